From an optimization exercise on the open Yosys and OpenROAD flow, aimed at small area, a short achievable clock period and few clock cycles; shortcuts taken in it are not production practice. Where RTL was checked, it was by simulation tests only, not by an equivalence proof against the original. Order is by start time. A run may have started before the one above it ended, and the first run may already hold edits. The series may have gaps, and a smaller design here may also do less where the tests do not look. For runs 2 and 4, only the layout was checked, not whether the RTL still works.

[design/flow/design.v]
module CHIP (	mem_read_D,
				mem_write_D,
				mem_addr_D,
				mem_rdata_D,
				mem_wdata_D,
				mem_ready_D,
				mem_read_I,
				mem_write_I,
				mem_addr_I,
				mem_rdata_I,
				mem_wdata_I,
				mem_ready_I,
				clk,
				rst_n,
				DCACHE_addr,
				DCACHE_wdata,
				DCACHE_wen
				);
output			mem_read_I;
output			mem_write_I;
output	[31:4]	mem_addr_I;
input	[127:0]	mem_rdata_I;
output	[127:0]	mem_wdata_I;
input			mem_ready_I;
output			mem_read_D;
output			mem_write_D;
output	[31:4]	mem_addr_D;
input	[127:0]	mem_rdata_D;
output	[127:0]	mem_wdata_D;
input			mem_ready_D;
input			clk, rst_n;
output	[29:0]	DCACHE_addr;
output	[31:0]	DCACHE_wdata;
output			DCACHE_wen;
wire [29:0] ICACHE_addr;
wire [31:0] ICACHE_rdata;
wire ICACHE_ren;
wire ICACHE_wen;
wire [31:0] ICACHE_wdata;
wire ICACHE_stall;
wire [29:0] DCACHE_addr;
wire [31:0] DCACHE_rdata;
wire DCACHE_ren;
wire DCACHE_wen_int;
wire [31:0] DCACHE_wdata;
wire DCACHE_stall;
	MIPS_Pipeline i_MIPS(
		clk, 
		rst_n,
		ICACHE_addr,
		ICACHE_rdata,
		ICACHE_ren,
		ICACHE_wen,
		ICACHE_wdata,
		ICACHE_stall,
		DCACHE_addr,
		DCACHE_rdata,
		DCACHE_ren,
		DCACHE_wen_int,
		DCACHE_wdata,
		DCACHE_stall
	);
	assign DCACHE_wen = DCACHE_wen_int & ~DCACHE_stall & ~ICACHE_stall;
	cache D_cache(
		clk,
		~rst_n,
		DCACHE_ren,
		DCACHE_wen_int,
		DCACHE_addr,
		DCACHE_rdata,
		DCACHE_wdata,
		DCACHE_stall,
		mem_read_D,
		mem_write_D,
		mem_addr_D,
		mem_rdata_D,
		mem_wdata_D,
		mem_ready_D
	);
	cache I_cache(
		clk,
		~rst_n,
		ICACHE_ren,
		ICACHE_wen,
		ICACHE_addr,
		ICACHE_rdata,
		ICACHE_wdata,
		ICACHE_stall,
		mem_read_I,
		mem_write_I,
		mem_addr_I,
		mem_rdata_I,
		mem_wdata_I,
		mem_ready_I
	);
endmodule
module MIPS_Pipeline(
        clk, 
        rst_n,
        ICACHE_addr,
        ICACHE_rdata,
        ICACHE_ren,
        ICACHE_wen,
        ICACHE_wdata,
        ICACHE_stall,
        DCACHE_addr,
        DCACHE_rdata,
        DCACHE_ren,
        DCACHE_wen,
        DCACHE_wdata,
        DCACHE_stall
    );
    input clk;
    input rst_n; 
    output [29:0] ICACHE_addr;
    input [31:0] ICACHE_rdata;
    output ICACHE_ren;
    output ICACHE_wen;
    output [31:0] ICACHE_wdata;
    input ICACHE_stall;
    output reg [29:0] DCACHE_addr;
    input [31:0] DCACHE_rdata;
    output reg DCACHE_ren;
    output reg DCACHE_wen;
    output reg [31:0] DCACHE_wdata;
    input DCACHE_stall;
    parameter R_TYPE = 6'b000000;
	integer i;
	wire j, jal, jr, branch_signal, branch;
	wire memtoreg;
	wire regwrite;
	wire memread;
	wire memwrite;
	wire ALUsrc;
	reg [3:0] ALUop;
	wire RegDst;
	wire memtoreg_b;
	wire regwrite_b;
	wire memread_b;
	wire memwrite_b;
	wire ALUsrc_b;
	wire [3:0] ALUop_b;
	wire RegDst_b;
	wire bubble;
	wire redo;
	wire nope;
	reg [4:0] MEM_WB_reg_rd;
	reg [4:0] EX_MEM_reg_rd;
	reg [1:0] ForwardA;
	reg [1:0] ForwardB;
	reg [31:0] PC_in;
	wire [31:0] PC_next;
	wire [31:0] PC_4;
	wire [31:0] PC_4_ID_w;
	reg [31:0] jump_addr;
	wire [31:0] jump_or_PC_add4;
	wire [31:0] jump_out;
	wire [31:0] branch_out;
	wire [31:0] instruction_next;
	reg [31:0] instruction;
	wire [31:0] instruction_w;
	reg [4:0] rtrd_prev;
	reg [4:0] rtrd;
	reg [3:0] ALUop_EX;
	reg [31:0] RegMemory[0:31];
	reg memtoreg_EX;
	reg regwrite_EX;
	reg jal_EX;
	reg jal_ex;
	reg memwrite_EX;
	reg memread_EX;
	reg memwrite_ex;
	reg memread_ex;
	reg ALUsrc_EX;
	reg ALUsrc_ex;
	reg [31:0] ReadData1_EX;
	reg [31:0] ReadData2_EX;
	reg [31:0] sign_ext_out_EX;
	wire [31:0] sign_ext_out;
	reg [31:0] PC_4_EX;
	reg [4:0] rs_EX;
	reg [4:0] rtrd_EX;
	reg [3:0]ALUop_ex;
	reg memtoreg_ex;
	reg regwrite_ex;
	reg [31:0] ReadData1_ex;
	reg [31:0] ReadData2_ex;
	reg [31:0] sign_ext_out_ex;
	reg [31:0] PC_4_ex;
	reg [4:0] rs_ex;
	reg [4:0] rtrd_ex;
  	reg memtoreg_MEM;
	reg regwrite_MEM;
	reg jal_MEM;
	reg memwrite_MEM;
	reg memread_MEM;
	reg [31:0] ALU_out_MEM;
	reg [31:0] Mem_writedata;
	reg [31:0] PC_4_MEM;
	reg memtoreg_MEM_w;
	reg regwrite_MEM_w;
	reg jal_MEM_w;
	reg memwrite_MEM_w;
	reg memread_MEM_w;
	reg [31:0] ALU_out_MEM_w;
	reg [31:0] Mem_writedata_w;
	reg [4:0] EX_MEM_reg_rd_w;
	reg [31:0] PC_4_MEM_w;
  	reg [4:0] EX_reg_rd;
	reg [31:0] ReadMem_MEM;
	reg [31:0] writedata_MEM;
	reg memtoreg_WB;
	reg regwrite_WB;
	reg jal_WB;
	reg [31:0] ReadMem_WB;	
	reg [31:0] ALU_out_WB;
	reg [4:0] MEM_WB_reg_rd_no_jal;
	reg [31:0] PC_4_WB;
	reg memtoreg_WB_w;
	reg regwrite_WB_w;
	reg jal_WB_w;
	reg [31:0] ReadMem_WB_w;
	reg [31:0] ALU_out_WB_w;
	reg [4:0] MEM_WB_reg_rd_w;
	reg [31:0] PC_4_WB_w;
  	reg [31:0] ALU_input1;
	reg [31:0] ALU_input2;
	reg [31:0] ALU_input2_no_ALUsrc;
	reg [31:0] write_data_1;
	reg [31:0] WriteData;
  	wire [5:0] op;
	wire [4:0] rs;
	wire [4:0] rt;
	wire [4:0] rd;
	wire [15:0] imm;
	wire [25:0] addr;
	wire [5:0] funct;
	reg [31:0] ReadData1;
	reg [31:0] ReadData2;
	reg [4:0] WriteReg;
	reg [31:0] ALU_out_EX;
	reg [31:0] PC_4_ID;
	reg zero;
	wire [27:0] shiftl_out_2;
	wire [31:0] shiftl_out;
	assign op = instruction[31:26];
	assign rs = instruction[25:21];
	assign rt = instruction[20:16];
	assign rd = instruction[15:11];
	assign imm = instruction[15:0];
	assign addr = instruction[25:0];
	assign funct = instruction[5:0];
	assign memtoreg = (op==6'b100011)? 1'b1: 1'b0;
	assign regwrite = (op==6'b000100 || op==6'b000010 || ((op==R_TYPE)&&(funct == 6'b001000))||(op==6'b101011) || instruction==0)? 1'b0:1'b1;
	assign memread = memtoreg;
	assign memwrite = (op==6'b101011)? 1'b1: 1'b0;
	assign ALUsrc = (op==R_TYPE || op==6'b000010 || op==6'b000011)?1'b0:1'b1;
	assign RegDst = (op==R_TYPE)?1'b1:1'b0;
	assign memtoreg_b = (bubble)? 0: memtoreg;
	assign regwrite_b = (bubble)? 0: regwrite;
	assign memread_b =  (bubble)? 0: memread;
  	assign memwrite_b = (bubble)? 0: memwrite;
	assign ALUop_b =    (bubble)? 0: ALUop;
	assign ALUsrc_b =   (bubble)? 0: ALUsrc;
	assign RegDst_b =   (bubble)? 0: RegDst;
	assign jr = (op == R_TYPE && (funct == 6'b001000 || funct == 6'b001001))? 1'b1:1'b0;
	assign jal = ((op == 6'b000011)||(op == R_TYPE && funct == 6'b001001))? 1'b1:1'b0;
	assign j = (op == 6'b000010)? 1'b1: 1'b0;
	assign branch_signal = (op == 6'b000100)? 1'b1: 1'b0;
	assign branch = branch_signal & zero;
	always@(*)begin
		case(op)
			R_TYPE:
				case(funct)
					6'b100000: ALUop = 0;
					6'b100010: ALUop = 1;
					6'b100100: ALUop = 2;
					6'b100101: ALUop = 3;
					6'b100110: ALUop = 4;
					6'b000000: ALUop = 5;
					6'b000011: ALUop = 6;
					6'b000010: ALUop = 7;
					6'b101010: ALUop = 8;
					6'b011011: ALUop = 9;
					default: ALUop = 0;
				endcase
			6'b001000: ALUop = 0;
			6'b001100: ALUop = 2;
			6'b001101: ALUop = 3;
			6'b001110: ALUop = 4;
			6'b001010: ALUop = 8;
			6'b000100: ALUop = 1;  
			default: ALUop = 0;
		endcase
	end
	assign redo = (DCACHE_stall || ICACHE_stall)? 1'b1: 1'b0;
	assign nope = (j || jr || branch || jal)?1'b1: 1'b0;
	assign bubble = (memread_EX && ((EX_reg_rd == rs)||(EX_reg_rd == rt)))? 1'b1: 1'b0;
	assign ICACHE_ren = 1'b1;
	assign ICACHE_wen = 1'b0;
	assign ICACHE_wdata = 0;
	assign PC_4 = PC_in + 3'b100;
	assign jump_or_PC_add4 = (j||jal||jr||branch)? jump_addr: PC_4;
    assign PC_next = (bubble || redo)? PC_in: jump_or_PC_add4;
	assign instruction_next = (bubble)?instruction:
							(nope)?32'b0:
							ICACHE_rdata;
	assign instruction_w = (redo)? instruction: instruction_next;
    assign ICACHE_addr = PC_in [31:2];
	assign  PC_4_ID_w = (redo || bubble)? PC_4_ID: PC_4;
	always @(posedge clk or negedge rst_n)
		begin 
          	if(~rst_n) begin
            	PC_in<=0;
              	instruction <= 0;
				PC_4_ID <= 0;
          	end
			else begin 
				PC_in <= PC_next;
				instruction <= instruction_w;
				PC_4_ID <= PC_4_ID_w;
			end
		end
always@(*) begin
	WriteReg = MEM_WB_reg_rd;
    WriteData = write_data_1;
end    
always@(*)begin
  case(ForwardA)
    2'b00: ReadData1 = RegMemory[rs];
    2'b01:	ReadData1 = ALU_out_EX;
    2'b10:	ReadData1 = writedata_MEM;
    2'b11:	ReadData1 = WriteData;
  endcase
  case(ForwardB)
    2'b00: ReadData2 = RegMemory[rt];
    2'b01:	ReadData2 = ALU_out_EX;
    2'b10:	ReadData2 = writedata_MEM;
    2'b11:	ReadData2 = WriteData;
  endcase
end  
assign  sign_ext_out = {{16{imm[15]}},imm[15:0]};  
assign  shiftl_out = sign_ext_out << 2;  
assign  branch_out = PC_4_ID + shiftl_out;  
assign  shiftl_out_2 = {addr,2'b00};  
assign  jump_out = {PC_4_ID[31:28],shiftl_out_2[27:0]}; 
always@(*)begin
    if(ReadData1==ReadData2)
        zero = 1;
    else 
        zero = 0;
    if(jr)
        jump_addr = ReadData1;
    else if (branch)
        jump_addr = branch_out;
    else
        jump_addr = jump_out;
end
always@(*)begin
	if(redo) begin
    memtoreg_ex = memtoreg_EX;
 	regwrite_ex = regwrite_EX;
	jal_ex = jal_EX;
    memread_ex = memread_EX;
    memwrite_ex = memwrite_EX;
    ALUsrc_ex = ALUsrc_EX;
    ALUop_ex = ALUop_EX;
    ReadData1_ex = ReadData1_EX;
    ReadData2_ex = ReadData2_EX;
    PC_4_ex = PC_4_EX;
    rs_ex = rs_EX;
    rtrd_ex = EX_reg_rd;
    sign_ext_out_ex = sign_ext_out_EX;
	end
	else begin
    memtoreg_ex = memtoreg_b;
 	regwrite_ex = regwrite_b;
	jal_ex = jal;
    memread_ex = memread_b;
    memwrite_ex = memwrite_b;
    ALUsrc_ex = ALUsrc_b;
    ALUop_ex = ALUop_b;
    ReadData1_ex = ReadData1;
    ReadData2_ex = ReadData2;
    PC_4_ex = PC_4_ID;
    rs_ex = rs;
    rtrd_ex = rtrd;
    sign_ext_out_ex = sign_ext_out;
	end
end 
always @(posedge clk or negedge rst_n)begin
    if (~rst_n)begin
        for(i=0;i<32;i=i+1)
            RegMemory[i] <= 0;
		memtoreg_EX <= 0;
		regwrite_EX <= 0;
		jal_EX <= 0;
		memread_EX <= 0;
		memwrite_EX <= 0;
		ALUsrc_EX <= 0;
		ALUop_EX <= 0;
		ReadData1_EX <= 0;
		ReadData2_EX <= 0;
		PC_4_EX <= 0;
		rs_EX <= 0;
		EX_reg_rd <= 0;
		sign_ext_out_EX <= 0;
    end
    else
    begin
        if (regwrite_WB)begin
			RegMemory[WriteReg] <= WriteData;
        end
		memtoreg_EX <= memtoreg_ex;
		regwrite_EX <= regwrite_ex;
		jal_EX <= jal_ex;
		memread_EX <= memread_ex;
		memwrite_EX <= memwrite_ex;
		ALUsrc_EX <= ALUsrc_ex;
		ALUop_EX <= ALUop_ex;
		ReadData1_EX <= ReadData1_ex;
		ReadData2_EX <= ReadData2_ex;
		PC_4_EX <= PC_4_ex;
		rs_EX <= rs_ex;
		EX_reg_rd <= rtrd_ex;
		sign_ext_out_EX <= sign_ext_out_ex;
    end 
end
  	always@(*)
        if (RegDst)
            rtrd_prev = rd;
		else
          	rtrd_prev = rt;
  	always@(*)
        if (jal)
            rtrd = 5'b11111;
		else
          	rtrd = rtrd_prev;    
always@(*)
begin
    if(regwrite_EX & (EX_reg_rd == rs))
        ForwardA = 2'd1;
    else if(regwrite_MEM & (EX_MEM_reg_rd == rs) )
        ForwardA = 2'd2;
    else if(regwrite_WB & (WriteReg == rs))
        ForwardA = 2'd3;
    else
        ForwardA = 2'd0;
end
always@(*)
begin
    if(regwrite_EX & (EX_reg_rd == rt))
        ForwardB = 2'd1;
    else if(regwrite_MEM & (EX_MEM_reg_rd == rt) )
        ForwardB = 2'd2;
    else if(regwrite_WB & (WriteReg == rt))
        ForwardB = 2'd3;
    else
        ForwardB = 2'd0;
end
always@(*)
begin
    ALU_input1 = ReadData1_EX;
	ALU_input2_no_ALUsrc = ReadData2_EX;
end
always@(*)
begin
    if(ALUsrc_EX)
        ALU_input2 = sign_ext_out_EX;
    else
        ALU_input2 = ALU_input2_no_ALUsrc;
end
always@(*)
begin
    case(ALUop_EX)
    4'd0:  ALU_out_EX = ALU_input1 + ALU_input2;
    4'd1:  ALU_out_EX = ALU_input1 - ALU_input2;
    4'd2:  ALU_out_EX = ALU_input1 & ALU_input2;
    4'd3:  ALU_out_EX = ALU_input1 | ALU_input2;
    4'd4:  ALU_out_EX = ALU_input1 ^ ALU_input2;
    4'd5:  ALU_out_EX = ALU_input1 << ALU_input2;
    4'd6:  ALU_out_EX = ALU_input1 >>> ALU_input2;
    4'd7:  ALU_out_EX = ALU_input1 >> ALU_input2;
    4'd8:	begin
      		if(ALU_input1 < ALU_input2)
            	ALU_out_EX = 1;
            else
                ALU_out_EX = 0;
    	end
    default: ALU_out_EX = ~(ALU_input1 | ALU_input2);
    endcase
end
always@(*)
begin
  	if(redo)
    begin
        memtoreg_MEM_w      = memtoreg_MEM;
        regwrite_MEM_w      = regwrite_MEM;
        jal_MEM_w           = jal_MEM;
        memwrite_MEM_w      = memwrite_MEM;
        memread_MEM_w       = memread_MEM;
        ALU_out_MEM_w       = ALU_out_MEM;
        Mem_writedata_w     = Mem_writedata;
        EX_MEM_reg_rd_w     = EX_MEM_reg_rd;
        PC_4_MEM_w          = PC_4_MEM;
    end
    else
    begin
        memtoreg_MEM_w      = memtoreg_EX;
        regwrite_MEM_w      = regwrite_EX;
        jal_MEM_w           = jal_EX;
        memwrite_MEM_w      = memwrite_EX;
        memread_MEM_w       = memread_EX;
        ALU_out_MEM_w       = ALU_out_EX;
        Mem_writedata_w     = ALU_input2_no_ALUsrc;
        EX_MEM_reg_rd_w     = EX_reg_rd;
        PC_4_MEM_w          = PC_4_EX;
    end
end
always@(posedge clk or negedge rst_n)
begin
	if(~rst_n) begin
		memtoreg_MEM    <= 0;
		regwrite_MEM    <= 0;
		jal_MEM         <= 0;
		memwrite_MEM    <= 0;
		memread_MEM     <= 0;
		ALU_out_MEM     <= 0;
		Mem_writedata   <= 0;
		EX_MEM_reg_rd   <= 0;
		PC_4_MEM        <= 0;
	end
	else begin
		memtoreg_MEM    <= memtoreg_MEM_w;
		regwrite_MEM    <= regwrite_MEM_w;
		jal_MEM         <= jal_MEM_w;
		memwrite_MEM    <= memwrite_MEM_w;
		memread_MEM     <= memread_MEM_w;
		ALU_out_MEM     <= ALU_out_MEM_w;
		Mem_writedata   <= Mem_writedata_w;
		EX_MEM_reg_rd   <= EX_MEM_reg_rd_w;
		PC_4_MEM        <= PC_4_MEM_w;
	end
end
always@(*)
begin
  	DCACHE_addr = ALU_out_MEM [31:2];
    ReadMem_MEM = DCACHE_rdata;
    DCACHE_ren = memread_MEM;
    DCACHE_wen = memwrite_MEM;
    DCACHE_wdata = Mem_writedata;
end
always@(*)
begin
	if(jal_MEM)
		writedata_MEM = PC_4_MEM;
	else if (memtoreg_MEM)
		writedata_MEM = ReadMem_MEM;
	else
		writedata_MEM = ALU_out_MEM;
end
always@(*)
begin
  	if(redo)
    begin
        memtoreg_WB_w               = memtoreg_WB;
        regwrite_WB_w               = regwrite_WB;
        jal_WB_w                    = jal_WB;
        ReadMem_WB_w                = write_data_1;
        ALU_out_WB_w                = ALU_out_WB;
        MEM_WB_reg_rd_w             = MEM_WB_reg_rd;
        PC_4_WB_w                   = PC_4_WB;
    end
    else
    begin
        memtoreg_WB_w               = memtoreg_MEM;
        regwrite_WB_w               = regwrite_MEM;
        jal_WB_w                    = jal_MEM;
        ReadMem_WB_w                = writedata_MEM;
        ALU_out_WB_w                = ALU_out_MEM;
        MEM_WB_reg_rd_w      = EX_MEM_reg_rd;
        PC_4_WB_w                   = PC_4_MEM;
    end
end
always@(posedge clk or negedge rst_n)
begin
	if(~rst_n)begin
		memtoreg_WB             <= 0;
		regwrite_WB             <= 0;
		jal_WB                  <= 0;
		ReadMem_WB              <= 0;
		ALU_out_WB              <= 0;
		MEM_WB_reg_rd           <= 0;
		PC_4_WB                 <= 0;
	end
	else begin
		memtoreg_WB             <= memtoreg_WB_w;
		regwrite_WB             <= regwrite_WB_w;
		jal_WB                  <= jal_WB_w;
		write_data_1              <= ReadMem_WB_w;
		ALU_out_WB              <= ALU_out_WB_w;
		MEM_WB_reg_rd           <= MEM_WB_reg_rd_w;
		PC_4_WB                 <= PC_4_WB_w;
	end
end
endmodule
module cache(
    clk,
    proc_reset,
    proc_read,
    proc_write,
    proc_addr,
    proc_rdata,
    proc_wdata,
    proc_stall,
    mem_read,
    mem_write,
    mem_addr,
    mem_rdata,
    mem_wdata,
    mem_ready
);
    input          clk;
    input          proc_reset;
    input          proc_read, proc_write;
    input   [29:0] proc_addr;
    input   [31:0] proc_wdata;
    output         proc_stall;
    output  [31:0] proc_rdata;
    input  [127:0] mem_rdata;
    input          mem_ready;
    output         mem_read, mem_write;
    output  [27:0] mem_addr;
    output [127:0] mem_wdata;
reg [127:0] mem_wdata;
reg [31:0] Cache_w [0:31];
reg [31:0] Cache_r [0:31];
reg [31:0] proc_rdata;
reg [27:0] mem_addr;
reg [24:0] tag_w[0:7], tag_r[0:7];
reg [1:0] current_state, next_state;
reg v_w[0:7], v_r[0:7], d_w[0:7], d_r[0:7], hit, dirty, proc_stall, mem_read, mem_write;
integer i, j, k;
always@(*)
begin
    case(current_state)
    2'b10:
    begin
        if(mem_ready)
            next_state = 2'b00;
        else
            next_state = 2'b10;
    end
    2'b11:
    begin
        if(mem_ready)
            next_state = 2'b10;
        else
            next_state = 2'b11;
    end
    default:
    begin
        if((~proc_read) & (~proc_write))
            next_state = 2'b00;
        else if(~hit)
        begin
            if(dirty)
                next_state = 2'b11;
            else
                next_state = 2'b10;
        end
        else
            next_state = 2'b00;
    end
    endcase
end
always@(*)
begin
    case(current_state)
    2'b00:
    if(proc_write)
    begin
        for(j = 0; j < 8; j = j + 1)
        begin
            v_w[j] = v_r[j];
            d_w[j] = d_r[j];
            tag_w[j] = tag_r[j];
        end
        for(j = 0; j < 32; j = j + 1)
            Cache_w[j] = Cache_r[j];
        if(hit)
        case(proc_addr[4:0])
        5'd0: begin
            Cache_w[0] = proc_wdata;
            d_w[0] = 1'b1;
            end
        5'd1: begin
            Cache_w[1] = proc_wdata;
            d_w[0] = 1'b1;
            end
        5'd2: begin
            Cache_w[2] = proc_wdata;
            d_w[0] = 1'b1;
            end
        5'd3: begin
            Cache_w[3] = proc_wdata;
            d_w[0] = 1'b1;
            end
        5'd4: begin
            Cache_w[4] = proc_wdata;
            d_w[1] = 1'b1;
            end
        5'd5: begin
            Cache_w[5] = proc_wdata;
            d_w[1] = 1'b1;
            end
        5'd6: begin
            Cache_w[6] = proc_wdata;
            d_w[1] = 1'b1;
            end
        5'd7: begin
            Cache_w[7] = proc_wdata;
            d_w[1] = 1'b1;
            end
        5'd8: begin
            Cache_w[8] = proc_wdata;
            d_w[2] = 1'b1;
            end
        5'd9: begin
            Cache_w[9] = proc_wdata;
            d_w[2] = 1'b1;
            end
        5'd10: begin
            Cache_w[10] = proc_wdata;
            d_w[2] = 1'b1;
            end
        5'd11: begin
            Cache_w[11] = proc_wdata;
            d_w[2] = 1'b1;
            end
        5'd12: begin
            Cache_w[12] = proc_wdata;
            d_w[3] = 1'b1;
            end
        5'd13: begin
            Cache_w[13] = proc_wdata;
            d_w[3] = 1'b1;
            end
        5'd14: begin
            Cache_w[14] = proc_wdata;
            d_w[3] = 1'b1;
            end
        5'd15: begin
            Cache_w[15] = proc_wdata;
            d_w[3] = 1'b1;
            end
        5'd16: begin
            Cache_w[16] = proc_wdata;
            d_w[4] = 1'b1;
            end
        5'd17: begin
            Cache_w[17] = proc_wdata;
            d_w[4] = 1'b1;
            end
        5'd18: begin
            Cache_w[18] = proc_wdata;
            d_w[4] = 1'b1;
            end
        5'd19: begin
            Cache_w[19] = proc_wdata;
            d_w[4] = 1'b1;
            end
        5'd20: begin
            Cache_w[20] = proc_wdata;
            d_w[5] = 1'b1;
            end
        5'd21: begin
            Cache_w[21] = proc_wdata;
            d_w[5] = 1'b1;
            end
        5'd22: begin
            Cache_w[22] = proc_wdata;
            d_w[5] = 1'b1;
            end
        5'd23: begin
            Cache_w[23] = proc_wdata;
            d_w[5] = 1'b1;
            end
        5'd24: begin
            Cache_w[24] = proc_wdata;
            d_w[6] = 1'b1;
            end
        5'd25: begin
            Cache_w[25] = proc_wdata;
            d_w[6] = 1'b1;
            end
        5'd26: begin
            Cache_w[26] = proc_wdata;
            d_w[6] = 1'b1;
            end
        5'd27: begin
            Cache_w[27] = proc_wdata;
            d_w[6] = 1'b1;
            end
        5'd28: begin
            Cache_w[28] = proc_wdata;
            d_w[7] = 1'b1;
            end
        5'd29: begin
            Cache_w[29] = proc_wdata;
            d_w[7] = 1'b1;
            end
        5'd30: begin
            Cache_w[30] = proc_wdata;
            d_w[7] = 1'b1;
            end
        default: begin
            Cache_w[31] = proc_wdata;
            d_w[7] = 1'b1;
            end
        endcase
    end
    else
    begin
        for(j = 0; j < 8; j = j + 1)
        begin
            v_w[j] = v_r[j];
            d_w[j] = d_r[j];            
            tag_w[j] = tag_r[j];
        end
        for(j = 0; j < 32; j = j + 1)
            Cache_w[j] = Cache_r[j];
    end
    2'b10:
    begin
        for(j = 0; j < 8; j = j + 1)
        begin
            v_w[j] = v_r[j];
            d_w[j] = d_r[j];            
            tag_w[j] = tag_r[j];
        end
        for(j = 0; j < 32; j = j + 1)
            Cache_w[j] = Cache_r[j];
        case(mem_addr[2:0])
        3'd0:begin
            {Cache_w[3], Cache_w[2], Cache_w[1], Cache_w[0]} = mem_rdata;
            tag_w[0] = mem_addr[27:3];
            v_w[0] = 1;
            d_w[0] = 0;
            end
        3'd1:begin
            {Cache_w[7], Cache_w[6], Cache_w[5], Cache_w[4]} = mem_rdata;
            tag_w[1] = mem_addr[27:3];
            v_w[1] = 1;
            d_w[1] = 0;
            end
        3'd2:begin
            {Cache_w[11], Cache_w[10], Cache_w[9], Cache_w[8]} = mem_rdata;
            tag_w[2] = mem_addr[27:3];
            v_w[2] = 1;
            d_w[2] = 0;
            end
        3'd3:begin
            {Cache_w[15], Cache_w[14], Cache_w[13], Cache_w[12]} = mem_rdata;
            tag_w[3] = mem_addr[27:3];
            v_w[3] = 1;
            d_w[3] = 0;
            end
        3'd4:begin
            {Cache_w[19], Cache_w[18], Cache_w[17], Cache_w[16]} = mem_rdata;
            tag_w[4] = mem_addr[27:3];
            v_w[4] = 1;
            d_w[4] = 0;
            end
        3'd5:begin
            {Cache_w[23], Cache_w[22], Cache_w[21], Cache_w[20]} = mem_rdata;
            tag_w[5] = mem_addr[27:3];
            v_w[5] = 1;
            d_w[5] = 0;
            end
        3'd6:begin
            {Cache_w[27], Cache_w[26], Cache_w[25], Cache_w[24]} = mem_rdata;
            tag_w[6] = mem_addr[27:3];
            v_w[6] = 1;
            d_w[6] = 0;
            end
        default:begin
            {Cache_w[31], Cache_w[30], Cache_w[29], Cache_w[28]} = mem_rdata;
            tag_w[7] = mem_addr[27:3];
            v_w[7] = 1;
            d_w[7] = 0;
            end
        endcase
    end
    default:
    begin
        for(j = 0; j < 8; j = j + 1)
        begin
            v_w[j] = v_r[j];
            d_w[j] = d_r[j];            
            tag_w[j] = tag_r[j];
        end
        for(j = 0; j < 32; j = j + 1)
            Cache_w[j] = Cache_r[j];
    end
    endcase
end
always@(*)
begin
    case(proc_addr[4:2])
    3'd0: begin
        hit = v_r[0] & (proc_addr[29:5] == tag_r[0]);
        dirty = d_r[0];
        end
    3'd1: begin
        hit = v_r[1] & (proc_addr[29:5] == tag_r[1]);
        dirty = d_r[1];
        end
    3'd2: begin
        hit = v_r[2] & (proc_addr[29:5] == tag_r[2]);
        dirty = d_r[2];
        end
    3'd3: begin
        hit = v_r[3] & (proc_addr[29:5] == tag_r[3]);
        dirty = d_r[3];
        end
    3'd4: begin
        hit = v_r[4] & (proc_addr[29:5] == tag_r[4]);
        dirty = d_r[4];
        end
    3'd5: begin
        hit = v_r[5] & (proc_addr[29:5] == tag_r[5]);
        dirty = d_r[5];
        end
    3'd6: begin
        hit = v_r[6] & (proc_addr[29:5] == tag_r[6]);
        dirty = d_r[6];
        end
    default: begin
        hit = v_r[7] & (proc_addr[29:5] == tag_r[7]);
        dirty = d_r[7];
        end
    endcase
end
always@(*)
begin
    if(~current_state[1])
        if((~proc_read) & (~proc_write))
            proc_stall = 1'b0;
        else if(hit)
            proc_stall = 1'b0;
        else
            proc_stall = 1'b1;
    else
        proc_stall = 1'b1;
    case(proc_addr[4:0])
    5'd0: proc_rdata = Cache_r[0];
    5'd1: proc_rdata = Cache_r[1];
    5'd2: proc_rdata = Cache_r[2];
    5'd3: proc_rdata = Cache_r[3];
    5'd4: proc_rdata = Cache_r[4];
    5'd5: proc_rdata = Cache_r[5];
    5'd6: proc_rdata = Cache_r[6];
    5'd7: proc_rdata = Cache_r[7];
    5'd8: proc_rdata = Cache_r[8];
    5'd9: proc_rdata = Cache_r[9];
    5'd10: proc_rdata = Cache_r[10];
    5'd11: proc_rdata = Cache_r[11];
    5'd12: proc_rdata = Cache_r[12];
    5'd13: proc_rdata = Cache_r[13];
    5'd14: proc_rdata = Cache_r[14];
    5'd15: proc_rdata = Cache_r[15];
    5'd16: proc_rdata = Cache_r[16];
    5'd17: proc_rdata = Cache_r[17];
    5'd18: proc_rdata = Cache_r[18];
    5'd19: proc_rdata = Cache_r[19];
    5'd20: proc_rdata = Cache_r[20];
    5'd21: proc_rdata = Cache_r[21];
    5'd22: proc_rdata = Cache_r[22];
    5'd23: proc_rdata = Cache_r[23];
    5'd24: proc_rdata = Cache_r[24];
    5'd25: proc_rdata = Cache_r[25];
    5'd26: proc_rdata = Cache_r[26];
    5'd27: proc_rdata = Cache_r[27];
    5'd28: proc_rdata = Cache_r[28];
    5'd29: proc_rdata = Cache_r[29];
    5'd30: proc_rdata = Cache_r[30];
    default: proc_rdata = Cache_r[31];
    endcase
    if(next_state == 2'b10)
        mem_read = 1'b1;
    else
        mem_read = 1'b0;
    if(next_state == 2'b11)
        mem_write = 1'b1;
    else
        mem_write = 1'b0;
    if(next_state == 2'b11)
        case(proc_addr[4:2])
        3'd0: mem_addr = {tag_r[0], 3'd0};
        3'd1: mem_addr = {tag_r[1], 3'd1};
        3'd2: mem_addr = {tag_r[2], 3'd2};
        3'd3: mem_addr = {tag_r[3], 3'd3};
        3'd4: mem_addr = {tag_r[4], 3'd4};
        3'd5: mem_addr = {tag_r[5], 3'd5};
        3'd6: mem_addr = {tag_r[6], 3'd6};
        default: mem_addr = {tag_r[7], 3'd7};
        endcase 
    else 
        mem_addr = proc_addr[29:2];
    case(proc_addr[4:2])
    3'd0: mem_wdata = {Cache_r[3], Cache_r[2], Cache_r[1], Cache_r[0]};
    3'd1: mem_wdata = {Cache_r[7], Cache_r[6], Cache_r[5], Cache_r[4]};
    3'd2: mem_wdata = {Cache_r[11], Cache_r[10], Cache_r[9], Cache_r[8]};
    3'd3: mem_wdata = {Cache_r[15], Cache_r[14], Cache_r[13], Cache_r[12]};
    3'd4: mem_wdata = {Cache_r[19], Cache_r[18], Cache_r[17], Cache_r[16]};
    3'd5: mem_wdata = {Cache_r[23], Cache_r[22], Cache_r[21], Cache_r[20]};
    3'd6: mem_wdata = {Cache_r[27], Cache_r[26], Cache_r[25], Cache_r[24]};
    default: mem_wdata = {Cache_r[31], Cache_r[30], Cache_r[29], Cache_r[28]};
    endcase
end
always@( posedge clk or posedge proc_reset ) begin
    if( proc_reset ) begin 
        current_state <= 2'b00;
        for(i = 0; i < 8; i = i + 1)
        begin
            v_r[i] <= 0;
            d_r[i] <= 0;
        end
    end
    else begin
        current_state <= next_state;
        for(i = 0; i < 8; i = i + 1)
        begin
            v_r[i] <= v_w[i];
            d_r[i] <= d_w[i];
        end
    end    
end
always@( posedge clk )
begin
    for(k = 0; k < 8; k = k + 1)
    begin
        tag_r[k] <= tag_w[k];
    end
    for(k = 0; k < 32; k = k + 1)
        Cache_r[k] <= Cache_w[k];
end
endmodule
[design/flow/run.sh]
#!/bin/bash
# synth_recipe.tcl (not shown) runs the flow's synth.tcl, then flattens the netlist and writes it again
# the make line also repeats each setting of config.mk as NAME=value (left out here)
make -C /OpenROAD-flow-scripts/flow DESIGN_CONFIG=/design/flow/config.mk WORK_HOME=/design/flow/orfs CLKGATE_MAP_FILE= SYNTH_SCRIPT=/design/flow/synth_recipe.tcl finish
[design/flow/config.mk]
export PLATFORM = sky130hd
export DESIGN_NAME = CHIP
export DESIGN_NICKNAME = CHIP
export VERILOG_FILES = /design/flow/design.v
export SDC_FILE = /design/flow/constraint.sdc
export NUM_CORES = 8
export LEC_CHECK = 0
export CAP_MARGIN = 20
export CORE_MARGIN = 2
export CORE_UTILIZATION = 40
export SLEW_MARGIN = 20
[design/flow/constraint.sdc]
create_clock -name core_clock -period 12.0 [get_ports {clk}]
set_input_delay 2.4000 -clock core_clock [delete_from_list [all_inputs] [get_ports {clk}]]
set_output_delay 2.4000 -clock core_clock [all_outputs]
set_load 0.01 [all_outputs]
==> results of run 1 <==
-- worst paths after layout --
kind | startpoint | slack, ns | to | depth (start not counted)
min in group asynchronous | rst_n | 1.26 | i_MIPS.RegMemory[30][29] | 1
worst max register to register | i_MIPS.ALUsrc_EX | 3.12 | i_MIPS.PC_in[0] | 20
worst min register to register | i_MIPS.PC_4_EX[20] | 0.41 | i_MIPS.PC_4_MEM[20] | 2
worst min-delay path | i_MIPS.PC_4_EX[20] | 0.41 | i_MIPS.PC_4_MEM[20] | 2
max in group asynchronous | rst_n | 7.48 | i_MIPS.ALU_out_MEM[3] | 4
worst max-delay path | i_MIPS.ALU_out_MEM[5] | 1.99 | mem_addr_D[20] | 14
-- per-stage QoR --
step / cells / cell area, um^2 / util, % / setup slack [ns] / hold slack (ns)
after floorplan: 15573 / 187400 / - / 3.087 / 0.4334
after global placement: 21693 / 202400 / 43.35 / 3.407 / 0.4510
after detailed placement: 21698 / 202500 / 43.37 / 3.309 / 0.4527
after CTS: 22459 / 216200 / 46.29 / 2.268 / 0.4048
after global routing: 22470 / 216300 / 46.31 / 1.904 / 0.4536
final: 22538 / 216400 / 46.35 / 1.994 / 0.4054
-- tightest hold or removal path, delay by kind of cell (launching register included) --
kind	cells	cell delay (ns)
flops	1	0.34
simple gates	2	0.11
-- cell usage in the layout, fill, tap and decap left out, types with 147 or more instances in the layout --
master | netlist | routed
a21oi_1 | 591 | 579
a221oi_1 | 274 | 273
a22o_1 | 147 | 147
a22oi_1 | 889 | 889
and3_1 | 200 | 198
buf_4 | 45 | 556
clkbuf_16 | 0 | 419
clkdlybuf4s50_1 | 0 | 637
dfrtp_1 | 1385 | 1361
edfxtp_1 | 2480 | 2480
inv_1 | 182 | 177
mux2_2 | 1200 | 1200
mux2i_1 | 343 | 342
nand2_1 | 1636 | 1621
nand3_1 | 427 | 423
nand4_1 | 272 | 272
nor2_1 | 824 | 691
nor3_1 | 179 | 163
o21ai_0 | 623 | 615
xnor2_1 | 299 | 299
xor2_1 | 212 | 212
-- cells by family (layout without fill, tap and decap cells) --
logic type / Yosys count / count (layout) / share of synthesized area, %
and+or+nand+nor: 4112 / 4112 / 10.24
muxes: 1683 / 1683 / 10.73
buffers and inverters: 1487 / 2180 / 3.210
xor gates and xnor gates: 511 / 511 / 2.389
other: 0 / 74 / 0
AOI/OAI and AO/OA: 3781 / 3781 / 14.28
adders and majority gates: 134 / 134 / 0.9068
DFF: 3865 / 3865 / 58.24
-- registers in the layout, summed over array words and instances, names as in the netlist, 8 cells and up --
signal,cells
i_MIPS.PC_4_ID,32
D_cache.v_r,8
I_cache.tag_r,200
i_MIPS.Mem_writedata,32
i_MIPS.PC_4_MEM,32
i_MIPS.write_data_1,32
i_MIPS.ReadData2_EX,32
i_MIPS.sign_ext_out_EX,16
i_MIPS.PC_4_EX,32
D_cache.d_r,8
i_MIPS.PC_in,32
i_MIPS.instruction,32
i_MIPS.ReadData1_EX,32
i_MIPS.RegMemory,1024
I_cache.Cache_r,1024
D_cache.tag_r,200
i_MIPS.ALU_out_MEM,32
D_cache.Cache_r,1024
I_cache.v_r,8
-- routing by layer --
metal / track usage [%] / share of wire [%]
met1: 48.52 / 36
met4: 24.16 / 8.3
met5: 0.3673 / 0.098
met2: 52.87 / 41
met3: 13.04 / 14
-- final cells by class --
class | instances | area [um^2]
inverter | 199 | 759.5
clock inverter | 207 | 2216
fill | 42182 | 250600
tap | 6198 | 7755
clock buffer | 554 | 11390
multi-input combinational | 10221 | 73880
sequential | 3865 | 109200
timing repair buffer | 1220 | 11070
antenna | 74 | 185.2
-- Yosys cell counts, types with 147 or more instances --
master    instances  area share [%]
xnor2_1         299             1.4
clkbuf_1        908             1.8
mux2i_1         343             1.8
o21ai_0         623             1.7
xor2_1          212            0.99
nand2_1        1636             3.3
a221oi_1        274             1.3
edfxtp_1       2480              40
buf_1           200            0.40
a22oi_1         889             3.6
a22o_1          147            0.69
mux2_2         1200             7.2
inv_1           182            0.36
nor3_1          179            0.48
nor2_1          824             1.7
nand3_1         427             1.1
a21oi_1         591             1.6
nand4_1         272            0.91
nor4_1          149            0.50
and3_1          200            0.67
dfrtp_1        1385              18
==> impl_metrics.json, run 1 <==
{
  "status": "timing/DRC/antenna clean",
  "endpoint_kind": "primary output",
  "clockRootBuffer": "clkbuf_16",
  "port_buffers": 638,
  "grt_max_degree": 146,
  "place.gp.congestion": 1.057,
  "remaining_drc_errors": 0,
  "drt_iter0_drc": 27452,
  "syn2layout_area_growth_pct": 15.51,
  "clock_path_buffers": 4,
  "start_util_pct": 40.12,
  "fin_nets": 16316,
  "grt_overflow": 0,
  "cp_num_buf_inv": 3,
  "synth-main-ff-cell": "edfxtp_1",
  "startpoint_type": "flip-flop",
  "cts_resized": 0,
  "path_delay_family": "compound AO/OA/AOI/OAI gates",
  "ys_async_sr_fraction_pct": 35.83,
  "grtUsageTotal_pct": 37.38,
  "rows": 251,
  "relSlewSlack_pct": 10.63,
  "synth_warnings": 11,
  "cts_tree": "built",
  "finClkSkew_ns": 0.09946,
  "drtPass1Iterations": 13,
  "maxCapViolations": 0,
  "path_cells": "buf_4 > and3b_2 > nand4_1 > nor4_1 > nand4_1 > nand4_1 > nor2_1 > a21boi_1 > o211ai_1 > o22ai_4 > buf_4 > nor2_1 > a21oi_1 > clkdlybuf4s50_1",
  "ys_ff_latch": 3865,
  "grt_pass1_wl_mm": 1236,
  "insertion_delay_ns": 1.09,
  "dp_hpwl_mm": 595.1,
  "syn_avg_cell_area_um2": 12.03,
  "hold_viol": 0,
  "die_area_um2": 473900,
  "setup-tns-final_ns": 0,
  "synthDistinctLibCells": 105,
  "crit_arrival_ns": 7.61,
  "cp.required_ns": 9.60,
  "cts_sinks": 3865,
  "critPathKind": "reg -> out",
  "max_stage_delay_ns": 0.85,
  "slew_viol_final": 0,
  "routedWlPerCell_um": 40.59,
  "ctsHoldBuffers": 0,
  "post-route-period-util_pct": 83.38,
  "rsz0062_at_grt": "no",
  "fmax_mhz": 99.94,
  "crit_slowest_cell": "a21oi_1",
  "core_area_um2": 467000,
  "ioPinCount": 639,
  "finalSetupViolCount": 0,
  "htreeDepth": 5,
  "worst_pin_slew_ns": 1.328,
  "hold_class": "reg -> reg",
  "first_global_vias": 145060,
  "ys_seq_area_share_pct": 58.24,
  "via_per_inst": 6.931,
  "drt-total-wl_mm": 914.8,
  "syn_inst": 15573,
  "drive_above_1_share_pct": 18.10,
  "critPathMaxFanout": 52,
  "dieWidth_um": 688.4,
  "postCtsSetupBuffers": 0,
  "die_h_um": 688.4,
  "cpMostUsedCell": "nand4_1",
  "antenna_found_initial": 123,
  "path_clk_slew_ns": 0.06,
  "drtAntennaViolNets": 0,
  "cts_buffers": 415,
  "synth_edf_count": 2480,
  "min_period_ns": 10.01,
  "syn_area_um2": 187400,
  "vias": 156222
}
Testbench counts, summed over its fixed seeds: cycles 110,076.
Power of run 1 is not shown: the default activity estimate is doubtful for this run.
==> run 2, diff against run 1 <==
==> design/flow/design.v (replaced) <==
module CHIP (	mem_read_D,
				mem_write_D,
				mem_addr_D,
				mem_rdata_D,
				mem_wdata_D,
				mem_ready_D,
				mem_read_I,
				mem_write_I,
				mem_addr_I,
				mem_rdata_I,
				mem_wdata_I,
				mem_ready_I,
				clk,
				rst_n,
				DCACHE_addr,
				DCACHE_wdata,
				DCACHE_wen
				);
output			mem_read_I;
output			mem_write_I;
output	[31:4]	mem_addr_I;
input	[127:0]	mem_rdata_I;
output	[127:0]	mem_wdata_I;
input			mem_ready_I;
output			mem_read_D;
output			mem_write_D;
output	[31:4]	mem_addr_D;
input	[127:0]	mem_rdata_D;
output	[127:0]	mem_wdata_D;
input			mem_ready_D;
input			clk, rst_n;
output	[29:0]	DCACHE_addr;
output	[31:0]	DCACHE_wdata;
output			DCACHE_wen;
localparam IL = 8;             
localparam IB = 3;             
localparam DS = 4;             
localparam DSB = 2;            
localparam ITW = 10 - IB;      
localparam DTW = 10 - DSB;
localparam PREFETCH = 1;       
localparam IFWD = 1;           
localparam DFWD = 0;           
reg  [13:0] pc;
reg         id_v;              
reg  [31:0] id_ins;
reg  [13:0] id_pc4;
reg         ex_wr, ex_ld, ex_st, ex_beq, ex_jr, ex_link, ex_imm;
reg  [3:0]  ex_op;
reg  [4:0]  ex_rd;
reg  [31:0] ex_a, ex_b;
reg  [15:0] ex_im;
reg  [13:0] ex_pc4;
reg  [13:0] ex_bt;
reg         ex_fa_m, ex_fa_w, ex_fb_m, ex_fb_w;
reg         m_wr, m_ld, m_st, m_first;
reg  [4:0]  m_rd;
reg  [31:0] m_res, m_sd;
reg         w_wr;
reg  [4:0]  w_rd;
reg  [31:0] w_d;
reg  [31:0] rf [0:31];
reg  [31:0] rf_ok;             
reg  [127:0] ic_data [0:IL-1];
reg  [ITW-1:0] ic_tag [0:IL-1];
reg  [IL-1:0] ic_val;
reg         ib_busy;
reg  [9:0]  ib_line;
wire [9:0]  pc_line = pc[13:4];
wire [IB-1:0] pc_idx = pc_line[IB-1:0];
wire [9:0]  nx_line = pc_line + 10'd1;
wire [IB-1:0] nx_idx = nx_line[IB-1:0];
wire        ic_hit = ic_val[pc_idx] & (ic_tag[pc_idx] == pc_line[9:IB]);
wire        ic_nhit = ic_val[nx_idx] & (ic_tag[nx_idx] == nx_line[9:IB]);
wire        ib_pc = ib_busy & (ib_line == pc_line);
wire        ib_nx = ib_busy & (ib_line == nx_line);
wire        ib_fill = ib_busy & mem_ready_I;
wire        if_fwd = (IFWD != 0) & ib_fill & ib_pc;
wire        if_hit = ic_hit | if_fwd;
wire        ib_can = ~ib_busy | mem_ready_I;
wire        ib_dem = ~ic_hit & ~ib_pc;
wire        ib_pf = (PREFETCH != 0) & ~ic_nhit & ~ib_nx;
assign mem_read_I = ib_can & (ib_dem | ib_pf);
wire [9:0]  ib_req = ib_dem ? pc_line : nx_line;
assign mem_addr_I = {18'd0, ib_req};
assign mem_write_I = 1'b0;
assign mem_wdata_I = 128'd0;
wire [127:0] if_line = if_fwd ? mem_rdata_I : ic_data[pc_idx];
reg  [31:0] if_ins;
always @(*) begin
	case (pc[3:2])
	2'd0: if_ins = if_line[31:0];
	2'd1: if_ins = if_line[63:32];
	2'd2: if_ins = if_line[95:64];
	default: if_ins = if_line[127:96];
	endcase
end
integer k;
always @(posedge clk or negedge rst_n) begin
	if (~rst_n) begin
		ic_val <= 0;
		ib_busy <= 1'b0;
	end else begin
		if (ib_fill)
			ic_val[ib_line[IB-1:0]] <= 1'b1;
		if (mem_read_I & ib_can)
			ib_busy <= 1'b1;
		else if (ib_fill)
			ib_busy <= 1'b0;
	end
end
always @(posedge clk) begin
	if (mem_read_I & ib_can)
		ib_line <= ib_req;
	if (ib_fill) begin
		ic_data[ib_line[IB-1:0]] <= mem_rdata_I;
		ic_tag[ib_line[IB-1:0]] <= ib_line[9:IB];
	end
end
reg  [31:0] dc_data [0:DS*8-1];    
reg  [DTW-1:0] dc_tag [0:DS*2-1];  
reg  [DS*2-1:0] dc_val, dc_dirty;
reg  [DS-1:0] dc_lru;              
reg  [1:0]  ds;                    
wire [9:0]  m_line = m_res[13:4];
wire [DSB-1:0] m_set = m_line[DSB-1:0];
wire [DTW-1:0] m_tag = m_line[9:DSB];
wire        m_mem = m_ld | m_st;
wire        dh0 = dc_val[{m_set,1'b0}] & (dc_tag[{m_set,1'b0}] == m_tag);
wire        dh1 = dc_val[{m_set,1'b1}] & (dc_tag[{m_set,1'b1}] == m_tag);
wire        dc_hit = dh0 | dh1;
wire        vway = ~dc_val[{m_set,1'b0}] ? 1'b0 : ~dc_val[{m_set,1'b1}] ? 1'b1 : dc_lru[m_set];
wire        dc_vdirty = dc_val[{m_set,vway}] & dc_dirty[{m_set,vway}];
wire        d_fill = (ds == 2'd2) & mem_ready_D;
wire        d_fwd = (DFWD != 0) & d_fill;
wire        d_ok = dc_hit | d_fwd;
wire        dstall = m_mem & ~d_ok;
wire        m_way = dc_hit ? dh1 : vway;
assign mem_write_D = (ds == 2'd0) & m_mem & ~dc_hit & dc_vdirty;
assign mem_read_D  = ((ds == 2'd0) & m_mem & ~dc_hit & ~dc_vdirty) |
                     ((ds == 2'd1) & mem_ready_D);
assign mem_addr_D  = {18'd0, mem_write_D ? {dc_tag[{m_set,vway}], m_set} : m_line};
assign mem_wdata_D = {dc_data[{m_set,vway,2'd3}], dc_data[{m_set,vway,2'd2}],
                      dc_data[{m_set,vway,2'd1}], dc_data[{m_set,vway,2'd0}]};
reg  [31:0] m_fw;
always @(*) begin
	case (m_res[3:2])
	2'd0: m_fw = mem_rdata_D[31:0];
	2'd1: m_fw = mem_rdata_D[63:32];
	2'd2: m_fw = mem_rdata_D[95:64];
	default: m_fw = mem_rdata_D[127:96];
	endcase
end
wire [31:0] m_ldw = d_fwd ? m_fw : dc_data[{m_set,dh1,m_res[3:2]}];
wire        m_stw = m_st & d_ok;
always @(posedge clk or negedge rst_n) begin
	if (~rst_n) begin
		ds <= 2'd0;
		dc_val <= 0;
		dc_dirty <= 0;
		dc_lru <= 0;
	end else begin
		case (ds)
		2'd0: if (mem_write_D) ds <= 2'd1; else if (mem_read_D) ds <= 2'd2;
		2'd1: if (mem_ready_D) ds <= 2'd2;
		default: if (mem_ready_D) ds <= 2'd0;
		endcase
		if (d_fill) begin
			dc_val[{m_set,vway}] <= 1'b1;
			dc_dirty[{m_set,vway}] <= m_stw;
		end else if (m_stw)
			dc_dirty[{m_set,m_way}] <= 1'b1;
		if (m_mem & d_ok)
			dc_lru[m_set] <= ~m_way;
	end
end
integer r, w;
always @(posedge clk) begin
	for (r = 0; r < DS*2; r = r + 1)
		for (w = 0; w < 4; w = w + 1)
			if ({m_set,m_way} == r) begin
				if (m_stw & (m_res[3:2] == w))
					dc_data[r*4+w] <= m_sd;
				else if (d_fill)
					dc_data[r*4+w] <= mem_rdata_D[32*w +: 32];
			end
	if (d_fill)
		dc_tag[{m_set,vway}] <= m_tag;
end
assign DCACHE_wen = m_st & m_first;
assign DCACHE_addr = m_res[31:2];
assign DCACHE_wdata = m_sd;
wire [5:0]  if_op = if_ins[31:26];
wire        if_j = if_hit & ((if_op == 6'h02) | (if_op == 6'h03));
wire [13:0] pc4 = pc + 14'd4;
wire [5:0]  op = id_ins[31:26];
wire [4:0]  rs = id_ins[25:21];
wire [4:0]  rt = id_ins[20:16];
wire [4:0]  rd = id_ins[15:11];
wire [5:0]  fn = id_ins[5:0];
wire        is_r = (op == 6'h00);
wire        is_nop = (id_ins == 32'd0);
wire        is_jr = is_r & ((fn == 6'h08) | (fn == 6'h09));
wire        is_jalr = is_r & (fn == 6'h09);
wire        is_jal = (op == 6'h03);
wire        is_j = (op == 6'h02);
wire        is_beq = (op == 6'h04);
wire        is_lw = (op == 6'h23);
wire        is_sw = (op == 6'h2B);
wire        d_wr = id_v & ~(is_beq | is_j | (is_r & (fn == 6'h08)) | is_sw | is_nop);
wire [4:0]  d_rd = (is_jal | is_jalr) ? 5'd31 : is_r ? rd : rt;
wire        use_rs = ~(is_j | is_jal);
wire        use_rt = is_r | is_beq | is_sw;
reg  [3:0]  d_op;
always @(*) begin
	case (op)
	6'h00:
		case (fn)
		6'h22: d_op = 4'd1;
		6'h24: d_op = 4'd2;
		6'h25: d_op = 4'd3;
		6'h26: d_op = 4'd4;
		6'h00: d_op = 4'd5;
		6'h03: d_op = 4'd7;
		6'h02: d_op = 4'd7;
		6'h2A: d_op = 4'd8;
		6'h1B: d_op = 4'd9;
		default: d_op = 4'd0;
		endcase
	6'h0C: d_op = 4'd2;
	6'h0D: d_op = 4'd3;
	6'h0E: d_op = 4'd4;
	6'h0A: d_op = 4'd8;
	default: d_op = 4'd0;
	endcase
end
wire [31:0] rf_a = (w_wr & (w_rd == rs)) ? w_d : (rf[rs] & {32{rf_ok[rs]}});
wire [31:0] rf_b = (w_wr & (w_rd == rt)) ? w_d : (rf[rt] & {32{rf_ok[rt]}});
wire        lu = id_v & ex_ld & ((use_rs & (ex_rd == rs)) | (use_rt & (ex_rd == rt)));
wire [31:0] fa = ex_fa_m ? m_res : ex_fa_w ? w_d : ex_a;
wire [31:0] fb = ex_fb_m ? m_res : ex_fb_w ? w_d : ex_b;
wire [31:0] sx = {{16{ex_im[15]}}, ex_im};
wire [31:0] o2 = ex_imm ? sx : fb;
reg  [31:0] alu;
always @(*) begin
	case (ex_op)
	4'd0: alu = fa + o2;
	4'd1: alu = fa - o2;
	4'd2: alu = fa & o2;
	4'd3: alu = fa | o2;
	4'd4: alu = fa ^ o2;
	4'd5: alu = fa << o2;
	4'd7: alu = fa >> o2;
	4'd8: alu = {31'd0, fa < o2};
	default: alu = ~(fa | o2);
	endcase
end
wire [31:0] ex_res = ex_link ? {18'd0, ex_pc4} : alu;
wire        ex_taken = (ex_beq & (fa == fb)) | ex_jr;
wire [13:0] ex_tgt = ex_jr ? fa[13:0] : ex_bt;
wire        redir = ex_taken & ~dstall;
wire        id_hold = dstall | lu;
always @(posedge clk or negedge rst_n) begin
	if (~rst_n) begin
		pc <= 14'd0;
		id_v <= 1'b0;
		ex_wr <= 1'b0; ex_ld <= 1'b0; ex_st <= 1'b0; ex_beq <= 1'b0; ex_jr <= 1'b0; ex_link <= 1'b0;
		m_wr <= 1'b0; m_ld <= 1'b0; m_st <= 1'b0; m_first <= 1'b0;
		w_wr <= 1'b0;
		rf_ok <= 32'd0;
	end else begin
		if (redir) begin
			pc <= ex_tgt;
			id_v <= 1'b0;
		end else if (~id_hold) begin
			if (if_hit) begin
				pc <= if_j ? {if_ins[11:0], 2'b00} : pc4;
				id_v <= 1'b1;
			end else
				id_v <= 1'b0;
		end
		if (~dstall) begin
			if (lu | redir) begin
				ex_wr <= 1'b0; ex_ld <= 1'b0; ex_st <= 1'b0; ex_beq <= 1'b0; ex_jr <= 1'b0; ex_link <= 1'b0;
			end else begin
				ex_wr <= d_wr;
				ex_ld <= id_v & is_lw;
				ex_st <= id_v & is_sw;
				ex_beq <= id_v & is_beq;
				ex_jr <= id_v & is_jr;
				ex_link <= is_jal | is_jalr;
			end
		end
		if (~dstall) begin
			m_wr <= ex_wr;
			m_ld <= ex_ld;
			m_st <= ex_st;
			m_first <= 1'b1;
		end else
			m_first <= 1'b0;
		if (~dstall) begin
			w_wr <= m_wr;
		end
		if (w_wr)
			rf_ok[w_rd] <= 1'b1;
	end
end
always @(posedge clk) begin
	if (~id_hold & ~redir & if_hit) begin
		id_ins <= if_ins;
		id_pc4 <= pc4;
	end
	if (~dstall) begin
		ex_op <= d_op;
		ex_imm <= ~is_r;
		ex_rd <= d_rd;
		ex_a <= rf_a;
		ex_b <= rf_b;
		ex_im <= id_ins[15:0];
		ex_pc4 <= id_pc4;
		ex_bt <= id_pc4 + {id_ins[11:0], 2'b00};
		ex_fa_m <= ex_wr & ~ex_ld & (ex_rd == rs);
		ex_fa_w <= m_wr & (m_rd == rs);
		ex_fb_m <= ex_wr & ~ex_ld & (ex_rd == rt);
		ex_fb_w <= m_wr & (m_rd == rt);
		m_rd <= ex_rd;
		m_res <= ex_res;
		m_sd <= fb;
		w_rd <= m_rd;
		w_d <= m_ld ? m_ldw : m_res;
	end
	if (w_wr)
		rf[w_rd] <= w_d;
end
endmodule
==> run 2 against run 1 <==
  * Critical path depth stayed put
  * Fmax is 4.9% lower
  * Area after synthesis down 11%
  * Die area decreased by 11%
  * Synthesized cell count down 33%
  * First-iteration DRC count is 35% lower
  * Largest cell class unchanged
  * Setup slack worse by 0.51 ns
  * Non-clock buffer count decreased by 409
==> impl_metrics.json, run 2 <==
{
  "status": "timing/DRC/antenna clean",
  "ys_top_cells_by_count": "edfxtp_1 (3474), mux4_2 (978), nand2_1 (874)",
  "r2r_slack_ns": 4.91,
  "finalSetupViolCount": 0,
  "ys_ff_latch": 3575,
  "ys_seq_area_share_pct": 64.08,
  "die_h_um": 649.5,
  "synth_warnings": 2,
  "dieWidth_um": 649.5,
  "syn_avg_cell_area_um2": 15.98,
  "fin_nets": 11215,
  "core_area_um2": 415700,
  "ctsHoldBuffers": 0,
  "port_buffers": 473,
  "ioPinCount": 639,
  "synth-main-ff-cell": "edfxtp_1",
  "critPathMaxFanout": 48,
  "cts_buffers": 380,
  "synth_area_leaders": "edfxtp_1 (63%), mux4_2 (13%), mux2i_1 (2.1%)",
  "synthDistinctLibCells": 90,
  "layout_commonest_cell": "edfxtp_1",
  "synth_top_area_cell": "edfxtp_1",
  "crit_arrival_ns": 8.12,
  "post-route-period-util_pct": 87.65,
  "grtUsageTotal_pct": 28.68,
  "die_area_um2": 421800,
  "start_util_pct": 40.09,
  "cts_resized": 0,
  "remaining_drc_errors": 0,
  "place.gp.congestion": 0.9726,
  "drtAntennaViolNets": 0,
  "multi_input_area_um2": 56330,
  "hold_depth": 0,
  "insertion_delay_ns": 1.02,
  "drt-total-wl_mm": 625.2,
  "ys_async_sr_fraction_pct": 2.490,
  "synth_top_area_share_pct": 62.60,
  "syn2layout_area_growth_pct": 14.22,
  "drive_above_1_share_pct": 19.16,
  "dp_hpwl_mm": 377.1,
  "clock_path_buffers": 4,
  "antenna_found_initial": 58,
  "drt_iter0_drc": 17710,
  "critPathKind": "reg -> out",
  "slew_viol_final": 0,
  "cts_sinks": 3575,
  "min_period_ns": 10.52,
  "cp.required_ns": 9.60,
  "synth_edf_count": 3474,
  "startpoint_type": "flip-flop",
  "maxCapViolations": 0,
  "ff_latch_area_um2": 106800,
  "grt_overflow": 0,
  "postCtsSetupBuffers": 0,
  "finClkSkew_ns": 0.1094,
  "routedWlPerCell_um": 37.54,
  "worst_pin_slew_ns": 1.248,
  "hold_viol": 0,
  "r2r.worst_path.cells": 17,
  "syn_area_um2": 166700,
  "clockRootBuffer": "clkbuf_16",
  "vias": 110581,
  "rsz0062_at_grt": "no",
  "first_global_vias": 109255,
  "endpoint_kind": "primary output",
  "syn_inst": 10431,
  "grt_pass1_wl_mm": 863.1,
  "via_per_inst": 6.641,
  "synth_most_common_cell": "edfxtp_1",
  "grt_max_degree": 131,
  "path_clk_slew_ns": 0.06,
  "postLayoutCoreUtil_pct": 45.78,
  "cts_tree": "built",
  "relSlewSlack_pct": 16.58,
  "final_cell_mix": "edfxtp_1 (3474), mux4_2 (978), nand2_1 (870)",
  "hold_class": "reg -> reg",
  "htreeDepth": 5,
  "fmax_mhz": 95.07,
  "nFillCells": 35631,
  "rows": 237,
  "drtPass1Iterations": 14,
  "setup-tns-final_ns": 0
}
-- run 2: cell families (layout without fill, tap and decap cells) --
logic type / count (synthesis) / in the layout / synth area share, %
AOI/OAI and AO/OA: 2081 / 2081 / 9.312
xor gates and xnor gates: 170 / 170 / 0.9114
adders and majority gates: 143 / 143 / 1.086
buffers and inverters: 1155 / 1677 / 3.119
DFF: 3575 / 3575 / 64.08
muxes: 1555 / 1555 / 16.86
other: 1 / 202 / 0.002250
and+or+nand+nor: 1751 / 1751 / 4.634
-- run 2: per-layer routing --
metal | routed length (um) | track usage (%)
met1 | 224900 | 36.45
met2 | 285800 | 44.83
met3 | 73230 | 7.570
met4 | 41010 | 15.86
met5 | 265 | 0
-- run 2: worst max-delay path: stages (launching register included) --
cell	delay (ns)
edfxtp_1	0.59
buf_4	0.74
mux4_2	0.40
o21ai_2	0.29
buf_4	0.33
inv_1	0.25
ha_4	0.67
inv_1	0.28
nor2_4	0.77
buf_4	0.70
a22oi_1	0.15
nand3_1	0.14
mux2i_1	0.08
o21ai_0	0.88
clkdlybuf4s50_1	0.73
-- run 2: worst paths after layout --
kind	from	to
max	m_res[4]	mem_wdata_D[26]
min	id_pc4[1]	ex_bt[1]
max reg2reg	ex_fb_w	m_res[30]
min reg2reg	id_pc4[1]	ex_bt[1]
max in group asynchronous	rst_n	pc[5]
min in group asynchronous	rst_n	rf_ok[7]
-- run 2: final cells by class --
cell class	count	share of cell area, %
flip-flops and latches	3575	56.13
inverters	180	0.3635
repair buffers	811	3.976
multi-input cells	5865	29.60
well taps	5497	3.613
clock buffers	458	5.188
clock inverters	228	1.089
diodes	37	0.04864
-- run 2: metrics by stage --
| step | hold slack, ns | setup WS (ns) | cells | cell area, um^2 |
|---|---|---|---|---|
| global placement | 0.4031 | 3.003 | 15914 | 178000 |
| global route | 0.4423 | 1.683 | 16634 | 190300 |
| finish | 0.4394 | 1.482 | 16651 | 190300 |
| floorplan | 0.4003 | -4.236 | 10595 | 167300 |
| CTS | 0.4424 | 1.905 | 16600 | 190000 |
| detailed placement | 0.4253 | 2.953 | 15914 | 178100 |
Power of run 2 is not shown: the default activity estimate is doubtful for this run.
==> run 3, diff against run 2 <==
==> design/flow/design.v (replaced) <==
module CHIP (	mem_read_D,
				mem_write_D,
				mem_addr_D,
				mem_rdata_D,
				mem_wdata_D,
				mem_ready_D,
				mem_read_I,
				mem_write_I,
				mem_addr_I,
				mem_rdata_I,
				mem_wdata_I,
				mem_ready_I,
				clk,
				rst_n,
				DCACHE_addr,
				DCACHE_wdata,
				DCACHE_wen
				);
output			mem_read_I;
output			mem_write_I;
output	[31:4]	mem_addr_I;
input	[127:0]	mem_rdata_I;
output	[127:0]	mem_wdata_I;
input			mem_ready_I;
output			mem_read_D;
output			mem_write_D;
output	[31:4]	mem_addr_D;
input	[127:0]	mem_rdata_D;
output	[127:0]	mem_wdata_D;
input			mem_ready_D;
input			clk, rst_n;
output	[29:0]	DCACHE_addr;
output	[31:0]	DCACHE_wdata;
output			DCACHE_wen;
localparam IS = 2;             
localparam ISB = 1;            
localparam IW = 3;             
localparam IWB = 2;            
localparam INB = 3;            
localparam DS = 1;             
localparam DSB = 0;            
localparam DW = 2;             
localparam DWB = 1;            
localparam DNB = 1;            
localparam ITW = 10 - ISB;     
localparam DTW = 10 - DSB;
localparam PREFETCH = 1;       
localparam IFWD = 1;           
localparam DFWD = 1;           
reg  [13:0] pc;
reg         id_v;              
reg  [31:0] id_ins;
reg  [13:0] id_pc4;
reg         ex_wr, ex_ld, ex_st, ex_beq, ex_jr, ex_imm;
reg  [3:0]  ex_op;
reg  [4:0]  ex_rd;
reg  [31:0] ex_a, ex_b;
reg  [15:0] ex_im;
reg  [13:0] ex_pc4;
reg  [13:0] ex_bt;
reg  [13:0] ex_addr;           
reg         ex_fa, ex_fb;      
reg         w_wr;
reg  [4:0]  w_rd;
reg  [31:0] w_d;               
reg  [13:2] w_addr;            
reg         st_q;              
reg  [31:0] rf [0:31];
reg  [31:0] rf_ok;             
localparam IN = IS * IW;           
reg  [127:0] ic_data [0:IN-1];     
reg  [ITW-1:0] ic_tag [0:IN-1];
reg  [IN-1:0] ic_val;
reg  [IWB-1:0] ic_age [0:IN-1];    
reg         iq_v;                  
reg  [9:0]  iq_line;
reg         ib_busy;               
reg  [9:0]  ib_line;
wire [9:0]  pc_line = pc[13:4];
wire [9:0]  nx_line = pc_line + 10'd1;
integer r, w;
reg  [IN-1:0] ih, inh;             
reg  [INB-1:0] ih_idx;
reg  [INB-1:0] iv_idx;             
always @(*) begin
	ih_idx = 0;
	iv_idx = 0;
	for (r = 0; r < IN; r = r + 1) begin
		ih[r] = ((r / IW) == (pc_line % IS)) & ic_val[r] & (ic_tag[r] == pc_line[9:ISB]);
		inh[r] = ((r / IW) == (nx_line % IS)) & ic_val[r] & (ic_tag[r] == nx_line[9:ISB]);
		if (ih[r])
			ih_idx = ih_idx | r;
	end
	for (r = IN - 1; r >= 0; r = r - 1)
		if (((r / IW) == (ib_line % IS)) & (ic_age[r] == IW - 1))
			iv_idx = r;
	for (r = IN - 1; r >= 0; r = r - 1)
		if (((r / IW) == (ib_line % IS)) & ~ic_val[r])
			iv_idx = r;
end
wire        ic_hit = |ih;
wire        ic_nhit = |inh;
wire        ib_fill = ib_busy & mem_ready_I;
wire        i_acc = iq_v & (~ib_busy | mem_ready_I);
wire        ib_busy_n = i_acc | (ib_busy & ~mem_ready_I);
wire [9:0]  ib_line_n = i_acc ? iq_line : ib_line;
wire        if_fwd = (IFWD != 0) & ib_fill & (ib_line == pc_line);
wire        if_hit = ic_hit | if_fwd;
wire        i_have_pc = ic_hit | (ib_fill & (ib_line == pc_line)) | (ib_busy_n & (ib_line_n == pc_line));
wire        i_have_nx = ic_nhit | (ib_fill & (ib_line == nx_line)) | (ib_busy_n & (ib_line_n == nx_line));
assign mem_read_I = iq_v;
assign mem_addr_I = {18'd0, iq_line};
assign mem_write_I = 1'b0;
assign mem_wdata_I = 128'd0;
wire [127:0] if_line = if_fwd ? mem_rdata_I : ic_data[ih_idx];
reg  [31:0] if_ins;
always @(*) begin
	case (pc[3:2])
	2'd0: if_ins = if_line[31:0];
	2'd1: if_ins = if_line[63:32];
	2'd2: if_ins = if_line[95:64];
	default: if_ins = if_line[127:96];
	endcase
end
wire        iage_upd = ib_fill | ic_hit;
wire [INB-1:0] iage_idx = ib_fill ? iv_idx : ih_idx;
always @(posedge clk or negedge rst_n) begin
	if (~rst_n) begin
		ic_val <= 0;
		for (r = 0; r < IN; r = r + 1)
			ic_age[r] <= r % IW;
		ib_busy <= 1'b0;
		iq_v <= 1'b0;
	end else begin
		if (ib_fill)
			ic_val[iv_idx] <= 1'b1;
		if (iage_upd & (IW > 1))
			for (r = 0; r < IN; r = r + 1)
				if ((r / IW) == (iage_idx / IW)) begin
					if (r == iage_idx)
						ic_age[r] <= 0;
					else if (ic_age[r] < ic_age[iage_idx])
						ic_age[r] <= ic_age[r] + 1'b1;
				end
		ib_busy <= ib_busy_n;
		iq_v <= ~i_have_pc | ((PREFETCH != 0) & ~i_have_nx);
	end
end
always @(posedge clk) begin
	iq_line <= ~i_have_pc ? pc_line : nx_line;
	if (i_acc)
		ib_line <= iq_line;
	if (ib_fill) begin
		ic_data[iv_idx] <= mem_rdata_I;
		ic_tag[iv_idx] <= ib_line[9:ISB];
	end
end
localparam DN = DS * DW;           
reg  [31:0] dc_data [0:DN*4-1];    
reg  [DTW-1:0] dc_tag [0:DN-1];
reg  [DN-1:0] dc_val, dc_dirty;
reg  [DWB-1:0] dc_age [0:DN-1];    
reg         dq_rd, dq_wr;          
reg  [9:0]  dq_line;
reg  [127:0] dq_wdata;
reg         wb_pend;               
reg  [9:0]  wb_line;
reg         db_busy;               
reg         db_rd;                 
reg         f_pend;                
reg  [9:0]  f_line;
reg  [DNB-1:0] f_idx;              
reg         f_st;                  
reg  [1:0]  f_word;
reg  [31:0] f_data;
wire [9:0]  m_line = ex_addr[13:4];
wire [DTW-1:0] m_tag = m_line[9:DSB];
wire        m_ld = ex_ld;
wire        m_st = ex_st;
wire        m_mem = m_ld | m_st;
wire [31:0] m_sd = fb;
reg  [DN-1:0] dh;                  
reg  [DN-1:0] d_inset;             
reg  [DNB-1:0] h_idx;              
reg  [DNB-1:0] v_idx;              
reg         v_found;
always @(*) begin
	h_idx = 0;
	v_idx = 0;
	v_found = 1'b0;
	for (r = 0; r < DN; r = r + 1) begin
		d_inset[r] = ((r / DW) == (m_line % DS));
		dh[r] = d_inset[r] & dc_val[r] & (dc_tag[r] == m_tag);
		if (dh[r])
			h_idx = h_idx | r;
	end
	for (r = DN - 1; r >= 0; r = r - 1)
		if (d_inset[r] & (dc_age[r] == DW - 1)) begin
			v_idx = r;
			v_found = 1'b1;
		end
	for (r = DN - 1; r >= 0; r = r - 1)
		if (d_inset[r] & ~dc_val[r])
			v_idx = r;
end
wire        dc_hit = |dh;
wire        dc_vdirty = dc_val[v_idx] & dc_dirty[v_idx];
wire        d_acc = (dq_rd | dq_wr) & (~db_busy | mem_ready_D);
wire        d_fill = db_busy & db_rd & mem_ready_D;
wire        d_conf = (f_pend & (h_idx == f_idx)) | (d_fill & m_st);
wire        d_hitok = dc_hit & ~d_conf;
wire        d_fwd = (DFWD != 0) & d_fill & ~f_st & m_ld & (m_line == f_line);
wire        d_free = ~f_pend & ~dq_rd & ~dq_wr;
wire        d_issue = d_free & m_mem & ~dc_hit;
wire        d_ok = d_hitok | d_fwd | (d_issue & m_st);
wire        dstall = m_mem & ~d_ok;
assign mem_read_D  = dq_rd;
assign mem_write_D = dq_wr;
assign mem_addr_D  = {18'd0, dq_line};
assign mem_wdata_D = dq_wdata;
reg  [31:0] m_fw;
always @(*) begin
	case (ex_addr[3:2])
	2'd0: m_fw = mem_rdata_D[31:0];
	2'd1: m_fw = mem_rdata_D[63:32];
	2'd2: m_fw = mem_rdata_D[95:64];
	default: m_fw = mem_rdata_D[127:96];
	endcase
end
wire [31:0] m_ldw = d_fwd ? m_fw : dc_data[{h_idx,ex_addr[3:2]}];
wire        m_stw = m_st & d_hitok;
wire        dw_fst = d_fill & f_st;
wire [31:0] dw_sd = dw_fst ? f_data : m_sd;
reg  [3:0]  dw_st;                 
reg  [DN*4-1:0] dw_en;
always @(*) begin
	for (w = 0; w < 4; w = w + 1)
		dw_st[w] = (m_stw & (ex_addr[3:2] == w)) | (dw_fst & (f_word == w));
	for (r = 0; r < DN; r = r + 1)
		for (w = 0; w < 4; w = w + 1)
			dw_en[r*4+w] = (m_stw & dh[r] & (ex_addr[3:2] == w)) |
			               (d_fill & (f_idx == r));
end
wire        age_upd = d_fill | (m_mem & d_hitok);
wire [DNB-1:0] age_idx = d_fill ? f_idx : h_idx;
always @(posedge clk or negedge rst_n) begin
	if (~rst_n) begin
		dc_val <= 0;
		dc_dirty <= 0;
		for (r = 0; r < DN; r = r + 1)
			dc_age[r] <= r % DW;
		dq_rd <= 1'b0;
		dq_wr <= 1'b0;
		wb_pend <= 1'b0;
		db_busy <= 1'b0;
		f_pend <= 1'b0;
	end else begin
		if (d_issue) begin
			dq_rd <= 1'b1;
			wb_pend <= dc_vdirty;
			f_pend <= 1'b1;
		end else if (d_acc) begin
			dq_rd <= 1'b0;
			dq_wr <= dq_rd & wb_pend;
			wb_pend <= 1'b0;
		end
		if (d_acc)
			db_busy <= 1'b1;
		else if (mem_ready_D)
			db_busy <= 1'b0;
		if (d_fill) begin
			dc_val[f_idx] <= 1'b1;
			dc_dirty[f_idx] <= f_st;
			f_pend <= 1'b0;
		end
		if (m_stw)
			dc_dirty[h_idx] <= 1'b1;
		if (age_upd & (DW > 1))
			for (r = 0; r < DN; r = r + 1)
				if ((r / DW) == (age_idx / DW)) begin
					if (r == age_idx)
						dc_age[r] <= 0;
					else if (dc_age[r] < dc_age[age_idx])
						dc_age[r] <= dc_age[r] + 1'b1;
				end
	end
end
always @(posedge clk) begin
	if (d_acc)
		db_rd <= dq_rd;
	if (d_issue) begin
		dq_line <= m_line;
		dq_wdata <= {dc_data[{v_idx,2'd3}], dc_data[{v_idx,2'd2}],
		             dc_data[{v_idx,2'd1}], dc_data[{v_idx,2'd0}]};
		wb_line <= (dc_tag[v_idx] << DSB) | (m_line % DS);
		f_line <= m_line;
		f_idx <= v_idx;
		f_st <= m_st;
		f_word <= ex_addr[3:2];
		f_data <= m_sd;
	end else if (d_acc)
		dq_line <= wb_line;
	for (r = 0; r < DN; r = r + 1)
		for (w = 0; w < 4; w = w + 1)
			if (dw_en[r*4+w])
				dc_data[r*4+w] <= dw_st[w] ? dw_sd : mem_rdata_D[32*w +: 32];
	if (d_fill)
		dc_tag[f_idx] <= f_line[9:DSB];
end
assign DCACHE_wen = st_q;
assign DCACHE_addr = {18'd0, w_addr};
assign DCACHE_wdata = w_d;
wire [5:0]  if_op = if_ins[31:26];
wire        if_j = (if_op == 6'h02) | (if_op == 6'h03);
wire [13:0] pc4 = pc + 14'd4;
wire [5:0]  op = id_ins[31:26];
wire [4:0]  rs = id_ins[25:21];
wire [4:0]  rt = id_ins[20:16];
wire [4:0]  rd = id_ins[15:11];
wire [5:0]  fn = id_ins[5:0];
wire        is_r = (op == 6'h00);
wire        is_nop = (id_ins == 32'd0);
wire        is_jr = is_r & ((fn == 6'h08) | (fn == 6'h09));
wire        is_jalr = is_r & (fn == 6'h09);
wire        is_jal = (op == 6'h03);
wire        is_j = (op == 6'h02);
wire        is_beq = (op == 6'h04);
wire        is_lw = (op == 6'h23);
wire        is_sw = (op == 6'h2B);
wire        d_wr = id_v & ~(is_beq | is_j | (is_r & (fn == 6'h08)) | is_sw | is_nop);
wire [4:0]  d_rd = (is_jal | is_jalr) ? 5'd31 : is_r ? rd : rt;
wire        use_rs = ~(is_j | is_jal);
wire        use_rt = is_r | is_beq | is_sw;
reg  [3:0]  d_op;
always @(*) begin
	case (op)
	6'h00:
		case (fn)
		6'h22: d_op = 4'd1;
		6'h24: d_op = 4'd2;
		6'h25: d_op = 4'd3;
		6'h26: d_op = 4'd4;
		6'h00: d_op = 4'd5;
		6'h03: d_op = 4'd7;
		6'h02: d_op = 4'd7;
		6'h2A: d_op = 4'd8;
		6'h1B: d_op = 4'd9;
		default: d_op = 4'd0;
		endcase
	6'h0C: d_op = 4'd2;
	6'h0D: d_op = 4'd3;
	6'h0E: d_op = 4'd4;
	6'h0A: d_op = 4'd8;
	6'h2B: d_op = 4'd6;
	6'h03: d_op = 4'd10;
	default: d_op = 4'd0;
	endcase
	if (is_jalr)
		d_op = 4'd10;
end
wire [31:0] rf_a = (w_wr & (w_rd == rs)) ? w_d : (rf[rs] & {32{rf_ok[rs]}});
wire [31:0] rf_b = (w_wr & (w_rd == rt)) ? w_d : (rf[rt] & {32{rf_ok[rt]}});
wire        lu = id_v & (is_lw | is_sw) & ex_wr & (ex_rd == rs);
wire [13:0] id_addr = rf_a[13:0] + id_ins[13:0];
wire [31:0] fa = ex_fa ? w_d : ex_a;
wire [31:0] fb = ex_fb ? w_d : ex_b;
wire [31:0] sx = {{16{ex_im[15]}}, ex_im};
wire [31:0] o2 = ex_imm ? sx : fb;
reg  [31:0] alu;
always @(*) begin
	case (ex_op)
	4'd0: alu = fa + o2;
	4'd1: alu = fa - o2;
	4'd2: alu = fa & o2;
	4'd3: alu = fa | o2;
	4'd4: alu = fa ^ o2;
	4'd5: alu = fa << o2;
	4'd6: alu = o2;
	4'd7: alu = fa >> o2;
	4'd8: alu = {31'd0, fa < o2};
	4'd10: alu = {18'd0, ex_pc4};
	default: alu = ~(fa | o2);
	endcase
end
wire [31:0] ex_res = ex_ld ? m_ldw : alu;
wire        ex_taken = (ex_beq & (fa == fb)) | ex_jr;
wire [13:0] ex_tgt = ex_jr ? fa[13:0] : ex_bt;
wire        redir = ex_taken & ~dstall;
wire        id_hold = dstall | lu;
always @(posedge clk or negedge rst_n) begin
	if (~rst_n) begin
		pc <= 14'd0;
		id_v <= 1'b0;
		ex_wr <= 1'b0; ex_ld <= 1'b0; ex_st <= 1'b0; ex_beq <= 1'b0; ex_jr <= 1'b0;
		w_wr <= 1'b0;
		st_q <= 1'b0;
		rf_ok <= 32'd0;
	end else begin
		if (redir) begin
			pc <= ex_tgt;
			id_v <= 1'b0;
		end else if (~id_hold) begin
			if (if_hit) begin
				pc <= if_j ? {if_ins[11:0], 2'b00} : pc4;
				id_v <= 1'b1;
			end else
				id_v <= 1'b0;
		end
		if (~dstall) begin
			if (lu | redir) begin
				ex_wr <= 1'b0; ex_ld <= 1'b0; ex_st <= 1'b0; ex_beq <= 1'b0; ex_jr <= 1'b0;
			end else begin
				ex_wr <= d_wr;
				ex_ld <= id_v & is_lw;
				ex_st <= id_v & is_sw;
				ex_beq <= id_v & is_beq;
				ex_jr <= id_v & is_jr;
			end
		end
		if (~dstall)
			w_wr <= ex_wr;
		st_q <= ~dstall & ex_st;
		if (w_wr)
			rf_ok[w_rd] <= 1'b1;
	end
end
always @(posedge clk) begin
	if (~id_hold & ~redir & if_hit) begin
		id_ins <= if_ins;
		id_pc4 <= pc4;
	end
	if (~dstall) begin
		ex_op <= d_op;
		ex_imm <= ~is_r & ~is_sw;
		ex_rd <= d_rd;
		ex_a <= rf_a;
		ex_b <= rf_b;
		ex_im <= id_ins[15:0];
		ex_pc4 <= id_pc4;
		ex_bt <= id_pc4 + {id_ins[11:0], 2'b00};
		ex_addr <= id_addr;
		ex_fa <= ex_wr & (ex_rd == rs);
		ex_fb <= ex_wr & (ex_rd == rt);
		w_rd <= ex_rd;
		w_d <= ex_res;
		w_addr <= ex_addr[13:2];
	end
	if (w_wr)
		rf[w_rd] <= w_d;
end
endmodule
==> run 3 against run 2 <==
  * Wire length decreased by 27%
  * Sequential share of layout area decreased by 3.2 points
  * Via count decreased by 22%
  * Utilization increased by 0.35 points
  * First-iteration DRC count decreased by 33%
  * Synthesized cell count decreased by 15%
  * Hold slack improved by 0.0084 ns
  * Largest cell class unchanged
  * Highest routed layer unchanged
==> impl_metrics.json, run 3 <==
{
  "nFillCells": 28178,
  "synthDistinctLibCells": 101,
  "finalSetupViolCount": 0,
  "drive_above_1_share_pct": 19.43,
  "htreeDepth": 5,
  "rsz0062_at_grt": "no",
  "synth_warnings": 4,
  "fin_nets": 9691,
  "hold_viol": 0,
  "drt-total-wl_mm": 453.6,
  "start_util_pct": 40.13,
  "syn_avg_cell_area_um2": 14.66,
  "regMostFlops": "rf",
  "antenna_found_initial": 55,
  "postCtsSetupBuffers": 0,
  "ys_seq_area_share_pct": 60.85,
  "critPathMaxFanout": 52,
  "syn_inst": 8866,
  "fmax_mhz": 151.7,
  "ctsHoldBuffers": 0,
  "drt_iter0_drc": 11804,
  "synth_area_leaders": "edfxtp_1 (59%), mux4_2 (12%), mux2i_1 (3.2%)",
  "largest_reg_flops": 1024,
  "grt_max_degree": 138,
  "cts_resized": 0,
  "core_area_um2": 323700,
  "ioPinCount": 639,
  "min_period_ns": 6.594,
  "dp_hpwl_mm": 285.8,
  "status": "timing/DRC/antenna clean",
  "synth_top_area_cell": "edfxtp_1",
  "vias": 85777,
  "slew_viol_final": 0,
  "multi_input_area_um2": 47590,
  "setup-tns-final_ns": 0,
  "synth_edf_count": 2542,
  "post-route-period-util_pct": 54.95,
  "ys_ff_latch": 2657,
  "drtPass1Iterations": 8,
  "worst_pin_slew_ns": 1.293,
  "grt_overflow": 0,
  "synth_most_common_cell": "edfxtp_1",
  "grt_pass1_wl_mm": 638.7,
  "ys_top_cells_by_count": "edfxtp_1 (2542), nand2_1 (748), mux4_2 (718)",
  "insertion_delay_ns": 0.94,
  "ys_async_sr_fraction_pct": 3.199,
  "cts_sinks": 2657,
  "cts_buffers": 297,
  "place.gp.congestion": 0.9836,
  "clock_path_buffers": 4,
  "drtAntennaViolNets": 0,
  "relSlewSlack_pct": 13.79,
  "r2r.worst_path.cells": 18,
  "layout_commonest_cell": "edfxtp_1",
  "synth_top_area_share_pct": 58.75,
  "hold_depth": 0,
  "via_per_inst": 6.187,
  "die_area_um2": 329400,
  "routedWlPerCell_um": 32.72,
  "first_global_vias": 84725,
  "clockRootBuffer": "clkbuf_16",
  "path_clk_slew_ns": 0.08,
  "crit_arrival_ns": 7.35,
  "cts_tree": "built",
  "dieWidth_um": 573.9,
  "syn2layout_area_growth_pct": 14.94,
  "whs_ns": 0.4479,
  "final_cell_mix": "edfxtp_1 (2542), nand2_1 (746), mux4_2 (718)",
  "remaining_drc_errors": 0,
  "port_buffers": 455,
  "grtUsageTotal_pct": 26.76,
  "critPathKind": "reg -> reg",
  "finClkSkew_ns": 0.08576,
  "synth-main-ff-cell": "edfxtp_1",
  "startpoint_type": "flip-flop",
  "endpoint_kind": "flip-flop",
  "die_h_um": 573.9,
  "cp.required_ns": 12.75,
  "rows": 209,
  "ff_latch_area_um2": 79100,
  "maxCapViolations": 0,
  "hold_class": "reg -> reg",
  "syn_area_um2": 129900
}
## run 3: cell count changes after synthesis, moves of 62 or more
cell	previous run	this run
edfxtp_1	3474	2542
o21ai_0	332	521
mux4_2	978	718
a222oi_1	311	24
mux2i_1	356	418
mux2_2	82	237
a22oi_1	253	35
a221oi_1	147	66
a22o_1	109	16
mux2_1	134	0
a211oi_1	30	120
nand2_1	874	748
clkbuf_1	571	418
## run 3: cell type report
class	instances	area share, %
Timing Repair Buffer	732	4.520
Sequential cell	2657	52.97
Clock buffer	348	5.209
Inverter	200	0.5127
Clock inverter	186	1.272
Multi-Input combinational cell	5398	31.87
Tap cell	4325	3.623
Antenna cell	18	0.03016
## run 3: kinds of logic after synthesis
group           after synthesis  share of synthesized area [%]
buf+inv                     993                          3.564
fa+ha+maj                   146                          1.421
compound gates             1669                          8.379
mux                        1376                          17.75
xor+xnor                    269                          1.839
other cells                   1                       0.002886
flops                      2657                          60.85
simple gates               1755                          6.187
## run 3: path summary, 6_finish.rpt
kind,startpoint,end,slack [ns]
hold / removal,id_pc4[10],ex_pc4[10],0.45
min in group asynchronous,rst_n,st_q,1.40
max in group asynchronous,rst_n,ex_ld,9.31
setup / recovery,ex_fb,w_d[0],5.41
hold reg to reg,id_pc4[10],ex_pc4[10],0.45
setup reg to reg,ex_fb,w_d[0],5.41
## run 3: per-layer routing
layer | vias up | share of wire, % | wire (um) | GRT usage [%]
met2 | 4860 | 46 | 210500 | 42.36
met3 | 974 | 9.2 | 41860 | 5.543
met4 | 66 | 4.8 | 21900 | 11.28
met5 | - | 0.093 | 422 | 0
met1 | 44207 | 39 | 178900 | 35.89
li1 | 35670 | - | - | -
## run 3: worst max-delay path: stages (launching register included)
cell and delay (ns):
edfxtp_1 0.32, buf_4 0.43, mux2_2 0.35, o21ai_4 0.06, buf_4 0.34, inv_2 0.10
buf_4 0.59, fa_1 0.36, o21bai_1 0.09, a21oi_1 0.30, nor2_1 0.15, a211o_1 0.35
and2_1 0.21, a2111oi_1 0.70, a21oi_1 0.36, a221oi_1 0.57, o41ai_1 0.23, or4_1 0.65
a31oi_1 0.24
## run 3: per-stage QoR
stage,setup WS [ns],util (%),std cells,area (um^2)
2_1_floorplan,2.360,-,9048,130600
3_3_place_gp,5.224,43.10,13306,139500
3_5_place_dp,5.158,43.12,13310,139600
4_1_cts,5.452,46.11,13844,149300
5_1_grt,5.120,46.12,13850,149300
6_report,5.406,46.13,13864,149300
Testbench counts for the RTL of run 3, summed over its fixed seeds: cycles 87,857.
Power of run 3 is not shown: the default activity estimate is doubtful for this run.
==> run 4, diff against run 3 <==
==> design/flow/design.v (replaced) <==
module CHIP (	mem_read_D,
				mem_write_D,
				mem_addr_D,
				mem_rdata_D,
				mem_wdata_D,
				mem_ready_D,
				mem_read_I,
				mem_write_I,
				mem_addr_I,
				mem_rdata_I,
				mem_wdata_I,
				mem_ready_I,
				clk,
				rst_n,
				DCACHE_addr,
				DCACHE_wdata,
				DCACHE_wen
				);
output			mem_read_I;
output			mem_write_I;
output	[31:4]	mem_addr_I;
input	[127:0]	mem_rdata_I;
output	[127:0]	mem_wdata_I;
input			mem_ready_I;
output			mem_read_D;
output			mem_write_D;
output	[31:4]	mem_addr_D;
input	[127:0]	mem_rdata_D;
output	[127:0]	mem_wdata_D;
input			mem_ready_D;
input			clk, rst_n;
output	[29:0]	DCACHE_addr;
output	[31:0]	DCACHE_wdata;
output			DCACHE_wen;
integer i, j;
reg  [13:0] pc;
reg         id_v;              
reg  [31:0] id_ins;
reg  [13:0] id_pc4;
reg         ex_wr, ex_ld, ex_st, ex_beq, ex_jr;
reg  [4:0]  ex_rd;
reg  [31:0] ex_a, ex_b;        
reg         ex_fa, ex_fb;      
reg         ex_imm;            
reg  [15:0] ex_im;
reg         ex_sub;            
reg         ex_s_add, ex_s_and, ex_s_or, ex_s_xor, ex_s_nor, ex_s_sll, ex_s_srl,
            ex_s_slt, ex_s_link;
reg  [13:0] ex_pc4;
reg  [13:0] ex_bt;             
reg  [13:0] ex_addr;           
reg         w_wr;
reg  [4:0]  w_rd;
reg  [31:0] w_d;               
reg  [13:2] w_addr;            
reg  [31:0] w_sd;              
reg         st_q;              
reg  [31:0] rf [0:31];
reg  [31:0] rf_ok;             
wire        dstall;            
wire        lu;                
wire        redir;             
reg  [127:0] ic_data [0:5];        
reg  [8:0]  ic_tag [0:5];
reg  [5:0]  ic_val;
reg  [1:0]  ic_age [0:5];          
reg         iq_v;                  
reg  [9:0]  iq_line;
reg         ib_busy;               
reg  [9:0]  ib_line;
wire [9:0]  pc_line = pc[13:4];
reg  [9:0]  nx_line;               
reg  [5:0]  ih, inh;               
reg  [5:0]  iv;                    
reg  [5:0]  iv_old;
reg  [31:0] if_ins;
always @(*) begin
	for (i = 0; i < 6; i = i + 1) begin
		ih[i] = ((i / 3) == pc_line[0]) & ic_val[i] & (ic_tag[i] == pc_line[9:1]);
		inh[i] = ((i / 3) == nx_line[0]) & ic_val[i] & (ic_tag[i] == nx_line[9:1]);
		iv_old[i] = ((i / 3) == ib_line[0]) & (ic_age[i] == 2'd2);
	end
	iv = 6'd0;
	if (ib_line[0]) begin
		if (~ic_val[3]) iv[3] = 1'b1;
		else if (~ic_val[4]) iv[4] = 1'b1;
		else if (~ic_val[5]) iv[5] = 1'b1;
		else iv[5:3] = iv_old[5:3];
	end else begin
		if (~ic_val[0]) iv[0] = 1'b1;
		else if (~ic_val[1]) iv[1] = 1'b1;
		else if (~ic_val[2]) iv[2] = 1'b1;
		else iv[2:0] = iv_old[2:0];
	end
	if_ins = 32'd0;
	for (i = 0; i < 6; i = i + 1)
		if_ins = if_ins | ({32{ih[i]}} & ic_data[i][32*pc[3:2] +: 32]);
end
wire        if_hit = |ih;
wire        ic_nhit = |inh;
wire        ib_fill = ib_busy & mem_ready_I;
wire        i_acc = iq_v & (~ib_busy | mem_ready_I);
wire        iq_pc = iq_v & (iq_line == pc_line);
wire        iq_nx = iq_v & (iq_line == nx_line);
wire        i_have_pc = if_hit | (ib_busy & (ib_line == pc_line)) | (iq_pc & (~ib_busy | mem_ready_I));
wire        i_have_nx = ic_nhit | (ib_busy & (ib_line == nx_line)) | (iq_nx & (~ib_busy | mem_ready_I));
assign mem_read_I = iq_v;
assign mem_addr_I = {18'd0, iq_line};
assign mem_write_I = 1'b0;
assign mem_wdata_I = 128'd0;
reg  [5:0]  iu;
reg  [1:0]  iu_age;
always @(*) begin
	iu = ih;
	iu_age = 2'd0;
	for (i = 0; i < 6; i = i + 1)
		if (iu[i])
			iu_age = iu_age | ic_age[i];
end
wire        iu_set = pc_line[0];
always @(posedge clk or negedge rst_n) begin
	if (~rst_n) begin
		ic_val <= 6'd0;
		for (i = 0; i < 6; i = i + 1)
			ic_age[i] <= i % 3;
		ib_busy <= 1'b0;
		iq_v <= 1'b0;
	end else begin
		if (ib_fill)
			ic_val <= ic_val | iv;
		if (|iu)
			for (i = 0; i < 6; i = i + 1)
				if ((i / 3) == iu_set) begin
					if (iu[i])
						ic_age[i] <= 2'd0;
					else if (ic_age[i] < iu_age)
						ic_age[i] <= ic_age[i] + 2'd1;
				end
		if (i_acc)
			ib_busy <= 1'b1;
		else if (mem_ready_I)
			ib_busy <= 1'b0;
		iq_v <= ~i_have_pc | ~i_have_nx;
	end
end
always @(posedge clk) begin
	iq_line <= ~i_have_pc ? pc_line : nx_line;
	nx_line <= pc_line + 10'd1;
	if (i_acc)
		ib_line <= iq_line;
	for (i = 0; i < 6; i = i + 1)
		if (ib_fill & iv[i]) begin
			ic_data[i] <= mem_rdata_I;
			ic_tag[i] <= ib_line[9:1];
		end
end
reg  [31:0] dc_data [0:7];         
reg  [9:0]  dc_tag [0:1];
reg  [1:0]  dc_val, dc_dirty;
reg         dc_lru;                
reg         dq_rd, dq_wr;          
reg  [9:0]  dq_line;
reg  [127:0] dq_wdata;
reg         wb_pend;               
reg  [9:0]  wb_line;
reg         db_busy;               
reg         db_rd;                 
reg         f_pend;                
reg  [9:0]  f_line;
reg         f_idx;                 
reg         f_st;                  
reg  [1:0]  f_word;
reg  [31:0] f_data;
reg         f_ld;                  
wire [31:0] fb;                    
wire [9:0]  m_line = ex_addr[13:4];
wire [1:0]  m_word = ex_addr[3:2];
wire        m_mem = ex_ld | ex_st;
wire        dh0 = dc_val[0] & (dc_tag[0] == m_line);
wire        dh1 = dc_val[1] & (dc_tag[1] == m_line);
wire        dc_hit = dh0 | dh1;
wire        v_idx = ~dc_val[0] ? 1'b0 : ~dc_val[1] ? 1'b1 : dc_lru;
wire        dc_vdirty = dc_val[v_idx] & dc_dirty[v_idx];
wire        d_acc = (dq_rd | dq_wr) & (~db_busy | mem_ready_D);
wire        d_rdy = db_busy & db_rd;   
wire        d_fill = d_rdy & mem_ready_D;
wire        d_conf = f_pend & (dh1 == f_idx);
wire        d_hitok = dc_hit & ~d_conf;
wire        d_free = ~f_pend & ~dq_rd & ~dq_wr;
wire        d_issue = d_free & m_mem & ~dc_hit;
wire        d_fwd = f_ld & d_rdy & mem_ready_D;
wire        d_go_early = ~m_mem | d_hitok | (d_issue & ex_st);
wire        d_go_fill = f_ld & d_rdy;
assign      dstall = ~(d_go_early | (d_go_fill & mem_ready_D));
assign mem_read_D  = dq_rd;
assign mem_write_D = dq_wr;
assign mem_addr_D  = {18'd0, dq_line};
assign mem_wdata_D = dq_wdata;
wire [31:0] m_fw = mem_rdata_D[32*m_word +: 32];
wire [31:0] m_cw = dc_data[{dh1, m_word}];
wire        m_stw = ex_st & d_hitok;
reg  [31:0] dw_sd [0:1];           
reg  [7:0]  dw_st;                 
reg  [7:0]  dw_en;
always @(*) begin
	for (i = 0; i < 2; i = i + 1) begin
		dw_sd[i] = (f_pend & (f_idx == i)) ? f_data : fb;
		for (j = 0; j < 4; j = j + 1) begin
			dw_st[i*4+j] = (f_pend & (f_idx == i)) ? (f_st & (f_word == j)) : (m_word == j);
			dw_en[i*4+j] = (m_stw & (dh1 == i) & (m_word == j)) | (d_fill & (f_idx == i));
		end
	end
end
always @(posedge clk or negedge rst_n) begin
	if (~rst_n) begin
		dc_val <= 2'd0;
		dc_dirty <= 2'd0;
		dc_lru <= 1'b0;
		dq_rd <= 1'b0;
		dq_wr <= 1'b0;
		wb_pend <= 1'b0;
		db_busy <= 1'b0;
		f_pend <= 1'b0;
		f_ld <= 1'b0;
	end else begin
		if (d_issue) begin
			dq_rd <= 1'b1;
			wb_pend <= dc_vdirty;
			f_pend <= 1'b1;
			f_ld <= ex_ld;
		end else if (d_acc) begin
			dq_rd <= 1'b0;
			dq_wr <= dq_rd & wb_pend;
			wb_pend <= 1'b0;
		end
		if (d_acc)
			db_busy <= 1'b1;
		else if (mem_ready_D)
			db_busy <= 1'b0;
		if (d_fill) begin
			dc_val[f_idx] <= 1'b1;
			dc_dirty[f_idx] <= f_st;
			f_pend <= 1'b0;
			f_ld <= 1'b0;
		end
		if (m_stw)
			dc_dirty[dh1] <= 1'b1;
		if (d_fill)
			dc_lru <= ~f_idx;
		else if (m_mem & d_hitok)
			dc_lru <= ~dh1;
	end
end
always @(posedge clk) begin
	if (d_acc)
		db_rd <= dq_rd;
	if (d_issue) begin
		dq_line <= m_line;
		dq_wdata <= {dc_data[{v_idx,2'd3}], dc_data[{v_idx,2'd2}],
		             dc_data[{v_idx,2'd1}], dc_data[{v_idx,2'd0}]};
		wb_line <= dc_tag[v_idx];
		f_line <= m_line;
		f_idx <= v_idx;
		f_st <= ex_st;
		f_word <= m_word;
		f_data <= fb;
	end else if (d_acc)
		dq_line <= wb_line;
	for (i = 0; i < 8; i = i + 1)
		if (dw_en[i])
			dc_data[i] <= dw_st[i] ? dw_sd[i / 4] : mem_rdata_D[32*(i % 4) +: 32];
	if (d_fill)
		dc_tag[f_idx] <= f_line;
end
assign DCACHE_wen = st_q;
assign DCACHE_addr = {18'd0, w_addr};
assign DCACHE_wdata = w_sd;
wire        if_j = (if_ins[31:26] == 6'h02) | (if_ins[31:26] == 6'h03);
wire [13:0] pc4 = pc + 14'd4;
wire [5:0]  op = id_ins[31:26];
wire [4:0]  rs = id_ins[25:21];
wire [4:0]  rt = id_ins[20:16];
wire [4:0]  rd = id_ins[15:11];
wire [5:0]  fn = id_ins[5:0];
wire        is_r = (op == 6'h00);
wire        is_nop = (id_ins == 32'd0);
wire        is_jr = is_r & ((fn == 6'h08) | (fn == 6'h09));
wire        is_jalr = is_r & (fn == 6'h09);
wire        is_jal = (op == 6'h03);
wire        is_j = (op == 6'h02);
wire        is_beq = (op == 6'h04);
wire        is_lw = (op == 6'h23);
wire        is_sw = (op == 6'h2B);
wire        d_wr = id_v & ~(is_beq | is_j | (is_r & (fn == 6'h08)) | is_sw | is_nop);
wire [4:0]  d_rd = (is_jal | is_jalr) ? 5'd31 : is_r ? rd : rt;
wire        f_sub  = is_r & (fn == 6'h22);
wire        f_and  = (is_r & (fn == 6'h24)) | (op == 6'h0C);
wire        f_or   = (is_r & (fn == 6'h25)) | (op == 6'h0D);
wire        f_xor  = (is_r & (fn == 6'h26)) | (op == 6'h0E);
wire        f_nor  = is_r & (fn == 6'h1B);
wire        f_sll  = is_r & (fn == 6'h00);
wire        f_srl  = is_r & ((fn == 6'h02) | (fn == 6'h03));
wire        f_slt  = (is_r & (fn == 6'h2A)) | (op == 6'h0A);
wire        f_link = is_jal | is_jalr;
wire        f_add  = ~(f_sub | f_and | f_or | f_xor | f_nor | f_sll | f_srl | f_slt | f_link | is_lw);
wire        byp_a = w_wr & (w_rd == rs);
wire        byp_b = w_wr & (w_rd == rt);
wire [31:0] rf_ra = rf[rs] & {32{rf_ok[rs]}};
wire [31:0] rf_a = byp_a ? w_d : rf_ra;
wire [31:0] rf_b = byp_b ? w_d : (rf[rt] & {32{rf_ok[rt]}});
assign      lu = id_v & (is_lw | is_sw) & ex_wr & (ex_rd == rs);
wire [13:0] id_addr = byp_a ? w_d[13:0] + id_ins[13:0] : rf_ra[13:0] + id_ins[13:0];
wire [31:0] fa = ex_fa ? w_d : ex_a;
assign      fb = ex_fb ? w_d : ex_b;
wire [31:0] o2 = ex_imm ? {{16{ex_im[15]}}, ex_im} : fb;
wire [31:0] ad_b = o2 ^ {32{ex_sub}};
reg  [31:0] ad_g, ad_p, ad_s;
integer lv;
always @(*) begin
	ad_g = fa & ad_b;
	ad_p = fa ^ ad_b;
	ad_g[0] = ad_g[0] | (ad_p[0] & ex_sub);
	for (lv = 1; lv < 32; lv = lv * 2)
		for (i = 31; i >= lv; i = i - 1) begin
			ad_g[i] = ad_g[i] | (ad_p[i] & ad_g[i-lv]);
			ad_p[i] = ad_p[i] & ad_p[i-lv];
		end
	ad_s = (fa ^ ad_b) ^ {ad_g[30:0], ex_sub};
end
wire        sh_big = |fb[31:5];
wire [31:0] sh_l = fa << fb[4:0];
wire [31:0] sh_r = fa >> fb[4:0];
wire [31:0] ex_res =
	({32{ex_s_add}}  & ad_s) |
	({32{ex_s_and}}  & (fa & o2)) |
	({32{ex_s_or}}   & (fa | o2)) |
	({32{ex_s_xor}}  & (fa ^ o2)) |
	({32{ex_s_nor}}  & ~(fa | o2)) |
	({32{ex_s_sll & ~sh_big}} & sh_l) |
	({32{ex_s_srl & ~sh_big}} & sh_r) |
	({32{ex_s_slt}}  & {31'd0, ~ad_g[31]}) |
	({32{ex_s_link}} & {18'd0, ex_pc4}) |
	({32{ex_ld}}     & m_cw);
wire        ex_taken = (ex_beq & (fa == fb)) | ex_jr;
wire [13:0] ex_tgt = ex_jr ? fa[13:0] : ex_bt;
assign      redir = ex_taken & ~dstall;
wire        id_hold = dstall | lu;
always @(posedge clk or negedge rst_n) begin
	if (~rst_n) begin
		pc <= 14'd0;
		id_v <= 1'b0;
		ex_wr <= 1'b0; ex_ld <= 1'b0; ex_st <= 1'b0; ex_beq <= 1'b0; ex_jr <= 1'b0;
		w_wr <= 1'b0;
		st_q <= 1'b0;
		rf_ok <= 32'd0;
	end else begin
		if (redir) begin
			pc <= ex_tgt;
			id_v <= 1'b0;
		end else if (~id_hold) begin
			if (if_hit) begin
				pc <= if_j ? {if_ins[11:0], 2'b00} : pc4;
				id_v <= 1'b1;
			end else
				id_v <= 1'b0;
		end
		if (~dstall) begin
			if (lu | redir) begin
				ex_wr <= 1'b0; ex_ld <= 1'b0; ex_st <= 1'b0; ex_beq <= 1'b0; ex_jr <= 1'b0;
			end else begin
				ex_wr <= d_wr;
				ex_ld <= id_v & is_lw;
				ex_st <= id_v & is_sw;
				ex_beq <= id_v & is_beq;
				ex_jr <= id_v & is_jr;
			end
		end
		if (~dstall)
			w_wr <= ex_wr;
		st_q <= ~dstall & ex_st;
		if (w_wr)
			rf_ok[w_rd] <= 1'b1;
	end
end
always @(posedge clk) begin
	if (~id_hold & ~redir & if_hit) begin
		id_ins <= if_ins;
		id_pc4 <= pc4;
	end
	if (~dstall) begin
		ex_rd <= d_rd;
		ex_a <= rf_a;
		ex_b <= rf_b;
		ex_fa <= ex_wr & (ex_rd == rs);
		ex_fb <= ex_wr & (ex_rd == rt);
		ex_imm <= ~is_r & ~is_sw;
		ex_im <= id_ins[15:0];
		ex_sub <= f_sub | f_slt;
		ex_s_add <= f_add | f_sub;
		ex_s_and <= f_and;
		ex_s_or <= f_or;
		ex_s_xor <= f_xor;
		ex_s_nor <= f_nor;
		ex_s_sll <= f_sll;
		ex_s_srl <= f_srl;
		ex_s_slt <= f_slt;
		ex_s_link <= f_link;
		ex_pc4 <= id_pc4;
		ex_bt <= id_pc4 + {id_ins[11:0], 2'b00};
		ex_addr <= id_addr;
		w_rd <= ex_rd;
		w_d <= d_fwd ? m_fw : ex_res;
		w_addr <= ex_addr[13:2];
		w_sd <= fb;
	end
	if (w_wr)
		rf[w_rd] <= w_d;
end
endmodule
==> design/flow/flow/run.sh (new file) <==
#!/bin/bash
# Layout flow: the standard ORFS flow (standard.sh, standard synthesis
# unchanged), with three layout settings changed:
#  - timing repair aims for 7.5 ns of setup slack, so it keeps sizing and
#    buffering the critical paths well below the 12 ns clock period;
#  - cell sizing may swap cells of any footprint (the platform default only
#    allows swaps between cells of the same footprint);
#  - the port buffers are sky130_fd_sc_hd__buf_4 instead of delay buffers.
# make's full output goes to flow_make.log; every ORFS step also keeps its own
# log under orfs/logs/.
set -euo pipefail
cd "$(dirname "$0")/.."
bash standard.sh \
  SETUP_SLACK_MARGIN=7.5 \
  MATCH_CELL_FOOTPRINT=0 \
  "BUFFER_PORTS_ARGS=-buffer_cell sky130_fd_sc_hd__buf_4" \
  finish > flow_make.log 2>&1
==> design/flow/standard.sh (new file) <==
#!/bin/bash
# synth_recipe.tcl (not shown) runs the flow's synth.tcl, then flattens the netlist and writes it again
# the make line also repeats each setting of config.mk as NAME=value (left out here)
make -C /OpenROAD-flow-scripts/flow DESIGN_CONFIG=/design/flow/config.mk WORK_HOME=/design/flow/orfs CLKGATE_MAP_FILE= SYNTH_SCRIPT=/design/flow/synth_recipe.tcl "${@:-finish}"
removed: design/flow/run.sh
==> run 4 against run 3 <==
  * Register-to-register slack improved by 2.1 ns
  * Global-route usage decreased by 1.5 points
  * Setup slack improved by 2.1 ns
  * Highest routed layer unchanged
  * Still clean
  * Count of clock-buffer cells in the layout increased by 14
  * Sequential cell count increased by 48
  * Critical path depth decreased by 4
  * Utilization increased by 0.26 points
==> impl_metrics.json, run 4 <==
{
  "antenna_found_initial": 53,
  "start_util_pct": 40.17,
  "ioPinCount": 639,
  "min_period_ns": 4.522,
  "synth-main-ff-cell": "edfxtp_1",
  "hold_class": "reg -> reg",
  "cts_buffers": 297,
  "synth_top_area_share_pct": 60.97,
  "rows": 207,
  "insertion_delay_ns": 0.94,
  "ys_ff_latch": 2705,
  "relSlewSlack_pct": 18.73,
  "synthDistinctLibCells": 93,
  "fmax_mhz": 221.1,
  "grtUsageTotal_pct": 25.21,
  "drtPass1Iterations": 7,
  "syn2layout_area_growth_pct": 15.48,
  "synth_most_common_cell": "edfxtp_1",
  "layout_commonest_cell": "edfxtp_1",
  "path_clk_slew_ns": 0.07,
  "routedWlPerCell_um": 31.94,
  "synth_warnings": 6,
  "remaining_drc_errors": 0,
  "post-route-period-util_pct": 37.68,
  "worst_pin_slew_ns": 1.204,
  "cp.required_ns": 12.64,
  "finalSetupViolCount": 0,
  "critPathKind": "reg -> reg",
  "startpoint_type": "flip-flop",
  "endpoint_kind": "flip-flop",
  "hold_viol": 0,
  "htreeDepth": 5,
  "fin_nets": 9116,
  "port_buffers": 455,
  "clockRootBuffer": "clkbuf_16",
  "syn_avg_cell_area_um2": 15.52,
  "ys_seq_area_share_pct": 63.11,
  "finClkSkew_ns": 0.08788,
  "drt_iter0_drc": 10363,
  "crit_arrival_ns": 5.16,
  "grt_pass1_wl_mm": 587.5,
  "dp_hpwl_mm": 264.7,
  "dp_slack_ns": 5.770,
  "regMostFlops": "rf",
  "synth_top_area_cell": "edfxtp_1",
  "setup-tns-final_ns": 0,
  "final_cell_mix": "edfxtp_1 (2590), nand2_1 (1075), mux4_2 (883)",
  "place.gp.congestion": 0.9596,
  "grt_max_degree": 139,
  "startpoint": "ex_fb",
  "clock_path_buffers": 4,
  "drive_above_1_share_pct": 25.73,
  "synth_area_leaders": "edfxtp_1 (61%), mux4_2 (16%), nand2_1 (3.2%)",
  "worstHoldStart": "id_pc4[0]",
  "die_area_um2": 323400,
  "ys_async_sr_fraction_pct": 3.142,
  "drtAntennaViolNets": 0,
  "rr_startpoint": "ex_fb",
  "synth_edf_count": 2590,
  "vias": 79696,
  "setup_ws_ns": 7.478,
  "first_global_vias": 78604,
  "cts_tree": "built",
  "rsz0062_at_grt": "yes",
  "largest_reg_flops": 1024,
  "maxCapViolations": 0,
  "core_area_um2": 317500,
  "postLayoutCoreUtil_pct": 46.39,
  "cts_sinks": 2705,
  "syn_area_um2": 127600,
  "dieWidth_um": 568.7,
  "nFillCells": 27222,
  "drt-total-wl_mm": 419.8,
  "critPathMaxFanout": 10,
  "ys_top_cells_by_count": "edfxtp_1 (2590), nand2_1 (1082), mux4_2 (883)",
  "die_h_um": 568.7,
  "slew_viol_final": 0,
  "ctsHoldBuffers": 0,
  "status": "timing/DRC/antenna clean",
  "syn_inst": 8219,
  "grt_overflow": 0,
  "via_per_inst": 6.064
}
[run 4: cell count changes after synthesis, sizes merged, moves of 44 or more]
cell	change
o211ai	-67
a221oi	-44
nand3	-77
a211oi	-103
xnor2	+64
nor2	-88
mux2	-188
a21oi	-110
edfxtp	+48
a22oi	+99
mux4	+165
mux2i	-132
nor3	-57
nand2	+332
[run 4: stage by stage]
stage | hold slack [ns] | std cells | cell area, um^2
6_report | 0.4422 | 13142 | 147300
5_1_grt | 0.4570 | 13134 | 147300
4_1_cts | 0.4488 | 13099 | 146500
3_5_place_dp | 0.4343 | 12519 | 135700
3_3_place_gp | 0.4244 | 12518 | 135700
2_1_floorplan | 0.4003 | 8401 | 128400
[run 4: routing by layer]
layer / up-vias / GRT usage [%] / part of all wire (%)
li1: 32973 / - / -
met1: 41092 / 33.35 / 38
met2: 4592 / 40.07 / 47
met3: 959 / 6.134 / 11
met4: 80 / 9.993 / 4.6
met5: - / 0 / 0.12
[run 4: cells by family (layout without fill, tap and decap cells)]
| group | count (synthesis) | after routing | synth area share [%] |
|---|---|---|---|
| DFF | 2705 | 2705 | 63.11 |
| buffers and inverters | 869 | 1419 | 3.199 |
| and+or+nand+nor | 1736 | 1736 | 5.826 |
| xor gates and xnor gates | 317 | 317 | 2.177 |
| AOI/OAI and AO/OA | 1224 | 1225 | 5.920 |
| other | 1 | 193 | 0.002940 |
| muxes | 1221 | 1221 | 18.32 |
| adders and majority gates | 146 | 146 | 1.444 |
[run 4: critical path, cell delays in order (launching register included)]
cell       delay (ns)
edfxtp_1         0.41
buf_4            0.17
buf_12           0.18
buf_12           0.16
mux2i_2          0.49
inv_1            0.29
o21ai_1          0.42
xnor2_1          0.18
ha_1             0.29
nand2b_1         0.34
o2111ai_1        0.16
a21oi_1          0.29
o21ai_0          0.28
nor3_1           0.41
a21oi_1          0.12
[run 4: final cells by class]
cell class                      count  area, um^2  share of cell area (%)
Sequential cell                  2705       80550                   54.68
Multi-Input combinational cell   4828       44890                   30.47
Clock buffer                      362        7896                   5.360
Timing Repair Buffer              720        6211                   4.216
Tap cell                         4180        5230                   3.550
Clock inverter                    179        1898                   1.289
Inverter                          157       605.6                  0.4111
Antenna cell                       10       25.02                 0.01699
Timing Repair inverter              1       5.005                0.003398
[run 4: worst paths after layout]
check,end,slack [ns],cells after the start
min in group asynchronous,st_q,1.34,1
max in group asynchronous,pc[2],9.50,2
hold / removal,ex_bt[0],0.44,0
setup reg to reg,w_d[0],7.48,14
hold reg to reg,ex_bt[0],0.44,0
setup / recovery,w_d[0],7.48,14
[run 4: timing repair]
action,CTS,global route
resized for setup,132,92
endpoints found under the setup margin,431,211
setup buffers,28,26
pin swaps,3,10
cloned,11,5
Power of run 4 is not shown: the default activity estimate is doubtful for this run.
==> run 5, diff against run 4 <==
--- a/design/flow/design.v
+++ b/design/flow/design.v
@@ -73,4 +73,5 @@
 reg  [5:0]  ih, inh;               
 reg  [5:0]  iv;                    
+reg  [5:0]  iv_q;                  
 reg  [5:0]  iv_old;
 reg  [31:0] if_ins;
@@ -79,8 +80,8 @@
 		ih[i] = ((i / 3) == pc_line[0]) & ic_val[i] & (ic_tag[i] == pc_line[9:1]);
 		inh[i] = ((i / 3) == nx_line[0]) & ic_val[i] & (ic_tag[i] == nx_line[9:1]);
-		iv_old[i] = ((i / 3) == ib_line[0]) & (ic_age[i] == 2'd2);
+		iv_old[i] = ((i / 3) == iq_line[0]) & (ic_age[i] == 2'd2);
 	end
 	iv = 6'd0;
-	if (ib_line[0]) begin
+	if (iq_line[0]) begin
 		if (~ic_val[3]) iv[3] = 1'b1;
 		else if (~ic_val[4]) iv[4] = 1'b1;
@@ -112,5 +113,5 @@
 reg  [1:0]  iu_age;
 always @(*) begin
-	iu = ih;
+	iu = i_acc ? iv : ih;
 	iu_age = 2'd0;
 	for (i = 0; i < 6; i = i + 1)
@@ -118,5 +119,5 @@
 			iu_age = iu_age | ic_age[i];
 end
-wire        iu_set = pc_line[0];
+wire        iu_set = i_acc ? iq_line[0] : pc_line[0];
 always @(posedge clk or negedge rst_n) begin
 	if (~rst_n) begin
@@ -127,6 +128,5 @@
 		iq_v <= 1'b0;
 	end else begin
-		if (ib_fill)
-			ic_val <= ic_val | iv;
+		ic_val <= (ic_val | ({6{ib_fill}} & iv_q)) & ~({6{i_acc}} & iv);
 		if (|iu)
 			for (i = 0; i < 6; i = i + 1)
@@ -147,16 +147,23 @@
 	iq_line <= ~i_have_pc ? pc_line : nx_line;
 	nx_line <= pc_line + 10'd1;
-	if (i_acc)
+	if (i_acc) begin
 		ib_line <= iq_line;
-	for (i = 0; i < 6; i = i + 1)
-		if (ib_fill & iv[i]) begin
+		iv_q <= iv;
+	end
+	for (i = 0; i < 6; i = i + 1) begin
+		if (i_acc & iv[i])
+			ic_tag[i] <= iq_line[9:1];
+		if (ib_busy & iv_q[i])
 			ic_data[i] <= mem_rdata_I;
-			ic_tag[i] <= ib_line[9:1];
-		end
+	end
 end
-reg  [31:0] dc_data [0:7];         
-reg  [9:0]  dc_tag [0:1];
-reg  [1:0]  dc_val, dc_dirty;
-reg         dc_lru;                
+localparam DN = 2;                 
+localparam DNB = 1;                
+localparam PF = 1;                 
+localparam PFW = 3;                
+reg  [31:0] dc_data [0:DN*4-1];    
+reg  [9:0]  dc_tag [0:DN-1];
+reg  [DN-1:0] dc_val, dc_dirty;
+reg  [DNB-1:0] dc_age [0:DN-1];    
 reg         dq_rd, dq_wr;          
 reg  [9:0]  dq_line;
@@ -168,5 +175,5 @@
 reg         f_pend;                
 reg  [9:0]  f_line;
-reg         f_idx;                 
+reg  [DN-1:0] f_oh;                
 reg         f_st;                  
 reg  [1:0]  f_word;
@@ -176,17 +183,48 @@
 wire [9:0]  m_line = ex_addr[13:4];
 wire [1:0]  m_word = ex_addr[3:2];
+wire [9:0]  ex_nline = m_line + 10'd1;  
 wire        m_mem = ex_ld | ex_st;
-wire        dh0 = dc_val[0] & (dc_tag[0] == m_line);
-wire        dh1 = dc_val[1] & (dc_tag[1] == m_line);
-wire        dc_hit = dh0 | dh1;
-wire        v_idx = ~dc_val[0] ? 1'b0 : ~dc_val[1] ? 1'b1 : dc_lru;
-wire        dc_vdirty = dc_val[v_idx] & dc_dirty[v_idx];
+reg  [DN-1:0] dh, dnh, v_oh;
+reg  [DNB-1:0] h_age;
+reg  [31:0] m_cw;
+reg  [127:0] v_line;
+reg  [9:0]  v_tag;
+reg         v_found;
+always @(*) begin
+	h_age = 0;
+	m_cw = 32'd0;
+	for (i = 0; i < DN; i = i + 1) begin
+		dh[i] = dc_val[i] & (dc_tag[i] == m_line);
+		dnh[i] = dc_val[i] & (dc_tag[i] == ex_nline);
+		if (dh[i]) h_age = h_age | dc_age[i];
+		m_cw = m_cw | ({32{dh[i]}} & dc_data[i*4 + m_word]);
+	end
+	v_oh = 0;
+	v_found = 1'b0;
+	for (i = 0; i < DN; i = i + 1)
+		if (~v_found & ~dc_val[i]) begin v_oh[i] = 1'b1; v_found = 1'b1; end
+	for (i = 0; i < DN; i = i + 1)
+		if (~v_found & (dc_age[i] == DN - 1) & ~dh[i]) begin v_oh[i] = 1'b1; v_found = 1'b1; end
+	for (i = 0; i < DN; i = i + 1)
+		if (~v_found & (dc_age[i] == DN - 2)) begin v_oh[i] = 1'b1; v_found = 1'b1; end
+	v_line = 128'd0;
+	v_tag = 10'd0;
+	for (i = 0; i < DN; i = i + 1) begin
+		v_line = v_line | ({128{v_oh[i]}} & {dc_data[i*4+3], dc_data[i*4+2], dc_data[i*4+1], dc_data[i*4]});
+		v_tag = v_tag | ({10{v_oh[i]}} & dc_tag[i]);
+	end
+end
+wire        dc_hit_w = |dh;
+wire        dc_hit = dc_hit_w;
+wire        dc_vdirty = |(v_oh & dc_val & dc_dirty);
 wire        d_acc = (dq_rd | dq_wr) & (~db_busy | mem_ready_D);
 wire        d_rdy = db_busy & db_rd;   
 wire        d_fill = d_rdy & mem_ready_D;
-wire        d_conf = f_pend & (dh1 == f_idx);
+wire        d_conf = f_pend & |(dh & f_oh);
 wire        d_hitok = dc_hit & ~d_conf;
 wire        d_free = ~f_pend & ~dq_rd & ~dq_wr;
 wire        d_issue = d_free & m_mem & ~dc_hit;
+wire        d_pf = (PF != 0) & d_free & ex_ld & d_hitok & (m_word >= PFW) & ~(|dnh);
+wire        d_req = d_issue | d_pf;
 wire        d_fwd = f_ld & d_rdy & mem_ready_D;
 wire        d_go_early = ~m_mem | d_hitok | (d_issue & ex_st);
@@ -198,23 +236,32 @@
 assign mem_wdata_D = dq_wdata;
 wire [31:0] m_fw = mem_rdata_D[32*m_word +: 32];
-wire [31:0] m_cw = dc_data[{dh1, m_word}];
 wire        m_stw = ex_st & d_hitok;
-reg  [31:0] dw_sd [0:1];           
-reg  [7:0]  dw_st;                 
-reg  [7:0]  dw_en;
+reg  [31:0] dw_sd [0:DN-1];        
+reg  [DN*4-1:0] dw_st;             
+reg  [DN*4-1:0] dw_en;
 always @(*) begin
-	for (i = 0; i < 2; i = i + 1) begin
-		dw_sd[i] = (f_pend & (f_idx == i)) ? f_data : fb;
+	for (i = 0; i < DN; i = i + 1) begin
+		dw_sd[i] = (f_pend & f_oh[i]) ? f_data : fb;
 		for (j = 0; j < 4; j = j + 1) begin
-			dw_st[i*4+j] = (f_pend & (f_idx == i)) ? (f_st & (f_word == j)) : (m_word == j);
-			dw_en[i*4+j] = (m_stw & (dh1 == i) & (m_word == j)) | (d_fill & (f_idx == i));
+			dw_st[i*4+j] = (f_pend & f_oh[i]) ? (f_st & (f_word == j)) : (m_word == j);
+			dw_en[i*4+j] = (m_stw & dh[i] & (m_word == j)) | (d_rdy & f_oh[i]);
 		end
 	end
 end
+wire        dage_upd = d_fill | (m_mem & d_hitok);
+reg  [DN-1:0] du;
+reg  [DNB-1:0] du_age;
+always @(*) begin
+	du = d_fill ? f_oh : dh;
+	du_age = 0;
+	for (i = 0; i < DN; i = i + 1)
+		if (du[i]) du_age = du_age | dc_age[i];
+end
 always @(posedge clk or negedge rst_n) begin
 	if (~rst_n) begin
-		dc_val <= 2'd0;
-		dc_dirty <= 2'd0;
-		dc_lru <= 1'b0;
+		dc_val <= 0;
+		dc_dirty <= 0;
+		for (i = 0; i < DN; i = i + 1)
+			dc_age[i] <= i;
 		dq_rd <= 1'b0;
 		dq_wr <= 1'b0;
@@ -224,9 +271,9 @@
 		f_ld <= 1'b0;
 	end else begin
-		if (d_issue) begin
+		if (d_req) begin
 			dq_rd <= 1'b1;
 			wb_pend <= dc_vdirty;
 			f_pend <= 1'b1;
-			f_ld <= ex_ld;
+			f_ld <= d_issue & ex_ld;
 		end else if (d_acc) begin
 			dq_rd <= 1'b0;
@@ -239,15 +286,17 @@
 			db_busy <= 1'b0;
 		if (d_fill) begin
-			dc_val[f_idx] <= 1'b1;
-			dc_dirty[f_idx] <= f_st;
+			dc_val <= dc_val | f_oh;
+			dc_dirty <= (dc_dirty & ~f_oh) | ({DN{f_st}} & f_oh) | ({DN{m_stw}} & dh);
 			f_pend <= 1'b0;
 			f_ld <= 1'b0;
-		end
-		if (m_stw)
-			dc_dirty[dh1] <= 1'b1;
-		if (d_fill)
-			dc_lru <= ~f_idx;
-		else if (m_mem & d_hitok)
-			dc_lru <= ~dh1;
+		end else if (m_stw)
+			dc_dirty <= dc_dirty | dh;
+		if (dage_upd)
+			for (i = 0; i < DN; i = i + 1) begin
+				if (du[i])
+					dc_age[i] <= 0;
+				else if (dc_age[i] < du_age)
+					dc_age[i] <= dc_age[i] + 1'b1;
+			end
 	end
 end
@@ -255,21 +304,21 @@
 	if (d_acc)
 		db_rd <= dq_rd;
-	if (d_issue) begin
-		dq_line <= m_line;
-		dq_wdata <= {dc_data[{v_idx,2'd3}], dc_data[{v_idx,2'd2}],
-		             dc_data[{v_idx,2'd1}], dc_data[{v_idx,2'd0}]};
-		wb_line <= dc_tag[v_idx];
-		f_line <= m_line;
-		f_idx <= v_idx;
-		f_st <= ex_st;
+	if (d_req) begin
+		dq_line <= d_issue ? m_line : ex_nline;
+		dq_wdata <= v_line;
+		wb_line <= v_tag;
+		f_line <= d_issue ? m_line : ex_nline;
+		f_oh <= v_oh;
+		f_st <= d_issue & ex_st;
 		f_word <= m_word;
 		f_data <= fb;
 	end else if (d_acc)
 		dq_line <= wb_line;
-	for (i = 0; i < 8; i = i + 1)
+	for (i = 0; i < DN*4; i = i + 1)
 		if (dw_en[i])
 			dc_data[i] <= dw_st[i] ? dw_sd[i / 4] : mem_rdata_D[32*(i % 4) +: 32];
-	if (d_fill)
-		dc_tag[f_idx] <= f_line;
+	for (i = 0; i < DN; i = i + 1)
+		if (d_fill & f_oh[i])
+			dc_tag[i] <= f_line;
 end
 assign DCACHE_wen = st_q;
==> run 5 against run 4 <==
  * Non-clock buffer count is 27 higher
  * Synthesized cell count is 3.8% lower
  * Sequential share of layout area is 0.16 points lower
  * Area after synthesis is 0.62% higher
  * Wire length is 0.90% lower
  * Setup slack better by 0.056 ns
  * Sequential cell count is 8 higher
  * Register-to-register slack better by 0.06 ns
  * Fmax is 1.2% higher
  * Still clean on timing, DRC and antenna
  * Highest routed layer unchanged
  * Die area is 0.62% higher
  * First-iteration DRC count is 3.0% higher
  * Cell count is 2.2% lower
==> impl_metrics.json, run 5 <==
{
  "synth_most_common_cell": "edfxtp_1",
  "die_h_um": 570.5,
  "clockRootBuffer": "clkbuf_16",
  "synth_top_area_share_pct": 60.76,
  "synthDistinctLibCells": 99,
  "path_cells": "buf_12 > buf_16 > mux4_2 > mux4_2 > mux2i_4 > o21ai_4 > ha_4 > a21o_1 > a21o_1 > a21o_1 > a21o_1 > a21o_1 > a221oi_4 > o21ai_2 > o21a_1 > nor2_2 > xnor2_1",
  "drt-total-wl_mm": 416.1,
  "rsz0062_at_grt": "yes",
  "worstHoldStart": "f_line[9]",
  "cp_num_buf_inv": 2,
  "regMostFlops": "rf",
  "setup-tns-final_ns": 0,
  "start_util_pct": 40.29,
  "place.gp.congestion": 0.9456,
  "relSlewSlack_pct": 17.28,
  "layout_commonest_cell": "edfxtp_1",
  "hold_class": "reg -> reg",
  "whs_endpoint": "dc_tag[0][9]",
  "cts_tree": "built",
  "slew_viol_final": 0,
  "cp.depth": 17,
  "r2r_slack_ns": 7.53,
  "maxCapViolations": 0,
  "ys_top_cells_by_count": "edfxtp_1 (2597), mux4_2 (941), nand2_1 (629)",
  "cpMostUsedCell": "a21o_1",
  "clock_path_buffers": 4,
  "hold_depth": 0,
  "htreeDepth": 5,
  "crit_slowest_cell": "mux4_2",
  "path_clk_slew_ns": 0.07,
  "drive_above_1_share_pct": 27.31,
  "endpoint_kind": "flip-flop",
  "synth_edf_count": 2597,
  "setup_ws_ns": 7.534,
  "ys_async_sr_fraction_pct": 3.170,
  "cts_buffers": 296,
  "drtAntennaViolNets": 0,
  "min_period_ns": 4.466,
  "synth_top_area_cell": "edfxtp_1",
  "dp_hpwl_mm": 260.2,
  "syn_inst": 7908,
  "dieWidth_um": 570.5,
  "finClkSkew_ns": 0.09510,
  "die_area_um2": 325400,
  "crit_arrival_ns": 5.11,
  "synth_warnings": 8,
  "port_buffers": 455,
  "vias": 79205,
  "critPathKind": "reg -> reg",
  "grtUsageTotal_pct": 24.80,
  "synth-main-ff-cell": "edfxtp_1",
  "drtPass1Iterations": 9,
  "post-route-period-util_pct": 37.22,
  "path_delay_family": "compound AO/OA/AOI/OAI gates",
  "insertion_delay_ns": 0.95,
  "fin_nets": 8825,
  "ioPinCount": 639,
  "worst_pin_slew_ns": 1.228,
  "finalSetupViolCount": 0,
  "synth_area_leaders": "edfxtp_1 (61%), mux4_2 (17%), o21ai_0 (2.1%)",
  "grt_overflow": 0,
  "syn_area_um2": 128400,
  "syn_avg_cell_area_um2": 16.23,
  "final_cell_mix": "edfxtp_1 (2597), mux4_2 (941), buf_4 (672)",
  "largest_reg_flops": 1024,
  "remaining_drc_errors": 0,
  "r2r.worst_path.cells": 17,
  "via_per_inst": 6.164,
  "core_area_um2": 318600,
  "cp.required_ns": 12.65,
  "first_global_vias": 77519,
  "ys_seq_area_share_pct": 62.91,
  "max_stage_delay_ns": 0.51,
  "antenna_found_initial": 69,
  "hold_viol": 0,
  "drt_iter0_drc": 10675,
  "placed_cell_area_um2": 136500,
  "status": "timing/DRC/antenna clean",
  "routedWlPerCell_um": 32.38,
  "ys_ff_latch": 2713,
  "critPathMaxFanout": 6,
  "startpoint_type": "flip-flop",
  "fmax_mhz": 223.9,
  "fin_area_um2": 148200,
  "postLayoutCoreUtil_pct": 46.51,
  "rows": 207,
  "grt_max_degree": 157,
  "cts_sinks": 2713,
  "syn2layout_area_growth_pct": 15.44,
  "ctsHoldBuffers": 0,
  "dp_slack_ns": 5.804,
  "grt_pass1_wl_mm": 581.4,
  "timing.rr.end": "ex_addr[13]"
}
-- run 5: cell count changes in the layout (fill, tap and decap cells not counted), moves of 17 or more --
cell | before | now
mux2i_1 | 234 | 198
a22o_1 | 6 | 172
buf_4 | 649 | 672
o21ai_0 | 531 | 498
mux4_2 | 883 | 941
xor2_1 | 80 | 103
nand2_1 | 1075 | 624
clkinv_2 | 56 | 39
nor2_1 | 239 | 217
nor4_1 | 26 | 51
o22ai_1 | 36 | 19
mux2i_2 | 31 | 13
-- run 5: layout make-up --
| class | count | area (um^2) |
|---|---|---|
| Antenna cell | 19 | 47.55 |
| Clock buffer | 365 | 7760 |
| Clock inverter | 160 | 1862 |
| Fill cell | 27050 | 170400 |
| Inverter | 161 | 615.6 |
| Multi-Input combinational cell | 4504 | 45330 |
| Sequential cell | 2713 | 80790 |
| Tap cell | 4180 | 5230 |
| Timing Repair Buffer | 747 | 6533 |
| Timing Repair inverter | 1 | 5.005 |
-- run 5: how the worst max path moves through the flow --
stage | slack [ns] | startpoint | end
floorplan | 5.31 | mem_ready_D | ex_a[0]
global placement | 5.80 | flip-flop | ex_addr[13]
detailed placement | 5.80 | flip-flop | ex_addr[13]
CTS | 7.33 | w_d[21] | w_d[27]
global route | 7.44 | ex_fb | w_d[27]
finish | 7.53 | flip-flop | ex_addr[13]
-- run 5: per-stage QoR --
stage,instances,hold WS [ns]
after CTS,12784,0.4106
after floorplan,8090,0.4003
after global routing,12832,0.4163
after detailed placement,12212,0.4188
final,12850,0.4276
after global placement,12210,0.4201
-- run 5: kinds of logic after synthesis --
logic type | after synthesis | share of synthesized area, %
flops | 2713 | 62.91
buf+inv | 876 | 3.263
simple gates | 1260 | 4.372
fa+ha+maj | 141 | 1.386
xor+xnor | 357 | 2.442
other cells | 1 | 0.002922
mux | 1231 | 18.88
compound gates | 1329 | 6.744
-- run 5: metal layers --
metal / wire length, um / global-route usage (%) / vias to the layer above
met5: 653 / 0 / -
met4: 17030 / 9.062 / 98
met3: 41840 / 5.311 / 865
met2: 192900 / 39.16 / 4409
met1: 163700 / 33.85 / 41368
li1: - / - / 32465
-- run 5: repair_timing --
action | in CTS | in global routing
endpoints found under the setup margin | 339 | 104
gates resized for setup | 120 | 94
buffers inserted | 35 | 37
pin swaps | 6 | 26
gates cloned | 12 | 10
-- run 5: worst reg2reg max path, stage by stage, from the launching register on --
cell,delay [ns]
dfxtp_4,0.36
buf_12,0.16
buf_16,0.17
mux4_2,0.51
mux4_2,0.51
mux2i_4,0.37
o21ai_4,0.13
ha_4,0.26
a21o_1,0.15
a21o_1,0.15
a21o_1,0.16
a21o_1,0.17
a21o_1,0.20
a221oi_4,0.39
o21ai_2,0.12
o21a_1,0.22
nor2_2,0.12
xnor2_1,0.07
Testbench counts for the RTL of run 5, summed over its fixed seeds: cycles 81,464.
Power of run 5 is not shown: the default activity estimate is doubtful for this run.
==> run 6, diff against run 5 <==
--- a/design/flow/design.v
+++ b/design/flow/design.v
@@ -76,4 +76,5 @@
 reg  [5:0]  iv_old;
 reg  [31:0] if_ins;
+reg  [17:0] if_nx;                 
 always @(*) begin
 	for (i = 0; i < 6; i = i + 1) begin
@@ -95,6 +96,13 @@
 	end
 	if_ins = 32'd0;
-	for (i = 0; i < 6; i = i + 1)
+	if_nx = 18'd0;
+	for (i = 0; i < 6; i = i + 1) begin
 		if_ins = if_ins | ({32{ih[i]}} & ic_data[i][32*pc[3:2] +: 32]);
+		case (pc[3:2])
+		2'd0: if_nx = if_nx | ({18{ih[i]}} & {ic_data[i][63:58], ic_data[i][43:32]});
+		2'd1: if_nx = if_nx | ({18{ih[i]}} & {ic_data[i][95:90], ic_data[i][75:64]});
+		default: if_nx = if_nx | ({18{ih[i]}} & {ic_data[i][127:122], ic_data[i][107:96]});
+		endcase
+	end
 end
 wire        if_hit = |ih;
@@ -110,8 +118,9 @@
 assign mem_write_I = 1'b0;
 assign mem_wdata_I = 128'd0;
+reg         i_acc_q;               
 reg  [5:0]  iu;
 reg  [1:0]  iu_age;
 always @(*) begin
-	iu = i_acc ? iv : ih;
+	iu = i_acc_q ? iv_q : ih;
 	iu_age = 2'd0;
 	for (i = 0; i < 6; i = i + 1)
@@ -119,5 +128,5 @@
 			iu_age = iu_age | ic_age[i];
 end
-wire        iu_set = i_acc ? iq_line[0] : pc_line[0];
+wire        iu_set = i_acc_q ? ib_line[0] : pc_line[0];
 always @(posedge clk or negedge rst_n) begin
 	if (~rst_n) begin
@@ -127,5 +136,7 @@
 		ib_busy <= 1'b0;
 		iq_v <= 1'b0;
+		i_acc_q <= 1'b0;
 	end else begin
+		i_acc_q <= i_acc;
 		ic_val <= (ic_val | ({6{ib_fill}} & iv_q)) & ~({6{i_acc}} & iv);
 		if (|iu)
@@ -180,4 +191,5 @@
 reg  [31:0] f_data;
 reg         f_ld;                  
+reg         f_arm;                 
 wire [31:0] fb;                    
 wire [9:0]  m_line = ex_addr[13:4];
@@ -227,8 +239,7 @@
 wire        d_pf = (PF != 0) & d_free & ex_ld & d_hitok & (m_word >= PFW) & ~(|dnh);
 wire        d_req = d_issue | d_pf;
-wire        d_fwd = f_ld & d_rdy & mem_ready_D;
+wire        d_fwd = f_arm & mem_ready_D;
 wire        d_go_early = ~m_mem | d_hitok | (d_issue & ex_st);
-wire        d_go_fill = f_ld & d_rdy;
-assign      dstall = ~(d_go_early | (d_go_fill & mem_ready_D));
+assign      dstall = ~(d_go_early | (f_arm & mem_ready_D));
 assign mem_read_D  = dq_rd;
 assign mem_write_D = dq_wr;
@@ -270,5 +281,10 @@
 		f_pend <= 1'b0;
 		f_ld <= 1'b0;
+		f_arm <= 1'b0;
 	end else begin
+		if (d_acc & dq_rd & f_ld)
+			f_arm <= 1'b1;
+		else if (mem_ready_D)
+			f_arm <= 1'b0;
 		if (d_req) begin
 			dq_rd <= 1'b1;
@@ -326,4 +342,5 @@
 assign DCACHE_wdata = w_sd;
 wire        if_j = (if_ins[31:26] == 6'h02) | (if_ins[31:26] == 6'h03);
+wire        if_fold = (pc[3:2] != 2'd3) & (if_nx[17:12] == 6'h02);
 wire [13:0] pc4 = pc + 14'd4;
 wire [5:0]  op = id_ins[31:26];
@@ -409,5 +426,5 @@
 		end else if (~id_hold) begin
 			if (if_hit) begin
-				pc <= if_j ? {if_ins[11:0], 2'b00} : pc4;
+				pc <= if_j ? {if_ins[11:0], 2'b00} : if_fold ? {if_nx[11:0], 2'b00} : pc4;
 				id_v <= 1'b1;
 			end else
==> design/flow/flow/run.sh (replaced) <==
#!/bin/bash
# Layout flow: the standard ORFS flow (standard.sh, standard synthesis
# unchanged; config.mk's settings come in through config.mk), with three
# layout settings changed:
#  - timing repair aims for 8 ns of setup slack, so it keeps sizing and
#    buffering the critical paths well below the 12 ns clock period;
#  - cell sizing may swap cells of any footprint (the platform default only
#    allows swaps between cells of the same footprint);
#  - the port buffers are sky130_fd_sc_hd__buf_2 instead of delay buffers.
# make's full output goes to flow_make.log; every ORFS step also keeps its own
# log under orfs/logs/.
set -euo pipefail
cd "$(dirname "$0")/.."
bash standard.sh \
  SETUP_SLACK_MARGIN=8.0 \
  MATCH_CELL_FOOTPRINT=0 \
  "BUFFER_PORTS_ARGS=-buffer_cell sky130_fd_sc_hd__buf_2" \
  finish > flow_make.log 2>&1
--- a/design/flow/config.mk
+++ b/design/flow/config.mk
@@ -8,4 +8,8 @@
 export CAP_MARGIN = 20
 export CORE_MARGIN = 2
-export CORE_UTILIZATION = 40
+export CORE_UTILIZATION = 60
+export CTS_BUF_LIST = sky130_fd_sc_hd__clkbuf_16
+export CTS_CLUSTER_DIAMETER = 80
+export CTS_CLUSTER_SIZE = 20
 export SLEW_MARGIN = 20
+export TNS_END_PERCENT = 20
==> run 6 against run 5 <==
  * Setup slack better by 0.17 ns
  * Global-route usage is 11 points higher
  * Cell count fell by 9.5%
  * Via count is 3.1% higher
  * Area after synthesis up 1.7%
  * Register-to-register slack better by 0.17 ns
  * First-iteration DRC count increased by 5.1%
  * Sequential share of layout area increased by 1.8 points
  * Design area shrank 3.1%
  * Sequential cell count up 2
  * Clock skew fell by 0.049 ns
  * Highest routed layer unchanged
==> impl_metrics.json, run 6 <==
{
  "r2r.worst_path.cells": 6,
  "grt_max_degree": 124,
  "insertion_delay_ns": 0.89,
  "syn_area_um2": 130600,
  "critPathKind": "reg -> reg",
  "start_util_pct": 60.25,
  "placedCellCount": 11227,
  "layout_commonest_cell": "edfxtp_1",
  "routedWlPerCell_um": 34.56,
  "hold_viol": 0,
  "hold_class": "reg -> reg",
  "place.gp.congestion": 0.9884,
  "crit_slowest_cell": "dfxtp_4",
  "largest_reg_flops": 1024,
  "ys_async_sr_fraction_pct": 3.241,
  "clock_path_buffers": 3,
  "finalSetupViolCount": 0,
  "setup-tns-final_ns": 0,
  "setup_ws_ns": 7.700,
  "htreeDepth": 4,
  "die_area_um2": 221400,
  "maxCapViolations": 0,
  "first_global_vias": 80012,
  "rows": 171,
  "startpoint_type": "flip-flop",
  "dieWidth_um": 470.5,
  "fmax_mhz": 232.6,
  "vias": 81638,
  "remaining_drc_errors": 0,
  "ys_top_cells_by_count": "edfxtp_1 (2597), mux4_2 (942), nand2_1 (686)",
  "endpoint_kind": "flip-flop",
  "antenna_found_initial": 40,
  "drt-total-wl_mm": 401.8,
  "synth_top_area_cell": "edfxtp_1",
  "grtUsageTotal_pct": 35.84,
  "synth-main-ff-cell": "edfxtp_1",
  "r2r_slack_ns": 7.70,
  "path_cells": "buf_12 > buf_12 > mux4_2 > mux4_2 > mux2i_1 > o21ai_0",
  "ys_ff_latch": 2715,
  "synthDistinctLibCells": 96,
  "finClkSkew_ns": 0.04627,
  "ioPinCount": 639,
  "fin_area_um2": 143500,
  "cts_sinks": 2715,
  "placed_cell_area_um2": 135600,
  "grt_pass1_wl_mm": 569.9,
  "worstHoldStart": "id_pc4[0]",
  "final_cell_mix": "edfxtp_1 (2597), mux4_2 (942), nand2_1 (680)",
  "syn_avg_cell_area_um2": 15.76,
  "critPathMaxFanout": 113,
  "dp_hpwl_mm": 245.4,
  "fin_nets": 9093,
  "ff_latch_area_um2": 80850,
  "path_clk_slew_ns": 0.09,
  "dp_slack_ns": 5.581,
  "drt_iter0_drc": 11215,
  "synth_warnings": 8,
  "synth_most_common_cell": "edfxtp_1",
  "cts_buffers": 159,
  "status": "timing/DRC/antenna clean",
  "via_per_inst": 7.022,
  "syn2layout_area_growth_pct": 9.912,
  "synth_area_leaders": "edfxtp_1 (60%), mux4_2 (16%), o21ai_0 (2.1%)",
  "nFillCells": 15009,
  "synth_edf_count": 2597,
  "min_period_ns": 4.300,
  "multi_input_area_um2": 47680,
  "rsz0062_at_grt": "yes",
  "worst_pin_slew_ns": 1.160,
  "cts_tree": "built",
  "post-route-period-util_pct": 35.83,
  "synth_top_area_share_pct": 59.72,
  "cp.required_ns": 12.60,
  "regMostFlops": "rf",
  "port_buffers": 455,
  "crit_arrival_ns": 4.90,
  "max_stage_delay_ns": 0.75,
  "relSlewSlack_pct": 21.86,
  "die_h_um": 470.5,
  "slew_viol_final": 0,
  "clockRootBuffer": "clkbuf_16",
  "finalNonFillerCells": 11626,
  "drtPass1Iterations": 6,
  "syn_inst": 8286,
  "grt_overflow": 0,
  "ys_seq_area_share_pct": 61.87,
  "hold_depth": 0,
  "drtAntennaViolNets": 0,
  "core_area_um2": 216700,
  "drive_above_1_share_pct": 25.74
}
## run 6: cell families (layout without fill, tap and decap cells)
kind of cell	after synthesis	in the layout	share of synthesized area (%)
flip-flops	2715	2715	61.87
other	1	198	0.002872
multiplexers	1250	1250	18.74
adder cells (fa/ha/maj)	142	142	1.372
XOR/XNOR	353	353	2.368
buffers and inverters	916	1199	3.306
AND/OR/NAND/NOR	1386	1392	4.832
AO/OA/AOI/OAI	1523	1523	7.504
## run 6: per-stage QoR
stage	utilization [%]	hold WS, ns
after floorplan	-	0.4003
after global placement	62.57	0.4031
after detailed placement	62.57	0.4124
after CTS	65.92	0.4328
after global routing	66.22	0.4463
final	66.22	0.4326
## run 6: layer usage
layer  share of wire, %  vias to the layer above  track usage (%)
met1                 37                    42040            50.12
met5              0.076                        -                0
met3                 11                      905            6.534
met2                 48                     5172            56.49
li1                   -                    33471                -
met4                4.6                       50            14.40
## run 6: layout make-up
cell class                 instances  share of cell area, %
tap                             2854                  2.488
timing repair inverter             1               0.005231
inverter                         173                 0.4681
antenna                           15                0.02615
timing repair buffer             798                  4.244
multi-input combinational       4843                  33.22
clock inverter                    68                 0.4446
sequential                      2715                  56.33
clock buffer                     159                  2.772
## run 6: path summary, 6_finish.rpt
kind | to
worst max-delay path | ex_b[21]
worst min-delay path | ex_bt[0]
worst max register to register | ex_b[21]
worst min register to register | ex_bt[0]
max in group asynchronous | pc[2]
min in group asynchronous | ic_age[1][1]
## run 6: worst max-delay path: cells and delay by family, from the launching register on
family,cells,cell delay [ns]
mux,3,1.52
buf+inv,2,1.02
flops,1,0.75
compound gates,1,0.20
## run 6: timing repair
action / 4_1_cts / 5_1_grt
resized for setup: 292 / 76
gates cloned: 31 / 5
hold buffers: 0 / 0
buffers inserted: 99 / 21
setup endpoints to repair: 889 / 649
pin swaps: 37 / 18
Testbench counts for the RTL of run 6, summed over its fixed seeds: cycles 76,405.
Power of run 6 is not shown: the default activity estimate is doubtful for this run.
==> run 7, diff against run 6 <==
--- a/design/flow/design.v
+++ b/design/flow/design.v
@@ -40,8 +40,6 @@
 reg         ex_wr, ex_ld, ex_st, ex_beq, ex_jr;
 reg  [4:0]  ex_rd;
-reg  [31:0] ex_a, ex_b;        
-reg         ex_fa, ex_fb;      
-reg         ex_imm;            
-reg  [15:0] ex_im;
+reg  [31:0] ex_a;              
+reg  [31:0] ex_b;              
 reg         ex_sub;            
 reg         ex_s_add, ex_s_and, ex_s_or, ex_s_xor, ex_s_nor, ex_s_sll, ex_s_srl,
@@ -192,5 +190,4 @@
 reg         f_ld;                  
 reg         f_arm;                 
-wire [31:0] fb;                    
 wire [9:0]  m_line = ex_addr[13:4];
 wire [1:0]  m_word = ex_addr[3:2];
@@ -253,5 +250,5 @@
 always @(*) begin
 	for (i = 0; i < DN; i = i + 1) begin
-		dw_sd[i] = (f_pend & f_oh[i]) ? f_data : fb;
+		dw_sd[i] = (f_pend & f_oh[i]) ? f_data : ex_b;
 		for (j = 0; j < 4; j = j + 1) begin
 			dw_st[i*4+j] = (f_pend & f_oh[i]) ? (f_st & (f_word == j)) : (m_word == j);
@@ -328,5 +325,5 @@
 		f_st <= d_issue & ex_st;
 		f_word <= m_word;
-		f_data <= fb;
+		f_data <= ex_b;
 	end else if (d_acc)
 		dq_line <= wb_line;
@@ -369,15 +366,30 @@
 wire        f_slt  = (is_r & (fn == 6'h2A)) | (op == 6'h0A);
 wire        f_link = is_jal | is_jalr;
+wire        id_sub = f_sub | f_slt;
 wire        f_add  = ~(f_sub | f_and | f_or | f_xor | f_nor | f_sll | f_srl | f_slt | f_link | is_lw);
 wire        byp_a = w_wr & (w_rd == rs);
 wire        byp_b = w_wr & (w_rd == rt);
-wire [31:0] rf_ra = rf[rs] & {32{rf_ok[rs]}};
+wire [31:0] rs_oh = (32'd1 << rs) & rf_ok;
+wire [31:0] rt_oh = (32'd1 << rt) & rf_ok;
+reg  [31:0] rf_ra, rf_rb;
+always @(*) begin
+	rf_ra = 32'd0;
+	rf_rb = 32'd0;
+	for (i = 0; i < 32; i = i + 1) begin
+		rf_ra = rf_ra | ({32{rs_oh[i]}} & rf[i]);
+		rf_rb = rf_rb | ({32{rt_oh[i]}} & rf[i]);
+	end
+end
 wire [31:0] rf_a = byp_a ? w_d : rf_ra;
-wire [31:0] rf_b = byp_b ? w_d : (rf[rt] & {32{rf_ok[rt]}});
+wire [31:0] rf_b = byp_b ? w_d : rf_rb;
+wire        fwd_a = ex_wr & (ex_rd == rs);
+wire        fwd_b = ex_wr & (ex_rd == rt);
+wire        use_imm = ~is_r & ~is_sw & ~is_beq;
+wire [31:0] id_imm = {{16{id_ins[15]}}, id_ins[15:0]};
 assign      lu = id_v & (is_lw | is_sw) & ex_wr & (ex_rd == rs);
 wire [13:0] id_addr = byp_a ? w_d[13:0] + id_ins[13:0] : rf_ra[13:0] + id_ins[13:0];
-wire [31:0] fa = ex_fa ? w_d : ex_a;
-assign      fb = ex_fb ? w_d : ex_b;
-wire [31:0] o2 = ex_imm ? {{16{ex_im[15]}}, ex_im} : fb;
+wire [31:0] fa = ex_a;
+wire [31:0] fb = ex_b;
+wire [31:0] o2 = ex_b;
 wire [31:0] ad_b = o2 ^ {32{ex_sub}};
 reg  [31:0] ad_g, ad_p, ad_s;
@@ -397,5 +409,5 @@
 wire [31:0] sh_l = fa << fb[4:0];
 wire [31:0] sh_r = fa >> fb[4:0];
-wire [31:0] ex_res =
+wire [31:0] ex_res_c =
 	({32{ex_s_add}}  & ad_s) |
 	({32{ex_s_and}}  & (fa & o2)) |
@@ -408,4 +420,5 @@
 	({32{ex_s_link}} & {18'd0, ex_pc4}) |
 	({32{ex_ld}}     & m_cw);
+wire [31:0] ex_res = ex_res_c | ({32{f_arm}} & m_fw);
 wire        ex_taken = (ex_beq & (fa == fb)) | ex_jr;
 wire [13:0] ex_tgt = ex_jr ? fa[13:0] : ex_bt;
@@ -456,11 +469,7 @@
 	if (~dstall) begin
 		ex_rd <= d_rd;
-		ex_a <= rf_a;
-		ex_b <= rf_b;
-		ex_fa <= ex_wr & (ex_rd == rs);
-		ex_fb <= ex_wr & (ex_rd == rt);
-		ex_imm <= ~is_r & ~is_sw;
-		ex_im <= id_ins[15:0];
-		ex_sub <= f_sub | f_slt;
+		ex_a <= ({32{fwd_a}} & ex_res) | ({32{~fwd_a}} & rf_a);
+		ex_b <= ({32{use_imm}} & id_imm) | ({32{~use_imm & fwd_b}} & ex_res) | ({32{~use_imm & ~fwd_b}} & rf_b);
+		ex_sub <= id_sub;
 		ex_s_add <= f_add | f_sub;
 		ex_s_and <= f_and;
@@ -476,7 +485,7 @@
 		ex_addr <= id_addr;
 		w_rd <= ex_rd;
-		w_d <= d_fwd ? m_fw : ex_res;
+		w_d <= ex_res;
 		w_addr <= ex_addr[13:2];
-		w_sd <= fb;
+		w_sd <= ex_b;
 	end
 	if (w_wr)
==> run 7 against run 6 <==
  * Clock skew rose by 0.033 ns
  * Fmax is 0.28% lower
  * Cell count up 3.0%
  * Sequential share of layout area increased by 1.9 points
  * Largest cell class unchanged
==> impl_metrics.json, run 7 <==
{
  "ys_seq_area_share_pct": 64.49,
  "synth_top_area_cell": "edfxtp_1",
  "syn2layout_area_growth_pct": 10.77,
  "rows": 166,
  "critPathMaxFanout": 17,
  "cts_sinks": 2686,
  "synth_edf_count": 2578,
  "vias": 92730,
  "setup-tns-final_ns": 0,
  "path_clk_slew_ns": 0.08,
  "ioPinCount": 639,
  "ys_top_cells_by_count": "edfxtp_1 (2578), a22oi_1 (644), a21oi_1 (561)",
  "worst_pin_slew_ns": 1.240,
  "ys_async_sr_fraction_pct": 3.276,
  "clockRootBuffer": "clkbuf_16",
  "worstHoldStart": "id_pc4[1]",
  "antenna_found_initial": 68,
  "dieWidth_um": 458.8,
  "drt_iter0_drc": 21128,
  "placed_cell_area_um2": 128600,
  "htreeDepth": 4,
  "finClkSkew_ns": 0.07885,
  "insertion_delay_ns": 0.91,
  "die_h_um": 458.8,
  "slew_viol_final": 0,
  "grt_max_degree": 160,
  "synth_most_common_cell": "edfxtp_1",
  "die_area_um2": 210500,
  "ctsHoldBuffers": 0,
  "port_buffers": 455,
  "layout_commonest_cell": "edfxtp_1",
  "routedWlPerCell_um": 39.99,
  "synth_area_leaders": "edfxtp_1 (62%), mux4_2 (5.6%), a22oi_1 (3.9%)",
  "synth_top_area_share_pct": 62.38,
  "syn_avg_cell_area_um2": 14.19,
  "cts_tree": "built",
  "syn_area_um2": 124100,
  "largest_reg_flops": 1024,
  "core_area_um2": 205000,
  "finalSetupViolCount": 0,
  "dp_hpwl_mm": 261.1,
  "start_util_pct": 60.53,
  "grt_overflow": 0,
  "startpoint_type": "flip-flop",
  "grt_pass1_wl_mm": 657.9,
  "drt-total-wl_mm": 478.7,
  "cts_buffers": 159,
  "cp.required_ns": 12.60,
  "clock_path_buffers": 3,
  "hold_viol": 0,
  "crit_arrival_ns": 4.92,
  "min_period_ns": 4.312,
  "startpoint": "id_ins[24]",
  "regMostFlops": "rf",
  "via_per_inst": 7.746,
  "fin_nets": 9549,
  "maxCapViolations": 0,
  "nFillCells": 14434,
  "rr_startpoint": "id_ins[24]",
  "critPathKind": "reg -> reg",
  "post-route-period-util_pct": 35.94,
  "drive_above_1_share_pct": 18.69,
  "status": "timing/DRC/antenna clean",
  "rsz0062_at_grt": "yes",
  "grtUsageTotal_pct": 44.42,
  "relSlewSlack_pct": 17.30,
  "first_global_vias": 86827,
  "place.gp.congestion": 0.9649,
  "syn_inst": 8744,
  "hold_class": "reg -> reg",
  "endpoint_kind": "flip-flop",
  "synth_warnings": 8,
  "drtPass1Iterations": 17,
  "synth-main-ff-cell": "edfxtp_1",
  "drtAntennaViolNets": 0,
  "synthDistinctLibCells": 104,
  "fmax_mhz": 231.9,
  "remaining_drc_errors": 0,
  "final_cell_mix": "edfxtp_1 (2578), a22oi_1 (643), a21oi_1 (542)",
  "fin_area_um2": 137500,
  "ys_ff_latch": 2686
}
## run 7: repair_timing
item / 4_1_cts / 5_1_grt
setup buffers: 137 / 65
pin swaps: 55 / 49
gates cloned: 27 / 4
setup endpoints to repair: 583 / 408
gates resized for setup: 252 / 107
## run 7: layout make-up
| cell class | instances | area, um^2 | share of cell area [%] |
|---|---|---|---|
| antenna | 64 | 160.2 | 0.1165 |
| clock buffer | 160 | 4004 | 2.913 |
| clock inverter | 73 | 699.4 | 0.5088 |
| inverter | 256 | 989.7 | 0.7200 |
| multi-input combinational | 5158 | 41360 | 30.09 |
| sequential | 2686 | 80040 | 58.23 |
| tap | 2688 | 3363 | 2.447 |
| timing repair buffer | 886 | 6835 | 4.973 |
## run 7: kinds of logic (layout without fill, tap and decap cells)
logic type | after synthesis | count (layout) | synth area share, %
compound gates | 2499 | 2501 | 14.36
xor+xnor | 301 | 301 | 2.149
buf+inv | 1089 | 1375 | 4.036
fa+ha+maj | 142 | 142 | 1.444
flops | 2686 | 2686 | 64.49
other cells | 1 | 247 | 0.003022
simple gates | 1482 | 1487 | 5.970
mux | 544 | 544 | 7.553
## run 7: final timing paths
kind / endpoint / cells after the start / slack, ns
max: ex_addr[13] / 17 / 7.69
min: ex_bt[1] / 0 / 0.43
max reg2reg: ex_addr[13] / 17 / 7.69
min reg2reg: ex_bt[1] / 0 / 0.43
max in group asynchronous: pc[3] / 3 / 9.42
min in group asynchronous: db_busy / 1 / 1.44
## run 7: layer usage
metal,track usage [%],share of wire (%),vias to the layer above
met3,19.39,16,2596
met1,57.98,34,45383
li1,-,-,35558
met5,2.090,0.35,-
met2,61.59,41,9098
met4,25.93,8.0,95
## run 7: through the flow
step / setup WS, ns / hold WS (ns) / cells / util [%]
6_report: 7.688 / 0.4250 / 11971 / 67.05
5_1_grt: 7.727 / 0.4392 / 11929 / 67.00
4_1_cts: 7.810 / 0.4226 / 11826 / 66.35
3_5_place_dp: 6.745 / 0.4135 / 11429 / 62.72
3_3_place_gp: 6.845 / 0.4227 / 11428 / 62.71
2_1_floorplan: 7.325 / 0.4003 / 8926 / -
## run 7: critical path, stage by stage (launching register included)
cell      delay (ns)
edfxtp_1        0.37
buf_4           0.14
buf_4           0.13
nor2b_4         0.46
and3_4          0.45
buf_8           0.33
a22oi_1         0.15
nand4_1         0.14
nor4_4          0.08
a21oi_2         0.29
ha_1            0.27
nand2b_1        0.17
a21oi_2         0.08
a211o_1         0.32
a21boi_4        0.21
o21a_1          0.19
a21oi_1         0.09
xnor2_1         0.13
Testbench counts for the RTL of run 7, summed over its fixed seeds: cycles 76,405.
Power of run 7 is not shown: the default activity estimate is doubtful for this run.
==> run 8, diff against run 7 <==
--- a/design/flow/design.v
+++ b/design/flow/design.v
@@ -39,4 +39,6 @@
 reg  [13:0] id_pc4;
 reg         ex_wr, ex_ld, ex_st, ex_beq, ex_jr;
+reg         id_rp, ex_rp;      
+reg  [13:0] ras;               
 reg  [4:0]  ex_rd;
 reg  [31:0] ex_a;              
@@ -95,12 +97,10 @@
 	if_ins = 32'd0;
 	if_nx = 18'd0;
-	for (i = 0; i < 6; i = i + 1) begin
-		if_ins = if_ins | ({32{ih[i]}} & ic_data[i][32*pc[3:2] +: 32]);
-		case (pc[3:2])
-		2'd0: if_nx = if_nx | ({18{ih[i]}} & {ic_data[i][63:58], ic_data[i][43:32]});
-		2'd1: if_nx = if_nx | ({18{ih[i]}} & {ic_data[i][95:90], ic_data[i][75:64]});
-		default: if_nx = if_nx | ({18{ih[i]}} & {ic_data[i][127:122], ic_data[i][107:96]});
-		endcase
-	end
+	for (i = 0; i < 6; i = i + 1)
+		for (j = 0; j < 4; j = j + 1) begin
+			if_ins = if_ins | ({32{ih[i] & (pc[3:2] == j)}} & ic_data[i][32*j +: 32]);
+			if (j < 3)
+				if_nx = if_nx | ({18{ih[i] & (pc[3:2] == j)}} & {ic_data[i][32*j+63 -: 6], ic_data[i][32*j+43 -: 12]});
+		end
 end
 wire        if_hit = |ih;
@@ -340,4 +340,6 @@
 wire        if_j = (if_ins[31:26] == 6'h02) | (if_ins[31:26] == 6'h03);
 wire        if_fold = (pc[3:2] != 2'd3) & (if_nx[17:12] == 6'h02);
+wire        if_link = (if_ins[31:26] == 6'h03) | ((if_ins[31:26] == 6'h00) & (if_ins[5:0] == 6'h09));
+wire        if_ret = (if_ins[31:26] == 6'h00) & (if_ins[5:0] == 6'h08) & (if_ins[25:21] == 5'd31);
 wire [13:0] pc4 = pc + 14'd4;
 wire [5:0]  op = id_ins[31:26];
@@ -387,5 +389,5 @@
 wire        use_imm = ~is_r & ~is_sw & ~is_beq;
 wire [31:0] id_imm = {{16{id_ins[15]}}, id_ins[15:0]};
-assign      lu = id_v & (is_lw | is_sw) & ex_wr & (ex_rd == rs);
+assign      lu = id_v & (((is_lw | is_sw) & ex_wr & (ex_rd == rs)) | (f_arm & (fwd_a | fwd_b)));
 wire [13:0] id_addr = byp_a ? w_d[13:0] + id_ins[13:0] : rf_ra[13:0] + id_ins[13:0];
 wire [31:0] fa = ex_a;
@@ -421,5 +423,5 @@
 	({32{ex_ld}}     & m_cw);
 wire [31:0] ex_res = ex_res_c | ({32{f_arm}} & m_fw);
-wire        ex_taken = (ex_beq & (fa == fb)) | ex_jr;
+wire        ex_taken = (ex_beq & (fa == fb)) | (ex_jr & ~(ex_rp & (fa[13:0] == ex_pc4)));
 wire [13:0] ex_tgt = ex_jr ? fa[13:0] : ex_bt;
 assign      redir = ex_taken & ~dstall;
@@ -430,4 +432,6 @@
 		id_v <= 1'b0;
 		ex_wr <= 1'b0; ex_ld <= 1'b0; ex_st <= 1'b0; ex_beq <= 1'b0; ex_jr <= 1'b0;
+		id_rp <= 1'b0; ex_rp <= 1'b0;
+		ras <= 14'd0;
 		w_wr <= 1'b0;
 		st_q <= 1'b0;
@@ -439,6 +443,9 @@
 		end else if (~id_hold) begin
 			if (if_hit) begin
-				pc <= if_j ? {if_ins[11:0], 2'b00} : if_fold ? {if_nx[11:0], 2'b00} : pc4;
+				pc <= if_j ? {if_ins[11:0], 2'b00} : if_ret ? ras : if_fold ? {if_nx[11:0], 2'b00} : pc4;
 				id_v <= 1'b1;
+				id_rp <= if_ret;
+				if (if_link)
+					ras <= pc4;
 			end else
 				id_v <= 1'b0;
@@ -453,4 +460,5 @@
 				ex_beq <= id_v & is_beq;
 				ex_jr <= id_v & is_jr;
+				ex_rp <= id_rp;
 			end
 		end
@@ -465,10 +473,10 @@
 	if (~id_hold & ~redir & if_hit) begin
 		id_ins <= if_ins;
-		id_pc4 <= pc4;
+		id_pc4 <= if_ret ? ras : pc4;
 	end
 	if (~dstall) begin
 		ex_rd <= d_rd;
-		ex_a <= ({32{fwd_a}} & ex_res) | ({32{~fwd_a}} & rf_a);
-		ex_b <= ({32{use_imm}} & id_imm) | ({32{~use_imm & fwd_b}} & ex_res) | ({32{~use_imm & ~fwd_b}} & rf_b);
+		ex_a <= ({32{fwd_a}} & ex_res_c) | ({32{~fwd_a}} & rf_a);
+		ex_b <= ({32{use_imm}} & id_imm) | ({32{~use_imm & fwd_b}} & ex_res_c) | ({32{~use_imm & ~fwd_b}} & rf_b);
 		ex_sub <= id_sub;
 		ex_s_add <= f_add | f_sub;
==> run 8 against run 7 <==
  * Largest cell class unchanged
  * Via count rose by 7.8%
  * Sequential share of layout area fell by 1.3 points
  * Critical path depth did not move
  * Setup slack got worse by 0.50 ns
  * Still clean
==> impl_metrics.json, run 8 <==
{
  "synth_top_area_cell": "edfxtp_1",
  "crit_arrival_ns": 5.41,
  "synth_most_common_cell": "edfxtp_1",
  "fin_nets": 10201,
  "syn_inst": 9263,
  "min_period_ns": 4.810,
  "wl_met3_mm": 88.89,
  "rows": 167,
  "dieWidth_um": 461.0,
  "hold_depth": 0,
  "insertion_delay_ns": 0.91,
  "setup-tns-final_ns": 0,
  "path_clk_slew_ns": 0.08,
  "maxCapViolations": 0,
  "r2r_slack_ns": 7.19,
  "ioPinCount": 639,
  "syn2layout_area_growth_pct": 12.82,
  "worst_pin_slew_ns": 1.256,
  "finalSetupViolCount": 0,
  "synth_warnings": 8,
  "post-route-period-util_pct": 40.08,
  "status": "timing/DRC/antenna clean",
  "drive_above_1_share_pct": 18.63,
  "place.gp.congestion": 1.025,
  "fmax_mhz": 207.9,
  "largest_reg_flops": 1024,
  "grtUsageTotal_pct": 48.20,
  "vias": 99984,
  "fin_area_um2": 141300,
  "routedWlPerCell_um": 41.55,
  "cts_buffers": 160,
  "cts_sinks": 2702,
  "synth_edf_count": 2578,
  "cts_tree": "built",
  "drt-met1-wl_mm": 171.8,
  "drt_iter0_drc": 21863,
  "rr_startpoint": "id_ins[23]",
  "first_global_vias": 93717,
  "drtPass1Iterations": 14,
  "syn_avg_cell_area_um2": 13.53,
  "htreeDepth": 4,
  "die_h_um": 461.0,
  "synthDistinctLibCells": 101,
  "layout_commonest_cell": "edfxtp_1",
  "whs_endpoint": "dc_tag[0][8]",
  "ys_async_sr_fraction_pct": 3.849,
  "synth_area_leaders": "edfxtp_1 (62%), a22oi_1 (4.9%), a22o_1 (2.8%)",
  "start_util_pct": 60.44,
  "critPathMaxFanout": 21,
  "finClkSkew_ns": 0.07214,
  "slew_viol_final": 0,
  "clock_path_buffers": 3,
  "placed_cell_area_um2": 130200,
  "via_per_inst": 7.873,
  "hold_class": "reg -> reg",
  "ys_ff_latch": 2702,
  "drtAntennaViolNets": 0,
  "clockRootBuffer": "clkbuf_16",
  "regMostFlops": "rf",
  "synth_top_area_share_pct": 61.79,
  "ys_seq_area_share_pct": 64.19,
  "worstHoldStart": "f_line[8]",
  "grt_pass1_wl_mm": 715.5,
  "critPathKind": "reg -> reg",
  "synth-main-ff-cell": "edfxtp_1",
  "rsz0062_at_grt": "yes",
  "grt_max_degree": 183,
  "relSlewSlack_pct": 16.28,
  "remaining_drc_errors": 0,
  "final_cell_mix": "edfxtp_1 (2578), a22oi_1 (815), nand2_1 (538)",
  "syn_area_um2": 125300,
  "hold_viol": 0,
  "drt-total-wl_mm": 527.7,
  "ctsHoldBuffers": 0,
  "die_area_um2": 212500,
  "highest_layer": "met5",
  "ys_top_cells_by_count": "edfxtp_1 (2578), a22oi_1 (818), clkbuf_1 (547)",
  "core_area_um2": 207300,
  "grt_overflow": 0,
  "port_buffers": 455,
  "cp.required_ns": 12.60,
  "timing.rr.end": "ex_addr[13]",
  "dp_hpwl_mm": 294.3,
  "antenna_found_initial": 61,
  "endpoint_kind": "flip-flop",
  "nFillCells": 14567,
  "startpoint_type": "flip-flop",
  "wl_met2_mm": 216.8,
  "r2r.worst_path.cells": 17
}
-- run 8: cell types whose count changed after synthesis, sizes merged, moves of 39 or more --
cell	change
a2111oi	+39
a21oi	-128
a221oi	+88
a22oi	+174
clkbuf	+74
inv	-116
mux2	+58
mux4	-198
nand2	+315
nand4	+118
nor4	+95
o211ai	+44
o21ai	-51
xnor2	+48
-- run 8: layer usage --
| layer | vias up | GRT usage (%) |
|---|---|---|
| met5 | - | 0.5511 |
| met1 | 48268 | 61.23 |
| met3 | 3031 | 19.09 |
| met2 | 10709 | 67.48 |
| met4 | 52 | 33.78 |
| li1 | 37924 | - |
-- run 8: how the worst max path moves through the flow --
stage | startpoint | to | slack (ns) | depth (start not counted)
after global placement | pc[13] | pc[0] | 6.03 | 13
after CTS | id_ins[22] | ex_addr[13] | 7.39 | 18
final | id_ins[23] | ex_addr[13] | 7.19 | 17
after global routing | id_ins[23] | ex_addr[13] | 7.13 | 18
after floorplan | mem_ready_D | ex_a[0] | 5.83 | 3
after detailed placement | pc[9] | ras[13] | 6.03 | 11
-- run 8: cell type report --
cell class	instances	area [um^2]	area share (%)
flip-flops and latches	2702	80440	56.91
clock buffers	160	4004	2.833
clock inverters	77	858.3	0.6072
repair buffers	1062	8889	6.288
well taps	2788	3488	2.468
diodes	39	97.59	0.06905
inverters	140	551.8	0.3904
multi-input cells	5732	43020	30.44
-- run 8: critical path: stages (launching register included) --
cell       delay [ns]
edfxtp_1         0.52
buf_6            0.18
nor2b_4          0.16
and3_4           0.18
buf_12           0.17
a22o_1           0.28
a221oi_2         0.21
nand4_1          0.16
a2111oi_2        0.43
buf_4            0.22
a21oi_1          0.10
ha_1             0.38
and3_1           0.18
a211o_1          0.32
o41a_1           0.39
a211o_1          0.36
a21oi_2          0.16
xnor2_1          0.08
-- run 8: logic make-up after synthesis --
kind of cell / after synthesis / share of synthesized area [%]
DFF: 2702 / 64.19
AOI/OAI and AO/OA: 2662 / 15.77
and+or+nand+nor: 2022 / 8.164
buffers and inverters: 1018 / 3.780
muxes: 384 / 4.310
xor gates and xnor gates: 331 / 2.338
adders and majority gates: 143 / 1.440
other: 1 / 0.002993
-- run 8: timing repair --
| action | in CTS | in global routing |
|---|---|---|
| gates cloned | 35 | 9 |
| pin swaps | 81 | 55 |
| resized for setup | 434 | 126 |
| setup endpoints to repair | 757 | 556 |
| buffers inserted | 229 | 88 |
-- run 8: metrics by stage --
stage	util, %	worst slack (ns)	hold slack, ns	instances
2_1_floorplan	-	5.835	0.4003	9445
3_5_place_dp	62.82	6.029	0.4116	12051
4_1_cts	67.33	7.393	0.4314	12552
3_3_place_gp	62.80	6.033	0.4051	12048
6_report	68.19	7.190	0.4320	12700
5_1_grt	68.17	7.134	0.4448	12684
Testbench counts for the RTL of run 8, summed over its fixed seeds: cycles 76,391.
Power of run 8 is not shown: the default activity estimate is doubtful for this run.
==> run 9, diff against run 8 <==
--- a/design/flow/design.v
+++ b/design/flow/design.v
@@ -38,4 +38,5 @@
 reg  [31:0] id_ins;
 reg  [13:0] id_pc4;
+reg  [31:0] id_rs_oh, id_rt_oh;  
 reg         ex_wr, ex_ld, ex_st, ex_beq, ex_jr;
 reg         id_rp, ex_rp;      
@@ -190,4 +191,5 @@
 reg         f_ld;                  
 reg         f_arm;                 
+reg         d_req_q;               
 wire [9:0]  m_line = ex_addr[13:4];
 wire [1:0]  m_word = ex_addr[3:2];
@@ -220,6 +222,6 @@
 	v_tag = 10'd0;
 	for (i = 0; i < DN; i = i + 1) begin
-		v_line = v_line | ({128{v_oh[i]}} & {dc_data[i*4+3], dc_data[i*4+2], dc_data[i*4+1], dc_data[i*4]});
-		v_tag = v_tag | ({10{v_oh[i]}} & dc_tag[i]);
+		v_line = v_line | ({128{f_oh[i]}} & {dc_data[i*4+3], dc_data[i*4+2], dc_data[i*4+1], dc_data[i*4]});
+		v_tag = v_tag | ({10{f_oh[i]}} & dc_tag[i]);
 	end
 end
@@ -279,5 +281,7 @@
 		f_ld <= 1'b0;
 		f_arm <= 1'b0;
+		d_req_q <= 1'b0;
 	end else begin
+		d_req_q <= d_req;
 		if (d_acc & dq_rd & f_ld)
 			f_arm <= 1'b1;
@@ -317,8 +321,10 @@
 	if (d_acc)
 		db_rd <= dq_rd;
-	if (d_req) begin
-		dq_line <= d_issue ? m_line : ex_nline;
+	if (d_req_q) begin
 		dq_wdata <= v_line;
 		wb_line <= v_tag;
+	end
+	if (d_req) begin
+		dq_line <= d_issue ? m_line : ex_nline;
 		f_line <= d_issue ? m_line : ex_nline;
 		f_oh <= v_oh;
@@ -327,5 +333,5 @@
 		f_data <= ex_b;
 	end else if (d_acc)
-		dq_line <= wb_line;
+		dq_line <= d_req_q ? v_tag : wb_line;
 	for (i = 0; i < DN*4; i = i + 1)
 		if (dw_en[i])
@@ -372,6 +378,6 @@
 wire        byp_a = w_wr & (w_rd == rs);
 wire        byp_b = w_wr & (w_rd == rt);
-wire [31:0] rs_oh = (32'd1 << rs) & rf_ok;
-wire [31:0] rt_oh = (32'd1 << rt) & rf_ok;
+wire [31:0] rs_oh = id_rs_oh & rf_ok;
+wire [31:0] rt_oh = id_rt_oh & rf_ok;
 reg  [31:0] rf_ra, rf_rb;
 always @(*) begin
@@ -473,4 +479,6 @@
 	if (~id_hold & ~redir & if_hit) begin
 		id_ins <= if_ins;
+		id_rs_oh <= 32'd1 << if_ins[25:21];
+		id_rt_oh <= 32'd1 << if_ins[20:16];
 		id_pc4 <= if_ret ? ras : pc4;
 	end
==> run 9 against run 8 <==
  * Via count down 4.3%
  * Synthesized cell count down 1.0%
  * Wire length down 5.6%
  * Sequential cell count up 65
  * Clock skew down 0.0071 ns
  * Count of clock-buffer cells in the layout up 6
  * Hold slack better by 0.014 ns
  * Register-to-register slack better by 0.45 ns
  * Still clean on timing, DRC and antenna
  * Global-route usage down 2.8 points
  * Setup slack better by 0.45 ns
  * Highest routed layer unchanged
  * Critical endpoint unchanged
==> impl_metrics.json, run 9 <==
{
  "status": "timing/DRC/antenna clean",
  "drtPass1Iterations": 29,
  "critPathKind": "reg -> reg",
  "synth_top_area_cell": "edfxtp_1",
  "routedWlPerCell_um": 40.24,
  "dieWidth_um": 462.3,
  "endpoint_kind": "flip-flop",
  "synth-main-ff-cell": "edfxtp_1",
  "worst_pin_slew_ns": 1.182,
  "hold_depth": 0,
  "syn_inst": 9166,
  "layout_commonest_cell": "edfxtp_1",
  "cts_sinks": 2767,
  "syn_area_um2": 126000,
  "timing.rr.end": "ex_addr[13]",
  "ff_latch_area_um2": 82310,
  "insertion_delay_ns": 0.89,
  "cts_tree": "built",
  "drive_above_1_share_pct": 15.29,
  "synth_warnings": 8,
  "via_per_inst": 7.730,
  "synth_top_area_share_pct": 62.73,
  "place.gp.congestion": 0.9885,
  "critPathMaxFanout": 32,
  "port_buffers": 455,
  "setup-tns-final_ns": 0,
  "ys_top_cells_by_count": "edfxtp_1 (2632), a22oi_1 (1015), nor2_1 (596)",
  "grt_util_met2_pct": 65.05,
  "multi_input_area_um2": 41080,
  "syn_avg_cell_area_um2": 13.75,
  "rr_startpoint": "rf_ok[4]",
  "fmax_mhz": 229.6,
  "drt_iter0_drc": 20578,
  "drtAntennaViolNets": 0,
  "dp_hpwl_mm": 287.6,
  "grt_max_degree": 108,
  "startpoint_type": "flip-flop",
  "synth_area_leaders": "edfxtp_1 (63%), a22oi_1 (6.0%), a22o_1 (2.8%)",
  "htreeDepth": 4,
  "largest_reg_flops": 1024,
  "final_cell_mix": "edfxtp_1 (2632), a22oi_1 (1015), nor2_1 (560)",
  "hold_viol": 0,
  "finClkSkew_ns": 0.06506,
  "min_period_ns": 4.356,
  "post-route-period-util_pct": 36.30,
  "ys_async_sr_fraction_pct": 3.795,
  "ys_seq_area_share_pct": 65.29,
  "drt-total-wl_mm": 497.9,
  "regMostFlops": "rf",
  "vias": 95646,
  "relSlewSlack_pct": 21.17,
  "ys_ff_latch": 2767,
  "grt_overflow": 0,
  "core_area_um2": 209200,
  "finalSetupViolCount": 0,
  "met1_usage_pct": 58.85,
  "rows": 168,
  "path_clk_slew_ns": 0.09,
  "fin_nets": 9855,
  "die_h_um": 462.3,
  "whs_endpoint": "ex_bt[0]",
  "grtUsageTotal_pct": 45.39,
  "die_area_um2": 213700,
  "r2r.worst_path.cells": 13,
  "clock_path_buffers": 3,
  "cts_buffers": 163,
  "ioPinCount": 639,
  "start_util_pct": 60.25,
  "synth_most_common_cell": "edfxtp_1",
  "remaining_drc_errors": 0,
  "maxCapViolations": 0,
  "grt.busiest_layer": "met2",
  "worstHoldStart": "id_pc4[0]",
  "grt_pass1_wl_mm": 678.9,
  "synthDistinctLibCells": 94,
  "grt_util_met3_pct": 15.59,
  "rsz0062_at_grt": "yes",
  "first_global_vias": 89484,
  "crit_arrival_ns": 4.92,
  "slew_viol_final": 0,
  "r2r_slack_ns": 7.64,
  "clockRootBuffer": "clkbuf_16",
  "antenna_found_initial": 52,
  "synth_edf_count": 2632,
  "syn2layout_area_growth_pct": 9.648,
  "cp.required_ns": 12.56,
  "nFillCells": 15166,
  "hold_class": "reg -> reg"
}
run 9: cell count changes after synthesis, sizes merged, moves of 35 or more:
cell	before	now
and2	35	94
nor3	54	93
clkbuf	548	477
edfxtp	2578	2632
a22oi	818	1015
nor4	160	80
nor2	503	596
a2111oi	44	1
nand2	544	310
and3	93	29
a222oi	105	39
inv	137	181
buf	330	365
run 9: what timing repair did:
item                       in CTS  in global routing
hold endpoints to repair        0                  0
pin swaps                      16                 26
resized for setup             194                104
cloned                          6                  5
hold buffers                    0                  0
setup endpoints to repair     497                411
buffers inserted               40                 42
run 9: layout make-up:
type | count | share of cell area (%)
Antenna cell | 35 | 0.06339
Clock inverter | 80 | 0.5189
Clock buffer | 166 | 3.007
Inverter | 182 | 0.5108
Multi-Input combinational cell | 5561 | 29.74
Timing Repair Buffer | 777 | 4.048
Sequential cell | 2767 | 59.58
Tap cell | 2805 | 2.540
run 9: how the worst max path moves through the flow:
stage / cells after the start / end / slack, ns / startpoint
detailed placement: 9 / w_addr[4] / 5.98 / mem_ready_D
finish: 13 / ex_addr[13] / 7.64 / rf_ok[4]
CTS: 15 / pc[2] / 7.82 / ex_b[1]
floorplan: 6 / w_wr / 5.62 / mem_ready_D
global placement: 9 / w_sd[20] / 6.05 / mem_ready_D
global route: 13 / ex_addr[11] / 7.70 / rf_ok[4]
run 9: worst max-delay path: stages (launching register included):
cell and delay [ns]:
dfrtp_1 0.41, and2_4 0.16, buf_4 0.41, a22o_1 0.32
a221oi_1 0.31, nand4_1 0.15, nor3_1 0.33, a31oi_2 0.25
ha_1 0.43, o21ai_0 0.44, a31oi_4 0.08, a211o_1 0.36
a21oi_2 0.20, xnor2_2 0.13
run 9: metrics by stage:
stage / utilization, % / cell area, um^2 / hold slack (ns) / instances / worst slack (ns)
floorplan: - / 126700 / 0.4003 / 9348 / 5.625
global placement: 62.61 / 130900 / 0.4090 / 11993 / 6.046
detailed placement: 62.62 / 131000 / 0.4144 / 11994 / 5.978
CTS: 65.58 / 137200 / 0.4437 / 12286 / 7.819
global route: 66.03 / 138100 / 0.4493 / 12352 / 7.705
finish: 66.06 / 138200 / 0.4463 / 12373 / 7.644
run 9: cell families (layout without fill, tap and decap cells):
logic type | after synthesis | after routing | share of synthesized area, %
AOI/OAI and AO/OA | 2729 | 2729 | 15.87
xor gates and xnor gates | 321 | 321 | 2.231
adders and majority gates | 143 | 143 | 1.432
buffers and inverters | 1024 | 1205 | 3.772
DFF | 2767 | 2767 | 65.29
muxes | 382 | 382 | 4.210
other | 1 | 218 | 0.002976
and+or+nand+nor | 1799 | 1803 | 7.186
run 9: routing by layer:
| metal | part of all wire (%) | wire length (um) |
|---|---|---|
| met1 | 33 | 165700 |
| met2 | 42 | 208100 |
| met3 | 16 | 79100 |
| met4 | 9.0 | 44700 |
| met5 | 0.069 | 344 |
Testbench counts for the RTL of run 9, summed over its fixed seeds: cycles 76,391.
Power of run 9 is not shown: the default activity estimate is doubtful for this run.
==> run 10, diff against run 9 <==
--- a/design/flow/design.v
+++ b/design/flow/design.v
@@ -469,6 +469,5 @@
 			end
 		end
-		if (~dstall)
-			w_wr <= ex_wr;
+		w_wr <= ~dstall & ex_wr;
 		st_q <= ~dstall & ex_st;
 		if (w_wr)
@@ -500,9 +499,9 @@
 		ex_bt <= id_pc4 + {id_ins[11:0], 2'b00};
 		ex_addr <= id_addr;
-		w_rd <= ex_rd;
-		w_d <= ex_res;
-		w_addr <= ex_addr[13:2];
-		w_sd <= ex_b;
 	end
+	w_rd <= ex_rd;
+	w_d <= ex_res;
+	w_addr <= ex_addr[13:2];
+	w_sd <= ex_b;
 	if (w_wr)
 		rf[w_rd] <= w_d;
--- a/design/flow/config.mk
+++ b/design/flow/config.mk
@@ -13,3 +13,2 @@
 export CTS_CLUSTER_SIZE = 20
 export SLEW_MARGIN = 20
-export TNS_END_PERCENT = 20
==> run 10 against run 9 <==
  * Synthesized cell count grew 2.0%
  * Global-route usage up 1.6 points
  * Fmax is 0.82% higher
  * Wire length rose by 5.7%
  * Critical path depth fell by 10
  * Cell count grew 3.2%
  * Sequential share of layout area fell by 1.8 points
  * Die area grew 0.19%
  * Setup slack better by 0.035 ns
  * Highest routed layer unchanged
==> impl_metrics.json, run 10 <==
{
  "grt_max_degree": 82,
  "ctsHoldBuffers": 0,
  "crit_slowest_cell": "nor2_4",
  "cts_buffers": 163,
  "synth-main-ff-cell": "edfxtp_1",
  "layout_commonest_cell": "edfxtp_1",
  "rsz0062_at_grt": "yes",
  "start_util_pct": 60.30,
  "synth_top_area_cell": "edfxtp_1",
  "drt_iter0_drc": 21695,
  "synth_edf_count": 2551,
  "drtAntennaViolNets": 0,
  "path_delay_family": "simple AND/OR/NAND/NOR gates",
  "regMostFlops": "rf",
  "hold_depth": 0,
  "ys_ff_latch": 2767,
  "startpoint_type": "flip-flop",
  "place.gp.congestion": 1.018,
  "endpoint_kind": "flip-flop",
  "hold_viol": 0,
  "syn_area_um2": 126200,
  "cp.required_ns": 12.50,
  "path_clk_slew_ns": 0.09,
  "synthDistinctLibCells": 100,
  "insertion_delay_ns": 0.91,
  "remaining_drc_errors": 0,
  "die_area_um2": 214100,
  "synth_top_area_share_pct": 60.68,
  "ff_latch_area_um2": 81540,
  "htreeDepth": 4,
  "crit_arrival_ns": 4.82,
  "via_per_inst": 7.831,
  "ys_seq_area_share_pct": 64.52,
  "r2r.worst_path.cells": 3,
  "post-route-period-util_pct": 36.00,
  "port_buffers": 455,
  "drt-met1-wl_mm": 175.2,
  "relSlewSlack_pct": 14.53,
  "drt-total-wl_mm": 526.4,
  "fin_nets": 10218,
  "final_cell_mix": "edfxtp_1 (2551), a22oi_1 (1004), nor2_1 (519)",
  "ioPinCount": 639,
  "cts_sinks": 2767,
  "slew_viol_final": 0,
  "grt_overflow": 0,
  "max_stage_delay_ns": 1.21,
  "critPathKind": "reg -> reg",
  "worst_pin_slew_ns": 1.279,
  "routedWlPerCell_um": 41.24,
  "syn2layout_area_growth_pct": 11.78,
  "min_period_ns": 4.320,
  "drive_above_1_share_pct": 17.46,
  "dp_hpwl_mm": 318.3,
  "core_area_um2": 209400,
  "nFillCells": 15035,
  "cts_tree": "built",
  "wl_met2_mm": 216.1,
  "finalSetupViolCount": 0,
  "ys_top_cells_by_count": "edfxtp_1 (2551), a22oi_1 (1004), nor2_1 (563)",
  "synth_warnings": 8,
  "setup-tns-final_ns": 0,
  "clock_path_buffers": 3,
  "cp.depth": 3,
  "grt_pass1_wl_mm": 713.0,
  "cp_num_buf_inv": 1,
  "hold_class": "reg -> reg",
  "antenna_found_initial": 50,
  "critPathMaxFanout": 17,
  "ys_async_sr_fraction_pct": 3.795,
  "rows": 168,
  "syn_avg_cell_area_um2": 13.50,
  "synth_most_common_cell": "edfxtp_1",
  "first_global_vias": 93034,
  "maxCapViolations": 0,
  "status": "timing/DRC/antenna clean",
  "syn_inst": 9352,
  "path_cells": "nand2_1 > nor2_4 > buf_4",
  "multi_input_area_um2": 42920,
  "finClkSkew_ns": 0.07810,
  "grtUsageTotal_pct": 47.03,
  "highest_layer": "met5",
  "largest_reg_flops": 1024,
  "dieWidth_um": 462.7,
  "fmax_mhz": 231.5,
  "drtPass1Iterations": 14,
  "wl_met3_mm": 88.02,
  "die_h_um": 462.7,
  "synth_area_leaders": "edfxtp_1 (61%), a22oi_1 (6.0%), a22o_1 (2.8%)",
  "vias": 99961,
  "clockRootBuffer": "clkbuf_16"
}
==> run 10: cell count changes after synthesis, sizes merged, moves of 31 or more <==
cell | previous run | this run
o2bb2ai | 33 | 2
nand3 | 100 | 162
edfxtp | 2632 | 2551
o21ai | 214 | 282
nand2 | 310 | 395
dfxtp | 30 | 111
nand4 | 339 | 410
nor2 | 596 | 564
==> run 10: per-stage QoR <==
step | util [%] | instance area [um^2] | cells | setup WS (ns) | hold WS (ns)
6_report | 67.40 | 141100 | 12764 | 7.680 | 0.4409
5_1_grt | 67.38 | 141100 | 12742 | 7.765 | 0.4468
4_1_cts | 66.36 | 138900 | 12623 | 7.868 | 0.4379
3_5_place_dp | 62.83 | 131500 | 12234 | 6.405 | 0.4171
3_3_place_gp | 62.83 | 131500 | 12234 | 6.521 | 0.4233
2_1_floorplan | - | 127000 | 9534 | 7.046 | 0.3462
==> run 10: final timing paths <==
check,start,end,slack [ns]
max,w_wr,rf[18][27],7.68
min,id_pc4[0],ex_bt[0],0.44
max reg2reg,w_wr,rf[18][27],7.68
min reg2reg,id_pc4[0],ex_bt[0],0.44
max in group asynchronous,rst_n,d_req_q,8.93
min in group asynchronous,rst_n,rf_ok[17],1.47
==> run 10: what timing repair did <==
action,4_1_cts,5_1_grt
endpoints found under the setup margin,634,249
gates cloned,15,15
buffers inserted,99,90
pin swaps,49,72
gates resized for setup,349,235
==> run 10: per-layer routing <==
| metal | up-vias | GRT usage [%] |
|---|---|---|
| met1 | 48545 | 61.28 |
| met3 | 2735 | 18.05 |
| met4 | 50 | 30.65 |
| met2 | 10624 | 65.75 |
| met5 | - | 0.6016 |
| li1 | 38007 | - |
==> run 10: layout make-up <==
type,count,share of cell area (%)
flip-flops and latches,2767,57.78
multi-input cells,5770,30.41
repair buffers,940,5.300
clock buffers,167,2.961
well taps,2805,2.487
clock inverters,108,0.5107
inverters,172,0.4806
diodes,34,0.06029
repair inverters,1,0.003547
==> run 10: cells by family after synthesis <==
logic type | synth area share (%)
AO/OA/AOI/OAI | 15.71
adder cells (fa/ha/maj) | 1.429
XOR/XNOR | 2.261
AND/OR/NAND/NOR | 8.208
other | 0.002970
multiplexers | 4.208
buffers and inverters | 3.653
flip-flops | 64.52
Testbench counts for the RTL of run 10, summed over its fixed seeds: cycles 76,391.
Power of run 10 is not shown: the default activity estimate is doubtful for this run.
==> run 11, diff against run 10 <==
--- a/design/flow/design.v
+++ b/design/flow/design.v
@@ -469,5 +469,6 @@
 			end
 		end
-		w_wr <= ~dstall & ex_wr;
+		if (~dstall)
+			w_wr <= ex_wr;
 		st_q <= ~dstall & ex_st;
 		if (w_wr)
@@ -499,9 +500,9 @@
 		ex_bt <= id_pc4 + {id_ins[11:0], 2'b00};
 		ex_addr <= id_addr;
+		w_rd <= ex_rd;
+		w_d <= ex_res;
+		w_addr <= ex_addr[13:2];
+		w_sd <= ex_b;
 	end
-	w_rd <= ex_rd;
-	w_d <= ex_res;
-	w_addr <= ex_addr[13:2];
-	w_sd <= ex_b;
 	if (w_wr)
 		rf[w_rd] <= w_d;
--- a/design/flow/config.mk
+++ b/design/flow/config.mk
@@ -8,7 +8,9 @@
 export CAP_MARGIN = 20
 export CORE_MARGIN = 2
-export CORE_UTILIZATION = 60
+export CORE_UTILIZATION = 70
 export CTS_BUF_LIST = sky130_fd_sc_hd__clkbuf_16
 export CTS_CLUSTER_DIAMETER = 80
 export CTS_CLUSTER_SIZE = 20
+export PLACE_DENSITY = 0.75
 export SLEW_MARGIN = 20
+export TNS_END_PERCENT = 20
==> run 11 against run 10 <==
  * Synthesized cell count shrank 2.0%
  * Area after synthesis is 0.19% lower
  * Sequential share of layout area up 1.4 points
  * Highest routed layer unchanged
  * Critical endpoint is now ras[12]
  * Via count about the same
  * Wire length decreased by 5.5%
  * Still clean
  * Clock skew down 0.028 ns
  * Design area decreased by 1.5%
  * Setup slack got worse by 0.047 ns
==> impl_metrics.json, run 11 <==
{
  "synth-main-ff-cell": "edfxtp_1",
  "setup-tns-final_ns": 0,
  "ys_async_sr_fraction_pct": 3.795,
  "worst_pin_slew_ns": 1.362,
  "dieWidth_um": 428.3,
  "post-route-period-util_pct": 36.39,
  "cts_sinks": 2767,
  "fin_nets": 9994,
  "drt-total-wl_mm": 497.4,
  "ys_ff_latch": 2767,
  "rows": 155,
  "synth_edf_count": 2632,
  "whs_endpoint": "dc_tag[1][9]",
  "ys_top_cells_by_count": "edfxtp_1 (2632), a22oi_1 (1015), nor2_1 (596)",
  "startpoint_type": "flip-flop",
  "via_per_inst": 8.275,
  "r2r_slack_ns": 7.63,
  "ctsHoldBuffers": 0,
  "synth_top_area_share_pct": 62.73,
  "grt_max_degree": 163,
  "first_global_vias": 93022,
  "syn_avg_cell_area_um2": 13.75,
  "synthDistinctLibCells": 94,
  "grtUsageTotal_pct": 51.51,
  "relSlewSlack_pct": 8.773,
  "core_area_um2": 178600,
  "syn2layout_area_growth_pct": 10.31,
  "nFillCells": 10250,
  "crit_arrival_ns": 5.12,
  "vias": 100012,
  "syn_inst": 9166,
  "fmax_mhz": 229.0,
  "critPathMaxFanout": 10,
  "grt_overflow": 0,
  "path_clk_slew_ns": 0.09,
  "finClkSkew_ns": 0.05034,
  "ff_latch_area_um2": 82310,
  "r2r.worst_path.cells": 14,
  "port_buffers": 455,
  "hold_viol": 0,
  "insertion_delay_ns": 0.89,
  "clock_path_buffers": 3,
  "slew_viol_final": 0,
  "hold_class": "reg -> reg",
  "timing.rr.end": "ras[12]",
  "finalSetupViolCount": 0,
  "antenna_found_initial": 77,
  "clockRootBuffer": "clkbuf_16",
  "synth_warnings": 8,
  "multi_input_area_um2": 41210,
  "start_util_pct": 70.54,
  "placedCellCount": 11541,
  "ioPinCount": 639,
  "worstHoldStart": "f_line[9]",
  "drtAntennaViolNets": 0,
  "cts_buffers": 160,
  "drtPass1Iterations": 17,
  "routedWlPerCell_um": 41.16,
  "remaining_drc_errors": 0,
  "rsz0062_at_grt": "yes",
  "grt_pass1_wl_mm": 670.9,
  "dp_hpwl_mm": 275.4,
  "syn_area_um2": 126000,
  "critPathKind": "reg -> reg",
  "endpoint_kind": "flip-flop",
  "hold_depth": 0,
  "layout_commonest_cell": "edfxtp_1",
  "largest_reg_flops": 1024,
  "cp.required_ns": 12.75,
  "drive_above_1_share_pct": 16.51,
  "final_cell_mix": "edfxtp_1 (2632), a22oi_1 (1008), nor2_1 (560)",
  "htreeDepth": 4,
  "drt_iter0_drc": 25063,
  "maxCapViolations": 0,
  "ys_seq_area_share_pct": 65.29,
  "status": "timing/DRC/antenna clean",
  "min_period_ns": 4.367,
  "synth_top_area_cell": "edfxtp_1",
  "place.gp.congestion": 1.027,
  "synth_area_leaders": "edfxtp_1 (63%), a22oi_1 (6.0%), a22o_1 (2.8%)",
  "cts_tree": "built",
  "die_h_um": 428.3,
  "finalNonFillerCells": 12086,
  "rr_startpoint": "pc[11]",
  "regMostFlops": "rf",
  "die_area_um2": 183400,
  "synth_most_common_cell": "edfxtp_1"
}
==> run 11: logic make-up after synthesis <==
group / Yosys count / share of synthesized area [%]
xor gates and xnor gates: 321 / 2.231
and+or+nand+nor: 1799 / 7.186
DFF: 2767 / 65.29
buffers and inverters: 1024 / 3.772
adders and majority gates: 143 / 1.432
AOI/OAI and AO/OA: 2729 / 15.87
muxes: 382 / 4.210
other: 1 / 0.002976
==> run 11: per-layer routing <==
layer	vias up	track usage (%)	wire (um)
met3	3662	22.51	91450
li1	37219	-	-
met4	58	41.01	56650
met1	46859	63.13	147700
met2	12214	71.21	200900
met5	-	1.353	732
==> run 11: critical path, stage by stage, from the launching register on <==
cell     delay, ns
dfrtp_4       0.54
buf_6         0.15
xor2_2        0.16
or4_4         0.62
buf_6         0.16
nor4_4        0.42
buf_4         0.31
buf_8         0.27
a22oi_1       0.13
and3_1        0.20
nand4_1       0.23
nor3_4        0.12
buf_4         0.16
a21oi_2       0.37
mux2_2        0.39
==> run 11: cell type report <==
cell class,instances,area share (%)
Sequential cell,2767,59.22
Multi-Input combinational cell,5561,29.65
Timing Repair Buffer,917,5.054
Clock buffer,161,2.899
Tap cell,2355,2.120
Inverter,182,0.5104
Clock inverter,79,0.4312
Antenna cell,62,0.1116
Timing Repair inverter,2,0.009002
==> run 11: what timing repair did <==
| action | CTS | global route |
|---|---|---|
| gates cloned | 11 | 20 |
| pin swaps | 27 | 56 |
| resized for setup | 184 | 171 |
| endpoints found under the setup margin | 546 | 475 |
| setup buffers | 71 | 136 |
==> run 11: worst max path at each step <==
stage,start,end,slack (ns),depth (start not counted)
final,pc[11],ras[12],7.63,14
after global routing,pc[11],ras[12],7.63,14
after CTS,iq_line[7],mem_addr_I[11],7.72,1
after detailed placement,pc[5],id_pc4[13],6.54,10
after global placement,pc[5],id_pc4[13],6.66,10
after floorplan,mem_ready_D,w_wr,5.62,6
==> run 11: stage by stage <==
stage,hold slack [ns],area (um^2),utilization [%],setup slack [ns]
2_1_floorplan,0.4003,126700,-,5.625
3_3_place_gp,0.4022,130300,72.97,6.659
3_5_place_dp,0.4296,130300,72.97,6.538
4_1_cts,0.4538,136400,76.38,7.718
5_1_grt,0.4579,138900,77.79,7.632
6_report,0.4452,139000,77.82,7.633
Testbench counts for the RTL of run 11, summed over its fixed seeds: cycles 76,391.
Power of run 11 is not shown: the default activity estimate is doubtful for this run.
==> run 12, diff against run 11 <==
--- a/design/flow/design.v
+++ b/design/flow/design.v
@@ -469,6 +469,5 @@
 			end
 		end
-		if (~dstall)
-			w_wr <= ex_wr;
+		w_wr <= ~dstall & ex_wr;
 		st_q <= ~dstall & ex_st;
 		if (w_wr)
@@ -500,9 +499,9 @@
 		ex_bt <= id_pc4 + {id_ins[11:0], 2'b00};
 		ex_addr <= id_addr;
-		w_rd <= ex_rd;
-		w_d <= ex_res;
-		w_addr <= ex_addr[13:2];
-		w_sd <= ex_b;
 	end
+	w_rd <= ex_rd;
+	w_d <= ex_res;
+	w_addr <= ex_addr[13:2];
+	w_sd <= ex_b;
 	if (w_wr)
 		rf[w_rd] <= w_d;
--- a/design/flow/config.mk
+++ b/design/flow/config.mk
@@ -8,9 +8,8 @@
 export CAP_MARGIN = 20
 export CORE_MARGIN = 2
-export CORE_UTILIZATION = 70
+export CORE_UTILIZATION = 60
 export CTS_BUF_LIST = sky130_fd_sc_hd__clkbuf_16
 export CTS_CLUSTER_DIAMETER = 80
 export CTS_CLUSTER_SIZE = 20
-export PLACE_DENSITY = 0.75
 export SLEW_MARGIN = 20
 export TNS_END_PERCENT = 20
==> run 12 against run 11 <==
  * Still clean
  * Count of clock-buffer cells in the layout increased by 3
  * Area after synthesis rose by 0.19%
  * Clock skew about the same
  * Register-to-register slack better by 0.10 ns
  * Synthesized cell count is 2.0% higher
  * Sequential share of layout area down 0.93 points
  * Via count decreased by 1.1%
  * Critical endpoint is now mem_addr_I[12]
  * Highest routed layer unchanged
==> impl_metrics.json, run 12 <==
{
  "status": "timing/DRC/antenna clean",
  "grt_overflow": 0,
  "layout_commonest_cell": "edfxtp_1",
  "finClkSkew_ns": 0.05012,
  "ys_async_sr_fraction_pct": 3.795,
  "cp.required_ns": 9.60,
  "slew_viol_final": 0,
  "cts_tree": "built",
  "path_delay_family": "flip-flops",
  "hold_class": "reg -> reg",
  "synth_top_area_share_pct": 60.68,
  "regMostFlops": "rf",
  "min_period_ns": 4.267,
  "ff_latch_area_um2": 81520,
  "cts_buffers": 162,
  "fin_nets": 10138,
  "core_area_um2": 209400,
  "fmax_mhz": 234.3,
  "start_util_pct": 60.30,
  "ctsHoldBuffers": 0,
  "drt_iter0_drc": 21528,
  "path_cells": "buf_2",
  "drtPass1Iterations": 13,
  "worst_pin_slew_ns": 1.206,
  "crit_arrival_ns": 1.87,
  "synth_most_common_cell": "edfxtp_1",
  "postLayoutCoreUtil_pct": 66.80,
  "via_per_inst": 7.799,
  "cp_num_buf_inv": 1,
  "port_buffers": 455,
  "syn_area_um2": 126200,
  "clock_path_buffers": 3,
  "ioPinCount": 639,
  "setup-tns-final_ns": 0,
  "first_global_vias": 92969,
  "synth_warnings": 8,
  "htreeDepth": 4,
  "rsz0062_at_grt": "yes",
  "grt_max_degree": 94,
  "critPathKind": "reg -> out",
  "synth_top_area_cell": "edfxtp_1",
  "maxCapViolations": 0,
  "ys_top_cells_by_count": "edfxtp_1 (2551), a22oi_1 (1004), nor2_1 (563)",
  "critPathMaxFanout": 10,
  "crit_slowest_cell": "dfxtp_1",
  "drt-total-wl_mm": 523.2,
  "nFillCells": 15104,
  "clockRootBuffer": "clkbuf_16",
  "synth_area_leaders": "edfxtp_1 (61%), a22oi_1 (6.0%), a22o_1 (2.8%)",
  "post-route-period-util_pct": 35.56,
  "relSlewSlack_pct": 18.83,
  "grt_pass1_wl_mm": 717.9,
  "final_cell_mix": "edfxtp_1 (2551), a22oi_1 (1004), nor2_1 (526)",
  "max_stage_delay_ns": 0.75,
  "die_h_um": 462.7,
  "multi_input_area_um2": 42460,
  "die_area_um2": 214100,
  "syn_avg_cell_area_um2": 13.50,
  "place.gp.congestion": 1.002,
  "rows": 168,
  "synth-main-ff-cell": "edfxtp_1",
  "startpoint_type": "flip-flop",
  "synth_edf_count": 2551,
  "insertion_delay_ns": 0.87,
  "synthDistinctLibCells": 100,
  "dieWidth_um": 462.7,
  "drive_above_1_share_pct": 16.11,
  "routedWlPerCell_um": 41.26,
  "syn_inst": 9352,
  "ys_ff_latch": 2767,
  "ys_seq_area_share_pct": 64.52,
  "antenna_found_initial": 37,
  "syn2layout_area_growth_pct": 10.78,
  "drtAntennaViolNets": 0,
  "remaining_drc_errors": 0,
  "grtUsageTotal_pct": 47.49,
  "cts_sinks": 2767,
  "hold_viol": 0,
  "path_clk_slew_ns": 0.09,
  "largest_reg_flops": 1024,
  "dp_hpwl_mm": 310.1,
  "finalSetupViolCount": 0,
  "vias": 98919,
  "endpoint_kind": "primary output"
}
run 12: cell count changes after synthesis, moves of 15 or more:
cell | previous run | this run
a21oi_1 | 411 | 396
dfxtp_1 | 30 | 111
edfxtp_1 | 2632 | 2551
mux2_1 | 2 | 28
mux2i_1 | 191 | 173
nand2_1 | 309 | 394
nand3_1 | 99 | 161
nand4_1 | 335 | 400
nor2_1 | 596 | 563
nor2b_1 | 31 | 16
o21ai_0 | 204 | 261
o2bb2ai_1 | 33 | 2
run 12: stage by stage:
step	cell area [um^2]	worst slack [ns]	instances	hold WS, ns
after floorplan	127000	7.046	9534	0.3462
after global placement	131500	6.273	12224	0.4237
after detailed placement	131500	6.240	12224	0.4196
after CTS	139400	7.523	12638	0.4363
after global routing	139800	7.706	12663	0.4546
final	139900	7.733	12683	0.4376
run 12: area by class of cell:
cell class | count | area share [%]
flip-flops and latches | 2767 | 58.29
multi-input cells | 5768 | 30.36
repair buffers | 862 | 4.864
clock buffers | 164 | 2.934
well taps | 2805 | 2.509
clock inverters | 108 | 0.4956
inverters | 172 | 0.4742
diodes | 35 | 0.06262
repair inverters | 2 | 0.008946
run 12: path summary, 6_finish.rpt:
kind	startpoint	to	slack (ns)	cells past startpoint
worst max-delay path	iq_line[8]	mem_addr_I[12]	7.73	1
worst min-delay path	id_pc4[1]	ex_bt[1]	0.44	0
worst max register to register	rf_ok[16]	ex_addr[11]	7.73	11
worst min register to register	id_pc4[1]	ex_bt[1]	0.44	0
max in group asynchronous	rst_n	d_req_q	9.10	2
min in group asynchronous	rst_n	rf_ok[18]	1.56	1
run 12: kinds of logic after synthesis:
family | after synthesis | share of synthesized area (%)
simple gates | 2013 | 8.208
other cells | 1 | 0.002970
xor+xnor | 325 | 2.261
mux | 379 | 4.208
flops | 2767 | 64.52
fa+ha+maj | 143 | 1.429
compound gates | 2723 | 15.71
buf+inv | 1001 | 3.653
run 12: what timing repair did:
| item | in CTS | in global routing |
|---|---|---|
| endpoints found under the hold margin | 0 | 0 |
| cloned | 27 | 3 |
| pin swaps | 47 | 8 |
| setup endpoints to repair | 570 | 378 |
| buffers inserted | 115 | 6 |
| resized for setup | 421 | 49 |
run 12: per-layer routing:
metal  routed length [um]  GRT usage [%]  up-vias  part of all wire [%]
met5                  372         0.1783        -                 0.071
met4                45980          31.20       38                   8.8
met3                86160          18.53     2626                    16
met2               215500          66.51    10435                    41
met1               175200          61.51    47988                    33
li1                     -              -    37832                     -
Testbench counts for the RTL of run 12, summed over its fixed seeds: cycles 76,391.
Power of run 12 is not shown: the default activity estimate is doubtful for this run.
==> run 13, diff against run 12 <==
--- a/design/flow/design.v
+++ b/design/flow/design.v
@@ -189,6 +189,4 @@
 reg  [1:0]  f_word;
 reg  [31:0] f_data;
-reg         f_ld;                  
-reg         f_arm;                 
 reg         d_req_q;               
 wire [9:0]  m_line = ex_addr[13:4];
@@ -238,12 +236,9 @@
 wire        d_pf = (PF != 0) & d_free & ex_ld & d_hitok & (m_word >= PFW) & ~(|dnh);
 wire        d_req = d_issue | d_pf;
-wire        d_fwd = f_arm & mem_ready_D;
-wire        d_go_early = ~m_mem | d_hitok | (d_issue & ex_st);
-assign      dstall = ~(d_go_early | (f_arm & mem_ready_D));
+assign      dstall = m_mem & ~d_hitok & ~(d_issue & ex_st);
 assign mem_read_D  = dq_rd;
 assign mem_write_D = dq_wr;
 assign mem_addr_D  = {18'd0, dq_line};
 assign mem_wdata_D = dq_wdata;
-wire [31:0] m_fw = mem_rdata_D[32*m_word +: 32];
 wire        m_stw = ex_st & d_hitok;
 reg  [31:0] dw_sd [0:DN-1];        
@@ -279,18 +274,11 @@
 		db_busy <= 1'b0;
 		f_pend <= 1'b0;
-		f_ld <= 1'b0;
-		f_arm <= 1'b0;
 		d_req_q <= 1'b0;
 	end else begin
 		d_req_q <= d_req;
-		if (d_acc & dq_rd & f_ld)
-			f_arm <= 1'b1;
-		else if (mem_ready_D)
-			f_arm <= 1'b0;
 		if (d_req) begin
 			dq_rd <= 1'b1;
 			wb_pend <= dc_vdirty;
 			f_pend <= 1'b1;
-			f_ld <= d_issue & ex_ld;
 		end else if (d_acc) begin
 			dq_rd <= 1'b0;
@@ -306,5 +294,4 @@
 			dc_dirty <= (dc_dirty & ~f_oh) | ({DN{f_st}} & f_oh) | ({DN{m_stw}} & dh);
 			f_pend <= 1'b0;
-			f_ld <= 1'b0;
 		end else if (m_stw)
 			dc_dirty <= dc_dirty | dh;
@@ -378,6 +365,6 @@
 wire        byp_a = w_wr & (w_rd == rs);
 wire        byp_b = w_wr & (w_rd == rt);
-wire [31:0] rs_oh = id_rs_oh & rf_ok;
-wire [31:0] rt_oh = id_rt_oh & rf_ok;
+wire        ok_a = |(id_rs_oh & rf_ok);
+wire        ok_b = |(id_rt_oh & rf_ok);
 reg  [31:0] rf_ra, rf_rb;
 always @(*) begin
@@ -385,16 +372,17 @@
 	rf_rb = 32'd0;
 	for (i = 0; i < 32; i = i + 1) begin
-		rf_ra = rf_ra | ({32{rs_oh[i]}} & rf[i]);
-		rf_rb = rf_rb | ({32{rt_oh[i]}} & rf[i]);
+		rf_ra = rf_ra | ({32{id_rs_oh[i]}} & rf[i]);
+		rf_rb = rf_rb | ({32{id_rt_oh[i]}} & rf[i]);
 	end
 end
-wire [31:0] rf_a = byp_a ? w_d : rf_ra;
-wire [31:0] rf_b = byp_b ? w_d : rf_rb;
+wire [31:0] rf_a = ({32{byp_a}} & w_d) | ({32{~byp_a & ok_a}} & rf_ra);
+wire [31:0] rf_b = ({32{byp_b}} & w_d) | ({32{~byp_b & ok_b}} & rf_rb);
 wire        fwd_a = ex_wr & (ex_rd == rs);
 wire        fwd_b = ex_wr & (ex_rd == rt);
 wire        use_imm = ~is_r & ~is_sw & ~is_beq;
 wire [31:0] id_imm = {{16{id_ins[15]}}, id_ins[15:0]};
-assign      lu = id_v & (((is_lw | is_sw) & ex_wr & (ex_rd == rs)) | (f_arm & (fwd_a | fwd_b)));
-wire [13:0] id_addr = byp_a ? w_d[13:0] + id_ins[13:0] : rf_ra[13:0] + id_ins[13:0];
+assign      lu = id_v & (is_lw | is_sw) & ex_wr & (ex_rd == rs);
+wire [13:0] id_addr = byp_a ? w_d[13:0] + id_ins[13:0] :
+                      ok_a ? rf_ra[13:0] + id_ins[13:0] : id_ins[13:0];
 wire [31:0] fa = ex_a;
 wire [31:0] fb = ex_b;
@@ -428,5 +416,5 @@
 	({32{ex_s_link}} & {18'd0, ex_pc4}) |
 	({32{ex_ld}}     & m_cw);
-wire [31:0] ex_res = ex_res_c | ({32{f_arm}} & m_fw);
+wire [31:0] ex_res = ex_res_c;
 wire        ex_taken = (ex_beq & (fa == fb)) | (ex_jr & ~(ex_rp & (fa[13:0] == ex_pc4)));
 wire [13:0] ex_tgt = ex_jr ? fa[13:0] : ex_bt;
==> run 13 against run 12 <==
  * Still clean
  * Setup slack got worse by 0.34 ns
  * Sequential share of layout area is 0.75 points lower
  * Clock skew is 0.011 ns higher
  * Via count up 3.2%
  * Fmax down 7.4%
  * Count of clock-buffer cells in the layout is 2 higher
  * Non-clock buffer count is 200 higher
  * Cell count is 1.7% higher
  * Critical path type is now reg -> reg
==> impl_metrics.json, run 13 <==
{
  "r2r.worst_path.cells": 14,
  "synth_edf_count": 2551,
  "synth_area_leaders": "edfxtp_1 (61%), a22oi_1 (6.5%), a22o_1 (2.5%)",
  "startpoint_type": "flip-flop",
  "drtAntennaViolNets": 0,
  "htreeDepth": 4,
  "post-route-period-util_pct": 38.39,
  "clock_path_buffers": 3,
  "via_per_inst": 7.917,
  "crit_arrival_ns": 5.25,
  "hold_class": "reg -> reg",
  "drtPass1Iterations": 15,
  "final_cell_mix": "edfxtp_1 (2551), a22oi_1 (1084), nor2_1 (565)",
  "synth_top_area_cell": "edfxtp_1",
  "cts_buffers": 163,
  "relSlewSlack_pct": 8.426,
  "routedWlPerCell_um": 41.80,
  "rsz0062_at_grt": "yes",
  "syn_inst": 9358,
  "synth-main-ff-cell": "edfxtp_1",
  "fin_nets": 10377,
  "synth_simple_gate_area_share_pct": 8.127,
  "ys_top_cells_by_count": "edfxtp_1 (2551), a22oi_1 (1086), nor2_1 (609)",
  "synth_mux_area_share_pct": 3.564,
  "met1_usage_pct": 63.32,
  "cts_tree": "built",
  "port_buffers": 455,
  "die_h_um": 461.8,
  "grt_max_degree": 88,
  "grt_util_met2_pct": 66.97,
  "grt_overflow": 0,
  "critPathKind": "reg -> reg",
  "endpoint_kind": "flip-flop",
  "core_area_um2": 208900,
  "crit_path_end": "ex_addr[12]",
  "min_period_ns": 4.607,
  "slew_viol_final": 0,
  "antenna_found_initial": 59,
  "ioPinCount": 639,
  "timing.rr.end": "ex_addr[12]",
  "start_util_pct": 60.17,
  "fmax_mhz": 217.1,
  "synth_fa_ha_area_share_pct": 1.554,
  "setup-tns-final_ns": 0,
  "synth_top_family_by_area": "compound AO/OA/AOI/OAI gates",
  "insertion_delay_ns": 0.90,
  "cp.required_ns": 12.64,
  "ys_seq_area_share_pct": 64.75,
  "critPathMaxFanout": 21,
  "r2r_slack_ns": 7.39,
  "layout_commonest_cell": "edfxtp_1",
  "synth_top_area_share_pct": 60.93,
  "largest_reg_flops": 1024,
  "regMostFlops": "rf",
  "ctsHoldBuffers": 0,
  "ys_async_sr_fraction_pct": 3.725,
  "startpoint": "id_rs_oh[25]",
  "maxCapViolations": 0,
  "ys_ff_latch": 2765,
  "finClkSkew_ns": 0.06114,
  "syn_area_um2": 125700,
  "syn2layout_area_growth_pct": 12.61,
  "synthDistinctLibCells": 94,
  "drt-total-wl_mm": 539.2,
  "place.gp.congestion": 1.036,
  "path_clk_slew_ns": 0.09,
  "hold_viol": 0,
  "synth-compound-area-share_pct": 16.17,
  "grt_pass1_wl_mm": 726.7,
  "dieWidth_um": 461.8,
  "drive_above_1_share_pct": 17.85,
  "clockRootBuffer": "clkbuf_16",
  "synth_warnings": 8,
  "grt_util_met3_pct": 21.75,
  "cts_sinks": 2765,
  "syn_avg_cell_area_um2": 13.44,
  "first_global_vias": 94289,
  "finalSetupViolCount": 0,
  "placed_cell_area_um2": 131700,
  "grt.busiest_layer": "met2",
  "vias": 102117,
  "dp_hpwl_mm": 319.0,
  "synth_most_common_cell": "edfxtp_1",
  "rows": 168,
  "drt_iter0_drc": 24052,
  "grtUsageTotal_pct": 48.99,
  "remaining_drc_errors": 0,
  "synth_xor_area_share_pct": 2.312,
  "status": "timing/DRC/antenna clean",
  "rr_startpoint": "id_rs_oh[25]",
  "die_area_um2": 213200,
  "fin_area_um2": 141600,
  "worst_pin_slew_ns": 1.356
}
## run 13: cell count changes after synthesis, moves of 48 or more
cell,before,now
a22o_1,405,357
a221oi_1,288,229
a22oi_1,1004,1086
a21oi_1,396,451
nand4_1,400,267
or4_1,10,70
nand3_1,161,278
o21ai_0,261,188
## run 13: per-stage QoR
step	hold WS, ns	setup slack (ns)	util, %	cells
2_1_floorplan	0.3462	7.500	-	9540
3_3_place_gp	0.4131	6.193	63.01	12319
3_5_place_dp	0.4045	6.109	63.02	12319
4_1_cts	0.4256	7.678	66.91	12770
5_1_grt	0.4553	7.448	67.73	12873
6_report	0.4273	7.393	67.76	12898
## run 13: repair_timing
action                     in CTS  in global routing
setup buffers                 166                 83
pin swaps                      64                 42
cloned                         26                  8
setup endpoints to repair     612                464
resized for setup             370                169
## run 13: cell type report
type                       count  area [um^2]
inverter                     162        633.1
tap                         2805         3510
clock buffer                 166         4154
timing repair inverter         1        7.507
multi-input combinational   5807        42950
clock inverter                93        629.4
fill                       14812        67350
sequential                  2765        81460
antenna                       37        92.59
timing repair buffer        1062         8148
## run 13: layer usage
layer,wire length (um),vias to the layer above
met2,215800,11300
met3,96630,2986
met5,927,-
li1,-,38371
met4,47870,76
met1,178000,49384
## run 13: critical path, stage by stage, from the launching register on
cell      delay, ns
edfxtp_1       0.39
buf_4          0.30
buf_4          0.42
a22oi_1        0.25
nand4_1        0.13
or4_4          0.47
ha_1           0.31
and4_1         0.15
a221o_1        0.34
o2111a_1       0.27
o41a_1         0.39
a31o_2         0.29
xor2_1         0.14
mux2i_1        0.12
mux2i_2        0.37
## run 13: logic make-up after synthesis
family / Yosys count
adder cells (fa/ha/maj): 155
buffers and inverters: 973
flip-flops: 2765
AND/OR/NAND/NOR: 2037
AO/OA/AOI/OAI: 2776
other: 1
XOR/XNOR: 331
multiplexers: 320
## run 13: worst min-delay path by stage
| stage | start | endpoint | slack (ns) | cells after the start |
|---|---|---|---|---|
| 2_1_floorplan | ex_addr[11] | w_addr[11] | 0.35 | 0 |
| 3_3_place_gp | id_pc4[1] | ex_bt[1] | 0.41 | 0 |
| 3_5_place_dp | id_pc4[1] | ex_bt[1] | 0.40 | 0 |
| 4_1_cts | id_pc4[1] | ex_bt[1] | 0.43 | 0 |
| 5_1_grt | id_pc4[1] | ex_bt[1] | 0.46 | 0 |
| 6_report | id_pc4[1] | ex_bt[1] | 0.43 | 0 |
Testbench counts for the RTL of run 13, summed over its fixed seeds: cycles 76,568.
Power of run 13 is not shown: the default activity estimate is doubtful for this run.
==> run 14, diff against run 13 <==
--- a/design/flow/design.v
+++ b/design/flow/design.v
@@ -38,5 +38,4 @@
 reg  [31:0] id_ins;
 reg  [13:0] id_pc4;
-reg  [31:0] id_rs_oh, id_rt_oh;  
 reg         ex_wr, ex_ld, ex_st, ex_beq, ex_jr;
 reg         id_rp, ex_rp;      
@@ -50,5 +49,5 @@
 reg  [13:0] ex_pc4;
 reg  [13:0] ex_bt;             
-reg  [13:0] ex_addr;           
+reg  [13:0] ex_im;             
 reg         w_wr;
 reg  [4:0]  w_rd;
@@ -190,8 +189,16 @@
 reg  [31:0] f_data;
 reg         d_req_q;               
-wire [9:0]  m_line = ex_addr[13:4];
-wire [1:0]  m_word = ex_addr[3:2];
-wire [9:0]  ex_nline = m_line + 10'd1;  
+reg         pf_q;                  
+reg  [9:0]  pf_base;
+wire [13:0] m_sum = ex_a[13:0] + ex_im;
+wire [4:0]  m_lo = {1'b0, ex_a[3:0]} + {1'b0, ex_im[3:0]};
+wire [9:0]  m_line = m_sum[13:4];
+wire [1:0]  m_word = m_lo[3:2];
+wire [9:0]  la = ex_a[13:4];
+wire [9:0]  lb = ex_im[13:4];
+wire        lc = m_lo[4];
+wire [9:0]  pf_line = pf_base + 10'd1;   
 wire        m_mem = ex_ld | ex_st;
+reg  [9:0]  sa_z, sa_c;
 reg  [DN-1:0] dh, dnh, v_oh;
 reg  [DNB-1:0] h_age;
@@ -204,6 +211,8 @@
 	m_cw = 32'd0;
 	for (i = 0; i < DN; i = i + 1) begin
-		dh[i] = dc_val[i] & (dc_tag[i] == m_line);
-		dnh[i] = dc_val[i] & (dc_tag[i] == ex_nline);
+		sa_z = la ^ lb ^ dc_tag[i];
+		sa_c = (la & lb) | ((la ^ lb) & ~dc_tag[i]);
+		dh[i] = dc_val[i] & (sa_z[0] == lc) & (sa_z[9:1] == sa_c[8:0]);
+		dnh[i] = dc_val[i] & (dc_tag[i] == pf_line);
 		if (dh[i]) h_age = h_age | dc_age[i];
 		m_cw = m_cw | ({32{dh[i]}} & dc_data[i*4 + m_word]);
@@ -234,5 +243,5 @@
 wire        d_free = ~f_pend & ~dq_rd & ~dq_wr;
 wire        d_issue = d_free & m_mem & ~dc_hit;
-wire        d_pf = (PF != 0) & d_free & ex_ld & d_hitok & (m_word >= PFW) & ~(|dnh);
+wire        d_pf = (PF != 0) & pf_q & d_free & ~(m_mem & ~dc_hit) & ~(|dnh);
 wire        d_req = d_issue | d_pf;
 assign      dstall = m_mem & ~d_hitok & ~(d_issue & ex_st);
@@ -275,6 +284,8 @@
 		f_pend <= 1'b0;
 		d_req_q <= 1'b0;
+		pf_q <= 1'b0;
 	end else begin
 		d_req_q <= d_req;
+		pf_q <= ex_ld & d_hitok & (m_word >= PFW);
 		if (d_req) begin
 			dq_rd <= 1'b1;
@@ -308,4 +319,5 @@
 	if (d_acc)
 		db_rd <= dq_rd;
+	pf_base <= m_line;
 	if (d_req_q) begin
 		dq_wdata <= v_line;
@@ -313,6 +325,6 @@
 	end
 	if (d_req) begin
-		dq_line <= d_issue ? m_line : ex_nline;
-		f_line <= d_issue ? m_line : ex_nline;
+		dq_line <= d_issue ? m_line : pf_line;
+		f_line <= d_issue ? m_line : pf_line;
 		f_oh <= v_oh;
 		f_st <= d_issue & ex_st;
@@ -365,4 +377,6 @@
 wire        byp_a = w_wr & (w_rd == rs);
 wire        byp_b = w_wr & (w_rd == rt);
+wire [31:0] id_rs_oh = 32'd1 << rs;
+wire [31:0] id_rt_oh = 32'd1 << rt;
 wire        ok_a = |(id_rs_oh & rf_ok);
 wire        ok_b = |(id_rt_oh & rf_ok);
@@ -382,7 +396,5 @@
 wire        use_imm = ~is_r & ~is_sw & ~is_beq;
 wire [31:0] id_imm = {{16{id_ins[15]}}, id_ins[15:0]};
-assign      lu = id_v & (is_lw | is_sw) & ex_wr & (ex_rd == rs);
-wire [13:0] id_addr = byp_a ? w_d[13:0] + id_ins[13:0] :
-                      ok_a ? rf_ra[13:0] + id_ins[13:0] : id_ins[13:0];
+assign      lu = 1'b0;
 wire [31:0] fa = ex_a;
 wire [31:0] fb = ex_b;
@@ -466,6 +478,4 @@
 	if (~id_hold & ~redir & if_hit) begin
 		id_ins <= if_ins;
-		id_rs_oh <= 32'd1 << if_ins[25:21];
-		id_rt_oh <= 32'd1 << if_ins[20:16];
 		id_pc4 <= if_ret ? ras : pc4;
 	end
@@ -486,9 +496,9 @@
 		ex_pc4 <= id_pc4;
 		ex_bt <= id_pc4 + {id_ins[11:0], 2'b00};
-		ex_addr <= id_addr;
+		ex_im <= id_ins[13:0];
 	end
 	w_rd <= ex_rd;
 	w_d <= ex_res;
-	w_addr <= ex_addr[13:2];
+	w_addr <= m_sum[13:2];
 	w_sd <= ex_b;
 	if (w_wr)
==> run 14 against run 13 <==
  * Sequential cell count decreased by 61
  * Register-to-register slack improved by 0.26 ns
  * Synthesized cell count is 5.7% lower
  * Wire length fell by 8.3%
  * Cell count decreased by 5.9%
  * Critical endpoint is now id_pc4[0]
  * Still clean on timing, DRC and antenna
  * Die area decreased by 2.8%
  * Via count shrank 7.3%
  * Non-clock buffer count decreased by 85
  * Fmax rose by 6.0%
  * Highest routed layer unchanged
  * Sequential share of layout area grew 0.61 points
==> impl_metrics.json, run 14 <==
{
  "status": "timing/DRC/antenna clean",
  "worst_pin_slew_ns": 1.219,
  "ioPinCount": 639,
  "cp.required_ns": 12.63,
  "insertion_delay_ns": 0.90,
  "vias": 94712,
  "core_area_um2": 202300,
  "min_period_ns": 4.348,
  "antenna_found_initial": 47,
  "slew_viol_final": 0,
  "crit_arrival_ns": 4.98,
  "rows": 165,
  "critPathMaxFanout": 14,
  "die_area_um2": 207400,
  "clockRootBuffer": "clkbuf_16",
  "remaining_drc_errors": 0,
  "grt_overflow": 0,
  "path_clk_slew_ns": 0.08,
  "fin_nets": 9782,
  "grtUsageTotal_pct": 46.30,
  "cts_tree": "built",
  "ys_top_cells_by_count": "edfxtp_1 (2489), a22oi_1 (787), nor2_1 (545)",
  "grt_pass1_wl_mm": 673.6,
  "clock_path_buffers": 3,
  "synth_warnings": 8,
  "die_h_um": 455.4,
  "fmax_mhz": 230.0,
  "regMostFlops": "rf",
  "syn_inst": 8821,
  "drtPass1Iterations": 17,
  "relSlewSlack_pct": 18.61,
  "endpoint_kind": "flip-flop",
  "via_per_inst": 7.805,
  "synthDistinctLibCells": 89,
  "synth_top_area_share_pct": 61.14,
  "drtAntennaViolNets": 0,
  "synth_area_leaders": "edfxtp_1 (61%), a22oi_1 (4.8%), a22o_1 (3.7%)",
  "syn2layout_area_growth_pct": 12.02,
  "start_util_pct": 60.42,
  "dp_hpwl_mm": 279.2,
  "ys_seq_area_share_pct": 65.10,
  "setup-tns-final_ns": 0,
  "synth_edf_count": 2489,
  "layout_commonest_cell": "edfxtp_1",
  "rsz0062_at_grt": "yes",
  "synth_top_area_cell": "edfxtp_1",
  "ys_ff_latch": 2704,
  "critPathKind": "reg -> reg",
  "port_buffers": 455,
  "ff_latch_area_um2": 79620,
  "startpoint_type": "flip-flop",
  "ys_async_sr_fraction_pct": 3.846,
  "final_cell_mix": "edfxtp_1 (2489), a22oi_1 (767), a22o_1 (512)",
  "finalSetupViolCount": 0,
  "hold_viol": 0,
  "maxCapViolations": 0,
  "nFillCells": 14211,
  "synth_most_common_cell": "edfxtp_1",
  "synth-main-ff-cell": "edfxtp_1",
  "cts_sinks": 2704,
  "drt-total-wl_mm": 494.3,
  "first_global_vias": 89003,
  "multi_input_area_um2": 41280,
  "ctsHoldBuffers": 0,
  "hold_class": "reg -> reg",
  "drt_iter0_drc": 21531,
  "routedWlPerCell_um": 40.73,
  "drive_above_1_share_pct": 18.28,
  "largest_reg_flops": 1024,
  "cts_buffers": 156,
  "syn_avg_cell_area_um2": 13.86,
  "place.gp.congestion": 0.9925,
  "post-route-period-util_pct": 36.23,
  "dieWidth_um": 455.4,
  "finClkSkew_ns": 0.06747,
  "grt_max_degree": 87,
  "htreeDepth": 4,
  "syn_area_um2": 122200
}
## run 14: cell count changes in the layout (fill, tap and decap cells not counted), moves of 29 or more
cell      change
a221oi_1    +180
a222oi_1     +29
a22o_1      +156
a22oi_1     -317
and2_1       -29
buf_4        -57
edfxtp_1     -62
nand2_1      -57
nand3_1      -31
nand4_1      -91
nor2_1      -122
nor2_4       +63
o21ai_0      -41
## run 14: layout make-up
type | count | area share (%)
sequential | 2704 | 58.15
multi-input combinational | 5354 | 30.15
timing repair buffer | 977 | 5.432
clock buffer | 159 | 2.906
tap | 2672 | 2.442
inverter | 168 | 0.4870
clock inverter | 74 | 0.3893
antenna | 27 | 0.04934
## run 14: routing by layer
| metal | routed length (um) | vias up | global-route usage [%] |
|---|---|---|---|
| met5 | 390 | - | 0 |
| met4 | 42050 | 52 | 30.01 |
| met3 | 81180 | 2452 | 16.90 |
| met2 | 208100 | 9834 | 66.30 |
| met1 | 162600 | 46049 | 59.64 |
| li1 | - | 36325 | - |
## run 14: worst max-delay path, stage by stage (launching register included)
cell       delay, ns
dfrtp_4         0.55
buf_12          0.16
xnor2_1         0.25
nand4_4         0.22
buf_12          0.19
nor4_4          0.33
clkbuf_16       0.29
clkbuf_16       0.24
a22oi_1         0.11
nand3_1         0.10
nor3_1          0.09
or4b_4          0.58
nor4_4          0.28
buf_4           0.19
clkbuf_16       0.17
mux2_4          0.29
## run 14: path summary, 6_finish.rpt
path / from / to / slack (ns) / cells past startpoint
worst max-delay path: pc[13] / id_pc4[0] / 7.65 / 15
worst min-delay path: id_pc4[1] / ex_bt[1] / 0.43 / 0
worst max register to register: pc[13] / id_pc4[0] / 7.65 / 15
worst min register to register: id_pc4[1] / ex_bt[1] / 0.43 / 0
max in group asynchronous: rst_n / d_req_q / 9.32 / 2
min in group asynchronous: rst_n / ras[3] / 1.47 / 1
## run 14: logic make-up (layout without fill, tap and decap cells)
family / count (synthesis) / in the layout / synth area share (%)
flops: 2704 / 2704 / 65.10
compound gates: 2692 / 2692 / 16.49
simple gates: 1643 / 1644 / 6.626
buf+inv: 947 / 1378 / 3.588
mux: 349 / 349 / 4.104
xor+xnor: 324 / 325 / 2.321
fa+ha+maj: 161 / 161 / 1.771
other cells: 1 / 210 / 0.003068
## run 14: per-stage QoR
step | util, % | cells | hold slack [ns] | cell area, um^2 | setup WS (ns)
floorplan | - | 9003 | 0.3859 | 123000 | 6.840
global placement | 63.23 | 11607 | 0.4044 | 127900 | 6.551
detailed placement | 63.23 | 11607 | 0.4071 | 127900 | 6.477
CTS | 66.88 | 11994 | 0.4270 | 135300 | 7.733
global route | 67.66 | 12117 | 0.4457 | 136900 | 7.568
finish | 67.68 | 12135 | 0.4284 | 136900 | 7.652
## run 14: repair_timing
item / in CTS / in global routing
gates cloned: 24 / 6
setup endpoints to repair: 883 / 529
hold endpoints to repair: 0 / 0
gates resized for setup: 322 / 124
pin swaps: 54 / 70
buffers inserted: 130 / 106
Testbench counts for the RTL of run 14, summed over its fixed seeds: cycles 76,899.
Power of run 14 is not shown: the default activity estimate is doubtful for this run.
==> run 15, diff against run 14 <==
--- a/design/flow/design.v
+++ b/design/flow/design.v
@@ -50,4 +50,5 @@
 reg  [13:0] ex_bt;             
 reg  [13:0] ex_im;             
+reg         ex_big;            
 reg         w_wr;
 reg  [4:0]  w_rd;
@@ -396,5 +397,5 @@
 wire        use_imm = ~is_r & ~is_sw & ~is_beq;
 wire [31:0] id_imm = {{16{id_ins[15]}}, id_ins[15:0]};
-assign      lu = 1'b0;
+assign      lu = id_v & (f_sll | f_srl) & fwd_b;
 wire [31:0] fa = ex_a;
 wire [31:0] fb = ex_b;
@@ -414,5 +415,5 @@
 	ad_s = (fa ^ ad_b) ^ {ad_g[30:0], ex_sub};
 end
-wire        sh_big = |fb[31:5];
+wire        sh_big = ex_big;
 wire [31:0] sh_l = fa << fb[4:0];
 wire [31:0] sh_r = fa >> fb[4:0];
@@ -497,4 +498,5 @@
 		ex_bt <= id_pc4 + {id_ins[11:0], 2'b00};
 		ex_im <= id_ins[13:0];
+		ex_big <= |rf_b[31:5];
 	end
 	w_rd <= ex_rd;
==> run 15 against run 14 <==
  * Wire length up 5.3%
  * Via count up 4.0%
  * Cell count up 3.2%
  * Highest routed layer unchanged
  * Global-route usage up 0.81 points
  * Hold slack worse by 0.0069 ns
  * Synthesized cell count up 2.3%
==> impl_metrics.json, run 15 <==
{
  "slew_viol_final": 0,
  "multi_input_area_um2": 42890,
  "fin_nets": 10123,
  "hold_viol": 0,
  "grt_overflow": 0,
  "path_delay_family": "buffers and inverters",
  "start_util_pct": 60.40,
  "drt-total-wl_mm": 520.5,
  "syn_avg_cell_area_um2": 13.69,
  "syn_inst": 9026,
  "routedWlPerCell_um": 41.57,
  "via_per_inst": 7.867,
  "cp.depth": 18,
  "grt_pass1_wl_mm": 694.4,
  "antenna_found_initial": 52,
  "synth_area_leaders": "edfxtp_1 (61%), a22oi_1 (5.6%), a22o_1 (3.2%)",
  "synth_warnings": 8,
  "maxCapViolations": 0,
  "synth_top_area_share_pct": 60.51,
  "cts_tree": "built",
  "final_cell_mix": "edfxtp_1 (2490), a22oi_1 (909), nor2_1 (476)",
  "critPathMaxFanout": 15,
  "finClkSkew_ns": 0.06621,
  "grt_max_degree": 83,
  "hold_depth": 0,
  "syn_area_um2": 123600,
  "cp_num_buf_inv": 7,
  "status": "timing/DRC/antenna clean",
  "cpMostUsedCell": "buf_12",
  "clockRootBuffer": "clkbuf_16",
  "drt_iter0_drc": 21422,
  "dieWidth_um": 457.8,
  "remaining_drc_errors": 0,
  "ys_top_cells_by_count": "edfxtp_1 (2490), a22oi_1 (923), nor2_1 (575)",
  "drive_above_1_share_pct": 20.16,
  "synth_most_common_cell": "edfxtp_1",
  "port_buffers": 455,
  "startpoint_type": "flip-flop",
  "clock_path_buffers": 3,
  "cp.required_ns": 12.63,
  "path_cells": "clkbuf_4 > nand3b_1 > buf_12 > nor2_4 > buf_4 > a22o_1 > a221oi_1 > nand4_1 > nor3_4 > buf_12 > buf_12 > buf_12 > nor3_1 > a21oi_1 > nand4_1 > nor4_2 > buf_4 > nand2_1",
  "r2r.worst_path.cells": 18,
  "nFillCells": 14004,
  "drtAntennaViolNets": 0,
  "ys_ff_latch": 2705,
  "worst_pin_slew_ns": 1.326,
  "die_area_um2": 209600,
  "rows": 166,
  "ys_seq_area_share_pct": 64.42,
  "synthDistinctLibCells": 99,
  "ys_async_sr_fraction_pct": 3.845,
  "vias": 98508,
  "insertion_delay_ns": 0.89,
  "dp_hpwl_mm": 298.8,
  "min_period_ns": 4.364,
  "finalSetupViolCount": 0,
  "regMostFlops": "rf",
  "setup-tns-final_ns": 0,
  "fin_area_um2": 140900,
  "grtUsageTotal_pct": 47.11,
  "placed_cell_area_um2": 129100,
  "hold_class": "reg -> reg",
  "cts_sinks": 2705,
  "post-route-period-util_pct": 36.36,
  "crit_slowest_cell": "a21oi_1",
  "setup_ws_ns": 7.636,
  "largest_reg_flops": 1024,
  "dp_slack_ns": 5.989,
  "whs_ns": 0.4215,
  "path_clk_slew_ns": 0.09,
  "first_global_vias": 91303,
  "place.gp.congestion": 1.014,
  "ioPinCount": 639,
  "synth_edf_count": 2490,
  "cts_buffers": 158,
  "max_stage_delay_ns": 0.53,
  "fmax_mhz": 229.2,
  "critPathKind": "reg -> reg",
  "core_area_um2": 204600,
  "crit_arrival_ns": 4.99,
  "layout_commonest_cell": "edfxtp_1",
  "rsz0062_at_grt": "yes",
  "synth-main-ff-cell": "edfxtp_1",
  "die_h_um": 457.8,
  "htreeDepth": 4,
  "relSlewSlack_pct": 10.79,
  "endpoint_kind": "flip-flop",
  "ff_latch_area_um2": 79660,
  "drtPass1Iterations": 13,
  "synth_top_area_cell": "edfxtp_1",
  "syn2layout_area_growth_pct": 14.06
}
## run 15: cell types whose count changed after synthesis, moves of 14 or more
cell      delta
a21oi_1     +17
a22o_1      -60
a222oi_1    -21
clkbuf_1    -49
or4_1       -25
nor3_1      +47
nand3_1     +22
buf_2       +57
o21ai_0     +14
a22oi_1    +136
nand4_1     +50
nor2_1      +30
o31ai_1     -19
a221oi_1    -58
## run 15: cell families after synthesis
family	share of synthesized area (%)
XOR/XNOR	2.299
other	0.003035
AND/OR/NAND/NOR	7.406
adder cells (fa/ha/maj)	1.752
multiplexers	4.218
flip-flops	64.42
AO/OA/AOI/OAI	16.20
buffers and inverters	3.705
## run 15: repair_timing
action | 4_1_cts | 5_1_grt
cloned | 26 | 28
setup buffers | 186 | 172
setup endpoints to repair | 831 | 440
hold buffers | 0 | 0
endpoints found under the hold margin | 0 | 0
resized for setup | 462 | 249
pin swaps | 67 | 88
## run 15: routing by layer
metal  GRT usage, %  part of all wire (%)  vias up
met3          18.60                    17     2809
met5              0                  0.10        -
met4          30.26                   8.9       72
met2          66.36                    41    10498
li1               -                     -    37323
met1          60.83                    33    47806
## run 15: worst paths after layout
kind,from,end,slack [ns]
setup / recovery,id_ins[18],ex_big,7.64
hold / removal,id_pc4[0],ex_pc4[0],0.42
setup reg to reg,id_ins[18],ex_big,7.64
hold reg to reg,id_pc4[0],ex_pc4[0],0.42
max in group asynchronous,rst_n,pc[8],8.81
min in group asynchronous,rst_n,f_pend,1.62
## run 15: area by class of cell
cell class / instances / share of cell area [%]
inverter: 165 / 0.4705
multi-input combinational: 5544 / 30.43
clock inverter: 106 / 0.5167
timing repair buffer: 1125 / 6.771
sequential: 2705 / 56.52
antenna: 25 / 0.04439
tap: 2688 / 2.386
clock buffer: 160 / 2.841
timing repair inverter: 3 / 0.02042
## run 15: through the flow
step | std cells | util (%)
4_1_cts | 12295 | 67.31
6_report | 12521 | 68.89
2_1_floorplan | 9208 | -
3_3_place_gp | 11815 | 63.09
5_1_grt | 12504 | 68.87
3_5_place_dp | 11817 | 63.11
## run 15: worst register-to-register path, cell delays in order, from the launching register on
cell	delay [ns]
edfxtp_1	0.49
clkbuf_4	0.23
nand3b_1	0.16
buf_12	0.14
nor2_4	0.03
buf_4	0.27
a22o_1	0.30
a221oi_1	0.27
nand4_1	0.21
nor3_4	0.24
buf_12	0.14
buf_12	0.15
buf_12	0.16
nor3_1	0.08
a21oi_1	0.53
nand4_1	0.19
nor4_2	0.31
buf_4	0.17
nand2_1	0.04
Testbench counts for the RTL of run 15, summed over its fixed seeds: cycles 76,912.
Power of run 15 is not shown: the default activity estimate is doubtful for this run.
==> run 16, diff against run 15 <==
--- a/design/flow/flow/run.sh
+++ b/design/flow/flow/run.sh
@@ -3,5 +3,5 @@
 # unchanged; config.mk's settings come in through config.mk), with three
 # layout settings changed:
-#  - timing repair aims for 8 ns of setup slack, so it keeps sizing and
+#  - timing repair aims for 8.3 ns of setup slack, so it keeps sizing and
 #    buffering the critical paths well below the 12 ns clock period;
 #  - cell sizing may swap cells of any footprint (the platform default only
@@ -13,5 +13,5 @@
 cd "$(dirname "$0")/.."
 bash standard.sh \
-  SETUP_SLACK_MARGIN=8.0 \
+  SETUP_SLACK_MARGIN=8.3 \
   MATCH_CELL_FOOTPRINT=0 \
   "BUFFER_PORTS_ARGS=-buffer_cell sky130_fd_sc_hd__buf_2" \
==> run 16 against run 15 <==
  * Synthesized cell count stayed put
  * Critical path depth is 3 lower
  * Highest routed layer unchanged
  * Count of clock-buffer cells in the layout is 1 higher
  * Global-route usage is 0.37 points higher
  * Area after synthesis stayed put
  * Sequential cell count stayed put
  * Still clean
  * Design area hardly changed
==> impl_metrics.json, run 16 <==
{
  "slew_viol_final": 0,
  "synth_area_leaders": "edfxtp_1 (61%), a22oi_1 (5.6%), a22o_1 (3.2%)",
  "hold_viol": 0,
  "finalSetupViolCount": 0,
  "ys_ff_latch": 2705,
  "cp.required_ns": 12.72,
  "clockRootBuffer": "clkbuf_16",
  "largest_reg_flops": 1024,
  "grt_max_degree": 81,
  "htreeDepth": 4,
  "vias": 98861,
  "ys_top_cells_by_count": "edfxtp_1 (2490), a22oi_1 (923), nor2_1 (575)",
  "path_clk_slew_ns": 0.09,
  "cp.depth": 15,
  "synth_most_common_cell": "edfxtp_1",
  "drt-met1-wl_mm": 171.8,
  "syn_inst": 9026,
  "path_cells": "xnor2_1 > nand3_4 > nor3_1 > buf_4 > a222oi_1 > nand4_1 > nor4b_2 > nand4_1 > buf_4 > nor4_4 > and4_4 > clkbuf_16 > buf_4 > mux2i_1 > a31oi_1",
  "layout_commonest_cell": "edfxtp_1",
  "r2r.worst_path.cells": 15,
  "syn_area_um2": 123600,
  "core_area_um2": 204600,
  "min_period_ns": 4.264,
  "drive_above_1_share_pct": 20.14,
  "port_buffers": 455,
  "dieWidth_um": 457.8,
  "grtUsageTotal_pct": 47.49,
  "regMostFlops": "rf",
  "fin_nets": 10073,
  "routedWlPerCell_um": 41.69,
  "critPathMaxFanout": 8,
  "cts_buffers": 158,
  "worst_pin_slew_ns": 1.234,
  "crit_slowest_cell": "dfrtp_4",
  "ctsHoldBuffers": 0,
  "relSlewSlack_pct": 17.62,
  "hold_class": "reg -> reg",
  "final_cell_mix": "edfxtp_1 (2490), a22oi_1 (909), nor2_1 (476)",
  "drt-total-wl_mm": 520.9,
  "maxCapViolations": 0,
  "ys_async_sr_fraction_pct": 3.845,
  "wl_met2_mm": 209.7,
  "rows": 166,
  "endpoint_kind": "flip-flop",
  "highest_layer": "met5",
  "wl_met3_mm": 91.82,
  "max_stage_delay_ns": 0.59,
  "path_delay_family": "simple AND/OR/NAND/NOR gates",
  "syn_avg_cell_area_um2": 13.69,
  "crit_arrival_ns": 4.98,
  "grt_overflow": 0,
  "drtAntennaViolNets": 0,
  "cts_tree": "built",
  "insertion_delay_ns": 0.87,
  "die_area_um2": 209600,
  "setup-tns-final_ns": 0,
  "startpoint_type": "flip-flop",
  "synthDistinctLibCells": 99,
  "grt_pass1_wl_mm": 699.1,
  "die_h_um": 457.8,
  "crit_path_end": "pc[4]",
  "syn2layout_area_growth_pct": 14.04,
  "ys_seq_area_share_pct": 64.42,
  "finalNonFillerCells": 12495,
  "place.gp.congestion": 1.002,
  "first_global_vias": 91511,
  "cp_num_buf_inv": 4,
  "via_per_inst": 7.912,
  "rsz0062_at_grt": "yes",
  "finClkSkew_ns": 0.03937,
  "synth_warnings": 8,
  "synth-main-ff-cell": "edfxtp_1",
  "r2r_slack_ns": 7.74,
  "synth_top_area_cell": "edfxtp_1",
  "synth_edf_count": 2490,
  "remaining_drc_errors": 0,
  "fmax_mhz": 234.5,
  "dp_hpwl_mm": 295.6,
  "drt_iter0_drc": 23087,
  "antenna_found_initial": 66,
  "clock_path_buffers": 3,
  "timing.rr.end": "pc[4]",
  "cts_sinks": 2705,
  "critPathKind": "reg -> reg",
  "cpMostUsedCell": "buf_4",
  "drtPass1Iterations": 14,
  "synth_top_area_share_pct": 60.51,
  "startpoint": "pc[12]",
  "start_util_pct": 60.40,
  "post-route-period-util_pct": 35.53,
  "ioPinCount": 639,
  "postLayoutCoreUtil_pct": 68.88,
  "rr_startpoint": "pc[12]",
  "nFillCells": 14100,
  "status": "timing/DRC/antenna clean",
  "placedCellCount": 11824
}
## run 16: worst reg2reg max path: cells and delay by family, from the launching register on
kind            cells  cell delay, ns
compound gates      2            0.58
xor+xnor            1            0.21
buf+inv             4            0.69
flops               1            0.59
mux                 1            0.19
simple gates        7            1.88
## run 16: area by class of cell
| cell class | instances | area [um^2] | area share, % |
|---|---|---|---|
| tap | 2688 | 3363 | 2.387 |
| sequential | 2705 | 79660 | 56.53 |
| inverter | 165 | 669.4 | 0.4750 |
| timing repair buffer | 1078 | 9263 | 6.573 |
| clock buffer | 161 | 4029 | 2.859 |
| clock inverter | 109 | 605.6 | 0.4297 |
| antenna | 45 | 112.6 | 0.07991 |
| multi-input combinational | 5541 | 43190 | 30.65 |
| timing repair inverter | 3 | 31.28 | 0.02220 |
## run 16: worst min path at each step
stage / startpoint / endpoint / slack, ns / cells past startpoint
2_1_floorplan: ex_b[0] / w_sd[0] / 0.39 / 0
3_3_place_gp: id_pc4[1] / ex_pc4[1] / 0.42 / 0
3_5_place_dp: id_pc4[1] / ex_pc4[1] / 0.42 / 0
4_1_cts: id_pc4[1] / ex_pc4[1] / 0.44 / 0
5_1_grt: id_pc4[1] / ex_pc4[1] / 0.46 / 0
6_report: id_pc4[1] / ex_pc4[1] / 0.44 / 0
## run 16: cells by family (layout without fill, tap and decap cells)
| family | Yosys count | count (layout) | share of synthesized area [%] |
|---|---|---|---|
| DFF | 2705 | 2705 | 64.42 |
| AOI/OAI and AO/OA | 2702 | 2702 | 16.20 |
| and+or+nand+nor | 1812 | 1812 | 7.406 |
| buffers and inverters | 962 | 1516 | 3.705 |
| muxes | 362 | 362 | 4.218 |
| xor gates and xnor gates | 321 | 321 | 2.299 |
| adders and majority gates | 161 | 161 | 1.752 |
| other | 1 | 228 | 0.003035 |
## run 16: metal layers
metal,up-vias,track usage (%)
met5,-,0.7118
met4,72,30.00
met3,2973,19.50
met2,10819,65.89
met1,47740,61.86
li1,37257,-
## run 16: timing repair
| item | 4_1_cts | 5_1_grt |
|---|---|---|
| gates resized for setup | 564 | 194 |
| cloned | 35 | 25 |
| pin swaps | 92 | 79 |
| setup buffers | 214 | 81 |
| setup endpoints to repair | 1152 | 1059 |
## run 16: per-stage QoR
step	hold slack (ns)	area [um^2]	setup WS [ns]
final	0.4400	140900	7.736
after detailed placement	0.4161	129200	6.434
after global placement	0.4150	129200	6.578
after floorplan	0.3859	124500	6.823
after global routing	0.4558	140900	7.760
after CTS	0.4363	138600	7.855
Power of run 16 is not shown: the default activity estimate is doubtful for this run.
==> run 17, diff against run 16 <==
--- a/design/flow/design.v
+++ b/design/flow/design.v
@@ -59,8 +59,11 @@
 reg  [31:0] rf [0:31];
 reg  [31:0] rf_ok;             
+reg  [31:0] rf_big;            
+wire        w_big = |w_d[31:5];
 wire        dstall;            
 wire        lu;                
 wire        redir;             
 reg  [127:0] ic_data [0:5];        
+reg  [7:0]  ic_pd [0:5];           
 reg  [8:0]  ic_tag [0:5];
 reg  [5:0]  ic_val;
@@ -77,5 +80,6 @@
 reg  [5:0]  iv_old;
 reg  [31:0] if_ins;
-reg  [17:0] if_nx;                 
+reg  [11:0] if_nx;                 
+reg  [1:0]  if_pd, if_pdn;         
 always @(*) begin
 	for (i = 0; i < 6; i = i + 1) begin
@@ -97,10 +101,15 @@
 	end
 	if_ins = 32'd0;
-	if_nx = 18'd0;
+	if_nx = 12'd0;
+	if_pd = 2'd0;
+	if_pdn = 2'd0;
 	for (i = 0; i < 6; i = i + 1)
 		for (j = 0; j < 4; j = j + 1) begin
 			if_ins = if_ins | ({32{ih[i] & (pc[3:2] == j)}} & ic_data[i][32*j +: 32]);
 			if (j < 3)
-				if_nx = if_nx | ({18{ih[i] & (pc[3:2] == j)}} & {ic_data[i][32*j+63 -: 6], ic_data[i][32*j+43 -: 12]});
+				if_nx = if_nx | ({12{ih[i] & (pc[3:2] == j)}} & ic_data[i][32*j+43 -: 12]);
+			if_pd = if_pd | ({2{ih[i] & (pc[3:2] == j)}} & ic_pd[i][2*j +: 2]);
+			if (j < 3)
+				if_pdn = if_pdn | ({2{ih[i] & (pc[3:2] == j)}} & ic_pd[i][2*j+2 +: 2]);
 		end
 end
@@ -128,4 +137,12 @@
 end
 wire        iu_set = i_acc_q ? ib_line[0] : pc_line[0];
+reg  [7:0]  pd_fill;
+integer pw;
+always @(*)
+	for (pw = 0; pw < 4; pw = pw + 1)
+		pd_fill[2*pw +: 2] = (mem_rdata_I[32*pw+26 +: 6] == 6'h02) ? 2'd1 :
+		                     (mem_rdata_I[32*pw+26 +: 6] == 6'h03) ? 2'd2 :
+		                     ((mem_rdata_I[32*pw+26 +: 6] == 6'h00) & (mem_rdata_I[32*pw +: 6] == 6'h08) &
+		                      (mem_rdata_I[32*pw+21 +: 5] == 5'd31)) ? 2'd3 : 2'd0;
 always @(posedge clk or negedge rst_n) begin
 	if (~rst_n) begin
@@ -164,6 +181,8 @@
 		if (i_acc & iv[i])
 			ic_tag[i] <= iq_line[9:1];
-		if (ib_busy & iv_q[i])
+		if (ib_busy & iv_q[i]) begin
 			ic_data[i] <= mem_rdata_I;
+			ic_pd[i] <= pd_fill;
+		end
 	end
 end
@@ -344,8 +363,8 @@
 assign DCACHE_addr = {18'd0, w_addr};
 assign DCACHE_wdata = w_sd;
-wire        if_j = (if_ins[31:26] == 6'h02) | (if_ins[31:26] == 6'h03);
-wire        if_fold = (pc[3:2] != 2'd3) & (if_nx[17:12] == 6'h02);
+wire        if_j = if_pd[0] ^ if_pd[1];
+wire        if_fold = (pc[3:2] != 2'd3) & (if_pdn == 2'd1);
 wire        if_link = (if_ins[31:26] == 6'h03) | ((if_ins[31:26] == 6'h00) & (if_ins[5:0] == 6'h09));
-wire        if_ret = (if_ins[31:26] == 6'h00) & (if_ins[5:0] == 6'h08) & (if_ins[25:21] == 5'd31);
+wire        if_ret = (if_pd == 2'd3);
 wire [13:0] pc4 = pc + 14'd4;
 wire [5:0]  op = id_ins[31:26];
@@ -498,5 +517,5 @@
 		ex_bt <= id_pc4 + {id_ins[11:0], 2'b00};
 		ex_im <= id_ins[13:0];
-		ex_big <= |rf_b[31:5];
+		ex_big <= byp_b ? w_big : ok_b & |(id_rt_oh & rf_big);
 	end
 	w_rd <= ex_rd;
@@ -504,6 +523,8 @@
 	w_addr <= m_sum[13:2];
 	w_sd <= ex_b;
-	if (w_wr)
+	if (w_wr) begin
 		rf[w_rd] <= w_d;
+		rf_big[w_rd] <= w_big;
+	end
 end
 endmodule
--- a/design/flow/flow/run.sh
+++ b/design/flow/flow/run.sh
@@ -3,5 +3,5 @@
 # unchanged; config.mk's settings come in through config.mk), with three
 # layout settings changed:
-#  - timing repair aims for 8.3 ns of setup slack, so it keeps sizing and
+#  - timing repair aims for 8 ns of setup slack, so it keeps sizing and
 #    buffering the critical paths well below the 12 ns clock period;
 #  - cell sizing may swap cells of any footprint (the platform default only
@@ -13,5 +13,5 @@
 cd "$(dirname "$0")/.."
 bash standard.sh \
-  SETUP_SLACK_MARGIN=8.3 \
+  SETUP_SLACK_MARGIN=8.0 \
   MATCH_CELL_FOOTPRINT=0 \
   "BUFFER_PORTS_ARGS=-buffer_cell sky130_fd_sc_hd__buf_2" \
==> run 17 against run 16 <==
  * Still clean
  * Setup slack gained 0.041 ns
  * Count of clock-buffer cells in the layout grew 3
  * Synthesized cell count grew 3.7%
  * Highest routed layer unchanged
==> impl_metrics.json, run 17 <==
{
  "drive_above_1_share_pct": 15.71,
  "regMostFlops": "rf",
  "synth_mux_area_share_pct": 3.580,
  "critPathKind": "reg -> reg",
  "clockRootBuffer": "clkbuf_16",
  "synth_fa_ha_area_share_pct": 1.721,
  "critPathMaxFanout": 24,
  "rows": 168,
  "slew_viol_final": 0,
  "synth_top_area_cell": "edfxtp_1",
  "place.gp.congestion": 0.9685,
  "fmax_mhz": 236.8,
  "syn_inst": 9362,
  "post-route-period-util_pct": 35.19,
  "ioPinCount": 639,
  "synth-main-ff-cell": "edfxtp_1",
  "ys_ff_latch": 2785,
  "cts_tree": "built",
  "antenna_found_initial": 31,
  "drtPass1Iterations": 13,
  "synth-compound-area-share_pct": 16.43,
  "postLayoutCoreUtil_pct": 66.62,
  "die_area_um2": 214500,
  "syn2layout_area_growth_pct": 10.37,
  "synth_top_family_by_area": "compound AO/OA/AOI/OAI gates",
  "die_h_um": 463.2,
  "nFillCells": 15182,
  "dp_hpwl_mm": 292.7,
  "rsz0062_at_grt": "yes",
  "routedWlPerCell_um": 40.17,
  "cts_sinks": 2785,
  "grt_overflow": 0,
  "crit_arrival_ns": 4.90,
  "largest_reg_flops": 1024,
  "finClkSkew_ns": 0.05876,
  "hold_class": "reg -> reg",
  "remaining_drc_errors": 0,
  "grtUsageTotal_pct": 45.63,
  "via_per_inst": 7.697,
  "start_util_pct": 60.36,
  "synth_edf_count": 2570,
  "clock_path_buffers": 3,
  "synthDistinctLibCells": 100,
  "fin_nets": 10179,
  "drtAntennaViolNets": 0,
  "endpoint_kind": "flip-flop",
  "finalSetupViolCount": 0,
  "synth_top_area_share_pct": 61.01,
  "synth_simple_gate_area_share_pct": 7.508,
  "core_area_um2": 209600,
  "setup-tns-final_ns": 0,
  "vias": 97483,
  "synth_most_common_cell": "edfxtp_1",
  "syn_area_um2": 126500,
  "insertion_delay_ns": 0.90,
  "cp.required_ns": 12.68,
  "worst_pin_slew_ns": 1.310,
  "syn_avg_cell_area_um2": 13.51,
  "startpoint_type": "flip-flop",
  "hold_viol": 0,
  "htreeDepth": 4,
  "drt-total-wl_mm": 508.7,
  "synth_area_leaders": "edfxtp_1 (61%), a22oi_1 (7.0%), a22o_1 (2.5%)",
  "min_period_ns": 4.222,
  "grt_max_degree": 75,
  "path_clk_slew_ns": 0.09,
  "status": "timing/DRC/antenna clean",
  "synth_warnings": 9,
  "drt_iter0_drc": 21476,
  "ys_top_cells_by_count": "edfxtp_1 (2570), a22oi_1 (1184), nor2_1 (590)",
  "relSlewSlack_pct": 11.97,
  "cts_buffers": 163,
  "maxCapViolations": 0,
  "synth_xor_area_share_pct": 2.280,
  "first_global_vias": 91516,
  "ys_async_sr_fraction_pct": 3.734,
  "grt_pass1_wl_mm": 693.0,
  "layout_commonest_cell": "edfxtp_1",
  "ys_seq_area_share_pct": 64.83,
  "port_buffers": 455,
  "dieWidth_um": 463.2,
  "final_cell_mix": "edfxtp_1 (2570), a22oi_1 (1183), nand2_1 (504)"
}
==> run 17: layer usage <==
layer,global-route usage [%],part of all wire (%)
met2,66.39,42
met3,15.98,16
met1,59.48,34
met4,26.53,7.9
met5,0.4234,0.047
==> run 17: cells by family after synthesis <==
group,after synthesis
XOR/XNOR,325
flip-flops,2785
adder cells (fa/ha/maj),162
other,1
buffers and inverters,977
AND/OR/NAND/NOR,1939
multiplexers,327
AO/OA/AOI/OAI,2846
==> run 17: through the flow <==
step | hold slack [ns] | std cells | worst slack [ns] | cell area (um^2)
after floorplan | 0.3894 | 9544 | 7.443 | 127300
after global placement | 0.4100 | 12265 | 6.554 | 132200
after detailed placement | 0.4138 | 12266 | 6.628 | 132200
after CTS | 0.4278 | 12571 | 7.841 | 138300
after global routing | 0.4252 | 12647 | 7.831 | 139600
final | 0.4280 | 12665 | 7.778 | 139600
==> run 17: critical path, cell delays in order, from the launching register on <==
cell and delay, ns:
edfxtp_1 0.57, or3b_2 0.66, nor2_4 0.59, buf_4 0.71, a22oi_1 0.20, nand4_1 0.21, nor3_1 0.08, a21oi_1 0.51
a211oi_1 0.11, a211oi_1 0.34
==> run 17: final timing paths <==
kind | start | endpoint | slack (ns) | cells after the start
max | id_ins[19] | ex_b[20] | 7.78 | 9
min | id_pc4[1] | ex_pc4[1] | 0.43 | 0
max reg2reg | id_ins[19] | ex_b[20] | 7.78 | 9
min reg2reg | id_pc4[1] | ex_pc4[1] | 0.43 | 0
max in group asynchronous | rst_n | w_wr | 9.03 | 2
min in group asynchronous | rst_n | ic_age[4][1] | 1.55 | 1
==> run 17: timing repair <==
action	in CTS	in global routing
resized for setup	177	127
hold buffers	0	0
pin swaps	19	25
gates cloned	6	13
setup endpoints to repair	696	446
setup buffers	50	61
==> run 17: layout make-up <==
class                      count  area (um^2)  share of cell area [%]
tap                         2805         3510                   2.514
antenna                       19        47.55                 0.03405
timing repair buffer         845         6165                   4.415
clock buffer                 164         4104                   2.939
sequential                  2785        82040                   58.76
clock inverter                85        778.2                  0.5574
timing repair inverter         2        12.51                0.008962
inverter                     176        695.7                  0.4983
multi-input combinational   5784        42260                   30.27
Testbench counts for the RTL of run 17, summed over its fixed seeds: cycles 76,912.
Power of run 17 is not shown: the default activity estimate is doubtful for this run.
==> run 18, diff against run 17 <==
--- a/design/flow/flow/run.sh
+++ b/design/flow/flow/run.sh
@@ -3,5 +3,5 @@
 # unchanged; config.mk's settings come in through config.mk), with three
 # layout settings changed:
-#  - timing repair aims for 8 ns of setup slack, so it keeps sizing and
+#  - timing repair aims for 8.3 ns of setup slack, so it keeps sizing and
 #    buffering the critical paths well below the 12 ns clock period;
 #  - cell sizing may swap cells of any footprint (the platform default only
@@ -13,5 +13,5 @@
 cd "$(dirname "$0")/.."
 bash standard.sh \
-  SETUP_SLACK_MARGIN=8.0 \
+  SETUP_SLACK_MARGIN=8.3 \
   MATCH_CELL_FOOTPRINT=0 \
   "BUFFER_PORTS_ARGS=-buffer_cell sky130_fd_sc_hd__buf_2" \
==> run 18 against run 17 <==
  * Still clean on timing, DRC and antenna
  * Area after synthesis unchanged
  * Clock skew decreased by 0.0038 ns
  * Non-clock buffer count grew 312
  * Highest routed layer unchanged
==> impl_metrics.json, run 18 <==
{
  "relSlewSlack_pct": 14.93,
  "r2r_slack_ns": 8.00,
  "regMostFlops": "rf",
  "synth_warnings": 9,
  "placed_cell_area_um2": 132400,
  "remaining_drc_errors": 0,
  "cts_tree": "built",
  "syn_inst": 9362,
  "via_per_inst": 7.732,
  "dp_hpwl_mm": 288.1,
  "fin_nets": 10493,
  "postLayoutCoreUtil_pct": 68.90,
  "insertion_delay_ns": 0.90,
  "hold_class": "reg -> reg",
  "drt_iter0_drc": 22375,
  "synthDistinctLibCells": 100,
  "largest_reg_flops": 1024,
  "finClkSkew_ns": 0.05498,
  "status": "timing/DRC/antenna clean",
  "critPathKind": "reg -> reg",
  "ys_seq_area_share_pct": 64.83,
  "syn_area_um2": 126500,
  "highest_layer": "met5",
  "syn2layout_area_growth_pct": 14.14,
  "clockRootBuffer": "clkbuf_16",
  "crit_arrival_ns": 4.54,
  "fin_area_um2": 144400,
  "drtPass1Iterations": 8,
  "clock_path_buffers": 3,
  "routedWlPerCell_um": 40.79,
  "max_stage_delay_ns": 0.95,
  "cts_sinks": 2785,
  "drtAntennaViolNets": 0,
  "setup-tns-final_ns": 0,
  "wl_met3_mm": 87.52,
  "die_h_um": 463.2,
  "rsz0062_at_grt": "yes",
  "htreeDepth": 4,
  "drive_above_1_share_pct": 19.76,
  "startpoint_type": "flip-flop",
  "grtUsageTotal_pct": 47.30,
  "finalSetupViolCount": 0,
  "min_period_ns": 4.003,
  "vias": 100320,
  "synth_top_area_share_pct": 61.01,
  "ioPinCount": 639,
  "cts_buffers": 164,
  "path_cells": "ha_1 > nand2_1 > nor2_4 > buf_4",
  "synth_area_leaders": "edfxtp_1 (61%), a22oi_1 (7.0%), a22o_1 (2.5%)",
  "ys_async_sr_fraction_pct": 3.734,
  "nFillCells": 14607,
  "die_area_um2": 214500,
  "grt_pass1_wl_mm": 715.8,
  "maxCapViolations": 0,
  "final_cell_mix": "edfxtp_1 (2570), a22oi_1 (1179), nand2_1 (500)",
  "endpoint_kind": "flip-flop",
  "dieWidth_um": 463.2,
  "syn_avg_cell_area_um2": 13.51,
  "port_buffers": 455,
  "cp.required_ns": 12.53,
  "ys_top_cells_by_count": "edfxtp_1 (2570), a22oi_1 (1184), nor2_1 (590)",
  "wl_met2_mm": 221.9,
  "antenna_found_initial": 33,
  "grt_max_degree": 75,
  "start_util_pct": 60.36,
  "core_area_um2": 209600,
  "ctsHoldBuffers": 0,
  "first_global_vias": 93706,
  "hold_viol": 0,
  "path_delay_family": "simple AND/OR/NAND/NOR gates",
  "synth_most_common_cell": "edfxtp_1",
  "layout_commonest_cell": "edfxtp_1",
  "synth-main-ff-cell": "edfxtp_1",
  "grt_overflow": 0,
  "post-route-period-util_pct": 33.36,
  "path_clk_slew_ns": 0.09,
  "ys_ff_latch": 2785,
  "drt-total-wl_mm": 529.2,
  "fmax_mhz": 249.8,
  "synth_top_area_cell": "edfxtp_1",
  "critPathMaxFanout": 22,
  "synth_edf_count": 2570,
  "slew_viol_final": 0,
  "worst_pin_slew_ns": 1.276,
  "drt-met1-wl_mm": 172.0,
  "rows": 168,
  "crit_slowest_cell": "nor2_4",
  "cp_num_buf_inv": 1,
  "place.gp.congestion": 0.9773
}
-- run 18: cell counts after synthesis --
Identical to the previous run, type by type.
-- run 18: through the flow --
step / setup slack (ns) / hold WS (ns) / instances
floorplan: 7.443 / 0.3894 / 9544
global placement: 5.990 / 0.4130 / 12278
detailed placement: 6.217 / 0.4099 / 12279
CTS: 8.006 / 0.4290 / 12772
global route: 8.027 / 0.4505 / 12962
finish: 7.997 / 0.4244 / 12974
-- run 18: routing by layer --
metal / track usage, % / vias up
met3: 17.39 / 2687
met2: 67.72 / 10490
met4: 31.49 / 46
met1: 60.43 / 48687
met5: 0.2897 / -
li1: - / 38410
-- run 18: final timing paths --
check                               start         end  depth (start not counted)
worst max register to register    w_rd[0]  rf[27][12]                          4
max in group asynchronous           rst_n        w_wr                          2
worst min register to register  id_pc4[0]   ex_pc4[0]                          0
worst max-delay path              w_rd[0]  rf[27][12]                          4
worst min-delay path            id_pc4[0]   ex_pc4[0]                          0
min in group asynchronous           rst_n     i_acc_q                          1
-- run 18: timing repair --
item / in CTS / in global routing
cloned: 39 / 16
endpoints found under the setup margin: 1006 / 879
buffers inserted: 202 / 174
hold endpoints to repair: 0 / 0
pin swaps: 64 / 123
resized for setup: 386 / 316
-- run 18: final cells by class --
type / instances / area [um^2] / share of cell area (%)
antenna: 12 / 30.03 / 0.02080
clock buffer: 164 / 4104 / 2.842
clock inverter: 88 / 729.5 / 0.5052
inverter: 176 / 701.9 / 0.4861
multi-input combinational: 5785 / 43550 / 30.17
sequential: 2785 / 82050 / 56.83
tap: 2805 / 3510 / 2.431
timing repair buffer: 1157 / 9692 / 6.712
timing repair inverter: 2 / 12.51 / 0.008666
-- run 18: cells by family (layout without fill, tap and decap cells) --
logic type,after synthesis,in the layout,synth area share [%]
compound gates,2846,2846,16.43
mux,327,327,3.580
fa+ha+maj,162,162,1.721
simple gates,1939,1942,7.508
other cells,1,195,0.002964
buf+inv,977,1587,3.647
flops,2785,2785,64.83
xor+xnor,325,325,2.280
Power of run 18 is not shown: the default activity estimate is doubtful for this run.
==> run 19, diff against run 18 <==
--- a/design/flow/flow/run.sh
+++ b/design/flow/flow/run.sh
@@ -3,5 +3,5 @@
 # unchanged; config.mk's settings come in through config.mk), with three
 # layout settings changed:
-#  - timing repair aims for 8.3 ns of setup slack, so it keeps sizing and
+#  - timing repair aims for 8 ns of setup slack, so it keeps sizing and
 #    buffering the critical paths well below the 12 ns clock period;
 #  - cell sizing may swap cells of any footprint (the platform default only
@@ -13,5 +13,5 @@
 cd "$(dirname "$0")/.."
 bash standard.sh \
-  SETUP_SLACK_MARGIN=8.3 \
+  SETUP_SLACK_MARGIN=8.0 \
   MATCH_CELL_FOOTPRINT=0 \
   "BUFFER_PORTS_ARGS=-buffer_cell sky130_fd_sc_hd__buf_2" \
--- a/design/flow/config.mk
+++ b/design/flow/config.mk
@@ -8,8 +8,9 @@
 export CAP_MARGIN = 20
 export CORE_MARGIN = 2
-export CORE_UTILIZATION = 60
+export CORE_UTILIZATION = 64
 export CTS_BUF_LIST = sky130_fd_sc_hd__clkbuf_16
 export CTS_CLUSTER_DIAMETER = 80
 export CTS_CLUSTER_SIZE = 20
+export PLACE_DENSITY = 0.68
 export SLEW_MARGIN = 20
 export TNS_END_PERCENT = 20
==> run 19 against run 18 <==
  * Sequential share of layout area grew 1.6 points
  * Cell count shrank 2.9%
  * Clock skew grew 0.012 ns
  * Area after synthesis is the same
  * Fmax shrank 5.1%
  * Hold slack lost 0.0011 ns
  * Global-route usage grew 0.61 points
  * Largest cell class unchanged
==> impl_metrics.json, run 19 <==
{
  "hold_depth": 0,
  "syn_avg_cell_area_um2": 13.51,
  "synth_edf_count": 2570,
  "crit_arrival_ns": 4.84,
  "hold_class": "reg -> reg",
  "place.gp.congestion": 1.016,
  "remaining_drc_errors": 0,
  "cp_num_buf_inv": 2,
  "grt_overflow": 0,
  "rows": 163,
  "startpoint_type": "flip-flop",
  "regMostFlops": "rf",
  "antenna_found_initial": 30,
  "synth_top_area_cell": "edfxtp_1",
  "synthDistinctLibCells": 100,
  "dp_slack_ns": 6.277,
  "setup_ws_ns": 7.784,
  "slew_viol_final": 0,
  "fin_nets": 10275,
  "htreeDepth": 4,
  "port_buffers": 455,
  "critPathKind": "reg -> reg",
  "dp_hpwl_mm": 279.4,
  "drtAntennaViolNets": 0,
  "finalSetupViolCount": 0,
  "cts_tree": "built",
  "synth_top_area_share_pct": 61.01,
  "r2r.worst_path.cells": 11,
  "drive_above_1_share_pct": 16.66,
  "drt-total-wl_mm": 501.9,
  "path_clk_slew_ns": 0.09,
  "syn_area_um2": 126500,
  "routedWlPerCell_um": 39.85,
  "layout_commonest_cell": "edfxtp_1",
  "cp.required_ns": 12.62,
  "path_delay_family": "compound AO/OA/AOI/OAI gates",
  "synth_warnings": 9,
  "syn2layout_area_growth_pct": 10.95,
  "core_area_um2": 196800,
  "dieWidth_um": 448.6,
  "grt_pass1_wl_mm": 685.8,
  "status": "timing/DRC/antenna clean",
  "crit_slowest_cell": "edfxtp_1",
  "nFillCells": 13169,
  "critPathMaxFanout": 18,
  "die_h_um": 448.6,
  "clock_path_buffers": 3,
  "largest_reg_flops": 1024,
  "maxCapViolations": 0,
  "max_stage_delay_ns": 0.59,
  "ctsHoldBuffers": 0,
  "synth-main-ff-cell": "edfxtp_1",
  "drt_iter0_drc": 22013,
  "post-route-period-util_pct": 35.14,
  "rsz0062_at_grt": "yes",
  "hold_viol": 0,
  "ys_top_cells_by_count": "edfxtp_1 (2570), a22oi_1 (1184), nor2_1 (590)",
  "ioPinCount": 639,
  "die_area_um2": 201200,
  "ys_seq_area_share_pct": 64.83,
  "worst_pin_slew_ns": 1.364,
  "cp.depth": 11,
  "relSlewSlack_pct": 8.354,
  "start_util_pct": 64.27,
  "cts_buffers": 164,
  "synth_most_common_cell": "edfxtp_1",
  "grt_max_degree": 80,
  "clockRootBuffer": "clkbuf_16",
  "grtUsageTotal_pct": 47.91,
  "ys_ff_latch": 2785,
  "fmax_mhz": 237.2,
  "synth_area_leaders": "edfxtp_1 (61%), a22oi_1 (7.0%), a22o_1 (2.5%)",
  "setup-tns-final_ns": 0,
  "path_cells": "nand2b_2 > nor2_4 > buf_4 > buf_4 > a22oi_1 > nand4_1 > nor2_1 > a21oi_1 > a211o_1 > o21ai_0 > o21ai_0",
  "min_period_ns": 4.216,
  "first_global_vias": 93334,
  "insertion_delay_ns": 0.91,
  "drtPass1Iterations": 13,
  "cts_sinks": 2785,
  "endpoint_kind": "flip-flop",
  "ys_async_sr_fraction_pct": 3.734,
  "finClkSkew_ns": 0.06730,
  "via_per_inst": 7.852,
  "syn_inst": 9362,
  "final_cell_mix": "edfxtp_1 (2570), a22oi_1 (1184), nand2_1 (506)",
  "vias": 98901
}
-- run 19: cell count changes in the layout (fill, tap and decap cells not counted), moves of 18 or more --
cell	before	now
buf_6	84	38
buf_4	483	374
a221oi_1	233	255
a21oi_1	429	447
xnor2_1	138	158
clkbuf_16	208	182
a221oi_2	25	6
-- run 19: final timing paths --
kind,start,endpoint,slack (ns)
max,id_ins[16],ex_b[19],7.78
min reg2reg,id_pc4[1],ex_pc4[1],0.42
min,id_pc4[1],ex_pc4[1],0.42
max reg2reg,id_ins[16],ex_b[19],7.78
max in group asynchronous,rst_n,w_wr,8.99
min in group asynchronous,rst_n,ic_age[4][1],1.56
-- run 19: layer usage --
layer | global-route usage [%] | vias up | wire [um]
li1 | - | 37940 | -
met4 | 30.33 | 32 | 46670
met1 | 60.55 | 47301 | 158600
met5 | 0.9233 | - | 360
met3 | 18.60 | 2915 | 85670
met2 | 69.37 | 10713 | 210600
-- run 19: cells by family after synthesis --
group,synth area share [%]
compound gates,16.43
xor+xnor,2.280
fa+ha+maj,1.721
buf+inv,3.647
flops,64.83
mux,3.580
other cells,0.002964
simple gates,7.508
-- run 19: repair_timing --
action,in CTS,in global routing
pin swaps,22,36
endpoints found under the hold margin,0,0
setup buffers,66,128
gates cloned,10,13
resized for setup,228,142
setup endpoints to repair,762,600
-- run 19: layout make-up --
class	instances	area, um^2	share of cell area, %
antenna	21	52.55	0.03744
clock buffer	166	4154	2.960
clock inverter	81	703.2	0.5010
inverter	176	704.4	0.5019
multi-input combinational	5786	42390	30.21
sequential	2785	82060	58.47
tap	2640	3303	2.353
timing repair buffer	939	6979	4.973
timing repair inverter	1	5.005	0.003566
-- run 19: stage by stage --
step	area [um^2]	hold slack [ns]	util (%)	instances
5_1_grt	140300	0.4378	71.30	12579
3_5_place_dp	132100	0.4045	67.12	12110
6_report	140400	0.4233	71.32	12595
4_1_cts	138500	0.4234	70.37	12433
2_1_floorplan	127300	0.3894	-	9544
3_3_place_gp	132100	0.4060	67.10	12109
Power of run 19 is not shown: the default activity estimate is doubtful for this run.
==> run 20, diff against run 19 <==
--- a/design/flow/design.v
+++ b/design/flow/design.v
@@ -53,4 +53,5 @@
 reg         w_wr;
 reg  [4:0]  w_rd;
+reg  [31:0] w_we;              
 reg  [31:0] w_d;               
 reg  [13:2] w_addr;            
@@ -461,4 +462,5 @@
 		ras <= 14'd0;
 		w_wr <= 1'b0;
+		w_we <= 32'd0;
 		st_q <= 1'b0;
 		rf_ok <= 32'd0;
@@ -490,7 +492,7 @@
 		end
 		w_wr <= ~dstall & ex_wr;
+		w_we <= {32{~dstall & ex_wr}} & (32'd1 << ex_rd);
 		st_q <= ~dstall & ex_st;
-		if (w_wr)
-			rf_ok[w_rd] <= 1'b1;
+		rf_ok <= rf_ok | w_we;
 	end
 end
@@ -523,8 +525,9 @@
 	w_addr <= m_sum[13:2];
 	w_sd <= ex_b;
-	if (w_wr) begin
-		rf[w_rd] <= w_d;
-		rf_big[w_rd] <= w_big;
-	end
+	for (i = 0; i < 32; i = i + 1)
+		if (w_we[i]) begin
+			rf[i] <= w_d;
+			rf_big[i] <= w_big;
+		end
 end
 endmodule
--- a/design/flow/flow/run.sh
+++ b/design/flow/flow/run.sh
@@ -3,5 +3,5 @@
 # unchanged; config.mk's settings come in through config.mk), with three
 # layout settings changed:
-#  - timing repair aims for 8 ns of setup slack, so it keeps sizing and
+#  - timing repair aims for 8.3 ns of setup slack, so it keeps sizing and
 #    buffering the critical paths well below the 12 ns clock period;
 #  - cell sizing may swap cells of any footprint (the platform default only
@@ -13,5 +13,5 @@
 cd "$(dirname "$0")/.."
 bash standard.sh \
-  SETUP_SLACK_MARGIN=8.0 \
+  SETUP_SLACK_MARGIN=8.3 \
   MATCH_CELL_FOOTPRINT=0 \
   "BUFFER_PORTS_ARGS=-buffer_cell sky130_fd_sc_hd__buf_2" \
--- a/design/flow/config.mk
+++ b/design/flow/config.mk
@@ -8,9 +8,8 @@
 export CAP_MARGIN = 20
 export CORE_MARGIN = 2
-export CORE_UTILIZATION = 64
+export CORE_UTILIZATION = 60
 export CTS_BUF_LIST = sky130_fd_sc_hd__clkbuf_16
 export CTS_CLUSTER_DIAMETER = 80
 export CTS_CLUSTER_SIZE = 20
-export PLACE_DENSITY = 0.68
 export SLEW_MARGIN = 20
 export TNS_END_PERCENT = 20
==> run 20 against run 19 <==
  * Global-route usage grew 0.050 points
  * Design area grew 2.9%
  * Die area increased by 6.6%
  * Sequential cell count grew 32
  * Non-clock buffer count rose by 170
  * Fmax grew 3.0%
  * Setup slack improved by 0.12 ns
  * Utilization decreased by 2.4 points
  * Critical endpoint is now ex_a[5]
  * Largest cell class unchanged
==> impl_metrics.json, run 20 <==
{
  "dp_hpwl_mm": 288.6,
  "synth_area_leaders": "edfxtp_1 (61%), a22oi_1 (6.7%), a22o_1 (2.8%)",
  "cts_tree": "built",
  "syn2layout_area_growth_pct": 14.19,
  "dp_slack_ns": 6.197,
  "syn_area_um2": 126500,
  "path_cells": "buf_2 > nand3b_1 > buf_12 > nor2_4 > buf_12 > buf_4 > a22o_1 > a221oi_1 > nand4_1 > o31a_1 > a21oi_1 > o21ai_0",
  "startpoint": "id_ins[25]",
  "start_util_pct": 60.37,
  "ioPinCount": 639,
  "routedWlPerCell_um": 41.42,
  "timing.rr.end": "ex_a[5]",
  "ys_async_sr_fraction_pct": 4.828,
  "setup_ws_ns": 7.908,
  "fin_nets": 10364,
  "synth_top_area_share_pct": 61.00,
  "die_h_um": 463.2,
  "critPathKind": "reg -> reg",
  "drive_above_1_share_pct": 19.85,
  "place.gp.congestion": 1.006,
  "largest_reg_flops": 1024,
  "finClkSkew_ns": 0.06336,
  "hold_depth": 0,
  "grtUsageTotal_pct": 47.96,
  "ff_latch_area_um2": 82910,
  "cp.required_ns": 12.55,
  "path_clk_slew_ns": 0.09,
  "grt_pass1_wl_mm": 724.0,
  "drt-total-wl_mm": 532.9,
  "drtPass1Iterations": 14,
  "hold_viol": 0,
  "clockRootBuffer": "clkbuf_16",
  "grt_max_degree": 85,
  "rows": 168,
  "layout_commonest_cell": "edfxtp_1",
  "cts_buffers": 166,
  "syn_avg_cell_area_um2": 13.64,
  "endpoint_kind": "flip-flop",
  "slew_viol_final": 0,
  "worst_pin_slew_ns": 1.313,
  "min_period_ns": 4.092,
  "ctsHoldBuffers": 0,
  "multi_input_area_um2": 42920,
  "syn_inst": 9273,
  "r2r.worst_path.cells": 12,
  "cts_sinks": 2817,
  "startpoint_type": "flip-flop",
  "nFillCells": 14606,
  "hold_class": "reg -> reg",
  "die_area_um2": 214600,
  "first_global_vias": 93963,
  "cpMostUsedCell": "buf_12",
  "whs_ns": 0.4226,
  "critPathMaxFanout": 20,
  "whs_endpoint": "ex_pc4[1]",
  "drtAntennaViolNets": 0,
  "fmax_mhz": 244.4,
  "via_per_inst": 7.764,
  "core_area_um2": 209600,
  "status": "timing/DRC/antenna clean",
  "antenna_found_initial": 33,
  "port_buffers": 455,
  "worstHoldStart": "id_pc4[1]",
  "vias": 99901,
  "setup-tns-final_ns": 0,
  "synth-main-ff-cell": "edfxtp_1",
  "ys_seq_area_share_pct": 65.45,
  "remaining_drc_errors": 0,
  "ys_ff_latch": 2817,
  "htreeDepth": 4,
  "rr_startpoint": "id_ins[25]",
  "finalSetupViolCount": 0,
  "synthDistinctLibCells": 104,
  "post-route-period-util_pct": 34.10,
  "relSlewSlack_pct": 11.81,
  "max_stage_delay_ns": 0.73,
  "dieWidth_um": 463.2,
  "synth_warnings": 10,
  "maxCapViolations": 0,
  "r2r_slack_ns": 7.91,
  "rsz0062_at_grt": "yes",
  "ys_top_cells_by_count": "edfxtp_1 (2570), a22oi_1 (1133), nor2_1 (595)",
  "crit_slowest_cell": "a21oi_1",
  "drt_iter0_drc": 21688,
  "insertion_delay_ns": 0.90,
  "regMostFlops": "rf",
  "final_cell_mix": "edfxtp_1 (2570), a22oi_1 (1124), nor2_1 (526)",
  "synth_most_common_cell": "edfxtp_1",
  "synth_edf_count": 2570,
  "clock_path_buffers": 3,
  "synth_top_area_cell": "edfxtp_1",
  "crit_arrival_ns": 4.64,
  "grt_overflow": 0
}
[run 20: changes by cell type after synthesis, sizes merged, moves of 28 or more]
cell,before,now
xor2,151,111
xnor2,174,203
nand2,507,467
a22o,363,398
or2,9,42
o21bai,35,7
dfrtp,99,131
a22oi,1186,1133
[run 20: final cells by class]
cell class              count  area share (%)
diodes                     23         0.03984
clock buffers             167           2.893
clock inverters            94          0.5508
inverters                 159          0.4590
multi-input cells        5692           29.71
flip-flops and latches   2817           57.39
well taps                2805           2.429
repair buffers           1109           6.531
repair inverters            1        0.003464
[run 20: logic make-up (layout without fill, tap and decap cells)]
kind of cell	Yosys count	in the layout	synth area share, %
buffers and inverters	950	1530	3.521
muxes	303	303	3.318
and+or+nand+nor	1899	1902	7.491
other	1	206	0.002964
adders and majority gates	158	158	1.681
DFF	2817	2817	65.45
AOI/OAI and AO/OA	2831	2832	16.35
xor gates and xnor gates	314	314	2.185
[run 20: worst max-delay path, delay by kind of cell (launching register included)]
family	cells	cell delay (ns)
simple gates	3	0.41
buf+inv	4	0.88
flops	1	0.50
compound gates	5	1.93
[run 20: what timing repair did]
item / 4_1_cts / 5_1_grt
cloned: 45 / 8
resized for setup: 498 / 271
setup buffers: 212 / 122
endpoints found under the setup margin: 994 / 738
pin swaps: 92 / 103
[run 20: routing by layer]
layer | up-vias | GRT usage, % | share of wire, %
met2 | 10654 | 67.60 | 41
met3 | 2641 | 18.99 | 17
met4 | 40 | 30.97 | 8.7
li1 | 38042 | - | -
met5 | - | 0.6462 | 0.10
met1 | 48524 | 61.71 | 33
[run 20: per-stage QoR]
stage / utilization (%) / area, um^2 / cells
3_3_place_gp: 63.06 / 132200 / 12196
4_1_cts: 67.75 / 142000 / 12714
3_5_place_dp: 63.06 / 132200 / 12196
6_report: 68.94 / 144500 / 12867
2_1_floorplan: - / 127300 / 9455
5_1_grt: 68.91 / 144400 / 12846
[run 20: worst max path at each step]
stage	end	slack, ns	cells after the start
floorplan	w_we[17]	7.11	13
global placement	w_we[20]	6.34	14
detailed placement	w_we[20]	6.20	14
CTS	mem_wdata_D[1]	7.97	1
global route	mem_wdata_D[1]	8.00	1
finish	ex_a[5]	7.91	12
Testbench counts for the RTL of run 20, summed over its fixed seeds: cycles 76,912.
Power of run 20 is not shown: the default activity estimate is doubtful for this run.
==> run 21, diff against run 20 <==
--- a/design/flow/design.v
+++ b/design/flow/design.v
@@ -38,4 +38,5 @@
 reg  [31:0] id_ins;
 reg  [13:0] id_pc4;
+reg  [31:0] id_rs_oh, id_rt_oh;  
 reg         ex_wr, ex_ld, ex_st, ex_beq, ex_jr;
 reg         id_rp, ex_rp;      
@@ -398,6 +399,4 @@
 wire        byp_a = w_wr & (w_rd == rs);
 wire        byp_b = w_wr & (w_rd == rt);
-wire [31:0] id_rs_oh = 32'd1 << rs;
-wire [31:0] id_rt_oh = 32'd1 << rt;
 wire        ok_a = |(id_rs_oh & rf_ok);
 wire        ok_b = |(id_rt_oh & rf_ok);
@@ -500,4 +499,6 @@
 	if (~id_hold & ~redir & if_hit) begin
 		id_ins <= if_ins;
+		id_rs_oh <= 32'd1 << if_ins[25:21];
+		id_rt_oh <= 32'd1 << if_ins[20:16];
 		id_pc4 <= if_ret ? ras : pc4;
 	end
==> run 21 against run 20 <==
  * Clock skew increased by 0.022 ns
  * Global-route usage is essentially flat
  * Design area down 0.29%
  * Sequential cell count grew 64
  * Count of clock-buffer cells in the layout rose by 1
  * Non-clock buffer count is 86 lower
==> impl_metrics.json, run 21 <==
{
  "status": "timing/DRC/antenna clean",
  "multi_input_area_um2": 41400,
  "core_area_um2": 212300,
  "crit_arrival_ns": 4.81,
  "synth_xor_area_share_pct": 2.230,
  "synth_most_common_cell": "edfxtp_1",
  "largest_reg_flops": 1024,
  "synth-compound-area-share_pct": 15.76,
  "first_global_vias": 93939,
  "synth_fa_ha_area_share_pct": 1.659,
  "critPathKind": "reg -> reg",
  "layout_commonest_cell": "edfxtp_1",
  "syn2layout_area_growth_pct": 12.36,
  "final_cell_mix": "edfxtp_1 (2634), a22oi_1 (1147), nor2_1 (511)",
  "min_period_ns": 4.044,
  "hold_class": "reg -> reg",
  "routedWlPerCell_um": 42.02,
  "critPathMaxFanout": 10,
  "ioPinCount": 639,
  "synth_simple_gate_area_share_pct": 7.304,
  "die_area_um2": 217400,
  "regMostFlops": "rf",
  "drtAntennaViolNets": 0,
  "insertion_delay_ns": 0.90,
  "drt_iter0_drc": 21968,
  "syn_area_um2": 128200,
  "ys_seq_area_share_pct": 66.09,
  "synth_top_area_cell": "edfxtp_1",
  "cts_tree": "built",
  "synth_area_leaders": "edfxtp_1 (62%), a22oi_1 (6.7%), dfrtp_1 (2.6%)",
  "dieWidth_um": 466.2,
  "hold_viol": 0,
  "rows": 169,
  "slew_viol_final": 0,
  "fmax_mhz": 247.3,
  "post-route-period-util_pct": 33.70,
  "synth_top_family_by_area": "compound AO/OA/AOI/OAI gates",
  "clockRootBuffer": "clkbuf_16",
  "relSlewSlack_pct": 13.91,
  "port_buffers": 455,
  "synth-main-ff-cell": "edfxtp_1",
  "maxCapViolations": 0,
  "grtUsageTotal_pct": 47.95,
  "rsz0062_at_grt": "yes",
  "clock_path_buffers": 3,
  "synthDistinctLibCells": 103,
  "syn_inst": 9260,
  "synth_top_area_share_pct": 61.70,
  "grt_overflow": 0,
  "path_clk_slew_ns": 0.09,
  "syn_avg_cell_area_um2": 13.84,
  "cts_sinks": 2881,
  "startpoint_type": "flip-flop",
  "cp.required_ns": 12.76,
  "antenna_found_initial": 59,
  "ys_ff_latch": 2881,
  "remaining_drc_errors": 0,
  "fin_nets": 10218,
  "endpoint_kind": "flip-flop",
  "place.gp.congestion": 0.9863,
  "synth_mux_area_share_pct": 3.255,
  "drtPass1Iterations": 17,
  "drive_above_1_share_pct": 17.90,
  "synth_edf_count": 2634,
  "via_per_inst": 7.919,
  "dp_hpwl_mm": 300.6,
  "setup-tns-final_ns": 0,
  "drt-total-wl_mm": 536.3,
  "grt_max_degree": 82,
  "ff_latch_area_um2": 84910,
  "finalSetupViolCount": 0,
  "nFillCells": 14926,
  "die_h_um": 466.2,
  "synth_warnings": 10,
  "grt_pass1_wl_mm": 728.1,
  "htreeDepth": 4,
  "ys_async_sr_fraction_pct": 4.721,
  "worst_pin_slew_ns": 1.291,
  "ys_top_cells_by_count": "edfxtp_1 (2634), a22oi_1 (1148), nor2_1 (521)",
  "ctsHoldBuffers": 0,
  "start_util_pct": 60.39,
  "finClkSkew_ns": 0.08567,
  "cts_buffers": 167,
  "vias": 101089
}
-- run 21: cell types whose count changed in the layout (fill, tap and decap cells not counted), moves of 50 or more --
cell,before,now
nand4_1,172,247
nand2_1,458,333
nand3_1,178,254
edfxtp_1,2570,2634
buf_4,451,401
nor2_4,67,6
-- run 21: cell families after synthesis --
family / count (synthesis)
flip-flops: 2881
AO/OA/AOI/OAI: 2759
AND/OR/NAND/NOR: 1832
buffers and inverters: 1010
XOR/XNOR: 323
multiplexers: 296
adder cells (fa/ha/maj): 158
other: 1
-- run 21: worst paths after layout --
check / startpoint / to / slack (ns) / cells after the start
worst min register to register: id_pc4[0] / ex_pc4[0] / 0.44 / 0
max in group asynchronous: rst_n / d_req_q / 8.77 / 2
worst min-delay path: id_pc4[0] / ex_pc4[0] / 0.44 / 0
worst max register to register: pc[11] / pc[7] / 7.96 / 14
min in group asynchronous: rst_n / rf_ok[11] / 1.59 / 1
worst max-delay path: pc[11] / pc[7] / 7.96 / 14
-- run 21: layout make-up --
type,count,share of cell area [%]
tap,2821,2.450
clock inverter,107,0.5116
inverter,172,0.4977
sequential,2881,58.95
multi-input combinational,5554,28.74
clock buffer,168,2.918
timing repair buffer,1023,5.867
timing repair inverter,1,0.003474
antenna,38,0.06601
-- run 21: layer usage --
| metal | up-vias | global-route usage [%] | routed length [um] |
|---|---|---|---|
| met4 | 82 | 27.75 | 42990 |
| li1 | 37878 | - | - |
| met3 | 2849 | 21.38 | 97820 |
| met5 | - | 1.405 | 876 |
| met2 | 11058 | 66.14 | 217700 |
| met1 | 49222 | 62.72 | 177000 |
-- run 21: worst max-delay path, cell delays in order (launching register included) --
cell and delay (ns):
dfrtp_4 0.54, clkbuf_4 0.21, xnor2_2 0.16, nand4_4 0.23, buf_4 0.17, nor4_4 0.05, clkbuf_16 0.17, buf_4 0.18
a222oi_1 0.42, nand4_1 0.15, nor2_1 0.22, nand2_2 0.37, nor3_2 0.59, o32ai_2 0.17, mux2_4 0.29
-- run 21: timing repair --
item	CTS	global route
resized for setup	469	120
pin swaps	66	38
gates cloned	40	16
endpoints found under the setup margin	1288	1072
buffers inserted	217	43
-- run 21: through the flow --
stage | hold WS (ns) | area, um^2 | worst slack (ns) | std cells | util, %
after floorplan | 0.3427 | 129000 | 7.905 | 9442 | -
after global placement | 0.4042 | 133100 | 6.080 | 12135 | 62.71
after detailed placement | 0.4115 | 133200 | 5.907 | 12136 | 62.72
after CTS | 0.4302 | 142700 | 8.016 | 12668 | 67.21
after global routing | 0.4478 | 144000 | 7.984 | 12737 | 67.82
final | 0.4360 | 144100 | 7.956 | 12765 | 67.85
Testbench counts for the RTL of run 21, summed over its fixed seeds: cycles 76,912.
Power of run 21 is not shown: the default activity estimate is doubtful for this run.
==> run 22, diff against run 21 <==
--- a/design/flow/design.v
+++ b/design/flow/design.v
@@ -38,5 +38,4 @@
 reg  [31:0] id_ins;
 reg  [13:0] id_pc4;
-reg  [31:0] id_rs_oh, id_rt_oh;  
 reg         ex_wr, ex_ld, ex_st, ex_beq, ex_jr;
 reg         id_rp, ex_rp;      
@@ -54,5 +53,4 @@
 reg         w_wr;
 reg  [4:0]  w_rd;
-reg  [31:0] w_we;              
 reg  [31:0] w_d;               
 reg  [13:2] w_addr;            
@@ -399,4 +397,6 @@
 wire        byp_a = w_wr & (w_rd == rs);
 wire        byp_b = w_wr & (w_rd == rt);
+wire [31:0] id_rs_oh = 32'd1 << rs;
+wire [31:0] id_rt_oh = 32'd1 << rt;
 wire        ok_a = |(id_rs_oh & rf_ok);
 wire        ok_b = |(id_rt_oh & rf_ok);
@@ -461,5 +461,4 @@
 		ras <= 14'd0;
 		w_wr <= 1'b0;
-		w_we <= 32'd0;
 		st_q <= 1'b0;
 		rf_ok <= 32'd0;
@@ -491,7 +490,7 @@
 		end
 		w_wr <= ~dstall & ex_wr;
-		w_we <= {32{~dstall & ex_wr}} & (32'd1 << ex_rd);
 		st_q <= ~dstall & ex_st;
-		rf_ok <= rf_ok | w_we;
+		if (w_wr)
+			rf_ok[w_rd] <= 1'b1;
 	end
 end
@@ -499,6 +498,4 @@
 	if (~id_hold & ~redir & if_hit) begin
 		id_ins <= if_ins;
-		id_rs_oh <= 32'd1 << if_ins[25:21];
-		id_rt_oh <= 32'd1 << if_ins[20:16];
 		id_pc4 <= if_ret ? ras : pc4;
 	end
@@ -526,9 +523,8 @@
 	w_addr <= m_sum[13:2];
 	w_sd <= ex_b;
-	for (i = 0; i < 32; i = i + 1)
-		if (w_we[i]) begin
-			rf[i] <= w_d;
-			rf_big[i] <= w_big;
-		end
+	if (w_wr) begin
+		rf[w_rd] <= w_d;
+		rf_big[w_rd] <= w_big;
+	end
 end
 endmodule
--- a/design/flow/config.mk
+++ b/design/flow/config.mk
@@ -10,6 +10,6 @@
 export CORE_UTILIZATION = 60
 export CTS_BUF_LIST = sky130_fd_sc_hd__clkbuf_16
-export CTS_CLUSTER_DIAMETER = 80
-export CTS_CLUSTER_SIZE = 20
+export CTS_CLUSTER_DIAMETER = 90
+export CTS_CLUSTER_SIZE = 24
 export SLEW_MARGIN = 20
 export TNS_END_PERCENT = 20
==> run 22 against run 21 <==
  * Design area down 0.76%
  * Utilization up 0.36 points
  * Sequential share of layout area is 1.6 points lower
  * Clock skew shrank 0.036 ns
  * First-iteration DRC count increased by 0.56%
  * Global-route usage is 0.90 points lower
  * Register-to-register slack better by 0.03 ns
  * Sequential cell count decreased by 96
  * Cell count grew 1.1%
  * Critical path type unchanged
==> impl_metrics.json, run 22 <==
{
  "drt_iter0_drc": 22090,
  "crit_slowest_cell": "or4_1",
  "ys_async_sr_fraction_pct": 3.734,
  "rows": 168,
  "vias": 100059,
  "start_util_pct": 60.36,
  "clock_path_buffers": 3,
  "fmax_mhz": 249.2,
  "syn_area_um2": 126500,
  "synth_fa_ha_area_share_pct": 1.721,
  "cts_buffers": 140,
  "grt_pass1_wl_mm": 713.0,
  "synth_simple_gate_area_share_pct": 7.508,
  "syn2layout_area_growth_pct": 13.01,
  "startpoint_type": "flip-flop",
  "path_cells": "buf_4 > nor2_1 > nand2_1 > nor2_4 > buf_4 > a22o_1 > a221oi_1 > nand3_1 > or4_1 > a221oi_1 > a21oi_1",
  "fin_nets": 10415,
  "rsz0062_at_grt": "yes",
  "setup-tns-final_ns": 0,
  "drive_above_1_share_pct": 18.88,
  "path_clk_slew_ns": 0.10,
  "htreeDepth": 4,
  "synth_most_common_cell": "edfxtp_1",
  "max_stage_delay_ns": 0.72,
  "cp.required_ns": 12.60,
  "worst_pin_slew_ns": 1.191,
  "r2r.worst_path.cells": 11,
  "synth-main-ff-cell": "edfxtp_1",
  "relSlewSlack_pct": 20.47,
  "slew_viol_final": 0,
  "grtUsageTotal_pct": 47.06,
  "port_buffers": 455,
  "synth-compound-area-share_pct": 16.43,
  "drtAntennaViolNets": 0,
  "synthDistinctLibCells": 100,
  "met1_usage_pct": 60.32,
  "synth_top_area_share_pct": 61.01,
  "grt.busiest_layer": "met2",
  "status": "timing/DRC/antenna clean",
  "synth_top_family_by_area": "compound AO/OA/AOI/OAI gates",
  "largest_reg_flops": 1024,
  "layout_commonest_cell": "edfxtp_1",
  "place.gp.congestion": 0.9773,
  "drt-total-wl_mm": 524.7,
  "crit_arrival_ns": 4.61,
  "hold_class": "reg -> reg",
  "via_per_inst": 7.754,
  "core_area_um2": 209600,
  "post-route-period-util_pct": 33.44,
  "rr_startpoint": "id_ins[24]",
  "clockRootBuffer": "clkbuf_16",
  "synth_mux_area_share_pct": 3.580,
  "endpoint_kind": "flip-flop",
  "synth_area_leaders": "edfxtp_1 (61%), a22oi_1 (7.0%), a22o_1 (2.5%)",
  "grt_util_met2_pct": 67.91,
  "remaining_drc_errors": 0,
  "drtPass1Iterations": 14,
  "maxCapViolations": 0,
  "synth_xor_area_share_pct": 2.280,
  "ioPinCount": 639,
  "startpoint": "id_ins[24]",
  "finalSetupViolCount": 0,
  "ys_top_cells_by_count": "edfxtp_1 (2570), a22oi_1 (1184), nor2_1 (590)",
  "ys_ff_latch": 2785,
  "syn_avg_cell_area_um2": 13.51,
  "dieWidth_um": 463.2,
  "critPathKind": "reg -> reg",
  "routedWlPerCell_um": 40.66,
  "finClkSkew_ns": 0.04942,
  "hold_depth": 0,
  "grt_overflow": 0,
  "final_cell_mix": "edfxtp_1 (2570), a22oi_1 (1182), nand2_1 (504)",
  "grt_max_degree": 75,
  "worstHoldStart": "id_pc4[0]",
  "grt_util_met3_pct": 16.75,
  "dp_hpwl_mm": 288.1,
  "synth_edf_count": 2570,
  "ys_seq_area_share_pct": 64.83,
  "antenna_found_initial": 29,
  "die_area_um2": 214500,
  "hold_viol": 0,
  "synth_warnings": 9,
  "critPathMaxFanout": 32,
  "insertion_delay_ns": 0.89,
  "regMostFlops": "rf",
  "synth_top_area_cell": "edfxtp_1",
  "min_period_ns": 4.012,
  "cts_tree": "built",
  "syn_inst": 9362,
  "die_h_um": 463.2,
  "nFillCells": 14754,
  "first_global_vias": 93411,
  "cts_sinks": 2785
}
run 22: logic make-up (layout without fill, tap and decap cells):
group / after synthesis / after routing
xor+xnor: 325 / 325
fa+ha+maj: 162 / 162
buf+inv: 977 / 1506
simple gates: 1939 / 1941
compound gates: 2846 / 2846
flops: 2785 / 2785
mux: 327 / 327
other cells: 1 / 208
run 22: worst max-delay path: cells and delay by family (launching register included):
kind / cells / cell delay (ns)
AND/OR/NAND/NOR: 5 / 1.24
AO/OA/AOI/OAI: 4 / 1.20
buffers and inverters: 2 / 0.64
flip-flops: 1 / 0.62
run 22: metal layers:
metal  part of all wire, %  wire, um  up-vias
met3                    16     86100     2652
met1                    33    171400    48525
met2                    42    220500    10616
li1                      -         -    38234
met4                   8.9     46590       32
met5                 0.044       230        -
run 22: worst paths after layout:
kind                                 to  slack [ns]
max reg2reg                    ex_a[20]        7.99
min in group asynchronous  ic_age[0][0]        1.62
min reg2reg                   ex_pc4[0]        0.43
max                            ex_a[20]        7.99
min                           ex_pc4[0]        0.43
max in group asynchronous          w_wr        8.99
run 22: timing repair:
| action | in CTS | in global routing |
|---|---|---|
| pin swaps | 65 | 97 |
| buffers inserted | 197 | 132 |
| setup endpoints to repair | 995 | 892 |
| cloned | 36 | 12 |
| hold endpoints to repair | 0 | 0 |
| gates resized for setup | 387 | 274 |
| hold buffers | 0 | 0 |
run 22: area by class of cell:
cell class / instances / area (um^2) / share of cell area (%)
inverter: 176 / 701.9 / 0.4910
clock buffer: 142 / 3553 / 2.486
multi-input combinational: 5784 / 43350 / 30.32
antenna: 25 / 62.56 / 0.04376
sequential: 2785 / 82050 / 57.39
timing repair inverter: 2 / 10.01 / 0.007002
tap: 2805 / 3510 / 2.455
timing repair buffer: 1104 / 9047 / 6.329
clock inverter: 82 / 676.9 / 0.4735
run 22: stage by stage:
stage	util (%)	cells	worst slack (ns)	area (um^2)	hold slack [ns]
3_3_place_gp	63.14	12278	5.990	132300	0.4130
4_1_cts	66.99	12736	8.016	140400	0.4317
6_report	68.21	12905	7.988	143000	0.4319
5_1_grt	68.18	12880	8.016	142900	0.4557
3_5_place_dp	63.16	12279	6.217	132400	0.4099
2_1_floorplan	-	9544	7.443	127300	0.3894
Testbench counts for the RTL of run 22, summed over its fixed seeds: cycles 76,912.
Power of run 22 is not shown: the default activity estimate is doubtful for this run.
==> run 23, diff against run 22 <==
--- a/design/flow/design.v
+++ b/design/flow/design.v
@@ -38,4 +38,5 @@
 reg  [31:0] id_ins;
 reg  [13:0] id_pc4;
+reg  [31:0] id_rs_oh, id_rt_oh;  
 reg         ex_wr, ex_ld, ex_st, ex_beq, ex_jr;
 reg         id_rp, ex_rp;      
@@ -53,4 +54,5 @@
 reg         w_wr;
 reg  [4:0]  w_rd;
+reg  [31:0] w_we;              
 reg  [31:0] w_d;               
 reg  [13:2] w_addr;            
@@ -397,6 +399,4 @@
 wire        byp_a = w_wr & (w_rd == rs);
 wire        byp_b = w_wr & (w_rd == rt);
-wire [31:0] id_rs_oh = 32'd1 << rs;
-wire [31:0] id_rt_oh = 32'd1 << rt;
 wire        ok_a = |(id_rs_oh & rf_ok);
 wire        ok_b = |(id_rt_oh & rf_ok);
@@ -461,4 +461,5 @@
 		ras <= 14'd0;
 		w_wr <= 1'b0;
+		w_we <= 32'd0;
 		st_q <= 1'b0;
 		rf_ok <= 32'd0;
@@ -490,7 +491,7 @@
 		end
 		w_wr <= ~dstall & ex_wr;
+		w_we <= {32{~dstall & ex_wr}} & (32'd1 << ex_rd);
 		st_q <= ~dstall & ex_st;
-		if (w_wr)
-			rf_ok[w_rd] <= 1'b1;
+		rf_ok <= rf_ok | w_we;
 	end
 end
@@ -498,4 +499,6 @@
 	if (~id_hold & ~redir & if_hit) begin
 		id_ins <= if_ins;
+		id_rs_oh <= 32'd1 << if_ins[25:21];
+		id_rt_oh <= 32'd1 << if_ins[20:16];
 		id_pc4 <= if_ret ? ras : pc4;
 	end
@@ -523,8 +526,9 @@
 	w_addr <= m_sum[13:2];
 	w_sd <= ex_b;
-	if (w_wr) begin
-		rf[w_rd] <= w_d;
-		rf_big[w_rd] <= w_big;
-	end
+	for (i = 0; i < 32; i = i + 1)
+		if (w_we[i]) begin
+			rf[i] <= w_d;
+			rf_big[i] <= w_big;
+		end
 end
 endmodule
==> run 23 against run 22 <==
  * Still clean on timing, DRC and antenna
  * Count of clock-buffer cells in the layout up 2
  * Area after synthesis up 1.3%
  * Register-to-register slack about the same
  * Wire length up 3.1%
  * Setup slack about the same
  * Global-route usage up 0.83 points
==> impl_metrics.json, run 23 <==
{
  "worstHoldStart": "id_pc4[0]",
  "die_area_um2": 217400,
  "synth_fa_ha_area_share_pct": 1.659,
  "dp_hpwl_mm": 300.6,
  "ys_top_cells_by_count": "edfxtp_1 (2634), a22oi_1 (1148), nor2_1 (521)",
  "status": "timing/DRC/antenna clean",
  "ys_seq_area_share_pct": 66.09,
  "synth_edf_count": 2634,
  "place.gp.congestion": 0.9863,
  "synth_warnings": 10,
  "cts_tree": "built",
  "drive_above_1_share_pct": 18.81,
  "largest_reg_flops": 1024,
  "synth_most_common_cell": "edfxtp_1",
  "clockRootBuffer": "clkbuf_16",
  "synth_xor_area_share_pct": 2.230,
  "rsz0062_at_grt": "yes",
  "maxCapViolations": 0,
  "die_h_um": 466.2,
  "synth_mux_area_share_pct": 3.255,
  "synthDistinctLibCells": 103,
  "startpoint": "pc[9]",
  "grt_pass1_wl_mm": 727.7,
  "insertion_delay_ns": 0.87,
  "min_period_ns": 4.013,
  "grtUsageTotal_pct": 47.88,
  "post-route-period-util_pct": 33.44,
  "max_stage_delay_ns": 0.59,
  "finalSetupViolCount": 0,
  "synth_area_leaders": "edfxtp_1 (62%), a22oi_1 (6.7%), dfrtp_1 (2.6%)",
  "fin_nets": 10268,
  "drt_iter0_drc": 22486,
  "fmax_mhz": 249.2,
  "crit_arrival_ns": 4.76,
  "remaining_drc_errors": 0,
  "cpMostUsedCell": "nand4_1",
  "dieWidth_um": 466.2,
  "finClkSkew_ns": 0.07110,
  "syn_avg_cell_area_um2": 13.84,
  "ys_async_sr_fraction_pct": 4.721,
  "path_cells": "xnor2_2 > nand4_1 > buf_6 > buf_12 > buf_4 > nor4_1 > a2111oi_0 > nand4_1 > nor2_1 > nand2_2 > nor3_2 > o32ai_2 > mux2_4",
  "crit_slowest_cell": "dfrtp_4",
  "synth_top_area_share_pct": 61.70,
  "rr_startpoint": "pc[9]",
  "grt_overflow": 0,
  "htreeDepth": 4,
  "synth_top_area_cell": "edfxtp_1",
  "synth_top_family_by_area": "compound AO/OA/AOI/OAI gates",
  "syn_area_um2": 128200,
  "endpoint_kind": "flip-flop",
  "antenna_found_initial": 64,
  "whs_ns": 0.4323,
  "cts_sinks": 2881,
  "hold_viol": 0,
  "layout_commonest_cell": "edfxtp_1",
  "drt-total-wl_mm": 540.9,
  "final_cell_mix": "edfxtp_1 (2634), a22oi_1 (1146), nor2_1 (514)",
  "cp.required_ns": 12.74,
  "startpoint_type": "flip-flop",
  "ys_ff_latch": 2881,
  "port_buffers": 455,
  "synth-main-ff-cell": "edfxtp_1",
  "cts_buffers": 143,
  "ioPinCount": 639,
  "rows": 169,
  "path_clk_slew_ns": 0.09,
  "synth-compound-area-share_pct": 15.76,
  "routedWlPerCell_um": 42.32,
  "syn_inst": 9260,
  "start_util_pct": 60.39,
  "drtAntennaViolNets": 0,
  "synth_simple_gate_area_share_pct": 7.304,
  "critPathKind": "reg -> reg",
  "first_global_vias": 93421,
  "clock_path_buffers": 3,
  "relSlewSlack_pct": 14.27,
  "regMostFlops": "rf",
  "setup-tns-final_ns": 0,
  "core_area_um2": 212300,
  "critPathMaxFanout": 10,
  "worst_pin_slew_ns": 1.286,
  "hold_class": "reg -> reg",
  "syn2layout_area_growth_pct": 12.81,
  "via_per_inst": 7.939,
  "vias": 101474,
  "slew_viol_final": 0,
  "grt_max_degree": 82,
  "drtPass1Iterations": 12
}
-- run 23: cell count changes in the layout (fill, tap and decap cells not counted), sizes merged, moves of 27 or more --
cell / before / now
a22oi: 1186 / 1148
xnor2: 174 / 201
xor2: 151 / 122
nor3: 88 / 55
nand2: 507 / 344
or2: 9 / 43
nand4: 207 / 260
o21bai: 35 / 4
nand3: 218 / 261
a221oi: 261 / 290
dfrtp: 99 / 131
nor2: 592 / 522
edfxtp: 2570 / 2634
-- run 23: metal layers --
metal | wire [um] | track usage, %
met1 | 177800 | 62.80
met2 | 219600 | 66.72
met3 | 99430 | 20.77
met4 | 43420 | 26.89
met5 | 726 | 0.9223
-- run 23: per-stage QoR --
stage / util, % / worst slack, ns / std cells / area, um^2
2_1_floorplan: - / 7.905 / 9442 / 129000
3_5_place_dp: 62.72 / 5.907 / 12136 / 133200
5_1_grt: 68.10 / 8.011 / 12764 / 144600
6_report: 68.12 / 7.987 / 12781 / 144600
4_1_cts: 66.82 / 8.021 / 12610 / 141900
3_3_place_gp: 62.71 / 6.080 / 12135 / 133100
-- run 23: layout make-up --
type | instances | area, um^2
inverter | 172 | 720.7
timing repair inverter | 1 | 5.005
antenna | 22 | 55.05
fill | 14783 | 67680
multi-input combinational | 5557 | 41880
sequential | 2881 | 84940
tap | 2821 | 3530
timing repair buffer | 1094 | 9176
clock buffer | 144 | 3603
clock inverter | 89 | 720.7
-- run 23: worst max-delay path, delay by kind of cell (launching register included) --
kind / cells / cell delay (ns)
AO/OA/AOI/OAI: 2 / 0.70
XOR/XNOR: 1 / 0.17
buffers and inverters: 3 / 0.46
flip-flops: 1 / 0.59
multiplexers: 1 / 0.28
AND/OR/NAND/NOR: 6 / 1.68
-- run 23: logic make-up after synthesis --
family / count (synthesis)
other: 1
XOR/XNOR: 323
AO/OA/AOI/OAI: 2759
buffers and inverters: 1010
multiplexers: 296
adder cells (fa/ha/maj): 158
AND/OR/NAND/NOR: 1832
flip-flops: 2881
-- run 23: final timing paths --
check                            end  cells after the start  slack, ns
max                            pc[7]                     13       7.99
min                        ex_pc4[0]                      0       0.43
max in group asynchronous    d_req_q                      2       8.77
min reg2reg                ex_pc4[0]                      0       0.43
max reg2reg                    pc[7]                     13       7.99
min in group asynchronous  rf_ok[20]                      1       1.58
-- run 23: what timing repair did --
action	4_1_cts	5_1_grt
hold buffers	0	0
endpoints found under the setup margin	1278	1064
gates cloned	42	14
pin swaps	61	80
setup buffers	199	134
resized for setup	461	244
Testbench counts for the RTL of run 23, summed over its fixed seeds: cycles 76,912.
Power of run 23 is not shown: the default activity estimate is doubtful for this run.

-- static timing again, ports no longer ideal --
How much do the figures lean on ideal ports? The routed layouts below were timed once more, with nothing changed but the port constraints.
Step 1 sets driving cells, clkbuf_16 on the clock port and buf_2 on the other inputs (assumed; they add their load-dependent delay and slew).
Step 2 adds t to the input delays and takes it off the output delays; t is the mean of the earliest and latest rising clock arrival at the registers after step 1. Input paths then give back, and output paths get back, about the clock's delay inside the block.
a / b / c = ideal / step 1 / step 2; a / b = the first two.
run	t (ns)	slack for setup (ns)	clock arrival spread, ns	worst data-port slew with drivers (ns)	cell pins on the clock port's net
run 1	1.172	1.994 / 1.866 / 3.038	0.101 / 0.102	0.35	1
run 2	1.078	1.482 / 1.362 / 2.440	0.116 / 0.116	0.17	1
run 3	1.003	5.406 / 5.406 / 4.955	0.090 / 0.090	0.18	1
run 4	1.001	7.478 / 7.478 / 6.639	0.088 / 0.088	0.13	1
run 5	1.014	7.534 / 7.534 / 6.625	0.117 / 0.117	0.17	1
run 6	0.970	7.700 / 7.700 / 7.009	0.049 / 0.049	0.10	1
run 7	0.981	7.688 / 7.688 / 7.022	0.082 / 0.082	0.15	1
run 8	0.985	7.190 / 7.190 / 7.190	0.073 / 0.072	0.23	1
run 9	0.958	7.644 / 7.644 / 7.217	0.075 / 0.075	0.19	1
run 10	0.962	7.680 / 7.680 / 7.373	0.085 / 0.085	0.12	1
run 11	0.969	7.633 / 7.633 / 7.087	0.053 / 0.052	0.22	1
run 12	0.961	7.733 / 7.619 / 7.445	0.052 / 0.052	0.12	1
run 13	0.965	7.393 / 7.393 / 7.393	0.063 / 0.063	0.17	1
run 14	0.966	7.652 / 7.652 / 7.652	0.069 / 0.069	0.12	1
run 15	0.950	7.636 / 7.636 / 7.501	0.076 / 0.076	0.10	1
run 16	0.954	7.736 / 7.736 / 7.707	0.048 / 0.047	0.12	1
run 17	0.971	7.778 / 7.778 / 7.312	0.062 / 0.062	0.19	1
run 18	0.972	7.997 / 7.917 / 7.386	0.066 / 0.067	0.12	1
run 19	0.979	7.784 / 7.784 / 7.132	0.068 / 0.068	0.18	1
run 20	0.967	7.908 / 7.881 / 7.385	0.068 / 0.068	0.17	1
run 21	0.949	7.956 / 7.929 / 7.489	0.098 / 0.098	0.20	1
run 22	0.963	7.988 / 7.925 / 7.465	0.053 / 0.053	0.11	1
run 23	0.934	7.987 / 7.937 / 7.466	0.083 / 0.082	0.25	1
After both steps every run listed still meets setup and hold. For run 5, which loses most, drivers alone change the setup slack by 0.000 ns; drivers and shift together by -0.909 ns.
